Context: an optimization exercise on an open-source flow, tuned for small area and a short achievable clock period. The choices shown serve that exercise and are no tape-out recipe.
At most, simulation tests tie the RTL to the original design; equivalence was not proved.
Runs are listed by start time; runs that overlapped did not see each other's results, and the first one shown may already differ from the original design.
Some runs may be left out. An edit can pass the tests and still lose a function that they never use.
Function not checked in runs 2, 4, 5, 7 to 12, 17, 18 and 20 to 23: the RTL went through the layout flow alone.
Power figures rest on the tool's default switching activity, not on a simulated workload.

### constraint.sdc
create_clock -name core_clock -period 6.5 [get_ports {clk}]
set_input_delay 1.3000 -clock core_clock [delete_from_list [all_inputs] [get_ports {clk}]]
set_output_delay 1.3000 -clock core_clock [all_outputs]
set_load 0.01 [all_outputs]
### design.v
module Mod_Add(
    input clk,
    input reset,
    input [11:0] a,
    input [11:0] b,
    output reg [11:0] result
);
    parameter P = 13'd3329;
    wire [12:0] sum;
    wire [11:0] sum_mod;
    assign sum = a + b;
    assign sum_mod = (sum >= P) ? (sum - P) : sum[11:0];
    always @(posedge clk) begin
        if (reset)
            result <= 12'd0;
        else
            result <= sum_mod;
    end
endmodule
module Mod_Sub(
    input clk,
    input reset,
    input [11:0] a,
    input [11:0] b,
    output reg [11:0] result
);
    parameter P = 13'd3329;
    wire [12:0] diff;
    wire [11:0] diff_mod;
    assign diff = (a >= b) ? (a - b) : (13'd3329 + {1'b0, a} - {1'b0, b});
    assign diff_mod = diff[11:0];
    always @(posedge clk) begin
        if (reset)
            result <= 12'd0;
        else
            result <= diff_mod;
    end
endmodule
module Barrett_Reduce(
    input clk,
    input [23:0] Tbr,
    input reset,
    output reg [11:0] Rmdr
);
    parameter P = 13'd3329;
    parameter MU = 13'd5039;
    reg [23:0] Tbr1, Tbr2;
    reg [25:0] tq;
    reg [24:0] tq_mul_p;
    always @(posedge clk) begin
        if (reset) begin
            tq <= 26'd0;
            Tbr1 <= 24'd0;
        end else begin
            tq <= Tbr[23:11] * MU;
            Tbr1 <= Tbr;
        end
    end
    always @(posedge clk) begin
        if (reset) begin
            tq_mul_p <= 25'd0;
            Tbr2 <= 24'd0;
        end else begin
            tq_mul_p <= tq[25:13] * P;
            Tbr2 <= Tbr1;
        end
    end
    wire [24:0] Tbr2_ext;
    wire signed [25:0] r1_signed;
    wire [24:0] r1, r2, r3;
    assign Tbr2_ext = {1'b0, Tbr2};
    assign r1_signed = {1'b0, Tbr2_ext} - {1'b0, tq_mul_p};
    assign r1 = r1_signed[25] ? (r1_signed + P) : r1_signed[24:0];
    assign r2 = (r1 >= P) ? (r1 - P) : r1;
    assign r3 = (r2 >= P) ? (r2 - P) : r2;
    always @(posedge clk) begin
        if (reset)
            Rmdr <= 12'd0;
        else
            Rmdr <= r3[11:0];
    end
endmodule
module Mod_Mul(
    input clk,
    input reset,
    input [11:0] a,
    input [11:0] b,
    output wire [11:0] result
);
    parameter P = 13'd3329;
    reg [23:0] product;
    always @(posedge clk) begin
        if (reset)
            product <= 24'd0;
        else
            product <= a * b;
    end
    Barrett_Reduce barrett_inst (
        .clk(clk),
        .reset(reset),
        .Tbr(product),
        .Rmdr(result)
    );
endmodule
module Butterfly_Unit (
    input clk,
    input reset,
    input [1:0] operation,   
    input valid_in,
    input [11:0] a_in,
    input [11:0] b_in,
    input [11:0] zeta,      
    output reg [11:0] a_out,
    output reg [11:0] b_out,
    output reg valid_out
);
    parameter P = 13'd3329;
    localparam OP_NTT  = 2'b00;   
    localparam OP_INTT = 2'b01;   
    wire [11:0] add0, sub0;
    Mod_Add mod_add_0 (
        .clk(clk),
        .reset(reset),
        .a(a_in),
        .b(b_in),
        .result(add0)
    );
    Mod_Sub mod_sub_0 (
        .clk(clk),
        .reset(reset),
        .a(a_in),
        .b(b_in),
        .result(sub0)
    );
    reg [11:0] a_r1, b_r1;
    reg [11:0] zeta_r1;
    reg [1:0] op_r1;
    reg valid_r1;
    always @(posedge clk) begin
        if (reset) begin
            a_r1 <= 12'd0;
            b_r1 <= 12'd0;
            zeta_r1 <= 12'd0;
            op_r1 <= 2'b00;
            valid_r1 <= 1'b0;
        end else begin
            a_r1 <= a_in;
            b_r1 <= b_in;
            zeta_r1 <= zeta;
            op_r1 <= operation;
            valid_r1 <= valid_in;
        end
    end
    wire [11:0] mul_a, mul_b;
    assign mul_a = zeta_r1;
    assign mul_b = (op_r1 == OP_NTT) ? b_r1 : sub0;   
    wire [11:0] mul_result;
    Mod_Mul multiplier (
        .clk(clk),
        .reset(reset),
        .a(mul_a),
        .b(mul_b),
        .result(mul_result)   
    );
    reg [11:0] add0_d1, add0_d2, add0_d3, add0_d4;
    reg [11:0] a_d1, a_d2, a_d3, a_d4;
    reg [1:0] op_d1, op_d2, op_d3, op_d4;
    reg valid_d1, valid_d2, valid_d3, valid_d4;
    always @(posedge clk) begin
        if (reset) begin
            add0_d1 <= 12'd0; add0_d2 <= 12'd0; add0_d3 <= 12'd0; add0_d4 <= 12'd0;
            a_d1 <= 12'd0; a_d2 <= 12'd0; a_d3 <= 12'd0; a_d4 <= 12'd0;
            op_d1 <= 2'b00; op_d2 <= 2'b00; op_d3 <= 2'b00; op_d4 <= 2'b00;
            valid_d1 <= 1'b0; valid_d2 <= 1'b0; valid_d3 <= 1'b0; valid_d4 <= 1'b0;
        end else begin
            add0_d1 <= add0;
            a_d1 <= a_r1;
            op_d1 <= op_r1;
            valid_d1 <= valid_r1;
            add0_d2 <= add0_d1;
            a_d2 <= a_d1;
            op_d2 <= op_d1;
            valid_d2 <= valid_d1;
            add0_d3 <= add0_d2;
            a_d3 <= a_d2;
            op_d3 <= op_d2;
            valid_d3 <= valid_d2;
            add0_d4 <= add0_d3;
            a_d4 <= a_d3;
            op_d4 <= op_d3;
            valid_d4 <= valid_d3;
        end
    end
    wire [11:0] final_add, final_sub;
    Mod_Add mod_add_final (
        .clk(clk),
        .reset(reset),
        .a(a_d4),
        .b(mul_result),
        .result(final_add)
    );
    Mod_Sub mod_sub_final (
        .clk(clk),
        .reset(reset),
        .a(a_d4),
        .b(mul_result),
        .result(final_sub)
    );
    reg [11:0] add0_d5;
    reg [11:0] mul_d5;   
    reg [1:0] op_d5;
    reg valid_d5;
    always @(posedge clk) begin
        if (reset) begin
            add0_d5 <= 12'd0;
            mul_d5 <= 12'd0;
            op_d5 <= 2'b00;
            valid_d5 <= 1'b0;
        end else begin
            add0_d5 <= add0_d4;
            mul_d5 <= mul_result;
            op_d5 <= op_d4;
            valid_d5 <= valid_d4;
        end
    end
    always @(posedge clk) begin
        if (reset) begin
            a_out <= 12'd0;
            b_out <= 12'd0;
            valid_out <= 1'b0;
        end else begin
            valid_out <= valid_d5;
            if (valid_d5) begin
                case (op_d5)
                    OP_NTT: begin
                        a_out <= final_add;
                        b_out <= final_sub;
                    end
                    OP_INTT: begin
                        a_out <= add0_d5;
                        b_out <= mul_d5;   
                    end
                    default: begin
                        a_out <= 12'd0;
                        b_out <= 12'd0;
                    end
                endcase
            end
        end
    end
endmodule
### config.mk
export PLATFORM = sky130hd
export DESIGN_NAME = Butterfly_Unit
export DESIGN_NICKNAME = Butterfly_Unit
export VERILOG_FILES = /design/flow/design.v
export SDC_FILE = /design/flow/constraint.sdc
export NUM_CORES = 4
export LEC_CHECK = 0
export CAP_MARGIN = 20
export CORE_MARGIN = 2
export CORE_UTILIZATION = 40
export SLEW_MARGIN = 20
### run.sh
#!/bin/bash
# synth_recipe.tcl (not shown) runs the flow's synth.tcl, then flattens the netlist and writes it again
# the make line also repeats each setting of config.mk as NAME=value (left out here)
make -C /OpenROAD-flow-scripts/flow DESIGN_CONFIG=/design/flow/config.mk WORK_HOME=/design/flow/orfs CLKGATE_MAP_FILE= SYNTH_SCRIPT=/design/flow/synth_recipe.tcl finish
==> load_flow_metrics.sql, run 1 <==
INSERT INTO impl_metrics (metric_group, metric, value, unit) VALUES
('grt', 'grt_pass1_wl', '93410', 'um'),
('detailed_routing', 'detail_route_antenna_nets', '0', ''),
('detailed_routing', 'via_count', '18730', ''),
('sta', 'setup_repair_after_global_routing_missed_its_margin', 'yes', ''),
('sta', 'relSlewSlack', '37.74', '%'),
('yosys', 'netlist_area', '0.02633', 'mm2'),
('hold_path', 'min_path_type', 'flop to flop', ''),
('floorplan', 'die_area', '0.06790', 'mm2'),
('yosys', 'synth.ff_latch_count', '369', ''),
('grt', 'grt_start_max_net_pins', '152', ''),
('sta', 'layout_worst_path_cycle_share', '95.59', '%'),
('sta', 'fin_worst_skew', '0.03872', 'ns'),
('placement', 'gp_congestion', '0.8809', ''),
('worst_setup_path', 'crit_path_max_fo', '8', ''),
('detailed_routing', 'drt_pre_antenna_iters', '5', ''),
('detailed_routing', 'avg_vias_per_cell', '4.867', ''),
('worst_setup_path', 'cell_with_the_biggest_individual_delay_on_the_critical_path', 'fa_1', ''),
('cts', 'cts-buffers-inserted', '42', ''),
('worst_setup_path', 'kind_of_critical_path', 'flop to flop', ''),
('yosys', 'top_cell_type_s_share_of_synthesized_area', '28.05', '%'),
('cts', 'tritoncts', 'yes', ''),
('cts', 'cts.reportedPaths.clkPinSlew', '0.06', 'ns'),
('worst_setup_path', 'crit_arrival', '6.68', 'ns'),
('grt', 'first_global_vias', '19280', ''),
('placement', 'buffer_ports.inserted', '65', ''),
('layout', 'fin_area', '0.02977', 'mm2'),
('sta', 'final-hold-violation-count', '0', ''),
('sta', 'timing.setup.tns', '0', 'ns'),
('yosys', 'seq_area_frac_synth', '28.05', '%'),
('yosys', 'synth_largest_area_cell', 'dfxtp_1', ''),
('detailed_routing', 'drc', '0', ''),
('grt', 'initial_antenna_violation_count', '0', ''),
('worst_setup_path', 'critical_path_required', '6.97', 'ns'),
('detailed_routing', 'wl_per_cell', '14.31', 'um'),
('job', 'max_capacitance_violation_count', '0', ''),
('sta', 'hold-worst-slack', '0.4131', 'ns'),
('worst_setup_path', 'critPathCapture', 'multiplier.product[22]$_SDFF_PP0_', ''),
('yosys', 'synth-main-ff-cell', 'dfxtp_1', ''),
('yosys', 'synthesis.instances', '2878', ''),
('yosys', 'yosys_warnings', '5', ''),
('placement', 'post-dp-hpwl', '43430', 'um'),
('cts', 'clock_sink_count', '369', ''),
('sta', 'setup-violations-final', '0', ''),
('worst_setup_path', 'critical_path_launch_point', 'op_r1[1]$_SDFF_PP0_', ''),
('power', 'ir_worst_vdd', '0.2457', 'mV'),
('sta', 'finalMaxSlewViolations', '0', ''),
('detailed_routing', 'first_iter_violations', '869', ''),
('worst_setup_path', 'ff2ff_path_depth', '26', ''),
('yosys', 'postSynthNetCount', '3433', ''),
('grt', 'globalRouteTotalUtil', '16.58', '%'),
('outcome', 'status', 'timing/DRC/antenna clean', ''),
('worst_setup_path', 'r2r_end', 'multiplier.product[22]$_SDFF_PP0_', ''),
('placement', 'dpl_cell_area', '0.02819', 'mm2'),
('power', 'total_power_consumption_of_the_routed_design', '0.01280', 'W'),
('floorplan', 'core-area', '0.06551', 'mm2'),
('layout', 'area_delta_synth_final', '13.06', '%'),
('yosys', 'ys_top_cells_by_area', 'dfxtp_1 28%, ha_1 15%, fa_1 15%, nor2b_1 6.3%, inv_1 5.1%', ''),
('power', 'leakage', '14.08', 'nW'),
('cts', 'cts_root_buf', 'clkbuf_16', ''),
('yosys', 'async_sr_flop_fraction', '0', '%'),
('floorplan', 'floorplan.initialDensity', '40.19', '%'),
('worst_setup_path', 'crit_path_max_incr_delay', '0.53', 'ns'),
('cts', 'clock_latency', '0.58', 'ns'),
('sta', 'layout_min_cycle_time', '6.214', 'ns'),
('yosys', 'synth_area_per_cell', '9.149', 'um2'),
('detailed_routing', 'routed_wirelength', '55060', 'um'),
('worst_setup_path', 'rrSetupSlack', '0.29', 'ns'),
('grt', 'grt_remaining_overflow', '0', ''),
('power', 'power.density', '430.0', 'mW/mm2'),
('floorplan', 'floorplan.rows', '94', ''),
('layout', 'final_layout_size_suffix_gt1_share', '7.504', '%');
## state kept, by name, indices dropped and copies added, names as in the netlist, 13 cells and up
signal	flops
multiplier.barrett_inst.Tbr2	24
multiplier.barrett_inst.tq_mul_p	25
multiplier.barrett_inst.tq	13
multiplier.product	24
multiplier.barrett_inst.Tbr1	24
## critical path, delay by kind of cell (launching register included)
family / cells / cell delay, ns
adder cells (fa/ha/maj): 6 / 2.77
AO/OA/AOI/OAI: 9 / 1.35
buffers and inverters: 6 / 0.66
multiplexers: 2 / 0.65
AND/OR/NAND/NOR: 3 / 0.34
flip-flops: 1 / 0.32
## routing by layer
layer	wire length, um	vias up	track usage (%)
met1	26330	8925	22.08
li1	-	9491	-
met5	0	-	0
met4	1272	0	4.365
met3	1568	74	2.117
met2	25890	243	28.35
## per-stage QoR
step	util (%)	std cells	setup slack, ns
2_1_floorplan	-	2878	0.01918
3_3_place_gp	43.04	3771	-0.05890
3_5_place_dp	43.04	3771	-0.1760
4_1_cts	45.28	3847	0.02364
5_1_grt	45.44	3849	-0.08018
6_report	45.44	3849	0.2864
## repair_timing
| item | in CTS | in global routing |
|---|---|---|
| pin swaps | 2 | 13 |
| gates resized for setup | 7 | 31 |
| hold buffers | 0 | 0 |
| setup buffers | 0 | 1 |
| endpoints found under the setup margin | 2 | 8 |
## area by class of cell
| class | instances | area, um2 |
|---|---|---|
| clock buffer | 54 | 1176 |
| clock inverter | 22 | 280.3 |
| fill | 6209 | 35740 |
| inverter | 359 | 1348 |
| multi-input combinational | 2044 | 17270 |
| sequential | 369 | 7387 |
| tap | 864 | 1081 |
| timing repair buffer | 137 | 1229 |
## cells in the final DEF (no fill, tap or decap), types with 7 or more instances in the layout
cell             count
dfxtp_1            369
inv_1              359
ha_1               321
nor2b_1            265
nor2_1             257
fa_1               192
nand2_1            170
a21oi_1            145
xnor2_1            125
buf_4               67
clkdlybuf4s50_1     64
o21ai_0             45
nor3_1              43
clkbuf_16           42
xor2_1              39
a21o_1              36
o21bai_1            36
mux2_2              34
and2_1              32
nand3_1             30
nand2b_1            24
a31oi_1             16
and3_1              12
o211ai_1            12
nor4_1              12
o21a_1              11
a211oi_1            11
or3_1               10
nand4_1             10
o21ai_1              8
mux2i_1              8
clkbuf_8             8
and4_1               7
or4_1                7
a211o_1              7
clkinv_2             7
## cell usage after synthesis, drive strengths merged (16+ instances only)
master / count
o21ai: 58
and2: 32
nand2b: 24
xor2: 39
o21bai: 36
inv: 359
xnor2: 125
clkbuf: 94
nor2b: 265
nor2: 259
nand3: 30
a21oi: 150
a21o: 36
ha: 322
nor3: 43
dfxtp: 369
a211oi: 17
nand2: 170
fa: 192
mux2: 34
a31oi: 16
## how the worst min path moves through the flow
stage,start,to,slack [ns],cells after the start
2_1_floorplan,a_r1[0]$_SDFF_PP0_,a_d1[0]$_SDFF_PP0_,0.41,1
3_3_place_gp,valid_d1$_SDFF_PP0_,valid_d2$_SDFF_PP0_,0.42,1
3_5_place_dp,multiplier.barrett_inst.Tbr1[5]$_SDFF_PP0_,multiplier.barrett_inst.Tbr2[5]$_SDFF_PP0_,0.42,1
4_1_cts,multiplier.barrett_inst.Tbr1[5]$_SDFF_PP0_,multiplier.barrett_inst.Tbr2[5]$_SDFF_PP0_,0.41,1
5_1_grt,add0_d4[4]$_SDFF_PP0_,add0_d5[4]$_SDFF_PP0_,0.43,1
6_report,add0_d4[2]$_SDFF_PP0_,add0_d5[2]$_SDFF_PP0_,0.41,1
## cells by family (layout without fill, tap and decap cells)
| group | count (synthesis) | in the layout | share of synthesized area [%] |
|---|---|---|---|
| buf+inv | 465 | 572 | 6.728 |
| xor+xnor | 164 | 164 | 5.455 |
| fa+ha+maj | 514 | 514 | 29.90 |
| flops | 369 | 369 | 28.05 |
| simple gates | 907 | 907 | 17.50 |
| compound gates | 414 | 414 | 10.50 |
| mux | 45 | 45 | 1.872 |
## power by group
group,switching (W),total [W],internal [W],leakage [nW]
clock network,0.000980,0.00244,0.00146,0.712
logic,0.00432,0.00760,0.00328,10.3
registers,0.000194,0.00276,0.00257,3.02
==> inputs of run 2 (changes only) <==
==> design.v (replaced) <==
module Mod_Reduce24 (
    input  [23:0] p,
    output [13:0] x       
);
    reg [11:0] t0, t1, t2;
    always @(*) begin
        case (p[15:12])
            4'd0: t0 = 12'd0;    4'd1: t0 = 12'd767;  4'd2: t0 = 12'd1534; 4'd3: t0 = 12'd2301;
            4'd4: t0 = 12'd3068; 4'd5: t0 = 12'd506;  4'd6: t0 = 12'd1273; 4'd7: t0 = 12'd2040;
            4'd8: t0 = 12'd2807; 4'd9: t0 = 12'd245;  4'd10: t0 = 12'd1012; 4'd11: t0 = 12'd1779;
            4'd12: t0 = 12'd2546; 4'd13: t0 = 12'd3313; 4'd14: t0 = 12'd751; default: t0 = 12'd1518;
        endcase
        case (p[19:16])
            4'd0: t1 = 12'd0;    4'd1: t1 = 12'd2285; 4'd2: t1 = 12'd1241; 4'd3: t1 = 12'd197;
            4'd4: t1 = 12'd2482; 4'd5: t1 = 12'd1438; 4'd6: t1 = 12'd394;  4'd7: t1 = 12'd2679;
            4'd8: t1 = 12'd1635; 4'd9: t1 = 12'd591;  4'd10: t1 = 12'd2876; 4'd11: t1 = 12'd1832;
            4'd12: t1 = 12'd788; 4'd13: t1 = 12'd3073; 4'd14: t1 = 12'd2029; default: t1 = 12'd985;
        endcase
        case (p[23:20])
            4'd0: t2 = 12'd0;    4'd1: t2 = 12'd3270; 4'd2: t2 = 12'd3211; 4'd3: t2 = 12'd3152;
            4'd4: t2 = 12'd3093; 4'd5: t2 = 12'd3034; 4'd6: t2 = 12'd2975; 4'd7: t2 = 12'd2916;
            4'd8: t2 = 12'd2857; 4'd9: t2 = 12'd2798; 4'd10: t2 = 12'd2739; 4'd11: t2 = 12'd2680;
            4'd12: t2 = 12'd2621; 4'd13: t2 = 12'd2562; 4'd14: t2 = 12'd2503; default: t2 = 12'd2444;
        endcase
    end
    assign x = {2'b00, p[11:0]} + {2'b00, t0} + {2'b00, t1} + {2'b00, t2};
endmodule
module Mod_Final14 (
    input  [13:0] x,
    output [11:0] r
);
    reg [11:0] t3;
    always @(*) begin
        case (x[13:12])
            2'd0: t3 = 12'd0; 2'd1: t3 = 12'd767; 2'd2: t3 = 12'd1534; default: t3 = 12'd2301;
        endcase
    end
    wire [12:0] y  = {1'b0, x[11:0]} + {1'b0, t3};       
    wire [13:0] ym = {1'b0, y} - 14'd3329;
    assign r = ym[13] ? y[11:0] : ym[11:0];
endmodule
module Butterfly_Unit (
    input clk,
    input reset,
    input [1:0] operation,   
    input valid_in,
    input [11:0] a_in,
    input [11:0] b_in,
    input [11:0] zeta,
    output reg [11:0] a_out,
    output reg [11:0] b_out,
    output reg valid_out
);
    localparam [12:0] Q = 13'd3329;
    wire        intt0 = operation[0];
    wire [12:0] d0    = {1'b0, a_in} - {1'b0, b_in};
    wire [11:0] d0q   = d0[12] ? (d0[11:0] + Q[11:0]) : d0[11:0];
    wire [11:0] m0    = intt0 ? d0q : b_in;
    wire [12:0] s0    = {1'b0, a_in} + (intt0 ? {1'b0, b_in} : 13'd0);
    reg [11:0] m1, z1;
    reg [12:0] s1;
    reg [1:0]  op1;
    reg        v1;
    always @(posedge clk) begin
        m1  <= m0;
        s1  <= s0;
        z1  <= zeta;
        op1 <= operation;
    end
    wire [23:0] p1 = z1 * m1;
    reg [23:0] p2;
    reg [12:0] s2;
    reg [1:0]  op2;
    reg        v2;
    always @(posedge clk) begin
        p2  <= p1;
        s2  <= s1;
        op2 <= op1;
    end
    wire [13:0] x2;
    wire [11:0] r2;
    Mod_Reduce24 red (.p(p2), .x(x2));
    Mod_Final14  fin (.x(x2), .r(r2));
    reg [11:0] r3;
    reg [12:0] s3;
    reg [1:0]  op3;
    reg        v3;
    always @(posedge clk) begin
        r3  <= r2;
        s3  <= s2;
        op3 <= op2;
    end
    wire [12:0] t3  = s3 + (op3[0] ? 13'd0 : {1'b0, r3});    
    wire [13:0] t3m = {1'b0, t3} - Q;
    wire [11:0] ao  = t3m[13] ? t3[11:0] : t3m[11:0];
    wire [12:0] u3  = {1'b0, s3[11:0]} - {1'b0, r3};
    wire [11:0] bo  = u3[12] ? (u3[11:0] + Q[11:0]) : u3[11:0];
    always @(posedge clk) begin
        if (op3[1]) begin
            a_out <= 12'd0;
            b_out <= 12'd0;
        end else begin
            a_out <= ao;
            b_out <= op3[0] ? r3 : bo;
        end
    end
    always @(posedge clk) begin
        if (reset) begin
            v1 <= 1'b0; v2 <= 1'b0; v3 <= 1'b0; valid_out <= 1'b0;
        end else begin
            v1 <= valid_in; v2 <= v1; v3 <= v2; valid_out <= v3;
        end
    end
endmodule
==> run 2 against run 1 <==
Core utilization increased by 2.1 points. Non-clock buffer count shrank 11. Maximum frequency fell by 2.3%. Critical path type unchanged. Sequential share of layout area shrank 6.9 points. Hold slack got worse by 0.085 ns. First-iteration DRC count shrank 37%. Clock skew fell by 0.026 ns. Synthesized area shrank 43%. Count of clock-buffer cells in the layout is 37 lower. Global-route usage up 1.2 points. Die area decreased by 43%.
==> load_flow_metrics.sql, run 2 <==
INSERT INTO impl_metrics (metric_group, metric, value, unit) VALUES
('outcome', 'status', 'timing/DRC/antenna clean', ''),
('sta', 'fmax', '157.3', 'MHz'),
('cts', 'cts-buffers-inserted', '17', ''),
('yosys', 'synthesis.instances', '1713', ''),
('sta', 'setup-violations-final', '0', ''),
('job', 'max_capacitance_violation_count', '0', ''),
('cts', 'maximum_clock_insertion_buffer_count', '2', ''),
('detailed_routing', 'first_iter_violations', '546', ''),
('grt', 'initial_antenna_violation_count', '0', ''),
('floorplan', 'die_height', '196.9', 'um'),
('layout', 'layout_top_registers', 's1 x13, s2 x13, s3 x13', ''),
('floorplan', 'boundaryPins', '66', ''),
('placement', 'gp_congestion', '0.8464', ''),
('detailed_routing', 'wl_per_cell', '14.60', 'um'),
('worst_setup_path', 'cp.buffers_inverters', '3', ''),
('detailed_routing', 'detail_route_antenna_nets', '0', ''),
('yosys', 'synth.ff_latch_count', '155', ''),
('floorplan', 'chip_width', '196.9', 'um'),
('worst_setup_path', 'critical_path.top_delay_family', 'compound AO/OA/AOI/OAI gates', ''),
('sta', 'layout_worst_path_cycle_share', '97.81', '%'),
('worst_setup_path', 'crit_arrival', '6.69', 'ns'),
('floorplan', 'floorplan.rows', '70', ''),
('detailed_routing', 'via_count', '11720', ''),
('worst_setup_path', 'crit_path_max_incr_delay', '0.55', 'ns'),
('worst_setup_path', 'critPathCapture', 'r3[7]$_DFF_P_', ''),
('layout', 'antenna_cells', '0', ''),
('worst_setup_path', 'kind_of_critical_path', 'flop to flop', ''),
('detailed_routing', 'drt_pre_antenna_iters', '4', ''),
('sta', 'relSlewSlack', '35.29', '%'),
('placement', 'post-dp-hpwl', '27240', 'um'),
('yosys', 'synth-main-ff-cell', 'dfxtp_1', ''),
('grt', 'globalRouteTotalUtil', '17.81', '%'),
('worst_setup_path', 'cell_with_the_biggest_individual_delay_on_the_critical_path', 'fa_1', ''),
('grt', 'grt_remaining_overflow', '0', ''),
('worst_setup_path', 'ff2ff_path_depth', '33', ''),
('cts', 'tritoncts', 'yes', ''),
('layout', 'area_delta_synth_final', '16.98', '%'),
('yosys', 'top_cell_type_s_share_of_synthesized_area', '20.84', '%'),
('grt', 'first_global_vias', '11620', ''),
('layout', 'design.final.nets', '2147', ''),
('sta', 'setup_repair_after_global_routing_missed_its_margin', 'yes', ''),
('grt', 'grt_pass1_wl', '56290', 'um'),
('floorplan', 'core-area', '0.03661', 'mm2'),
('worst_setup_path', 'r2r_end', 'r3[7]$_DFF_P_', ''),
('worst_setup_path', 'critical_path.startpoint_type', 'flop', ''),
('cts', 'cts.reportedPaths.clkPinSlew', '0.08', 'ns'),
('layout', 'layout.cells.most_common_list', '252 x inv_1, 168 x ha_1, 147 x dfxtp_1', ''),
('placement', 'dpl_cell_area', '0.01633', 'mm2'),
('floorplan', 'floorplan.initialDensity', '40.66', '%'),
('floorplan', 'die_area', '0.03878', 'mm2'),
('yosys', 'synth_largest_area_cell', 'dfxtp_1', ''),
('detailed_routing', 'avg_vias_per_cell', '5.115', ''),
('yosys', 'seq_area_frac_synth', '20.84', '%'),
('yosys', 'netlist_area', '0.01489', 'mm2'),
('worst_setup_path', 'crit_cells', '33', ''),
('yosys', 'synth-edff-count', '0', ''),
('detailed_routing', 'routed_wirelength', '33460', 'um'),
('worst_setup_path', 'crit-reg2reg-launch', 'p2[0]$_DFF_P_', ''),
('sta', 'fin_worst_skew', '0.01274', 'ns'),
('sta', 'layout_min_cycle_time', '6.358', 'ns'),
('sta', 'timing.setup.tns', '0', 'ns'),
('cts', 'clock_latency', '0.44', 'ns'),
('layout', 'final_common_cell', 'inv_1', ''),
('worst_setup_path', 'rrSetupSlack', '0.14', 'ns'),
('yosys', 'synthDistinctLibCells', '83', ''),
('worst_setup_path', 'critical_path_required', '6.83', 'ns'),
('yosys', 'yosys_warnings', '3', ''),
('layout', 'fin_area', '0.01741', 'mm2'),
('sta', 'final-hold-violation-count', '0', ''),
('yosys', 'ys_top_cells_by_area', 'dfxtp_1 21%, fa_1 16%, ha_1 15%, inv_1 6.4%, and2_1 4.3%', ''),
('yosys', 'synth.most_common_cell', 'inv_1', ''),
('grt', 'grt_start_max_net_pins', '33', ''),
('detailed_routing', 'drc', '0', ''),
('yosys', 'synth_common_cells', '255 x inv_1, 177 x ha_1, 155 x dfxtp_1', ''),
('sta', 'finalMaxSlewViolations', '0', ''),
('cts', 'h-tree-depth', '4', ''),
('yosys', 'synth_area_per_cell', '8.690', 'um2'),
('cts', 'clock_sink_count', '155', ''),
('yosys', 'async_sr_flop_fraction', '0', '%'),
('sta', 'worst-slew-pin-transition', '0.9638', 'ns'),
('placement', 'buffer_ports.inserted', '65', ''),
('worst_setup_path', 'crit_path_end_kind', 'flop', ''),
('yosys', 'postSynthNetCount', '2050', ''),
('hold_path', 'min_path_type', 'flop to flop', ''),
('worst_setup_path', 'critical_path_launch_point', 'p2[0]$_DFF_P_', ''),
('worst_setup_path', 'crit_path_max_fo', '4', ''),
('cts', 'cts_root_buf', 'clkbuf_16', ''),
('layout', 'final_layout_size_suffix_gt1_share', '10.75', '%'),
('layout', 'fillerInstances', '3536', '');
==> run 2: cell families (layout without fill, tap and decap cells) <==
family,Yosys count,in the layout,share of synthesized area [%]
multiplexers,33,33,2.765
XOR/XNOR,96,96,5.698
AO/OA/AOI/OAI,333,333,15.15
AND/OR/NAND/NOR,496,496,16.93
adder cells (fa/ha/maj),296,296,30.88
flip-flops,155,155,20.84
buffers and inverters,304,414,7.741
==> run 2: worst min path at each step <==
stage                    from             end  slack, ns  cells past startpoint
2_1_floorplan  op1[0]$_DFF_P_  op2[0]$_DFF_P_       0.31                      0
5_1_grt        s1[12]$_DFF_P_  s2[12]$_DFF_P_       0.33                      0
3_5_place_dp   op1[0]$_DFF_P_  op2[0]$_DFF_P_       0.31                      0
6_report       s1[12]$_DFF_P_  s2[12]$_DFF_P_       0.33                      0
4_1_cts        s1[12]$_DFF_P_  s2[12]$_DFF_P_       0.33                      0
3_3_place_gp   op2[1]$_DFF_P_  op3[1]$_DFF_P_       0.31                      0
==> run 2: per-layer routing <==
layer  up-vias  share of wire (%)  global-route usage [%]
li1       5913                  -                       -
met1      5626                 49                   23.95
met2       157                 48                   30.21
met3        22                2.4                   2.396
met4         0                1.1                   4.511
met5         -                  0                       0
==> run 2: cell type report <==
| type | count | area [um2] | share of cell area (%) |
|---|---|---|---|
| tap | 468 | 585.6 | 3.363 |
| timing repair buffer | 126 | 1131 | 6.495 |
| multi-input combinational | 1254 | 11000 | 63.16 |
| clock buffer | 17 | 425.4 | 2.443 |
| inverter | 256 | 963.4 | 5.532 |
| sequential | 155 | 3113 | 17.88 |
| clock inverter | 15 | 196.4 | 1.128 |
==> run 2: timing repair <==
item                       CTS  global route
gates resized for setup     31            51
pin swaps                   18            18
setup buffers                6             4
setup endpoints to repair   12            28
hold buffers                 0             0
==> run 2: through the flow <==
step                hold WS (ns)  cells  setup slack [ns]  utilization, %
finish                    0.3281   2291            0.1422           47.57
floorplan                 0.3096   1713          0.009060               -
detailed placement        0.3121   2249           -0.3052           44.61
global route              0.3299   2291           -0.2086           47.57
global placement          0.3100   2249           -0.1336           44.61
CTS                       0.3283   2287          0.001823           46.86
Power of run 2 is left out: the tool's default activity adds up to more than one toggle a clock period on the data nets, which glitch-free logic cannot reach.
## Run 3: large edit since run 2, in outline
design.v: 114 -> 394 lines; modules unchanged: 0
  Mul12_CS: new, 243 lines, shown in part
  Tab_P12: new, 14 lines, not shown
  Tab_P16: new, 14 lines, not shown
  Tab_P20: new, 14 lines, not shown
  Tab_F12: new, 14 lines
  Butterfly_Unit: edited, 73 -> 95 lines, not shown
  removed: Mod_Reduce24, Mod_Final14
==> module Mul12_CS as of run 3, first 27 of 243 lines <==
module Mul12_CS (
    input  [11:0] a,
    input  [11:0] b,
    output [23:0] x,
    output [23:0] y
);
    wire s1, c1, s2, c2, s3, c3, s4, c4, s5, c5, s6, c6, s7, c7, s8, c8;
    wire s9, c9, s10, c10, s11, c11, s12, c12, s13, c13, s14, c14, s15, c15, s16, c16;
    wire s17, c17, s18, c18, s19, c19, s20, c20, s21, c21, s22, c22, s23, c23, s24, c24;
    wire s25, c25, s26, c26, s27, c27, s28, c28, s29, c29, s30, c30, s31, c31, s32, c32;
    wire s33, c33, s34, c34, s35, c35, s36, c36, s37, c37, s38, c38, s39, c39, s40, c40;
    wire s41, c41, s42, c42, s43, c43, s44, c44, s45, c45, s46, c46, s47, c47, s48, c48;
    wire s49, c49, s50, c50, s51, c51, s52, c52, s53, c53, s54, c54, s55, c55, s56, c56;
    wire s57, c57, s58, c58, s59, c59, s60, c60, s61, c61, s62, c62, s63, c63, s64, c64;
    wire s65, c65, s66, c66, s67, c67, s68, c68, s69, c69, s70, c70, s71, c71, s72, c72;
    wire s73, c73, s74, c74, s75, c75, s76, c76, s77, c77, s78, c78, s79, c79, s80, c80;
    wire s81, c81, s82, c82, s83, c83, s84, c84, s85, c85, s86, c86, s87, c87, s88, c88;
    wire s89, c89, s90, c90, s91, c91, s92, c92, s93, c93, s94, c94, s95, c95, s96, c96;
    wire s97, c97, s98, c98, s99, c99, s100, c100, s101, c101, s102, c102, s103, c103, s104, c104;
    wire s105, c105, s106, c106, s107, c107, s108, c108, s109, c109, s110, c110;
    assign s1 = (a[0] & b[9]) ^ (a[1] & b[8]);
    assign c1 = (a[0] & b[9]) & (a[1] & b[8]);
    assign s2 = (a[0] & b[10]) ^ (a[1] & b[9]) ^ (a[2] & b[8]);
    assign c2 = ((a[0] & b[10]) & (a[1] & b[9])) | ((a[0] & b[10]) & (a[2] & b[8])) | ((a[1] & b[9]) & (a[2] & b[8]));
    assign s3 = (a[3] & b[7]) ^ (a[4] & b[6]);
    assign c3 = (a[3] & b[7]) & (a[4] & b[6]);
    assign s4 = (a[0] & b[11]) ^ (a[1] & b[10]) ^ (a[2] & b[9]);
==> module Tab_F12 as of run 3 <==
module Tab_F12 (input [1:0] h, output [11:0] t);
    assign t[0] = (~h[1] & h[0]) | (h[1] & h[0]);
    assign t[1] = (~h[1] & h[0]) | (h[1] & ~h[0]);
    assign t[2] = (~h[1] & h[0]) | (h[1] & ~h[0]) | (h[1] & h[0]);
    assign t[3] = (~h[1] & h[0]) | (h[1] & ~h[0]) | (h[1] & h[0]);
    assign t[4] = (~h[1] & h[0]) | (h[1] & ~h[0]) | (h[1] & h[0]);
    assign t[5] = (~h[1] & h[0]) | (h[1] & ~h[0]) | (h[1] & h[0]);
    assign t[6] = (~h[1] & h[0]) | (h[1] & ~h[0]) | (h[1] & h[0]);
    assign t[7] = (~h[1] & h[0]) | (h[1] & ~h[0]) | (h[1] & h[0]);
    assign t[8] = (h[1] & ~h[0]);
    assign t[9] = (~h[1] & h[0]);
    assign t[10] = (h[1] & ~h[0]);
    assign t[11] = (h[1] & h[0]);
endmodule
==> run 3 against run 2 <==
Sequential share of layout area rose by 2.0 points. Highest routed layer unchanged. Global-route usage is 0.057 points lower. Hold slack lost 0.0042 ns. Critical path type unchanged. Worst setup slack gained 0.78 ns.
==> load_flow_metrics.sql, run 3 <==
INSERT INTO impl_metrics (metric_group, metric, value, unit) VALUES
('floorplan', 'core-area', '0.03643', 'mm2'),
('grt', 'grt_start_max_net_pins', '33', ''),
('worst_setup_path', 'crit_arrival', '5.95', 'ns'),
('yosys', 'synth_largest_area_cell', 'dfxtp_1', ''),
('yosys', 'synth.most_common_cell', 'inv_1', ''),
('cts', 'cts.repair_timing.setup_buffer_count', '0', ''),
('cts', 'cts_root_buf', 'clkbuf_16', ''),
('floorplan', 'floorplan.initialDensity', '40.50', '%'),
('detailed_routing', 'drc', '0', ''),
('yosys', 'synth.ff_latch_count', '163', ''),
('floorplan', 'die_area', '0.03845', 'mm2'),
('layout', 'layout.cells.most_common_list', '224 x inv_1, 163 x dfxtp_1, 145 x fa_1', ''),
('hold_path', 'hold_start', 's3[2]$_DFF_P_', ''),
('grt', 'globalRouteTotalUtil', '17.75', '%'),
('detailed_routing', 'detail_route.wirelength.met1', '15650', 'um'),
('yosys', 'async_sr_flop_fraction', '0', '%'),
('layout', 'largest-register', 'p2', ''),
('sta', 'finalMaxSlewViolations', '0', ''),
('grt', 'initial_antenna_violation_count', '0', ''),
('detailed_routing', 'detail_route_antenna_nets', '0', ''),
('outcome', 'status', 'timing/DRC/antenna clean', ''),
('detailed_routing', 'first_iter_violations', '527', ''),
('layout', 'area_delta_synth_final', '11.23', '%'),
('yosys', 'top_cell_type_s_share_of_synthesized_area', '22.11', '%'),
('yosys', 'synthesis.instances', '1655', ''),
('yosys', 'synth_common_cells', '224 x inv_1, 163 x dfxtp_1, 145 x fa_1', ''),
('worst_setup_path', 'kind_of_critical_path', 'flop to flop', ''),
('placement', 'place.detailed.instances', '2136', ''),
('yosys', 'synth-edff-count', '0', ''),
('cts', 'maximum_clock_insertion_buffer_count', '2', ''),
('yosys', 'synth-main-ff-cell', 'dfxtp_1', ''),
('detailed_routing', 'route.met3.wl', '985', 'um'),
('sta', 'setup-violations-final', '0', ''),
('cts', 'clock_latency', '0.44', 'ns'),
('yosys', 'ys_top_cells_by_area', 'dfxtp_1 22%, fa_1 20%, ha_1 12%, inv_1 5.7%, and2_1 5.5%', ''),
('sta', 'timing.setup.tns', '0', 'ns'),
('worst_setup_path', 'critical_path.startpoint_type', 'flop', ''),
('cts', 'clock_sink_count', '163', ''),
('sta', 'relSlewSlack', '41.04', '%'),
('layout', 'final_layout_size_suffix_gt1_share', '4.235', '%'),
('placement', 'dpl_cell_area', '0.01581', 'mm2'),
('sta', 'fmax', '179.2', 'MHz'),
('layout', 'antenna_cells', '0', ''),
('worst_setup_path', 'crit-reg2reg-launch', 'z1[2]$_DFF_P_', ''),
('cts', 'cts-buffers-inserted', '17', ''),
('worst_setup_path', 'critical_path_required', '6.87', 'ns'),
('worst_setup_path', 'ff2ff_path_depth', '17', ''),
('yosys', 'seq_area_frac_synth', '22.11', '%'),
('detailed_routing', 'route.met2.wl', '15750', 'um'),
('layout', 'largest_reg_flops', '24', ''),
('yosys', 'yosys_warnings', '1', ''),
('yosys', 'synthDistinctLibCells', '77', ''),
('floorplan', 'boundaryPins', '66', ''),
('yosys', 'synth_area_per_cell', '8.917', 'um2'),
('layout', 'finalNonFillerCells', '2168', ''),
('detailed_routing', 'routed_wirelength', '33010', 'um'),
('detailed_routing', 'avg_vias_per_cell', '5.066', ''),
('sta', 'setup_repair_after_global_routing_missed_its_margin', 'no', ''),
('grt', 'grt_remaining_overflow', '0', ''),
('sta', 'layout_worst_path_cycle_share', '85.83', '%'),
('cts', 'cts_hold_buf', '0', ''),
('cts', 'cts.reportedPaths.clkPinSlew', '0.07', 'ns'),
('layout', 'design.final.nets', '2013', ''),
('detailed_routing', 'wl_per_cell', '15.23', 'um'),
('placement', 'post-dp-hpwl', '26850', 'um'),
('worst_setup_path', 'rrSetupSlack', '0.92', 'ns'),
('detailed_routing', 'via_count', '10980', ''),
('detailed_routing', 'drt_pre_antenna_iters', '7', ''),
('worst_setup_path', 'r2r_end', 'p2[22]$_DFF_P_', ''),
('cts', 'tritoncts', 'yes', ''),
('job', 'max_capacitance_violation_count', '0', ''),
('floorplan', 'chip_width', '196.1', 'um'),
('grt', 'grt_pass1_wl', '54970', 'um'),
('cts', 'h-tree-depth', '4', ''),
('hold_path', 'hold_end', 's4[2]$_DFF_P_', ''),
('layout', 'final_common_cell', 'inv_1', ''),
('worst_setup_path', 'crit_path_max_fo', '12', ''),
('sta', 'final-hold-violation-count', '0', ''),
('floorplan', 'floorplan.rows', '70', ''),
('sta', 'hold-worst-slack', '0.3239', 'ns'),
('sta', 'fin_worst_skew', '0.01138', 'ns'),
('sta', 'worst-slew-pin-transition', '0.8734', 'ns'),
('yosys', 'netlist_area', '0.01476', 'mm2'),
('yosys', 'postSynthNetCount', '1981', ''),
('worst_setup_path', 'crit_path_end_kind', 'flop', ''),
('detailed_routing', 'highest_layer', 'met4', ''),
('hold_path', 'worst_hold_path.num_cells', '0', ''),
('sta', 'layout_min_cycle_time', '5.579', 'ns'),
('hold_path', 'min_path_type', 'flop to flop', ''),
('placement', 'gp_congestion', '0.8668', ''),
('cts', 'post_cts_resized', '0', ''),
('floorplan', 'die_height', '196.1', 'um'),
('placement', 'buffer_ports.inserted', '65', ''),
('grt', 'first_global_vias', '11060', ''),
('layout', 'fin_area', '0.01642', 'mm2'),
('layout', 'layout_top_registers', 'p2 x24, x3 x14', '');
-- run 3: changes by cell type in the layout (fill, tap and decap cells not counted), sizes merged, moves of 7 or more --
cell / change
fa: +26
buf: -57
dfxtp: +8
nand2: -15
and2: +27
mux2: -9
a21oi: -16
inv: -28
a31oi: +7
ha: -37
nor3: -18
a211oi: -8
-- run 3: worst max-delay path by stage --
stage / start / to / slack [ns] / cells past startpoint
after CTS: m1[7]$_DFF_P_ / p2[22]$_DFF_P_ / 0.92 / 17
after floorplan: z1[2]$_DFF_P_ / p2[21]$_DFF_P_ / 1.25 / 19
after detailed placement: m1[7]$_DFF_P_ / p2[22]$_DFF_P_ / 0.93 / 17
after global placement: m1[7]$_DFF_P_ / p2[22]$_DFF_P_ / 1.01 / 17
after global routing: m1[7]$_DFF_P_ / p2[22]$_DFF_P_ / 0.53 / 17
final: z1[2]$_DFF_P_ / p2[22]$_DFF_P_ / 0.92 / 17
-- run 3: area by class of cell --
class	count	area (um2)
Inverter	224	840.8
Multi-Input combinational cell	1212	10450
Timing Repair Buffer	69	680.7
Fill cell	3551	20020
Sequential cell	163	3263
Clock inverter	14	161.4
Tap cell	468	585.6
Clock buffer	18	439.2
-- run 3: logic make-up (layout without fill, tap and decap cells) --
family	after synthesis	after routing	synth area share [%]
adders and majority gates	285	285	31.54
other	1	1	0.02541
buffers and inverters	280	325	7.190
xor gates and xnor gates	95	95	5.638
DFF	163	163	22.11
and+or+nand+nor	490	490	17.16
AOI/OAI and AO/OA	318	318	14.73
muxes	23	23	1.611
-- run 3: per-layer routing --
metal | up-vias | track usage [%]
li1 | 5542 | -
met1 | 5236 | 23.75
met2 | 164 | 29.97
met3 | 41 | 2.424
met4 | 0 | 5.135
met5 | - | 0
-- run 3: worst max-delay path: stages, from the launching register on --
cell       delay (ns)
dfxtp_1          0.57
and2_1           0.22
fa_1             0.43
fa_1             0.55
inv_1            0.07
fa_1             0.53
inv_1            0.05
fa_1             0.51
fa_1             0.51
ha_1             0.37
a211oi_1         0.27
o211a_1          0.19
a2bb2oi_1        0.21
o211ai_1         0.17
a31oi_1          0.37
o2111ai_1        0.17
a21oi_1          0.19
xnor2_1          0.13
-- run 3: stage by stage --
step | setup WS, ns | util [%]
finish | 0.9208 | 45.05
global route | 0.5333 | 45.05
floorplan | 1.252 | -
global placement | 1.014 | 43.39
CTS | 0.9167 | 45.04
detailed placement | 0.9307 | 43.39
Power of run 3 is left out for the same reason.
==> inputs of run 4 (changes only) <==
--- a/design.v
+++ b/design.v
@@ -283,19 +283,30 @@
     assign t[10] = (~h[3] & ~h[2] & ~h[1] & ~h[0]) | (~h[3] & ~h[2] & ~h[1] & h[0]) | (~h[3] & ~h[2] & h[1] & ~h[0]) | (~h[3] & ~h[2] & h[1] & h[0]) | (~h[3] & h[2] & ~h[1] & ~h[0]);
     assign t[11] = (~h[3] & ~h[2] & ~h[1] & ~h[0]) | (~h[3] & ~h[2] & ~h[1] & h[0]) | (~h[3] & ~h[2] & h[1] & ~h[0]) | (~h[3] & ~h[2] & h[1] & h[0]) | (~h[3] & h[2] & ~h[1] & ~h[0]) | (~h[3] & h[2] & ~h[1] & h[0]) | (~h[3] & h[2] & h[1] & ~h[0]) | (~h[3] & h[2] & h[1] & h[0]) | (h[3] & ~h[2] & ~h[1] & ~h[0]) | (h[3] & ~h[2] & ~h[1] & h[0]) | (h[3] & ~h[2] & h[1] & ~h[0]) | (h[3] & ~h[2] & h[1] & h[0]) | (h[3] & h[2] & ~h[1] & ~h[0]) | (h[3] & h[2] & ~h[1] & h[0]) | (h[3] & h[2] & h[1] & ~h[0]) | (h[3] & h[2] & h[1] & h[0]);
 endmodule
-module Tab_F12 (input [1:0] h, output [11:0] t);
-    assign t[0] = (~h[1] & h[0]) | (h[1] & h[0]);
-    assign t[1] = (~h[1] & h[0]) | (h[1] & ~h[0]);
-    assign t[2] = (~h[1] & h[0]) | (h[1] & ~h[0]) | (h[1] & h[0]);
-    assign t[3] = (~h[1] & h[0]) | (h[1] & ~h[0]) | (h[1] & h[0]);
-    assign t[4] = (~h[1] & h[0]) | (h[1] & ~h[0]) | (h[1] & h[0]);
-    assign t[5] = (~h[1] & h[0]) | (h[1] & ~h[0]) | (h[1] & h[0]);
-    assign t[6] = (~h[1] & h[0]) | (h[1] & ~h[0]) | (h[1] & h[0]);
-    assign t[7] = (~h[1] & h[0]) | (h[1] & ~h[0]) | (h[1] & h[0]);
-    assign t[8] = (h[1] & ~h[0]);
-    assign t[9] = (~h[1] & h[0]);
-    assign t[10] = (h[1] & ~h[0]);
-    assign t[11] = (h[1] & h[0]);
+module Tab_F12 (input [2:0] h, output [11:0] t);
+    assign t[0] = (~h[2] & ~h[1] & h[0]) | (~h[2] & h[1] & h[0]);
+    assign t[1] = (~h[2] & ~h[1] & h[0]) | (~h[2] & h[1] & ~h[0]);
+    assign t[2] = (~h[2] & ~h[1] & h[0]) | (~h[2] & h[1] & ~h[0]) | (~h[2] & h[1] & h[0]) | (h[2] & ~h[1] & ~h[0]);
+    assign t[3] = (~h[2] & ~h[1] & h[0]) | (~h[2] & h[1] & ~h[0]) | (~h[2] & h[1] & h[0]) | (h[2] & ~h[1] & ~h[0]);
+    assign t[4] = (~h[2] & ~h[1] & h[0]) | (~h[2] & h[1] & ~h[0]) | (~h[2] & h[1] & h[0]) | (h[2] & ~h[1] & ~h[0]);
+    assign t[5] = (~h[2] & ~h[1] & h[0]) | (~h[2] & h[1] & ~h[0]) | (~h[2] & h[1] & h[0]) | (h[2] & ~h[1] & ~h[0]);
+    assign t[6] = (~h[2] & ~h[1] & h[0]) | (~h[2] & h[1] & ~h[0]) | (~h[2] & h[1] & h[0]) | (h[2] & ~h[1] & ~h[0]);
+    assign t[7] = (~h[2] & ~h[1] & h[0]) | (~h[2] & h[1] & ~h[0]) | (~h[2] & h[1] & h[0]) | (h[2] & ~h[1] & ~h[0]);
+    assign t[8] = (~h[2] & h[1] & ~h[0]) | (h[2] & ~h[1] & ~h[0]);
+    assign t[9] = (~h[2] & ~h[1] & h[0]) | (h[2] & ~h[1] & ~h[0]);
+    assign t[10] = (~h[2] & h[1] & ~h[0]);
+    assign t[11] = (~h[2] & h[1] & h[0]) | (h[2] & ~h[1] & ~h[0]);
+endmodule
+module CSA #(parameter W = 8) (
+    input  [W-1:0] a,
+    input  [W-1:0] b,
+    input  [W-1:0] c,
+    output [W-1:0] s,
+    output [W-1:0] y       
+);
+    wire [W-1:0] maj = (a & b) | (a & c) | (b & c);
+    assign s = a ^ b ^ c;
+    assign y = {maj[W-2:0], 1'b0};
 endmodule
 module Butterfly_Unit (
     input clk,
@@ -327,42 +338,40 @@
     end
     wire [23:0] px1, py1;
     Mul12_CS mul (.a(z1), .b(m1), .x(px1), .y(py1));
-    wire [23:0] p1 = px1 + py1;
-    reg [23:0] p2;
+    reg [23:0] px2, py2;
     reg [12:0] s2;
     reg [1:0]  op2;
     reg        v2;
     always @(posedge clk) begin
-        p2  <= p1;
+        px2 <= px1;
+        py2 <= py1;
         s2  <= s1;
         op2 <= op1;
     end
+    wire [11:0] h2 = px2[23:12] + py2[23:12];
     wire [11:0] t0, t1, t2;
-    Tab_P12 tab0 (.h(p2[15:12]), .t(t0));
-    Tab_P16 tab1 (.h(p2[19:16]), .t(t1));
-    Tab_P20 tab2 (.h(p2[23:20]), .t(t2));
-    wire [13:0] o1 = {2'b00, p2[11:0]};
-    wire [13:0] o2 = {2'b00, t0};
-    wire [13:0] o3 = {2'b00, t1};
-    wire [13:0] o4 = {2'b00, t2};
-    wire [13:0] cs1 = o1 ^ o2 ^ o3;
-    wire [13:0] cc1 = {(o1[12:0] & o2[12:0]) | (o1[12:0] & o3[12:0]) | (o2[12:0] & o3[12:0]), 1'b0};
-    wire [13:0] cs2 = cs1 ^ cc1 ^ o4;
-    wire [13:0] cc2 = {(cs1[12:0] & cc1[12:0]) | (cs1[12:0] & o4[12:0]) | (cc1[12:0] & o4[12:0]), 1'b0};
-    wire [13:0] x2 = cs2 + cc2;           
-    reg [13:0] x3;
+    Tab_P12 tab0 (.h(h2[3:0]),  .t(t0));
+    Tab_P16 tab1 (.h(h2[7:4]),  .t(t1));
+    Tab_P20 tab2 (.h(h2[11:8]), .t(t2));
+    wire [14:0] sa, ca, sb, cb, sc, cc;
+    CSA #(15) csa_a (.a({3'b000, px2[11:0]}), .b({3'b000, py2[11:0]}), .c({3'b000, t0}), .s(sa), .y(ca));
+    CSA #(15) csa_b (.a(sa), .b(ca), .c({3'b000, t1}), .s(sb), .y(cb));
+    CSA #(15) csa_c (.a(sb), .b(cb), .c({3'b000, t2}), .s(sc), .y(cc));
+    reg [14:0] xs3, xc3;
     reg [12:0] s3;
     reg [1:0]  op3;
     reg        v3;
     always @(posedge clk) begin
-        x3  <= x2;
+        xs3 <= sc;
+        xc3 <= cc;
         s3  <= s2;
         op3 <= op2;
     end
-    wire [11:0] t3;
-    Tab_F12 tab3 (.h(x3[13:12]), .t(t3));
-    wire [12:0] y3  = {1'b0, x3[11:0]} + {1'b0, t3};      
-    wire [13:0] ym3 = {1'b0, y3} - {1'b0, Q};
+    wire [14:0] x3 = xs3 + xc3;           
+    wire [11:0] f3;
+    Tab_F12 tab3 (.h(x3[14:12]), .t(f3));
+    wire [12:0] y3  = {1'b0, x3[11:0]} + {1'b0, f3};              
+    wire [13:0] ym3 = {2'b00, x3[11:0]} + {2'b00, f3} - {1'b0, Q};
     wire [11:0] r3  = ym3[13] ? y3[11:0] : ym3[11:0];
     reg [11:0] r4;
     reg [12:0] s4;
@@ -374,8 +383,8 @@
         op4 <= op3;
     end
     wire [11:0] rn4 = r4 & {12{~op4[0]}};
-    wire [12:0] t4  = s4 + {1'b0, rn4};                    
-    wire [13:0] tm4 = {1'b0, t4} - {1'b0, Q};
+    wire [12:0] t4  = s4 + {1'b0, rn4};                            
+    wire [13:0] tm4 = {1'b0, s4} + {2'b00, rn4} - {1'b0, Q};
     wire [11:0] ao4 = tm4[13] ? t4[11:0] : tm4[11:0];
     wire [12:0] u4  = {1'b0, s4[11:0]} - {1'b0, r4};
     wire [12:0] uq4 = {1'b0, s4[11:0]} + {1'b0, ~r4} + 13'd3330;    
==> run 4 against run 3 <==
First-iteration DRC count shrank 18%. Clock skew increased by 0.0025 ns. Sequential share of layout area is 2.1 points higher. Count of clock-buffer cells in the layout down 1. Non-clock buffer count up 2. Sequential cell count up 33. Critical path depth up 2. Die area rose by 8.6%. Cell count is 7.2% higher. Critical endpoint is now r4[6]$_DFF_P_.
==> load_flow_metrics.sql, run 4 <==
INSERT INTO impl_metrics (metric_group, metric, value, unit) VALUES
('cts', 'cts_hold_buf', '0', ''),
('grt', 'first_global_vias', '11830', ''),
('detailed_routing', 'detail_route_antenna_nets', '0', ''),
('detailed_routing', 'highest_layer', 'met4', ''),
('worst_setup_path', 'critical_path.most_common_cell', 'ha_1', ''),
('yosys', 'synth-main-ff-cell', 'dfxtp_1', ''),
('worst_setup_path', 'crit_path_max_incr_delay', '0.42', 'ns'),
('layout', 'final_common_cell', 'inv_1', ''),
('layout', 'design.final.nets', '2155', ''),
('layout', 'final_layout_size_suffix_gt1_share', '3.722', '%'),
('yosys', 'synth-edff-count', '0', ''),
('worst_setup_path', 'crit_arrival', '5.54', 'ns'),
('sta', 'fin_worst_skew', '0.01391', 'ns'),
('yosys', 'synth_area_per_cell', '9.182', 'um2'),
('layout', 'largest_reg_flops', '23', ''),
('sta', 'layout_worst_path_cycle_share', '79.70', '%'),
('yosys', 'synthDistinctLibCells', '75', ''),
('detailed_routing', 'wl_per_cell', '14.90', 'um'),
('yosys', 'postSynthNetCount', '2116', ''),
('yosys', 'synth.ff_latch_count', '196', ''),
('worst_setup_path', 'crit_chain', 'ha_1, fa_1, a211oi_1, o21ai_1, a221oi_1, o21ai_1, nor3b_1, a221oi_2, ha_1, inv_1, ha_1, a21oi_1, nor3b_1, nand2_1, a21oi_1, o21ai_0, a21boi_1, buf_4, mux2_2', ''),
('detailed_routing', 'routed_wirelength', '34640', 'um'),
('layout', 'antenna_cells', '0', ''),
('floorplan', 'die_height', '204.3', 'um'),
('grt', 'grt_remaining_overflow', '0', ''),
('cts', 'cts.repair_timing.setup_buffer_count', '0', ''),
('sta', 'worst-slew-pin-transition', '0.9184', 'ns'),
('detailed_routing', 'drc', '0', ''),
('placement', 'post-dp-hpwl', '27890', 'um'),
('cts', 'cts.reportedPaths.clkPinSlew', '0.09', 'ns'),
('cts', 'cts_root_buf', 'clkbuf_16', ''),
('yosys', 'synth_common_cells', '283 x inv_1, 196 x dfxtp_1, 167 x ha_1', ''),
('detailed_routing', 'avg_vias_per_cell', '4.896', ''),
('sta', 'timing.setup.tns', '0', 'ns'),
('cts', 'clock_latency', '0.47', 'ns'),
('layout', 'layout.cells.most_common_list', '283 x inv_1, 196 x dfxtp_1, 167 x ha_1', ''),
('detailed_routing', 'detail_route.wirelength.met1', '16320', 'um'),
('yosys', 'seq_area_frac_synth', '24.45', '%'),
('yosys', 'yosys_warnings', '1', ''),
('sta', 'layout_min_cycle_time', '5.181', 'ns'),
('job', 'max_capacitance_violation_count', '0', ''),
('detailed_routing', 'route.met3.wl', '1127', 'um'),
('yosys', 'synthesis.instances', '1748', ''),
('detailed_routing', 'via_count', '11380', ''),
('cts', 'h-tree-depth', '4', ''),
('floorplan', 'floorplan.initialDensity', '40.49', '%'),
('grt', 'initial_antenna_violation_count', '0', ''),
('grt', 'grt_start_max_net_pins', '36', ''),
('cts', 'cts-buffers-inserted', '17', ''),
('grt', 'globalRouteTotalUtil', '17.51', '%'),
('cts', 'maximum_clock_insertion_buffer_count', '2', ''),
('yosys', 'ys_top_cells_by_area', 'dfxtp_1 24%, fa_1 20%, ha_1 13%, inv_1 6.6%, and2_1 5.3%', ''),
('hold_path', 'min_path_type', 'flop to flop', ''),
('worst_setup_path', 'critical_path_required', '6.86', 'ns'),
('worst_setup_path', 'crit_path_end_kind', 'flop', ''),
('sta', 'setup-violations-final', '0', ''),
('detailed_routing', 'drt_pre_antenna_iters', '5', ''),
('worst_setup_path', 'critical_path.startpoint_type', 'flop', ''),
('cts', 'tritoncts', 'yes', ''),
('yosys', 'synth.most_common_cell', 'inv_1', ''),
('grt', 'grt_pass1_wl', '58350', 'um'),
('yosys', 'synth_largest_area_cell', 'dfxtp_1', ''),
('layout', 'largest-register', 'px2', ''),
('cts', 'post_cts_resized', '0', ''),
('floorplan', 'core-area', '0.03964', 'mm2'),
('placement', 'buffer_ports.inserted', '65', ''),
('floorplan', 'floorplan.rows', '73', ''),
('layout', 'area_delta_synth_final', '11.28', '%'),
('cts', 'clock_sink_count', '196', ''),
('worst_setup_path', 'cell_with_the_biggest_individual_delay_on_the_critical_path', 'fa_1', ''),
('sta', 'final-hold-violation-count', '0', ''),
('sta', 'relSlewSlack', '38.56', '%'),
('layout', 'final_util', '45.06', '%'),
('yosys', 'top_cell_type_s_share_of_synthesized_area', '24.45', '%'),
('floorplan', 'chip_width', '204.3', 'um'),
('placement', 'gp_congestion', '0.8558', ''),
('worst_setup_path', 'kind_of_critical_path', 'flop to flop', ''),
('yosys', 'async_sr_flop_fraction', '0', '%'),
('outcome', 'status', 'timing/DRC/antenna clean', ''),
('sta', 'fmax', '193.0', 'MHz'),
('yosys', 'netlist_area', '0.01605', 'mm2'),
('worst_setup_path', 'crit_path_max_fo', '11', ''),
('floorplan', 'die_area', '0.04174', 'mm2'),
('detailed_routing', 'first_iter_violations', '432', ''),
('sta', 'finalMaxSlewViolations', '0', ''),
('sta', 'setup_repair_after_global_routing_missed_its_margin', 'no', ''),
('floorplan', 'boundaryPins', '66', ''),
('detailed_routing', 'route.met2.wl', '16690', 'um');
-- run 4: final cells by class --
class	count	area [um2]
clock buffers	17	425.4
clock inverters	15	231.5
fillers	3826	21780
inverters	284	1066
multi-input cells	1217	10860
flip-flops and latches	196	3924
well taps	525	656.9
repair buffers	71	695.7
-- run 4: final timing paths --
check | startpoint | to | slack [ns] | cells past startpoint
worst max-delay path | xs3[1]$_DFF_P_ | r4[6]$_DFF_P_ | 1.32 | 19
worst min-delay path | op2[0]$_DFF_P_ | op3[0]$_DFF_P_ | 0.33 | 0
worst max register to register | xs3[1]$_DFF_P_ | r4[6]$_DFF_P_ | 1.32 | 19
worst min register to register | op2[0]$_DFF_P_ | op3[0]$_DFF_P_ | 0.33 | 0
-- run 4: worst max-delay path, delay by kind of cell, from the launching register on --
kind / cells / cell delay [ns]
fa+ha+maj: 4 / 1.40
buf+inv: 2 / 0.29
flops: 1 / 0.31
simple gates: 3 / 0.68
mux: 1 / 0.35
compound gates: 9 / 2.04
-- run 4: routing by layer --
layer	vias up	track usage, %
met5	-	0
met4	0	4.658
met3	33	2.583
met2	157	30.35
met1	5472	22.74
li1	5722	-
-- run 4: cell families (layout without fill, tap and decap cells) --
family	after synthesis	count (layout)	synth area share [%]
XOR/XNOR	109	109	6.135
flip-flops	196	196	24.45
multiplexers	25	25	1.590
AND/OR/NAND/NOR	444	444	14.07
adder cells (fa/ha/maj)	327	327	32.97
buffers and inverters	335	387	7.905
AO/OA/AOI/OAI	311	311	12.85
other	1	1	0.02336
-- run 4: per-stage QoR --
step                setup WS [ns]  instance area [um2]  hold WS (ns)  instances
floorplan                   1.975                16050        0.3096       1748
global placement            1.463                17200        0.3117       2293
detailed placement          1.352                17200        0.3121       2293
CTS                         1.316                17860        0.3293       2325
global route               0.8486                17860        0.3317       2325
finish                      1.319                17860        0.3266       2325
Power of run 4 is left out for the same reason.
==> inputs of run 5 (changes only) <==
--- a/config.mk
+++ b/config.mk
@@ -8,4 +8,5 @@
 export CAP_MARGIN = 20
 export CORE_MARGIN = 2
 export CORE_UTILIZATION = 40
+export SETUP_SLACK_MARGIN = 2.7
 export SLEW_MARGIN = 20
==> run 5 against run 4 <==
Count of clock-buffer cells in the layout unchanged. Cell count rose by 1.2%. Sequential cell count did not move. First-iteration DRC count rose by 25%. Worst setup slack gained 0.91 ns. Synthesized area is the same. Die area is the same. Cell area up 3.5%. Via count increased by 1.1%. Largest cell class unchanged.
==> load_flow_metrics.sql, run 5 <==
INSERT INTO impl_metrics (metric_group, metric, value, unit) VALUES
('yosys', 'synth_common_cells', '283 x inv_1, 196 x dfxtp_1, 167 x ha_1', ''),
('yosys', 'yosys_warnings', '1', ''),
('yosys', 'synth-main-ff-cell', 'dfxtp_1', ''),
('yosys', 'synth_largest_area_cell', 'dfxtp_1', ''),
('detailed_routing', 'drt_pre_antenna_iters', '5', ''),
('yosys', 'synth_area_per_cell', '9.182', 'um2'),
('outcome', 'status', 'timing/DRC/antenna clean', ''),
('cts', 'h-tree-depth', '4', ''),
('detailed_routing', 'routed_wirelength', '35580', 'um'),
('worst_setup_path', 'crit-reg2reg-launch', 'xc3[1]$_DFF_P_', ''),
('worst_setup_path', 'crit_path_max_incr_delay', '0.36', 'ns'),
('worst_setup_path', 'rrSetupSlack', '2.23', 'ns'),
('sta', 'timing.setup.tns', '0', 'ns'),
('sta', 'worst-slew-pin-transition', '0.6960', 'ns'),
('hold_path', 'min_path_type', 'flop to flop', ''),
('yosys', 'async_sr_flop_fraction', '0', '%'),
('cts', 'maximum_clock_insertion_buffer_count', '2', ''),
('floorplan', 'core-area', '0.03964', 'mm2'),
('grt', 'first_global_vias', '11530', ''),
('grt', 'grt_start_max_net_pins', '36', ''),
('layout', 'area_delta_synth_final', '15.14', '%'),
('layout', 'fillerInstances', '3780', ''),
('yosys', 'postSynthNetCount', '2116', ''),
('yosys', 'seq_area_frac_synth', '24.45', '%'),
('sta', 'setup_repair_after_global_routing_missed_its_margin', 'yes', ''),
('sta', 'final-hold-violation-count', '0', ''),
('placement', 'buffer_ports.inserted', '65', ''),
('worst_setup_path', 'critical_path_required', '6.85', 'ns'),
('yosys', 'netlist_area', '0.01605', 'mm2'),
('worst_setup_path', 'cell_with_the_biggest_individual_delay_on_the_critical_path', 'fa_2', ''),
('worst_setup_path', 'cp.buffers_inverters', '4', ''),
('hold_path', 'hold_start', 'op3[1]$_DFF_P_', ''),
('cts', 'cts_root_buf', 'clkbuf_16', ''),
('grt', 'globalRouteTotalUtil', '17.77', '%'),
('detailed_routing', 'avg_vias_per_cell', '4.889', ''),
('grt', 'grt_remaining_overflow', '0', ''),
('sta', 'relSlewSlack', '53.48', '%'),
('layout', 'final_util', '46.62', '%'),
('hold_path', 'worst_hold_path.num_cells', '0', ''),
('floorplan', 'boundaryPins', '66', ''),
('sta', 'finalMaxSlewViolations', '0', ''),
('cts', 'cts_hold_buf', '0', ''),
('yosys', 'synthDistinctLibCells', '75', ''),
('layout', 'largest-register', 'px2', ''),
('floorplan', 'chip_width', '204.3', 'um'),
('yosys', 'synth-edff-count', '0', ''),
('sta', 'layout_min_cycle_time', '4.268', 'ns'),
('detailed_routing', 'first_iter_violations', '538', ''),
('worst_setup_path', 'critical_path.startpoint_type', 'flop', ''),
('grt', 'initial_antenna_violation_count', '0', ''),
('cts', 'cts-buffers-inserted', '17', ''),
('yosys', 'synthesis.instances', '1748', ''),
('cts', 'tritoncts', 'yes', ''),
('yosys', 'top_cell_type_s_share_of_synthesized_area', '24.45', '%'),
('worst_setup_path', 'ff2ff_path_depth', '21', ''),
('worst_setup_path', 'critical_path_launch_point', 'xc3[1]$_DFF_P_', ''),
('worst_setup_path', 'crit_path_max_fo', '7', ''),
('worst_setup_path', 'critical_path.top_delay_family', 'compound AO/OA/AOI/OAI gates', ''),
('layout', 'final_common_cell', 'inv_1', ''),
('worst_setup_path', 'crit_arrival', '4.61', 'ns'),
('placement', 'post-dp-hpwl', '27880', 'um'),
('sta', 'layout_worst_path_cycle_share', '65.67', '%'),
('detailed_routing', 'detail_route_antenna_nets', '0', ''),
('floorplan', 'floorplan.initialDensity', '40.49', '%'),
('worst_setup_path', 'kind_of_critical_path', 'flop to flop', ''),
('worst_setup_path', 'critPathCapture', 'r4[6]$_DFF_P_', ''),
('sta', 'setup-violations-final', '0', ''),
('worst_setup_path', 'r2r_end', 'r4[6]$_DFF_P_', ''),
('floorplan', 'die_height', '204.3', 'um'),
('detailed_routing', 'drc', '0', ''),
('sta', 'fmax', '234.3', 'MHz'),
('yosys', 'synth.ff_latch_count', '196', ''),
('worst_setup_path', 'crit_path_end_kind', 'flop', ''),
('yosys', 'ys_top_cells_by_area', 'dfxtp_1 24%, fa_1 20%, ha_1 13%, inv_1 6.6%, and2_1 5.3%', ''),
('detailed_routing', 'wl_per_cell', '15.11', 'um'),
('worst_setup_path', 'crit_cells', '21', ''),
('sta', 'fin_worst_skew', '0.01515', 'ns'),
('detailed_routing', 'via_count', '11510', ''),
('cts', 'clock_latency', '0.46', 'ns'),
('layout', 'design.final.nets', '2184', ''),
('floorplan', 'die_area', '0.04174', 'mm2'),
('layout', 'layout.cells.most_common_list', '278 x inv_1, 194 x dfxtp_1, 158 x fa_1', ''),
('cts', 'cts.reportedPaths.clkPinSlew', '0.09', 'ns'),
('layout', 'antenna_cells', '0', ''),
('cts', 'clock_sink_count', '196', ''),
('yosys', 'synth.most_common_cell', 'inv_1', ''),
('layout', 'largest_reg_flops', '23', ''),
('placement', 'gp_congestion', '0.8513', ''),
('job', 'max_capacitance_violation_count', '0', ''),
('worst_setup_path', 'crit_chain', 'ha_4, fa_2, a211oi_4, o21ai_2, a221oi_2, o21ai_2, buf_4, nor3b_4, a221oi_4, buf_12, ha_4, inv_1, ha_4, a21oi_2, nor3b_2, nand2_1, a21oi_2, o21ai_2, a21boi_1, buf_6, mux2_2', ''),
('floorplan', 'floorplan.rows', '73', ''),
('layout', 'final_layout_size_suffix_gt1_share', '8.092', '%'),
('grt', 'grt_pass1_wl', '59160', 'um');
run 5: worst reg2reg max path, cell delays in order (launching register included):
cell	delay (ns)
dfxtp_2	0.34
ha_4	0.16
fa_2	0.36
a211oi_4	0.25
o21ai_2	0.10
a221oi_2	0.30
o21ai_2	0.13
buf_4	0.16
nor3b_4	0.23
a221oi_4	0.06
buf_12	0.16
ha_4	0.29
inv_1	0.07
ha_4	0.24
a21oi_2	0.14
nor3b_2	0.19
nand2_1	0.10
a21oi_2	0.18
o21ai_2	0.09
a21boi_1	0.16
buf_6	0.14
mux2_2	0.32
run 5: logic make-up after synthesis:
family	Yosys count	share of synthesized area (%)
AOI/OAI and AO/OA	311	12.85
adders and majority gates	327	32.97
xor gates and xnor gates	109	6.135
other	1	0.02336
DFF	196	24.45
muxes	25	1.590
and+or+nand+nor	444	14.07
buffers and inverters	335	7.905
run 5: what timing repair did:
action | 4_1_cts | 5_1_grt
buffers inserted | 15 | 14
gates cloned | 0 | 1
endpoints found under the setup margin | 39 | 42
gates resized for setup | 24 | 32
pin swaps | 17 | 6
run 5: per-stage QoR:
step                      instance area [um2]  setup WS [ns]  cells  hold slack, ns
after floorplan                         16170          2.444   1748          0.3096
after global placement                  17310          1.927   2292          0.3104
after detailed placement                17310          1.858   2292          0.3121
after CTS                               18210          2.184   2339          0.3239
after global routing                    18480          1.998   2354          0.3289
final                                   18480          2.232   2354          0.3220
run 5: cell type report:
cell class                      count  area [um2]  share of cell area, %
Multi-Input combinational cell   1218       11220                  60.70
Sequential cell                   196        3926                  21.25
Inverter                          284        1070                  5.789
Timing Repair Buffer               99       962.2                  5.207
Tap cell                          525       656.9                  3.555
Clock buffer                       17       425.4                  2.302
Clock inverter                     15       222.7                  1.205
run 5: layer usage:
metal  up-vias  routed length (um)  global-route usage (%)
li1       5771                   -                       -
met1      5538               16970                   23.59
met2       168               17040                   30.34
met3        32                1126                   2.647
met4         0                 441                   4.400
met5         -                   0                       0
run 5: how the worst min path moves through the flow:
| stage | to | slack, ns |
|---|---|---|
| 6_report | op4[1]$_DFF_P_ | 0.32 |
| 5_1_grt | s3[1]$_DFF_P_ | 0.33 |
| 4_1_cts | op4[1]$_DFF_P_ | 0.32 |
| 3_5_place_dp | s2[4]$_DFF_P_ | 0.31 |
| 3_3_place_gp | op2[1]$_DFF_P_ | 0.31 |
| 2_1_floorplan | op2[0]$_DFF_P_ | 0.31 |
Power of run 5 is left out for the same reason.
==> inputs of run 6 (changes only) <==
==> design.v: back to that of run 3 <==
--- a/config.mk
+++ b/config.mk
@@ -8,5 +8,5 @@
 export CAP_MARGIN = 20
 export CORE_MARGIN = 2
 export CORE_UTILIZATION = 40
-export SETUP_SLACK_MARGIN = 2.7
+export SETUP_SLACK_MARGIN = 2.5
 export SLEW_MARGIN = 20
==> run 6 against run 5 <==
Cell area is 5.7% lower. Sequential share of layout area is 2.1 points lower. Count of clock-buffer cells in the layout stayed put. Critical path depth is 4 lower. Register-to-register slack worse by 0.77 ns. Synthesized area is 8.1% lower. Non-clock buffer count is 31 higher. Worst setup slack worse by 0.77 ns. Via count is 1.3% lower. Hold slack worse by 0.00051 ns. Cell count is 5.3% lower. Highest routed layer unchanged.
==> load_flow_metrics.sql, run 6 <==
INSERT INTO impl_metrics (metric_group, metric, value, unit) VALUES
('yosys', 'yosys_warnings', '1', ''),
('detailed_routing', 'avg_vias_per_cell', '5.097', ''),
('floorplan', 'boundaryPins', '66', ''),
('worst_setup_path', 'cp.buffers_inverters', '2', ''),
('yosys', 'synth_area_per_cell', '8.917', 'um2'),
('yosys', 'synth.most_common_cell', 'inv_1', ''),
('sta', 'finalMaxSlewViolations', '0', ''),
('layout', 'fin_area', '0.01742', 'mm2'),
('layout', 'layout.cells.most_common_list', '215 x inv_1, 139 x fa_1, 139 x dfxtp_1', ''),
('sta', 'layout_worst_path_cycle_share', '77.58', '%'),
('worst_setup_path', 'cell_with_the_biggest_individual_delay_on_the_critical_path', 'fa_1', ''),
('detailed_routing', 'first_iter_violations', '468', ''),
('layout', 'final_layout_size_suffix_gt1_share', '13.06', '%'),
('sta', 'worst-slew-pin-transition', '0.9883', 'ns'),
('sta', 'fmax', '198.3', 'MHz'),
('worst_setup_path', 'crit_path_end_kind', 'flop', ''),
('sta', 'timing.setup.tns', '0', 'ns'),
('layout', 'largest-register', 'p2', ''),
('yosys', 'ys_top_cells_by_area', 'dfxtp_1 22%, fa_1 20%, ha_1 12%, inv_1 5.7%, and2_1 5.5%', ''),
('layout', 'design.final.nets', '2074', ''),
('worst_setup_path', 'kind_of_critical_path', 'flop to flop', ''),
('worst_setup_path', 'critical_path.top_delay_family', 'adder cells', ''),
('detailed_routing', 'via_count', '11360', ''),
('worst_setup_path', 'critical_path_required', '6.85', 'ns'),
('floorplan', 'floorplan.initialDensity', '40.50', '%'),
('hold_path', 'min_path_type', 'flop to flop', ''),
('worst_setup_path', 'crit_arrival', '5.39', 'ns'),
('worst_setup_path', 'crit_chain', 'and2_4, fa_1, inv_1, fa_1, fa_1, inv_2, fa_1, fa_1, ha_4, o21a_1, o211ai_1, a2bb2oi_2, o211ai_1, a31oi_2, o21bai_1, a21oi_1, xnor2_1', ''),
('layout', 'layout_top_registers', 'p2 x24, x3 x14', ''),
('cts', 'cts_hold_buf', '0', ''),
('placement', 'detailedPlace.worstSlack', '1.132', 'ns'),
('placement', 'gp_congestion', '0.8554', ''),
('job', 'max_capacitance_violation_count', '0', ''),
('cts', 'tritoncts', 'yes', ''),
('worst_setup_path', 'crit_path_max_incr_delay', '0.55', 'ns'),
('layout', 'antenna_cells', '0', ''),
('placement', 'buffer_ports.inserted', '65', ''),
('placement', 'post-dp-hpwl', '26280', 'um'),
('floorplan', 'floorplan.rows', '70', ''),
('cts', 'clock_latency', '0.43', 'ns'),
('sta', 'fin_worst_skew', '0.01135', 'ns'),
('cts', 'h-tree-depth', '4', ''),
('layout', 'area_delta_synth_final', '18.07', '%'),
('yosys', 'synthDistinctLibCells', '77', ''),
('yosys', 'seq_area_frac_synth', '22.11', '%'),
('yosys', 'synth.ff_latch_count', '163', ''),
('grt', 'grt_remaining_overflow', '0', ''),
('sta', 'final-hold-violation-count', '0', ''),
('layout', 'largest_reg_flops', '24', ''),
('yosys', 'synth_largest_area_cell', 'dfxtp_1', ''),
('cts', 'cts.reportedPaths.clkPinSlew', '0.07', 'ns'),
('detailed_routing', 'wl_per_cell', '15.21', 'um'),
('placement', 'dpl_cell_area', '0.01593', 'mm2'),
('detailed_routing', 'drc', '0', ''),
('yosys', 'synth-main-ff-cell', 'dfxtp_1', ''),
('worst_setup_path', 'critical_path.startpoint_type', 'flop', ''),
('cts', 'clock_sink_count', '163', ''),
('sta', 'layout_min_cycle_time', '5.043', 'ns'),
('detailed_routing', 'drt_pre_antenna_iters', '5', ''),
('floorplan', 'chip_width', '196.1', 'um'),
('sta', 'setup-violations-final', '0', ''),
('yosys', 'synthesis.instances', '1655', ''),
('floorplan', 'core-area', '0.03643', 'mm2'),
('yosys', 'async_sr_flop_fraction', '0', '%'),
('detailed_routing', 'routed_wirelength', '33900', 'um'),
('yosys', 'netlist_area', '0.01476', 'mm2'),
('worst_setup_path', 'crit_path_max_fo', '6', ''),
('grt', 'first_global_vias', '11030', ''),
('yosys', 'synth-edff-count', '0', ''),
('floorplan', 'die_area', '0.03845', 'mm2'),
('grt', 'initial_antenna_violation_count', '0', ''),
('yosys', 'postSynthNetCount', '1981', ''),
('outcome', 'status', 'timing/DRC/antenna clean', ''),
('yosys', 'top_cell_type_s_share_of_synthesized_area', '22.11', '%'),
('floorplan', 'die_height', '196.1', 'um'),
('layout', 'fillerInstances', '3466', ''),
('cts', 'cts_root_buf', 'clkbuf_16', ''),
('detailed_routing', 'detail_route_antenna_nets', '0', ''),
('yosys', 'synth_common_cells', '224 x inv_1, 163 x dfxtp_1, 145 x fa_1', ''),
('grt', 'globalRouteTotalUtil', '17.82', '%'),
('sta', 'worst_slack', '1.457', 'ns'),
('worst_setup_path', 'critical_path.most_common_cell', 'fa_1', ''),
('cts', 'cts-buffers-inserted', '17', ''),
('cts', 'maximum_clock_insertion_buffer_count', '2', ''),
('sta', 'setup_repair_after_global_routing_missed_its_margin', 'yes', ''),
('sta', 'relSlewSlack', '33.28', '%'),
('grt', 'grt_start_max_net_pins', '37', ''),
('grt', 'grt_pass1_wl', '55410', 'um'),
('layout', 'final_common_cell', 'inv_1', '');
## run 6: area by class of cell
| class | instances | area [um2] | share of cell area, % |
|---|---|---|---|
| multi-input combinational | 1212 | 10850 | 62.29 |
| sequential | 163 | 3336 | 19.14 |
| timing repair buffer | 130 | 1205 | 6.915 |
| inverter | 224 | 843.3 | 4.840 |
| tap | 468 | 585.6 | 3.361 |
| clock buffer | 17 | 425.4 | 2.441 |
| clock inverter | 15 | 175.2 | 1.005 |
## run 6: path summary, 6_finish.rpt
path                    end          start  slack, ns  cells past startpoint
min reg2reg   s4[1]$_DFF_P_  s3[1]$_DFF_P_       0.32                      0
max          p2[20]$_DFF_P_  z1[4]$_DFF_P_       1.46                     17
min           s4[1]$_DFF_P_  s3[1]$_DFF_P_       0.32                      0
max reg2reg  p2[20]$_DFF_P_  z1[4]$_DFF_P_       1.46                     17
## run 6: kinds of logic (layout without fill, tap and decap cells)
kind of cell / after synthesis / in the layout / synth area share, %
and+or+nand+nor: 490 / 490 / 17.16
AOI/OAI and AO/OA: 318 / 318 / 14.73
adders and majority gates: 285 / 285 / 31.54
buffers and inverters: 280 / 386 / 7.190
DFF: 163 / 163 / 22.11
xor gates and xnor gates: 95 / 95 / 5.638
muxes: 23 / 23 / 1.611
other: 1 / 1 / 0.02541
## run 6: per-layer routing
| metal | global-route usage (%) | vias to the layer above | routed length, um |
|---|---|---|---|
| met5 | 0 | - | 0 |
| met4 | 3.255 | 0 | 275 |
| met3 | 2.132 | 21 | 874 |
| met2 | 30.99 | 157 | 16770 |
| met1 | 24.02 | 5526 | 15990 |
| li1 | - | 5657 | - |
## run 6: per-stage QoR
stage	hold WS [ns]	instances	util (%)
6_report	0.3215	2229	47.82
5_1_grt	0.3287	2229	47.82
4_1_cts	0.3245	2219	47.07
3_5_place_dp	0.3121	2136	43.73
3_3_place_gp	0.3097	2136	43.73
2_1_floorplan	0.3096	1655	-
## run 6: repair_timing
action                                  4_1_cts  5_1_grt
resized for setup                            87       46
endpoints found under the setup margin       28       33
pin swaps                                    57       29
buffers inserted                             51       10
Power of run 6 is left out for the same reason.
==> inputs of run 7 (changes only) <==
==> design.v: back to that of run 4 <==
--- a/config.mk
+++ b/config.mk
@@ -8,5 +8,5 @@
 export CAP_MARGIN = 20
 export CORE_MARGIN = 2
 export CORE_UTILIZATION = 40
-export SETUP_SLACK_MARGIN = 2.5
+export SETUP_SLACK_MARGIN = 3.5
 export SLEW_MARGIN = 20
==> run 7 against run 6 <==
Critical path depth increased by 4. Synthesized area increased by 8.8%. Via count increased by 8.0%. Critical path type unchanged.
==> load_flow_metrics.sql, run 7 <==
INSERT INTO impl_metrics (metric_group, metric, value, unit) VALUES
('outcome', 'status', 'timing/DRC/antenna clean', ''),
('sta', 'relSlewSlack', '59.78', '%'),
('detailed_routing', 'routed_wirelength', '39580', 'um'),
('worst_setup_path', 'kind_of_critical_path', 'flop to flop', ''),
('detailed_routing', 'route.met2.wl', '19650', 'um'),
('layout', 'final_common_cell', 'inv_1', ''),
('worst_setup_path', 'crit_chain', 'ha_4, fa_2, a211oi_4, o21ai_2, a221oi_2, o21ai_2, buf_4, nor3b_4, a221oi_4, buf_12, ha_1, inv_1, ha_4, o21a_1, o21a_1, a21oi_2, o21ai_2, a21boi_1, buf_6, buf_4, mux2i_2', ''),
('sta', 'worst-slew-pin-transition', '0.5989', 'ns'),
('detailed_routing', 'avg_vias_per_cell', '4.985', ''),
('layout', 'fillerInstances', '3549', ''),
('yosys', 'synthesis.instances', '1748', ''),
('worst_setup_path', 'crit_path_max_fo', '7', ''),
('detailed_routing', 'drc', '0', ''),
('sta', 'setup-violations-final', '0', ''),
('placement', 'gp_congestion', '0.8652', ''),
('layout', 'largest_reg_flops', '23', ''),
('floorplan', 'floorplan.initialDensity', '40.49', '%'),
('cts', 'cts_root_buf', 'clkbuf_16', ''),
('worst_setup_path', 'critical_path_required', '6.87', 'ns'),
('yosys', 'postSynthNetCount', '2116', ''),
('job', 'max_capacitance_violation_count', '0', ''),
('worst_setup_path', 'critical_path.startpoint_type', 'flop', ''),
('worst_setup_path', 'critical_path.most_common_cell', 'o21ai_2', ''),
('layout', 'final_layout_size_suffix_gt1_share', '29.01', '%'),
('yosys', 'synth-main-ff-cell', 'dfxtp_1', ''),
('cts', 'cts.reportedPaths.clkPinSlew', '0.09', 'ns'),
('yosys', 'top_cell_type_s_share_of_synthesized_area', '24.45', '%'),
('grt', 'first_global_vias', '12770', ''),
('layout', 'layout.cells.most_common_list', '223 x inv_1, 166 x dfxtp_1, 124 x ha_1', ''),
('floorplan', 'floorplan.rows', '73', ''),
('cts', 'h-tree-depth', '4', ''),
('grt', 'grt_remaining_overflow', '0', ''),
('sta', 'fmax', '229.6', 'MHz'),
('detailed_routing', 'detail_route.wirelength.met1', '18130', 'um'),
('worst_setup_path', 'crit_arrival', '4.72', 'ns'),
('layout', 'design.final.nets', '2292', ''),
('detailed_routing', 'detail_route_antenna_nets', '0', ''),
('cts', 'tritoncts', 'yes', ''),
('sta', 'fin_worst_skew', '0.01193', 'ns'),
('cts', 'clock_sink_count', '196', ''),
('cts', 'cts_hold_buf', '0', ''),
('layout', 'area_delta_synth_final', '30.34', '%'),
('grt', 'grt_start_max_net_pins', '26', ''),
('yosys', 'seq_area_frac_synth', '24.45', '%'),
('yosys', 'synth.most_common_cell', 'inv_1', ''),
('worst_setup_path', 'rrSetupSlack', '2.14', 'ns'),
('sta', 'timing.setup.tns', '0', 'ns'),
('detailed_routing', 'route.met3.wl', '1033', 'um'),
('worst_setup_path', 'crit_path_max_incr_delay', '0.36', 'ns'),
('yosys', 'yosys_warnings', '1', ''),
('cts', 'clock_latency', '0.45', 'ns'),
('layout', 'combined_area_of_the_multi_input_logic_cells', '0.01252', 'mm2'),
('grt', 'initial_antenna_violation_count', '0', ''),
('floorplan', 'die_height', '204.3', 'um'),
('placement', 'post-dp-hpwl', '28390', 'um'),
('cts', 'maximum_clock_insertion_buffer_count', '2', ''),
('layout', 'combined_flip_flop_and_latch_cell_area', '0.004004', 'mm2'),
('layout', 'largest-register', 'px2', ''),
('detailed_routing', 'wl_per_cell', '16.07', 'um'),
('hold_path', 'min_path_type', 'flop to flop', ''),
('worst_setup_path', 'cell_with_the_biggest_individual_delay_on_the_critical_path', 'fa_2', ''),
('sta', 'final-hold-violation-count', '0', ''),
('layout', 'final_util', '52.77', '%'),
('detailed_routing', 'drt_pre_antenna_iters', '5', ''),
('grt', 'grt_pass1_wl', '64980', 'um'),
('sta', 'layout_worst_path_cycle_share', '67.00', '%'),
('floorplan', 'boundaryPins', '66', ''),
('floorplan', 'die_area', '0.04174', 'mm2'),
('worst_setup_path', 'critical_path.top_delay_family', 'compound AO/OA/AOI/OAI gates', ''),
('sta', 'layout_min_cycle_time', '4.355', 'ns'),
('yosys', 'synth_common_cells', '283 x inv_1, 196 x dfxtp_1, 167 x ha_1', ''),
('yosys', 'synthDistinctLibCells', '75', ''),
('placement', 'buffer_ports.inserted', '65', ''),
('detailed_routing', 'via_count', '12270', ''),
('detailed_routing', 'highest_layer', 'met4', ''),
('floorplan', 'chip_width', '204.3', 'um'),
('cts', 'cts-buffers-inserted', '17', ''),
('yosys', 'synth.ff_latch_count', '196', ''),
('yosys', 'ys_top_cells_by_area', 'dfxtp_1 24%, fa_1 20%, ha_1 13%, inv_1 6.6%, and2_1 5.3%', ''),
('yosys', 'synth-edff-count', '0', ''),
('worst_setup_path', 'cp.buffers_inverters', '5', ''),
('worst_setup_path', 'crit_path_end_kind', 'flop', ''),
('detailed_routing', 'first_iter_violations', '615', ''),
('sta', 'setup_repair_after_global_routing_missed_its_margin', 'yes', ''),
('sta', 'finalMaxSlewViolations', '0', ''),
('grt', 'globalRouteTotalUtil', '19.50', '%'),
('yosys', 'synth_area_per_cell', '9.182', 'um2'),
('floorplan', 'core-area', '0.03964', 'mm2'),
('yosys', 'synth_largest_area_cell', 'dfxtp_1', ''),
('layout', 'antenna_cells', '0', ''),
('yosys', 'async_sr_flop_fraction', '0', '%'),
('yosys', 'netlist_area', '0.01605', 'mm2');
-- run 7: final timing paths --
kind	from	endpoint	cells past startpoint
worst max register to register	xs3[1]$_DFF_P_	r4[1]$_DFF_P_	21
worst min register to register	s3[0]$_DFF_P_	s4[0]$_DFF_P_	0
worst min-delay path	s3[0]$_DFF_P_	s4[0]$_DFF_P_	0
worst max-delay path	xs3[1]$_DFF_P_	r4[1]$_DFF_P_	21
-- run 7: layout make-up --
type,count,share of cell area (%)
clock buffers,17,2.033
clock inverters,15,1.118
inverters,284,5.179
multi-input cells,1220,59.84
flip-flops and latches,196,19.14
well taps,525,3.140
repair buffers,205,9.545
-- run 7: timing repair --
action	CTS	global route
setup buffers	106	27
endpoints found under the setup margin	100	92
pin swaps	90	88
cloned	6	0
resized for setup	286	153
-- run 7: logic make-up after synthesis --
kind of cell / share of synthesized area, %
adder cells (fa/ha/maj): 32.97
other: 0.02336
multiplexers: 1.590
AND/OR/NAND/NOR: 14.07
buffers and inverters: 7.905
AO/OA/AOI/OAI: 12.85
XOR/XNOR: 6.135
flip-flops: 24.45
-- run 7: metal layers --
metal	global-route usage, %	vias to the layer above
met5	0	-
met4	5.797	0
met3	2.439	46
met2	33.80	214
met1	25.36	6007
li1	-	6005
-- run 7: through the flow --
step	cell area, um2	setup slack [ns]	cells	hold slack [ns]
5_1_grt	20920	1.910	2462	0.3243
3_3_place_gp	17800	1.907	2291	0.3100
3_5_place_dp	17800	1.847	2291	0.3121
2_1_floorplan	16860	2.444	1748	0.3096
4_1_cts	20260	2.166	2435	0.3195
6_report	20920	2.145	2462	0.3161
Power of run 7 is left out for the same reason.
## Run 8: large edit since run 7, in outline
design.v: 403 -> 425 lines; modules unchanged: 6
  Tab_F12x2: new, 14 lines, not shown
  Butterfly_Unit: edited, 93 -> 101 lines
==> module Butterfly_Unit, changes in run 8 <==
@@ -57,12 +57,20 @@
         s3  <= s2;
         op3 <= op2;
     end
-    wire [14:0] x3 = xs3 + xc3;           
+    wire [12:0] lc3 = {1'b0, xs3[11:0]} + {1'b0, xc3[11:0]};
+    wire        c12 = lc3[12];
     wire [11:0] f3;
-    Tab_F12 tab3 (.h(x3[14:12]), .t(f3));
-    wire [12:0] y3  = {1'b0, x3[11:0]} + {1'b0, f3};              
-    wire [13:0] ym3 = {2'b00, x3[11:0]} + {2'b00, f3} - {1'b0, Q};
-    wire [11:0] r3  = ym3[13] ? y3[11:0] : ym3[11:0];
+    Tab_F12x2 tab3 (.h({xs3[14:12], xc3[14:12]}), .t(f3));
+    wire [14:0] gs3, gc3;
+    CSA #(15) csa_g (.a({3'b000, xs3[11:0]}), .b({3'b000, xc3[11:0]}), .c({3'b000, f3}), .s(gs3), .y(gc3));
+    wire [14:0] hs1, hc1, hs2, hc2;
+    CSA #(15) csa_q1 (.a(gs3), .b(gc3), .c(15'h72ff), .s(hs1), .y(hc1));    
+    CSA #(15) csa_q2 (.a(gs3), .b(gc3), .c(15'h65fe), .s(hs2), .y(hc2));    
+    wire [14:0] g0 = gs3 + gc3;                        
+    wire [14:0] g1 = hs1 + hc1;                        
+    wire [14:0] g2 = hs2 + hc2;                        
+    wire [11:0] r3 = !c12 ? (g1[14] ? g0[11:0] : g1[11:0])
+                          : (g2[14] ? g1[11:0] : g2[11:0]);
     reg [11:0] r4;
     reg [12:0] s4;
     reg [1:0]  op4;
--- a/config.mk
+++ b/config.mk
@@ -8,5 +8,5 @@
 export CAP_MARGIN = 20
 export CORE_MARGIN = 2
 export CORE_UTILIZATION = 40
-export SETUP_SLACK_MARGIN = 3.5
+export SETUP_SLACK_MARGIN = 2.7
 export SLEW_MARGIN = 20
==> run 8 against run 7 <==
Via count down 0.17%. Synthesized area up 4.7%. Critical path depth down 9. Die area up 4.6%. First-iteration DRC count down 11%. Still clean on timing, DRC and antenna. Count of clock-buffer cells in the layout unchanged. Maximum frequency up 18%. Synthesized cell count up 4.6%.
==> load_flow_metrics.sql, run 8 <==
INSERT INTO impl_metrics (metric_group, metric, value, unit) VALUES
('layout', 'design.final.nets', '2264', ''),
('worst_setup_path', 'crit-reg2reg-launch', 'px2[13]$_DFF_P_', ''),
('yosys', 'post_synth_and_or_nand_nor_area_fraction', '14.75', '%'),
('grt', 'first_global_vias', '12390', ''),
('yosys', 'synth-main-ff-cell', 'dfxtp_1', ''),
('yosys', 'synthAdderAreaFrac', '33.32', '%'),
('placement', 'place.detailed.instances', '2383', ''),
('hold_path', 'worst_hold_path.num_cells', '0', ''),
('yosys', 'share_of_the_synthesized_area_in_compound_gates_ao_oa_aoi_oai', '12.86', '%'),
('placement', 'gp_congestion', '0.8618', ''),
('sta', 'relSlewSlack', '33.01', '%'),
('yosys', 'seq_area_frac_synth', '23.35', '%'),
('layout', 'fillerInstances', '4018', ''),
('detailed_routing', 'drc', '0', ''),
('sta', 'worst-slew-pin-transition', '1.003', 'ns'),
('sta', 'final-hold-violation-count', '0', ''),
('grt', 'grt_start_max_net_pins', '37', ''),
('layout', 'largest-register', 'px2', ''),
('yosys', 'ys_top_cells_by_area', 'dfxtp_1 23%, fa_1 20%, ha_1 13%, inv_1 7.0%, and2_1 5.1%', ''),
('sta', 'timing.setup.tns', '0', 'ns'),
('worst_setup_path', 'crit_chain', 'ha_1, a21o_1, a21oi_4, xnor2_4, nand2_1, o21ai_0, a221oi_1, fa_1, inv_1, fa_1, inv_1, fa_1', ''),
('yosys', 'synthMuxAreaShare', '2.070', '%'),
('worst_setup_path', 'crit_arrival', '4.03', 'ns'),
('cts', 'cts.reportedPaths.clkPinSlew', '0.09', 'ns'),
('floorplan', 'chip_width', '209.0', 'um'),
('layout', 'final_util', '46.07', '%'),
('cts', 'tritoncts', 'yes', ''),
('worst_setup_path', 'ff2ff_path_depth', '12', ''),
('floorplan', 'floorplan.initialDensity', '40.34', '%'),
('layout', 'final_common_cell', 'inv_1', ''),
('grt', 'globalRouteTotalUtil', '18.02', '%'),
('yosys', 'synth_common_cells', '314 x inv_1, 196 x dfxtp_1, 174 x ha_1', ''),
('detailed_routing', 'via_count', '12250', ''),
('worst_setup_path', 'rrSetupSlack', '2.80', 'ns'),
('floorplan', 'die_height', '209.0', 'um'),
('yosys', 'async_sr_flop_fraction', '0', '%'),
('sta', 'fin_worst_skew', '0.01125', 'ns'),
('layout', 'layout.cells.most_common_list', '311 x inv_1, 192 x dfxtp_1, 165 x fa_1', ''),
('sta', 'hold-worst-slack', '0.3239', 'ns'),
('yosys', 'postSynthNetCount', '2214', ''),
('detailed_routing', 'drt_pre_antenna_iters', '6', ''),
('cts', 'h-tree-depth', '4', ''),
('sta', 'setup_repair_after_global_routing_missed_its_margin', 'yes', ''),
('layout', 'largest_reg_flops', '23', ''),
('worst_setup_path', 'crit_path_max_incr_delay', '0.55', 'ns'),
('yosys', 'synthDistinctLibCells', '90', ''),
('yosys', 'synthesis.instances', '1828', ''),
('hold_path', 'min_path_type', 'flop to flop', ''),
('cts', 'cts-buffers-inserted', '17', ''),
('layout', 'finalNonFillerCells', '2431', ''),
('sta', 'setup-violations-final', '0', ''),
('worst_setup_path', 'critical_path.most_common_cell', 'fa_1', ''),
('detailed_routing', 'avg_vias_per_cell', '5.039', ''),
('yosys', 'yosys_warnings', '1', ''),
('worst_setup_path', 'cell_with_the_biggest_individual_delay_on_the_critical_path', 'fa_1', ''),
('yosys', 'synth.most_common_cell', 'inv_1', ''),
('cts', 'clock_sink_count', '196', ''),
('sta', 'fmax', '270.3', 'MHz'),
('sta', 'layout_worst_path_cycle_share', '56.91', '%'),
('sta', 'finalMaxSlewViolations', '0', ''),
('yosys', 'netlist_area', '0.01681', 'mm2'),
('placement', 'buffer_ports.inserted', '65', ''),
('hold_path', 'hold_end', 's2[11]$_DFF_P_', ''),
('job', 'max_capacitance_violation_count', '0', ''),
('cts', 'cts_root_buf', 'clkbuf_16', ''),
('yosys', 'top_cell_type_s_share_of_synthesized_area', '23.35', '%'),
('grt', 'initial_antenna_violation_count', '1', ''),
('yosys', 'synth_area_per_cell', '9.194', 'um2'),
('worst_setup_path', 'crit_path_end_kind', 'flop', ''),
('sta', 'layout_min_cycle_time', '3.699', 'ns'),
('outcome', 'status', 'timing/DRC/antenna clean', ''),
('yosys', 'main_combinational_cell_family_by_area_after_synthesis', 'adder cells', ''),
('detailed_routing', 'detail_route_antenna_nets', '0', ''),
('yosys', 'synth-edff-count', '0', ''),
('yosys', 'synth_largest_area_cell', 'dfxtp_1', ''),
('hold_path', 'hold_start', 's1[11]$_DFF_P_', ''),
('layout', 'final_layout_size_suffix_gt1_share', '7.879', '%'),
('layout', 'area_delta_synth_final', '14.20', '%'),
('worst_setup_path', 'r2r_end', 'xs3[2]$_DFF_P_', ''),
('cts', 'clock_latency', '0.47', 'ns'),
('placement', 'post-dp-hpwl', '30560', 'um'),
('grt', 'grt_remaining_overflow', '0', ''),
('floorplan', 'boundaryPins', '66', ''),
('detailed_routing', 'routed_wirelength', '38300', 'um'),
('worst_setup_path', 'critical_path.startpoint_type', 'flop', ''),
('floorplan', 'core-area', '0.04167', 'mm2'),
('floorplan', 'floorplan.rows', '75', ''),
('detailed_routing', 'first_iter_violations', '549', ''),
('worst_setup_path', 'crit_path_max_fo', '9', ''),
('detailed_routing', 'wl_per_cell', '15.75', 'um'),
('yosys', 'synthXorXnorAreaFrac', '5.248', '%'),
('floorplan', 'die_area', '0.04367', 'mm2'),
('worst_setup_path', 'kind_of_critical_path', 'flop to flop', ''),
('grt', 'grt_pass1_wl', '62980', 'um'),
('worst_setup_path', 'critical_path_required', '6.83', 'ns'),
('cts', 'maximum_clock_insertion_buffer_count', '2', ''),
('yosys', 'synth.ff_latch_count', '196', '');
run 8: cell count changes after synthesis, moves of 8 or more:
cell,change
inv_1,+31
nand2_1,-21
a211oi_1,+17
fa_1,+11
a21oi_1,-9
xnor2_1,-9
a221oi_1,-8
clkbuf_1,-8
nor3_1,+8
o211ai_1,-8
run 8: area by class of cell:
type / instances / area, um2 / area share (%)
diodes: 1 / 2.502 / 0.01304
clock buffers: 17 / 425.4 / 2.216
clock inverters: 15 / 222.7 / 1.160
inverters: 314 / 1179 / 6.141
multi-input cells: 1267 / 11960 / 62.29
flip-flops and latches: 196 / 3936 / 20.51
well taps: 539 / 674.4 / 3.514
repair buffers: 82 / 798.3 / 4.159
run 8: what timing repair did:
action	4_1_cts	5_1_grt
resized for setup	41	58
hold buffers	0	0
pin swaps	6	18
setup buffers	6	9
endpoints found under the setup margin	30	41
run 8: critical path: cells and delay by family (launching register included):
family          cells  cell delay [ns]
buf+inv             2             0.13
fa+ha+maj           4             1.94
flops               1             0.32
xor+xnor            1             0.20
compound gates      4             0.84
simple gates        1             0.14
run 8: worst max path at each step:
stage                          from              end  cells after the start
global route        px2[12]$_DFF_P_  xs3[10]$_DFF_P_                     13
floorplan           xc3[13]$_DFF_P_    r4[8]$_DFF_P_                     15
detailed placement          a_in[1]   m1[11]$_DFF_P_                     14
global placement            a_in[1]   m1[11]$_DFF_P_                     14
finish              px2[13]$_DFF_P_   xs3[2]$_DFF_P_                     12
CTS                 xs3[12]$_DFF_P_    r4[5]$_DFF_P_                     16
run 8: stage by stage:
stage,cell area (um2),setup WS (ns)
3_5_place_dp,17930,1.982
6_report,19190,2.801
3_3_place_gp,17930,2.059
4_1_cts,18770,2.703
5_1_grt,19190,2.633
2_1_floorplan,16820,2.730
run 8: cell families after synthesis:
kind of cell	Yosys count
compound gates	315
fa+ha+maj	345
xor+xnor	99
mux	34
other cells	1
buf+inv	365
flops	196
simple gates	473
run 8: per-layer routing:
| metal | global-route usage [%] | part of all wire (%) | wire length, um |
|---|---|---|---|
| met5 | 0 | 0 | 0 |
| met1 | 23.03 | 46 | 17670 |
| met3 | 2.299 | 2.3 | 895 |
| met2 | 32.00 | 50 | 19050 |
| met4 | 4.877 | 1.8 | 685 |
Power of run 8 is left out for the same reason.
==> inputs of run 9 (changes only) <==
--- a/config.mk
+++ b/config.mk
@@ -8,5 +8,5 @@
 export CAP_MARGIN = 20
 export CORE_MARGIN = 2
 export CORE_UTILIZATION = 40
-export SETUP_SLACK_MARGIN = 2.7
+export SETUP_SLACK_MARGIN = 3.1
 export SLEW_MARGIN = 20
==> run 9 against run 8 <==
Synthesized area did not move. Hold slack got worse by 0.0039 ns. Count of clock-buffer cells in the layout did not move. Critical path depth rose by 4. Synthesized cell count did not move. Sequential cell count did not move. Cell count rose by 3.5%. Cell area rose by 7.6%. Critical endpoint is now r4[9]$_DFF_P_. Highest routed layer unchanged.
==> load_flow_metrics.sql, run 9 <==
INSERT INTO impl_metrics (metric_group, metric, value, unit) VALUES
('floorplan', 'floorplan.initialDensity', '40.34', '%'),
('layout', 'final_common_cell', 'inv_1', ''),
('sta', 'relSlewSlack', '33.99', '%'),
('sta', 'finalMaxSlewViolations', '0', ''),
('sta', 'layout_worst_path_cycle_share', '55.82', '%'),
('grt', 'grt_remaining_overflow', '0', ''),
('yosys', 'synth.most_common_cell', 'inv_1', ''),
('yosys', 'post_synth_and_or_nand_nor_area_fraction', '14.75', '%'),
('sta', 'fin_worst_skew', '0.02026', 'ns'),
('yosys', 'synthXorXnorAreaFrac', '5.248', '%'),
('detailed_routing', 'routed_wirelength', '40450', 'um'),
('grt', 'grt_start_max_net_pins', '37', ''),
('layout', 'layout.cells.most_common_list', '290 x inv_1, 172 x dfxtp_1, 150 x fa_1', ''),
('layout', 'fillerInstances', '3872', ''),
('sta', 'fmax', '275.6', 'MHz'),
('placement', 'gp_congestion', '0.8716', ''),
('outcome', 'status', 'timing/DRC/antenna clean', ''),
('cts', 'cts_hold_buf', '0', ''),
('layout', 'final_layout_size_suffix_gt1_share', '18.73', '%'),
('cts', 'clock_sink_count', '196', ''),
('hold_path', 'hold_end', 'op2[1]$_DFF_P_', ''),
('placement', 'post-dp-hpwl', '30200', 'um'),
('layout', 'area_delta_synth_final', '22.92', '%'),
('layout', 'largest_reg_flops', '23', ''),
('worst_setup_path', 'ff2ff_path_depth', '16', ''),
('yosys', 'synth-main-ff-cell', 'dfxtp_1', ''),
('worst_setup_path', 'critical_path_required', '6.87', 'ns'),
('yosys', 'async_sr_flop_fraction', '0', '%'),
('floorplan', 'chip_width', '209.0', 'um'),
('yosys', 'synth-edff-count', '0', ''),
('cts', 'cts_root_buf', 'clkbuf_16', ''),
('yosys', 'yosys_warnings', '1', ''),
('yosys', 'main_combinational_cell_family_by_area_after_synthesis', 'adder cells', ''),
('layout', 'fin_area', '0.02066', 'mm2'),
('worst_setup_path', 'crit_path_end_kind', 'flop', ''),
('cts', 'clock_latency', '0.46', 'ns'),
('hold_path', 'hold_start', 'op1[1]$_DFF_P_', ''),
('worst_setup_path', 'crit-reg2reg-launch', 'xs3[12]$_DFF_P_', ''),
('job', 'max_capacitance_violation_count', '0', ''),
('placement', 'buffer_ports.inserted', '65', ''),
('layout', 'largest-register', 'px2', ''),
('sta', 'setup-violations-final', '0', ''),
('sta', 'worst_slack', '2.872', 'ns'),
('yosys', 'synth.ff_latch_count', '196', ''),
('detailed_routing', 'wl_per_cell', '16.08', 'um'),
('floorplan', 'floorplan.rows', '75', ''),
('floorplan', 'core-area', '0.04167', 'mm2'),
('yosys', 'postSynthNetCount', '2214', ''),
('yosys', 'synthAdderAreaFrac', '33.32', '%'),
('yosys', 'top_cell_type_s_share_of_synthesized_area', '23.35', '%'),
('detailed_routing', 'avg_vias_per_cell', '5.037', ''),
('hold_path', 'min_path_type', 'flop to flop', ''),
('yosys', 'netlist_area', '0.01681', 'mm2'),
('cts', 'cts-buffers-inserted', '17', ''),
('worst_setup_path', 'r2r_end', 'r4[9]$_DFF_P_', ''),
('placement', 'detailedPlace.worstSlack', '2.184', 'ns'),
('floorplan', 'die_height', '209.0', 'um'),
('sta', 'timing.setup.tns', '0', 'ns'),
('worst_setup_path', 'crit_arrival', '4.00', 'ns'),
('cts', 'tritoncts', 'yes', ''),
('yosys', 'synthesis.instances', '1828', ''),
('detailed_routing', 'detail_route_antenna_nets', '0', ''),
('detailed_routing', 'drt_pre_antenna_iters', '5', ''),
('worst_setup_path', 'critical_path_launch_point', 'xs3[12]$_DFF_P_', ''),
('yosys', 'ys_top_cells_by_area', 'dfxtp_1 23%, fa_1 20%, ha_1 13%, inv_1 7.0%, and2_1 5.1%', ''),
('yosys', 'synthDistinctLibCells', '90', ''),
('placement', 'dpl_cell_area', '0.01814', 'mm2'),
('grt', 'initial_antenna_violation_count', '1', ''),
('yosys', 'synth_largest_area_cell', 'dfxtp_1', ''),
('detailed_routing', 'first_iter_violations', '494', ''),
('sta', 'setup_repair_after_global_routing_missed_its_margin', 'yes', ''),
('cts', 'maximum_clock_insertion_buffer_count', '2', ''),
('detailed_routing', 'via_count', '12670', ''),
('floorplan', 'die_area', '0.04367', 'mm2'),
('sta', 'final-hold-violation-count', '0', ''),
('detailed_routing', 'drc', '0', ''),
('yosys', 'synthMuxAreaShare', '2.070', '%'),
('worst_setup_path', 'rrSetupSlack', '2.87', 'ns'),
('worst_setup_path', 'critical_path.startpoint_type', 'flop', ''),
('yosys', 'share_of_the_synthesized_area_in_compound_gates_ao_oa_aoi_oai', '12.86', '%'),
('yosys', 'synth_common_cells', '314 x inv_1, 196 x dfxtp_1, 174 x ha_1', ''),
('layout', 'final_util', '49.59', '%'),
('grt', 'globalRouteTotalUtil', '18.45', '%'),
('worst_setup_path', 'crit_path_max_fo', '7', ''),
('worst_setup_path', 'kind_of_critical_path', 'flop to flop', ''),
('grt', 'grt_pass1_wl', '65030', 'um'),
('cts', 'h-tree-depth', '4', ''),
('yosys', 'synth_area_per_cell', '9.194', 'um2'),
('yosys', 'seq_area_frac_synth', '23.35', '%'),
('sta', 'layout_min_cycle_time', '3.628', 'ns'),
('floorplan', 'boundaryPins', '66', ''),
('sta', 'worst-slew-pin-transition', '0.9887', 'ns'),
('grt', 'first_global_vias', '12970', ''),
('layout', 'design.final.nets', '2348', ''),
('hold_path', 'worst_hold_path.num_cells', '0', ''),
('cts', 'cts.reportedPaths.clkPinSlew', '0.08', 'ns');
==> run 9: repair_timing <==
item / 4_1_cts / 5_1_grt
pin swaps: 54 / 77
gates resized for setup: 166 / 120
gates cloned: 1 / 2
hold endpoints to repair: 0 / 0
setup buffers: 50 / 46
setup endpoints to repair: 78 / 67
==> run 9: worst max path at each step <==
stage | slack [ns] | end
global route | 2.74 | r4[9]$_DFF_P_
detailed placement | 2.18 | m1[11]$_DFF_P_
global placement | 2.23 | m1[11]$_DFF_P_
floorplan | 2.97 | r4[11]$_DFF_P_
finish | 2.87 | r4[9]$_DFF_P_
CTS | 2.86 | r4[9]$_DFF_P_
==> run 9: metal layers <==
metal / global-route usage [%] / vias up / wire (um)
met1: 23.51 / 6193 / 18370
li1: - / 6202 / -
met2: 32.53 / 219 / 20090
met5: 0 / - / 0
met4: 5.246 / 0 / 767
met3: 2.615 / 54 / 1217
==> run 9: area by class of cell <==
cell class	count	area (um2)	share of cell area, %
multi-input combinational	1268	12620	61.07
sequential	196	3999	19.36
timing repair buffer	165	1567	7.582
inverter	314	1185	5.735
tap	539	674.4	3.264
clock buffer	17	425.4	2.059
clock inverter	15	190.2	0.9205
antenna	1	2.502	0.01211
==> run 9: critical path: stages (launching register included) <==
cell and delay, ns:
dfxtp_4 0.43, nor3_4 0.07, buf_12 0.14, nand2b_4 0.14, fa_2 0.55, inv_2 0.05, ha_4 0.27, inv_2 0.05
ha_4 0.17, fa_2 0.37, a21oi_4 0.18, o21ai_4 0.08, a2111oi_4 0.38, nor2_1 0.11, xnor2_1 0.15, mux2_2 0.27
a22oi_2 0.15
==> run 9: cells by family after synthesis <==
logic type | Yosys count
and+or+nand+nor | 473
buffers and inverters | 365
adders and majority gates | 345
AOI/OAI and AO/OA | 315
DFF | 196
xor gates and xnor gates | 99
muxes | 34
other | 1
==> run 9: per-stage QoR <==
stage	instances	hold slack, ns
6_report	2515	0.3200
5_1_grt	2515	0.3216
4_1_cts	2466	0.3215
3_5_place_dp	2383	0.3121
3_3_place_gp	2383	0.3101
2_1_floorplan	1828	0.3096
Power of run 9 is left out for the same reason.
==> inputs of run 10 (changes only) <==
--- a/config.mk
+++ b/config.mk
@@ -8,5 +8,5 @@
 export CAP_MARGIN = 20
 export CORE_MARGIN = 2
 export CORE_UTILIZATION = 40
-export SETUP_SLACK_MARGIN = 3.1
+export SETUP_SLACK_MARGIN = 3.4
 export SLEW_MARGIN = 20
==> run 10 against run 9 <==
Core utilization up 1.7 points. Worst setup slack better by 0.0064 ns. Maximum frequency up 0.18%. First-iteration DRC count up 32%. Sequential share of layout area down 0.61 points. Synthesized area unchanged. Cell area up 3.5%. Critical endpoint is now r4[7]$_DFF_P_. Hold slack worse by 0.0067 ns. Count of clock-buffer cells in the layout unchanged. Largest cell class unchanged. Synthesized cell count unchanged. Via count up 1.9%. Critical path depth down 3.
==> load_flow_metrics.sql, run 10 <==
INSERT INTO impl_metrics (metric_group, metric, value, unit) VALUES
('cts', 'clock_sink_count', '196', ''),
('worst_setup_path', 'critical_path.startpoint_type', 'flop', ''),
('yosys', 'ys_top_cells_by_area', 'dfxtp_1 23%, fa_1 20%, ha_1 13%, inv_1 7.0%, and2_1 5.1%', ''),
('detailed_routing', 'detail_route_antenna_nets', '0', ''),
('worst_setup_path', 'rrSetupSlack', '2.88', 'ns'),
('grt', 'grt_start_max_net_pins', '25', ''),
('detailed_routing', 'drc', '0', ''),
('worst_setup_path', 'critical_path_required', '6.84', 'ns'),
('grt', 'grt_remaining_overflow', '0', ''),
('floorplan', 'die_height', '209.0', 'um'),
('worst_setup_path', 'crit_arrival', '3.96', 'ns'),
('layout', 'combined_area_of_the_multi_input_logic_cells', '0.01296', 'mm2'),
('worst_setup_path', 'crit_path_max_fo', '7', ''),
('layout', 'design.final.nets', '2382', ''),
('outcome', 'status', 'timing/DRC/antenna clean', ''),
('layout', 'largest_reg_flops', '23', ''),
('worst_setup_path', 'kind_of_critical_path', 'flop to flop', ''),
('sta', 'relSlewSlack', '30.95', '%'),
('yosys', 'seq_area_frac_synth', '23.35', '%'),
('yosys', 'synth.most_common_cell', 'inv_1', ''),
('layout', 'final_layout_size_suffix_gt1_share', '26.58', '%'),
('sta', 'setup-violations-final', '0', ''),
('yosys', 'top_cell_type_s_share_of_synthesized_area', '23.35', '%'),
('layout', 'antenna_cells', '0', ''),
('worst_setup_path', 'ff2ff_path_depth', '13', ''),
('cts', 'cts.reportedPaths.clkPinSlew', '0.09', 'ns'),
('floorplan', 'die_area', '0.04367', 'mm2'),
('grt', 'grt_pass1_wl', '67050', 'um'),
('detailed_routing', 'first_iter_violations', '652', ''),
('sta', 'final-hold-violation-count', '0', ''),
('sta', 'worst-slew-pin-transition', '1.034', 'ns'),
('yosys', 'yosys_warnings', '1', ''),
('layout', 'largest-register', 'px2', ''),
('worst_setup_path', 'critPathCapture', 'r4[7]$_DFF_P_', ''),
('layout', 'fillerInstances', '3810', ''),
('floorplan', 'boundaryPins', '66', ''),
('sta', 'fin_worst_skew', '0.01458', 'ns'),
('floorplan', 'core-area', '0.04167', 'mm2'),
('cts', 'cts_hold_buf', '0', ''),
('layout', 'final_common_cell', 'inv_1', ''),
('layout', 'area_delta_synth_final', '27.23', '%'),
('yosys', 'synth_largest_area_cell', 'dfxtp_1', ''),
('cts', 'cts-buffers-inserted', '17', ''),
('sta', 'layout_worst_path_cycle_share', '55.72', '%'),
('placement', 'gp_congestion', '0.8666', ''),
('detailed_routing', 'drt_pre_antenna_iters', '5', ''),
('job', 'max_capacitance_violation_count', '0', ''),
('yosys', 'synthDistinctLibCells', '90', ''),
('yosys', 'synth-edff-count', '0', ''),
('cts', 'tritoncts', 'yes', ''),
('detailed_routing', 'wl_per_cell', '16.42', 'um'),
('layout', 'layout.cells.most_common_list', '265 x inv_1, 165 x dfxtp_1, 127 x ha_1', ''),
('placement', 'buffer_ports.inserted', '65', ''),
('floorplan', 'floorplan.initialDensity', '40.34', '%'),
('placement', 'post-dp-hpwl', '30630', 'um'),
('yosys', 'synthesis.instances', '1828', ''),
('floorplan', 'floorplan.rows', '75', ''),
('hold_path', 'min_path_type', 'flop to flop', ''),
('yosys', 'synth.ff_latch_count', '196', ''),
('detailed_routing', 'avg_vias_per_cell', '5.068', ''),
('worst_setup_path', 'critical_path_launch_point', 'xc3[12]$_DFF_P_', ''),
('grt', 'globalRouteTotalUtil', '19.19', '%'),
('detailed_routing', 'routed_wirelength', '41830', 'um'),
('yosys', 'async_sr_flop_fraction', '0', '%'),
('detailed_routing', 'via_count', '12910', ''),
('worst_setup_path', 'crit_path_end_kind', 'flop', ''),
('floorplan', 'chip_width', '209.0', 'um'),
('yosys', 'netlist_area', '0.01681', 'mm2'),
('worst_setup_path', 'crit-reg2reg-launch', 'xc3[12]$_DFF_P_', ''),
('layout', 'combined_flip_flop_and_latch_cell_area', '0.004008', 'mm2'),
('yosys', 'synth_area_per_cell', '9.194', 'um2'),
('sta', 'layout_min_cycle_time', '3.622', 'ns'),
('grt', 'first_global_vias', '13230', ''),
('cts', 'h-tree-depth', '4', ''),
('cts', 'maximum_clock_insertion_buffer_count', '2', ''),
('cts', 'cts_root_buf', 'clkbuf_16', ''),
('sta', 'timing.setup.tns', '0', 'ns'),
('grt', 'initial_antenna_violation_count', '0', ''),
('sta', 'setup_repair_after_global_routing_missed_its_margin', 'yes', ''),
('yosys', 'synth_common_cells', '314 x inv_1, 196 x dfxtp_1, 174 x ha_1', ''),
('cts', 'clock_latency', '0.47', 'ns'),
('sta', 'finalMaxSlewViolations', '0', ''),
('yosys', 'synth-main-ff-cell', 'dfxtp_1', ''),
('sta', 'fmax', '276.1', 'MHz'),
('yosys', 'postSynthNetCount', '2214', ''),
('worst_setup_path', 'r2r_end', 'r4[7]$_DFF_P_', '');
==> run 10: cell type report <==
type / count / area share, %
repair buffers: 197 / 8.683
clock buffers: 17 / 1.989
multi-input cells: 1270 / 60.62
flip-flops and latches: 196 / 18.74
well taps: 539 / 3.154
inverters: 314 / 5.740
clock inverters: 15 / 1.071
==> run 10: how the worst min path moves through the flow <==
stage               slack (ns)  depth (start not counted)        endpoint      startpoint
global route              0.33                          0   s2[4]$_DFF_P_   s1[4]$_DFF_P_
finish                    0.31                          0   s2[7]$_DFF_P_   s1[7]$_DFF_P_
floorplan                 0.31                          0  op2[0]$_DFF_P_  op1[0]$_DFF_P_
CTS                       0.32                          0   s2[7]$_DFF_P_   s1[7]$_DFF_P_
global placement          0.31                          0  op2[1]$_DFF_P_  op1[1]$_DFF_P_
detailed placement        0.31                          0   s3[6]$_DFF_P_   s2[6]$_DFF_P_
==> run 10: timing repair <==
item	4_1_cts	5_1_grt
setup endpoints to repair	87	86
resized for setup	220	162
pin swaps	69	86
cloned	4	4
setup buffers	80	45
==> run 10: metrics by stage <==
| step | hold WS [ns] | utilization [%] | setup slack, ns | cell area [um2] | std cells |
|---|---|---|---|---|---|
| final | 0.3134 | 51.32 | 2.878 | 21380 | 2548 |
| after global routing | 0.3282 | 51.32 | 2.759 | 21380 | 2548 |
| after CTS | 0.3152 | 49.15 | 2.876 | 20480 | 2499 |
| after detailed placement | 0.3121 | 44.30 | 2.174 | 18460 | 2383 |
| after global placement | 0.3114 | 44.30 | 2.258 | 18460 | 2383 |
| after floorplan | 0.3096 | - | 2.965 | 17470 | 1828 |
==> run 10: cell families after synthesis <==
kind of cell,synth area share (%)
multiplexers,2.070
AND/OR/NAND/NOR,14.75
buffers and inverters,8.390
adder cells (fa/ha/maj),33.32
flip-flops,23.35
AO/OA/AOI/OAI,12.86
XOR/XNOR,5.248
other,0.02231
==> run 10: routing by layer <==
| layer | global-route usage [%] | share of wire, % | vias up |
|---|---|---|---|
| met3 | 2.780 | 3.2 | 62 |
| met2 | 34.20 | 50 | 240 |
| li1 | - | - | 6295 |
| met4 | 4.975 | 2.1 | 0 |
| met5 | 0 | 0 | - |
| met1 | 24.33 | 45 | 6316 |
==> run 10: critical path, stage by stage (launching register included) <==
cell and delay (ns):
dfxtp_4 0.40, xor2_1 0.23, o21ai_0 0.14, fa_1 0.56, inv_1 0.06, ha_1 0.34
ha_1 0.27, or3_1 0.37, a211oi_2 0.23, o21ai_2 0.11, a31o_4 0.28, a211oi_2 0.21
o21bai_2 0.15, o221ai_2 0.13
Power of run 10 is left out for the same reason.
==> inputs of run 11 (changes only) <==
--- a/design.v
+++ b/design.v
@@ -18,228 +18,129 @@
     wire s89, c89, s90, c90, s91, c91, s92, c92, s93, c93, s94, c94, s95, c95, s96, c96;
     wire s97, c97, s98, c98, s99, c99, s100, c100, s101, c101, s102, c102, s103, c103, s104, c104;
     wire s105, c105, s106, c106, s107, c107, s108, c108, s109, c109, s110, c110;
-    assign s1 = (a[0] & b[9]) ^ (a[1] & b[8]);
-    assign c1 = (a[0] & b[9]) & (a[1] & b[8]);
-    assign s2 = (a[0] & b[10]) ^ (a[1] & b[9]) ^ (a[2] & b[8]);
-    assign c2 = ((a[0] & b[10]) & (a[1] & b[9])) | ((a[0] & b[10]) & (a[2] & b[8])) | ((a[1] & b[9]) & (a[2] & b[8]));
-    assign s3 = (a[3] & b[7]) ^ (a[4] & b[6]);
-    assign c3 = (a[3] & b[7]) & (a[4] & b[6]);
-    assign s4 = (a[0] & b[11]) ^ (a[1] & b[10]) ^ (a[2] & b[9]);
-    assign c4 = ((a[0] & b[11]) & (a[1] & b[10])) | ((a[0] & b[11]) & (a[2] & b[9])) | ((a[1] & b[10]) & (a[2] & b[9]));
-    assign s5 = (a[3] & b[8]) ^ (a[4] & b[7]) ^ (a[5] & b[6]);
-    assign c5 = ((a[3] & b[8]) & (a[4] & b[7])) | ((a[3] & b[8]) & (a[5] & b[6])) | ((a[4] & b[7]) & (a[5] & b[6]));
-    assign s6 = (a[6] & b[5]) ^ (a[7] & b[4]);
-    assign c6 = (a[6] & b[5]) & (a[7] & b[4]);
-    assign s7 = (a[1] & b[11]) ^ (a[2] & b[10]) ^ (a[3] & b[9]);
-    assign c7 = ((a[1] & b[11]) & (a[2] & b[10])) | ((a[1] & b[11]) & (a[3] & b[9])) | ((a[2] & b[10]) & (a[3] & b[9]));
-    assign s8 = (a[4] & b[8]) ^ (a[5] & b[7]) ^ (a[6] & b[6]);
-    assign c8 = ((a[4] & b[8]) & (a[5] & b[7])) | ((a[4] & b[8]) & (a[6] & b[6])) | ((a[5] & b[7]) & (a[6] & b[6]));
-    assign s9 = (a[7] & b[5]) ^ (a[8] & b[4]);
-    assign c9 = (a[7] & b[5]) & (a[8] & b[4]);
-    assign s10 = (a[2] & b[11]) ^ (a[3] & b[10]) ^ (a[4] & b[9]);
-    assign c10 = ((a[2] & b[11]) & (a[3] & b[10])) | ((a[2] & b[11]) & (a[4] & b[9])) | ((a[3] & b[10]) & (a[4] & b[9]));
-    assign s11 = (a[5] & b[8]) ^ (a[6] & b[7]) ^ (a[7] & b[6]);
-    assign c11 = ((a[5] & b[8]) & (a[6] & b[7])) | ((a[5] & b[8]) & (a[7] & b[6])) | ((a[6] & b[7]) & (a[7] & b[6]));
-    assign s12 = (a[3] & b[11]) ^ (a[4] & b[10]) ^ (a[5] & b[9]);
-    assign c12 = ((a[3] & b[11]) & (a[4] & b[10])) | ((a[3] & b[11]) & (a[5] & b[9])) | ((a[4] & b[10]) & (a[5] & b[9]));
-    assign s13 = (a[0] & b[6]) ^ (a[1] & b[5]);
-    assign c13 = (a[0] & b[6]) & (a[1] & b[5]);
-    assign s14 = (a[0] & b[7]) ^ (a[1] & b[6]) ^ (a[2] & b[5]);
-    assign c14 = ((a[0] & b[7]) & (a[1] & b[6])) | ((a[0] & b[7]) & (a[2] & b[5])) | ((a[1] & b[6]) & (a[2] & b[5]));
-    assign s15 = (a[3] & b[4]) ^ (a[4] & b[3]);
-    assign c15 = (a[3] & b[4]) & (a[4] & b[3]);
-    assign s16 = (a[0] & b[8]) ^ (a[1] & b[7]) ^ (a[2] & b[6]);
-    assign c16 = ((a[0] & b[8]) & (a[1] & b[7])) | ((a[0] & b[8]) & (a[2] & b[6])) | ((a[1] & b[7]) & (a[2] & b[6]));
-    assign s17 = (a[3] & b[5]) ^ (a[4] & b[4]) ^ (a[5] & b[3]);
-    assign c17 = ((a[3] & b[5]) & (a[4] & b[4])) | ((a[3] & b[5]) & (a[5] & b[3])) | ((a[4] & b[4]) & (a[5] & b[3]));
-    assign s18 = (a[6] & b[2]) ^ (a[7] & b[1]);
-    assign c18 = (a[6] & b[2]) & (a[7] & b[1]);
-    assign s19 = s1 ^ (a[2] & b[7]) ^ (a[3] & b[6]);
-    assign c19 = (s1 & (a[2] & b[7])) | (s1 & (a[3] & b[6])) | ((a[2] & b[7]) & (a[3] & b[6]));
-    assign s20 = (a[4] & b[5]) ^ (a[5] & b[4]) ^ (a[6] & b[3]);
-    assign c20 = ((a[4] & b[5]) & (a[5] & b[4])) | ((a[4] & b[5]) & (a[6] & b[3])) | ((a[5] & b[4]) & (a[6] & b[3]));
-    assign s21 = (a[7] & b[2]) ^ (a[8] & b[1]) ^ (a[9] & b[0]);
-    assign c21 = ((a[7] & b[2]) & (a[8] & b[1])) | ((a[7] & b[2]) & (a[9] & b[0])) | ((a[8] & b[1]) & (a[9] & b[0]));
-    assign s22 = s2 ^ s3 ^ (a[5] & b[5]);
-    assign c22 = (s2 & s3) | (s2 & (a[5] & b[5])) | (s3 & (a[5] & b[5]));
-    assign s23 = (a[6] & b[4]) ^ (a[7] & b[3]) ^ (a[8] & b[2]);
-    assign c23 = ((a[6] & b[4]) & (a[7] & b[3])) | ((a[6] & b[4]) & (a[8] & b[2])) | ((a[7] & b[3]) & (a[8] & b[2]));
-    assign s24 = (a[9] & b[1]) ^ (a[10] & b[0]) ^ c1;
-    assign c24 = ((a[9] & b[1]) & (a[10] & b[0])) | ((a[9] & b[1]) & c1) | ((a[10] & b[0]) & c1);
-    assign s25 = s4 ^ s5 ^ s6;
-    assign c25 = (s4 & s5) | (s4 & s6) | (s5 & s6);
-    assign s26 = (a[8] & b[3]) ^ (a[9] & b[2]) ^ (a[10] & b[1]);
-    assign c26 = ((a[8] & b[3]) & (a[9] & b[2])) | ((a[8] & b[3]) & (a[10] & b[1])) | ((a[9] & b[2]) & (a[10] & b[1]));
-    assign s27 = (a[11] & b[0]) ^ c2 ^ c3;
-    assign c27 = ((a[11] & b[0]) & c2) | ((a[11] & b[0]) & c3) | (c2 & c3);
-    assign s28 = s7 ^ s8 ^ s9;
-    assign c28 = (s7 & s8) | (s7 & s9) | (s8 & s9);
-    assign s29 = (a[9] & b[3]) ^ (a[10] & b[2]) ^ (a[11] & b[1]);
-    assign c29 = ((a[9] & b[3]) & (a[10] & b[2])) | ((a[9] & b[3]) & (a[11] & b[1])) | ((a[10] & b[2]) & (a[11] & b[1]));
-    assign s30 = c4 ^ c5 ^ c6;
-    assign c30 = (c4 & c5) | (c4 & c6) | (c5 & c6);
-    assign s31 = s10 ^ s11 ^ (a[8] & b[5]);
-    assign c31 = (s10 & s11) | (s10 & (a[8] & b[5])) | (s11 & (a[8] & b[5]));
-    assign s32 = (a[9] & b[4]) ^ (a[10] & b[3]) ^ (a[11] & b[2]);
-    assign c32 = ((a[9] & b[4]) & (a[10] & b[3])) | ((a[9] & b[4]) & (a[11] & b[2])) | ((a[10] & b[3]) & (a[11] & b[2]));
-    assign s33 = c7 ^ c8 ^ c9;
-    assign c33 = (c7 & c8) | (c7 & c9) | (c8 & c9);
-    assign s34 = s12 ^ (a[6] & b[8]) ^ (a[7] & b[7]);
-    assign c34 = (s12 & (a[6] & b[8])) | (s12 & (a[7] & b[7])) | ((a[6] & b[8]) & (a[7] & b[7]));
-    assign s35 = (a[8] & b[6]) ^ (a[9] & b[5]) ^ (a[10] & b[4]);
-    assign c35 = ((a[8] & b[6]) & (a[9] & b[5])) | ((a[8] & b[6]) & (a[10] & b[4])) | ((a[9] & b[5]) & (a[10] & b[4]));
-    assign s36 = (a[11] & b[3]) ^ c10 ^ c11;
-    assign c36 = ((a[11] & b[3]) & c10) | ((a[11] & b[3]) & c11) | (c10 & c11);
-    assign s37 = (a[4] & b[11]) ^ (a[5] & b[10]) ^ (a[6] & b[9]);
-    assign c37 = ((a[4] & b[11]) & (a[5] & b[10])) | ((a[4] & b[11]) & (a[6] & b[9])) | ((a[5] & b[10]) & (a[6] & b[9]));
-    assign s38 = (a[7] & b[8]) ^ (a[8] & b[7]) ^ (a[9] & b[6]);
-    assign c38 = ((a[7] & b[8]) & (a[8] & b[7])) | ((a[7] & b[8]) & (a[9] & b[6])) | ((a[8] & b[7]) & (a[9] & b[6]));
-    assign s39 = (a[10] & b[5]) ^ (a[11] & b[4]) ^ c12;
-    assign c39 = ((a[10] & b[5]) & (a[11] & b[4])) | ((a[10] & b[5]) & c12) | ((a[11] & b[4]) & c12);
-    assign s40 = (a[5] & b[11]) ^ (a[6] & b[10]) ^ (a[7] & b[9]);
-    assign c40 = ((a[5] & b[11]) & (a[6] & b[10])) | ((a[5] & b[11]) & (a[7] & b[9])) | ((a[6] & b[10]) & (a[7] & b[9]));
-    assign s41 = (a[8] & b[8]) ^ (a[9] & b[7]) ^ (a[10] & b[6]);
-    assign c41 = ((a[8] & b[8]) & (a[9] & b[7])) | ((a[8] & b[8]) & (a[10] & b[6])) | ((a[9] & b[7]) & (a[10] & b[6]));
-    assign s42 = (a[6] & b[11]) ^ (a[7] & b[10]) ^ (a[8] & b[9]);
-    assign c42 = ((a[6] & b[11]) & (a[7] & b[10])) | ((a[6] & b[11]) & (a[8] & b[9])) | ((a[7] & b[10]) & (a[8] & b[9]));
-    assign s43 = (a[0] & b[4]) ^ (a[1] & b[3]);
-    assign c43 = (a[0] & b[4]) & (a[1] & b[3]);
-    assign s44 = (a[0] & b[5]) ^ (a[1] & b[4]) ^ (a[2] & b[3]);
-    assign c44 = ((a[0] & b[5]) & (a[1] & b[4])) | ((a[0] & b[5]) & (a[2] & b[3])) | ((a[1] & b[4]) & (a[2] & b[3]));
-    assign s45 = (a[3] & b[2]) ^ (a[4] & b[1]);
-    assign c45 = (a[3] & b[2]) & (a[4] & b[1]);
-    assign s46 = s13 ^ (a[2] & b[4]) ^ (a[3] & b[3]);
-    assign c46 = (s13 & (a[2] & b[4])) | (s13 & (a[3] & b[3])) | ((a[2] & b[4]) & (a[3] & b[3]));
-    assign s47 = (a[4] & b[2]) ^ (a[5] & b[1]) ^ (a[6] & b[0]);
-    assign c47 = ((a[4] & b[2]) & (a[5] & b[1])) | ((a[4] & b[2]) & (a[6] & b[0])) | ((a[5] & b[1]) & (a[6] & b[0]));
-    assign s48 = s14 ^ s15 ^ (a[5] & b[2]);
-    assign c48 = (s14 & s15) | (s14 & (a[5] & b[2])) | (s15 & (a[5] & b[2]));
-    assign s49 = (a[6] & b[1]) ^ (a[7] & b[0]) ^ c13;
-    assign c49 = ((a[6] & b[1]) & (a[7] & b[0])) | ((a[6] & b[1]) & c13) | ((a[7] & b[0]) & c13);
-    assign s50 = s16 ^ s17 ^ s18;
-    assign c50 = (s16 & s17) | (s16 & s18) | (s17 & s18);
-    assign s51 = (a[8] & b[0]) ^ c14 ^ c15;
-    assign c51 = ((a[8] & b[0]) & c14) | ((a[8] & b[0]) & c15) | (c14 & c15);
-    assign s52 = s19 ^ s20 ^ s21;
-    assign c52 = (s19 & s20) | (s19 & s21) | (s20 & s21);
-    assign s53 = c16 ^ c17 ^ c18;
-    assign c53 = (c16 & c17) | (c16 & c18) | (c17 & c18);
-    assign s54 = s22 ^ s23 ^ s24;
-    assign c54 = (s22 & s23) | (s22 & s24) | (s23 & s24);
-    assign s55 = c19 ^ c20 ^ c21;
-    assign c55 = (c19 & c20) | (c19 & c21) | (c20 & c21);
-    assign s56 = s25 ^ s26 ^ s27;
-    assign c56 = (s25 & s26) | (s25 & s27) | (s26 & s27);
-    assign s57 = c22 ^ c23 ^ c24;
-    assign c57 = (c22 & c23) | (c22 & c24) | (c23 & c24);
-    assign s58 = s28 ^ s29 ^ s30;
-    assign c58 = (s28 & s29) | (s28 & s30) | (s29 & s30);
-    assign s59 = c25 ^ c26 ^ c27;
-    assign c59 = (c25 & c26) | (c25 & c27) | (c26 & c27);
-    assign s60 = s31 ^ s32 ^ s33;
-    assign c60 = (s31 & s32) | (s31 & s33) | (s32 & s33);
-    assign s61 = c28 ^ c29 ^ c30;
-    assign c61 = (c28 & c29) | (c28 & c30) | (c29 & c30);
-    assign s62 = s34 ^ s35 ^ s36;
-    assign c62 = (s34 & s35) | (s34 & s36) | (s35 & s36);
-    assign s63 = c31 ^ c32 ^ c33;
-    assign c63 = (c31 & c32) | (c31 & c33) | (c32 & c33);
-    assign s64 = s37 ^ s38 ^ s39;
-    assign c64 = (s37 & s38) | (s37 & s39) | (s38 & s39);
-    assign s65 = c34 ^ c35 ^ c36;
-    assign c65 = (c34 & c35) | (c34 & c36) | (c35 & c36);
-    assign s66 = s40 ^ s41 ^ (a[11] & b[5]);
-    assign c66 = (s40 & s41) | (s40 & (a[11] & b[5])) | (s41 & (a[11] & b[5]));
-    assign s67 = c37 ^ c38 ^ c39;
-    assign c67 = (c37 & c38) | (c37 & c39) | (c38 & c39);
-    assign s68 = s42 ^ (a[9] & b[8]) ^ (a[10] & b[7]);
-    assign c68 = (s42 & (a[9] & b[8])) | (s42 & (a[10] & b[7])) | ((a[9] & b[8]) & (a[10] & b[7]));
-    assign s69 = (a[11] & b[6]) ^ c40 ^ c41;
-    assign c69 = ((a[11] & b[6]) & c40) | ((a[11] & b[6]) & c41) | (c40 & c41);
-    assign s70 = (a[7] & b[11]) ^ (a[8] & b[10]) ^ (a[9] & b[9]);
-    assign c70 = ((a[7] & b[11]) & (a[8] & b[10])) | ((a[7] & b[11]) & (a[9] & b[9])) | ((a[8] & b[10]) & (a[9] & b[9]));
-    assign s71 = (a[10] & b[8]) ^ (a[11] & b[7]) ^ c42;
-    assign c71 = ((a[10] & b[8]) & (a[11] & b[7])) | ((a[10] & b[8]) & c42) | ((a[11] & b[7]) & c42);
-    assign s72 = (a[8] & b[11]) ^ (a[9] & b[10]) ^ (a[10] & b[9]);
-    assign c72 = ((a[8] & b[11]) & (a[9] & b[10])) | ((a[8] & b[11]) & (a[10] & b[9])) | ((a[9] & b[10]) & (a[10] & b[9]));
-    assign s73 = (a[0] & b[3]) ^ (a[1] & b[2]);
-    assign c73 = (a[0] & b[3]) & (a[1] & b[2]);
-    assign s74 = s43 ^ (a[2] & b[2]) ^ (a[3] & b[1]);
-    assign c74 = (s43 & (a[2] & b[2])) | (s43 & (a[3] & b[1])) | ((a[2] & b[2]) & (a[3] & b[1]));
-    assign s75 = s44 ^ s45 ^ (a[5] & b[0]);
-    assign c75 = (s44 & s45) | (s44 & (a[5] & b[0])) | (s45 & (a[5] & b[0]));
-    assign s76 = s46 ^ s47 ^ c44;
-    assign c76 = (s46 & s47) | (s46 & c44) | (s47 & c44);
-    assign s77 = s48 ^ s49 ^ c46;
-    assign c77 = (s48 & s49) | (s48 & c46) | (s49 & c46);
-    assign s78 = s50 ^ s51 ^ c48;
-    assign c78 = (s50 & s51) | (s50 & c48) | (s51 & c48);
-    assign s79 = s52 ^ s53 ^ c50;
-    assign c79 = (s52 & s53) | (s52 & c50) | (s53 & c50);
-    assign s80 = s54 ^ s55 ^ c52;
-    assign c80 = (s54 & s55) | (s54 & c52) | (s55 & c52);
-    assign s81 = s56 ^ s57 ^ c54;
-    assign c81 = (s56 & s57) | (s56 & c54) | (s57 & c54);
-    assign s82 = s58 ^ s59 ^ c56;
-    assign c82 = (s58 & s59) | (s58 & c56) | (s59 & c56);
-    assign s83 = s60 ^ s61 ^ c58;
-    assign c83 = (s60 & s61) | (s60 & c58) | (s61 & c58);
-    assign s84 = s62 ^ s63 ^ c60;
-    assign c84 = (s62 & s63) | (s62 & c60) | (s63 & c60);
-    assign s85 = s64 ^ s65 ^ c62;
-    assign c85 = (s64 & s65) | (s64 & c62) | (s65 & c62);
-    assign s86 = s66 ^ s67 ^ c64;
-    assign c86 = (s66 & s67) | (s66 & c64) | (s67 & c64);
-    assign s87 = s68 ^ s69 ^ c66;
-    assign c87 = (s68 & s69) | (s68 & c66) | (s69 & c66);
-    assign s88 = s70 ^ s71 ^ c68;
-    assign c88 = (s70 & s71) | (s70 & c68) | (s71 & c68);
-    assign s89 = s72 ^ (a[11] & b[8]) ^ c70;
-    assign c89 = (s72 & (a[11] & b[8])) | (s72 & c70) | ((a[11] & b[8]) & c70);
-    assign s90 = (a[9] & b[11]) ^ (a[10] & b[10]) ^ (a[11] & b[9]);
-    assign c90 = ((a[9] & b[11]) & (a[10] & b[10])) | ((a[9] & b[11]) & (a[11] & b[9])) | ((a[10] & b[10]) & (a[11] & b[9]));
-    assign s91 = (a[0] & b[2]) ^ (a[1] & b[1]);
-    assign c91 = (a[0] & b[2]) & (a[1] & b[1]);
-    assign s92 = s73 ^ (a[2] & b[1]) ^ (a[3] & b[0]);
-    assign c92 = (s73 & (a[2] & b[1])) | (s73 & (a[3] & b[0])) | ((a[2] & b[1]) & (a[3] & b[0]));
-    assign s93 = s74 ^ (a[4] & b[0]) ^ c73;
-    assign c93 = (s74 & (a[4] & b[0])) | (s74 & c73) | ((a[4] & b[0]) & c73);
-    assign s94 = s75 ^ c43 ^ c74;
-    assign c94 = (s75 & c43) | (s75 & c74) | (c43 & c74);
-    assign s95 = s76 ^ c45 ^ c75;
-    assign c95 = (s76 & c45) | (s76 & c75) | (c45 & c75);
-    assign s96 = s77 ^ c47 ^ c76;
-    assign c96 = (s77 & c47) | (s77 & c76) | (c47 & c76);
-    assign s97 = s78 ^ c49 ^ c77;
-    assign c97 = (s78 & c49) | (s78 & c77) | (c49 & c77);
-    assign s98 = s79 ^ c51 ^ c78;
-    assign c98 = (s79 & c51) | (s79 & c78) | (c51 & c78);
-    assign s99 = s80 ^ c53 ^ c79;
-    assign c99 = (s80 & c53) | (s80 & c79) | (c53 & c79);
-    assign s100 = s81 ^ c55 ^ c80;
-    assign c100 = (s81 & c55) | (s81 & c80) | (c55 & c80);
-    assign s101 = s82 ^ c57 ^ c81;
-    assign c101 = (s82 & c57) | (s82 & c81) | (c57 & c81);
-    assign s102 = s83 ^ c59 ^ c82;
-    assign c102 = (s83 & c59) | (s83 & c82) | (c59 & c82);
-    assign s103 = s84 ^ c61 ^ c83;
-    assign c103 = (s84 & c61) | (s84 & c83) | (c61 & c83);
-    assign s104 = s85 ^ c63 ^ c84;
-    assign c104 = (s85 & c63) | (s85 & c84) | (c63 & c84);
-    assign s105 = s86 ^ c65 ^ c85;
-    assign c105 = (s86 & c65) | (s86 & c85) | (c65 & c85);
-    assign s106 = s87 ^ c67 ^ c86;
-    assign c106 = (s87 & c67) | (s87 & c86) | (c67 & c86);
-    assign s107 = s88 ^ c69 ^ c87;
-    assign c107 = (s88 & c69) | (s88 & c87) | (c69 & c87);
-    assign s108 = s89 ^ c71 ^ c88;
-    assign c108 = (s89 & c71) | (s89 & c88) | (c71 & c88);
-    assign s109 = s90 ^ c72 ^ c89;
-    assign c109 = (s90 & c72) | (s90 & c89) | (c72 & c89);
-    assign s110 = (a[10] & b[11]) ^ (a[11] & b[10]) ^ c90;
-    assign c110 = ((a[10] & b[11]) & (a[11] & b[10])) | ((a[10] & b[11]) & c90) | ((a[11] & b[10]) & c90);
-    assign x = {1'b0, (a[11] & b[11]), s110, s109, s108, s107, s106, s105, s104, s103, s102, s101, s100, s99, s98, s97, s96, s95, s94, s93, s92, s91, (a[0] & b[1]), (a[0] & b[0])};
-    assign y = {1'b0, c110, c109, c108, c107, c106, c105, c104, c103, c102, c101, c100, c99, c98, c97, c96, c95, c94, c93, c92, c91, (a[2] & b[0]), (a[1] & b[0]), 1'b0};
+    assign s1 = ~((~(a[0] & b[9])) ^ (~(a[1] & b[8])));
+    assign c1 = (~(a[0] & b[9])) | (~(a[1] & b[8]));
+    assign {c2, s2} = {1'b0, (~(a[0] & b[10]))} + {1'b0, (~(a[1] & b[9]))} + {1'b0, (~(a[2] & b[8]))};
+    assign s3 = ~((~(a[3] & b[7])) ^ (~(a[4] & b[6])));
+    assign c3 = (~(a[3] & b[7])) | (~(a[4] & b[6]));
+    assign {c4, s4} = {1'b0, (~(a[0] & b[11]))} + {1'b0, (~(a[1] & b[10]))} + {1'b0, (~(a[2] & b[9]))};
+    assign {c5, s5} = {1'b0, (~(a[3] & b[8]))} + {1'b0, (~(a[4] & b[7]))} + {1'b0, (~(a[5] & b[6]))};
+    assign s6 = ~((~(a[6] & b[5])) ^ (~(a[7] & b[4])));
+    assign c6 = (~(a[6] & b[5])) | (~(a[7] & b[4]));
+    assign {c7, s7} = {1'b0, (~(a[1] & b[11]))} + {1'b0, (~(a[2] & b[10]))} + {1'b0, (~(a[3] & b[9]))};
+    assign {c8, s8} = {1'b0, (~(a[4] & b[8]))} + {1'b0, (~(a[5] & b[7]))} + {1'b0, (~(a[6] & b[6]))};
+    assign s9 = ~((~(a[7] & b[5])) ^ (~(a[8] & b[4])));
+    assign c9 = (~(a[7] & b[5])) | (~(a[8] & b[4]));
+    assign {c10, s10} = {1'b0, (~(a[2] & b[11]))} + {1'b0, (~(a[3] & b[10]))} + {1'b0, (~(a[4] & b[9]))};
+    assign {c11, s11} = {1'b0, (~(a[5] & b[8]))} + {1'b0, (~(a[6] & b[7]))} + {1'b0, (~(a[7] & b[6]))};
+    assign {c12, s12} = {1'b0, (~(a[3] & b[11]))} + {1'b0, (~(a[4] & b[10]))} + {1'b0, (~(a[5] & b[9]))};
+    assign s13 = ~((~(a[0] & b[6])) ^ (~(a[1] & b[5])));
+    assign c13 = (~(a[0] & b[6])) | (~(a[1] & b[5]));
+    assign {c14, s14} = {1'b0, (~(a[0] & b[7]))} + {1'b0, (~(a[1] & b[6]))} + {1'b0, (~(a[2] & b[5]))};
+    assign s15 = ~((~(a[3] & b[4])) ^ (~(a[4] & b[3])));
+    assign c15 = (~(a[3] & b[4])) | (~(a[4] & b[3]));
+    assign {c16, s16} = {1'b0, (~(a[0] & b[8]))} + {1'b0, (~(a[1] & b[7]))} + {1'b0, (~(a[2] & b[6]))};
+    assign {c17, s17} = {1'b0, (~(a[3] & b[5]))} + {1'b0, (~(a[4] & b[4]))} + {1'b0, (~(a[5] & b[3]))};
+    assign s18 = ~((~(a[6] & b[2])) ^ (~(a[7] & b[1])));
+    assign c18 = (~(a[6] & b[2])) | (~(a[7] & b[1]));
+    assign {c19, s19} = {1'b0, s1} + {1'b0, (~(a[2] & b[7]))} + {1'b0, (~(a[3] & b[6]))};
+    assign {c20, s20} = {1'b0, (~(a[4] & b[5]))} + {1'b0, (~(a[5] & b[4]))} + {1'b0, (~(a[6] & b[3]))};
+    assign {c21, s21} = {1'b0, (~(a[7] & b[2]))} + {1'b0, (~(a[8] & b[1]))} + {1'b0, (~(a[9] & b[0]))};
+    assign {c22, s22} = {1'b0, s2} + {1'b0, s3} + {1'b0, (~(a[5] & b[5]))};
+    assign {c23, s23} = {1'b0, (~(a[6] & b[4]))} + {1'b0, (~(a[7] & b[3]))} + {1'b0, (~(a[8] & b[2]))};
+    assign {c24, s24} = {1'b0, (~(a[9] & b[1]))} + {1'b0, (~(a[10] & b[0]))} + {1'b0, c1};
+    assign {c25, s25} = {1'b0, s4} + {1'b0, s5} + {1'b0, s6};
+    assign {c26, s26} = {1'b0, (~(a[8] & b[3]))} + {1'b0, (~(a[9] & b[2]))} + {1'b0, (~(a[10] & b[1]))};
+    assign {c27, s27} = {1'b0, (~(a[11] & b[0]))} + {1'b0, c2} + {1'b0, c3};
+    assign {c28, s28} = {1'b0, s7} + {1'b0, s8} + {1'b0, s9};
+    assign {c29, s29} = {1'b0, (~(a[9] & b[3]))} + {1'b0, (~(a[10] & b[2]))} + {1'b0, (~(a[11] & b[1]))};
+    assign {c30, s30} = {1'b0, c4} + {1'b0, c5} + {1'b0, c6};
+    assign {c31, s31} = {1'b0, s10} + {1'b0, s11} + {1'b0, (~(a[8] & b[5]))};
+    assign {c32, s32} = {1'b0, (~(a[9] & b[4]))} + {1'b0, (~(a[10] & b[3]))} + {1'b0, (~(a[11] & b[2]))};
+    assign {c33, s33} = {1'b0, c7} + {1'b0, c8} + {1'b0, c9};
+    assign {c34, s34} = {1'b0, s12} + {1'b0, (~(a[6] & b[8]))} + {1'b0, (~(a[7] & b[7]))};
+    assign {c35, s35} = {1'b0, (~(a[8] & b[6]))} + {1'b0, (~(a[9] & b[5]))} + {1'b0, (~(a[10] & b[4]))};
+    assign {c36, s36} = {1'b0, (~(a[11] & b[3]))} + {1'b0, c10} + {1'b0, c11};
+    assign {c37, s37} = {1'b0, (~(a[4] & b[11]))} + {1'b0, (~(a[5] & b[10]))} + {1'b0, (~(a[6] & b[9]))};
+    assign {c38, s38} = {1'b0, (~(a[7] & b[8]))} + {1'b0, (~(a[8] & b[7]))} + {1'b0, (~(a[9] & b[6]))};
+    assign {c39, s39} = {1'b0, (~(a[10] & b[5]))} + {1'b0, (~(a[11] & b[4]))} + {1'b0, c12};
+    assign {c40, s40} = {1'b0, (~(a[5] & b[11]))} + {1'b0, (~(a[6] & b[10]))} + {1'b0, (~(a[7] & b[9]))};
+    assign {c41, s41} = {1'b0, (~(a[8] & b[8]))} + {1'b0, (~(a[9] & b[7]))} + {1'b0, (~(a[10] & b[6]))};
+    assign {c42, s42} = {1'b0, (~(a[6] & b[11]))} + {1'b0, (~(a[7] & b[10]))} + {1'b0, (~(a[8] & b[9]))};
+    assign s43 = ~((~(a[0] & b[4])) ^ (~(a[1] & b[3])));
+    assign c43 = (~(a[0] & b[4])) | (~(a[1] & b[3]));
+    assign {c44, s44} = {1'b0, (~(a[0] & b[5]))} + {1'b0, (~(a[1] & b[4]))} + {1'b0, (~(a[2] & b[3]))};
+    assign s45 = ~((~(a[3] & b[2])) ^ (~(a[4] & b[1])));
+    assign c45 = (~(a[3] & b[2])) | (~(a[4] & b[1]));
+    assign {c46, s46} = {1'b0, s13} + {1'b0, (~(a[2] & b[4]))} + {1'b0, (~(a[3] & b[3]))};
+    assign {c47, s47} = {1'b0, (~(a[4] & b[2]))} + {1'b0, (~(a[5] & b[1]))} + {1'b0, (~(a[6] & b[0]))};
+    assign {c48, s48} = {1'b0, s14} + {1'b0, s15} + {1'b0, (~(a[5] & b[2]))};
+    assign {c49, s49} = {1'b0, (~(a[6] & b[1]))} + {1'b0, (~(a[7] & b[0]))} + {1'b0, c13};
+    assign {c50, s50} = {1'b0, s16} + {1'b0, s17} + {1'b0, s18};
+    assign {c51, s51} = {1'b0, (~(a[8] & b[0]))} + {1'b0, c14} + {1'b0, c15};
+    assign {c52, s52} = {1'b0, s19} + {1'b0, s20} + {1'b0, s21};
+    assign {c53, s53} = {1'b0, c16} + {1'b0, c17} + {1'b0, c18};
+    assign {c54, s54} = {1'b0, s22} + {1'b0, s23} + {1'b0, s24};
+    assign {c55, s55} = {1'b0, c19} + {1'b0, c20} + {1'b0, c21};
+    assign {c56, s56} = {1'b0, s25} + {1'b0, s26} + {1'b0, s27};
+    assign {c57, s57} = {1'b0, c22} + {1'b0, c23} + {1'b0, c24};
+    assign {c58, s58} = {1'b0, s28} + {1'b0, s29} + {1'b0, s30};
+    assign {c59, s59} = {1'b0, c25} + {1'b0, c26} + {1'b0, c27};
+    assign {c60, s60} = {1'b0, s31} + {1'b0, s32} + {1'b0, s33};
+    assign {c61, s61} = {1'b0, c28} + {1'b0, c29} + {1'b0, c30};
+    assign {c62, s62} = {1'b0, s34} + {1'b0, s35} + {1'b0, s36};
+    assign {c63, s63} = {1'b0, c31} + {1'b0, c32} + {1'b0, c33};
+    assign {c64, s64} = {1'b0, s37} + {1'b0, s38} + {1'b0, s39};
+    assign {c65, s65} = {1'b0, c34} + {1'b0, c35} + {1'b0, c36};
+    assign {c66, s66} = {1'b0, s40} + {1'b0, s41} + {1'b0, (~(a[11] & b[5]))};
+    assign {c67, s67} = {1'b0, c37} + {1'b0, c38} + {1'b0, c39};
+    assign {c68, s68} = {1'b0, s42} + {1'b0, (~(a[9] & b[8]))} + {1'b0, (~(a[10] & b[7]))};
+    assign {c69, s69} = {1'b0, (~(a[11] & b[6]))} + {1'b0, c40} + {1'b0, c41};
+    assign {c70, s70} = {1'b0, (~(a[7] & b[11]))} + {1'b0, (~(a[8] & b[10]))} + {1'b0, (~(a[9] & b[9]))};
+    assign {c71, s71} = {1'b0, (~(a[10] & b[8]))} + {1'b0, (~(a[11] & b[7]))} + {1'b0, c42};
+    assign {c72, s72} = {1'b0, (~(a[8] & b[11]))} + {1'b0, (~(a[9] & b[10]))} + {1'b0, (~(a[10] & b[9]))};
+    assign s73 = ~((~(a[0] & b[3])) ^ (~(a[1] & b[2])));
+    assign c73 = (~(a[0] & b[3])) | (~(a[1] & b[2]));
+    assign {c74, s74} = {1'b0, s43} + {1'b0, (~(a[2] & b[2]))} + {1'b0, (~(a[3] & b[1]))};
+    assign {c75, s75} = {1'b0, s44} + {1'b0, s45} + {1'b0, (~(a[5] & b[0]))};
+    assign {c76, s76} = {1'b0, s46} + {1'b0, s47} + {1'b0, c44};
+    assign {c77, s77} = {1'b0, s48} + {1'b0, s49} + {1'b0, c46};
+    assign {c78, s78} = {1'b0, s50} + {1'b0, s51} + {1'b0, c48};
+    assign {c79, s79} = {1'b0, s52} + {1'b0, s53} + {1'b0, c50};
+    assign {c80, s80} = {1'b0, s54} + {1'b0, s55} + {1'b0, c52};
+    assign {c81, s81} = {1'b0, s56} + {1'b0, s57} + {1'b0, c54};
+    assign {c82, s82} = {1'b0, s58} + {1'b0, s59} + {1'b0, c56};
+    assign {c83, s83} = {1'b0, s60} + {1'b0, s61} + {1'b0, c58};
+    assign {c84, s84} = {1'b0, s62} + {1'b0, s63} + {1'b0, c60};
+    assign {c85, s85} = {1'b0, s64} + {1'b0, s65} + {1'b0, c62};
+    assign {c86, s86} = {1'b0, s66} + {1'b0, s67} + {1'b0, c64};
+    assign {c87, s87} = {1'b0, s68} + {1'b0, s69} + {1'b0, c66};
+    assign {c88, s88} = {1'b0, s70} + {1'b0, s71} + {1'b0, c68};
+    assign {c89, s89} = {1'b0, s72} + {1'b0, (~(a[11] & b[8]))} + {1'b0, c70};
+    assign {c90, s90} = {1'b0, (~(a[9] & b[11]))} + {1'b0, (~(a[10] & b[10]))} + {1'b0, (~(a[11] & b[9]))};
+    assign s91 = ~((~(a[0] & b[2])) ^ (~(a[1] & b[1])));
+    assign c91 = (~(a[0] & b[2])) | (~(a[1] & b[1]));
+    assign {c92, s92} = {1'b0, s73} + {1'b0, (~(a[2] & b[1]))} + {1'b0, (~(a[3] & b[0]))};
+    assign {c93, s93} = {1'b0, s74} + {1'b0, (~(a[4] & b[0]))} + {1'b0, c73};
+    assign {c94, s94} = {1'b0, s75} + {1'b0, c43} + {1'b0, c74};
+    assign {c95, s95} = {1'b0, s76} + {1'b0, c45} + {1'b0, c75};
+    assign {c96, s96} = {1'b0, s77} + {1'b0, c47} + {1'b0, c76};
+    assign {c97, s97} = {1'b0, s78} + {1'b0, c49} + {1'b0, c77};
+    assign {c98, s98} = {1'b0, s79} + {1'b0, c51} + {1'b0, c78};
+    assign {c99, s99} = {1'b0, s80} + {1'b0, c53} + {1'b0, c79};
+    assign {c100, s100} = {1'b0, s81} + {1'b0, c55} + {1'b0, c80};
+    assign {c101, s101} = {1'b0, s82} + {1'b0, c57} + {1'b0, c81};
+    assign {c102, s102} = {1'b0, s83} + {1'b0, c59} + {1'b0, c82};
+    assign {c103, s103} = {1'b0, s84} + {1'b0, c61} + {1'b0, c83};
+    assign {c104, s104} = {1'b0, s85} + {1'b0, c63} + {1'b0, c84};
+    assign {c105, s105} = {1'b0, s86} + {1'b0, c65} + {1'b0, c85};
+    assign {c106, s106} = {1'b0, s87} + {1'b0, c67} + {1'b0, c86};
+    assign {c107, s107} = {1'b0, s88} + {1'b0, c69} + {1'b0, c87};
+    assign {c108, s108} = {1'b0, s89} + {1'b0, c71} + {1'b0, c88};
+    assign {c109, s109} = {1'b0, s90} + {1'b0, c72} + {1'b0, c89};
+    assign {c110, s110} = {1'b0, (~(a[10] & b[11]))} + {1'b0, (~(a[11] & b[10]))} + {1'b0, c90};
+    assign x = ~{1'b1, (~(a[11] & b[11])), s110, s109, s108, s107, s106, s105, s104, s103, s102, s101, s100, s99, s98, s97, s96, s95, s94, s93, s92, s91, (~(a[0] & b[1])), (~(a[0] & b[0]))};
+    assign y = ~{1'b1, c110, c109, c108, c107, c106, c105, c104, c103, c102, c101, c100, c99, c98, c97, c96, c95, c94, c93, c92, c91, (~(a[2] & b[0])), (~(a[1] & b[0])), 1'b1};
 endmodule
 module Tab_P12 (input [3:0] h, output [11:0] t);
     assign t[0] = (~h[3] & ~h[2] & ~h[1] & ~h[0]) | (~h[3] & ~h[2] & ~h[1] & h[0]) | (~h[3] & ~h[2] & h[1] & h[0]) | (~h[3] & h[2] & h[1] & ~h[0]) | (h[3] & ~h[2] & ~h[1] & ~h[0]) | (h[3] & ~h[2] & h[1] & h[0]) | (h[3] & h[2] & ~h[1] & h[0]) | (h[3] & h[2] & h[1] & ~h[0]);
@@ -318,8 +219,13 @@
     output [W-1:0] s,
     output [W-1:0] y       
 );
-    wire [W-1:0] maj = (a & b) | (a & c) | (b & c);
-    assign s = a ^ b ^ c;
+    wire [W-1:0] maj;
+    genvar i;
+    generate
+        for (i = 0; i < W; i = i + 1) begin : bit_
+            assign {maj[i], s[i]} = {1'b0, a[i]} + {1'b0, b[i]} + {1'b0, c[i]};
+        end
+    endgenerate
     assign y = {maj[W-2:0], 1'b0};
 endmodule
 module Butterfly_Unit (
@@ -337,7 +243,9 @@
     localparam [12:0] Q = 13'd3329;
     wire        intt0 = operation[0];
     wire [12:0] d0    = {1'b0, a_in} - {1'b0, b_in};
-    wire [12:0] dq0   = {1'b0, a_in} + {1'b0, ~b_in} + 13'd3330;    
+    wire [12:0] ds0, dc0;
+    CSA #(13) csa_d (.a({1'b0, a_in}), .b({1'b1, ~b_in}), .c(13'd3330), .s(ds0), .y(dc0));
+    wire [12:0] dq0   = ds0 + dc0;                                   
     wire [11:0] m0    = !intt0 ? b_in : (d0[12] ? dq0[11:0] : d0[11:0]);
     wire [12:0] s0    = {1'b0, a_in} + {1'b0, b_in & {12{intt0}}};
     reg [11:0] m1, z1;
@@ -406,10 +314,14 @@
     end
     wire [11:0] rn4 = r4 & {12{~op4[0]}};
     wire [12:0] t4  = s4 + {1'b0, rn4};                            
-    wire [13:0] tm4 = {1'b0, s4} + {2'b00, rn4} - {1'b0, Q};
+    wire [13:0] ts4, tc4;
+    CSA #(14) csa_t (.a({1'b0, s4}), .b({2'b00, rn4}), .c(14'h32ff), .s(ts4), .y(tc4));
+    wire [13:0] tm4 = ts4 + tc4;                                   
     wire [11:0] ao4 = tm4[13] ? t4[11:0] : tm4[11:0];
     wire [12:0] u4  = {1'b0, s4[11:0]} - {1'b0, r4};
-    wire [12:0] uq4 = {1'b0, s4[11:0]} + {1'b0, ~r4} + 13'd3330;    
+    wire [12:0] us4, uc4;
+    CSA #(13) csa_u (.a({1'b0, s4[11:0]}), .b({1'b1, ~r4}), .c(13'd3330), .s(us4), .y(uc4));
+    wire [12:0] uq4 = us4 + uc4;                                   
     wire [11:0] bo4 = op4[0] ? r4 : (u4[12] ? uq4[11:0] : u4[11:0]);
     always @(posedge clk) begin
         a_out <= op4[1] ? 12'd0 : ao4;
--- a/config.mk
+++ b/config.mk
@@ -8,5 +8,5 @@
 export CAP_MARGIN = 20
 export CORE_MARGIN = 2
 export CORE_UTILIZATION = 40
-export SETUP_SLACK_MARGIN = 3.4
+export SETUP_SLACK_MARGIN = 2.8
 export SLEW_MARGIN = 20
==> run 11 against run 10 <==
Via count fell by 9.4%. Synthesized cell count shrank 5.9%. Sequential share of layout area up 1.9 points. First-iteration DRC count shrank 1.1%. Largest cell class unchanged. Highest routed layer unchanged.
==> load_flow_metrics.sql, run 11 <==
INSERT INTO impl_metrics (metric_group, metric, value, unit) VALUES
('outcome', 'status', 'timing/DRC/antenna clean', ''),
('layout', 'layout_top_registers', 'px2 x23, py2 x22', ''),
('layout', 'design.final.nets', '2203', ''),
('cts', 'cts.reportedPaths.clkPinSlew', '0.09', 'ns'),
('yosys', 'yosys_warnings', '1', ''),
('yosys', 'synthDistinctLibCells', '75', ''),
('layout', 'largest_reg_flops', '23', ''),
('layout', 'area_delta_synth_final', '18.50', '%'),
('sta', 'layout_worst_path_cycle_share', '59.81', '%'),
('floorplan', 'boundaryPins', '66', ''),
('layout', 'final_layout_size_suffix_gt1_share', '11.47', '%'),
('layout', 'layout.cells.most_common_list', '267 x inv_1, 192 x dfxtp_1, 164 x fa_1', ''),
('yosys', 'synth_largest_area_cell', 'dfxtp_1', ''),
('worst_setup_path', 'critical_path_required', '6.89', 'ns'),
('yosys', 'synth_common_cells', '277 x inv_1, 196 x dfxtp_1, 173 x ha_1', ''),
('sta', 'finalMaxSlewViolations', '0', ''),
('worst_setup_path', 'critPathCapture', 'r4[8]$_DFF_P_', ''),
('worst_setup_path', 'critical_path_launch_point', 'tab3.h[1]$_DFF_P_', ''),
('yosys', 'async_sr_flop_fraction', '0', '%'),
('layout', 'antenna_cells', '0', ''),
('floorplan', 'core-area', '0.03982', 'mm2'),
('hold_path', 'min_path_type', 'flop to flop', ''),
('sta', 'setup-violations-final', '0', ''),
('sta', 'fmax', '257.2', 'MHz'),
('yosys', 'netlist_area', '0.01614', 'mm2'),
('layout', 'fillerInstances', '3784', ''),
('cts', 'cts_root_buf', 'clkbuf_16', ''),
('yosys', 'synth.most_common_cell', 'inv_1', ''),
('job', 'max_capacitance_violation_count', '0', ''),
('floorplan', 'die_height', '204.9', 'um'),
('yosys', 'synth-main-ff-cell', 'dfxtp_1', ''),
('cts', 'clock_latency', '0.46', 'ns'),
('yosys', 'synth-edff-count', '0', ''),
('detailed_routing', 'detail_route_antenna_nets', '0', ''),
('yosys', 'synthesis.instances', '1721', ''),
('grt', 'grt_remaining_overflow', '0', ''),
('worst_setup_path', 'kind_of_critical_path', 'flop to flop', ''),
('placement', 'buffer_ports.inserted', '65', ''),
('sta', 'worst-slew-pin-transition', '1.037', 'ns'),
('placement', 'gp_congestion', '0.8765', ''),
('detailed_routing', 'first_iter_violations', '645', ''),
('grt', 'first_global_vias', '11780', ''),
('placement', 'post-dp-hpwl', '28000', 'um'),
('cts', 'maximum_clock_insertion_buffer_count', '2', ''),
('cts', 'cts-buffers-inserted', '17', ''),
('worst_setup_path', 'rrSetupSlack', '2.61', 'ns'),
('cts', 'tritoncts', 'yes', ''),
('floorplan', 'chip_width', '204.9', 'um'),
('worst_setup_path', 'crit_arrival', '4.27', 'ns'),
('sta', 'relSlewSlack', '30.78', '%'),
('yosys', 'top_cell_type_s_share_of_synthesized_area', '24.31', '%'),
('layout', 'final_common_cell', 'inv_1', ''),
('grt', 'initial_antenna_violation_count', '0', ''),
('grt', 'globalRouteTotalUtil', '17.74', '%'),
('layout', 'combined_flip_flop_and_latch_cell_area', '0.003939', 'mm2'),
('yosys', 'ys_top_cells_by_area', 'dfxtp_1 24%, fa_1 21%, ha_1 13%, inv_1 6.4%, and2_1 5.8%', ''),
('worst_setup_path', 'critical_path.startpoint_type', 'flop', ''),
('grt', 'grt_pass1_wl', '59080', 'um'),
('layout', 'combined_area_of_the_multi_input_logic_cells', '0.01165', 'mm2'),
('layout', 'largest-register', 'px2', ''),
('worst_setup_path', 'crit_path_end_kind', 'flop', ''),
('cts', 'cts_hold_buf', '0', ''),
('detailed_routing', 'avg_vias_per_cell', '4.967', ''),
('worst_setup_path', 'crit_path_max_fo', '6', ''),
('detailed_routing', 'routed_wirelength', '36810', 'um'),
('worst_setup_path', 'r2r_end', 'r4[8]$_DFF_P_', ''),
('worst_setup_path', 'ff2ff_path_depth', '17', ''),
('yosys', 'postSynthNetCount', '2106', ''),
('floorplan', 'floorplan.rows', '73', ''),
('grt', 'grt_start_max_net_pins', '36', ''),
('detailed_routing', 'wl_per_cell', '15.62', 'um'),
('worst_setup_path', 'crit-reg2reg-launch', 'tab3.h[1]$_DFF_P_', ''),
('worst_setup_path', 'cell_with_the_biggest_individual_delay_on_the_critical_path', 'fa_2', ''),
('sta', 'layout_min_cycle_time', '3.887', 'ns'),
('sta', 'setup_repair_after_global_routing_missed_its_margin', 'yes', ''),
('sta', 'final-hold-violation-count', '0', ''),
('cts', 'clock_sink_count', '196', ''),
('sta', 'hold-worst-slack', '0.3310', 'ns'),
('yosys', 'synth_area_per_cell', '9.377', 'um2'),
('floorplan', 'die_area', '0.04197', 'mm2'),
('worst_setup_path', 'crit_path_max_incr_delay', '0.46', 'ns'),
('sta', 'fin_worst_skew', '0.01557', 'ns'),
('detailed_routing', 'drc', '0', ''),
('sta', 'timing.setup.tns', '0', 'ns'),
('yosys', 'seq_area_frac_synth', '24.31', '%'),
('yosys', 'synth.ff_latch_count', '196', ''),
('cts', 'h-tree-depth', '4', ''),
('detailed_routing', 'drt_pre_antenna_iters', '5', ''),
('detailed_routing', 'via_count', '11700', ''),
('worst_setup_path', 'crit_chain', 'nor3_4, buf_12, nand2b_4, fa_2, ha_4, inv_4, ha_4, inv_2, fa_2, nand4b_1, a311oi_4, o31ai_4, o21bai_4, buf_4, buf_6, a311o_1, a22oi_2', ''),
('floorplan', 'floorplan.initialDensity', '40.52', '%');
-- run 11: area by class of cell --
| class | instances | area share [%] |
|---|---|---|
| inverters | 277 | 5.483 |
| multi-input cells | 1201 | 60.90 |
| clock buffers | 17 | 2.225 |
| flip-flops and latches | 196 | 20.60 |
| repair buffers | 125 | 6.366 |
| clock inverters | 15 | 0.9945 |
| well taps | 525 | 3.435 |
-- run 11: stage by stage --
stage	instances	setup WS [ns]	utilization, %	cell area, um2
2_1_floorplan	1721	2.736	-	16190
3_3_place_gp	2267	2.099	43.53	17330
3_5_place_dp	2267	1.983	43.53	17330
4_1_cts	2327	2.591	46.13	18370
5_1_grt	2356	2.488	48.02	19120
6_report	2356	2.613	48.02	19120
-- run 11: timing repair --
item                       4_1_cts  5_1_grt
setup endpoints to repair       59       53
pin swaps                       16       45
cloned                           0        3
setup buffers                   28       26
resized for setup               43       99
-- run 11: how the worst min path moves through the flow --
stage	startpoint	cells after the start	endpoint
global route	s2[7]$_DFF_P_	0	s3[7]$_DFF_P_
detailed placement	op1[0]$_DFF_P_	0	op2[0]$_DFF_P_
global placement	s3[7]$_DFF_P_	0	s4[7]$_DFF_P_
floorplan	op1[0]$_DFF_P_	0	op2[0]$_DFF_P_
finish	s3[6]$_DFF_P_	0	s4[6]$_DFF_P_
CTS	s2[6]$_DFF_P_	0	s3[6]$_DFF_P_
-- run 11: critical path, delay by kind of cell (launching register included) --
family                   cells  cell delay, ns
AO/OA/AOI/OAI                5            1.17
flip-flops                   1            0.37
AND/OR/NAND/NOR              3            0.65
adder cells (fa/ha/maj)      4            1.13
buffers and inverters        5            0.50
-- run 11: logic make-up (layout without fill, tap and decap cells) --
kind of cell / after synthesis / after routing / share of synthesized area (%)
AND/OR/NAND/NOR: 423 / 423 / 13.40
XOR/XNOR: 105 / 105 / 5.745
flip-flops: 196 / 196 / 24.31
multiplexers: 27 / 27 / 1.721
AO/OA/AOI/OAI: 300 / 301 / 12.53
buffers and inverters: 325 / 434 / 7.645
adder cells (fa/ha/maj): 344 / 344 / 34.63
other: 1 / 1 / 0.02324
-- run 11: per-layer routing --
| metal | GRT usage (%) | routed length (um) | up-vias |
|---|---|---|---|
| met4 | 5.087 | 730 | 0 |
| met1 | 22.61 | 16810 | 5715 |
| met3 | 2.975 | 1204 | 47 |
| li1 | - | - | 5732 |
| met2 | 30.85 | 18060 | 209 |
| met5 | 0 | 0 | - |
Power of run 11 is left out for the same reason.
==> inputs of run 12 (changes only) <==
--- a/config.mk
+++ b/config.mk
@@ -8,5 +8,5 @@
 export CAP_MARGIN = 20
 export CORE_MARGIN = 2
 export CORE_UTILIZATION = 40
-export SETUP_SLACK_MARGIN = 2.8
+export SETUP_SLACK_MARGIN = 2.4
 export SLEW_MARGIN = 20
==> run 12 against run 11 <==
Cell area down 4.4%. Critical endpoint is now r4[6]$_DFF_P_. Sequential share of layout area up 0.93 points. Maximum frequency down 2.0%. Hold slack worse by 0.0050 ns. Via count down 2.8%. Clock skew down 0.0033 ns. Non-clock buffer count down 35. Synthesized area unchanged. Largest cell class unchanged. Count of clock-buffer cells in the layout unchanged.
==> load_flow_metrics.sql, run 12 <==
INSERT INTO impl_metrics (metric_group, metric, value, unit) VALUES
('outcome', 'status', 'timing/DRC/antenna clean', ''),
('sta', 'fin_worst_skew', '0.01222', 'ns'),
('placement', 'dpl_cell_area', '0.01729', 'mm2'),
('yosys', 'yosys_warnings', '1', ''),
('hold_path', 'hold_start', 's3[7]$_DFF_P_', ''),
('worst_setup_path', 'critical_path_required', '6.87', 'ns'),
('worst_setup_path', 'r2r_end', 'r4[6]$_DFF_P_', ''),
('sta', 'layout_min_cycle_time', '3.968', 'ns'),
('layout', 'largest_reg_flops', '23', ''),
('yosys', 'synth-main-ff-cell', 'dfxtp_1', ''),
('sta', 'fmax', '252.0', 'MHz'),
('cts', 'h-tree-depth', '4', ''),
('layout', 'layout.cells.most_common_list', '275 x inv_1, 193 x dfxtp_1, 169 x ha_1', ''),
('sta', 'setup_repair_after_global_routing_missed_its_margin', 'yes', ''),
('job', 'max_capacitance_violation_count', '0', ''),
('worst_setup_path', 'crit_path_end_kind', 'flop', ''),
('cts', 'clock_sink_count', '196', ''),
('cts', 'tritoncts', 'yes', ''),
('floorplan', 'chip_width', '204.9', 'um'),
('cts', 'maximum_clock_insertion_buffer_count', '2', ''),
('layout', 'final_util', '45.90', '%'),
('layout', 'largest-register', 'px2', ''),
('hold_path', 'min_path_type', 'flop to flop', ''),
('detailed_routing', 'routed_wirelength', '34550', 'um'),
('cts', 'cts-buffers-inserted', '17', ''),
('grt', 'initial_antenna_violation_count', '0', ''),
('layout', 'combined_area_of_the_multi_input_logic_cells', '0.01112', 'mm2'),
('detailed_routing', 'avg_vias_per_cell', '4.901', ''),
('layout', 'finalNonFillerCells', '2320', ''),
('layout', 'antenna_cells', '0', ''),
('placement', 'buffer_ports.inserted', '65', ''),
('worst_setup_path', 'crit_path_max_fo', '8', ''),
('yosys', 'synthDistinctLibCells', '75', ''),
('yosys', 'netlist_area', '0.01614', 'mm2'),
('placement', 'gp_congestion', '0.8917', ''),
('yosys', 'synthesis.instances', '1721', ''),
('sta', 'relSlewSlack', '32.78', '%'),
('yosys', 'async_sr_flop_fraction', '0', '%'),
('yosys', 'ys_top_cells_by_area', 'dfxtp_1 24%, fa_1 21%, ha_1 13%, inv_1 6.4%, and2_1 5.8%', ''),
('grt', 'grt_start_max_net_pins', '36', ''),
('layout', 'design.final.nets', '2167', ''),
('worst_setup_path', 'crit_chain', 'nor3_4, nand2b_4, fa_2, ha_1, inv_1, ha_4, inv_1, fa_2, nand4b_1, a311oi_2, o31ai_4, o21bai_4, o31a_1, o21a_1, o31ai_1', ''),
('yosys', 'synth_common_cells', '277 x inv_1, 196 x dfxtp_1, 173 x ha_1', ''),
('sta', 'layout_worst_path_cycle_share', '61.04', '%'),
('cts', 'cts_root_buf', 'clkbuf_16', ''),
('worst_setup_path', 'crit_arrival', '4.34', 'ns'),
('detailed_routing', 'drc', '0', ''),
('sta', 'final-hold-violation-count', '0', ''),
('layout', 'combined_flip_flop_and_latch_cell_area', '0.003935', 'mm2'),
('yosys', 'postSynthNetCount', '2106', ''),
('detailed_routing', 'wl_per_cell', '14.89', 'um'),
('layout', 'layout_top_registers', 'px2 x23, py2 x22', ''),
('floorplan', 'boundaryPins', '66', ''),
('sta', 'setup-violations-final', '0', ''),
('yosys', 'top_cell_type_s_share_of_synthesized_area', '24.31', '%'),
('yosys', 'synth.ff_latch_count', '196', ''),
('placement', 'post-dp-hpwl', '28130', 'um'),
('sta', 'finalMaxSlewViolations', '0', ''),
('yosys', 'synth_largest_area_cell', 'dfxtp_1', ''),
('worst_setup_path', 'crit_cells', '15', ''),
('worst_setup_path', 'crit-reg2reg-launch', 'tab3.h[1]$_DFF_P_', ''),
('detailed_routing', 'detail_route_antenna_nets', '0', ''),
('detailed_routing', 'drt_pre_antenna_iters', '5', ''),
('sta', 'worst-slew-pin-transition', '1.007', 'ns'),
('worst_setup_path', 'rrSetupSlack', '2.53', 'ns'),
('cts', 'cts.reportedPaths.clkPinSlew', '0.08', 'ns'),
('worst_setup_path', 'critPathCapture', 'r4[6]$_DFF_P_', ''),
('layout', 'area_delta_synth_final', '13.27', '%'),
('worst_setup_path', 'critical_path.top_delay_family', 'compound AO/OA/AOI/OAI gates', ''),
('floorplan', 'floorplan.rows', '73', ''),
('sta', 'timing.setup.tns', '0', 'ns'),
('placement', 'place.detailed.instances', '2267', ''),
('layout', 'fin_area', '0.01828', 'mm2'),
('worst_setup_path', 'critical_path.startpoint_type', 'flop', ''),
('yosys', 'synth.most_common_cell', 'inv_1', ''),
('layout', 'fillerInstances', '3786', ''),
('layout', 'final_common_cell', 'inv_1', ''),
('grt', 'grt_remaining_overflow', '0', ''),
('floorplan', 'die_height', '204.9', 'um'),
('worst_setup_path', 'ff2ff_path_depth', '15', ''),
('worst_setup_path', 'cell_with_the_biggest_individual_delay_on_the_critical_path', 'fa_2', ''),
('yosys', 'synth_area_per_cell', '9.377', 'um2'),
('detailed_routing', 'via_count', '11370', ''),
('yosys', 'seq_area_frac_synth', '24.31', '%'),
('grt', 'first_global_vias', '11560', ''),
('worst_setup_path', 'critical_path_launch_point', 'tab3.h[1]$_DFF_P_', ''),
('grt', 'globalRouteTotalUtil', '17.30', '%'),
('floorplan', 'die_area', '0.04197', 'mm2'),
('yosys', 'synth-edff-count', '0', ''),
('cts', 'clock_latency', '0.46', 'ns'),
('grt', 'grt_pass1_wl', '57720', 'um'),
('floorplan', 'floorplan.initialDensity', '40.52', '%'),
('worst_setup_path', 'kind_of_critical_path', 'flop to flop', ''),
('floorplan', 'core-area', '0.03982', 'mm2'),
('worst_setup_path', 'crit_path_max_incr_delay', '0.43', 'ns'),
('worst_setup_path', 'cp.buffers_inverters', '2', ''),
('layout', 'final_layout_size_suffix_gt1_share', '6.072', '%'),
('detailed_routing', 'first_iter_violations', '502', '');
run 12: cell counts after synthesis:
Identical to the previous run, type by type.
run 12: layout make-up:
cell class,instances,share of cell area (%)
multi-input cells,1200,60.83
clock inverters,15,1.287
flip-flops and latches,196,21.53
clock buffers,17,2.327
inverters,277,5.709
well taps,525,3.594
repair buffers,90,4.723
run 12: cells by family (layout without fill, tap and decap cells):
family,count (synthesis),count (layout),synth area share (%)
xor+xnor,105,105,5.745
other cells,1,1,0.02324
buf+inv,325,399,7.645
compound gates,300,300,12.53
simple gates,423,423,13.40
mux,27,27,1.721
fa+ha+maj,344,344,34.63
flops,196,196,24.31
run 12: worst min-delay path by stage:
stage | cells past startpoint | slack, ns | to
2_1_floorplan | 0 | 0.31 | op2[0]$_DFF_P_
3_3_place_gp | 0 | 0.31 | s2[12]$_DFF_P_
3_5_place_dp | 0 | 0.31 | s2[12]$_DFF_P_
4_1_cts | 0 | 0.33 | s4[7]$_DFF_P_
5_1_grt | 0 | 0.34 | s3[2]$_DFF_P_
6_report | 0 | 0.33 | s4[7]$_DFF_P_
run 12: worst register-to-register path, cell delays in order (launching register included):
cell      delay [ns]
dfxtp_4         0.38
nor3_4          0.28
nand2b_4        0.20
fa_2            0.43
ha_1            0.19
inv_1           0.14
ha_4            0.16
inv_1           0.05
fa_2            0.41
nand4b_1        0.23
a311oi_2        0.41
o31ai_4         0.14
o21bai_4        0.22
o31a_1          0.27
o21a_1          0.17
o31ai_1         0.20
run 12: layer usage:
| layer | track usage, % | wire length (um) | vias to the layer above |
|---|---|---|---|
| li1 | - | - | 5678 |
| met1 | 22.19 | 15960 | 5449 |
| met2 | 29.14 | 16480 | 191 |
| met3 | 3.245 | 1270 | 53 |
| met4 | 6.038 | 833 | 0 |
| met5 | 0 | 0 | - |
run 12: metrics by stage:
| stage | setup WS, ns | hold slack [ns] |
|---|---|---|
| 2_1_floorplan | 2.471 | 0.3096 |
| 3_3_place_gp | 2.098 | 0.3103 |
| 3_5_place_dp | 1.940 | 0.3121 |
| 4_1_cts | 2.391 | 0.3292 |
| 5_1_grt | 2.343 | 0.3361 |
| 6_report | 2.532 | 0.3260 |
run 12: repair_timing:
item	in CTS	in global routing
setup buffers	4	17
resized for setup	7	31
endpoints found under the setup margin	21	37
hold buffers	0	0
pin swaps	3	8
Power of run 12 is left out for the same reason.
## Run 13: large edit since run 12, in outline
design.v: 337 -> 315 lines; modules unchanged: 3
  Tab_P12: edited, 14 -> 15 lines, not shown
  Tab_P20: edited, 14 -> 17 lines, shown in part
  Butterfly_Unit: edited, 107 -> 109 lines
  removed: Tab_F12, Tab_F12x2
==> module Tab_P20 as of run 13, first 8 of 17 lines <==
module Tab_P20 (input [3:0] h, output [14:0] t);
    assign t[0] = (~h[3] & ~h[2] & ~h[1] & h[0]) | (~h[3] & ~h[2] & h[1] & h[0]) | (~h[3] & h[2] & ~h[1] & h[0]) | (~h[3] & h[2] & h[1] & h[0]) | (h[3] & ~h[2] & ~h[1] & h[0]) | (h[3] & ~h[2] & h[1] & h[0]) | (h[3] & h[2] & ~h[1] & h[0]) | (h[3] & h[2] & h[1] & h[0]);
    assign t[1] = (~h[3] & ~h[2] & h[1] & ~h[0]) | (~h[3] & ~h[2] & h[1] & h[0]) | (~h[3] & h[2] & h[1] & ~h[0]) | (~h[3] & h[2] & h[1] & h[0]) | (h[3] & ~h[2] & h[1] & ~h[0]) | (h[3] & ~h[2] & h[1] & h[0]) | (h[3] & h[2] & h[1] & ~h[0]) | (h[3] & h[2] & h[1] & h[0]);
    assign t[2] = (~h[3] & ~h[2] & ~h[1] & h[0]) | (~h[3] & ~h[2] & h[1] & h[0]) | (~h[3] & h[2] & ~h[1] & ~h[0]) | (~h[3] & h[2] & h[1] & ~h[0]) | (h[3] & ~h[2] & ~h[1] & h[0]) | (h[3] & ~h[2] & h[1] & h[0]) | (h[3] & h[2] & ~h[1] & ~h[0]) | (h[3] & h[2] & h[1] & ~h[0]);
    assign t[3] = (~h[3] & ~h[2] & h[1] & ~h[0]) | (~h[3] & ~h[2] & h[1] & h[0]) | (~h[3] & h[2] & ~h[1] & h[0]) | (~h[3] & h[2] & h[1] & ~h[0]) | (h[3] & ~h[2] & ~h[1] & ~h[0]) | (h[3] & ~h[2] & ~h[1] & h[0]) | (h[3] & h[2] & ~h[1] & ~h[0]) | (h[3] & h[2] & h[1] & h[0]);
    assign t[4] = (~h[3] & h[2] & ~h[1] & ~h[0]) | (~h[3] & h[2] & ~h[1] & h[0]) | (~h[3] & h[2] & h[1] & ~h[0]) | (h[3] & ~h[2] & h[1] & ~h[0]) | (h[3] & ~h[2] & h[1] & h[0]) | (h[3] & h[2] & ~h[1] & ~h[0]);
    assign t[5] = (~h[3] & h[2] & h[1] & h[0]) | (h[3] & ~h[2] & ~h[1] & ~h[0]) | (h[3] & ~h[2] & ~h[1] & h[0]) | (h[3] & ~h[2] & h[1] & ~h[0]) | (h[3] & ~h[2] & h[1] & h[0]) | (h[3] & h[2] & ~h[1] & ~h[0]);
    assign t[6] = (~h[3] & ~h[2] & ~h[1] & h[0]) | (~h[3] & ~h[2] & h[1] & h[0]) | (~h[3] & h[2] & ~h[1] & h[0]) | (~h[3] & h[2] & h[1] & h[0]) | (h[3] & ~h[2] & ~h[1] & h[0]) | (h[3] & ~h[2] & h[1] & h[0]) | (h[3] & h[2] & h[1] & ~h[0]);
==> module Butterfly_Unit, changes in run 13 <==
@@ -41,14 +41,16 @@
         op2 <= op1;
     end
     wire [11:0] h2 = px2[23:12] + py2[23:12];
-    wire [11:0] t0, t1, t2;
+    wire [12:0] t0;
+    wire [11:0] t1;
+    wire [14:0] t2;
     Tab_P12 tab0 (.h(h2[3:0]),  .t(t0));
     Tab_P16 tab1 (.h(h2[7:4]),  .t(t1));
     Tab_P20 tab2 (.h(h2[11:8]), .t(t2));
     wire [14:0] sa, ca, sb, cb, sc, cc;
-    CSA #(15) csa_a (.a({3'b000, px2[11:0]}), .b({3'b000, py2[11:0]}), .c({3'b000, t0}), .s(sa), .y(ca));
+    CSA #(15) csa_a (.a({3'b000, px2[11:0]}), .b({3'b000, py2[11:0]}), .c({2'b00, t0}), .s(sa), .y(ca));
     CSA #(15) csa_b (.a(sa), .b(ca), .c({3'b000, t1}), .s(sb), .y(cb));
-    CSA #(15) csa_c (.a(sb), .b(cb), .c({3'b000, t2}), .s(sc), .y(cc));
+    CSA #(15) csa_c (.a(sb), .b(cb), .c(t2), .s(sc), .y(cc));
     reg [14:0] xs3, xc3;
     reg [12:0] s3;
     reg [1:0]  op3;
@@ -59,20 +61,20 @@
         s3  <= s2;
         op3 <= op2;
     end
-    wire [12:0] lc3 = {1'b0, xs3[11:0]} + {1'b0, xc3[11:0]};
-    wire        c12 = lc3[12];
-    wire [11:0] f3;
-    Tab_F12x2 tab3 (.h({xs3[14:12], xc3[14:12]}), .t(f3));
-    wire [14:0] gs3, gc3;
-    CSA #(15) csa_g (.a({3'b000, xs3[11:0]}), .b({3'b000, xc3[11:0]}), .c({3'b000, f3}), .s(gs3), .y(gc3));
-    wire [14:0] hs1, hc1, hs2, hc2;
-    CSA #(15) csa_q1 (.a(gs3), .b(gc3), .c(15'h72ff), .s(hs1), .y(hc1));    
-    CSA #(15) csa_q2 (.a(gs3), .b(gc3), .c(15'h65fe), .s(hs2), .y(hc2));    
-    wire [14:0] g0 = gs3 + gc3;                        
-    wire [14:0] g1 = hs1 + hc1;                        
-    wire [14:0] g2 = hs2 + hc2;                        
-    wire [11:0] r3 = !c12 ? (g1[14] ? g0[11:0] : g1[11:0])
-                          : (g2[14] ? g1[11:0] : g2[11:0]);
+    wire [14:0] x3 = xs3 + xc3;
+    wire [14:0] ks1, kc1, ks2, kc2, ks3, kc3, ks4, kc4;
+    CSA #(15) csa_k1 (.a(xs3), .b(xc3), .c(15'h72ff), .s(ks1), .y(kc1));    
+    CSA #(15) csa_k2 (.a(xs3), .b(xc3), .c(15'h65fe), .s(ks2), .y(kc2));    
+    CSA #(15) csa_k3 (.a(xs3), .b(xc3), .c(15'h58fd), .s(ks3), .y(kc3));    
+    CSA #(15) csa_k4 (.a(xs3), .b(xc3), .c(15'h4bfc), .s(ks4), .y(kc4));    
+    wire [14:0] x1 = ks1 + kc1;
+    wire [14:0] x2 = ks2 + kc2;
+    wire [14:0] x3q = ks3 + kc3;
+    wire [14:0] x4 = ks4 + kc4;
+    wire [11:0] r3 = !x4[14]  ? x4[11:0]  :
+                     !x3q[14] ? x3q[11:0] :
+                     !x2[14]  ? x2[11:0]  :
+                     !x1[14]  ? x1[11:0]  : x3[11:0];
     reg [11:0] r4;
     reg [12:0] s4;
     reg [1:0]  op4;
--- a/config.mk
+++ b/config.mk
@@ -8,5 +8,5 @@
 export CAP_MARGIN = 20
 export CORE_MARGIN = 2
 export CORE_UTILIZATION = 40
-export SETUP_SLACK_MARGIN = 2.4
+export SETUP_SLACK_MARGIN = 2.5
 export SLEW_MARGIN = 20
==> run 13 against run 12 <==
Via count is 6.4% higher. Cell count up 3.7%. Hold slack got worse by 0.0076 ns. Clock skew is 0.0071 ns higher. Largest cell class unchanged.
==> load_flow_metrics.sql, run 13 <==
INSERT INTO impl_metrics (metric_group, metric, value, unit) VALUES
('worst_setup_path', 'critical_path_required', '6.84', 'ns'),
('cts', 'tritoncts', 'yes', ''),
('detailed_routing', 'first_iter_violations', '524', ''),
('sta', 'timing.setup.tns', '0', 'ns'),
('yosys', 'synth_largest_area_cell', 'dfxtp_1', ''),
('sta', 'layout_min_cycle_time', '3.798', 'ns'),
('layout', 'largest-register', 'px2', ''),
('worst_setup_path', 'kind_of_critical_path', 'flop to flop', ''),
('placement', 'buffer_ports.inserted', '65', ''),
('layout', 'area_delta_synth_final', '11.67', '%'),
('yosys', 'synth-main-ff-cell', 'dfxtp_1', ''),
('layout', 'combined_flip_flop_and_latch_cell_area', '0.003985', 'mm2'),
('yosys', 'synth-edff-count', '0', ''),
('yosys', 'top_cell_type_s_share_of_synthesized_area', '23.98', '%'),
('yosys', 'async_sr_flop_fraction', '0', '%'),
('sta', 'finalMaxSlewViolations', '0', ''),
('sta', 'fin_worst_skew', '0.01927', 'ns'),
('sta', 'setup_repair_after_global_routing_missed_its_margin', 'yes', ''),
('floorplan', 'core-area', '0.04092', 'mm2'),
('job', 'max_capacitance_violation_count', '0', ''),
('yosys', 'postSynthNetCount', '2212', ''),
('yosys', 'yosys_warnings', '1', ''),
('layout', 'antenna_cells', '0', ''),
('cts', 'maximum_clock_insertion_buffer_count', '2', ''),
('sta', 'setup-violations-final', '0', ''),
('worst_setup_path', 'crit_arrival', '4.13', 'ns'),
('layout', 'layout_top_registers', 'px2 x23, py2 x22, xs3 x15', ''),
('layout', 'design.final.nets', '2245', ''),
('detailed_routing', 'avg_vias_per_cell', '5.030', ''),
('floorplan', 'die_area', '0.04318', 'mm2'),
('placement', 'gp_congestion', '0.8972', ''),
('cts', 'cts_root_buf', 'clkbuf_16', ''),
('detailed_routing', 'wl_per_cell', '15.05', 'um'),
('cts', 'clock_latency', '0.46', 'ns'),
('grt', 'globalRouteTotalUtil', '17.30', '%'),
('worst_setup_path', 'critical_path.startpoint_type', 'flop', ''),
('yosys', 'ys_top_cells_by_area', 'dfxtp_1 24%, fa_1 20%, ha_1 14%, inv_1 6.0%, and2_1 5.5%', ''),
('cts', 'clock_sink_count', '199', ''),
('hold_path', 'min_path_type', 'flop to flop', ''),
('sta', 'final-hold-violation-count', '0', ''),
('yosys', 'synthesis.instances', '1828', ''),
('sta', 'fmax', '263.3', 'MHz'),
('grt', 'first_global_vias', '12470', ''),
('grt', 'grt_remaining_overflow', '0', ''),
('yosys', 'netlist_area', '0.01661', 'mm2'),
('layout', 'final_layout_size_suffix_gt1_share', '4.482', '%'),
('detailed_routing', 'drt_pre_antenna_iters', '5', ''),
('cts', 'cts-buffers-inserted', '17', ''),
('cts', 'cts_hold_buf', '0', ''),
('outcome', 'status', 'timing/DRC/antenna clean', ''),
('floorplan', 'floorplan.rows', '74', ''),
('yosys', 'synth_common_cells', '266 x inv_1, 199 x dfxtp_1, 180 x ha_1', ''),
('floorplan', 'boundaryPins', '66', ''),
('detailed_routing', 'detail_route_antenna_nets', '0', ''),
('layout', 'largest_reg_flops', '23', ''),
('yosys', 'synth_area_per_cell', '9.088', 'um2'),
('cts', 'cts.reportedPaths.clkPinSlew', '0.09', 'ns'),
('sta', 'relSlewSlack', '35.23', '%'),
('floorplan', 'floorplan.initialDensity', '40.59', '%'),
('sta', 'worst-slew-pin-transition', '0.9646', 'ns'),
('layout', 'fillerInstances', '4003', ''),
('sta', 'hold-worst-slack', '0.3184', 'ns'),
('yosys', 'synthDistinctLibCells', '70', ''),
('grt', 'grt_start_max_net_pins', '41', ''),
('detailed_routing', 'routed_wirelength', '36210', 'um'),
('yosys', 'seq_area_frac_synth', '23.98', '%'),
('floorplan', 'die_height', '207.8', 'um'),
('layout', 'final_common_cell', 'inv_1', ''),
('yosys', 'synth.most_common_cell', 'inv_1', ''),
('detailed_routing', 'drc', '0', ''),
('layout', 'combined_area_of_the_multi_input_logic_cells', '0.01147', 'mm2'),
('placement', 'post-dp-hpwl', '29360', 'um'),
('floorplan', 'chip_width', '207.8', 'um'),
('detailed_routing', 'via_count', '12100', ''),
('layout', 'layout.cells.most_common_list', '265 x inv_1, 198 x dfxtp_1, 180 x ha_1', ''),
('sta', 'layout_worst_path_cycle_share', '58.42', '%'),
('worst_setup_path', 'crit_path_max_fo', '9', ''),
('yosys', 'synth.ff_latch_count', '199', ''),
('grt', 'grt_pass1_wl', '61290', 'um'),
('cts', 'h-tree-depth', '4', ''),
('worst_setup_path', 'crit_path_end_kind', 'flop', ''),
('grt', 'initial_antenna_violation_count', '2', '');
[run 13: cell types whose count changed after synthesis, sizes merged, moves of 8 or more]
cell,previous run,this run
mux2i,21,10
inv,277,266
a21oi,81,107
o21ai,61,93
a211oi,21,9
nor3,17,25
buf,5,13
xor2,29,37
nand2,88,112
fa,171,163
[run 13: final timing paths]
kind                   start              to  slack, ns  cells after the start
min reg2reg    s3[6]$_DFF_P_   s4[6]$_DFF_P_       0.32                      0
max reg2reg  px2[13]$_DFF_P_  xs3[2]$_DFF_P_       2.70                     12
max          px2[13]$_DFF_P_  xs3[2]$_DFF_P_       2.70                     12
min            s3[6]$_DFF_P_   s4[6]$_DFF_P_       0.32                      0
[run 13: cells by family after synthesis]
| group | share of synthesized area [%] |
|---|---|
| AO/OA/AOI/OAI | 13.95 |
| XOR/XNOR | 6.048 |
| adder cells (fa/ha/maj) | 33.20 |
| buffers and inverters | 7.585 |
| flip-flops | 23.98 |
| multiplexers | 0.8059 |
| AND/OR/NAND/NOR | 14.43 |
[run 13: routing by layer]
metal | track usage [%] | vias to the layer above | part of all wire, %
li1 | - | 5985 | -
met1 | 22.31 | 5863 | 46
met2 | 30.06 | 206 | 49
met3 | 2.602 | 46 | 3.2
met4 | 4.818 | 2 | 1.7
met5 | 0 | - | 0.036
[run 13: metrics by stage]
step           instances  setup WS [ns]  cell area (um2)  utilization (%)
2_1_floorplan       1828          2.826            16610                -
3_3_place_gp        2370          2.016            17720            43.30
3_5_place_dp        2370          1.956            17720            43.30
4_1_cts             2402          2.482            18420            45.02
5_1_grt             2406          2.422            18550            45.33
6_report            2406          2.702            18550            45.33
[run 13: layout make-up]
class                      instances  area share, %
multi-input combinational       1301          61.83
sequential                       199          21.48
inverter                         267          5.416
timing repair buffer              75          4.114
tap                              532          3.588
clock buffer                      17          2.293
clock inverter                    15          1.281
[run 13: timing repair]
item | CTS | global route
gates resized for setup | 9 | 23
setup buffers | 0 | 4
setup endpoints to repair | 30 | 52
pin swaps | 0 | 5
endpoints found under the hold margin | 0 | 0
[run 13: worst max-delay path: stages, from the launching register on]
cell and delay [ns]:
dfxtp_1 0.32, ha_1 0.28, a21o_1 0.19, a21oi_2 0.27, xor2_2 0.35, nand2_1 0.21
a21boi_0 0.17, o21ai_0 0.20, a21oi_1 0.09, fa_1 0.55, inv_1 0.06, fa_1 0.50
fa_1 0.49
Power of run 13 is left out for the same reason.
==> inputs of run 14 (changes only) <==
--- a/config.mk
+++ b/config.mk
@@ -8,5 +8,5 @@
 export CAP_MARGIN = 20
 export CORE_MARGIN = 2
 export CORE_UTILIZATION = 40
-export SETUP_SLACK_MARGIN = 2.5
+export SETUP_SLACK_MARGIN = 2.9
 export SLEW_MARGIN = 20
==> run 14 against run 13 <==
Critical path type unchanged. Non-clock buffer count up 27. Maximum frequency up 8.1%. First-iteration DRC count increased by 14%. Register-to-register slack improved by 0.28 ns. Sequential share of layout area shrank 0.69 points. Synthesized area did not move. Largest cell class unchanged. Cell area increased by 3.7%. Global-route usage is 0.51 points higher. Worst setup slack improved by 0.28 ns. Highest routed layer is now met4. Routed wire length is 6.2% higher.
==> load_flow_metrics.sql, run 14 <==
INSERT INTO impl_metrics (metric_group, metric, value, unit) VALUES
('detailed_routing', 'wl_per_cell', '15.79', 'um'),
('detailed_routing', 'first_iter_violations', '598', ''),
('sta', 'layout_min_cycle_time', '3.514', 'ns'),
('worst_setup_path', 'ff2ff_path_depth', '13', ''),
('floorplan', 'die_area', '0.04318', 'mm2'),
('worst_setup_path', 'crit_arrival', '3.84', 'ns'),
('cts', 'cts_root_buf', 'clkbuf_16', ''),
('yosys', 'synthDistinctLibCells', '70', ''),
('yosys', 'synth.ff_latch_count', '199', ''),
('sta', 'setup-violations-final', '0', ''),
('detailed_routing', 'drc', '0', ''),
('floorplan', 'floorplan.rows', '74', ''),
('grt', 'grt_start_max_net_pins', '36', ''),
('worst_setup_path', 'rrSetupSlack', '2.99', 'ns'),
('layout', 'design.final.nets', '2275', ''),
('cts', 'clock_latency', '0.47', 'ns'),
('yosys', 'ys_top_cells_by_area', 'dfxtp_1 24%, fa_1 20%, ha_1 14%, inv_1 6.0%, and2_1 5.5%', ''),
('grt', 'first_global_vias', '12440', ''),
('yosys', 'async_sr_flop_fraction', '0', '%'),
('layout', 'layout_top_registers', 'px2 x23, py2 x22, xs3 x15', ''),
('yosys', 'top_cell_type_s_share_of_synthesized_area', '23.98', '%'),
('job', 'max_capacitance_violation_count', '0', ''),
('layout', 'final_common_cell', 'inv_1', ''),
('layout', 'largest-register', 'px2', ''),
('detailed_routing', 'detail_route_antenna_nets', '0', ''),
('placement', 'post-dp-hpwl', '29500', 'um'),
('layout', 'final_util', '46.99', '%'),
('sta', 'fin_worst_skew', '0.01707', 'ns'),
('layout', 'antenna_cells', '0', ''),
('worst_setup_path', 'critical_path.startpoint_type', 'flop', ''),
('worst_setup_path', 'crit_chain', 'ha_2, inv_1, fa_2, xor2_4, buf_4, nor2_4, a21boi_2, o21ai_1, a21oi_2, fa_1, inv_2, fa_1, fa_1', ''),
('worst_setup_path', 'r2r_end', 'xs3[2]$_DFF_P_', ''),
('grt', 'grt_pass1_wl', '62770', 'um'),
('yosys', 'yosys_warnings', '1', ''),
('worst_setup_path', 'crit_path_end_kind', 'flop', ''),
('sta', 'fmax', '284.6', 'MHz'),
('yosys', 'synth-edff-count', '0', ''),
('cts', 'cts-buffers-inserted', '17', ''),
('cts', 'cts_hold_buf', '0', ''),
('layout', 'fillerInstances', '3931', ''),
('grt', 'globalRouteTotalUtil', '17.81', '%'),
('worst_setup_path', 'critical_path_required', '6.83', 'ns'),
('sta', 'timing.setup.tns', '0', 'ns'),
('sta', 'setup_repair_after_global_routing_missed_its_margin', 'yes', ''),
('layout', 'combined_flip_flop_and_latch_cell_area', '0.003998', 'mm2'),
('hold_path', 'worst_hold_path.num_cells', '0', ''),
('yosys', 'synth_common_cells', '266 x inv_1, 199 x dfxtp_1, 180 x ha_1', ''),
('detailed_routing', 'routed_wirelength', '38470', 'um'),
('worst_setup_path', 'critical_path.most_common_cell', 'fa_1', ''),
('sta', 'layout_worst_path_cycle_share', '54.06', '%'),
('worst_setup_path', 'crit_path_max_fo', '4', ''),
('worst_setup_path', 'cp.buffers_inverters', '3', ''),
('detailed_routing', 'avg_vias_per_cell', '5.055', ''),
('worst_setup_path', 'crit_path_max_incr_delay', '0.54', 'ns'),
('placement', 'buffer_ports.inserted', '65', ''),
('cts', 'clock_sink_count', '199', ''),
('worst_setup_path', 'critical_path.top_delay_family', 'adder cells', ''),
('floorplan', 'floorplan.initialDensity', '40.59', '%'),
('yosys', 'synth_area_per_cell', '9.088', 'um2'),
('floorplan', 'chip_width', '207.8', 'um'),
('layout', 'final_layout_size_suffix_gt1_share', '9.769', '%'),
('worst_setup_path', 'kind_of_critical_path', 'flop to flop', ''),
('cts', 'maximum_clock_insertion_buffer_count', '2', ''),
('layout', 'area_delta_synth_final', '15.76', '%'),
('sta', 'finalMaxSlewViolations', '0', ''),
('yosys', 'netlist_area', '0.01661', 'mm2'),
('placement', 'gp_congestion', '0.8757', ''),
('sta', 'final-hold-violation-count', '0', ''),
('worst_setup_path', 'critical_path_launch_point', 'py2[12]$_DFF_P_', ''),
('floorplan', 'core-area', '0.04092', 'mm2'),
('grt', 'initial_antenna_violation_count', '2', ''),
('cts', 'tritoncts', 'yes', ''),
('yosys', 'synth-main-ff-cell', 'dfxtp_1', ''),
('yosys', 'synth_largest_area_cell', 'dfxtp_1', ''),
('detailed_routing', 'drt_pre_antenna_iters', '5', ''),
('yosys', 'synthesis.instances', '1828', ''),
('worst_setup_path', 'crit-reg2reg-launch', 'py2[12]$_DFF_P_', ''),
('layout', 'combined_area_of_the_multi_input_logic_cells', '0.01194', 'mm2'),
('hold_path', 'min_path_type', 'flop to flop', ''),
('floorplan', 'die_height', '207.8', 'um'),
('yosys', 'postSynthNetCount', '2212', ''),
('sta', 'worst-slew-pin-transition', '0.9982', 'ns'),
('cts', 'cts.reportedPaths.clkPinSlew', '0.10', 'ns'),
('sta', 'hold-worst-slack', '0.3234', 'ns'),
('floorplan', 'boundaryPins', '66', ''),
('hold_path', 'hold_start', 's3[10]$_DFF_P_', ''),
('detailed_routing', 'via_count', '12320', ''),
('cts', 'h-tree-depth', '4', ''),
('sta', 'relSlewSlack', '33.37', '%'),
('yosys', 'seq_area_frac_synth', '23.98', '%'),
('yosys', 'synth.most_common_cell', 'inv_1', ''),
('outcome', 'status', 'timing/DRC/antenna clean', ''),
('grt', 'grt_remaining_overflow', '0', ''),
('hold_path', 'hold_end', 's4[10]$_DFF_P_', ''),
('layout', 'largest_reg_flops', '23', ''),
('layout', 'layout.cells.most_common_list', '262 x inv_1, 190 x dfxtp_1, 166 x ha_1', ''),
('worst_setup_path', 'cell_with_the_biggest_individual_delay_on_the_critical_path', 'fa_1', '');
## run 14: cell types whose count changed in the layout (fill, tap and decap cells not counted), sizes merged
cell           delta
inv               -1
dlymetal6s2s      +4
dlygate4sd2       +1
clkinv            +1
clkbuf            +3
buf              +25
xnor2             +1
xor2              +2
clkdlybuf4s15     +2
clkdlybuf4s50     -8
## run 14: metrics by stage
| step | instances | area (um2) | setup WS, ns |
|---|---|---|---|
| 2_1_floorplan | 1828 | 16620 | 2.900 |
| 3_3_place_gp | 2370 | 17730 | 2.086 |
| 3_5_place_dp | 2370 | 17730 | 1.966 |
| 4_1_cts | 2419 | 18790 | 2.872 |
| 5_1_grt | 2436 | 19230 | 2.837 |
| 6_report | 2436 | 19230 | 2.986 |
## run 14: logic make-up (layout without fill, tap and decap cells)
| kind of cell | count (synthesis) | in the layout | share of synthesized area (%) |
|---|---|---|---|
| xor gates and xnor gates | 113 | 116 | 6.048 |
| and+or+nand+nor | 469 | 469 | 14.43 |
| AOI/OAI and AO/OA | 363 | 363 | 13.95 |
| DFF | 199 | 199 | 23.98 |
| adders and majority gates | 343 | 343 | 33.20 |
| buffers and inverters | 328 | 401 | 7.585 |
| muxes | 13 | 13 | 0.8059 |
## run 14: how the worst max path moves through the flow
stage / to / slack (ns) / cells past startpoint
2_1_floorplan: m1[1]$_DFF_P_ / 2.90 / 12
3_3_place_gp: m1[11]$_DFF_P_ / 2.09 / 16
3_5_place_dp: m1[11]$_DFF_P_ / 1.97 / 15
4_1_cts: xs3[10]$_DFF_P_ / 2.87 / 14
5_1_grt: xs3[1]$_DFF_P_ / 2.84 / 12
6_report: xs3[2]$_DFF_P_ / 2.99 / 13
## run 14: repair_timing
| action | 4_1_cts | 5_1_grt |
|---|---|---|
| buffers inserted | 14 | 12 |
| cloned | 3 | 5 |
| resized for setup | 58 | 89 |
| pin swaps | 12 | 41 |
| endpoints found under the setup margin | 66 | 65 |
## run 14: layout make-up
class                   count  area share [%]
clock inverters            15           1.236
flip-flops and latches    199           20.79
repair buffers            102           4.990
multi-input cells        1304           62.08
clock buffers              17           2.212
inverters                 267           5.238
well taps                 532           3.461
## run 14: worst register-to-register path: cells and delay by family (launching register included)
kind | cells | cell delay (ns)
XOR/XNOR | 1 | 0.21
flip-flops | 1 | 0.33
AO/OA/AOI/OAI | 3 | 0.32
buffers and inverters | 3 | 0.27
AND/OR/NAND/NOR | 1 | 0.10
adder cells (fa/ha/maj) | 5 | 2.15
## run 14: metal layers
| layer | part of all wire (%) | track usage (%) | up-vias | wire, um |
|---|---|---|---|---|
| met4 | 1.8 | 5.307 | 0 | 691 |
| met1 | 47 | 23.50 | 5985 | 18010 |
| met3 | 2.7 | 2.163 | 45 | 1021 |
| met2 | 49 | 30.53 | 219 | 18750 |
| met5 | 0 | 0 | - | 0 |
| li1 | - | - | 6066 | - |
Power of run 14 is left out for the same reason.
==> inputs of run 15 (changes only) <==
--- a/config.mk
+++ b/config.mk
@@ -7,6 +7,7 @@
 export LEC_CHECK = 0
 export CAP_MARGIN = 20
 export CORE_MARGIN = 2
-export CORE_UTILIZATION = 40
-export SETUP_SLACK_MARGIN = 2.9
+export CORE_UTILIZATION = 65
+export PLACE_DENSITY = 0.75
+export SETUP_SLACK_MARGIN = 2.7
 export SLEW_MARGIN = 20
==> run 15 against run 14 <==
Core utilization is 27 points higher. Cell count decreased by 8.9%. Still clean on timing, DRC and antenna. Routed wire length decreased by 6.4%. Clock skew grew 0.0091 ns. Via count rose by 0.24%.
==> load_flow_metrics.sql, run 15 <==
INSERT INTO impl_metrics (metric_group, metric, value, unit) VALUES
('yosys', 'synthesis.instances', '1828', ''),
('yosys', 'post_synth_and_or_nand_nor_area_fraction', '14.43', '%'),
('yosys', 'synthDistinctLibCells', '70', ''),
('grt', 'initial_antenna_violation_count', '0', ''),
('layout', 'final_layout_size_suffix_gt1_share', '6.035', '%'),
('layout', 'design.final.nets', '2260', ''),
('yosys', 'postSynthNetCount', '2212', ''),
('sta', 'layout_min_cycle_time', '3.686', 'ns'),
('placement', 'buffer_ports.inserted', '65', ''),
('layout', 'largest_reg_flops', '23', ''),
('worst_setup_path', 'crit_arrival', '4.04', 'ns'),
('cts', 'clock_sink_count', '199', ''),
('grt', 'grt_remaining_overflow', '0', ''),
('yosys', 'synth.most_common_cell', 'inv_1', ''),
('sta', 'final-hold-violation-count', '0', ''),
('layout', 'final_common_cell', 'inv_1', ''),
('sta', 'finalMaxSlewViolations', '0', ''),
('cts', 'h-tree-depth', '4', ''),
('floorplan', 'die_area', '0.02685', 'mm2'),
('yosys', 'netlist_area', '0.01661', 'mm2'),
('worst_setup_path', 'ff2ff_path_depth', '13', ''),
('floorplan', 'floorplan.rows', '58', ''),
('worst_setup_path', 'crit_path_max_incr_delay', '0.55', 'ns'),
('yosys', 'synth-main-ff-cell', 'dfxtp_1', ''),
('job', 'max_capacitance_violation_count', '0', ''),
('floorplan', 'die_height', '163.9', 'um'),
('yosys', 'synth_area_per_cell', '9.088', 'um2'),
('cts', 'cts_root_buf', 'clkbuf_16', ''),
('worst_setup_path', 'crit_path_max_fo', '9', ''),
('sta', 'worst-slew-pin-transition', '0.9307', 'ns'),
('worst_setup_path', 'rrSetupSlack', '2.81', 'ns'),
('layout', 'layout_top_registers', 'px2 x23, py2 x22, xs3 x15', ''),
('yosys', 'synthMuxAreaShare', '0.8059', '%'),
('grt', 'globalRouteTotalUtil', '27.76', '%'),
('layout', 'antenna_cells', '0', ''),
('sta', 'setup-violations-final', '0', ''),
('worst_setup_path', 'critical_path.startpoint_type', 'flop', ''),
('grt', 'grt_pass1_wl', '59440', 'um'),
('grt', 'grt_start_max_net_pins', '41', ''),
('yosys', 'synth_largest_area_cell', 'dfxtp_1', ''),
('detailed_routing', 'drc', '0', ''),
('layout', 'largest-register', 'px2', ''),
('placement', 'gp_congestion', '0.9333', ''),
('layout', 'finalNonFillerCells', '2219', ''),
('detailed_routing', 'routed_wirelength', '36000', 'um'),
('placement', 'post-dp-hpwl', '27630', 'um'),
('cts', 'cts.reportedPaths.clkPinSlew', '0.08', 'ns'),
('sta', 'relSlewSlack', '37.87', '%'),
('worst_setup_path', 'crit_chain', 'ha_1, inv_1, fa_2, nor2b_1, o21ai_0, a21o_1, and3b_1, xnor2_4, nand2_1, a21oi_1, fa_1, fa_1, inv_1', ''),
('yosys', 'synth-edff-count', '0', ''),
('cts', 'cts-buffers-inserted', '17', ''),
('detailed_routing', 'wl_per_cell', '16.23', 'um'),
('detailed_routing', 'avg_vias_per_cell', '5.563', ''),
('placement', 'place.detailed.instances', '2168', ''),
('yosys', 'synthAdderAreaFrac', '33.20', '%'),
('yosys', 'share_of_the_synthesized_area_in_compound_gates_ao_oa_aoi_oai', '13.95', '%'),
('hold_path', 'min_path_type', 'flop to flop', ''),
('detailed_routing', 'first_iter_violations', '712', ''),
('cts', 'maximum_clock_insertion_buffer_count', '2', ''),
('hold_path', 'hold_end', 'op4[0]$_DFF_P_', ''),
('detailed_routing', 'via_count', '12340', ''),
('grt', 'first_global_vias', '12340', ''),
('cts', 'clock_latency', '0.46', 'ns'),
('sta', 'layout_worst_path_cycle_share', '56.70', '%'),
('worst_setup_path', 'cell_with_the_biggest_individual_delay_on_the_critical_path', 'fa_1', ''),
('yosys', 'synth.ff_latch_count', '199', ''),
('sta', 'fmax', '271.3', 'MHz'),
('sta', 'fin_worst_skew', '0.02612', 'ns'),
('sta', 'timing.setup.tns', '0', 'ns'),
('hold_path', 'hold_start', 'op3[0]$_DFF_P_', ''),
('yosys', 'seq_area_frac_synth', '23.98', '%'),
('floorplan', 'boundaryPins', '66', ''),
('yosys', 'async_sr_flop_fraction', '0', '%'),
('hold_path', 'worst_hold_path.num_cells', '0', ''),
('outcome', 'status', 'timing/DRC/antenna clean', ''),
('yosys', 'yosys_warnings', '1', ''),
('layout', 'layout.cells.most_common_list', '265 x inv_1, 198 x dfxtp_1, 175 x ha_1', ''),
('worst_setup_path', 'crit-reg2reg-launch', 'px2[12]$_DFF_P_', ''),
('sta', 'setup_repair_after_global_routing_missed_its_margin', 'yes', ''),
('yosys', 'ys_top_cells_by_area', 'dfxtp_1 24%, fa_1 20%, ha_1 14%, inv_1 6.0%, and2_1 5.5%', ''),
('cts', 'cts_hold_buf', '0', ''),
('detailed_routing', 'detail_route_antenna_nets', '0', ''),
('yosys', 'synth_common_cells', '266 x inv_1, 199 x dfxtp_1, 180 x ha_1', ''),
('yosys', 'top_cell_type_s_share_of_synthesized_area', '23.98', '%'),
('floorplan', 'chip_width', '163.9', 'um'),
('cts', 'tritoncts', 'yes', ''),
('floorplan', 'floorplan.initialDensity', '66.16', '%'),
('detailed_routing', 'drt_pre_antenna_iters', '5', ''),
('worst_setup_path', 'crit_path_end_kind', 'flop', ''),
('worst_setup_path', 'r2r_end', 'xs3[9]$_DFF_P_', ''),
('yosys', 'synthXorXnorAreaFrac', '6.048', '%'),
('floorplan', 'core-area', '0.02511', 'mm2'),
('yosys', 'main_combinational_cell_family_by_area_after_synthesis', 'adder cells', ''),
('worst_setup_path', 'critical_path_required', '6.85', 'ns'),
('worst_setup_path', 'kind_of_critical_path', 'flop to flop', ''),
('layout', 'area_delta_synth_final', '11.79', '%');
[run 15: worst max-delay path by stage]
stage | from | end | cells after the start
floorplan | a_in[0] | m1[1]$_DFF_P_ | 12
global placement | operation[0] | s1[12]$_DFF_P_ | 15
detailed placement | op4[0]$_DFF_P_ | a_out[2]$_SDFF_PP0_ | 16
CTS | op4[0]$_DFF_P_ | a_out[2]$_SDFF_PP0_ | 16
global route | px2[13]$_DFF_P_ | xs3[10]$_DFF_P_ | 13
finish | px2[12]$_DFF_P_ | xs3[9]$_DFF_P_ | 13
[run 15: critical path, delay by kind of cell (launching register included)]
| kind | cells | cell delay, ns |
|---|---|---|
| compound gates | 3 | 0.70 |
| xor+xnor | 1 | 0.30 |
| fa+ha+maj | 4 | 1.66 |
| simple gates | 3 | 0.52 |
| buf+inv | 2 | 0.10 |
| flops | 1 | 0.33 |
[run 15: per-stage QoR]
stage               hold WS [ns]  worst slack, ns  util, %  cell area [um2]
floorplan                 0.3096            2.826        -            16610
global placement          0.3095            2.205    69.57            17470
detailed placement        0.3121            2.023    69.57            17470
CTS                       0.3293            2.624    72.74            18270
global route              0.3310            2.617    73.96            18570
finish                    0.3264            2.814    73.96            18570
[run 15: cell families (layout without fill, tap and decap cells)]
group                      Yosys count  in the layout
adders and majority gates          343            343
muxes                               13             13
and+or+nand+nor                    469            469
buffers and inverters              328            389
DFF                                199            199
AOI/OAI and AO/OA                  363            363
xor gates and xnor gates           113            113
[run 15: final cells by class]
cell class / count / area [um2]
Clock buffer: 17 / 425.4
Clock inverter: 15 / 225.2
Fill cell: 1876 / 6539
Inverter: 267 / 1005
Multi-Input combinational cell: 1301 / 11620
Sequential cell: 199 / 3988
Tap cell: 330 / 412.9
Timing Repair Buffer: 90 / 890.9
[run 15: timing repair]
action                                  CTS  global route
setup buffers                             4            12
endpoints found under the hold margin     0             0
endpoints found under the setup margin   60            61
cloned                                    0             3
resized for setup                        24            36
pin swaps                                 1            16
[run 15: routing by layer]
metal,wire [um],GRT usage (%),vias up
met3,1242,4.217,68
li1,-,-,6030
met4,900,8.214,0
met5,0,0,-
met1,16040,35.44,5953
met2,17820,48.78,293
Power of run 15 is left out for the same reason.
==> inputs of run 16 (changes only) <==
--- a/config.mk
+++ b/config.mk
@@ -6,8 +6,9 @@
 export NUM_CORES = 4
 export LEC_CHECK = 0
 export CAP_MARGIN = 20
+export CELL_PAD_IN_SITES_DETAIL_PLACEMENT = 0
+export CELL_PAD_IN_SITES_GLOBAL_PLACEMENT = 0
 export CORE_MARGIN = 2
-export CORE_UTILIZATION = 65
-export PLACE_DENSITY = 0.75
+export CORE_UTILIZATION = 55
 export SETUP_SLACK_MARGIN = 2.7
 export SLEW_MARGIN = 20
==> run 16 against run 15 <==
Non-clock buffer count down 3. Maximum frequency is 2.0% higher. Synthesized area stayed put. Routed wire length up 1.9%. Clock skew decreased by 0.012 ns. Critical path depth fell by 1. First-iteration DRC count shrank 19%. Sequential cell count is the same. Core utilization is 11 points lower.
==> load_flow_metrics.sql, run 16 <==
INSERT INTO impl_metrics (metric_group, metric, value, unit) VALUES
('yosys', 'synthDistinctLibCells', '70', ''),
('layout', 'antenna_cells', '0', ''),
('layout', 'largest-register', 'px2', ''),
('grt', 'grt_start_max_net_pins', '41', ''),
('worst_setup_path', 'critical_path.startpoint_type', 'flop', ''),
('sta', 'relSlewSlack', '36.86', '%'),
('worst_setup_path', 'crit-reg2reg-launch', 'px2[13]$_DFF_P_', ''),
('placement', 'place.detailed.instances', '2228', ''),
('layout', 'layout.cells.most_common_list', '263 x inv_1, 198 x dfxtp_1, 174 x ha_1', ''),
('yosys', 'synthAdderAreaFrac', '33.20', '%'),
('yosys', 'async_sr_flop_fraction', '0', '%'),
('detailed_routing', 'drt_pre_antenna_iters', '6', ''),
('yosys', 'synthesis.instances', '1828', ''),
('sta', 'setup_repair_after_global_routing_missed_its_margin', 'yes', ''),
('detailed_routing', 'first_iter_violations', '574', ''),
('floorplan', 'die_height', '177.8', 'um'),
('floorplan', 'die_area', '0.03161', 'mm2'),
('layout', 'combined_flip_flop_and_latch_cell_area', '0.003988', 'mm2'),
('sta', 'setup-violations-final', '0', ''),
('layout', 'area_delta_synth_final', '12.16', '%'),
('cts', 'clock_latency', '0.46', 'ns'),
('cts', 'cts.reportedPaths.clkPinSlew', '0.08', 'ns'),
('layout', 'fillerInstances', '2567', ''),
('sta', 'worst-slew-pin-transition', '0.9403', 'ns'),
('placement', 'post-dp-hpwl', '28740', 'um'),
('yosys', 'synth.ff_latch_count', '199', ''),
('grt', 'grt_pass1_wl', '59880', 'um'),
('sta', 'timing.setup.tns', '0', 'ns'),
('yosys', 'synth_largest_area_cell', 'dfxtp_1', ''),
('grt', 'first_global_vias', '12020', ''),
('yosys', 'synthXorXnorAreaFrac', '6.048', '%'),
('cts', 'clock_sink_count', '199', ''),
('layout', 'combined_area_of_the_multi_input_logic_cells', '0.01164', 'mm2'),
('worst_setup_path', 'crit_arrival', '4.01', 'ns'),
('yosys', 'postSynthNetCount', '2212', ''),
('floorplan', 'boundaryPins', '66', ''),
('sta', 'hold-worst-slack', '0.3308', 'ns'),
('yosys', 'ys_top_cells_by_area', 'dfxtp_1 24%, fa_1 20%, ha_1 14%, inv_1 6.0%, and2_1 5.5%', ''),
('yosys', 'synth_common_cells', '266 x inv_1, 199 x dfxtp_1, 180 x ha_1', ''),
('yosys', 'main_combinational_cell_family_by_area_after_synthesis', 'adder cells', ''),
('yosys', 'yosys_warnings', '1', ''),
('layout', 'final_common_cell', 'inv_1', ''),
('worst_setup_path', 'ff2ff_path_depth', '12', ''),
('yosys', 'synth_area_per_cell', '9.088', 'um2'),
('floorplan', 'floorplan.rows', '63', ''),
('grt', 'grt_remaining_overflow', '0', ''),
('sta', 'fin_worst_skew', '0.01377', 'ns'),
('hold_path', 'hold_start', 's1[1]$_DFF_P_', ''),
('layout', 'final_util', '62.70', '%'),
('yosys', 'share_of_the_synthesized_area_in_compound_gates_ao_oa_aoi_oai', '13.95', '%'),
('layout', 'finalNonFillerCells', '2276', ''),
('layout', 'final_layout_size_suffix_gt1_share', '5.992', '%'),
('layout', 'largest_reg_flops', '23', ''),
('floorplan', 'chip_width', '177.8', 'um'),
('yosys', 'netlist_area', '0.01661', 'mm2'),
('placement', 'buffer_ports.inserted', '65', ''),
('hold_path', 'worst_hold_path.num_cells', '0', ''),
('cts', 'tritoncts', 'yes', ''),
('grt', 'globalRouteTotalUtil', '24.04', '%'),
('worst_setup_path', 'critical_path_required', '6.90', 'ns'),
('yosys', 'synth-main-ff-cell', 'dfxtp_1', ''),
('cts', 'cts-buffers-inserted', '17', ''),
('yosys', 'synth.most_common_cell', 'inv_1', ''),
('hold_path', 'min_path_type', 'flop to flop', ''),
('cts', 'cts_hold_buf', '0', ''),
('detailed_routing', 'drc', '0', ''),
('sta', 'final-hold-violation-count', '0', ''),
('detailed_routing', 'routed_wirelength', '36680', 'um'),
('job', 'max_capacitance_violation_count', '0', ''),
('worst_setup_path', 'r2r_end', 'xs3[1]$_DFF_P_', ''),
('outcome', 'status', 'timing/DRC/antenna clean', ''),
('sta', 'finalMaxSlewViolations', '0', ''),
('yosys', 'seq_area_frac_synth', '23.98', '%'),
('sta', 'layout_worst_path_cycle_share', '55.59', '%'),
('layout', 'layout_top_registers', 'px2 x23, py2 x22, xs3 x15', ''),
('detailed_routing', 'avg_vias_per_cell', '5.305', ''),
('yosys', 'post_synth_and_or_nand_nor_area_fraction', '14.43', '%'),
('cts', 'h-tree-depth', '4', ''),
('yosys', 'synth-edff-count', '0', ''),
('floorplan', 'core-area', '0.02972', 'mm2'),
('cts', 'maximum_clock_insertion_buffer_count', '2', ''),
('grt', 'initial_antenna_violation_count', '1', ''),
('worst_setup_path', 'rrSetupSlack', '2.89', 'ns'),
('detailed_routing', 'wl_per_cell', '16.12', 'um'),
('sta', 'fmax', '276.7', 'MHz'),
('worst_setup_path', 'kind_of_critical_path', 'flop to flop', ''),
('sta', 'layout_min_cycle_time', '3.613', 'ns'),
('cts', 'cts_root_buf', 'clkbuf_16', ''),
('placement', 'gp_congestion', '0.8775', ''),
('yosys', 'top_cell_type_s_share_of_synthesized_area', '23.98', '%'),
('detailed_routing', 'detail_route_antenna_nets', '0', ''),
('layout', 'design.final.nets', '2257', ''),
('floorplan', 'floorplan.initialDensity', '55.90', '%'),
('detailed_routing', 'via_count', '12080', ''),
('yosys', 'synthMuxAreaShare', '0.8059', '%'),
('worst_setup_path', 'crit_path_max_fo', '6', ''),
('worst_setup_path', 'crit_path_end_kind', 'flop', ''),
('hold_path', 'hold_end', 's2[1]$_DFF_P_', '');
run 16: cell types whose count changed in the layout (fill, tap and decap cells not counted), moves of 2 or more:
cell,change
inv_1,-2
a21oi_2,-2
xor2_4,+2
buf_4,-4
inv_2,+2
a21oi_1,+2
xor2_2,-2
run 16: layout make-up:
| type | count | area share [%] |
|---|---|---|
| clock inverters | 15 | 1.222 |
| flip-flops and latches | 199 | 21.40 |
| well taps | 390 | 2.619 |
| multi-input cells | 1301 | 62.47 |
| inverters | 267 | 5.393 |
| clock buffers | 17 | 2.283 |
| repair buffers | 87 | 4.614 |
run 16: cell families after synthesis:
logic type                 after synthesis
and+or+nand+nor                        469
AOI/OAI and AO/OA                      363
adders and majority gates              343
buffers and inverters                  328
DFF                                    199
xor gates and xnor gates               113
muxes                                   13
run 16: timing repair:
action | CTS | global route
hold endpoints to repair | 0 | 0
setup endpoints to repair | 55 | 64
cloned | 0 | 4
resized for setup | 19 | 44
pin swaps | 0 | 12
setup buffers | 0 | 12
run 16: worst max-delay path by stage:
stage | startpoint | endpoint | slack, ns | cells past startpoint
finish | px2[13]$_DFF_P_ | xs3[1]$_DFF_P_ | 2.89 | 12
global route | op4[0]$_DFF_P_ | a_out[2]$_SDFF_PP0_ | 2.63 | 16
CTS | op4[0]$_DFF_P_ | a_out[2]$_SDFF_PP0_ | 2.67 | 16
detailed placement | op4[0]$_DFF_P_ | a_out[2]$_SDFF_PP0_ | 2.10 | 16
global placement | operation[0] | s1[10]$_DFF_P_ | 2.20 | 15
floorplan | a_in[0] | m1[1]$_DFF_P_ | 2.83 | 12
run 16: critical path, stage by stage (launching register included):
cell and delay [ns]:
dfxtp_1 0.32, ha_1 0.29, a21o_1 0.22, a21oi_4 0.25, xnor2_1 0.20, nor2_1 0.21, nand2_1 0.12, nand3_1 0.11
o21ai_0 0.18, fa_1 0.58, inv_1 0.05, fa_1 0.50, fa_1 0.54
run 16: stage by stage:
step	area, um2	setup WS, ns
after floorplan	16610	2.826
after global placement	17540	2.197
after detailed placement	17540	2.102
after CTS	18280	2.666
after global routing	18630	2.634
final	18630	2.887
run 16: layer usage:
metal  share of wire (%)  track usage [%]  routed length [um]  vias to the layer above
li1                    -                -                   -                     6025
met4                 1.9            6.489                 679                        2
met2                  49            41.59               18000                      234
met3                 3.5            3.642                1282                       46
met5               0.035                0                  13                        -
met1                  46            31.30               16710                     5768
Power of run 16 is left out for the same reason.
==> run 17: too many edits to list; what changed since run 16 <==
design.v: 315 -> 326 lines; modules unchanged: 3
  Mul12x13_CS: new, 155 lines, not shown
  Tab_P20: edited, 17 -> 17 lines, shown in part
  Butterfly_Unit: edited, 109 -> 109 lines
  removed: Mul12_CS
==> module Tab_P20 as of run 17, first 3 of 17 lines <==
module Tab_P20 (input [4:0] h, output [14:0] t);
    assign t[0] = (~h[4] & ~h[3] & ~h[2] & ~h[1] & h[0]) | (~h[4] & ~h[3] & ~h[2] & h[1] & h[0]) | (~h[4] & ~h[3] & h[2] & ~h[1] & h[0]) | (~h[4] & ~h[3] & h[2] & h[1] & h[0]) | (~h[4] & h[3] & ~h[2] & ~h[1] & h[0]) | (~h[4] & h[3] & ~h[2] & h[1] & h[0]) | (~h[4] & h[3] & h[2] & ~h[1] & h[0]) | (~h[4] & h[3] & h[2] & h[1] & h[0]) | (h[4] & ~h[3] & ~h[2] & ~h[1] & h[0]) | (h[4] & ~h[3] & ~h[2] & h[1] & h[0]) | (h[4] & ~h[3] & h[2] & ~h[1] & h[0]) | (h[4] & ~h[3] & h[2] & h[1] & h[0]) | (h[4] & h[3] & ~h[2] & ~h[1] & h[0]) | (h[4] & h[3] & ~h[2] & h[1] & h[0]) | (h[4] & h[3] & h[2] & ~h[1] & h[0]) | (h[4] & h[3] & h[2] & h[1] & h[0]);
    assign t[1] = (~h[4] & ~h[3] & ~h[2] & h[1] & ~h[0]) | (~h[4] & ~h[3] & ~h[2] & h[1] & h[0]) | (~h[4] & ~h[3] & h[2] & h[1] & ~h[0]) | (~h[4] & ~h[3] & h[2] & h[1] & h[0]) | (~h[4] & h[3] & ~h[2] & h[1] & ~h[0]) | (~h[4] & h[3] & ~h[2] & h[1] & h[0]) | (~h[4] & h[3] & h[2] & h[1] & ~h[0]) | (~h[4] & h[3] & h[2] & h[1] & h[0]) | (h[4] & ~h[3] & ~h[2] & h[1] & ~h[0]) | (h[4] & ~h[3] & ~h[2] & h[1] & h[0]) | (h[4] & ~h[3] & h[2] & h[1] & ~h[0]) | (h[4] & ~h[3] & h[2] & h[1] & h[0]) | (h[4] & h[3] & ~h[2] & h[1] & ~h[0]) | (h[4] & h[3] & ~h[2] & h[1] & h[0]) | (h[4] & h[3] & h[2] & h[1] & ~h[0]) | (h[4] & h[3] & h[2] & h[1] & h[0]);
==> module Butterfly_Unit, changes in run 17 <==
@@ -12,13 +12,13 @@
 );
     localparam [12:0] Q = 13'd3329;
     wire        intt0 = operation[0];
-    wire [12:0] d0    = {1'b0, a_in} - {1'b0, b_in};
     wire [12:0] ds0, dc0;
     CSA #(13) csa_d (.a({1'b0, a_in}), .b({1'b1, ~b_in}), .c(13'd3330), .s(ds0), .y(dc0));
     wire [12:0] dq0   = ds0 + dc0;                                   
-    wire [11:0] m0    = !intt0 ? b_in : (d0[12] ? dq0[11:0] : d0[11:0]);
+    wire [12:0] m0    = intt0 ? dq0 : {1'b0, b_in};
     wire [12:0] s0    = {1'b0, a_in} + {1'b0, b_in & {12{intt0}}};
-    reg [11:0] m1, z1;
+    reg [12:0] m1;
+    reg [11:0] z1;
     reg [12:0] s1;
     reg [1:0]  op1;
     reg        v1;
@@ -28,9 +28,9 @@
         z1  <= zeta;
         op1 <= operation;
     end
-    wire [23:0] px1, py1;
-    Mul12_CS mul (.a(z1), .b(m1), .x(px1), .y(py1));
-    reg [23:0] px2, py2;
+    wire [24:0] px1, py1;
+    Mul12x13_CS mul (.a(z1), .b(m1), .x(px1), .y(py1));
+    reg [24:0] px2, py2;
     reg [12:0] s2;
     reg [1:0]  op2;
     reg        v2;
@@ -40,13 +40,13 @@
         s2  <= s1;
         op2 <= op1;
     end
-    wire [11:0] h2 = px2[23:12] + py2[23:12];
+    wire [12:0] h2 = px2[24:12] + py2[24:12];
     wire [12:0] t0;
     wire [11:0] t1;
     wire [14:0] t2;
     Tab_P12 tab0 (.h(h2[3:0]),  .t(t0));
     Tab_P16 tab1 (.h(h2[7:4]),  .t(t1));
-    Tab_P20 tab2 (.h(h2[11:8]), .t(t2));
+    Tab_P20 tab2 (.h(h2[12:8]), .t(t2));
     wire [14:0] sa, ca, sb, cb, sc, cc;
     CSA #(15) csa_a (.a({3'b000, px2[11:0]}), .b({3'b000, py2[11:0]}), .c({2'b00, t0}), .s(sa), .y(ca));
     CSA #(15) csa_b (.a(sa), .b(ca), .c({3'b000, t1}), .s(sb), .y(cb));
==> run 17 against run 16 <==
Cell area up 2.8%. Clock skew up 0.0081 ns. Sequential cell count grew 3. Count of clock-buffer cells in the layout is 14 higher. Routed wire length up 3.4%. First-iteration DRC count is 3.7% higher. Core utilization increased by 1.7 points. Worst setup slack lost 0.14 ns. Die area hardly changed.
==> load_flow_metrics.sql, run 17 <==
INSERT INTO impl_metrics (metric_group, metric, value, unit) VALUES
('outcome', 'status', 'timing/DRC/antenna clean', ''),
('sta', 'timing.setup.tns', '0', 'ns'),
('worst_setup_path', 'critical_path_required', '6.91', 'ns'),
('hold_path', 'worst_hold_path.num_cells', '0', ''),
('layout', 'area_delta_synth_final', '15.29', '%'),
('worst_setup_path', 'kind_of_critical_path', 'flop to flop', ''),
('worst_setup_path', 'cp.buffers_inverters', '3', ''),
('worst_setup_path', 'r2r_end', 'xc3[12]$_DFF_P_', ''),
('placement', 'post-dp-hpwl', '29480', 'um'),
('grt', 'initial_antenna_violation_count', '0', ''),
('yosys', 'synth-edff-count', '0', ''),
('worst_setup_path', 'crit_arrival', '4.16', 'ns'),
('sta', 'fmax', '266.6', 'MHz'),
('yosys', 'synth_area_per_cell', '9.259', 'um2'),
('cts', 'tritoncts', 'yes', ''),
('grt', 'grtUsageMet2', '43.06', '%'),
('cts', 'clock_sink_count', '202', ''),
('grt', 'grt_util_met3', '2.892', '%'),
('worst_setup_path', 'crit-reg2reg-launch', 'px2[12]$_DFF_P_', ''),
('sta', 'final-hold-violation-count', '0', ''),
('sta', 'worst-slew-pin-transition', '1.167', 'ns'),
('placement', 'place.detailed.instances', '2200', ''),
('floorplan', 'floorplan.initialDensity', '55.90', '%'),
('yosys', 'netlist_area', '0.01661', 'mm2'),
('grt', 'globalRouteTotalUtil', '24.48', '%'),
('yosys', 'async_sr_flop_fraction', '0', '%'),
('detailed_routing', 'avg_vias_per_cell', '5.416', ''),
('yosys', 'postSynthNetCount', '2177', ''),
('yosys', 'synthDistinctLibCells', '83', ''),
('layout', 'design.final.nets', '2250', ''),
('cts', 'h-tree-depth', '1', ''),
('cts', 'cts-buffers-inserted', '25', ''),
('sta', 'setup-violations-final', '0', ''),
('layout', 'layout_top_registers', 'px2 x24, py2 x23, xs3 x15', ''),
('worst_setup_path', 'rrSetupSlack', '2.75', 'ns'),
('sta', 'layout_worst_path_cycle_share', '57.71', '%'),
('yosys', 'synth.ff_latch_count', '202', ''),
('sta', 'fin_worst_skew', '0.02185', 'ns'),
('cts', 'cts_root_buf', 'clkbuf_16', ''),
('cts', 'cts_hold_buf', '0', ''),
('sta', 'relSlewSlack', '21.63', '%'),
('worst_setup_path', 'crit_path_max_fo', '7', ''),
('worst_setup_path', 'crit_path_end_kind', 'flop', ''),
('cts', 'clock_latency', '0.55', 'ns'),
('layout', 'combined_flip_flop_and_latch_cell_area', '0.004044', 'mm2'),
('hold_path', 'min_path_type', 'flop to flop', ''),
('layout', 'combined_area_of_the_multi_input_logic_cells', '0.01178', 'mm2'),
('yosys', 'synth_common_cells', '247 x inv_1, 202 x dfxtp_1, 178 x ha_1', ''),
('worst_setup_path', 'critical_path.most_common_cell', 'fa_1', ''),
('grt', 'global_route.peak_usage_layer', 'met2', ''),
('yosys', 'synth-main-ff-cell', 'dfxtp_1', ''),
('layout', 'final_layout_size_suffix_gt1_share', '8.594', '%'),
('grt', 'grt_start_max_net_pins', '28', ''),
('floorplan', 'chip_width', '177.8', 'um'),
('hold_path', 'hold_start', 's1[11]$_DFF_P_', ''),
('worst_setup_path', 'crit_chain', 'ha_1, fa_2, buf_4, xor2_2, nand2_1, a21oi_1, or3_1, fa_1, inv_1, fa_1, inv_1, fa_1', ''),
('detailed_routing', 'wl_per_cell', '16.67', 'um'),
('grt', 'first_global_vias', '12520', ''),
('yosys', 'ys_top_cells_by_area', 'dfxtp_1 24%, fa_1 20%, ha_1 13%, and2_1 5.8%, inv_1 5.6%', ''),
('worst_setup_path', 'critical_path.top_delay_family', 'adder cells', ''),
('cts', 'cts.reportedPaths.clkPinSlew', '0.06', 'ns'),
('floorplan', 'core-area', '0.02972', 'mm2'),
('worst_setup_path', 'cell_with_the_biggest_individual_delay_on_the_critical_path', 'fa_1', ''),
('placement', 'gp_congestion', '0.9290', ''),
('cts', 'maximum_clock_insertion_buffer_count', '3', ''),
('yosys', 'seq_area_frac_synth', '24.34', '%'),
('layout', 'largest-register', 'px2', ''),
('sta', 'layout_min_cycle_time', '3.751', 'ns'),
('placement', 'buffer_ports.inserted', '65', ''),
('grt', 'grt_pass1_wl', '62110', 'um'),
('detailed_routing', 'drt_pre_antenna_iters', '7', ''),
('layout', 'layout.cells.most_common_list', '245 x inv_1, 202 x dfxtp_1, 177 x ha_1', ''),
('floorplan', 'boundaryPins', '66', ''),
('detailed_routing', 'detail_route_antenna_nets', '0', ''),
('layout', 'final_common_cell', 'inv_1', ''),
('worst_setup_path', 'ff2ff_path_depth', '12', ''),
('sta', 'finalMaxSlewViolations', '0', ''),
('yosys', 'synth.most_common_cell', 'inv_1', ''),
('floorplan', 'die_height', '177.8', 'um'),
('detailed_routing', 'drc', '0', ''),
('detailed_routing', 'routed_wirelength', '37930', 'um'),
('worst_setup_path', 'crit_path_max_incr_delay', '0.59', 'ns'),
('grt', 'grt.met1_usage', '31.81', '%'),
('detailed_routing', 'first_iter_violations', '595', ''),
('layout', 'fillerInstances', '2540', ''),
('job', 'max_capacitance_violation_count', '0', ''),
('yosys', 'yosys_warnings', '1', ''),
('sta', 'setup_repair_after_global_routing_missed_its_margin', 'yes', ''),
('detailed_routing', 'via_count', '12320', ''),
('layout', 'largest_reg_flops', '24', ''),
('grt', 'grt_remaining_overflow', '0', ''),
('worst_setup_path', 'critical_path.startpoint_type', 'flop', ''),
('hold_path', 'hold_end', 's2[11]$_DFF_P_', ''),
('floorplan', 'floorplan.rows', '63', ''),
('yosys', 'synthesis.instances', '1794', ''),
('yosys', 'synth_largest_area_cell', 'dfxtp_1', ''),
('layout', 'antenna_cells', '0', ''),
('layout', 'finalNonFillerCells', '2275', ''),
('floorplan', 'die_area', '0.03161', 'mm2'),
('yosys', 'top_cell_type_s_share_of_synthesized_area', '24.34', '%');
run 17: changes by cell type after synthesis, sizes merged, moves of 10 or more:
cell,before,now
nor2,97,127
o21ai,93,71
inv,266,250
nand2,112,97
a21oi,107,93
and2,145,155
run 17: per-layer routing:
layer,part of all wire [%],wire length (um)
met1,45,16950
met3,3.8,1424
met5,0,0
met2,49,18600
met4,2.5,947
run 17: kinds of logic (layout without fill, tap and decap cells):
kind of cell | Yosys count | count (layout) | synth area share [%]
buf+inv | 305 | 394 | 6.998
compound gates | 333 | 333 | 13.25
simple gates | 482 | 482 | 14.67
xor+xnor | 109 | 111 | 6.244
fa+ha+maj | 343 | 343 | 33.23
mux | 20 | 20 | 1.258
flops | 202 | 202 | 24.34
run 17: area by class of cell:
type	count	share of cell area, %
multi-input cells	1289	61.51
flip-flops and latches	202	21.12
repair buffers	98	5.050
inverters	251	5.018
clock buffers	31	3.646
well taps	390	2.548
clock inverters	14	1.111
run 17: what timing repair did:
item                       in CTS  in global routing
gates resized for setup        27                 39
buffers inserted                9                 18
cloned                          1                  2
pin swaps                       4                 14
setup endpoints to repair      47                 47
run 17: worst max-delay path by stage:
stage,cells past startpoint,from,end
2_1_floorplan,14,operation[0],s1[11]$_DFF_P_
3_3_place_gp,16,operation[0],s1[10]$_DFF_P_
3_5_place_dp,16,operation[0],s1[12]$_DFF_P_
4_1_cts,14,xc3[2]$_DFF_P_,r4[11]$_DFF_P_
5_1_grt,12,px2[12]$_DFF_P_,xc3[12]$_DFF_P_
6_report,12,px2[12]$_DFF_P_,xc3[12]$_DFF_P_
run 17: stage by stage:
stage | worst slack (ns) | cell area, um2 | hold WS (ns) | utilization [%]
after global routing | 2.627 | 19150 | 0.3295 | 64.44
after floorplan | 2.726 | 16620 | 0.3096 | -
after CTS | 2.702 | 18730 | 0.3249 | 63.02
after global placement | 2.069 | 17570 | 0.3097 | 59.13
after detailed placement | 1.971 | 17570 | 0.3121 | 59.13
final | 2.749 | 19150 | 0.3246 | 64.44
Power of run 17 is left out for the same reason.
==> inputs of run 18 (changes only) <==
--- a/design.v
+++ b/design.v
@@ -257,17 +257,16 @@
         s2  <= s1;
         op2 <= op1;
     end
-    wire [12:0] h2 = px2[24:12] + py2[24:12];
+    wire [24:0] p2 = px2 + py2;
     wire [12:0] t0;
     wire [11:0] t1;
     wire [14:0] t2;
-    Tab_P12 tab0 (.h(h2[3:0]),  .t(t0));
-    Tab_P16 tab1 (.h(h2[7:4]),  .t(t1));
-    Tab_P20 tab2 (.h(h2[12:8]), .t(t2));
-    wire [14:0] sa, ca, sb, cb, sc, cc;
-    CSA #(15) csa_a (.a({3'b000, px2[11:0]}), .b({3'b000, py2[11:0]}), .c({2'b00, t0}), .s(sa), .y(ca));
-    CSA #(15) csa_b (.a(sa), .b(ca), .c({3'b000, t1}), .s(sb), .y(cb));
-    CSA #(15) csa_c (.a(sb), .b(cb), .c(t2), .s(sc), .y(cc));
+    Tab_P12 tab0 (.h(p2[15:12]), .t(t0));
+    Tab_P16 tab1 (.h(p2[19:16]), .t(t1));
+    Tab_P20 tab2 (.h(p2[24:20]), .t(t2));
+    wire [14:0] sa, ca, sc, cc;
+    CSA #(15) csa_a (.a({3'b000, p2[11:0]}), .b({2'b00, t0}), .c({3'b000, t1}), .s(sa), .y(ca));
+    CSA #(15) csa_c (.a(sa), .b(ca), .c(t2), .s(sc), .y(cc));
     reg [14:0] xs3, xc3;
     reg [12:0] s3;
     reg [1:0]  op3;
@@ -279,17 +278,14 @@
         op3 <= op2;
     end
     wire [14:0] x3 = xs3 + xc3;
-    wire [14:0] ks1, kc1, ks2, kc2, ks3, kc3, ks4, kc4;
+    wire [14:0] ks1, kc1, ks2, kc2, ks3, kc3;
     CSA #(15) csa_k1 (.a(xs3), .b(xc3), .c(15'h72ff), .s(ks1), .y(kc1));    
     CSA #(15) csa_k2 (.a(xs3), .b(xc3), .c(15'h65fe), .s(ks2), .y(kc2));    
     CSA #(15) csa_k3 (.a(xs3), .b(xc3), .c(15'h58fd), .s(ks3), .y(kc3));    
-    CSA #(15) csa_k4 (.a(xs3), .b(xc3), .c(15'h4bfc), .s(ks4), .y(kc4));    
     wire [14:0] x1 = ks1 + kc1;
     wire [14:0] x2 = ks2 + kc2;
     wire [14:0] x3q = ks3 + kc3;
-    wire [14:0] x4 = ks4 + kc4;
-    wire [11:0] r3 = !x4[14]  ? x4[11:0]  :
-                     !x3q[14] ? x3q[11:0] :
+    wire [11:0] r3 = !x3q[14] ? x3q[11:0] :
                      !x2[14]  ? x2[11:0]  :
                      !x1[14]  ? x1[11:0]  : x3[11:0];
     reg [11:0] r4;
==> run 18 against run 17 <==
Still clean. Die area decreased by 0.48%. Register-to-register slack got worse by 0.12 ns. Cell area increased by 1.4%. Critical path type unchanged. Largest cell class unchanged. Highest routed layer unchanged.
==> load_flow_metrics.sql, run 18 <==
INSERT INTO impl_metrics (metric_group, metric, value, unit) VALUES
('yosys', 'synth_common_cells', '228 x inv_1, 200 x dfxtp_1, 182 x ha_1', ''),
('layout', 'final_common_cell', 'inv_1', ''),
('yosys', 'postSynthNetCount', '2163', ''),
('detailed_routing', 'drt_pre_antenna_iters', '6', ''),
('detailed_routing', 'detail_route_antenna_nets', '0', ''),
('floorplan', 'die_height', '177.4', 'um'),
('layout', 'largest-register', 'px2', ''),
('layout', 'area_delta_synth_final', '17.53', '%'),
('cts', 'clock_latency', '0.45', 'ns'),
('detailed_routing', 'first_iter_violations', '567', ''),
('layout', 'final_util', '65.54', '%'),
('layout', 'combined_flip_flop_and_latch_cell_area', '0.004014', 'mm2'),
('floorplan', 'chip_width', '177.4', 'um'),
('worst_setup_path', 'critPathCapture', 'xs3[11]$_DFF_P_', ''),
('cts', 'tritoncts', 'yes', ''),
('worst_setup_path', 'r2r_end', 'xs3[11]$_DFF_P_', ''),
('placement', 'post-dp-hpwl', '30730', 'um'),
('detailed_routing', 'routed_wirelength', '40480', 'um'),
('floorplan', 'floorplan.initialDensity', '55.77', '%'),
('layout', 'largest_reg_flops', '24', ''),
('sta', 'layout_min_cycle_time', '3.867', 'ns'),
('yosys', 'synth_area_per_cell', '9.254', 'um2'),
('yosys', 'yosys_warnings', '1', ''),
('floorplan', 'die_area', '0.03145', 'mm2'),
('yosys', 'ys_top_cells_by_area', 'dfxtp_1 24%, fa_1 19%, ha_1 14%, and2_1 5.8%, inv_1 5.2%', ''),
('yosys', 'synth_largest_area_cell', 'dfxtp_1', ''),
('cts', 'maximum_clock_insertion_buffer_count', '2', ''),
('yosys', 'synthesis.instances', '1786', ''),
('cts', 'h-tree-depth', '4', ''),
('worst_setup_path', 'cell_with_the_biggest_individual_delay_on_the_critical_path', 'fa_2', ''),
('yosys', 'synthDistinctLibCells', '86', ''),
('job', 'max_capacitance_violation_count', '0', ''),
('cts', 'clock_sink_count', '200', ''),
('worst_setup_path', 'crit_path_max_incr_delay', '0.57', 'ns'),
('worst_setup_path', 'ff2ff_path_depth', '14', ''),
('worst_setup_path', 'crit_chain', 'ha_4, a211o_1, a2111oi_4, buf_4, o31ai_4, a21oi_2, o21bai_1, a21oi_2, xnor2_4, buf_6, o21bai_1, o211ai_1, fa_1, fa_2', ''),
('sta', 'setup-violations-final', '0', ''),
('sta', 'layout_worst_path_cycle_share', '59.49', '%'),
('worst_setup_path', 'critical_path_required', '6.90', 'ns'),
('cts', 'cts-buffers-inserted', '17', ''),
('worst_setup_path', 'critical_path.startpoint_type', 'flop', ''),
('floorplan', 'boundaryPins', '66', ''),
('grt', 'grt_remaining_overflow', '0', ''),
('yosys', 'top_cell_type_s_share_of_synthesized_area', '24.22', '%'),
('detailed_routing', 'drc', '0', ''),
('yosys', 'synth.ff_latch_count', '200', ''),
('worst_setup_path', 'crit_path_end_kind', 'flop', ''),
('yosys', 'async_sr_flop_fraction', '0', '%'),
('yosys', 'netlist_area', '0.01653', 'mm2'),
('sta', 'finalMaxSlewViolations', '0', ''),
('sta', 'final-hold-violation-count', '0', ''),
('detailed_routing', 'via_count', '12690', ''),
('layout', 'design.final.nets', '2262', ''),
('worst_setup_path', 'rrSetupSlack', '2.63', 'ns'),
('placement', 'buffer_ports.inserted', '65', ''),
('placement', 'gp_congestion', '0.9012', ''),
('worst_setup_path', 'crit_arrival', '4.27', 'ns'),
('sta', 'timing.setup.tns', '0', 'ns'),
('layout', 'antenna_cells', '0', ''),
('layout', 'layout.cells.most_common_list', '226 x inv_1, 194 x dfxtp_1, 168 x ha_1', ''),
('layout', 'combined_area_of_the_multi_input_logic_cells', '0.01215', 'mm2'),
('grt', 'initial_antenna_violation_count', '0', ''),
('floorplan', 'core-area', '0.02964', 'mm2'),
('worst_setup_path', 'kind_of_critical_path', 'flop to flop', ''),
('layout', 'final_layout_size_suffix_gt1_share', '13.28', '%'),
('cts', 'cts_root_buf', 'clkbuf_16', ''),
('grt', 'first_global_vias', '12510', ''),
('grt', 'globalRouteTotalUtil', '25.69', '%'),
('yosys', 'synth-edff-count', '0', ''),
('sta', 'worst-slew-pin-transition', '0.8843', 'ns'),
('outcome', 'status', 'timing/DRC/antenna clean', ''),
('sta', 'setup_repair_after_global_routing_missed_its_margin', 'yes', ''),
('worst_setup_path', 'crit-reg2reg-launch', 'py2[2]$_DFF_P_', ''),
('sta', 'relSlewSlack', '40.97', '%'),
('hold_path', 'min_path_type', 'flop to flop', ''),
('detailed_routing', 'wl_per_cell', '17.69', 'um'),
('yosys', 'seq_area_frac_synth', '24.22', '%'),
('grt', 'grt_pass1_wl', '63110', 'um'),
('cts', 'cts.reportedPaths.clkPinSlew', '0.08', 'ns'),
('worst_setup_path', 'crit_path_max_fo', '6', ''),
('sta', 'fmax', '258.6', 'MHz'),
('yosys', 'synth.most_common_cell', 'inv_1', ''),
('grt', 'grt_start_max_net_pins', '25', ''),
('sta', 'fin_worst_skew', '0.01119', 'ns'),
('layout', 'layout_top_registers', 'px2 x24, py2 x23, xs3 x14', ''),
('layout', 'fillerInstances', '2467', ''),
('cts', 'cts_hold_buf', '0', ''),
('floorplan', 'floorplan.rows', '63', ''),
('detailed_routing', 'avg_vias_per_cell', '5.544', ''),
('yosys', 'synth-main-ff-cell', 'dfxtp_1', ''),
('worst_setup_path', 'critical_path_launch_point', 'py2[2]$_DFF_P_', '');
run 18: stage by stage:
| stage | hold WS (ns) | instance area (um2) | std cells | setup slack (ns) |
|---|---|---|---|---|
| after global placement | 0.3098 | 17400 | 2179 | 1.867 |
| final | 0.3280 | 19430 | 2288 | 2.633 |
| after global routing | 0.3351 | 19430 | 2288 | 2.522 |
| after CTS | 0.3289 | 18860 | 2257 | 2.607 |
| after floorplan | 0.3096 | 16530 | 1786 | 2.700 |
| after detailed placement | 0.3121 | 17400 | 2180 | 1.815 |
run 18: critical path: cells and delay by family, from the launching register on:
kind	cells	cell delay, ns
AOI/OAI and AO/OA	8	1.54
adders and majority gates	3	1.35
buffers and inverters	2	0.36
DFF	1	0.34
xor gates and xnor gates	1	0.21
run 18: per-layer routing:
layer | vias up | GRT usage [%] | share of wire, %
met4 | 0 | 10.55 | 3.9
met2 | 285 | 45.87 | 50
met3 | 86 | 3.470 | 3.6
li1 | 6115 | - | -
met1 | 6199 | 31.13 | 42
met5 | - | 0 | 0
run 18: how the worst min path moves through the flow:
stage	start	to	slack (ns)	cells past startpoint
final	s2[10]$_DFF_P_	s3[10]$_DFF_P_	0.33	0
after global routing	s1[5]$_DFF_P_	s2[5]$_DFF_P_	0.34	0
after CTS	s1[0]$_DFF_P_	s2[0]$_DFF_P_	0.33	0
after detailed placement	s2[8]$_DFF_P_	s3[8]$_DFF_P_	0.31	0
after global placement	s2[7]$_DFF_P_	s3[7]$_DFF_P_	0.31	0
after floorplan	op1[0]$_DFF_P_	op2[0]$_DFF_P_	0.31	0
run 18: area by class of cell:
type,count,share of cell area (%)
Clock buffer,18,2.261
Clock inverter,14,0.8631
Inverter,232,4.541
Multi-Input combinational cell,1293,62.53
Sequential cell,200,20.66
Tap cell,390,2.512
Timing Repair Buffer,141,6.628
run 18: logic make-up after synthesis:
family,Yosys count,share of synthesized area [%]
and+or+nand+nor,468,14.63
AOI/OAI and AO/OA,370,15.22
adders and majority gates,338,32.55
buffers and inverters,296,6.987
DFF,200,24.22
xor gates and xnor gates,99,5.428
muxes,15,0.9538
run 18: repair_timing:
action                                 CTS  global route
buffers inserted                        42            29
setup endpoints to repair               52            58
pin swaps                               43            43
gates resized for setup                 96            74
cloned                                   3             2
endpoints found under the hold margin    0             0
Power of run 18 is left out for the same reason.
==> inputs of run 19 (changes only) <==
==> design.v: back to that of run 13 <==
--- a/config.mk
+++ b/config.mk
@@ -10,5 +10,6 @@
 export CELL_PAD_IN_SITES_GLOBAL_PLACEMENT = 0
 export CORE_MARGIN = 2
 export CORE_UTILIZATION = 55
-export SETUP_SLACK_MARGIN = 2.7
+export SETUP_SLACK_MARGIN = 3.0
 export SLEW_MARGIN = 20
+export TNS_END_PERCENT = 0
==> run 19 against run 18 <==
Register-to-register slack improved by 0.37 ns. Core utilization fell by 1.0 points. Highest routed layer unchanged. Critical endpoint is now xs3[10]$_DFF_P_. Worst setup slack improved by 0.37 ns. Cell count rose by 0.44%. Synthesized area rose by 0.51%. Via count fell by 2.6%. Critical path depth fell by 3. Maximum frequency rose by 11%.
==> load_flow_metrics.sql, run 19 <==
INSERT INTO impl_metrics (metric_group, metric, value, unit) VALUES
('worst_setup_path', 'crit-reg2reg-launch', 'px2[12]$_DFF_P_', ''),
('yosys', 'top_cell_type_s_share_of_synthesized_area', '23.98', '%'),
('layout', 'largest-register', 'px2', ''),
('hold_path', 'hold_start', 'op3[0]$_DFF_P_', ''),
('grt', 'globalRouteTotalUtil', '24.79', '%'),
('yosys', 'synth.ff_latch_count', '199', ''),
('cts', 'clock_latency', '0.45', 'ns'),
('grt', 'grt_remaining_overflow', '0', ''),
('layout', 'area_delta_synth_final', '15.46', '%'),
('layout', 'final_util', '64.54', '%'),
('yosys', 'postSynthNetCount', '2212', ''),
('worst_setup_path', 'rrSetupSlack', '3.00', 'ns'),
('yosys', 'seq_area_frac_synth', '23.98', '%'),
('layout', 'largest_reg_flops', '23', ''),
('hold_path', 'min_path_type', 'flop to flop', ''),
('layout', 'combined_area_of_the_multi_input_logic_cells', '0.01202', 'mm2'),
('sta', 'timing.setup.tns', '0', 'ns'),
('sta', 'layout_min_cycle_time', '3.498', 'ns'),
('placement', 'gp_congestion', '0.8829', ''),
('sta', 'finalMaxSlewViolations', '0', ''),
('job', 'max_capacitance_violation_count', '0', ''),
('grt', 'grt_start_max_net_pins', '25', ''),
('yosys', 'synth-edff-count', '0', ''),
('yosys', 'synthDistinctLibCells', '70', ''),
('detailed_routing', 'first_iter_violations', '667', ''),
('sta', 'relSlewSlack', '30.86', '%'),
('yosys', 'synthesis.instances', '1828', ''),
('layout', 'layout_top_registers', 'px2 x23, py2 x22, xs3 x15', ''),
('yosys', 'synth_common_cells', '266 x inv_1, 199 x dfxtp_1, 180 x ha_1', ''),
('layout', 'antenna_cells', '0', ''),
('cts', 'h-tree-depth', '4', ''),
('worst_setup_path', 'crit_path_end_kind', 'flop', ''),
('layout', 'layout.cells.most_common_list', '261 x inv_1, 187 x dfxtp_1, 166 x ha_1', ''),
('detailed_routing', 'drt_pre_antenna_iters', '6', ''),
('layout', 'final_common_cell', 'inv_1', ''),
('cts', 'maximum_clock_insertion_buffer_count', '2', ''),
('cts', 'tritoncts', 'yes', ''),
('floorplan', 'chip_width', '177.8', 'um'),
('sta', 'fmax', '285.9', 'MHz'),
('placement', 'buffer_ports.inserted', '65', ''),
('hold_path', 'hold_end', 'op4[0]$_DFF_P_', ''),
('yosys', 'synth_area_per_cell', '9.088', 'um2'),
('detailed_routing', 'wl_per_cell', '16.63', 'um'),
('placement', 'post-dp-hpwl', '28810', 'um'),
('grt', 'grt_pass1_wl', '61820', 'um'),
('worst_setup_path', 'crit_path_max_fo', '5', ''),
('grt', 'first_global_vias', '12540', ''),
('detailed_routing', 'detail_route_antenna_nets', '0', ''),
('floorplan', 'die_height', '177.8', 'um'),
('cts', 'cts.reportedPaths.clkPinSlew', '0.08', 'ns'),
('detailed_routing', 'via_count', '12360', ''),
('layout', 'fillerInstances', '2548', ''),
('sta', 'setup-violations-final', '0', ''),
('worst_setup_path', 'crit_arrival', '3.82', 'ns'),
('layout', 'design.final.nets', '2279', ''),
('grt', 'initial_antenna_violation_count', '0', ''),
('cts', 'cts-buffers-inserted', '17', ''),
('yosys', 'synth-main-ff-cell', 'dfxtp_1', ''),
('floorplan', 'die_area', '0.03161', 'mm2'),
('sta', 'fin_worst_skew', '0.01598', 'ns'),
('yosys', 'synth_largest_area_cell', 'dfxtp_1', ''),
('floorplan', 'core-area', '0.02972', 'mm2'),
('yosys', 'synth.most_common_cell', 'inv_1', ''),
('sta', 'layout_worst_path_cycle_share', '53.82', '%'),
('outcome', 'status', 'timing/DRC/antenna clean', ''),
('detailed_routing', 'routed_wirelength', '38210', 'um'),
('sta', 'worst-slew-pin-transition', '1.036', 'ns'),
('worst_setup_path', 'critical_path_required', '6.82', 'ns'),
('worst_setup_path', 'r2r_end', 'xs3[10]$_DFF_P_', ''),
('yosys', 'yosys_warnings', '1', ''),
('worst_setup_path', 'ff2ff_path_depth', '11', ''),
('cts', 'cts_root_buf', 'clkbuf_16', ''),
('detailed_routing', 'drc', '0', ''),
('yosys', 'async_sr_flop_fraction', '0', '%'),
('yosys', 'netlist_area', '0.01661', 'mm2'),
('layout', 'combined_flip_flop_and_latch_cell_area', '0.004001', 'mm2'),
('worst_setup_path', 'critical_path.startpoint_type', 'flop', ''),
('sta', 'final-hold-violation-count', '0', ''),
('layout', 'final_layout_size_suffix_gt1_share', '10.64', '%'),
('floorplan', 'floorplan.initialDensity', '55.90', '%'),
('floorplan', 'boundaryPins', '66', ''),
('floorplan', 'floorplan.rows', '63', ''),
('sta', 'setup_repair_after_global_routing_missed_its_margin', 'yes', ''),
('yosys', 'ys_top_cells_by_area', 'dfxtp_1 24%, fa_1 20%, ha_1 14%, inv_1 6.0%, and2_1 5.5%', ''),
('detailed_routing', 'avg_vias_per_cell', '5.378', ''),
('cts', 'clock_sink_count', '199', ''),
('hold_path', 'worst_hold_path.num_cells', '0', ''),
('worst_setup_path', 'kind_of_critical_path', 'flop to flop', '');
[run 19: worst max-delay path by stage]
stage,startpoint,endpoint,slack [ns],cells past startpoint
floorplan,a_in[1],m1[11]$_DFF_P_,2.95,15
global placement,a_in[0],m1[10]$_DFF_P_,1.80,12
detailed placement,a_in[0],m1[5]$_DFF_P_,1.69,12
CTS,op4[0]$_DFF_P_,a_out[2]$_SDFF_PP0_,2.91,16
global route,px2[12]$_DFF_P_,xs3[10]$_DFF_P_,2.86,11
finish,px2[12]$_DFF_P_,xs3[10]$_DFF_P_,3.00,11
[run 19: area by class of cell]
cell class                 count  area share, %
timing repair buffer         106          5.486
sequential                   199          20.86
tap                          390          2.544
multi-input combinational   1304          62.64
clock inverter                14         0.9132
inverter                     267          5.264
clock buffer                  18          2.290
[run 19: per-layer routing]
metal / vias to the layer above / track usage (%) / routed length [um]
li1: 6069 / - / -
met3: 55 / 4.006 / 1525
met5: - / 0 / 0
met2: 268 / 42.52 / 18750
met1: 5966 / 31.97 / 17090
met4: 0 / 7.821 / 843
[run 19: what timing repair did]
action | 4_1_cts | 5_1_grt
endpoints found under the setup margin | 70 | 79
pin swaps | 15 | 51
buffers inserted | 13 | 18
cloned | 4 | 4
gates resized for setup | 63 | 109
hold buffers | 0 | 0
[run 19: per-stage QoR]
step                hold slack, ns  instances  instance area [um2]  setup WS [ns]
floorplan                   0.3096       1828                16630          2.945
global placement            0.3106       2227                17550          1.798
detailed placement          0.3121       2227                17550          1.695
global route                0.3339       2298                19180          2.863
finish                      0.3275       2298                19180          3.002
CTS                         0.3301       2276                18620          2.909
[run 19: critical path, stage by stage (launching register included)]
cell and delay, ns:
dfxtp_2 0.33, ha_2 0.17, inv_1 0.06, fa_2 0.46, xnor2_4 0.28, nand2_1 0.13
nor3b_2 0.18, a21oi_1 0.21, fa_1 0.49, fa_1 0.55, inv_1 0.05, fa_1 0.47
[run 19: cells by family (layout without fill, tap and decap cells)]
logic type               count (synthesis)  after routing  share of synthesized area [%]
adder cells (fa/ha/maj)                343            343                          33.20
flip-flops                             199            199                          23.98
XOR/XNOR                               113            115                          6.048
buffers and inverters                  328            405                          7.585
multiplexers                            13             13                         0.8059
AO/OA/AOI/OAI                          363            364                          13.95
AND/OR/NAND/NOR                        469            469                          14.43
Power of run 19 is left out for the same reason.
==> inputs of run 20 (changes only) <==
--- a/design.v
+++ b/design.v
@@ -267,20 +267,16 @@
         s3  <= s2;
         op3 <= op2;
     end
-    wire [14:0] x3 = xs3 + xc3;
-    wire [14:0] ks1, kc1, ks2, kc2, ks3, kc3, ks4, kc4;
-    CSA #(15) csa_k1 (.a(xs3), .b(xc3), .c(15'h72ff), .s(ks1), .y(kc1));    
-    CSA #(15) csa_k2 (.a(xs3), .b(xc3), .c(15'h65fe), .s(ks2), .y(kc2));    
-    CSA #(15) csa_k3 (.a(xs3), .b(xc3), .c(15'h58fd), .s(ks3), .y(kc3));    
-    CSA #(15) csa_k4 (.a(xs3), .b(xc3), .c(15'h4bfc), .s(ks4), .y(kc4));    
-    wire [14:0] x1 = ks1 + kc1;
-    wire [14:0] x2 = ks2 + kc2;
-    wire [14:0] x3q = ks3 + kc3;
-    wire [14:0] x4 = ks4 + kc4;
-    wire [11:0] r3 = !x4[14]  ? x4[11:0]  :
-                     !x3q[14] ? x3q[11:0] :
-                     !x2[14]  ? x2[11:0]  :
-                     !x1[14]  ? x1[11:0]  : x3[11:0];
+    wire [14:0] x3  = xs3 + xc3;
+    wire        ge1 = x3 >= 15'd3329;
+    wire        ge2 = x3 >= 15'd6658;
+    wire        ge3 = x3 >= 15'd9987;
+    wire        ge4 = x3 >= 15'd13316;
+    wire [11:0] x31 = x3[11:0] + 12'd767;
+    wire [11:0] x32 = x3[11:0] + 12'd1534;
+    wire [11:0] x33 = x3[11:0] + 12'd2301;
+    wire [11:0] x34 = x3[11:0] + 12'd3068;
+    wire [11:0] r3  = ge4 ? x34 : ge3 ? x33 : ge2 ? x32 : ge1 ? x31 : x3[11:0];
     reg [11:0] r4;
     reg [12:0] s4;
     reg [1:0]  op4;
==> run 20 against run 19 <==
Synthesized area down 7.7%. Critical path depth rose by 2. Cell area fell by 6.0%. Count of clock-buffer cells in the layout is 1 lower. Register-to-register slack worse by 0.08 ns. Die area decreased by 7.5%. Maximum frequency fell by 2.1%. Synthesized cell count shrank 12%. Non-clock buffer count is 32 higher. Clock skew fell by 0.0014 ns.
==> load_flow_metrics.sql, run 20 <==
INSERT INTO impl_metrics (metric_group, metric, value, unit) VALUES
('layout', 'largest_reg_flops', '23', ''),
('detailed_routing', 'drc', '0', ''),
('placement', 'place.detailed.instances', '2008', ''),
('detailed_routing', 'drt_pre_antenna_iters', '4', ''),
('sta', 'worst-slew-pin-transition', '0.9770', 'ns'),
('yosys', 'synth-main-ff-cell', 'dfxtp_1', ''),
('cts', 'h-tree-depth', '4', ''),
('grt', 'globalRouteTotalUtil', '24.37', '%'),
('layout', 'combined_flip_flop_and_latch_cell_area', '0.003991', 'mm2'),
('yosys', 'ys_top_cells_by_area', 'dfxtp_1 26%, fa_1 20%, ha_1 12%, and2_1 5.6%, inv_1 5.0%', ''),
('layout', 'combined_area_of_the_multi_input_logic_cells', '0.01091', 'mm2'),
('worst_setup_path', 'crit_path_max_incr_delay', '0.55', 'ns'),
('yosys', 'synth_largest_area_cell', 'dfxtp_1', ''),
('grt', 'initial_antenna_violation_count', '0', ''),
('yosys', 'synth-edff-count', '0', ''),
('grt', 'grt_remaining_overflow', '0', ''),
('worst_setup_path', 'critical_path.top_delay_family', 'adder cells', ''),
('grt', 'grt_pass1_wl', '56260', 'um'),
('job', 'max_capacitance_violation_count', '0', ''),
('layout', 'area_delta_synth_final', '17.57', '%'),
('placement', 'buffer_ports.inserted', '65', ''),
('yosys', 'synth.ff_latch_count', '199', ''),
('placement', 'gp_congestion', '0.8791', ''),
('yosys', 'synth_common_cells', '205 x inv_1, 199 x dfxtp_1, 154 x fa_1', ''),
('worst_setup_path', 'crit_path_end_kind', 'flop', ''),
('yosys', 'synthesis.instances', '1616', ''),
('worst_setup_path', 'crit_chain', 'ha_1, a21o_1, a21oi_4, xnor2_4, nor2_2, nand2_1, a21boi_0, o22ai_1, nor2_2, fa_1, inv_1, fa_1, fa_1', ''),
('detailed_routing', 'via_count', '11090', ''),
('layout', 'antenna_cells', '0', ''),
('layout', 'final_layout_size_suffix_gt1_share', '13.68', '%'),
('floorplan', 'chip_width', '171.0', 'um'),
('sta', 'relSlewSlack', '34.78', '%'),
('yosys', 'seq_area_frac_synth', '25.99', '%'),
('cts', 'clock_latency', '0.44', 'ns'),
('worst_setup_path', 'cell_with_the_biggest_individual_delay_on_the_critical_path', 'fa_1', ''),
('sta', 'layout_worst_path_cycle_share', '54.97', '%'),
('cts', 'maximum_clock_insertion_buffer_count', '2', ''),
('yosys', 'netlist_area', '0.01533', 'mm2'),
('detailed_routing', 'detail_route_antenna_nets', '0', ''),
('layout', 'final_common_cell', 'inv_1', ''),
('cts', 'cts_root_buf', 'clkbuf_16', ''),
('sta', 'layout_min_cycle_time', '3.573', 'ns'),
('detailed_routing', 'avg_vias_per_cell', '5.255', ''),
('worst_setup_path', 'crit_path_max_fo', '5', ''),
('sta', 'fin_worst_skew', '0.01456', 'ns'),
('grt', 'grt_start_max_net_pins', '26', ''),
('sta', 'setup-violations-final', '0', ''),
('yosys', 'synth.most_common_cell', 'inv_1', ''),
('floorplan', 'floorplan.initialDensity', '55.49', '%'),
('floorplan', 'core-area', '0.02763', 'mm2'),
('hold_path', 'min_path_type', 'flop to flop', ''),
('sta', 'setup_repair_after_global_routing_missed_its_margin', 'yes', ''),
('detailed_routing', 'wl_per_cell', '16.10', 'um'),
('floorplan', 'boundaryPins', '66', ''),
('placement', 'post-dp-hpwl', '25870', 'um'),
('layout', 'design.final.nets', '2065', ''),
('layout', 'fillerInstances', '2331', ''),
('detailed_routing', 'routed_wirelength', '33980', 'um'),
('sta', 'final-hold-violation-count', '0', ''),
('worst_setup_path', 'critical_path_required', '6.81', 'ns'),
('worst_setup_path', 'critical_path.most_common_cell', 'fa_1', ''),
('cts', 'cts.reportedPaths.clkPinSlew', '0.08', 'ns'),
('yosys', 'top_cell_type_s_share_of_synthesized_area', '25.99', '%'),
('floorplan', 'die_area', '0.02923', 'mm2'),
('yosys', 'async_sr_flop_fraction', '0', '%'),
('worst_setup_path', 'crit_arrival', '3.88', 'ns'),
('sta', 'fmax', '279.8', 'MHz'),
('worst_setup_path', 'critical_path.startpoint_type', 'flop', ''),
('sta', 'finalMaxSlewViolations', '0', ''),
('cts', 'clock_sink_count', '199', ''),
('layout', 'layout.cells.most_common_list', '196 x inv_1, 195 x dfxtp_1, 148 x fa_1', ''),
('cts', 'tritoncts', 'yes', ''),
('layout', 'largest-register', 'px2', ''),
('detailed_routing', 'first_iter_violations', '466', ''),
('sta', 'timing.setup.tns', '0', 'ns'),
('cts', 'cts-buffers-inserted', '17', ''),
('yosys', 'synth_area_per_cell', '9.487', 'um2'),
('grt', 'first_global_vias', '11220', ''),
('floorplan', 'floorplan.rows', '61', ''),
('floorplan', 'die_height', '171.0', 'um'),
('worst_setup_path', 'kind_of_critical_path', 'flop to flop', ''),
('yosys', 'yosys_warnings', '1', ''),
('yosys', 'synthDistinctLibCells', '91', ''),
('layout', 'finalNonFillerCells', '2111', ''),
('worst_setup_path', 'cp.buffers_inverters', '1', ''),
('layout', 'layout_top_registers', 'px2 x23, py2 x22, xs3 x15', ''),
('sta', 'hold-worst-slack', '0.3202', 'ns'),
('yosys', 'postSynthNetCount', '1961', ''),
('outcome', 'status', 'timing/DRC/antenna clean', '');
==> run 20: changes by cell type in the layout (fill, tap and decap cells not counted), moves of 10 or more <==
cell and change:
inv_1 -65, buf_4 +41, o21ai_0 -29, a21oi_1 -25, ha_1 -24, nand2_1 -14, a21o_1 -11, nor3_1 -11
fa_1 -10, nor2_1 +10, o31ai_1 -10, xnor2_1 -10
==> run 20: layout make-up <==
| cell class | instances | share of cell area [%] |
|---|---|---|
| clock inverters | 15 | 1.041 |
| flip-flops and latches | 199 | 22.14 |
| multi-input cells | 1157 | 60.54 |
| well taps | 378 | 2.624 |
| inverters | 207 | 4.394 |
| repair buffers | 138 | 6.900 |
| clock buffers | 17 | 2.360 |
==> run 20: path summary, 6_finish.rpt <==
| check | from | cells after the start | endpoint | slack [ns] |
|---|---|---|---|---|
| setup / recovery | px2[13]$_DFF_P_ | 13 | xs3[2]$_DFF_P_ | 2.93 |
| hold / removal | op3[0]$_DFF_P_ | 0 | op4[0]$_DFF_P_ | 0.32 |
| setup reg to reg | px2[13]$_DFF_P_ | 13 | xs3[2]$_DFF_P_ | 2.93 |
| hold reg to reg | op3[0]$_DFF_P_ | 0 | op4[0]$_DFF_P_ | 0.32 |
==> run 20: worst register-to-register path, delay by kind of cell (launching register included) <==
family                   cells  cell delay [ns]
AO/OA/AOI/OAI                4             0.83
flip-flops                   1             0.32
AND/OR/NAND/NOR              3             0.32
XOR/XNOR                     1             0.13
buffers and inverters        1             0.05
adder cells (fa/ha/maj)      4             1.79
==> run 20: cell families (layout without fill, tap and decap cells) <==
kind of cell | after synthesis | after routing | share of synthesized area [%]
AO/OA/AOI/OAI | 310 | 310 | 13.80
adder cells (fa/ha/maj) | 305 | 305 | 32.42
multiplexers | 10 | 10 | 0.6692
flip-flops | 199 | 199 | 25.99
buffers and inverters | 260 | 377 | 6.496
XOR/XNOR | 104 | 104 | 6.211
AND/OR/NAND/NOR | 428 | 428 | 14.42
==> run 20: per-layer routing <==
metal	track usage (%)	wire length [um]	vias up
li1	-	-	5497
met1	32.72	15640	5362
met2	42.62	16960	208
met3	3.123	1009	27
met4	4.569	373	0
met5	0	0	-
==> run 20: timing repair <==
| item | 4_1_cts | 5_1_grt |
|---|---|---|
| resized for setup | 111 | 30 |
| pin swaps | 63 | 31 |
| buffers inserted | 51 | 18 |
| cloned | 2 | 0 |
| hold buffers | 0 | 0 |
| endpoints found under the setup margin | 68 | 75 |
==> run 20: through the flow <==
step                worst slack (ns)  utilization (%)  cell area, um2
floorplan                      2.938                -           15370
global placement               1.775            58.93           16280
detailed placement             1.542            58.93           16280
CTS                            2.951            64.31           17770
global route                   2.801            65.24           18020
finish                         2.927            65.24           18020
Power of run 20 is left out for the same reason.
==> inputs of run 21 (changes only) <==
--- a/design.v
+++ b/design.v
@@ -288,15 +288,12 @@
     end
     wire [11:0] rn4 = r4 & {12{~op4[0]}};
     wire [12:0] t4  = s4 + {1'b0, rn4};                            
-    wire [13:0] ts4, tc4;
-    CSA #(14) csa_t (.a({1'b0, s4}), .b({2'b00, rn4}), .c(14'h32ff), .s(ts4), .y(tc4));
-    wire [13:0] tm4 = ts4 + tc4;                                   
-    wire [11:0] ao4 = tm4[13] ? t4[11:0] : tm4[11:0];
+    wire        tg4 = t4 >= 13'd3329;
+    wire [11:0] tm4 = t4[11:0] + 12'd767;
+    wire [11:0] ao4 = tg4 ? tm4 : t4[11:0];
     wire [12:0] u4  = {1'b0, s4[11:0]} - {1'b0, r4};
-    wire [12:0] us4, uc4;
-    CSA #(13) csa_u (.a({1'b0, s4[11:0]}), .b({1'b1, ~r4}), .c(13'd3330), .s(us4), .y(uc4));
-    wire [12:0] uq4 = us4 + uc4;                                   
-    wire [11:0] bo4 = op4[0] ? r4 : (u4[12] ? uq4[11:0] : u4[11:0]);
+    wire [11:0] uq4 = u4[11:0] + 12'd3329;
+    wire [11:0] bo4 = op4[0] ? r4 : (u4[12] ? uq4 : u4[11:0]);
     always @(posedge clk) begin
         a_out <= op4[1] ? 12'd0 : ao4;
         b_out <= op4[1] ? 12'd0 : bo4;
==> run 21 against run 20 <==
Critical endpoint is now m1[11]$_DFF_P_. Largest cell class unchanged. Still clean. Global-route usage shrank 0.22 points. First-iteration DRC count grew 21%. Cell area shrank 6.6%. Sequential share of layout area grew 1.5 points. Highest routed layer unchanged. Synthesized area shrank 3.4%. Hold slack gained 0.0069 ns. Die area shrank 3.4%. Non-clock buffer count shrank 48. Via count shrank 2.4%.
==> load_flow_metrics.sql, run 21 <==
INSERT INTO impl_metrics (metric_group, metric, value, unit) VALUES
('outcome', 'status', 'timing/DRC/antenna clean', ''),
('placement', 'detailedPlace.worstSlack', '1.581', 'ns'),
('sta', 'relSlewSlack', '37.48', '%'),
('cts', 'h-tree-depth', '4', ''),
('worst_setup_path', 'critical_path_launch_point', 'a_in[1]', ''),
('worst_setup_path', 'critical_path_required', '6.81', 'ns'),
('yosys', 'share_of_the_synthesized_area_in_compound_gates_ao_oa_aoi_oai', '14.78', '%'),
('yosys', 'synthXorXnorAreaFrac', '5.114', '%'),
('layout', 'layout_top_registers', 'px2 x23, py2 x22, xs3 x15', ''),
('grt', 'grt_remaining_overflow', '0', ''),
('layout', 'final_util', '63.17', '%'),
('sta', 'layout_worst_path_cycle_share', '58.02', '%'),
('grt', 'grt_pass1_wl', '54920', 'um'),
('floorplan', 'die_area', '0.02824', 'mm2'),
('floorplan', 'chip_width', '168.1', 'um'),
('worst_setup_path', 'r2r_end', 'r4[7]$_DFF_P_', ''),
('layout', 'largest-register', 'px2', ''),
('sta', 'layout_min_cycle_time', '3.771', 'ns'),
('yosys', 'synthDistinctLibCells', '87', ''),
('layout', 'final_layout_size_suffix_gt1_share', '10.33', '%'),
('yosys', 'seq_area_frac_synth', '26.91', '%'),
('floorplan', 'boundaryPins', '66', ''),
('detailed_routing', 'via_count', '10830', ''),
('sta', 'fmax', '265.2', 'MHz'),
('floorplan', 'floorplan.initialDensity', '55.54', '%'),
('sta', 'timing.setup.tns', '0', 'ns'),
('layout', 'antenna_cells', '0', ''),
('sta', 'final-hold-violation-count', '0', ''),
('yosys', 'yosys_warnings', '1', ''),
('grt', 'first_global_vias', '11060', ''),
('detailed_routing', 'first_iter_violations', '565', ''),
('sta', 'worst-slew-pin-transition', '0.9310', 'ns'),
('placement', 'dpl_cell_area', '0.01568', 'mm2'),
('yosys', 'synth_largest_area_cell', 'dfxtp_1', ''),
('grt', 'globalRouteTotalUtil', '24.15', '%'),
('worst_setup_path', 'rrSetupSlack', '2.74', 'ns'),
('placement', 'post-dp-hpwl', '25140', 'um'),
('yosys', 'synth_area_per_cell', '9.489', 'um2'),
('detailed_routing', 'avg_vias_per_cell', '5.505', ''),
('layout', 'layout.cells.most_common_list', '199 x dfxtp_1, 154 x inv_1, 148 x and2_1', ''),
('yosys', 'synthesis.instances', '1560', ''),
('floorplan', 'core-area', '0.02665', 'mm2'),
('yosys', 'top_cell_type_s_share_of_synthesized_area', '26.91', '%'),
('yosys', 'post_synth_and_or_nand_nor_area_fraction', '17.17', '%'),
('worst_setup_path', 'critPathCapture', 'm1[11]$_DFF_P_', ''),
('worst_setup_path', 'crit_chain', 'buf_4, clkinvlp_4, ha_4, inv_1, ha_2, inv_1, fa_2, o21bai_1, a21oi_2, o21bai_1, a21oi_2, o21bai_1, a21o_1, nor3_2, a311oi_2, nor4b_1, or4_1', ''),
('placement', 'gp_congestion', '0.9033', ''),
('sta', 'setup_repair_after_global_routing_missed_its_margin', 'yes', ''),
('worst_setup_path', 'critical_path.most_common_cell', 'o21bai_1', ''),
('sta', 'finalMaxSlewViolations', '0', ''),
('worst_setup_path', 'ff2ff_path_depth', '12', ''),
('yosys', 'netlist_area', '0.01480', 'mm2'),
('worst_setup_path', 'kind_of_critical_path', 'input port to flop', ''),
('floorplan', 'die_height', '168.1', 'um'),
('sta', 'fin_worst_skew', '0.01338', 'ns'),
('worst_setup_path', 'cell_with_the_biggest_individual_delay_on_the_critical_path', 'or4_1', ''),
('cts', 'clock_sink_count', '199', ''),
('job', 'max_capacitance_violation_count', '0', ''),
('yosys', 'synthMuxAreaShare', '0.7438', '%'),
('detailed_routing', 'detail_route_antenna_nets', '0', ''),
('cts', 'cts.reportedPaths.clkPinSlew', '0.09', 'ns'),
('floorplan', 'floorplan.rows', '60', ''),
('placement', 'buffer_ports.inserted', '65', ''),
('cts', 'tritoncts', 'yes', ''),
('layout', 'area_delta_synth_final', '13.73', '%'),
('cts', 'maximum_clock_insertion_buffer_count', '2', ''),
('yosys', 'postSynthNetCount', '1862', ''),
('worst_setup_path', 'crit-reg2reg-launch', 'xs3[1]$_DFF_P_', ''),
('grt', 'initial_antenna_violation_count', '0', ''),
('worst_setup_path', 'crit_path_max_incr_delay', '0.40', 'ns'),
('yosys', 'synth-edff-count', '0', ''),
('hold_path', 'worst_hold_path.num_cells', '0', ''),
('yosys', 'synth.ff_latch_count', '199', ''),
('yosys', 'ys_top_cells_by_area', 'dfxtp_1 27%, fa_1 20%, ha_1 9.7%, and2_1 6.3%, inv_1 4.0%', ''),
('layout', 'largest_reg_flops', '23', ''),
('worst_setup_path', 'crit_path_max_fo', '3', ''),
('layout', 'final_common_cell', 'dfxtp_1', ''),
('yosys', 'main_combinational_cell_family_by_area_after_synthesis', 'adder cells', ''),
('detailed_routing', 'drc', '0', ''),
('cts', 'cts-buffers-inserted', '17', ''),
('detailed_routing', 'routed_wirelength', '32740', 'um'),
('yosys', 'synth.most_common_cell', 'dfxtp_1', ''),
('yosys', 'async_sr_flop_fraction', '0', '%'),
('worst_setup_path', 'crit_arrival', '4.08', 'ns'),
('grt', 'grt_start_max_net_pins', '29', ''),
('cts', 'cts_root_buf', 'clkbuf_16', ''),
('yosys', 'synth_common_cells', '199 x dfxtp_1, 158 x inv_1, 148 x and2_1', ''),
('worst_setup_path', 'crit_path_end_kind', 'flop', ''),
('detailed_routing', 'drt_pre_antenna_iters', '5', ''),
('sta', 'worst_slack', '2.729', 'ns'),
('sta', 'setup-violations-final', '0', ''),
('cts', 'clock_latency', '0.44', 'ns'),
('detailed_routing', 'wl_per_cell', '16.64', 'um'),
('yosys', 'synth-main-ff-cell', 'dfxtp_1', ''),
('worst_setup_path', 'critical_path.startpoint_type', 'input port', ''),
('yosys', 'synthAdderAreaFrac', '29.53', '%'),
('layout', 'fin_area', '0.01683', 'mm2'),
('layout', 'design.final.nets', '1915', ''),
('hold_path', 'min_path_type', 'flop to flop', '');
==> run 21: cell types whose count changed in the layout (fill, tap and decap cells not counted), moves of 11 or more <==
cell     before  now
buf_4        68   24
inv_1       196  154
ha_1        142  107
nand2_1      93   76
nor3_1       13   29
nor2_1      100   85
nand3_1      11   23
and2_1      137  148
==> run 21: what timing repair did <==
item	in CTS	in global routing
gates resized for setup	91	11
pin swaps	28	8
buffers inserted	18	2
hold buffers	0	0
endpoints found under the setup margin	77	87
gates cloned	1	1
==> run 21: cells by family after synthesis <==
kind of cell	count (synthesis)
AND/OR/NAND/NOR	469
flip-flops	199
buffers and inverters	216
AO/OA/AOI/OAI	319
XOR/XNOR	84
adder cells (fa/ha/maj)	262
multiplexers	11
==> run 21: metrics by stage <==
stage,hold slack (ns),std cells
floorplan,0.3096,1560
global placement,0.3104,1913
detailed placement,0.3121,1913
CTS,0.3294,1964
global route,0.3306,1967
finish,0.3272,1967
==> run 21: layout make-up <==
cell class	instances	area, um2
inverter	159	600.6
sequential	199	3984
fill	2262	9816
tap	341	426.7
multi-input combinational	1146	10310
timing repair buffer	90	860.8
clock buffer	17	425.4
clock inverter	15	229.0
==> run 21: routing by layer <==
metal / track usage (%) / share of wire, % / vias to the layer above / wire length [um]
li1: - / - / 5348 / -
met3: 3.009 / 3.0 / 36 / 977
met4: 5.922 / 1.8 / 0 / 580
met1: 32.12 / 47 / 5235 / 15510
met5: 0 / 0 / - / 0
met2: 42.13 / 48 / 210 / 15670
==> run 21: worst min-delay path by stage <==
stage	from	to	slack [ns]
after floorplan	op1[0]$_DFF_P_	op2[0]$_DFF_P_	0.31
after global placement	s3[9]$_DFF_P_	s4[9]$_DFF_P_	0.31
after detailed placement	s3[2]$_DFF_P_	s4[2]$_DFF_P_	0.31
after CTS	op3[0]$_DFF_P_	op4[0]$_DFF_P_	0.33
after global routing	s1[6]$_DFF_P_	s2[6]$_DFF_P_	0.33
final	s3[3]$_DFF_P_	s4[3]$_DFF_P_	0.33
==> run 21: worst max-delay path, delay by kind of cell <==
kind / cells / cell delay [ns]
compound gates: 7 / 1.19
simple gates: 3 / 0.55
buf+inv: 4 / 0.32
fa+ha+maj: 3 / 0.73
Power of run 21 is left out for the same reason.
==> inputs of run 22 (changes only) <==
--- a/config.mk
+++ b/config.mk
@@ -10,6 +10,6 @@
 export CELL_PAD_IN_SITES_GLOBAL_PLACEMENT = 0
 export CORE_MARGIN = 2
 export CORE_UTILIZATION = 55
-export SETUP_SLACK_MARGIN = 3.0
+export SETUP_SLACK_MARGIN = 3.3
 export SLEW_MARGIN = 20
 export TNS_END_PERCENT = 0
==> run 22 against run 21 <==
Still clean. Synthesized area unchanged. Cell count unchanged. Die area unchanged. Count of clock-buffer cells in the layout unchanged. Register-to-register slack about the same. Via count unchanged. Maximum frequency unchanged. Critical endpoint unchanged.
==> load_flow_metrics.sql, run 22 <==
INSERT INTO impl_metrics (metric_group, metric, value, unit) VALUES
('outcome', 'status', 'timing/DRC/antenna clean', ''),
('sta', 'final-hold-violation-count', '0', ''),
('floorplan', 'die_area', '0.02824', 'mm2'),
('detailed_routing', 'drt_pre_antenna_iters', '5', ''),
('yosys', 'ys_top_cells_by_area', 'dfxtp_1 27%, fa_1 20%, ha_1 9.7%, and2_1 6.3%, inv_1 4.0%', ''),
('cts', 'cts_hold_buf', '0', ''),
('yosys', 'synthMuxAreaShare', '0.7438', '%'),
('cts', 'clock_sink_count', '199', ''),
('yosys', 'synth_largest_area_cell', 'dfxtp_1', ''),
('detailed_routing', 'drc', '0', ''),
('worst_setup_path', 'cell_with_the_biggest_individual_delay_on_the_critical_path', 'or4_1', ''),
('layout', 'area_delta_synth_final', '13.73', '%'),
('layout', 'antenna_cells', '0', ''),
('cts', 'cts.reportedPaths.clkPinSlew', '0.09', 'ns'),
('grt', 'globalRouteTotalUtil', '24.15', '%'),
('cts', 'cts_root_buf', 'clkbuf_16', ''),
('sta', 'fin_worst_skew', '0.01338', 'ns'),
('floorplan', 'floorplan.rows', '60', ''),
('yosys', 'synthesis.instances', '1560', ''),
('hold_path', 'min_path_type', 'flop to flop', ''),
('detailed_routing', 'detail_route_antenna_nets', '0', ''),
('job', 'max_capacitance_violation_count', '0', ''),
('detailed_routing', 'avg_vias_per_cell', '5.505', ''),
('yosys', 'synthAdderAreaFrac', '29.53', '%'),
('sta', 'worst-slew-pin-transition', '0.9310', 'ns'),
('grt', 'initial_antenna_violation_count', '0', ''),
('floorplan', 'floorplan.initialDensity', '55.54', '%'),
('detailed_routing', 'routed_wirelength', '32740', 'um'),
('layout', 'final_common_cell', 'dfxtp_1', ''),
('cts', 'tritoncts', 'yes', ''),
('detailed_routing', 'first_iter_violations', '565', ''),
('sta', 'setup_repair_after_global_routing_missed_its_margin', 'yes', ''),
('sta', 'relSlewSlack', '37.48', '%'),
('cts', 'clock_latency', '0.44', 'ns'),
('worst_setup_path', 'kind_of_critical_path', 'input port to flop', ''),
('detailed_routing', 'wl_per_cell', '16.64', 'um'),
('floorplan', 'boundaryPins', '66', ''),
('layout', 'final_layout_size_suffix_gt1_share', '10.33', '%'),
('floorplan', 'chip_width', '168.1', 'um'),
('yosys', 'synth-edff-count', '0', ''),
('yosys', 'postSynthNetCount', '1862', ''),
('layout', 'largest-register', 'px2', ''),
('layout', 'fillerInstances', '2262', ''),
('grt', 'first_global_vias', '11060', ''),
('placement', 'post-dp-hpwl', '25140', 'um'),
('placement', 'buffer_ports.inserted', '65', ''),
('layout', 'combined_flip_flop_and_latch_cell_area', '0.003984', 'mm2'),
('worst_setup_path', 'critical_path.top_delay_family', 'compound AO/OA/AOI/OAI gates', ''),
('worst_setup_path', 'crit_path_end_kind', 'flop', ''),
('worst_setup_path', 'critical_path_required', '6.81', 'ns'),
('worst_setup_path', 'crit_path_max_fo', '3', ''),
('yosys', 'synth.most_common_cell', 'dfxtp_1', ''),
('yosys', 'synthDistinctLibCells', '87', ''),
('sta', 'setup-violations-final', '0', ''),
('layout', 'largest_reg_flops', '23', ''),
('layout', 'design.final.nets', '1915', ''),
('floorplan', 'die_height', '168.1', 'um'),
('grt', 'grt_remaining_overflow', '0', ''),
('yosys', 'async_sr_flop_fraction', '0', '%'),
('sta', 'finalMaxSlewViolations', '0', ''),
('yosys', 'post_synth_and_or_nand_nor_area_fraction', '17.17', '%'),
('floorplan', 'core-area', '0.02665', 'mm2'),
('grt', 'grt_pass1_wl', '54920', 'um'),
('sta', 'fmax', '265.2', 'MHz'),
('sta', 'layout_worst_path_cycle_share', '58.02', '%'),
('layout', 'combined_area_of_the_multi_input_logic_cells', '0.01031', 'mm2'),
('worst_setup_path', 'crit_chain', 'buf_4, clkinvlp_4, ha_4, inv_1, ha_2, inv_1, fa_2, o21bai_1, a21oi_2, o21bai_1, a21oi_2, o21bai_1, a21o_1, nor3_2, a311oi_2, nor4b_1, or4_1', ''),
('detailed_routing', 'via_count', '10830', ''),
('cts', 'cts-buffers-inserted', '17', ''),
('layout', 'layout_top_registers', 'px2 x23, py2 x22, xs3 x15', ''),
('sta', 'timing.setup.tns', '0', 'ns'),
('yosys', 'main_combinational_cell_family_by_area_after_synthesis', 'adder cells', ''),
('worst_setup_path', 'critical_path.startpoint_type', 'input port', ''),
('worst_setup_path', 'cp.buffers_inverters', '4', ''),
('yosys', 'netlist_area', '0.01480', 'mm2'),
('worst_setup_path', 'crit_arrival', '4.08', 'ns'),
('placement', 'gp_congestion', '0.9033', ''),
('worst_setup_path', 'critical_path.most_common_cell', 'o21bai_1', ''),
('yosys', 'top_cell_type_s_share_of_synthesized_area', '26.91', '%'),
('cts', 'h-tree-depth', '4', ''),
('yosys', 'share_of_the_synthesized_area_in_compound_gates_ao_oa_aoi_oai', '14.78', '%'),
('yosys', 'synth_area_per_cell', '9.489', 'um2'),
('yosys', 'synth-main-ff-cell', 'dfxtp_1', ''),
('layout', 'layout.cells.most_common_list', '199 x dfxtp_1, 154 x inv_1, 148 x and2_1', ''),
('sta', 'layout_min_cycle_time', '3.771', 'ns'),
('yosys', 'synthXorXnorAreaFrac', '5.114', '%'),
('yosys', 'seq_area_frac_synth', '26.91', '%'),
('yosys', 'synth.ff_latch_count', '199', ''),
('cts', 'maximum_clock_insertion_buffer_count', '2', ''),
('yosys', 'synth_common_cells', '199 x dfxtp_1, 158 x inv_1, 148 x and2_1', ''),
('grt', 'grt_start_max_net_pins', '29', ''),
('yosys', 'yosys_warnings', '1', ''),
('worst_setup_path', 'crit_path_max_incr_delay', '0.40', 'ns');
==> run 22: through the flow <==
stage	instance area (um2)	cells	hold slack (ns)	setup slack, ns	utilization (%)
5_1_grt	16830	1967	0.3306	2.554	63.17
2_1_floorplan	14830	1560	0.3096	2.694	-
6_report	16830	1967	0.3272	2.729	63.17
3_3_place_gp	15680	1913	0.3104	1.613	58.83
3_5_place_dp	15680	1913	0.3121	1.581	58.83
4_1_cts	16770	1964	0.3294	2.786	62.92
==> run 22: cell type report <==
type / count / area share, %
Sequential cell: 199 / 23.66
Timing Repair Buffer: 90 / 5.113
Tap cell: 341 / 2.534
Inverter: 159 / 3.567
Clock inverter: 15 / 1.360
Clock buffer: 17 / 2.527
Multi-Input combinational cell: 1146 / 61.23
==> run 22: per-layer routing <==
layer,GRT usage (%),vias to the layer above,wire length (um)
li1,-,5348,-
met1,32.12,5235,15510
met2,42.13,210,15670
met3,3.009,36,977
met4,5.922,0,580
met5,0,-,0
==> run 22: timing repair <==
action	in CTS	in global routing
pin swaps	28	8
gates cloned	1	1
setup endpoints to repair	101	101
setup buffers	18	2
resized for setup	91	11
hold endpoints to repair	0	0
==> run 22: path summary, 6_finish.rpt <==
path                  startpoint              to  slack (ns)  cells after the start
hold / removal     s3[3]$_DFF_P_   s4[3]$_DFF_P_        0.33                      0
hold reg to reg    s3[3]$_DFF_P_   s4[3]$_DFF_P_        0.33                      0
setup reg to reg  xs3[1]$_DFF_P_   r4[7]$_DFF_P_        2.74                     12
setup / recovery         a_in[1]  m1[11]$_DFF_P_        2.73                     17
==> run 22: logic make-up after synthesis <==
kind of cell               Yosys count
AOI/OAI and AO/OA                  319
xor gates and xnor gates            84
adders and majority gates          262
buffers and inverters              216
DFF                                199
muxes                               11
and+or+nand+nor                    469
Power of run 22 is left out for the same reason.
==> inputs of run 23 (changes only) <==
--- a/config.mk
+++ b/config.mk
@@ -10,6 +10,5 @@
 export CELL_PAD_IN_SITES_GLOBAL_PLACEMENT = 0
 export CORE_MARGIN = 2
 export CORE_UTILIZATION = 55
-export SETUP_SLACK_MARGIN = 3.3
+export SETUP_SLACK_MARGIN = 3.0
 export SLEW_MARGIN = 20
-export TNS_END_PERCENT = 0
==> run 23 against run 22 <==
Cell area rose by 8.7%. Sequential share of layout area fell by 1.8 points. Largest cell class unchanged. Synthesized cell count did not move.
==> load_flow_metrics.sql, run 23 <==
INSERT INTO impl_metrics (metric_group, metric, value, unit) VALUES
('grt', 'grt_start_max_net_pins', '29', ''),
('layout', 'fillerInstances', '2107', ''),
('layout', 'largest_reg_flops', '23', ''),
('sta', 'relSlewSlack', '60.31', '%'),
('yosys', 'synth.most_common_cell', 'dfxtp_1', ''),
('layout', 'final_common_cell', 'dfxtp_1', ''),
('floorplan', 'core-area', '0.02665', 'mm2'),
('detailed_routing', 'first_iter_violations', '606', ''),
('worst_setup_path', 'critical_path_required', '6.85', 'ns'),
('grt', 'initial_antenna_violation_count', '0', ''),
('detailed_routing', 'avg_vias_per_cell', '5.520', ''),
('grt', 'grt_remaining_overflow', '0', ''),
('layout', 'combined_flip_flop_and_latch_cell_area', '0.004008', 'mm2'),
('yosys', 'postSynthNetCount', '1862', ''),
('yosys', 'netlist_area', '0.01480', 'mm2'),
('layout', 'largest-register', 'px2', ''),
('cts', 'clock_sink_count', '199', ''),
('layout', 'layout_top_registers', 'px2 x23, py2 x22, xs3 x15', ''),
('sta', 'worst-slew-pin-transition', '0.5911', 'ns'),
('yosys', 'synth_area_per_cell', '9.489', 'um2'),
('worst_setup_path', 'crit_path_end_kind', 'flop', ''),
('sta', 'layout_worst_path_cycle_share', '57.85', '%'),
('yosys', 'share_of_the_synthesized_area_in_compound_gates_ao_oa_aoi_oai', '14.78', '%'),
('yosys', 'synthMuxAreaShare', '0.7438', '%'),
('sta', 'timing.setup.tns', '0', 'ns'),
('grt', 'first_global_vias', '11370', ''),
('cts', 'h-tree-depth', '4', ''),
('yosys', 'synthDistinctLibCells', '87', ''),
('yosys', 'seq_area_frac_synth', '26.91', '%'),
('detailed_routing', 'via_count', '11320', ''),
('sta', 'setup-violations-final', '0', ''),
('yosys', 'async_sr_flop_fraction', '0', '%'),
('yosys', 'synthXorXnorAreaFrac', '5.114', '%'),
('layout', 'layout.cells.most_common_list', '182 x dfxtp_1, 148 x and2_1, 145 x inv_1', ''),
('detailed_routing', 'detail_route_antenna_nets', '0', ''),
('grt', 'global_route.peak_usage_layer', 'met2', ''),
('sta', 'final-hold-violation-count', '0', ''),
('layout', 'antenna_cells', '0', ''),
('worst_setup_path', 'kind_of_critical_path', 'flop to flop', ''),
('job', 'max_capacitance_violation_count', '0', ''),
('placement', 'buffer_ports.inserted', '65', ''),
('grt', 'grt.met1_usage', '33.81', '%'),
('yosys', 'synthAdderAreaFrac', '29.53', '%'),
('yosys', 'synth.ff_latch_count', '199', ''),
('yosys', 'yosys_warnings', '1', ''),
('placement', 'post-dp-hpwl', '25360', 'um'),
('floorplan', 'boundaryPins', '66', ''),
('sta', 'fin_worst_skew', '0.01488', 'ns'),
('worst_setup_path', 'critical_path.startpoint_type', 'flop', ''),
('worst_setup_path', 'crit_arrival', '4.11', 'ns'),
('sta', 'fmax', '265.9', 'MHz'),
('grt', 'grtUsageMet2', '43.69', '%'),
('layout', 'area_delta_synth_final', '23.61', '%'),
('layout', 'final_layout_size_suffix_gt1_share', '22.00', '%'),
('yosys', 'ys_top_cells_by_area', 'dfxtp_1 27%, fa_1 20%, ha_1 9.7%, and2_1 6.3%, inv_1 4.0%', ''),
('hold_path', 'min_path_type', 'flop to flop', ''),
('floorplan', 'floorplan.initialDensity', '55.54', '%'),
('floorplan', 'die_area', '0.02824', 'mm2'),
('cts', 'cts_root_buf', 'clkbuf_16', ''),
('worst_setup_path', 'crit_path_max_fo', '6', ''),
('sta', 'layout_min_cycle_time', '3.760', 'ns'),
('cts', 'cts-buffers-inserted', '17', ''),
('detailed_routing', 'wl_per_cell', '17.35', 'um'),
('grt', 'globalRouteTotalUtil', '25.27', '%'),
('yosys', 'synth-main-ff-cell', 'dfxtp_1', ''),
('yosys', 'synth_common_cells', '199 x dfxtp_1, 158 x inv_1, 148 x and2_1', ''),
('yosys', 'synthesis.instances', '1560', ''),
('sta', 'worst_slack', '2.740', 'ns'),
('layout', 'design.final.nets', '1998', ''),
('cts', 'maximum_clock_insertion_buffer_count', '2', ''),
('cts', 'cts.reportedPaths.clkPinSlew', '0.09', 'ns'),
('yosys', 'synth-edff-count', '0', ''),
('detailed_routing', 'drc', '0', ''),
('cts', 'tritoncts', 'yes', ''),
('placement', 'detailedPlace.worstSlack', '1.655', 'ns'),
('placement', 'gp_congestion', '0.8897', ''),
('grt', 'grt_pass1_wl', '57440', 'um'),
('cts', 'clock_latency', '0.44', 'ns'),
('yosys', 'synth_largest_area_cell', 'dfxtp_1', ''),
('yosys', 'main_combinational_cell_family_by_area_after_synthesis', 'adder cells', ''),
('yosys', 'top_cell_type_s_share_of_synthesized_area', '26.91', '%'),
('yosys', 'post_synth_and_or_nand_nor_area_fraction', '17.17', '%'),
('sta', 'finalMaxSlewViolations', '0', ''),
('detailed_routing', 'drt_pre_antenna_iters', '5', ''),
('detailed_routing', 'routed_wirelength', '35570', 'um'),
('floorplan', 'die_height', '168.1', 'um'),
('layout', 'combined_area_of_the_multi_input_logic_cells', '0.01100', 'mm2'),
('floorplan', 'floorplan.rows', '60', ''),
('floorplan', 'chip_width', '168.1', 'um'),
('grt', 'grt_util_met3', '3.338', '%'),
('outcome', 'status', 'timing/DRC/antenna clean', ''),
('sta', 'setup_repair_after_global_routing_missed_its_margin', 'yes', '');
-- run 23: area by class of cell --
type	count	share of cell area [%]
clock inverters	15	1.306
clock buffers	17	2.325
inverters	159	3.282
flip-flops and latches	199	21.90
well taps	341	2.332
multi-input cells	1146	60.11
repair buffers	173	8.746
-- run 23: routing by layer --
| metal | share of wire, % | vias to the layer above |
|---|---|---|
| li1 | - | 5521 |
| met1 | 45 | 5510 |
| met2 | 50 | 253 |
| met3 | 3.4 | 32 |
| met4 | 1.3 | 0 |
| met5 | 0 | - |
-- run 23: critical path: stages, from the launching register on --
cell and delay (ns):
dfxtp_2 0.33, ha_4 0.16, fa_2 0.39, buf_6 0.14
a211oi_4 0.28, nor4b_2 0.08, nand4b_4 0.25, a2111o_1 0.37
a2111o_1 0.46, a211oi_4 0.40, and2_4 0.27, a221oi_2 0.08
o31ai_1 0.27, xnor2_1 0.20
-- run 23: logic make-up (layout without fill, tap and decap cells) --
group | after synthesis | in the layout
compound gates | 319 | 320
xor+xnor | 84 | 84
fa+ha+maj | 262 | 262
buf+inv | 216 | 364
flops | 199 | 199
mux | 11 | 11
simple gates | 469 | 469
-- run 23: repair_timing --
action / in CTS / in global routing
setup endpoints to repair: 75 / 77
resized for setup: 167 / 124
hold buffers: 0 / 0
buffers inserted: 61 / 42
cloned: 3 / 0
pin swaps: 81 / 97
-- run 23: path summary, 6_finish.rpt --
check,startpoint,slack [ns],depth (start not counted),to
worst max-delay path,xc3[1]$_DFF_P_,2.74,13,r4[9]$_DFF_P_
worst min-delay path,s1[0]$_DFF_P_,0.32,0,s2[0]$_DFF_P_
worst max register to register,xc3[1]$_DFF_P_,2.74,13,r4[9]$_DFF_P_
worst min register to register,s1[0]$_DFF_P_,0.32,0,s2[0]$_DFF_P_
-- run 23: through the flow --
stage,std cells,hold WS (ns),instance area (um2),utilization (%)
detailed placement,1912,0.3121,15740,59.05
CTS,2008,0.3213,17530,65.78
finish,2050,0.3230,18300,68.66
global placement,1912,0.3102,15740,59.05
floorplan,1560,0.3096,14940,-
global route,2050,0.3299,18300,68.66
Power of run 23 is left out for the same reason.
==> inputs of run 24 (changes only) <==
--- a/design.v
+++ b/design.v
@@ -218,27 +218,28 @@
 );
     localparam [12:0] Q = 13'd3329;
     wire        intt0 = operation[0];
+    wire        zero0 = operation[1];
     wire [12:0] d0    = {1'b0, a_in} - {1'b0, b_in};
     wire [12:0] ds0, dc0;
     CSA #(13) csa_d (.a({1'b0, a_in}), .b({1'b1, ~b_in}), .c(13'd3330), .s(ds0), .y(dc0));
     wire [12:0] dq0   = ds0 + dc0;                                   
     wire [11:0] m0    = !intt0 ? b_in : (d0[12] ? dq0[11:0] : d0[11:0]);
-    wire [12:0] s0    = {1'b0, a_in} + {1'b0, b_in & {12{intt0}}};
+    wire [12:0] s0    = {1'b0, a_in & {12{~zero0}}} + {1'b0, b_in & {12{intt0 & ~zero0}}};
     reg [11:0] m1, z1;
     reg [12:0] s1;
-    reg [1:0]  op1;
+    reg        op1;
     reg        v1;
     always @(posedge clk) begin
         m1  <= m0;
         s1  <= s0;
-        z1  <= zeta;
-        op1 <= operation;
+        z1  <= zeta & {12{~zero0}};
+        op1 <= intt0;
     end
     wire [23:0] px1, py1;
     Mul12_CS mul (.a(z1), .b(m1), .x(px1), .y(py1));
     reg [23:0] px2, py2;
     reg [12:0] s2;
-    reg [1:0]  op2;
+    reg        op2;
     reg        v2;
     always @(posedge clk) begin
         px2 <= px1;
@@ -259,7 +260,7 @@
     CSA #(15) csa_c (.a(sb), .b(cb), .c(t2), .s(sc), .y(cc));
     reg [14:0] xs3, xc3;
     reg [12:0] s3;
-    reg [1:0]  op3;
+    reg        op3;
     reg        v3;
     always @(posedge clk) begin
         xs3 <= sc;
@@ -279,24 +280,24 @@
     wire [11:0] r3  = ge4 ? x34 : ge3 ? x33 : ge2 ? x32 : ge1 ? x31 : x3[11:0];
     reg [11:0] r4;
     reg [12:0] s4;
-    reg [1:0]  op4;
+    reg        op4;
     reg        v4;
     always @(posedge clk) begin
         r4  <= r3;
         s4  <= s3;
         op4 <= op3;
     end
-    wire [11:0] rn4 = r4 & {12{~op4[0]}};
+    wire [11:0] rn4 = r4 & {12{~op4}};
     wire [12:0] t4  = s4 + {1'b0, rn4};                            
     wire        tg4 = t4 >= 13'd3329;
     wire [11:0] tm4 = t4[11:0] + 12'd767;
     wire [11:0] ao4 = tg4 ? tm4 : t4[11:0];
     wire [12:0] u4  = {1'b0, s4[11:0]} - {1'b0, r4};
     wire [11:0] uq4 = u4[11:0] + 12'd3329;
-    wire [11:0] bo4 = op4[0] ? r4 : (u4[12] ? uq4 : u4[11:0]);
+    wire [11:0] bo4 = op4 ? r4 : (u4[12] ? uq4 : u4[11:0]);
     always @(posedge clk) begin
-        a_out <= op4[1] ? 12'd0 : ao4;
-        b_out <= op4[1] ? 12'd0 : bo4;
+        a_out <= ao4;
+        b_out <= bo4;
     end
     always @(posedge clk) begin
         if (reset) begin
--- a/config.mk
+++ b/config.mk
@@ -10,5 +10,5 @@
 export CELL_PAD_IN_SITES_GLOBAL_PLACEMENT = 0
 export CORE_MARGIN = 2
 export CORE_UTILIZATION = 55
-export SETUP_SLACK_MARGIN = 3.0
+export SETUP_SLACK_MARGIN = 2.7
 export SLEW_MARGIN = 20
==> run 24 against run 23 <==
Hold slack gained 0.0017 ns. First-iteration DRC count shrank 10%. Critical path depth grew 2. Core utilization shrank 2.7 points. Largest cell class unchanged. Die area shrank 0.83%. Cell count shrank 3.5%. Still clean on timing, DRC and antenna. Worst setup slack gained 0.031 ns. Count of clock-buffer cells in the layout is the same. Global-route usage shrank 1.4 points. Maximum frequency grew 0.83%.
==> load_flow_metrics.sql, run 24 <==
INSERT INTO impl_metrics (metric_group, metric, value, unit) VALUES
('layout', 'fillerInstances', '2133', ''),
('detailed_routing', 'drt_pre_antenna_iters', '16', ''),
('yosys', 'synth.most_common_cell', 'dfxtp_1', ''),
('detailed_routing', 'drc', '0', ''),
('layout', 'fin_area', '0.01723', 'mm2'),
('layout', 'final_layout_size_suffix_gt1_share', '12.42', '%'),
('floorplan', 'core-area', '0.02613', 'mm2'),
('yosys', 'synthesis.instances', '1546', ''),
('grt', 'initial_antenna_violation_count', '0', ''),
('hold_path', 'worst_hold_path.num_cells', '0', ''),
('sta', 'fin_worst_skew', '0.01396', 'ns'),
('floorplan', 'floorplan.rows', '59', ''),
('grt', 'grt_start_max_net_pins', '34', ''),
('layout', 'antenna_cells', '0', ''),
('outcome', 'status', 'timing/DRC/antenna clean', ''),
('sta', 'finalMaxSlewViolations', '0', ''),
('sta', 'layout_min_cycle_time', '3.729', 'ns'),
('grt', 'grt_remaining_overflow', '0', ''),
('yosys', 'synth_largest_area_cell', 'dfxtp_1', ''),
('yosys', 'ys_top_cells_by_area', 'dfxtp_1 27%, fa_1 20%, ha_1 9.8%, and2_1 6.1%, inv_1 4.0%', ''),
('sta', 'timing.setup.tns', '0', 'ns'),
('job', 'max_capacitance_violation_count', '0', ''),
('layout', 'combined_area_of_the_multi_input_logic_cells', '0.01056', 'mm2'),
('cts', 'clock_sink_count', '195', ''),
('layout', 'layout.cells.most_common_list', '194 x dfxtp_1, 152 x inv_1, 144 x and2_1', ''),
('cts', 'tritoncts', 'yes', ''),
('detailed_routing', 'detail_route_antenna_nets', '0', ''),
('hold_path', 'min_path_type', 'flop to flop', ''),
('worst_setup_path', 'ff2ff_path_depth', '12', ''),
('yosys', 'top_cell_type_s_share_of_synthesized_area', '26.60', '%'),
('worst_setup_path', 'crit_chain', 'clkdlybuf4s50_1, inv_2, ha_4, inv_1, fa_2, o21bai_1, a21oi_2, o21bai_1, a21oi_2, o21bai_2, a211o_1, o211ai_1, mux2i_2, xor2_1, mux2i_1', ''),
('worst_setup_path', 'cell_with_the_biggest_individual_delay_on_the_critical_path', 'fa_2', ''),
('worst_setup_path', 'critical_path.startpoint_type', 'input port', ''),
('worst_setup_path', 'kind_of_critical_path', 'input port to flop', ''),
('layout', 'area_delta_synth_final', '17.37', '%'),
('yosys', 'seq_area_frac_synth', '26.60', '%'),
('cts', 'h-tree-depth', '4', ''),
('yosys', 'netlist_area', '0.01468', 'mm2'),
('cts', 'cts-buffers-inserted', '17', ''),
('cts', 'cts_root_buf', 'clkbuf_16', ''),
('sta', 'layout_worst_path_cycle_share', '57.38', '%'),
('grt', 'first_global_vias', '11030', ''),
('yosys', 'synthDistinctLibCells', '78', ''),
('yosys', 'synth.ff_latch_count', '195', ''),
('sta', 'worst-slew-pin-transition', '0.8919', 'ns'),
('placement', 'post-dp-hpwl', '24140', 'um'),
('layout', 'layout_top_registers', 'px2 x23, py2 x22, xs3 x15', ''),
('floorplan', 'die_height', '167.4', 'um'),
('yosys', 'yosys_warnings', '1', ''),
('floorplan', 'floorplan.initialDensity', '56.17', '%'),
('sta', 'setup-violations-final', '0', ''),
('floorplan', 'chip_width', '167.4', 'um'),
('yosys', 'synth_area_per_cell', '9.494', 'um2'),
('worst_setup_path', 'crit_arrival', '4.09', 'ns'),
('yosys', 'synth_common_cells', '195 x dfxtp_1, 155 x inv_1, 147 x fa_1', ''),
('floorplan', 'die_area', '0.02801', 'mm2'),
('worst_setup_path', 'critical_path_required', '6.86', 'ns'),
('sta', 'setup_repair_after_global_routing_missed_its_margin', 'yes', ''),
('detailed_routing', 'first_iter_violations', '543', ''),
('grt', 'grt_pass1_wl', '54140', 'um'),
('yosys', 'postSynthNetCount', '1849', ''),
('floorplan', 'boundaryPins', '66', ''),
('cts', 'maximum_clock_insertion_buffer_count', '2', ''),
('worst_setup_path', 'crit_path_end_kind', 'flop', ''),
('worst_setup_path', 'crit_path_max_incr_delay', '0.56', 'ns'),
('yosys', 'synth-edff-count', '0', ''),
('layout', 'largest-register', 'px2', ''),
('placement', 'buffer_ports.inserted', '65', ''),
('layout', 'combined_flip_flop_and_latch_cell_area', '0.003908', 'mm2'),
('detailed_routing', 'routed_wirelength', '33070', 'um'),
('placement', 'gp_congestion', '0.8660', ''),
('placement', 'dpl_cell_area', '0.01551', 'mm2'),
('layout', 'final_common_cell', 'dfxtp_1', ''),
('grt', 'globalRouteTotalUtil', '23.89', '%'),
('detailed_routing', 'wl_per_cell', '16.72', 'um'),
('layout', 'final_util', '65.92', '%'),
('sta', 'final-hold-violation-count', '0', ''),
('cts', 'clock_latency', '0.44', 'ns'),
('worst_setup_path', 'crit_path_max_fo', '3', ''),
('cts', 'cts.reportedPaths.clkPinSlew', '0.08', 'ns'),
('yosys', 'async_sr_flop_fraction', '0', '%'),
('layout', 'largest_reg_flops', '23', ''),
('detailed_routing', 'avg_vias_per_cell', '5.556', ''),
('sta', 'fmax', '268.1', 'MHz'),
('layout', 'design.final.nets', '1933', ''),
('yosys', 'synth-main-ff-cell', 'dfxtp_1', ''),
('sta', 'relSlewSlack', '39.79', '%'),
('detailed_routing', 'via_count', '10990', '');
## run 24: cell count changes after synthesis, moves of 9 or more
cell	delta
a211oi_1	-9
a21o_1	+16
nand2_1	+12
nor2_1	-13
nor4_1	-9
o21ai_0	+17
xor2_1	+15
## run 24: metrics by stage
stage                     std cells  hold WS, ns  setup WS [ns]
after floorplan                1546       0.3096          2.700
after global placement         1890       0.3106          1.815
after detailed placement       1890       0.3121          1.798
after CTS                      1955       0.3268          2.611
after global routing           1978       0.3284          2.632
final                          1978       0.3246          2.771
## run 24: layout make-up
cell class,count,share of cell area (%)
tap,335,2.433
sequential,195,22.68
timing repair buffer,120,6.515
clock inverter,15,1.198
multi-input combinational,1141,61.30
inverter,155,3.399
clock buffer,17,2.469
## run 24: kinds of logic after synthesis
group                    synth area share [%]
buffers and inverters                   5.780
AND/OR/NAND/NOR                         15.58
flip-flops                              26.60
adder cells (fa/ha/maj)                 29.92
XOR/XNOR                                6.146
multiplexers                            1.006
AO/OA/AOI/OAI                           14.97
## run 24: path summary, 6_finish.rpt
kind,startpoint,to,slack (ns)
max,b_in[2],m1[11]$_DFF_P_,2.77
max reg2reg,xs3[1]$_DFF_P_,r4[6]$_DFF_P_,2.77
min reg2reg,s3[3]$_DFF_P_,s4[3]$_DFF_P_,0.32
min,s3[3]$_DFF_P_,s4[3]$_DFF_P_,0.32
## run 24: layer usage
metal | vias up | GRT usage (%) | part of all wire (%)
met3 | 49 | 3.096 | 3.7
met4 | 0 | 6.919 | 1.9
met1 | 5364 | 31.72 | 45
met2 | 255 | 41.11 | 50
met5 | - | 0 | 0
li1 | 5322 | - | -
## run 24: timing repair
action | CTS | global route
buffers inserted | 30 | 20
pin swaps | 16 | 31
cloned | 3 | 3
endpoints found under the setup margin | 68 | 72
hold buffers | 0 | 0
gates resized for setup | 65 | 77
## run 24: critical path: cells and delay by family
family,cells,cell delay [ns]
AOI/OAI and AO/OA,7,1.11
adders and majority gates,2,0.70
buffers and inverters,3,0.56
muxes,2,0.27
xor gates and xnor gates,1,0.15
Power of run 24 is not shown: the default activity estimate is doubtful for this run.
==> inputs of run 25 (changes only) <==
--- a/config.mk
+++ b/config.mk
@@ -9,6 +9,8 @@
 export CELL_PAD_IN_SITES_DETAIL_PLACEMENT = 0
 export CELL_PAD_IN_SITES_GLOBAL_PLACEMENT = 0
 export CORE_MARGIN = 2
-export CORE_UTILIZATION = 55
-export SETUP_SLACK_MARGIN = 2.7
+export CORE_UTILIZATION = 70
+export PLACE_DENSITY = 0.8
+export SETUP_SLACK_MARGIN = 3.0
 export SLEW_MARGIN = 20
+export TNS_END_PERCENT = 0
==> run 25 against run 24 <==
Register-to-register slack is essentially flat. Largest cell class unchanged. Core utilization grew 21 points. Synthesized area is the same.
==> load_flow_metrics.sql, run 25 <==
INSERT INTO impl_metrics (metric_group, metric, value, unit) VALUES
('layout', 'final_common_cell', 'dfxtp_1', ''),
('cts', 'cts.reportedPaths.clkPinSlew', '0.08', 'ns'),
('outcome', 'status', 'timing/DRC/antenna clean', ''),
('detailed_routing', 'avg_vias_per_cell', '6.065', ''),
('cts', 'clock_latency', '0.46', 'ns'),
('grt', 'initial_antenna_violation_count', '0', ''),
('yosys', 'synth_common_cells', '195 x dfxtp_1, 155 x inv_1, 147 x fa_1', ''),
('layout', 'layout_top_registers', 'px2 x23, py2 x22, xs3 x15', ''),
('hold_path', 'hold_start', 's3[9]$_DFF_P_', ''),
('cts', 'clock_sink_count', '195', ''),
('placement', 'detailedPlace.worstSlack', '1.907', 'ns'),
('sta', 'hold-worst-slack', '0.3227', 'ns'),
('worst_setup_path', 'ff2ff_path_depth', '13', ''),
('layout', 'antenna_cells', '0', ''),
('grt', 'first_global_vias', '12020', ''),
('worst_setup_path', 'critical_path.startpoint_type', 'flop', ''),
('detailed_routing', 'drt_pre_antenna_iters', '7', ''),
('cts', 'h-tree-depth', '4', ''),
('floorplan', 'chip_width', '148.8', 'um'),
('sta', 'fin_worst_skew', '0.01420', 'ns'),
('layout', 'largest-register', 'px2', ''),
('hold_path', 'hold_end', 's4[9]$_DFF_P_', ''),
('layout', 'area_delta_synth_final', '21.58', '%'),
('job', 'max_capacitance_violation_count', '0', ''),
('placement', 'place.detailed.instances', '1825', ''),
('yosys', 'synthXorXnorAreaFrac', '6.146', '%'),
('placement', 'gp_congestion', '0.9238', ''),
('cts', 'cts-buffers-inserted', '17', ''),
('yosys', 'async_sr_flop_fraction', '0', '%'),
('yosys', 'netlist_area', '0.01468', 'mm2'),
('yosys', 'synth-main-ff-cell', 'dfxtp_1', ''),
('grt', 'globalRouteTotalUtil', '33.24', '%'),
('worst_setup_path', 'r2r_end', 'r4[2]$_DFF_P_', ''),
('yosys', 'post_synth_and_or_nand_nor_area_fraction', '15.58', '%'),
('detailed_routing', 'routed_wirelength', '38330', 'um'),
('yosys', 'share_of_the_synthesized_area_in_compound_gates_ao_oa_aoi_oai', '14.97', '%'),
('yosys', 'synth.ff_latch_count', '195', ''),
('layout', 'fillerInstances', '1021', ''),
('detailed_routing', 'via_count', '11840', ''),
('cts', 'tritoncts', 'yes', ''),
('detailed_routing', 'detail_route_antenna_nets', '0', ''),
('floorplan', 'floorplan.initialDensity', '71.85', '%'),
('layout', 'largest_reg_flops', '23', ''),
('worst_setup_path', 'crit_arrival', '4.06', 'ns'),
('worst_setup_path', 'crit_path_max_incr_delay', '0.59', 'ns'),
('worst_setup_path', 'crit_chain', 'ha_4, fa_2, a211o_4, a21o_1, a311oi_4, o31ai_4, or4b_4, a21oi_4, buf_6, nor2_1, a32o_1, a31oi_1, o22ai_1', ''),
('placement', 'buffer_ports.inserted', '65', ''),
('grt', 'grt_pass1_wl', '58390', 'um'),
('sta', 'setup_repair_after_global_routing_missed_its_margin', 'yes', ''),
('yosys', 'seq_area_frac_synth', '26.60', '%'),
('sta', 'setup-violations-final', '0', ''),
('sta', 'worst_slack', '2.775', 'ns'),
('layout', 'combined_flip_flop_and_latch_cell_area', '0.003914', 'mm2'),
('layout', 'design.final.nets', '1973', ''),
('detailed_routing', 'first_iter_violations', '818', ''),
('yosys', 'synth.most_common_cell', 'dfxtp_1', ''),
('yosys', 'main_combinational_cell_family_by_area_after_synthesis', 'adder cells', ''),
('sta', 'final-hold-violation-count', '0', ''),
('yosys', 'synthMuxAreaShare', '1.006', '%'),
('yosys', 'ys_top_cells_by_area', 'dfxtp_1 27%, fa_1 20%, ha_1 9.8%, and2_1 6.1%, inv_1 4.0%', ''),
('worst_setup_path', 'critical_path_required', '6.84', 'ns'),
('hold_path', 'worst_hold_path.num_cells', '0', ''),
('placement', 'post-dp-hpwl', '24360', 'um'),
('yosys', 'synth_largest_area_cell', 'dfxtp_1', ''),
('sta', 'timing.setup.tns', '0', 'ns'),
('sta', 'fmax', '268.4', 'MHz'),
('floorplan', 'die_area', '0.02214', 'mm2'),
('grt', 'grt_start_max_net_pins', '24', ''),
('sta', 'worst-slew-pin-transition', '0.7439', 'ns'),
('worst_setup_path', 'crit_path_end_kind', 'flop', ''),
('floorplan', 'core-area', '0.02043', 'mm2'),
('yosys', 'synthAdderAreaFrac', '29.92', '%'),
('sta', 'layout_worst_path_cycle_share', '57.31', '%'),
('layout', 'combined_area_of_the_multi_input_logic_cells', '0.01089', 'mm2'),
('yosys', 'yosys_warnings', '1', ''),
('floorplan', 'boundaryPins', '66', ''),
('grt', 'grt_remaining_overflow', '0', ''),
('cts', 'maximum_clock_insertion_buffer_count', '2', ''),
('layout', 'finalNonFillerCells', '1953', ''),
('worst_setup_path', 'kind_of_critical_path', 'flop to flop', ''),
('sta', 'relSlewSlack', '50.05', '%'),
('detailed_routing', 'drc', '0', ''),
('floorplan', 'floorplan.rows', '52', ''),
('detailed_routing', 'wl_per_cell', '19.63', 'um'),
('yosys', 'synth_area_per_cell', '9.494', 'um2'),
('layout', 'layout.cells.most_common_list', '189 x dfxtp_1, 150 x inv_1, 144 x and2_1', ''),
('worst_setup_path', 'crit_path_max_fo', '5', ''),
('yosys', 'top_cell_type_s_share_of_synthesized_area', '26.60', '%'),
('layout', 'final_layout_size_suffix_gt1_share', '17.41', '%'),
('worst_setup_path', 'cell_with_the_biggest_individual_delay_on_the_critical_path', 'or4b_4', ''),
('yosys', 'synthesis.instances', '1546', ''),
('sta', 'layout_min_cycle_time', '3.725', 'ns'),
('floorplan', 'die_height', '148.8', 'um'),
('yosys', 'synthDistinctLibCells', '78', ''),
('yosys', 'postSynthNetCount', '1849', ''),
('yosys', 'synth-edff-count', '0', ''),
('sta', 'finalMaxSlewViolations', '0', ''),
('hold_path', 'min_path_type', 'flop to flop', ''),
('cts', 'cts_root_buf', 'clkbuf_16', ''),
('worst_setup_path', 'rrSetupSlack', '2.77', 'ns'),
('worst_setup_path', 'crit-reg2reg-launch', 'xc3[1]$_DFF_P_', '');
run 25: worst max path at each step:
| stage | from | end | slack, ns | cells past startpoint |
|---|---|---|---|---|
| 2_1_floorplan | operation[1] | s1[10]$_DFF_P_ | 2.90 | 16 |
| 3_3_place_gp | operation[0] | s1[11]$_DFF_P_ | 1.98 | 15 |
| 3_5_place_dp | operation[0] | s1[11]$_DFF_P_ | 1.91 | 15 |
| 4_1_cts | xs3[1]$_DFF_P_ | r4[10]$_DFF_P_ | 2.91 | 12 |
| 5_1_grt | xs3[1]$_DFF_P_ | r4[11]$_DFF_P_ | 2.74 | 14 |
| 6_report | xc3[1]$_DFF_P_ | r4[2]$_DFF_P_ | 2.77 | 13 |
run 25: logic make-up after synthesis:
group           after synthesis
simple gates                435
compound gates              322
fa+ha+maj                   263
buf+inv                     214
flops                       195
xor+xnor                    103
mux                          14
run 25: worst max-delay path, delay by kind of cell (launching register included):
family	cells	cell delay (ns)
adder cells (fa/ha/maj)	2	0.55
buffers and inverters	1	0.16
AND/OR/NAND/NOR	2	0.63
AO/OA/AOI/OAI	8	1.93
flip-flops	1	0.33
run 25: per-stage QoR:
stage	cell area (um2)	utilization [%]
final	17850	87.35
after global routing	17850	87.35
after CTS	17200	84.19
after detailed placement	15450	75.65
after global placement	15450	75.65
after floorplan	14730	-
run 25: cell type report:
class | count | area share (%)
tap | 270 | 1.893
timing repair buffer | 162 | 8.329
clock inverter | 15 | 1.178
multi-input combinational | 1139 | 61.00
clock buffer | 17 | 2.384
sequential | 195 | 21.93
inverter | 155 | 3.281
run 25: what timing repair did:
item | in CTS | in global routing
gates cloned | 4 | 1
buffers inserted | 60 | 31
pin swaps | 51 | 67
resized for setup | 121 | 95
setup endpoints to repair | 81 | 84
hold buffers | 0 | 0
run 25: layer usage:
layer  up-vias  part of all wire, %  track usage (%)
met4         0                  3.7            12.67
li1       5402                    -                -
met1      5758                   39            41.17
met3       133                  6.6            4.434
met5         -                    0                0
met2       551                   51            59.44
Power of run 25 is left out: the tool's default activity adds up to more than one toggle a clock period on the data nets, which glitch-free logic cannot reach.
==> inputs of run 26 (changes only) <==
--- a/config.mk
+++ b/config.mk
@@ -9,8 +9,7 @@
 export CELL_PAD_IN_SITES_DETAIL_PLACEMENT = 0
 export CELL_PAD_IN_SITES_GLOBAL_PLACEMENT = 0
 export CORE_MARGIN = 2
-export CORE_UTILIZATION = 70
-export PLACE_DENSITY = 0.8
+export CORE_UTILIZATION = 55
 export SETUP_SLACK_MARGIN = 3.0
 export SLEW_MARGIN = 20
 export TNS_END_PERCENT = 0
==> run 26 against run 25 <==
Still clean on timing, DRC and antenna. Sequential cell count unchanged. Synthesized cell count did not move. Cell count increased by 3.1%. Synthesized area is the same. Sequential share of layout area hardly changed. Hold slack better by 0.00059 ns. Core utilization decreased by 19 points. Maximum frequency is 3.9% higher. Count of clock-buffer cells in the layout up 1.
==> load_flow_metrics.sql, run 26 <==
INSERT INTO impl_metrics (metric_group, metric, value, unit) VALUES
('yosys', 'netlist_area', '0.01468', 'mm2'),
('outcome', 'status', 'timing/DRC/antenna clean', ''),
('cts', 'maximum_clock_insertion_buffer_count', '2', ''),
('layout', 'largest-register', 'px2', ''),
('detailed_routing', 'drt_pre_antenna_iters', '19', ''),
('yosys', 'async_sr_flop_fraction', '0', '%'),
('layout', 'design.final.nets', '1968', ''),
('cts', 'clock_latency', '0.44', 'ns'),
('layout', 'area_delta_synth_final', '21.52', '%'),
('detailed_routing', 'wl_per_cell', '17.11', 'um'),
('layout', 'combined_flip_flop_and_latch_cell_area', '0.003915', 'mm2'),
('cts', 'cts-buffers-inserted', '17', ''),
('worst_setup_path', 'kind_of_critical_path', 'flop to flop', ''),
('layout', 'layout_top_registers', 'px2 x23, py2 x22, xs3 x15', ''),
('worst_setup_path', 'r2r_end', 'r4[11]$_DFF_P_', ''),
('sta', 'worst-slew-pin-transition', '0.7891', 'ns'),
('worst_setup_path', 'critical_path.startpoint_type', 'flop', ''),
('floorplan', 'boundaryPins', '66', ''),
('sta', 'finalMaxSlewViolations', '0', ''),
('hold_path', 'hold_start', 's2[0]$_DFF_P_', ''),
('placement', 'buffer_ports.inserted', '65', ''),
('sta', 'fmax', '278.8', 'MHz'),
('layout', 'layout.cells.most_common_list', '188 x dfxtp_1, 148 x inv_1, 144 x and2_1', ''),
('layout', 'final_common_cell', 'dfxtp_1', ''),
('floorplan', 'die_height', '167.4', 'um'),
('placement', 'dpl_cell_area', '0.01554', 'mm2'),
('sta', 'fin_worst_skew', '0.02104', 'ns'),
('worst_setup_path', 'ff2ff_path_depth', '15', ''),
('detailed_routing', 'via_count', '11150', ''),
('layout', 'combined_area_of_the_multi_input_logic_cells', '0.01083', 'mm2'),
('worst_setup_path', 'crit_arrival', '3.92', 'ns'),
('floorplan', 'die_area', '0.02801', 'mm2'),
('detailed_routing', 'routed_wirelength', '34440', 'um'),
('placement', 'detailedPlace.worstSlack', '1.894', 'ns'),
('grt', 'grt_pass1_wl', '57000', 'um'),
('yosys', 'synth.ff_latch_count', '195', ''),
('hold_path', 'hold_end', 's3[0]$_DFF_P_', ''),
('sta', 'timing.setup.tns', '0', 'ns'),
('floorplan', 'core-area', '0.02613', 'mm2'),
('grt', 'initial_antenna_violation_count', '0', ''),
('cts', 'h-tree-depth', '4', ''),
('yosys', 'synth-edff-count', '0', ''),
('layout', 'largest_reg_flops', '23', ''),
('yosys', 'seq_area_frac_synth', '26.60', '%'),
('placement', 'post-dp-hpwl', '24710', 'um'),
('floorplan', 'floorplan.rows', '59', ''),
('worst_setup_path', 'critical_path_required', '6.84', 'ns'),
('hold_path', 'worst_hold_path.num_cells', '0', ''),
('sta', 'hold-worst-slack', '0.3233', 'ns'),
('worst_setup_path', 'rrSetupSlack', '2.91', 'ns'),
('yosys', 'ys_top_cells_by_area', 'dfxtp_1 27%, fa_1 20%, ha_1 9.8%, and2_1 6.1%, inv_1 4.0%', ''),
('sta', 'layout_min_cycle_time', '3.587', 'ns'),
('grt', 'grt_start_max_net_pins', '23', ''),
('yosys', 'synth_area_per_cell', '9.494', 'um2'),
('yosys', 'synth-main-ff-cell', 'dfxtp_1', ''),
('detailed_routing', 'first_iter_violations', '653', ''),
('job', 'max_capacitance_violation_count', '0', ''),
('yosys', 'postSynthNetCount', '1849', ''),
('layout', 'antenna_cells', '0', ''),
('floorplan', 'chip_width', '167.4', 'um'),
('floorplan', 'floorplan.initialDensity', '56.17', '%'),
('cts', 'tritoncts', 'yes', ''),
('yosys', 'synthesis.instances', '1546', ''),
('yosys', 'synthDistinctLibCells', '78', ''),
('worst_setup_path', 'crit-reg2reg-launch', 'xc3[1]$_DFF_P_', ''),
('yosys', 'yosys_warnings', '1', ''),
('detailed_routing', 'drc', '0', ''),
('sta', 'relSlewSlack', '47.39', '%'),
('sta', 'setup-violations-final', '0', ''),
('hold_path', 'min_path_type', 'flop to flop', ''),
('layout', 'final_layout_size_suffix_gt1_share', '17.04', '%'),
('detailed_routing', 'avg_vias_per_cell', '5.538', ''),
('layout', 'fin_area', '0.01784', 'mm2'),
('detailed_routing', 'detail_route_antenna_nets', '0', ''),
('layout', 'fillerInstances', '2108', ''),
('sta', 'layout_worst_path_cycle_share', '55.18', '%'),
('grt', 'first_global_vias', '11430', ''),
('yosys', 'synth.most_common_cell', 'dfxtp_1', ''),
('grt', 'grt_remaining_overflow', '0', ''),
('yosys', 'synth_common_cells', '195 x dfxtp_1, 155 x inv_1, 147 x fa_1', ''),
('worst_setup_path', 'crit_path_end_kind', 'flop', ''),
('cts', 'cts_hold_buf', '0', ''),
('yosys', 'top_cell_type_s_share_of_synthesized_area', '26.60', '%'),
('cts', 'cts_root_buf', 'clkbuf_16', ''),
('yosys', 'synth_largest_area_cell', 'dfxtp_1', ''),
('sta', 'final-hold-violation-count', '0', ''),
('grt', 'globalRouteTotalUtil', '25.29', '%'),
('worst_setup_path', 'crit_path_max_fo', '5', ''),
('cts', 'clock_sink_count', '195', ''),
('cts', 'cts.reportedPaths.clkPinSlew', '0.09', 'ns'),
('sta', 'setup_repair_after_global_routing_missed_its_margin', 'yes', ''),
('placement', 'gp_congestion', '0.8899', ''),
('sta', 'worst_slack', '2.913', 'ns');
-- run 26: cell counts after synthesis --
Identical to the previous run, type by type.
-- run 26: layout make-up --
cell class / instances / area share (%)
Clock buffer: 18 / 2.406
Clock inverter: 14 / 1.066
Inverter: 155 / 3.283
Multi-Input combinational cell: 1138 / 60.74
Sequential cell: 195 / 21.95
Tap cell: 335 / 2.350
Timing Repair Buffer: 158 / 8.207
-- run 26: per-layer routing --
layer | track usage (%) | routed length (um) | vias to the layer above
li1 | - | - | 5383
met1 | 32.78 | 15230 | 5478
met2 | 44.85 | 17320 | 235
met3 | 3.805 | 1328 | 51
met4 | 5.747 | 561 | 0
met5 | 0 | 0 | -
-- run 26: worst max path at each step --
stage | to | slack [ns] | startpoint | depth (start not counted)
after floorplan | s1[10]$_DFF_P_ | 2.90 | operation[1] | 16
after global placement | s1[11]$_DFF_P_ | 1.96 | operation[0] | 15
after detailed placement | s1[11]$_DFF_P_ | 1.89 | operation[0] | 15
after CTS | xs3[9]$_DFF_P_ | 2.93 | py2[12]$_DFF_P_ | 10
after global routing | xs3[4]$_DFF_P_ | 2.81 | px2[13]$_DFF_P_ | 12
final | r4[11]$_DFF_P_ | 2.91 | xc3[1]$_DFF_P_ | 15
-- run 26: repair_timing --
| action | CTS | global route |
|---|---|---|
| pin swaps | 57 | 70 |
| setup buffers | 68 | 19 |
| gates cloned | 4 | 0 |
| resized for setup | 134 | 89 |
| endpoints found under the setup margin | 85 | 91 |
-- run 26: cell families after synthesis --
| family | count (synthesis) | synth area share [%] |
|---|---|---|
| simple gates | 435 | 15.58 |
| compound gates | 322 | 14.97 |
| fa+ha+maj | 263 | 29.92 |
| buf+inv | 214 | 5.780 |
| flops | 195 | 26.60 |
| xor+xnor | 103 | 6.146 |
| mux | 14 | 1.006 |
-- run 26: stage by stage --
| step | instances | utilization, % |
|---|---|---|
| 3_3_place_gp | 1890 | 59.45 |
| 3_5_place_dp | 1890 | 59.45 |
| 4_1_cts | 1994 | 66.24 |
| 5_1_grt | 2013 | 68.26 |
| 6_report | 2013 | 68.26 |
| 2_1_floorplan | 1546 | - |
-- run 26: critical path: stages (launching register included) --
cell	delay, ns
dfxtp_2	0.33
ha_4	0.17
fa_2	0.42
a211o_4	0.37
a211o_4	0.40
a211oi_4	0.26
o211ai_1	0.19
buf_4	0.18
buf_4	0.13
buf_6	0.11
buf_6	0.10
buf_4	0.12
buf_4	0.12
o211ai_1	0.21
o31ai_2	0.11
xnor2_1	0.29
Power of run 26 is left out for the same reason.
==> inputs of run 27 (changes only) <==
--- a/config.mk
+++ b/config.mk
@@ -10,6 +10,6 @@
 export CELL_PAD_IN_SITES_GLOBAL_PLACEMENT = 0
 export CORE_MARGIN = 2
 export CORE_UTILIZATION = 55
-export SETUP_SLACK_MARGIN = 3.0
+export SETUP_SLACK_MARGIN = 3.3
 export SLEW_MARGIN = 20
-export TNS_END_PERCENT = 0
+export TNS_END_PERCENT = 10
==> run 27 against run 26 <==
Still clean on timing, DRC and antenna. First-iteration DRC count fell by 12%. Non-clock buffer count fell by 7. Count of clock-buffer cells in the layout fell by 1. Clock skew fell by 0.0037 ns. Highest routed layer unchanged. Routed wire length fell by 0.83%. Die area did not move. Register-to-register slack got worse by 0.06 ns. Worst setup slack got worse by 0.056 ns. Maximum frequency fell by 1.5%. Hold slack got worse by 0.0030 ns. Cell count fell by 0.15%. Via count barely moved.
==> load_flow_metrics.sql, run 27 <==
INSERT INTO impl_metrics (metric_group, metric, value, unit) VALUES
('outcome', 'status', 'timing/DRC/antenna clean', ''),
('grt', 'first_global_vias', '11140', ''),
('yosys', 'share_of_the_synthesized_area_in_compound_gates_ao_oa_aoi_oai', '14.97', '%'),
('cts', 'clock_sink_count', '195', ''),
('layout', 'final_layout_size_suffix_gt1_share', '18.87', '%'),
('sta', 'layout_min_cycle_time', '3.643', 'ns'),
('grt', 'globalRouteTotalUtil', '24.99', '%'),
('sta', 'finalMaxSlewViolations', '0', ''),
('layout', 'design.final.nets', '1965', ''),
('yosys', 'synth.ff_latch_count', '195', ''),
('grt', 'initial_antenna_violation_count', '0', ''),
('placement', 'place.detailed.instances', '1890', ''),
('layout', 'layout.cells.most_common_list', '186 x dfxtp_1, 144 x and2_1, 136 x fa_1', ''),
('worst_setup_path', 'crit_path_end_kind', 'flop', ''),
('sta', 'worst_slack', '2.857', 'ns'),
('layout', 'largest_reg_flops', '23', ''),
('yosys', 'post_synth_and_or_nand_nor_area_fraction', '15.58', '%'),
('grt', 'grt_pass1_wl', '56480', 'um'),
('worst_setup_path', 'critical_path_launch_point', 'xs3[1]$_DFF_P_', ''),
('yosys', 'synth_largest_area_cell', 'dfxtp_1', ''),
('cts', 'maximum_clock_insertion_buffer_count', '2', ''),
('yosys', 'synth-edff-count', '0', ''),
('worst_setup_path', 'critical_path_required', '6.83', 'ns'),
('yosys', 'async_sr_flop_fraction', '0', '%'),
('sta', 'timing.setup.tns', '0', 'ns'),
('worst_setup_path', 'kind_of_critical_path', 'flop to flop', ''),
('layout', 'area_delta_synth_final', '23.48', '%'),
('layout', 'fillerInstances', '1987', ''),
('yosys', 'seq_area_frac_synth', '26.60', '%'),
('grt', 'grt_remaining_overflow', '0', ''),
('yosys', 'synth_common_cells', '195 x dfxtp_1, 155 x inv_1, 147 x fa_1', ''),
('yosys', 'synth-main-ff-cell', 'dfxtp_1', ''),
('layout', 'final_common_cell', 'dfxtp_1', ''),
('sta', 'relSlewSlack', '50.30', '%'),
('layout', 'largest-register', 'px2', ''),
('worst_setup_path', 'crit-reg2reg-launch', 'xs3[1]$_DFF_P_', ''),
('grt', 'grt_start_max_net_pins', '34', ''),
('placement', 'detailedPlace.worstSlack', '1.642', 'ns'),
('yosys', 'postSynthNetCount', '1849', ''),
('yosys', 'synthAdderAreaFrac', '29.92', '%'),
('worst_setup_path', 'r2r_end', 'r4[2]$_DFF_P_', ''),
('grt', 'grt.met1_usage', '33.86', '%'),
('hold_path', 'hold_end', 's3[3]$_DFF_P_', ''),
('yosys', 'ys_top_cells_by_area', 'dfxtp_1 27%, fa_1 20%, ha_1 9.8%, and2_1 6.1%, inv_1 4.0%', ''),
('yosys', 'netlist_area', '0.01468', 'mm2'),
('detailed_routing', 'routed_wirelength', '34150', 'um'),
('worst_setup_path', 'rrSetupSlack', '2.86', 'ns'),
('sta', 'fin_worst_skew', '0.01738', 'ns'),
('sta', 'worst-slew-pin-transition', '0.7338', 'ns'),
('detailed_routing', 'detail_route_antenna_nets', '0', ''),
('job', 'max_capacitance_violation_count', '0', ''),
('detailed_routing', 'drc', '0', ''),
('placement', 'gp_congestion', '0.8816', ''),
('floorplan', 'boundaryPins', '66', ''),
('cts', 'cts_root_buf', 'clkbuf_16', ''),
('detailed_routing', 'first_iter_violations', '576', ''),
('yosys', 'main_combinational_cell_family_by_area_after_synthesis', 'adder cells', ''),
('cts', 'cts.reportedPaths.clkPinSlew', '0.09', 'ns'),
('worst_setup_path', 'crit_path_max_fo', '8', ''),
('placement', 'post-dp-hpwl', '24270', 'um'),
('floorplan', 'die_height', '167.4', 'um'),
('worst_setup_path', 'critical_path.startpoint_type', 'flop', ''),
('sta', 'final-hold-violation-count', '0', ''),
('layout', 'layout_top_registers', 'px2 x23, py2 x22, xs3 x15', ''),
('worst_setup_path', 'ff2ff_path_depth', '13', ''),
('sta', 'setup_repair_after_global_routing_missed_its_margin', 'yes', ''),
('detailed_routing', 'wl_per_cell', '16.99', 'um'),
('yosys', 'synthesis.instances', '1546', ''),
('grt', 'global_route.peak_usage_layer', 'met2', ''),
('yosys', 'synth_area_per_cell', '9.494', 'um2'),
('hold_path', 'worst_hold_path.num_cells', '0', ''),
('sta', 'fmax', '274.5', 'MHz'),
('floorplan', 'core-area', '0.02613', 'mm2'),
('hold_path', 'min_path_type', 'flop to flop', ''),
('floorplan', 'die_area', '0.02801', 'mm2'),
('floorplan', 'floorplan.initialDensity', '56.17', '%'),
('floorplan', 'floorplan.rows', '59', ''),
('cts', 'clock_latency', '0.44', 'ns'),
('grt', 'grt_util_met3', '3.333', '%'),
('layout', 'finalNonFillerCells', '2010', ''),
('sta', 'setup-violations-final', '0', ''),
('layout', 'antenna_cells', '0', ''),
('detailed_routing', 'drt_pre_antenna_iters', '16', ''),
('yosys', 'synthXorXnorAreaFrac', '6.146', '%'),
('hold_path', 'hold_start', 's2[3]$_DFF_P_', ''),
('yosys', 'top_cell_type_s_share_of_synthesized_area', '26.60', '%'),
('detailed_routing', 'via_count', '11150', ''),
('detailed_routing', 'avg_vias_per_cell', '5.547', ''),
('grt', 'grtUsageMet2', '41.94', '%'),
('sta', 'layout_worst_path_cycle_share', '56.05', '%'),
('yosys', 'synthDistinctLibCells', '78', ''),
('yosys', 'synth.most_common_cell', 'dfxtp_1', ''),
('cts', 'h-tree-depth', '4', ''),
('worst_setup_path', 'crit_arrival', '3.97', 'ns'),
('yosys', 'synthMuxAreaShare', '1.006', '%'),
('cts', 'tritoncts', 'yes', ''),
('yosys', 'yosys_warnings', '1', ''),
('floorplan', 'chip_width', '167.4', 'um'),
('cts', 'cts-buffers-inserted', '17', ''),
('placement', 'buffer_ports.inserted', '65', '');
## run 27: worst max path at each step
stage / to / slack, ns / depth (start not counted)
after floorplan: r4[3]$_DFF_P_ / 3.01 / 14
after global placement: m1[11]$_DFF_P_ / 1.75 / 14
after detailed placement: m1[11]$_DFF_P_ / 1.64 / 14
after CTS: r4[3]$_DFF_P_ / 2.95 / 12
after global routing: xs3[9]$_DFF_P_ / 2.74 / 12
final: r4[2]$_DFF_P_ / 2.86 / 13
## run 27: what timing repair did
action | 4_1_cts | 5_1_grt
pin swaps | 79 | 38
cloned | 6 | 2
setup endpoints to repair | 102 | 99
gates resized for setup | 179 | 49
setup buffers | 71 | 9
hold buffers | 0 | 0
## run 27: kinds of logic (layout without fill, tap and decap cells)
logic type,after synthesis,after routing
and+or+nand+nor,435,436
muxes,14,14
AOI/OAI and AO/OA,322,325
xor gates and xnor gates,103,104
buffers and inverters,214,338
adders and majority gates,263,263
DFF,195,195
## run 27: per-stage QoR
step	area, um2	hold slack [ns]	utilization, %
floorplan	15060	0.3096	-
global placement	15810	0.3106	60.48
detailed placement	15810	0.3121	60.48
CTS	17820	0.3206	68.19
global route	18120	0.3174	69.36
finish	18120	0.3203	69.36
## run 27: area by class of cell
type / instances / area [um2] / area share [%]
inverter: 155 / 603.1 / 3.327
timing repair buffer: 151 / 1434 / 7.911
clock buffer: 17 / 425.4 / 2.347
multi-input combinational: 1142 / 11090 / 61.18
clock inverter: 15 / 237.7 / 1.312
sequential: 195 / 3918 / 21.61
tap: 335 / 419.2 / 2.313
## run 27: worst max-delay path, cell delays in order, from the launching register on
cell and delay, ns:
dfxtp_2 0.33, ha_4 0.17, fa_2 0.42, a211o_4 0.40, a21o_1 0.20, a311oi_4 0.35, o31ai_4 0.14, or4b_4 0.52
a21oi_4 0.33, buf_6 0.17, nor2_2 0.03, a32o_1 0.22, a31oi_1 0.15, o22ai_1 0.11
## run 27: metal layers
metal | part of all wire (%) | vias up
li1 | - | 5399
met1 | 46 | 5429
met2 | 48 | 272
met3 | 3.9 | 49
met4 | 2.3 | 0
met5 | 0 | -
Power of run 27 is left out for the same reason.
==> inputs of run 28 (changes only) <==
--- a/config.mk
+++ b/config.mk
@@ -9,7 +9,7 @@
 export CELL_PAD_IN_SITES_DETAIL_PLACEMENT = 0
 export CELL_PAD_IN_SITES_GLOBAL_PLACEMENT = 0
 export CORE_MARGIN = 2
-export CORE_UTILIZATION = 55
-export SETUP_SLACK_MARGIN = 3.3
+export CORE_UTILIZATION = 45
+export SETUP_SLACK_MARGIN = 3.0
 export SLEW_MARGIN = 20
-export TNS_END_PERCENT = 10
+export TNS_END_PERCENT = 0
==> run 28 against run 27 <==
Still clean. Hold slack worse by 0.0022 ns. Sequential share of layout area increased by 0.63 points. Worst setup slack got worse by 0.0047 ns. First-iteration DRC count is 0.35% lower. Global-route usage shrank 4.5 points. Highest routed layer unchanged.
==> load_flow_metrics.sql, run 28 <==
INSERT INTO impl_metrics (metric_group, metric, value, unit) VALUES
('hold_path', 'hold_start', 's2[0]$_DFF_P_', ''),
('cts', 'cts-buffers-inserted', '17', ''),
('yosys', 'netlist_area', '0.01468', 'mm2'),
('grt', 'grt_remaining_overflow', '0', ''),
('layout', 'fin_area', '0.01759', 'mm2'),
('detailed_routing', 'detail_route_antenna_nets', '0', ''),
('floorplan', 'die_height', '184.6', 'um'),
('sta', 'layout_worst_path_cycle_share', '56.12', '%'),
('cts', 'cts.reportedPaths.clkPinSlew', '0.09', 'ns'),
('job', 'max_capacitance_violation_count', '0', ''),
('layout', 'layout_top_registers', 'px2 x23, py2 x22, xs3 x15', ''),
('yosys', 'synth_largest_area_cell', 'dfxtp_1', ''),
('floorplan', 'chip_width', '184.6', 'um'),
('sta', 'timing.setup.tns', '0', 'ns'),
('layout', 'fillerInstances', '2903', ''),
('worst_setup_path', 'crit_path_end_kind', 'flop', ''),
('yosys', 'synth.most_common_cell', 'dfxtp_1', ''),
('detailed_routing', 'drc', '0', ''),
('layout', 'final_layout_size_suffix_gt1_share', '14.15', '%'),
('hold_path', 'min_path_type', 'flop to flop', ''),
('cts', 'cts_root_buf', 'clkbuf_16', ''),
('yosys', 'synth_area_per_cell', '9.494', 'um2'),
('grt', 'globalRouteTotalUtil', '20.48', '%'),
('floorplan', 'boundaryPins', '66', ''),
('cts', 'h-tree-depth', '4', ''),
('detailed_routing', 'routed_wirelength', '33220', 'um'),
('placement', 'gp_congestion', '0.8773', ''),
('layout', 'antenna_cells', '0', ''),
('yosys', 'synth_common_cells', '195 x dfxtp_1, 155 x inv_1, 147 x fa_1', ''),
('sta', 'hold-worst-slack', '0.3181', 'ns'),
('layout', 'area_delta_synth_final', '19.82', '%'),
('floorplan', 'floorplan.rows', '66', ''),
('placement', 'buffer_ports.inserted', '65', ''),
('layout', 'finalNonFillerCells', '2096', ''),
('outcome', 'status', 'timing/DRC/antenna clean', ''),
('grt', 'grt.met1_usage', '26.81', '%'),
('detailed_routing', 'wl_per_cell', '15.85', 'um'),
('worst_setup_path', 'critical_path_launch_point', 'operation[0]', ''),
('sta', 'final-hold-violation-count', '0', ''),
('detailed_routing', 'avg_vias_per_cell', '5.145', ''),
('yosys', 'synthDistinctLibCells', '78', ''),
('worst_setup_path', 'kind_of_critical_path', 'input port to flop', ''),
('grt', 'grt_util_met3', '2.746', '%'),
('grt', 'grtUsageMet2', '35.44', '%'),
('worst_setup_path', 'crit-reg2reg-launch', 'xc3[1]$_DFF_P_', ''),
('detailed_routing', 'via_count', '10780', ''),
('worst_setup_path', 'critical_path.startpoint_type', 'input port', ''),
('yosys', 'ys_top_cells_by_area', 'dfxtp_1 27%, fa_1 20%, ha_1 9.8%, and2_1 6.1%, inv_1 4.0%', ''),
('yosys', 'top_cell_type_s_share_of_synthesized_area', '26.60', '%'),
('worst_setup_path', 'critical_path_required', '6.85', 'ns'),
('yosys', 'yosys_warnings', '1', ''),
('grt', 'grt_pass1_wl', '54970', 'um'),
('yosys', 'synth-main-ff-cell', 'dfxtp_1', ''),
('sta', 'layout_min_cycle_time', '3.648', 'ns'),
('grt', 'grt_start_max_net_pins', '26', ''),
('cts', 'tritoncts', 'yes', ''),
('layout', 'design.final.nets', '1944', ''),
('sta', 'fin_worst_skew', '0.01188', 'ns'),
('yosys', 'async_sr_flop_fraction', '0', '%'),
('sta', 'setup_repair_after_global_routing_missed_its_margin', 'yes', ''),
('sta', 'worst-slew-pin-transition', '0.7037', 'ns'),
('yosys', 'synth.ff_latch_count', '195', ''),
('yosys', 'synthesis.instances', '1546', ''),
('yosys', 'synth-edff-count', '0', ''),
('cts', 'clock_latency', '0.45', 'ns'),
('layout', 'layout.cells.most_common_list', '191 x dfxtp_1, 150 x inv_1, 144 x and2_1', ''),
('detailed_routing', 'drt_pre_antenna_iters', '5', ''),
('sta', 'fmax', '274.1', 'MHz'),
('grt', 'initial_antenna_violation_count', '0', ''),
('placement', 'place.detailed.instances', '1997', ''),
('placement', 'dpl_cell_area', '0.01567', 'mm2'),
('floorplan', 'die_area', '0.03408', 'mm2'),
('layout', 'final_common_cell', 'dfxtp_1', ''),
('yosys', 'postSynthNetCount', '1849', ''),
('cts', 'clock_sink_count', '195', ''),
('yosys', 'seq_area_frac_synth', '26.60', '%'),
('sta', 'setup-violations-final', '0', ''),
('sta', 'finalMaxSlewViolations', '0', ''),
('worst_setup_path', 'crit_path_max_fo', '12', ''),
('floorplan', 'core-area', '0.03229', 'mm2'),
('floorplan', 'floorplan.initialDensity', '45.46', '%'),
('placement', 'post-dp-hpwl', '24920', 'um'),
('grt', 'global_route.peak_usage_layer', 'met2', ''),
('grt', 'first_global_vias', '10940', ''),
('layout', 'largest-register', 'px2', ''),
('cts', 'maximum_clock_insertion_buffer_count', '2', ''),
('detailed_routing', 'first_iter_violations', '574', ''),
('worst_setup_path', 'crit_arrival', '4.00', 'ns'),
('layout', 'largest_reg_flops', '23', ''),
('sta', 'relSlewSlack', '52.75', '%');
[run 28: cell counts after synthesis]
No cell type changed its count.
[run 28: layout make-up]
class	count	area, um2	share of cell area (%)
Clock buffer	17	425.4	2.419
Clock inverter	15	241.5	1.373
Inverter	155	585.6	3.330
Multi-Input combinational cell	1137	10620	60.41
Sequential cell	195	3911	22.24
Tap cell	442	553.0	3.145
Timing Repair Buffer	135	1246	7.086
[run 28: cells by family after synthesis]
family / after synthesis / share of synthesized area, %
adders and majority gates: 263 / 29.92
muxes: 14 / 1.006
and+or+nand+nor: 435 / 15.58
DFF: 195 / 26.60
AOI/OAI and AO/OA: 322 / 14.97
buffers and inverters: 214 / 5.780
xor gates and xnor gates: 103 / 6.146
[run 28: path summary, 6_finish.rpt]
kind | cells after the start | slack, ns | to
max | 18 | 2.85 | s1[4]$_DFF_P_
min | 0 | 0.32 | s3[0]$_DFF_P_
max reg2reg | 12 | 2.89 | r4[6]$_DFF_P_
min reg2reg | 0 | 0.32 | s3[0]$_DFF_P_
[run 28: per-stage QoR]
step	setup slack [ns]	util, %
after detailed placement	1.913	48.53
after CTS	2.891	53.46
final	2.852	54.47
after floorplan	2.900	-
after global placement	1.993	48.53
after global routing	2.723	54.47
[run 28: worst max-delay path, cell delays in order]
cell	delay, ns
clkdlybuf4s15_1	0.28
buf_12	0.17
clkinvlp_4	0.13
or3_4	0.40
fa_1	0.43
nor2b_1	0.13
o21ai_1	0.09
a21boi_2	0.18
buf_4	0.13
buf_4	0.09
buf_4	0.09
buf_4	0.09
buf_4	0.09
buf_4	0.09
buf_4	0.09
buf_4	0.09
buf_4	0.09
nor2_1	0.03
[run 28: metal layers]
layer / routed length [um] / vias up
met5: 0 / -
met2: 16010 / 174
met1: 15700 / 5254
met4: 627 / 0
li1: - / 5325
met3: 881 / 31
[run 28: repair_timing]
| item | 4_1_cts | 5_1_grt |
|---|---|---|
| gates cloned | 2 | 0 |
| hold buffers | 0 | 0 |
| endpoints found under the setup margin | 83 | 88 |
| pin swaps | 42 | 30 |
| setup buffers | 52 | 13 |
| gates resized for setup | 112 | 50 |
Power of run 28 is not shown: the default activity estimate is doubtful for this run.
==> inputs of run 29 (changes only) <==
--- a/config.mk
+++ b/config.mk
@@ -5,11 +5,12 @@
 export SDC_FILE = /design/flow/constraint.sdc
 export NUM_CORES = 4
 export LEC_CHECK = 0
+export ABC_AREA = 1
 export CAP_MARGIN = 20
 export CELL_PAD_IN_SITES_DETAIL_PLACEMENT = 0
 export CELL_PAD_IN_SITES_GLOBAL_PLACEMENT = 0
 export CORE_MARGIN = 2
-export CORE_UTILIZATION = 45
+export CORE_UTILIZATION = 55
 export SETUP_SLACK_MARGIN = 3.0
 export SLEW_MARGIN = 20
 export TNS_END_PERCENT = 0
==> run 29 against run 28 <==
Count of clock-buffer cells in the layout unchanged. Die area is 13% lower. Highest routed layer unchanged. Cell area fell by 1.0%. Critical path type is now flop to flop. Cell count increased by 19%. Maximum frequency down 1.4%. Non-clock buffer count down 57. First-iteration DRC count rose by 40%. Routed wire length increased by 4.6%. Still clean. Via count grew 15%. Global-route usage grew 4.4 points. Critical endpoint is now xs3[5]$_DFF_P_.
==> load_flow_metrics.sql, run 29 <==
INSERT INTO impl_metrics (metric_group, metric, value, unit) VALUES
('yosys', 'yosys_warnings', '1', ''),
('yosys', 'synthMuxAreaShare', '0', '%'),
('worst_setup_path', 'cell_with_the_biggest_individual_delay_on_the_critical_path', 'fa_1', ''),
('sta', 'relSlewSlack', '32.22', '%'),
('grt', 'initial_antenna_violation_count', '0', ''),
('sta', 'worst-slew-pin-transition', '1.017', 'ns'),
('sta', 'worst_slack', '2.801', 'ns'),
('grt', 'grt_start_max_net_pins', '26', ''),
('yosys', 'share_of_the_synthesized_area_in_compound_gates_ao_oa_aoi_oai', '7.332', '%'),
('yosys', 'synthesis.instances', '2059', ''),
('grt', 'globalRouteTotalUtil', '24.86', '%'),
('grt', 'grt_remaining_overflow', '0', ''),
('yosys', 'synth-edff-count', '0', ''),
('hold_path', 'min_path_type', 'flop to flop', ''),
('worst_setup_path', 'crit_path_max_fo', '3', ''),
('yosys', 'synth-main-ff-cell', 'dfxtp_1', ''),
('sta', 'layout_min_cycle_time', '3.699', 'ns'),
('placement', 'detailedPlace.worstSlack', '1.877', 'ns'),
('detailed_routing', 'drt_pre_antenna_iters', '8', ''),
('floorplan', 'core-area', '0.02778', 'mm2'),
('layout', 'final_layout_size_suffix_gt1_share', '6.783', '%'),
('yosys', 'top_cell_type_s_share_of_synthesized_area', '25.14', '%'),
('yosys', 'synthAdderAreaFrac', '28.22', '%'),
('worst_setup_path', 'critical_path_required', '6.82', 'ns'),
('yosys', 'main_combinational_cell_family_by_area_after_synthesis', 'adder cells', ''),
('yosys', 'async_sr_flop_fraction', '0', '%'),
('detailed_routing', 'wl_per_cell', '13.89', 'um'),
('layout', 'largest-register', 'px2', ''),
('placement', 'gp_congestion', '0.9073', ''),
('layout', 'layout_top_registers', 'px2 x23, py2 x22, xs3 x15', ''),
('detailed_routing', 'first_iter_violations', '802', ''),
('yosys', 'netlist_area', '0.01553', 'mm2'),
('sta', 'setup_repair_after_global_routing_missed_its_margin', 'yes', ''),
('yosys', 'synth_largest_area_cell', 'dfxtp_1', ''),
('worst_setup_path', 'ff2ff_path_depth', '17', ''),
('layout', 'fillerInstances', '2543', ''),
('sta', 'setup-violations-final', '0', ''),
('yosys', 'postSynthNetCount', '2362', ''),
('sta', 'final-hold-violation-count', '0', ''),
('detailed_routing', 'routed_wirelength', '34750', 'um'),
('sta', 'timing.setup.tns', '0', 'ns'),
('floorplan', 'chip_width', '172.0', 'um'),
('yosys', 'synthDistinctLibCells', '48', ''),
('cts', 'h-tree-depth', '4', ''),
('worst_setup_path', 'critical_path.startpoint_type', 'flop', ''),
('sta', 'finalMaxSlewViolations', '0', ''),
('cts', 'tritoncts', 'yes', ''),
('layout', 'final_common_cell', 'nand2_1', ''),
('yosys', 'synth_common_cells', '495 x nand2_1, 431 x inv_1, 195 x dfxtp_1', ''),
('outcome', 'status', 'timing/DRC/antenna clean', ''),
('detailed_routing', 'via_count', '12390', ''),
('yosys', 'synth.ff_latch_count', '195', ''),
('worst_setup_path', 'crit_path_max_incr_delay', '0.54', 'ns'),
('layout', 'design.final.nets', '2413', ''),
('layout', 'fin_area', '0.01741', 'mm2'),
('layout', 'antenna_cells', '0', ''),
('yosys', 'post_synth_and_or_nand_nor_area_fraction', '22.96', '%'),
('cts', 'clock_sink_count', '195', ''),
('detailed_routing', 'drc', '0', ''),
('cts', 'cts_hold_buf', '0', ''),
('detailed_routing', 'avg_vias_per_cell', '4.952', ''),
('floorplan', 'floorplan.initialDensity', '55.90', '%'),
('sta', 'fmax', '270.3', 'MHz'),
('grt', 'first_global_vias', '12160', ''),
('placement', 'dpl_cell_area', '0.01645', 'mm2'),
('sta', 'layout_worst_path_cycle_share', '56.91', '%'),
('worst_setup_path', 'kind_of_critical_path', 'flop to flop', ''),
('placement', 'buffer_ports.inserted', '65', ''),
('job', 'max_capacitance_violation_count', '0', ''),
('placement', 'post-dp-hpwl', '27450', 'um'),
('yosys', 'ys_top_cells_by_area', 'dfxtp_1 25%, fa_1 19%, nand2_1 12%, inv_1 10%, ha_1 9.3%', ''),
('floorplan', 'die_height', '172.0', 'um'),
('worst_setup_path', 'crit_path_end_kind', 'flop', ''),
('layout', 'largest_reg_flops', '23', ''),
('yosys', 'synthXorXnorAreaFrac', '4.407', '%'),
('layout', 'layout.cells.most_common_list', '491 x nand2_1, 419 x inv_1, 192 x dfxtp_1', ''),
('floorplan', 'boundaryPins', '66', ''),
('grt', 'grt_pass1_wl', '58030', 'um'),
('worst_setup_path', 'crit_chain', 'ha_4, inv_2, fa_2, inv_2, nand3_2, nand2_2, a21oi_2, o21ai_2, xor2_2, inv_2, nand2_2, nor2_1, nand2_1, nand3_2, or3_4, fa_1, fa_1', ''),
('worst_setup_path', 'critical_path.most_common_cell', 'inv_2', ''),
('yosys', 'seq_area_frac_synth', '25.14', '%'),
('cts', 'maximum_clock_insertion_buffer_count', '2', ''),
('cts', 'cts.reportedPaths.clkPinSlew', '0.08', 'ns'),
('cts', 'cts_root_buf', 'clkbuf_16', ''),
('yosys', 'synth.most_common_cell', 'nand2_1', ''),
('yosys', 'synth_area_per_cell', '7.542', 'um2'),
('worst_setup_path', 'crit_arrival', '4.02', 'ns'),
('detailed_routing', 'detail_route_antenna_nets', '0', ''),
('cts', 'clock_latency', '0.45', 'ns'),
('floorplan', 'floorplan.rows', '61', ''),
('sta', 'fin_worst_skew', '0.01443', 'ns'),
('cts', 'cts-buffers-inserted', '17', ''),
('hold_path', 'worst_hold_path.num_cells', '0', ''),
('floorplan', 'die_area', '0.02959', 'mm2'),
('layout', 'area_delta_synth_final', '12.10', '%');
==> run 29: changes by cell type in the layout (fill, tap and decap cells not counted), sizes merged, moves of 15 or more <==
cell,previous run,this run
nand2,89,513
inv,165,443
and2,145,2
nand3,18,106
nor2,76,160
buf,70,12
xnor2,61,16
nor2b,27,0
nand4,3,28
a21o,28,5
xor2,42,60
a211oi,16,1
==> run 29: final timing paths <==
| check | slack (ns) | end | start |
|---|---|---|---|
| worst max-delay path | 2.80 | xs3[5]$_DFF_P_ | px2[12]$_DFF_P_ |
| worst min-delay path | 0.33 | s4[2]$_DFF_P_ | s3[2]$_DFF_P_ |
| worst max register to register | 2.80 | xs3[5]$_DFF_P_ | px2[12]$_DFF_P_ |
| worst min register to register | 0.33 | s4[2]$_DFF_P_ | s3[2]$_DFF_P_ |
==> run 29: cell families (layout without fill, tap and decap cells) <==
| group | count (synthesis) | count (layout) |
|---|---|---|
| compound gates | 198 | 198 |
| xor+xnor | 76 | 76 |
| buf+inv | 483 | 547 |
| flops | 195 | 195 |
| simple gates | 845 | 845 |
| fa+ha+maj | 262 | 262 |
==> run 29: stage by stage <==
step / hold slack (ns) / utilization (%) / std cells
6_report: 0.3272 / 62.66 / 2501
5_1_grt: 0.3330 / 62.66 / 2501
4_1_cts: 0.3251 / 61.89 / 2494
3_5_place_dp: 0.3121 / 59.21 / 2457
3_3_place_gp: 0.3101 / 59.21 / 2457
2_1_floorplan: 0.3096 / - / 2059
==> run 29: what timing repair did <==
| item | in CTS | in global routing |
|---|---|---|
| resized for setup | 28 | 42 |
| setup buffers | 5 | 6 |
| pin swaps | 5 | 10 |
| cloned | 0 | 1 |
| setup endpoints to repair | 62 | 87 |
| hold endpoints to repair | 0 | 0 |
==> run 29: per-layer routing <==
metal	track usage (%)	vias to the layer above	wire (um)
met5	0	-	0
met3	3.502	38	1450
met1	33.95	5702	16500
li1	-	6373	-
met2	41.80	273	16330
met4	6.211	0	474
==> run 29: area by class of cell <==
type / count / area, um2 / area share, %
clock buffers: 17 / 425.4 / 2.444
clock inverters: 15 / 203.9 / 1.172
inverters: 437 / 1644 / 9.444
multi-input cells: 1381 / 9981 / 57.34
flip-flops and latches: 195 / 3910 / 22.46
well taps: 378 / 473.0 / 2.717
repair buffers: 78 / 770.7 / 4.428
==> run 29: worst max-delay path: cells and delay by family, from the launching register on <==
kind / cells / cell delay, ns
adder cells (fa/ha/maj): 4 / 1.55
buffers and inverters: 3 / 0.24
flip-flops: 1 / 0.35
AND/OR/NAND/NOR: 7 / 0.91
AO/OA/AOI/OAI: 2 / 0.25
XOR/XNOR: 1 / 0.27
Power of run 29 is not shown: the default activity estimate is doubtful for this run.
==> inputs of run 30 (changes only) <==
--- a/config.mk
+++ b/config.mk
@@ -5,12 +5,12 @@
 export SDC_FILE = /design/flow/constraint.sdc
 export NUM_CORES = 4
 export LEC_CHECK = 0
-export ABC_AREA = 1
 export CAP_MARGIN = 20
 export CELL_PAD_IN_SITES_DETAIL_PLACEMENT = 0
 export CELL_PAD_IN_SITES_GLOBAL_PLACEMENT = 0
 export CORE_MARGIN = 2
 export CORE_UTILIZATION = 55
+export CTS_CLUSTER_SIZE = 24
 export SETUP_SLACK_MARGIN = 3.0
 export SLEW_MARGIN = 20
 export TNS_END_PERCENT = 0
==> run 30 against run 29 <==
Die area decreased by 5.4%. Core utilization grew 5.6 points. Still clean on timing, DRC and antenna. Critical endpoint is now r4[11]$_DFF_P_. Non-clock buffer count up 80. Global-route usage is 0.44 points higher. Register-to-register slack gained 0.11 ns. Routed wire length down 0.89%. Count of clock-buffer cells in the layout is 1 higher. Hold slack got worse by 0.0039 ns. Sequential share of layout area shrank 0.51 points. Maximum frequency grew 3.1%. Critical path depth is 2 lower. First-iteration DRC count shrank 19%.
==> load_flow_metrics.sql, run 30 <==
INSERT INTO impl_metrics (metric_group, metric, value, unit) VALUES
('outcome', 'status', 'timing/DRC/antenna clean', ''),
('cts', 'clock_latency', '0.44', 'ns'),
('yosys', 'synthDistinctLibCells', '78', ''),
('cts', 'cts_hold_buf', '0', ''),
('worst_setup_path', 'kind_of_critical_path', 'flop to flop', ''),
('yosys', 'ys_top_cells_by_area', 'dfxtp_1 27%, fa_1 20%, ha_1 9.8%, and2_1 6.1%, inv_1 4.0%', ''),
('yosys', 'synth_largest_area_cell', 'dfxtp_1', ''),
('sta', 'fin_worst_skew', '0.02104', 'ns'),
('worst_setup_path', 'critical_path_launch_point', 'xc3[1]$_DFF_P_', ''),
('job', 'max_capacitance_violation_count', '0', ''),
('grt', 'grt_remaining_overflow', '0', ''),
('grt', 'globalRouteTotalUtil', '25.29', '%'),
('worst_setup_path', 'critical_path_required', '6.84', 'ns'),
('detailed_routing', 'wl_per_cell', '17.11', 'um'),
('yosys', 'synth-main-ff-cell', 'dfxtp_1', ''),
('floorplan', 'die_height', '167.4', 'um'),
('cts', 'cts_root_buf', 'clkbuf_16', ''),
('floorplan', 'floorplan.initialDensity', '56.17', '%'),
('yosys', 'synthesis.instances', '1546', ''),
('sta', 'fmax', '278.8', 'MHz'),
('worst_setup_path', 'critical_path.top_delay_family', 'compound AO/OA/AOI/OAI gates', ''),
('worst_setup_path', 'cp.buffers_inverters', '6', ''),
('grt', 'grt_start_max_net_pins', '23', ''),
('floorplan', 'core-area', '0.02613', 'mm2'),
('layout', 'fin_area', '0.01784', 'mm2'),
('layout', 'design.final.nets', '1968', ''),
('detailed_routing', 'detail_route_antenna_nets', '0', ''),
('sta', 'timing.setup.tns', '0', 'ns'),
('yosys', 'seq_area_frac_synth', '26.60', '%'),
('worst_setup_path', 'cell_with_the_biggest_individual_delay_on_the_critical_path', 'fa_2', ''),
('layout', 'layout.cells.most_common_list', '188 x dfxtp_1, 148 x inv_1, 144 x and2_1', ''),
('cts', 'cts-buffers-inserted', '17', ''),
('sta', 'finalMaxSlewViolations', '0', ''),
('yosys', 'synth_area_per_cell', '9.494', 'um2'),
('detailed_routing', 'drt_pre_antenna_iters', '19', ''),
('floorplan', 'chip_width', '167.4', 'um'),
('cts', 'cts.reportedPaths.clkPinSlew', '0.09', 'ns'),
('sta', 'final-hold-violation-count', '0', ''),
('cts', 'maximum_clock_insertion_buffer_count', '2', ''),
('worst_setup_path', 'crit_arrival', '3.92', 'ns'),
('layout', 'final_layout_size_suffix_gt1_share', '17.04', '%'),
('worst_setup_path', 'crit-reg2reg-launch', 'xc3[1]$_DFF_P_', ''),
('yosys', 'yosys_warnings', '1', ''),
('yosys', 'synth.ff_latch_count', '195', ''),
('grt', 'initial_antenna_violation_count', '0', ''),
('placement', 'buffer_ports.inserted', '65', ''),
('hold_path', 'hold_start', 's2[0]$_DFF_P_', ''),
('sta', 'layout_worst_path_cycle_share', '55.18', '%'),
('layout', 'largest_reg_flops', '23', ''),
('detailed_routing', 'routed_wirelength', '34440', 'um'),
('layout', 'layout_top_registers', 'px2 x23, py2 x22, xs3 x15', ''),
('detailed_routing', 'drc', '0', ''),
('detailed_routing', 'route.met2.wl', '17320', 'um'),
('detailed_routing', 'highest_layer', 'met4', ''),
('yosys', 'netlist_area', '0.01468', 'mm2'),
('yosys', 'top_cell_type_s_share_of_synthesized_area', '26.60', '%'),
('sta', 'worst-slew-pin-transition', '0.7891', 'ns'),
('worst_setup_path', 'crit_path_end_kind', 'flop', ''),
('yosys', 'synth_common_cells', '195 x dfxtp_1, 155 x inv_1, 147 x fa_1', ''),
('layout', 'area_delta_synth_final', '21.52', '%'),
('worst_setup_path', 'crit_path_max_incr_delay', '0.42', 'ns'),
('sta', 'setup-violations-final', '0', ''),
('detailed_routing', 'avg_vias_per_cell', '5.538', ''),
('layout', 'largest-register', 'px2', ''),
('grt', 'grt_pass1_wl', '57000', 'um'),
('floorplan', 'floorplan.rows', '59', ''),
('detailed_routing', 'first_iter_violations', '653', ''),
('cts', 'clock_sink_count', '195', ''),
('yosys', 'synth-edff-count', '0', ''),
('worst_setup_path', 'crit_chain', 'ha_4, fa_2, a211o_4, a211o_4, a211oi_4, o211ai_1, buf_4, buf_4, buf_6, buf_6, buf_4, buf_4, o211ai_1, o31ai_2, xnor2_1', ''),
('worst_setup_path', 'crit_path_max_fo', '5', '');
[run 30: cell types whose count changed after synthesis, moves of 13 or more]
cell,change
nand4_1,-25
xor2_1,-17
nand2_1,-406
and3_1,+13
nor2_1,-79
nand3_1,-84
nand2_2,-15
nor2b_1,+27
inv_1,-276
a21o_1,+23
xnor2_1,+45
and2_1,+142
[run 30: stage by stage]
step | std cells | utilization, % | worst slack [ns]
detailed placement | 1890 | 59.45 | 1.894
global route | 2013 | 68.26 | 2.805
CTS | 1994 | 66.24 | 2.931
global placement | 1890 | 59.45 | 1.957
floorplan | 1546 | - | 2.900
finish | 2013 | 68.26 | 2.913
[run 30: repair_timing]
| action | 4_1_cts | 5_1_grt |
|---|---|---|
| pin swaps | 57 | 70 |
| gates resized for setup | 134 | 89 |
| endpoints found under the setup margin | 85 | 91 |
| gates cloned | 4 | 0 |
| setup buffers | 68 | 19 |
[run 30: metal layers]
layer  track usage [%]  up-vias
met5                 0        -
met3             3.805       51
met4             5.747        0
li1                  -     5383
met2             44.85      235
met1             32.78     5478
[run 30: worst paths after layout]
kind	endpoint	slack, ns	cells past startpoint
hold reg to reg	s3[0]$_DFF_P_	0.32	0
setup / recovery	r4[11]$_DFF_P_	2.91	15
hold / removal	s3[0]$_DFF_P_	0.32	0
setup reg to reg	r4[11]$_DFF_P_	2.91	15
[run 30: kinds of logic after synthesis]
| logic type | after synthesis | share of synthesized area (%) |
|---|---|---|
| and+or+nand+nor | 435 | 15.58 |
| AOI/OAI and AO/OA | 322 | 14.97 |
| adders and majority gates | 263 | 29.92 |
| buffers and inverters | 214 | 5.780 |
| DFF | 195 | 26.60 |
| xor gates and xnor gates | 103 | 6.146 |
| muxes | 14 | 1.006 |
[run 30: area by class of cell]
| class | count | area, um2 |
|---|---|---|
| Timing Repair Buffer | 158 | 1464 |
| Clock buffer | 18 | 429.2 |
| Tap cell | 335 | 419.2 |
| Fill cell | 2108 | 8295 |
| Multi-Input combinational cell | 1138 | 10830 |
| Clock inverter | 14 | 190.2 |
| Inverter | 155 | 585.6 |
| Sequential cell | 195 | 3915 |
[run 30: worst register-to-register path, stage by stage, from the launching register on]
cell and delay (ns):
dfxtp_2 0.33, ha_4 0.17, fa_2 0.42, a211o_4 0.37, a211o_4 0.40, a211oi_4 0.26, o211ai_1 0.19, buf_4 0.18
buf_4 0.13, buf_6 0.11, buf_6 0.10, buf_4 0.12, buf_4 0.12, o211ai_1 0.21, o31ai_2 0.11, xnor2_1 0.29
Power of run 30 is not shown: default switching activity piles up to over one toggle a cycle in this logic, so the estimate is an artifact.

[re-timing with driven ports]
Ports are ideal in the flow. The routed layouts listed here were re-timed in OpenROAD.
Step 1 (the two cells are an assumption about what drives the block):
set clk [get_ports {clk}]
set_driving_cell -lib_cell sky130_fd_sc_hd__clkbuf_16 $clk
set_driving_cell -lib_cell sky130_fd_sc_hd__buf_2 [delete_from_list [all_inputs] $clk]
Step 2 also shifts input and output timing later by t, the mid clock arrival at the registers, as if the neighbouring blocks saw the same clock.
Three values: ideal, step 1, step 2; two values: the first two.
| run | shift t [ns] | slack for setup (ns) | hold WS [ns] | cell pins on the clock port's net |
|---|---|---|---|---|
| run 1 | 0.613 | 0.286 / 0.286 / 0.286 | 0.413 / 0.413 / 0.413 | 1 |
| run 2 | 0.484 | 0.142 / 0.142 / 0.142 | 0.328 / 0.328 / 0.328 | 1 |
| run 3 | 0.489 | 0.921 / 0.921 / 0.921 | 0.324 / 0.324 / 0.324 | 1 |
| run 4 | 0.512 | 1.319 / 1.319 / 1.319 | 0.327 / 0.327 / 0.327 | 1 |
| run 5 | 0.505 | 2.232 / 2.232 / 2.232 | 0.322 / 0.322 / 0.322 | 1 |
| run 6 | 0.475 | 1.457 / 1.457 / 1.457 | 0.322 / 0.322 / 0.322 | 1 |
| run 7 | 0.501 | 2.145 / 2.145 / 2.145 | 0.316 / 0.316 / 0.316 | 1 |
| run 8 | 0.514 | 2.801 / 2.801 / 2.372 | 0.324 / 0.324 / 0.324 | 1 |
| run 9 | 0.500 | 2.872 / 2.872 / 2.697 | 0.320 / 0.320 / 0.320 | 1 |
| run 10 | 0.511 | 2.878 / 2.878 / 2.814 | 0.313 / 0.313 / 0.313 | 1 |
| run 11 | 0.506 | 2.613 / 2.613 / 2.423 | 0.331 / 0.331 / 0.331 | 1 |
| run 12 | 0.499 | 2.532 / 2.532 / 2.119 | 0.326 / 0.326 / 0.326 | 1 |
| run 13 | 0.504 | 2.702 / 2.702 / 2.238 | 0.318 / 0.318 / 0.318 | 1 |
| run 14 | 0.520 | 2.986 / 2.986 / 2.540 | 0.323 / 0.323 / 0.323 | 1 |
| run 15 | 0.499 | 2.814 / 2.814 / 2.413 | 0.326 / 0.326 / 0.326 | 1 |
| run 16 | 0.502 | 2.887 / 2.887 / 2.408 | 0.331 / 0.331 / 0.331 | 1 |
| run 17 | 0.595 | 2.749 / 2.749 / 2.296 | 0.325 / 0.325 / 0.325 | 1 |
| run 18 | 0.499 | 2.633 / 2.633 / 2.340 | 0.328 / 0.328 / 0.328 | 1 |
| run 19 | 0.495 | 3.002 / 3.002 / 2.641 | 0.328 / 0.328 / 0.328 | 1 |
| run 20 | 0.484 | 2.927 / 2.927 / 2.490 | 0.320 / 0.320 / 0.320 | 1 |
| run 21 | 0.483 | 2.729 / 2.741 / 2.265 | 0.327 / 0.327 / 0.327 | 1 |
| run 22 | 0.483 | 2.729 / 2.741 / 2.265 | 0.327 / 0.327 / 0.327 | 1 |
| run 23 | 0.485 | 2.740 / 2.740 / 2.277 | 0.323 / 0.323 / 0.323 | 1 |
| run 24 | 0.480 | 2.771 / 2.771 / 2.320 | 0.325 / 0.325 / 0.325 | 1 |
| run 25 | 0.498 | 2.775 / 2.775 / 2.430 | 0.323 / 0.323 / 0.323 | 1 |
| run 26 | 0.482 | 2.913 / 2.913 / 2.520 | 0.323 / 0.323 / 0.323 | 1 |
| run 27 | 0.483 | 2.857 / 2.857 / 2.525 | 0.320 / 0.320 / 0.320 | 1 |
| run 28 | 0.495 | 2.852 / 2.878 / 2.383 | 0.318 / 0.318 / 0.318 | 1 |
| run 29 | 0.494 | 2.801 / 2.801 / 2.456 | 0.327 / 0.327 / 0.327 | 1 |
| run 30 | 0.482 | 2.913 / 2.913 / 2.520 | 0.323 / 0.323 / 0.323 | 1 |
After both steps every run listed still meets setup and hold. The setup slack of run 16, which loses most, moves by 0.000 ns with the drivers and by -0.479 ns with both steps.
